Source: an optimization exercise on an open RTL-to-GDS flow (aim: small area, a short achievable clock period and few clock cycles). Production flows keep margins and buffers that such runs may drop. RTL that was checked went through simulation tests only; none was proved equivalent to the original. Order is by start time. A run may have started before the one above it ended, and the first run may already hold edits. Some runs may be left out. An edit can pass the tests and still lose a function that they never use. Function not checked in runs 3 to 8, 11 and 12: the RTL went through the layout flow alone. Power is estimated from default activity; no workload was simulated.

--- flow/config.mk ---
export PLATFORM = sky130hd
export DESIGN_NAME = top
export DESIGN_NICKNAME = top
export VERILOG_FILES = /design/flow/design.v
export SDC_FILE = /design/flow/constraint.sdc
export NUM_CORES = 4
export LEC_CHECK = 0
export CAP_MARGIN = 20
export CORE_MARGIN = 2
export CORE_UTILIZATION = 40
export SLEW_MARGIN = 20
--- flow/constraint.sdc ---
create_clock -name core_clock -period 16.0 [get_ports {clk}]
set_input_delay 3.2000 -clock core_clock [delete_from_list [all_inputs] [get_ports {clk}]]
set_output_delay 3.2000 -clock core_clock [all_outputs]
set_load 0.01 [all_outputs]
--- flow/run.sh ---
#!/bin/bash
# synth_recipe.tcl (not shown) runs the flow's synth.tcl, then flattens the netlist and writes it again
# the make line also repeats each setting of config.mk as NAME=value (left out here)
make -C /OpenROAD-flow-scripts/flow DESIGN_CONFIG=/design/flow/config.mk WORK_HOME=/design/flow/orfs CLKGATE_MAP_FILE= SYNTH_SCRIPT=/design/flow/synth_recipe.tcl finish
--- flow/design.v ---
module maxpooling(
    input clk,
    input rst,
    input i_valid,
    output reg [15:0] address,
    output reg o_valid
);
reg [12:0] need_address_count_r;
reg [12:0] need_address_count_c;
reg [2:0] row_cnt;
reg [2:0] column_cnt;
reg [2:0] S_row_cnt;
reg [2:0] S_column_cnt;
reg [15:0] n_c;
reg [15:0] r_c;
reg [15:0] next_cnt;
always@(posedge clk)begin
    if(rst==1)begin
        address<=0;
        row_cnt<=0;
        column_cnt<=0;
        next_cnt<=0;
        need_address_count_r<=0;
        need_address_count_c<=0;
        S_row_cnt<=1;
        S_column_cnt<=2;
        n_c<=0;
        r_c<=0;
        o_valid<=0;
    end
    else if (i_valid) begin
            if(row_cnt<S_row_cnt) begin
               address<=column_cnt*5+n_c/4+row_cnt+r_c*5+next_cnt*100;
               row_cnt<=row_cnt+1; 
               o_valid<=1;
            end else if(column_cnt<S_column_cnt) begin
                column_cnt<=column_cnt+1;
                row_cnt<=0;
                o_valid<=0;
            end else if(need_address_count_r<1) begin
                column_cnt<=0;
                row_cnt<=0;
                need_address_count_r<=need_address_count_r+1;
                o_valid<=0;
            end else if(need_address_count_r<17) begin
                column_cnt<=0;
                row_cnt<=0;
                S_row_cnt<=2;
                need_address_count_r<=need_address_count_r+1;
                o_valid<=0;
                if(need_address_count_r==2) begin
                    n_c<=n_c;
                end else begin
                    n_c<=n_c+1;
                end
            end else if(need_address_count_r<19) begin
                S_row_cnt<=1;
                row_cnt<=0;
                column_cnt<=0;
                o_valid<=0;
                n_c<=n_c+1;
                need_address_count_r<=need_address_count_r+1;
            end else if(need_address_count_c<1) begin
                S_column_cnt<=3;
                o_valid<=0;
                row_cnt<=0;
                column_cnt<=0;
                need_address_count_r<=0;
                need_address_count_c<=need_address_count_c+1;
                n_c<=0;
            end else if(need_address_count_c<2) begin
                S_column_cnt<=4;
                o_valid<=0;
                row_cnt<=0;
                column_cnt<=0;
                need_address_count_r<=0;
                n_c<=0;
                need_address_count_c<=need_address_count_c+1;
            end else if(need_address_count_c<17) begin
                r_c<=r_c+1;
                S_column_cnt<=4;
                o_valid<=0;
                row_cnt<=0;
                column_cnt<=0;
                need_address_count_r<=0;
                n_c<=0;
                need_address_count_c<=need_address_count_c+1;
            end else if(need_address_count_c<18) begin
                r_c<=r_c+1;
                S_column_cnt<=3;
                o_valid<=0;
                row_cnt<=0;
                column_cnt<=0;
                need_address_count_r<=0;
                n_c<=0;
                need_address_count_c<=need_address_count_c+1;
            end else if(need_address_count_c<19) begin
                r_c<=r_c+1;
                S_column_cnt<=2;
                n_c<=0;
                row_cnt<=0;
                column_cnt<=0;
                o_valid<=0;
                need_address_count_r<=0;
                need_address_count_c<=need_address_count_c+1;
            end 
            else begin
            need_address_count_c<=0;
            need_address_count_r<=0;
            o_valid<=0;
            n_c<=0;
                row_cnt<=0;
                column_cnt<=0;
                o_valid<=0;
                next_cnt<=1+next_cnt;
            end
        end else begin
            o_valid<=0;
            row_cnt<=0;
        end
    end
endmodule
module maxpooling_i(
    input clk,
    input rst,
    input i_valid,
    input [63:0] i_data,
    output reg o_valid,
    output reg [15:0] o_data
);
reg [15:0] desire_data [0:39];
reg [15:0] max_temp;
reg [15:0] max_value;
reg [15:0] row_cnt;
reg [15:0] column_cnt;
reg [15:0] cnt;
reg [15:0] cnt_counter;
reg [15:0] next_matrix;
reg [15:0] matrix_cnt;
reg [15:0] row_size;
reg [2:0] step;
reg [15:0] timing_cnt;
reg [1:0]check;
reg [10:0] max_temp_cnt;
reg i_valid_u;
integer k;
reg [15:0] m1 [0:19];
reg [15:0] m2 [0:9];
reg [15:0] m3 [0:4];
reg [15:0] m4a, m4b, m5, dmax;
always @(*) begin
    for (k = 0; k < 20; k = k + 1)
        m1[k] = (desire_data[2*k+1] > desire_data[2*k]) ? desire_data[2*k+1] : desire_data[2*k];
    for (k = 0; k < 10; k = k + 1)
        m2[k] = (m1[2*k+1] > m1[2*k]) ? m1[2*k+1] : m1[2*k];
    for (k = 0; k < 5; k = k + 1)
        m3[k] = (m2[2*k+1] > m2[2*k]) ? m2[2*k+1] : m2[2*k];
    m4a = (m3[1] > m3[0]) ? m3[1] : m3[0];
    m4b = (m3[3] > m3[2]) ? m3[3] : m3[2];
    m5 = (m4b > m4a) ? m4b : m4a;
    dmax = (m3[4] > m5) ? m3[4] : m5;
end
reg [10:0] padding_cnt;
reg [10:0] padding_signal;
always@(posedge clk) begin
    if(i_valid||i_valid_u==1) begin
    if(cnt<cnt_counter+padding_signal*2) begin
    max_temp <= dmax;
         cnt<=cnt+1;
          o_valid<=0;
          check<=1;
    i_valid_u<=1;
    end 
   else begin
    max_temp_cnt<=0;
    o_valid<=1;
    cnt<=0;
    o_data <= max_temp;
    check<=2;
    i_valid_u<=0;
     matrix_cnt<=matrix_cnt+1;
     timing_cnt<=timing_cnt+1;
    end
end else begin
   o_data <= 0;
      o_valid<=0;
          desire_data[0]<=0;desire_data[1]<=0;desire_data[2]<=0;desire_data[3]<=0;desire_data[4]<=0;
    desire_data[5]<=0;desire_data[6]<=0;desire_data[7]<=0;desire_data[8]<=0;desire_data[9]<=0;
    desire_data[10]<=0;desire_data[11]<=0;desire_data[12]<=0;desire_data[13]<=0;desire_data[14]<=0;
    desire_data[15]<=0;desire_data[16]<=0;desire_data[17]<=0;desire_data[18]<=0;desire_data[19]<=0;
    desire_data[21]<=0;desire_data[22]<=0;desire_data[23]<=0;desire_data[24]<=0;desire_data[25]<=0;desire_data[20]<=0;
    desire_data[26]<=0;desire_data[27]<=0;desire_data[28]<=0;desire_data[29]<=0;desire_data[30]<=0;
    desire_data[31]<=0;desire_data[32]<=0;desire_data[33]<=0;desire_data[34]<=0;desire_data[35]<=0;
    desire_data[36]<=0;desire_data[37]<=0;desire_data[38]<=0;desire_data[39]<=0;
    max_temp <= 0;
    next_matrix<=0; 
    step<=0;
end
    if(rst==1)begin
    i_valid_u<=0;
    desire_data[0]<=0;desire_data[1]<=0;desire_data[2]<=0;desire_data[3]<=0;desire_data[4]<=0;
    desire_data[5]<=0;desire_data[6]<=0;desire_data[7]<=0;desire_data[8]<=0;desire_data[9]<=0;
    desire_data[10]<=0;desire_data[11]<=0;desire_data[12]<=0;desire_data[13]<=0;desire_data[14]<=0;
    desire_data[15]<=0;desire_data[16]<=0;desire_data[17]<=0;desire_data[18]<=0;desire_data[19]<=0;
    desire_data[21]<=0;desire_data[22]<=0;desire_data[23]<=0;desire_data[24]<=0;desire_data[25]<=0;desire_data[20]<=0;
    desire_data[26]<=0;desire_data[27]<=0;desire_data[28]<=0;desire_data[29]<=0;desire_data[30]<=0;
    desire_data[31]<=0;desire_data[32]<=0;desire_data[33]<=0;desire_data[34]<=0;desire_data[35]<=0;
    desire_data[36]<=0;desire_data[37]<=0;desire_data[38]<=0;desire_data[39]<=0;
        max_temp_cnt<=0;
        max_value <= 0;
        row_cnt<=0;
        next_matrix<=0;
        cnt_counter<=6;
        cnt<=0;
        column_cnt<=0;
        row_size<=3;
        matrix_cnt<=0;
        step<=0;
        timing_cnt<=0;
        o_valid<=0;
        o_data<=0;
        check<=0;
        padding_cnt<=0;
        padding_signal<=0;
    end
    else if (i_valid)begin 
    if(next_matrix<row_size+padding_cnt*2) begin
            if(step==1) begin
                step<=0;
            end else begin
                step<=step+1;
            end
            if(matrix_cnt>1&&matrix_cnt<18&&step==0)begin
                if(timing_cnt%4==2)begin
                    desire_data[next_matrix*4]  <= i_data[15:0];
                    desire_data[next_matrix*4+1]<= i_data[31:16];
                    desire_data[next_matrix*4+2]<= i_data[47:32];
                    desire_data[next_matrix*4+3]<= i_data[63:48];
                end
                else if(timing_cnt%4==3)begin
                    desire_data[next_matrix*4]  <= 0;
                    desire_data[next_matrix*4+1]<= i_data[31:16];
                    desire_data[next_matrix*4+2]<= i_data[47:32];
                    desire_data[next_matrix*4+3]<= i_data[63:48];
                end
                else if(timing_cnt%4==0)begin
                    desire_data[next_matrix*4]  <= 0;
                    desire_data[next_matrix*4+1]<= 0;
                    desire_data[next_matrix*4+2]<= i_data[47:32];
                    desire_data[next_matrix*4+3]<= i_data[63:48];
                end
                else if(timing_cnt%4==1)begin
                    desire_data[next_matrix*4]  <= 0;
                    desire_data[next_matrix*4+1]<= 0;
                    desire_data[next_matrix*4+2]<= 0;
                    desire_data[next_matrix*4+3]<= i_data[63:48];
                end
            end 
            else if(matrix_cnt>1&&matrix_cnt<18&&step==1)begin
                if(timing_cnt%4==2)begin
                    desire_data[next_matrix*4]  <= i_data[15:0];
                    desire_data[next_matrix*4+1]<= 0;
                    desire_data[next_matrix*4+2]<= 0;
                    desire_data[next_matrix*4+3]<= 0;
                end
                else if(timing_cnt%4==3)begin
                    desire_data[next_matrix*4]  <= i_data[15:0];
                    desire_data[next_matrix*4+1]<= i_data[31:16];
                    desire_data[next_matrix*4+2]<= 0;
                    desire_data[next_matrix*4+3]<= 0;
                end
                else if(timing_cnt%4==0)begin
                    desire_data[next_matrix*4]  <= i_data[15:0];
                    desire_data[next_matrix*4+1]<= i_data[31:16];
                    desire_data[next_matrix*4+2]<= i_data[47:32];
                    desire_data[next_matrix*4+3]<= 0;
                end
                else if(timing_cnt%4==1)begin
                    desire_data[next_matrix*4]  <= i_data[15:0];
                    desire_data[next_matrix*4+1]<= i_data[31:16];
                    desire_data[next_matrix*4+2]<= i_data[47:32];
                    desire_data[next_matrix*4+3]<= i_data[63:48];
                end           
                o_valid<=0;
                o_data<=0;
            end else begin
                    if (matrix_cnt==19) begin
                        desire_data[next_matrix*4]  <= 0;
                    end else begin
                        desire_data[next_matrix*4]  <= i_data[15:0];
                    end
                    desire_data[next_matrix*4+1]<= i_data[31:16];
                    desire_data[next_matrix*4+2]<= i_data[47:32];
                    if (row_size==3)begin
                        desire_data[next_matrix*4+3]<= 0;
                    end else begin
                        desire_data[next_matrix*4+3]<= i_data[63:48];
                    end
                end
            next_matrix<=next_matrix+1;
            o_valid<=0;
            o_data<=0;
    end 
end else if (matrix_cnt==0) begin
    check<=3;
end 
else if (matrix_cnt==1)begin
        row_size<=4;
    end else if (matrix_cnt>1&&matrix_cnt<18)begin;
        row_size<=6;
        cnt_counter<=9+padding_signal;
    end else if (matrix_cnt>16&&matrix_cnt<19)begin
        row_size<=4;
        cnt_counter<=6;
    end else if (matrix_cnt>19&&matrix_cnt<20)begin
        row_size<=3;
        cnt_counter<=6;
    end else if (matrix_cnt==20)begin
    if (padding_cnt==0||padding_cnt==17) begin
    padding_signal<=1;
    end else if (padding_cnt==18)begin
    padding_signal<=0;
    end else begin
    padding_signal<=2;
    end
    padding_cnt<=padding_cnt+1;
        matrix_cnt<=0;
        row_size<=3;
        cnt_counter<=6;
    end 
end
endmodule
module top(
    input wire clk,
    input wire rst,
    input wire [63:0]i_data,                     
    input wire start,
    output wire [15:0]address,                   
    output wire o_valid,                    
    output reg [63:0]out_data,
    output reg out_valid,
    output reg done,
    output reg [15:0] o_address,
    output reg [9:0] done_cnt
    );
    reg i_valid;
    reg [5:0] cnt;
    reg first;
    reg en;
    reg [2:0]check;
    reg [9:0] padding_cnt;
    reg [9:0] padding_count;
    reg [9:0] total_cnt;
    reg [9:0] max_cnt;
    reg [3:0] o_address_cnt;
    reg [15:0]  o_data_1, o_data_2, o_data_3, o_data_4;
    reg [5:0] cnt_output;
    wire [15:0] o_data;
    reg trigger;
    wire valid;
always@(posedge clk) begin
        done<=0;
        out_valid<=0;
    if (valid==1||trigger==1) begin
        if (max_cnt<=400||trigger==1) begin
        o_address_cnt<=o_address_cnt+1;
        if(max_cnt==403) begin
        done_cnt<=done_cnt+1;
            done<=1;
            max_cnt<=0;
            trigger<=0;
            o_address<=done_cnt*100;
        end
         if(o_address_cnt==0) begin
            if(cnt_output==0) begin
                o_data_1<=o_data;
            end else if (cnt_output==1||cnt_output==2) begin
                o_data_1<=o_data;
                out_data[15:0]<=o_data_1;
                out_data[31:16]<=o_data_2;
                out_data[47:32]<=o_data_3;
                out_data[63:48]<=o_data_4;
                out_valid<=1;
                if (cnt_output==1) begin
                cnt_output<=2;
                end else if (cnt_output==2) begin
                o_address<=o_address+1+done_cnt*100;
                end
            end
            end
         else if(o_address_cnt==1) begin
         o_data_2<=o_data;
         end 
         else if(o_address_cnt==2) begin
         o_data_3<=o_data;
         end
        else if(o_address_cnt==3) begin
        o_data_4<=o_data;
        o_address_cnt<=0;
        if (cnt_output==0) begin
                cnt_output<=1;
                end else if (cnt_output==2) begin
                cnt_output<=2;
                end
        end
        if(max_cnt==403) begin
        max_cnt<=0;
        end else begin
            max_cnt<=max_cnt+1;
            end
        end
    end
     else if(max_cnt==400) begin
        trigger<=1;
        end 
    if(rst==1) begin
    out_data<=0;
    trigger<=0;
    out_valid<=0;
    o_address<=0;
    max_cnt<=0;
    done<=0;
    cnt<=0;
    first<=0;
    i_valid<=0;
    en<=0;
    check<=0;
    padding_cnt<=0;
    padding_count<=0;
    total_cnt<=0;
    done_cnt<=0;
    o_address_cnt<=0;
    o_data_1<=0;
    o_data_2<=0;
    o_data_3<=0;
    o_data_4<=0;
    cnt_output<=0;
    end
    else if( start==1) begin
        if(padding_cnt>3)begin
            padding_cnt<=0;
            padding_count<=0;
            total_cnt<=total_cnt+1;
            first<=0;
        end
        if(total_cnt==0||total_cnt==19)begin
        if(padding_cnt<2||padding_count>209)begin
            if( first==0||valid==1)begin
                i_valid<=1;
                cnt<=cnt+1;
                first<=1;
                check<=1;
            end 
            else if (cnt==4||cnt==6||cnt==2) begin
                en<=1;
                check<=2;
                cnt<=cnt+1;
            end  
            else if(cnt==7)begin
                cnt<=cnt+1;       
                check<=3;
                i_valid<=0;
                en<=0;
            end
            else if(cnt==9)begin            
                cnt<=0;
                en<=0;
                padding_cnt<=padding_cnt+1;
            end
            else begin
                cnt<=cnt+1;
                en<=0;
            end
        end  else begin
        padding_count<=padding_count+1;
            if( first==0||valid==1)begin
                i_valid<=1;
                cnt<=cnt+1;
                first<=1;
                check<=1;
            end 
            else if (cnt==3||cnt==2||cnt==5||cnt==6||cnt==8||cnt==9) begin
                en<=1;
                check<=2;
                cnt<=cnt+1;
            end  
            else if(cnt==10)begin
                cnt<=cnt+1;       
                check<=3;
                i_valid<=0;
                en<=0;
            end
            else if(cnt==12)begin            
                cnt<=0;
                en<=0;
            end
            else begin
                cnt<=cnt+1;
                en<=0;
            end            
        end  
    end
        else if(total_cnt==1||total_cnt==18)begin
        if(padding_cnt<2||padding_count>257)begin
            if( first==0||valid==1)begin
                i_valid<=1;
                cnt<=cnt+1;
                first<=1;
                check<=1;
            end 
            else if (cnt==4||cnt==6||cnt==2||cnt==8) begin
                en<=1;
                check<=2;
                cnt<=cnt+1;
            end  
            else if(cnt==9)begin
                cnt<=cnt+1;       
                check<=3;
                i_valid<=0;
                en<=0;
            end
            else if(cnt==11)begin            
                cnt<=0;
                en<=0;
                padding_cnt<=padding_cnt+1;
            end
            else begin
                cnt<=cnt+1;
                en<=0;
            end
        end  else begin
        padding_count<=padding_count+1;
            if( first==0||valid==1)begin
                i_valid<=1;
                cnt<=cnt+1;
                first<=1;
                check<=1;
            end 
            else if (cnt==3||cnt==2||cnt==5||cnt==6||cnt==8||cnt==9||cnt==11||cnt==12) begin
                en<=1;
                check<=2;
                cnt<=cnt+1;
            end  
            else if(cnt==13)begin
                cnt<=cnt+1;       
                check<=3;
                i_valid<=0;
                en<=0;
            end
            else if(cnt==15)begin            
                cnt<=0;
                en<=0;
            end
            else begin
                cnt<=cnt+1;
                en<=0;
            end            
        end  
    end
        else if(total_cnt>1&&total_cnt<19)begin
        if(padding_cnt<2||padding_count>305)begin
            if( first==0||valid==1)begin
                i_valid<=1;
                cnt<=cnt+1;
                first<=1;
                check<=1;
            end 
            else if (cnt==4||cnt==6||cnt==2||cnt==8||cnt==10) begin
                en<=1;
                check<=2;
                cnt<=cnt+1;
            end  
            else if(cnt==11)begin
                cnt<=cnt+1;       
                check<=3;
                i_valid<=0;
                en<=0;
            end
            else if(cnt==13)begin            
                cnt<=0;
                en<=0;
                padding_cnt<=padding_cnt+1;
            end
            else begin
                cnt<=cnt+1;
                en<=0;
            end
        end  else begin
        padding_count<=padding_count+1;
            if( first==0||valid==1)begin
                i_valid<=1;
                cnt<=cnt+1;
                first<=1;
                check<=1;
            end 
            else if (cnt==3||cnt==2||cnt==5||cnt==6||cnt==8||cnt==9||cnt==11||cnt==12||cnt==14||cnt==15) begin
                en<=1;
                check<=2;
                cnt<=cnt+1;
            end  
            else if(cnt==16)begin
                cnt<=cnt+1;       
                check<=3;
                i_valid<=0;
                en<=0;
            end
            else if(cnt==18)begin            
                cnt<=0;
                en<=0;
            end
            else begin
                cnt<=cnt+1;
                en<=0;
            end            
        end  
    end
end
end
maxpooling dut (
        .clk(clk),
        .rst(rst),
        .i_valid(i_valid),
        .address(address),
        .o_valid(o_valid)
    );
maxpooling_i u_value (
        .clk     (clk),
        .rst     (rst),
        .i_valid (en),
        .i_data    (i_data),
        .o_valid (valid),
        .o_data  (o_data)
    );
endmodule
==> impl_metrics.toml, run 1 <==
[die]
rows = 150
core_area_um2 = 168000
dieWidth_um = 415
die_area_um2 = 173000
ios = 176
start_util = 0.404
die_h_um = 415

[global_routing]
first_global_vias = 51020
grt_pass1_wl_mm = 324
grt_use_total = 0.249
antenna_found_initial = 36
grt_max_degree = 174
grt.overflow.total = 0

[critical_path]
path_buf_inv = 4
cp.arrival_ns = 15.54
cp.required_ns = 16.67
slowest_delay_ns = 0.55
critPathKind = "reg2reg"
cpMaxStageDelayCell = "or3_1"
critical_path.most_common_cell = "a21oi_1"
crit_family = "compound AO/OA/AOI/OAI gates"
critPathLaunchType = "flop"
cp-end-kind = "flop"
crit_fanout = 25

[timing]
max_clock_freq_mhz = 67.2
clock_skew_ns = 0.0537
setup_viol = 0
finalSetupTns_ns = 0
worst_slack_ns = 1.13
worst_slew_pin_slew_ns = 1.23
min_period_ns = 14.87
period_share = 0.929
hold_violations = 0
rsz0062_at_grt = "false"
slew_headroom = 0.174
report.final.slew_viol_count = 0

[clock_network]
cts_buffer_depth = 3
clk_pin_slew_ns = 0.06
cts-htree-levels = 3
cts_root_buf = "clkbuf_16"
numCtsBuffers = 121
clock-sinks = 1059
cts_hold_buf = 0
cts_tree = "done"
clock_latency_ns = 0.80

[worst_hold_path]
hold_class = "reg2reg"

[logic_synthesis]
async_flop_share = 0
yosys_register_bits = 1059
netlist_top_cells_count = "ha_1 (795), nor2_1 (777), inv_1 (678)"
ys_warn_count = 6
synth_cells = 7149
synthTopCellsByArea = "edfxtp_1 (28%), ha_1 (15%), dfxtp_1 (12%), mux2i_1 (5.4%), nor2_1 (4.3%)"
synth.most_common_cell = "ha_1"
synth.avg_cell_area_um2 = 9.47
yosysTopAreaCellShare = 0.284
yosysTopAreaCell = "edfxtp_1"
synth.yosys.seq_area_share = 0.408
syn_area_um2 = 67700
yosysUniqueCellTypes = 96
synth-edff-count = 640
synth_ff_type = "edfxtp_1"

[cells_and_area]
final_area_um2 = 76500
top_regs = "u_value.desire_data x640, out_data x64"
regMostFlops = "u_value.desire_data"
fin_cells = 9679
final_nets = 8234
drive_gt1_frac = 0.0698
syn2layout_area_growth_pct = 13.1
largest_reg_flops = 640

[drt]
drt_iter0_drc = 4540
drt_first_pass_iters = 6
drcViolationCount = 0
routed_via_density = 5.52
wl_per_cell_um = 22.7
totalWireLength_mm = 219
vias = 53464
final_antenna_net_count = 0

[power_and_ir_drop]
p_per_area_nw_per_um2 = 154
leakage_nw = 33.7
ir_worst_vdd_mv = 0.398
power_mw = 11.8

[placed_design]
dp_hpwl_mm = 153
dp.cells = 9398
gp_congestion = 0.946
io_buffer_count = 175
pre_cts_ws_ns = 0.645
placed_cell_area_um2 = 72300

[outcome]
status = "complete, no violations"

[job]
cap_violations = 0
## where the power goes
part | internal (mW) | leakage (nW) | switching (mW)
sequential | 2.90 | 11.2 | 0.0232
clock | 1.60 | 1.96 | 1.21
combinational | 2.24 | 20.5 | 3.84
## layer usage
layer  vias up  part of all wire  GRT usage
met2      1805              0.46      0.410
met4         6             0.049      0.111
met5         -           0.00019          0
met1     25763              0.42      0.323
met3       394             0.067     0.0355
li1      25496                 -          -
## cells in the final DEF (no fill, tap or decap), drive strengths merged, types with 23 or more instances in the layout
master         count
a211oi            25
a21o             135
a21oi            524
a31oi             48
and2             343
and3              57
buf              144
clkbuf           177
clkdlybuf4s50    155
clkinv            31
dfxtp            419
diode             49
edfxtp           640
fa                49
ha               795
inv              690
mux2              83
mux2i            364
nand2            609
nand2b            69
nand3             99
nand4            140
nor2             778
nor2b             72
nor3              62
nor4              41
o211ai            35
o21a              62
o21ai            237
o21bai            32
or3               23
xnor2            103
xor2              91
## area by class of cell
type | count | area, µm²
fillers | 15973 | 91100
multi-input cells | 5159 | 36900
flip-flops and latches | 1059 | 27600
clock buffers | 177 | 3460
well taps | 2204 | 2760
repair buffers | 299 | 2620
inverters | 683 | 2560
clock inverters | 49 | 557
diodes | 49 | 123
## through the flow
stage,util,hold WS (ns)
final,0.457,0.450
after global routing,0.456,0.464
after CTS,0.455,0.453
after detailed placement,0.431,0.443
after global placement,0.431,0.436
after floorplan,-,0.430
## logic make-up (layout without fill, tap and decap cells)
logic type,count (synthesis),in the layout,share of synthesized area
XOR/XNOR,194,194,0.0251
buffers and inverters,931,1208,0.0519
AO/OA/AOI/OAI,1295,1295,0.118
AND/OR/NAND/NOR,2376,2376,0.167
flip-flops,1059,1059,0.408
multiplexers,447,447,0.0677
adder cells (fa/ha/maj),847,847,0.162
other,0,49,0
## worst register-to-register path: cells and delay by family (launching register included)
family / cells / cell delay (ns)
AO/OA/AOI/OAI: 43 / 8.81
adder cells (fa/ha/maj): 6 / 1.88
buffers and inverters: 4 / 0.35
flip-flops: 1 / 0.40
multiplexers: 2 / 0.70
AND/OR/NAND/NOR: 21 / 2.61
## final timing paths
path	end	depth (start not counted)	slack, ns	from
worst min-delay path	out_data[8]	2	0.45	o_data_1[8]
worst max-delay path	u_value.max_temp[8]	76	1.13	u_value.desire_data[17][5]
worst max register to register	u_value.max_temp[8]	76	1.13	u_value.desire_data[17][5]
worst min register to register	out_data[8]	2	0.45	o_data_1[8]
## repair_timing
item	in CTS	in global routing
buffers inserted	0	6
endpoints found under the setup margin	0	16
gates resized for setup	0	26
Testbench counts, summed over its fixed seeds: cycles 164,880.
==> run 2, diff against run 1 <==
==> flow/design.v (replaced) <==
module top(
    input  wire        clk,
    input  wire        rst,
    input  wire [63:0] i_data,
    input  wire        start,
    output wire [15:0] address,
    output reg         o_valid,
    output reg  [63:0] out_data,
    output reg         out_valid,
    output reg         done,
    output reg  [15:0] o_address,
    output wire [9:0]  done_cnt
);
    reg  [6:0] n;
    reg  [2:0] m;           
    reg        done_r;
    wire [6:0] n1 = n + 7'd1;
    assign address  = {9'd0, n};
    assign done_cnt = {9'd0, done_r};
    reg row0, flush;        
    reg left, right;        
    always @(posedge clk) begin
        if (rst || !start) begin
            n       <= 7'd0;
            m       <= 3'd0;
            o_valid <= 1'b1;
            row0    <= 1'b0;
            flush   <= 1'b0;
            left    <= 1'b0;
            right   <= 1'b0;
        end else if (n != 7'd114) begin
            n       <= n1;
            m       <= (m == 3'd4) ? 3'd0 : m + 3'd1;
            o_valid <= (n1 < 7'd100);
            row0    <= (n1 >= 7'd2) && (n1 < 7'd7);
            flush   <= (n1 >= 7'd102);
            left    <= (m == 3'd3);            
            right   <= (m == 3'd2);            
        end
    end
    always @(posedge clk) begin
        if (rst) begin
            out_valid <= 1'b0;
            done      <= 1'b0;
            done_r    <= 1'b0;
        end else begin
            out_valid <= start && (n >= 7'd14) && (n <= 7'd113);
            done      <= start && (n == 7'd113);
            if (start && n == 7'd113) done_r <= 1'b1;
        end
    end
    reg  [63:0]  X;
    reg  [255:0] ring [0:4];    
    wire [255:0] head = ring[4];
    wire [63:0]  hA = head[255:192], hB = head[191:128], hC = head[127:64], hD = head[63:0];
    reg  [63:0]  vA, vB, vC, vout;
    function [15:0] vmax(input [15:0] s, input [15:0] x, input r0, input fl);
        vmax = (!r0 && (fl || s > x)) ? s : x;
    endfunction
    integer j;
    always @(*) begin
        for (j = 0; j < 4; j = j + 1) begin
            vout[16*j +: 16] = vmax(hA[16*j +: 16], X[16*j +: 16], row0, flush);
            vA[16*j +: 16]   = vmax(hB[16*j +: 16], X[16*j +: 16], row0, flush);
            vB[16*j +: 16]   = vmax(hC[16*j +: 16], X[16*j +: 16], row0, flush);
            vC[16*j +: 16]   = vmax(hD[16*j +: 16], X[16*j +: 16], row0, flush);
        end
    end
    always @(posedge clk) begin
        X       <= i_data;
        ring[0] <= {vA, vB, vC, X};
        ring[1] <= ring[0];
        ring[2] <= ring[1];
        ring[3] <= ring[2];
        ring[4] <= ring[3];
    end
    reg [63:0] Vr, W1;
    reg [15:0] hprev, p1;
    function [15:0] max2(input [15:0] a, input [15:0] b);
        max2 = (a > b) ? a : b;
    endfunction
    wire [15:0] p2 = W1[15:0], p3 = W1[31:16], p4 = W1[47:32], p5 = W1[63:48];
    wire [15:0] p6 = Vr[15:0], p7 = Vr[31:16];
    wire [15:0] a = max2(p3, p4);
    wire [15:0] g = max2(p2, p3);
    wire [15:0] h = max2(p4, p5);
    wire [15:0] c = max2(p6, p7);
    wire [15:0] d = max2(p2, a);       
    wire [15:0] e = max2(a, p5);       
    wire [15:0] f = max2(g, h);        
    wire [15:0] o0 = (!left  && hprev > d) ? hprev : d;
    wire [15:0] o1 = (!left  && p1 > f)    ? p1    : f;
    wire [15:0] o2 = (!right && p6 > f)    ? p6    : f;
    wire [15:0] o3 = (!right && c > e)     ? c     : e;
    always @(posedge clk) begin
        Vr        <= vout;
        W1        <= Vr;
        hprev     <= h;
        p1        <= p5;
        out_data  <= {o3, o2, o1, o0};
        o_address <= {9'd0, n - 7'd14};
    end
endmodule
==> impl_metrics.toml, run 2 <==
[critical_path]
critical_path.most_common_cell = "a21oi_1"
r2r-end = "out_data[20]"
cp-end-kind = "flop"
worstRegToRegCells = 28
critPathKind = "reg2reg"
r2r_setup_slack_ns = 7.03
crit_fanout = 30
critPathLaunchType = "flop"
cp.required_ns = 16.64
cp.arrival_ns = 9.62
cpMaxStageDelayCell = "a221o_1"
slowest_delay_ns = 0.83
r2r_start = "W1[57]"

[clock_network]
numCtsBuffers = 156
cts_root_buf = "clkbuf_16"
clk_pin_slew_ns = 0.06
cts-htree-levels = 4
cts_buffer_depth = 3
clock-sinks = 1593
cts_tree = "done"
cts_resized = 0
cts_hold_buf = 0
post_cts_buffers = 0
clock_latency_ns = 0.77

[logic_synthesis]
synth.yosys.seq_area_share = 0.661
syn_area_um2 = 48300
async_flop_share = 0
synth.avg_cell_area_um2 = 13.3
netlist_top_cells_count = "dfxtp_1 (1,593), ha_1 (437), mux2_2 (272)"
yosysUniqueCellTypes = 66
synthTopCellsByArea = "dfxtp_1 (66%), ha_1 (11%), mux2_2 (6.3%), mux2i_1 (2.1%), inv_1 (2.0%)"
synth.most_common_cell = "dfxtp_1"
synth_cells = 3627
ys_warn_count = 2
synth_ff_type = "dfxtp_1"
yosysTopAreaCell = "dfxtp_1"
yosys_register_bits = 1593
synth-edff-count = 0
yosysTopAreaCellShare = 0.661

[timing]
min_period_ns = 8.97
worst_slack_ns = 7.03
finalSetupTns_ns = 0
clock_skew_ns = 0.0257
hold_violations = 0
max_clock_freq_mhz = 111
rsz0062_at_grt = "false"
setup_viol = 0
period_share = 0.561
report.final.slew_viol_count = 0
worst_slew_pin_slew_ns = 1.01
slew_headroom = 0.327

[global_routing]
grt_max_degree = 31
first_global_vias = 26032
antenna_found_initial = 6
grt_use_total = 0.168
grt_pass1_wl_mm = 156
grt.overflow.total = 0

[die]
ios = 176
dieWidth_um = 351
die_area_um2 = 123000
start_util = 0.403
rows = 127
die_h_um = 351
core_area_um2 = 120000

[placed_design]
gp_congestion = 0.888
dp_hpwl_mm = 75.4
pre_cts_ws_ns = 7.19
io_buffer_count = 148
dp.cells = 5351

[drt]
routed_via_density = 4.57
drt_first_pass_iters = 5
drt_iter0_drc = 949
wl_per_cell_um = 18.2
drcViolationCount = 0
totalWireLength_mm = 103
vias = 25746
final_antenna_net_count = 0

[worst_hold_path]
hold_class = "reg2reg"
hp-start = "ring[3][44]"
holdPathEnd = "ring[4][44]"
whs_path_depth = 0

[power_and_ir_drop]
ir_worst_vdd_mv = 0.165
power_mw = 12.9
p_per_area_nw_per_um2 = 226
leakage_nw = 25.3

[cells_and_area]
fin_cells = 5639
drive_gt1_frac = 0.151
finalCoreUtilization = 0.477
regMostFlops = "ring"
syn2layout_area_growth_pct = 18.4
final_nets = 4401
layout_commonest_cell = "dfxtp_1"
largest_reg_flops = 1280
layout_common_cells = "dfxtp_1 (1,593), ha_1 (437), mux2_2 (272)"

[outcome]
status = "complete, no violations"

[job]
cap_violations = 0
run 2: cell count changes in the layout (fill, tap and decap cells not counted), moves of 99 or more:
cell      change
and2_1      -340
buf_4        -99
o21ai_0     -142
a21oi_1     -386
inv_1       -417
dfxtp_1    +1174
ha_1        -358
edfxtp_1    -640
mux2i_1     -262
nand2_1     -524
xnor2_1     -100
nor2_1      -675
mux2_2      +190
run 2: worst max path at each step:
stage,startpoint,endpoint,cells after the start
floorplan,W1[34],out_data[10],39
global placement,W1[57],out_data[31],28
detailed placement,W1[27],out_data[20],29
CTS,W1[27],out_data[20],29
global route,W1[27],out_data[31],29
finish,W1[57],out_data[20],28
run 2: per-stage QoR:
stage               hold slack [ns]  area, µm²
floorplan                     0.310      48400
global placement              0.309      51600
detailed placement            0.312      51600
CTS                           0.301      57100
global route                  0.311      57100
finish                        0.301      57100
run 2: cell type report:
type / instances / area [µm²]
fillers: 10679 / 62700
well taps: 1612 / 2020
inverters: 261 / 980
clock inverters: 78 / 1080
flip-flops and latches: 1593 / 31900
clock buffers: 209 / 4390
repair buffers: 172 / 1670
diodes: 1 / 2.50
multi-input cells: 1713 / 15100
run 2: cell families (layout without fill, tap and decap cells):
group | Yosys count | in the layout | share of synthesized area
other cells | 1 | 28 | 0.0000777
mux | 389 | 389 | 0.0896
flops | 1593 | 1593 | 0.661
simple gates | 397 | 397 | 0.0430
fa+ha+maj | 437 | 437 | 0.113
compound gates | 452 | 452 | 0.0613
xor+xnor | 11 | 11 | 0.00200
buf+inv | 347 | 720 | 0.0299
run 2: worst max-delay path: cells and delay by family (launching register included):
| kind | cells | cell delay [ns] |
|---|---|---|
| and+or+nand+nor | 7 | 2.25 |
| buffers and inverters | 2 | 0.19 |
| AOI/OAI and AO/OA | 15 | 4.68 |
| adders and majority gates | 3 | 0.90 |
| muxes | 1 | 0.43 |
| DFF | 1 | 0.38 |
run 2: layer usage:
layer | part of all wire | global-route usage | wire length, µm
met1 | 0.48 | 0.225 | 49100
met2 | 0.45 | 0.265 | 45700
met3 | 0.042 | 0.0347 | 4270
met4 | 0.036 | 0.0701 | 3650
met5 | 0.00013 | 0 | 13
run 2: power breakdown:
part / switching, mW / total [mW] / internal, mW
clock network: 1.55 / 3.77 / 2.22
logic: 2.16 / 4.01 / 1.85
registers: 0.370 / 5.11 / 4.74
total: 4.08 / 12.9 / 8.81
Testbench counts for the RTL of run 2, summed over its fixed seeds: cycles 2,736.
==> run 3, diff against run 2 <==
==> flow/design.v (replaced) <==
module top(
    input  wire        clk,
    input  wire        rst,
    input  wire [63:0] i_data,
    input  wire        start,
    output wire [15:0] address,
    output reg         o_valid,
    output reg  [63:0] out_data,
    output reg         out_valid,
    output reg         done,
    output reg  [15:0] o_address,
    output wire [9:0]  done_cnt
);
    reg  [6:0] n;
    reg  [2:0] m;           
    reg        done_r;
    wire [6:0] n1 = n + 7'd1;
    assign address  = {9'd0, n};
    assign done_cnt = {9'd0, done_r};
    reg row0;               
    reg hopf;               
    reg flush;              
    reg left, right;        
    always @(posedge clk) begin
        if (rst || !start) begin
            n       <= 7'd0;
            m       <= 3'd0;
            o_valid <= 1'b1;
            row0    <= 1'b0;
            hopf    <= 1'b0;
            flush   <= 1'b0;
            left    <= 1'b0;
            right   <= 1'b0;
        end else if (n != 7'd113) begin
            n       <= n1;
            m       <= (m == 3'd4) ? 3'd0 : m + 3'd1;
            o_valid <= (n1 < 7'd100);
            row0    <= (n1 >= 7'd1)  && (n1 < 7'd6);
            hopf    <= (n1 >= 7'd2)  && (n1 < 7'd12);
            flush   <= (n1 >= 7'd101);
            left    <= (m == 3'd2);            
            right   <= (m == 3'd1);            
        end
    end
    always @(posedge clk) begin
        if (rst) begin
            out_valid <= 1'b0;
            done      <= 1'b0;
            done_r    <= 1'b0;
        end else begin
            out_valid <= start && (n >= 7'd13) && (n <= 7'd112);
            done      <= start && (n == 7'd112);
            if (start && n == 7'd112) done_r <= 1'b1;
        end
    end
    function gt16(input [15:0] a, input [15:0] b);
        reg [15:0] g, l;
        reg [7:0] g1, l1;
        reg [3:0] g2, l2;
        reg [1:0] g3, l3;
        integer i;
        begin
            g = a & ~b;
            l = ~a & b;
            for (i = 0; i < 8; i = i + 1) begin
                g1[i] = g[2*i+1] | (~l[2*i+1] & g[2*i]);
                l1[i] = l[2*i+1] | (~g[2*i+1] & l[2*i]);
            end
            for (i = 0; i < 4; i = i + 1) begin
                g2[i] = g1[2*i+1] | (~l1[2*i+1] & g1[2*i]);
                l2[i] = l1[2*i+1] | (~g1[2*i+1] & l1[2*i]);
            end
            for (i = 0; i < 2; i = i + 1) begin
                g3[i] = g2[2*i+1] | (~l2[2*i+1] & g2[2*i]);
                l3[i] = l2[2*i+1] | (~g2[2*i+1] & l2[2*i]);
            end
            gt16 = g3[1] | (~l3[1] & g3[0]);
        end
    endfunction
    function [15:0] max2(input [15:0] a, input [15:0] b);
        max2 = gt16(a, b) ? a : b;
    endfunction
    reg  [255:0] ring [0:4];    
    wire [255:0] head = ring[4];
    wire [63:0]  hQ = head[255:192], hR = head[191:128], hS = head[127:64], hY = head[63:0];
    wire [255:0] r0 = ring[0];
    wire [63:0]  r0R = r0[255:192], r0S = r0[191:128], r0P = r0[127:64], r0X = r0[63:0];
    wire [63:0]  x = i_data;
    reg  [63:0]  vout, pn, q1;
    integer j;
    always @(*) begin
        for (j = 0; j < 4; j = j + 1) begin
            vout[16*j +: 16] = (flush || gt16(hQ[16*j +: 16], x[16*j +: 16])) ? hQ[16*j +: 16] : x[16*j +: 16];
            pn[16*j +: 16]   = (!row0 && (flush || gt16(hY[16*j +: 16], x[16*j +: 16])))
                               ? hY[16*j +: 16] : x[16*j +: 16];
            q1[16*j +: 16]   = (!hopf && gt16(r0R[16*j +: 16], r0P[16*j +: 16])) ? r0R[16*j +: 16] : r0P[16*j +: 16];
        end
    end
    always @(posedge clk) begin
        ring[0] <= {hR, hS, pn, x};
        ring[1] <= {q1, r0S, r0P, r0X};
        ring[2] <= ring[1];
        ring[3] <= ring[2];
        ring[4] <= ring[3];
    end
    reg [63:0] Vr;
    reg [15:0] sd, se, sf, sh, sq3;     
    reg [15:0] ph, pq3;                 
    wire [15:0] q0 = Vr[15:0], q1v = Vr[31:16], q2 = Vr[47:32], q3 = Vr[63:48];
    wire [15:0] g  = max2(q0, q1v);
    wire [15:0] h  = max2(q2, q3);
    wire [15:0] a  = max2(q1v, q2);
    wire [15:0] d  = max2(q0, a);
    wire [15:0] e  = max2(a, q3);
    wire [15:0] f  = max2(g, h);
    wire [15:0] o0 = (!left  && gt16(ph, sd))  ? ph  : sd;
    wire [15:0] o1 = (!left  && gt16(pq3, sf)) ? pq3 : sf;
    wire [15:0] o2 = (!right && gt16(q0, sf))  ? q0  : sf;
    wire [15:0] o3 = (!right && gt16(g, se))   ? g   : se;
    always @(posedge clk) begin
        Vr        <= vout;
        sd        <= d;
        se        <= e;
        sf        <= f;
        sh        <= h;
        sq3       <= q3;
        ph        <= sh;
        pq3       <= sq3;
        out_data  <= {o3, o2, o1, o0};
        o_address <= {9'd0, n - 7'd13};
    end
endmodule
--- a/flow/config.mk
+++ b/flow/config.mk
@@ -7,2 +7,3 @@
 export LEC_CHECK = 0
+export ABC_CLOCK_PERIOD_IN_PS = 3000
 export CAP_MARGIN = 20
==> impl_metrics.toml, run 3 <==
[outcome]
status = "complete, no violations"

[clock_network]
clk_pin_slew_ns = 0.06
clock-sinks = 1546
numCtsBuffers = 143
clock_latency_ns = 0.75
cts_root_buf = "clkbuf_16"
cts_hold_buf = 0
cts_resized = 0
post_cts_buffers = 0
cts-htree-levels = 4
cts_buffer_depth = 3
cts_tree = "done"

[logic_synthesis]
synth-edff-count = 0
syn_area_um2 = 42400
synth.avg_cell_area_um2 = 13.1
synthTopCellsByArea = "dfxtp_1 (73%), mux2_2 (4.0%), maj3_1 (3.6%), inv_1 (2.2%), mux2i_1 (2.2%)"
synth.yosys.seq_area_share = 0.730
yosysTopAreaCellShare = 0.730
netlist_top_cells_count = "dfxtp_1 (1,546), inv_1 (250), maj3_1 (154)"
async_flop_share = 0
ys_warn_count = 2
yosysUniqueCellTypes = 83
yosysTopAreaCell = "dfxtp_1"
synth.most_common_cell = "dfxtp_1"
synth_cells = 3226
synth_ff_type = "dfxtp_1"
yosys_register_bits = 1546

[placed_design]
dp_hpwl_mm = 56.7
placed_cell_area_um2 = 45300
io_buffer_count = 148
gp_congestion = 0.870

[critical_path]
worstRegToRegCells = 15
crit_fanout = 18
worstPathCellList = "clkdlybuf4s50_1 > nand2b_1 > maj3_2 > maj3_2 > maj3_2 > maj3_2 > maj3_2 > maj3_2 > maj3_2 > maj3_2 > maj3_2 > o311ai_4 > mux2_2"
cp-end-kind = "flop"
critPathKind = "in2reg"
r2r_start = "Vr[34]"
slowest_delay_ns = 0.79
cp.required_ns = 16.62
r2r_setup_slack_ns = 10.16
cpMaxStageDelayCell = "o311ai_4"
critical_path.most_common_cell = "maj3_2"
cp.arrival_ns = 7.93
r2r-end = "se[6]"
critPathLaunchType = "input pin"

[cells_and_area]
top_regs = "ring x1280, Vr x64, out_data x64"
layout_commonest_cell = "dfxtp_1"
final_nets = 3538
largest_reg_flops = 1280
drive_gt1_frac = 0.134
final_area_um2 = 50300
regMostFlops = "ring"
syn2layout_area_growth_pct = 18.6
layout_common_cells = "dfxtp_1 (1,546), inv_1 (250), maj3_1 (154)"

[timing]
report.final.slew_viol_count = 0
max_clock_freq_mhz = 137
slew_headroom = 0.302
hold_violations = 0
clock_skew_ns = 0.0293
finalSetupTns_ns = 0
period_share = 0.457
setup_viol = 0
rsz0062_at_grt = "false"
worst_slew_pin_slew_ns = 1.05
min_period_ns = 7.31

[global_routing]
grt.overflow.total = 0
first_global_vias = 21807
grt_max_degree = 33
grt_pass1_wl_mm = 124
antenna_found_initial = 3
grt_use_total = 0.150

[worst_hold_path]
holdPathEnd = "ring[4][174]"
hold_class = "reg2reg"
whs_path_depth = 0
hp-start = "ring[3][174]"

[die]
core_area_um2 = 105000
dieWidth_um = 329
ios = 176
start_util = 0.403
die_h_um = 329
rows = 119
die_area_um2 = 109000

[power_and_ir_drop]
ir_worst_vdd_mv = 0.125
p_per_area_nw_per_um2 = 223
leakage_nw = 21.0

[drt]
wl_per_cell_um = 16.2
drt_iter0_drc = 1333
vias = 22279
final_antenna_net_count = 0
drcViolationCount = 0
totalWireLength_mm = 80.8
drt_first_pass_iters = 8
routed_via_density = 4.48

[job]
cap_violations = 0
## run 3: through the flow
stage / hold slack (ns) / instances / total power, mW / setup slack (ns) / util
global route: 0.311 / 4972 / 11.8 / 8.53 / 0.478
detailed placement: 0.312 / 4709 / 7.85 / 7.87 / 0.431
floorplan: 0.310 / 3252 / 6.86 / 8.83 / -
finish: 0.307 / 4973 / 11.2 / 8.69 / 0.478
CTS: 0.303 / 4970 / 11.3 / 8.68 / 0.478
global placement: 0.310 / 4708 / 7.80 / 7.89 / 0.431
## run 3: how the worst max path moves through the flow
stage | from | slack [ns] | to
after global routing | i_data[0] | 8.53 | Vr[1]
final | i_data[0] | 8.69 | Vr[2]
after floorplan | i_data[0] | 8.83 | Vr[12]
after CTS | i_data[0] | 8.68 | Vr[2]
after detailed placement | i_data[0] | 7.87 | Vr[2]
after global placement | i_data[0] | 7.89 | Vr[1]
## run 3: final cells by class
class	count	area, µm²
fillers	9312	54900
flip-flops and latches	1546	30900
multi-input cells	1361	10100
clock buffers	196	4090
well taps	1391	1740
repair buffers	160	1580
inverters	251	942
clock inverters	65	875
diodes	3	7.51
## run 3: power by group
| part | internal [mW] | switching [mW] | total, mW |
|---|---|---|---|
| Sequential | 4.63 | 0.462 | 5.09 |
| Clock | 2.03 | 1.44 | 3.47 |
| Combinational | 1.21 | 1.46 | 2.67 |
| Total | 7.87 | 3.36 | 11.2 |
## run 3: cell families after synthesis
| group | share of synthesized area |
|---|---|
| other | 0.0000885 |
| XOR/XNOR | 0.00248 |
| adder cells (fa/ha/maj) | 0.0478 |
| multiplexers | 0.0723 |
| flip-flops | 0.730 |
| AND/OR/NAND/NOR | 0.0502 |
| buffers and inverters | 0.0349 |
| AO/OA/AOI/OAI | 0.0619 |
## run 3: worst max-delay path, delay by kind of cell
kind | cells | cell delay (ns)
buffers and inverters | 1 | 0.48
AOI/OAI and AO/OA | 1 | 0.79
adders and majority gates | 9 | 2.83
and+or+nand+nor | 1 | 0.18
muxes | 1 | 0.42
## run 3: per-layer routing
| layer | routed length, µm | vias up | track usage | share of wire |
|---|---|---|---|---|
| li1 | - | 11170 | - | - |
| met1 | 38400 | 10528 | 0.198 | 0.47 |
| met2 | 37000 | 447 | 0.242 | 0.46 |
| met3 | 3280 | 134 | 0.0290 | 0.041 |
| met4 | 2130 | 0 | 0.0576 | 0.026 |
| met5 | 0 | - | 0 | 0 |
==> run 4, diff against run 3 <==
--- a/flow/config.mk
+++ b/flow/config.mk
@@ -7,3 +7,2 @@
 export LEC_CHECK = 0
-export ABC_CLOCK_PERIOD_IN_PS = 3000
 export CAP_MARGIN = 20
==> impl_metrics.toml, run 4 <==
[timing]
worst_slew_pin_slew_ns = 1.05
hold_violations = 0
report.final.slew_viol_count = 0
slew_headroom = 0.302
finalSetupTns_ns = 0
rsz0062_at_grt = "false"
min_period_ns = 7.31
setup_viol = 0
max_clock_freq_mhz = 137
clock_skew_ns = 0.0293
period_share = 0.457

[logic_synthesis]
synth_ff_type = "dfxtp_1"
synthTopCellsByArea = "dfxtp_1 (73%), mux2_2 (4.0%), maj3_1 (3.6%), inv_1 (2.2%), mux2i_1 (2.2%)"
synth.avg_cell_area_um2 = 13.1
syn_area_um2 = 42400
yosysUniqueCellTypes = 83
yosys_register_bits = 1546
ys_warn_count = 2
synth.yosys.seq_area_share = 0.730
netlist_top_cells_count = "dfxtp_1 (1,546), inv_1 (250), maj3_1 (154)"
synth_cells = 3226
synth.most_common_cell = "dfxtp_1"
yosysTopAreaCellShare = 0.730
yosysTopAreaCell = "dfxtp_1"
async_flop_share = 0
synth-edff-count = 0

[clock_network]
clk_pin_slew_ns = 0.06
cts_tree = "done"
cts_hold_buf = 0
clock-sinks = 1546
clock_latency_ns = 0.75
post_cts_buffers = 0
cts-htree-levels = 4
cts_resized = 0
numCtsBuffers = 143
cts_buffer_depth = 3
cts_root_buf = "clkbuf_16"

[cells_and_area]
top_regs = "ring x1280, Vr x64, out_data x64"
layout_commonest_cell = "dfxtp_1"
largest_reg_flops = 1280
regMostFlops = "ring"
final_area_um2 = 50300
layout_common_cells = "dfxtp_1 (1,546), inv_1 (250), maj3_1 (154)"
final_nets = 3538
drive_gt1_frac = 0.134
syn2layout_area_growth_pct = 18.6

[die]
dieWidth_um = 329
ios = 176
rows = 119
start_util = 0.403
die_area_um2 = 109000
die_h_um = 329
core_area_um2 = 105000

[drt]
totalWireLength_mm = 80.8
drcViolationCount = 0
final_antenna_net_count = 0
routed_via_density = 4.48
drt_iter0_drc = 1333
drt_first_pass_iters = 8
vias = 22279
wl_per_cell_um = 16.2

[critical_path]
cp.arrival_ns = 7.93
worstRegToRegCells = 15
cp-end-kind = "flop"
critical_path.most_common_cell = "maj3_2"
r2r_setup_slack_ns = 10.16
cpMaxStageDelayCell = "o311ai_4"
cp.required_ns = 16.62
crit_fanout = 18
critPathLaunchType = "input pin"
critPathKind = "in2reg"
worstPathCellList = "clkdlybuf4s50_1 > nand2b_1 > maj3_2 > maj3_2 > maj3_2 > maj3_2 > maj3_2 > maj3_2 > maj3_2 > maj3_2 > maj3_2 > o311ai_4 > mux2_2"
slowest_delay_ns = 0.79

[power_and_ir_drop]
ir_worst_vdd_mv = 0.125
p_per_area_nw_per_um2 = 223
power_mw = 11.2
leakage_nw = 21.0

[global_routing]
grt_use_total = 0.150
grt_max_degree = 33
grt_pass1_wl_mm = 124
antenna_found_initial = 3
grt.overflow.total = 0
first_global_vias = 21807

[outcome]
status = "complete, no violations"

[worst_hold_path]
hold_class = "reg2reg"
whs_path_depth = 0

[placed_design]
gp_congestion = 0.870
io_buffer_count = 148
dp_hpwl_mm = 56.7
placed_cell_area_um2 = 45300

[job]
cap_violations = 0
-- run 4: per-stage QoR --
stage | setup WS (ns) | instances | utilization | hold WS [ns]
5_1_grt | 8.53 | 4972 | 0.478 | 0.311
4_1_cts | 8.68 | 4970 | 0.478 | 0.303
3_3_place_gp | 7.89 | 4708 | 0.431 | 0.310
6_report | 8.69 | 4973 | 0.478 | 0.307
2_1_floorplan | 8.83 | 3252 | - | 0.310
3_5_place_dp | 7.87 | 4709 | 0.431 | 0.312
-- run 4: power by group --
group,leakage [nW],switching [mW],internal [mW]
registers,13.0,0.462,4.63
clock network,2.43,1.44,2.03
logic,5.49,1.46,1.21
-- run 4: metal layers --
metal	GRT usage	routed length, µm	vias up
li1	-	-	11170
met1	0.198	38400	10528
met2	0.242	37000	447
met3	0.0290	3280	134
met4	0.0576	2130	0
met5	0	0	-
-- run 4: kinds of logic after synthesis --
group | after synthesis | share of synthesized area
compound gates | 412 | 0.0619
other cells | 1 | 0.0000885
xor+xnor | 12 | 0.00248
simple gates | 441 | 0.0502
buf+inv | 345 | 0.0349
fa+ha+maj | 196 | 0.0478
flops | 1546 | 0.730
mux | 273 | 0.0723
-- run 4: area by class of cell --
class / instances / area (µm²)
clock inverters: 65 / 875
fillers: 9312 / 54900
clock buffers: 196 / 4090
flip-flops and latches: 1546 / 30900
repair buffers: 160 / 1580
diodes: 3 / 7.51
multi-input cells: 1361 / 10100
well taps: 1391 / 1740
inverters: 251 / 942
-- run 4: final timing paths --
check                             startpoint            to
worst max-delay path               i_data[0]         Vr[2]
worst min-delay path            ring[3][174]  ring[4][174]
worst max register to register        Vr[34]         se[6]
worst min register to register  ring[3][174]  ring[4][174]
-- run 4: critical path: cells and delay by family --
kind	cells	cell delay, ns
AND/OR/NAND/NOR	1	0.18
buffers and inverters	1	0.48
adder cells (fa/ha/maj)	9	2.83
multiplexers	1	0.42
AO/OA/AOI/OAI	1	0.79
==> run 5, diff against run 4 <==
==> flow/flow/run.sh (new file) <==
#!/bin/bash
# Standard layout, with timing repair aimed at a setup slack of 12 ns (a 4 ns path)
# instead of 0, so the resizer shortens the critical paths; the clock and SDC are unchanged.
set -euo pipefail
bash standard.sh SETUP_SLACK_MARGIN=12 finish > standard_flow.log 2>&1
==> flow/standard.sh (new file) <==
#!/bin/bash
# synth_recipe.tcl (not shown) runs the flow's synth.tcl, then flattens the netlist and writes it again
# the make line also repeats each setting of config.mk as NAME=value (left out here)
make -C /OpenROAD-flow-scripts/flow DESIGN_CONFIG=/design/flow/config.mk WORK_HOME=/design/flow/orfs CLKGATE_MAP_FILE= SYNTH_SCRIPT=/design/flow/synth_recipe.tcl "${@:-finish}"
removed: flow/run.sh
==> impl_metrics.toml, run 5 <==
[timing]
max_clock_freq_mhz = 157
min_period_ns = 6.35
worst_slack_ns = 9.65
hold_violations = 0
finalSetupTns_ns = 0
clock_skew_ns = 0.0312
worst_slew_pin_slew_ns = 1.12
report.final.slew_viol_count = 0
setup_viol = 0
fin_hold_ws_ns = 0.309
rsz0062_at_grt = "true"
period_share = 0.397
slew_headroom = 0.246

[placed_design]
pre_cts_ws_ns = 8.11
io_buffer_count = 148
dp_hpwl_mm = 58.1
dp.cells = 4711
gp_congestion = 0.879
placed_cell_area_um2 = 45700

[logic_synthesis]
yosysTopAreaCell = "dfxtp_1"
synth_cells = 3226
synth-edff-count = 0
netlist_top_cells_count = "dfxtp_1 (1,546), inv_1 (250), maj3_1 (154)"
synth.most_common_cell = "dfxtp_1"
synth_ff_type = "dfxtp_1"
ys_warn_count = 2
yosysTopAreaCellShare = 0.730
yosysUniqueCellTypes = 83
synthTopCellsByArea = "dfxtp_1 (73%), mux2_2 (4.0%), maj3_1 (3.6%), inv_1 (2.2%), mux2i_1 (2.2%)"
async_flop_share = 0
synth.avg_cell_area_um2 = 13.1
synth.yosys.seq_area_share = 0.730
syn_area_um2 = 42400
yosys_register_bits = 1546

[die]
dieWidth_um = 329
core_area_um2 = 105000
rows = 119
start_util = 0.403
die_h_um = 329
die_area_um2 = 109000
ios = 176

[cells_and_area]
diodes = 0
layout_commonest_cell = "dfxtp_1"
num-fill-cells = 8861
fin_cells = 5140
top_regs = "ring x1280, Vr x64, out_data x64"
finalCoreUtilization = 0.513
syn2layout_area_growth_pct = 27.1
layout_common_cells = "dfxtp_1 (1,434), inv_1 (236), clkbuf_16 (148)"
final_nets = 3710
final_area_um2 = 53900
regMostFlops = "ring"
drive_gt1_frac = 0.289
largest_reg_flops = 1280

[power_and_ir_drop]
p_per_area_nw_per_um2 = 233
power.share.switching = 0.304
p_comb_frac = 0.315
p_seq_frac = 0.415
ir_worst_vdd_mv = 0.140
p_int_mw = 8.72
leakage_nw = 22.7
clockPowerShare = 0.269
net-switching-power_mw = 3.81
power_mw = 12.5

[critical_path]
cp-end-kind = "flop"
crit_fanout = 7
critPathLaunchType = "input pin"
cp.required_ns = 16.61
cp.arrival_ns = 6.96
critPathKind = "in2reg"

[drt]
routed_via_density = 4.57
final_antenna_net_count = 0
drcViolationCount = 0
drt_first_pass_iters = 5
wl_per_cell_um = 17.3
totalWireLength_mm = 88.8
vias = 23471
drt_iter0_drc = 1453

[clock_network]
cts_root_buf = "clkbuf_16"
clk_pin_slew_ns = 0.06
cts_tree = "done"
numCtsBuffers = 145
cts_buffer_depth = 3
cts-htree-levels = 4
clock-sinks = 1546
clock_latency_ns = 0.73

[global_routing]
grt_max_degree = 26
antenna_found_initial = 3
grt_pass1_wl_mm = 133
first_global_vias = 22598
grt.overflow.total = 0
grt_use_total = 0.161

[job]
cap_violations = 0

[worst_hold_path]
hold_class = "reg2reg"

[outcome]
status = "complete, no violations"
[run 5: final timing paths]
path | cells past startpoint | to | start | slack, ns
hold / removal | 0 | ring[3][127] | ring[2][127] | 0.31
setup / recovery | 15 | Vr[3] | i_data[0] | 9.65
hold reg to reg | 0 | ring[3][127] | ring[2][127] | 0.31
setup reg to reg | 15 | ring[1][233] | ring[0][96] | 11.56
[run 5: layer usage]
layer  vias up  wire length (µm)  track usage  part of all wire
met5         -                 0            0                 0
met4         0              3140       0.0682             0.035
met3       194              4240       0.0314             0.048
met2       620             40300        0.255              0.45
met1     11114             41100        0.216              0.46
li1      11543                 -            -                 -
[run 5: cells by family after synthesis]
logic type | after synthesis | synth area share
buffers and inverters | 345 | 0.0349
DFF | 1546 | 0.730
adders and majority gates | 196 | 0.0478
and+or+nand+nor | 441 | 0.0502
muxes | 273 | 0.0723
xor gates and xnor gates | 12 | 0.00248
other | 1 | 0.0000885
AOI/OAI and AO/OA | 412 | 0.0619
[run 5: power groups by stage]
stage	combinational, mW	sequential, mW	clock [mW]
after floorplan	1.97	4.97	0
after global placement	2.62	5.21	0
after detailed placement	2.65	5.22	0
after CTS	3.56	5.20	3.46
after global routing	4.16	5.29	3.62
final	3.95	5.20	3.37
[run 5: what timing repair did]
item | 4_1_cts | 5_1_grt
resized for setup | 855 | 165
hold buffers | 0 | 0
pin swaps | 102 | 64
setup endpoints to repair | 315 | 332
setup buffers | 111 | 35
cloned | 20 | 2
[run 5: cell type report]
cell class / count / area (µm²) / area share
flip-flops and latches: 1546 / 31200 / 0.579
multi-input cells: 1369 / 11600 / 0.215
clock buffers: 193 / 4070 / 0.0755
repair buffers: 322 / 3610 / 0.0669
well taps: 1391 / 1740 / 0.0323
inverters: 251 / 968 / 0.0180
clock inverters: 68 / 726 / 0.0135
[run 5: critical path, stage by stage]
cell      delay, ns
buf_8          0.10
nand2b_4       0.13
maj3_2         0.29
maj3_2         0.30
maj3_2         0.30
maj3_2         0.30
maj3_2         0.29
maj3_2         0.29
maj3_2         0.29
maj3_2         0.31
maj3_2         0.32
o311ai_4       0.27
buf_6          0.15
buf_12         0.12
mux2_4         0.30
==> run 6, diff against run 5 <==
==> flow/flow/run.sh (replaced) <==
#!/bin/bash
# Standard layout, with timing repair aimed at a setup slack of 11 ns (a 5 ns path)
# instead of 0, so the resizer shortens the critical paths; the clock and SDC are unchanged.
set -euo pipefail
bash standard.sh SETUP_SLACK_MARGIN=11 finish > standard_flow.log 2>&1
==> impl_metrics.toml, run 6 <==
[outcome]
status = "complete, no violations"

[global_routing]
grt_pass1_wl_mm = 128
met2_usage = 0.245
busiest_layer = "met2"
met3_usage = 0.0288
first_global_vias = 22047
grt_max_degree = 35
antenna_found_initial = 1
grt_use_total = 0.155
grtUsageMet1 = 0.209
grt.overflow.total = 0

[cells_and_area]
top_regs = "ring x1280, Vr x64, out_data x64"
syn2layout_area_growth_pct = 22.6
num-fill-cells = 9059
largest_reg_flops = 1280
regMostFlops = "ring"
layout_commonest_cell = "dfxtp_1"
final_nets = 3623
finalCoreUtilization = 0.494
drive_gt1_frac = 0.194
layout_common_cells = "dfxtp_1 (1,528), inv_1 (245), clkbuf_16 (147)"

[job]
cap_violations = 0

[logic_synthesis]
ys_warn_count = 2
yosys_register_bits = 1546
synth.avg_cell_area_um2 = 13.1
synth-edff-count = 0
yosysTopAreaCellShare = 0.730
yosysUniqueCellTypes = 83
synth_ff_type = "dfxtp_1"
async_flop_share = 0
synthTopCellsByArea = "dfxtp_1 (73%), mux2_2 (4.0%), maj3_1 (3.6%), inv_1 (2.2%), mux2i_1 (2.2%)"
syn_area_um2 = 42400
synth.most_common_cell = "dfxtp_1"
synth_cells = 3226
synth.yosys.seq_area_share = 0.730
netlist_top_cells_count = "dfxtp_1 (1,546), inv_1 (250), maj3_1 (154)"
yosysTopAreaCell = "dfxtp_1"

[clock_network]
clock-sinks = 1546
cts_buffer_depth = 3
numCtsBuffers = 144
cts_root_buf = "clkbuf_16"
clk_pin_slew_ns = 0.06
cts-htree-levels = 4
cts_tree = "done"
clock_latency_ns = 0.74

[timing]
report.final.slew_viol_count = 0
min_period_ns = 6.27
setup_viol = 0
clock_skew_ns = 0.0222
worst_slew_pin_slew_ns = 0.950
hold_violations = 0
period_share = 0.392
rsz0062_at_grt = "true"
slew_headroom = 0.367
max_clock_freq_mhz = 159
finalSetupTns_ns = 0

[drt]
wl_per_cell_um = 16.9
routed_via_density = 4.55
drcViolationCount = 0
drt_first_pass_iters = 6
final_antenna_net_count = 0
vias = 22975
totalWireLength_mm = 85.2
drt_iter0_drc = 1357

[critical_path]
critical_path.most_common_cell = "maj3_2"
cp-end-kind = "flop"
crit_fanout = 4
worstPathCellList = "buf_8 > nand2b_4 > maj3_2 > maj3_2 > maj3_2 > maj3_2 > maj3_2 > maj3_2 > maj3_2 > maj3_2 > maj3_2 > o311ai_4 > buf_6 > mux2_4"
r2r_start = "Vr[35]"
cp.required_ns = 16.61
critPathKind = "in2reg"
cpMaxStageDelayCell = "maj3_2"
critPathLaunchType = "input pin"
startpoint = "i_data[0]"
slowest_delay_ns = 0.32
cp.arrival_ns = 6.89

[die]
die_area_um2 = 109000
dieWidth_um = 329
rows = 119
core_area_um2 = 105000
start_util = 0.403
die_h_um = 329
ios = 176

[power_and_ir_drop]
ir_worst_vdd_mv = 0.132
p_per_area_nw_per_um2 = 224
leakage_nw = 21.9

[placed_design]
io_buffer_count = 148
dp_hpwl_mm = 58.0
gp_congestion = 0.893

[worst_hold_path]
hold_class = "reg2reg"
hp-start = "ring[2][144]"
==> run 6: logic make-up after synthesis <==
logic type,Yosys count,synth area share
flip-flops,1546,0.730
AND/OR/NAND/NOR,441,0.0502
AO/OA/AOI/OAI,412,0.0619
buffers and inverters,345,0.0349
multiplexers,273,0.0723
adder cells (fa/ha/maj),196,0.0478
XOR/XNOR,12,0.00248
other,1,0.0000885
==> run 6: area by class of cell <==
| cell class | count | area [µm²] | share of cell area |
|---|---|---|---|
| clock buffer | 199 | 4090 | 0.0788 |
| timing repair buffer | 237 | 2460 | 0.0473 |
| sequential | 1546 | 31000 | 0.596 |
| clock inverter | 61 | 865 | 0.0166 |
| tap | 1391 | 1740 | 0.0335 |
| multi-input combinational | 1368 | 10900 | 0.209 |
| antenna | 1 | 2.50 | 0.0000482 |
| inverter | 251 | 955 | 0.0184 |
==> run 6: worst max-delay path: cells and delay by family <==
kind / cells / cell delay (ns)
adder cells (fa/ha/maj): 9 / 2.69
AO/OA/AOI/OAI: 1 / 0.30
multiplexers: 1 / 0.30
buffers and inverters: 2 / 0.28
AND/OR/NAND/NOR: 1 / 0.12
==> run 6: stage by stage <==
| stage | setup slack (ns) | instance area [µm²] | power [mW] | std cells | hold slack, ns |
|---|---|---|---|---|---|
| after global routing | 9.68 | 51900 | 12.2 | 5053 | 0.315 |
| after CTS | 9.73 | 51300 | 11.5 | 5013 | 0.310 |
| after floorplan | 8.96 | 42900 | 6.89 | 3252 | 0.310 |
| after global placement | 8.12 | 45600 | 7.80 | 4708 | 0.310 |
| after detailed placement | 8.09 | 45600 | 7.84 | 4708 | 0.312 |
| final | 9.73 | 51900 | 11.6 | 5054 | 0.313 |
==> run 6: final timing paths <==
check             cells past startpoint      endpoint  slack, ns
setup / recovery                     14         Vr[5]       9.73
hold / removal                        0  ring[3][144]       0.31
setup reg to reg                     15         sd[3]      11.14
hold reg to reg                       0  ring[3][144]       0.31
==> run 6: power by group <==
part | leakage (nW) | switching [mW] | total (mW) | internal (mW)
logic | 6.38 | 1.52 | 3.00 | 1.48
registers | 13.0 | 0.509 | 5.14 | 4.63
clock network | 2.44 | 1.44 | 3.48 | 2.04
==> run 6: layer usage <==
layer,share of wire,vias to the layer above
met5,0,-
met4,0.033,0
met3,0.041,175
met2,0.45,511
met1,0.48,10937
li1,-,11352
==> run 6: what timing repair did <==
| action | in CTS | in global routing |
|---|---|---|
| gates cloned | 11 | 2 |
| buffers inserted | 34 | 38 |
| endpoints found under the setup margin | 190 | 181 |
| pin swaps | 63 | 28 |
| gates resized for setup | 158 | 75 |
| hold buffers | 0 | 0 |
==> run 7, diff against run 6 <==
--- a/flow/design.v
+++ b/flow/design.v
@@ -33,3 +33,3 @@
             right   <= 1'b0;
-        end else if (n != 7'd113) begin
+        end else if (n != 7'd114) begin
             n       <= n1;
@@ -37,7 +37,7 @@
             o_valid <= (n1 < 7'd100);
-            row0    <= (n1 >= 7'd1)  && (n1 < 7'd6);
-            hopf    <= (n1 >= 7'd2)  && (n1 < 7'd12);
-            flush   <= (n1 >= 7'd101);
-            left    <= (m == 3'd2);            
-            right   <= (m == 3'd1);            
+            row0    <= (n1 >= 7'd2)  && (n1 < 7'd7);
+            hopf    <= (n1 >= 7'd3)  && (n1 < 7'd13);
+            flush   <= (n1 >= 7'd102);
+            left    <= (m == 3'd3);            
+            right   <= (m == 3'd2);            
         end
@@ -50,5 +50,5 @@
         end else begin
-            out_valid <= start && (n >= 7'd13) && (n <= 7'd112);
-            done      <= start && (n == 7'd112);
-            if (start && n == 7'd112) done_r <= 1'b1;
+            out_valid <= start && (n >= 7'd14) && (n <= 7'd113);
+            done      <= start && (n == 7'd113);
+            if (start && n == 7'd113) done_r <= 1'b1;
         end
@@ -87,3 +87,4 @@
     wire [63:0]  r0R = r0[255:192], r0S = r0[191:128], r0P = r0[127:64], r0X = r0[63:0];
-    wire [63:0]  x = i_data;
+    reg  [63:0]  X;
+    wire [63:0]  x = X;
     reg  [63:0]  vout, pn, q1;
@@ -99,2 +100,3 @@
     always @(posedge clk) begin
+        X       <= i_data;
         ring[0] <= {hR, hS, pn, x};
@@ -129,3 +131,3 @@
         out_data  <= {o3, o2, o1, o0};
-        o_address <= {9'd0, n - 7'd13};
+        o_address <= {9'd0, n - 7'd14};
     end
==> flow/flow/run.sh (replaced) <==
#!/bin/bash
# The standard layout (bash standard.sh), with two changes to how it is made; the clock,
# the SDC and the synthesis are unchanged:
#  - timing repair aims at a setup slack of 11.5 ns instead of 0, so the resizer keeps
#    shortening the critical paths well below the 16 ns clock period;
#  - the port buffers are buf_2 cells rather than the resizer's default choice.
set -euo pipefail
bash standard.sh SETUP_SLACK_MARGIN=11.5 "BUFFER_PORTS_ARGS=-buffer_cell sky130_fd_sc_hd__buf_2" finish > standard_flow.log 2>&1
==> impl_metrics.toml, run 7 <==
[logic_synthesis]
netlist_top_cells_count = "dfxtp_1 (1,610), inv_1 (238), maj3_1 (190)"
synth_ff_type = "dfxtp_1"
yosysTopAreaCell = "dfxtp_1"
synth.avg_cell_area_um2 = 13.0
synth.yosys.seq_area_share = 0.730
synth-edff-count = 0
synth_cells = 3386
yosysTopAreaCellShare = 0.730
synth.most_common_cell = "dfxtp_1"
yosysUniqueCellTypes = 86
yosys_register_bits = 1610
async_flop_share = 0
syn_area_um2 = 44200
ys_warn_count = 2
synthTopCellsByArea = "dfxtp_1 (73%), maj3_1 (4.3%), mux2_2 (3.2%), inv_1 (2.0%), mux2i_1 (1.8%)"

[drt]
drt_iter0_drc = 1229
wl_per_cell_um = 17.6
totalWireLength_mm = 93.0
drt_first_pass_iters = 5
vias = 24197
final_antenna_net_count = 0
drcViolationCount = 0
routed_via_density = 4.59

[cells_and_area]
final_nets = 3747
syn2layout_area_growth_pct = 20.6
layout_commonest_cell = "dfxtp_1"
layout_common_cells = "dfxtp_1 (1,533), inv_1 (237), maj3_1 (182)"
largest_reg_flops = 1280
finalCoreUtilization = 0.488
drive_gt1_frac = 0.214
regMostFlops = "ring"

[timing]
worst_slew_pin_slew_ns = 1.09
period_share = 0.286
report.final.slew_viol_count = 0
finalSetupTns_ns = 0
clock_skew_ns = 0.0337
max_clock_freq_mhz = 218
min_period_ns = 4.58
slew_headroom = 0.272
rsz0062_at_grt = "true"
hold_violations = 0
setup_viol = 0

[critical_path]
cp.required_ns = 16.64
critPathKind = "reg2reg"
worstRegToRegCells = 15
r2r_start = "ring[0][208]"
crit_fanout = 5
critPathLaunchType = "flop"
cp-end-kind = "flop"
cp.arrival_ns = 5.22
startpoint = "ring[0][208]"

[placed_design]
dp_hpwl_mm = 64.0
gp_congestion = 0.889
io_buffer_count = 148

[worst_hold_path]
whs_path_depth = 0
hp-start = "ring[3][147]"
hold_class = "reg2reg"

[power_and_ir_drop]
leakage_nw = 22.3
ir_worst_vdd_mv = 0.115
p_per_area_nw_per_um2 = 236

[die]
rows = 121
start_util = 0.404
die_h_um = 336
die_area_um2 = 113000
core_area_um2 = 109000
dieWidth_um = 336
ios = 176

[clock_network]
cts_tree = "done"
cts-htree-levels = 4
clk_pin_slew_ns = 0.06
cts_buffer_depth = 3
cts_root_buf = "clkbuf_16"
cts_hold_buf = 0
clock-sinks = 1610
numCtsBuffers = 155
clock_latency_ns = 0.76

[global_routing]
grt_max_degree = 36
grt_pass1_wl_mm = 140
antenna_found_initial = 3
first_global_vias = 23521
grt_use_total = 0.164
grt.overflow.total = 0

[outcome]
status = "complete, no violations"

[job]
cap_violations = 0
==> run 7: cell count changes in the layout (fill, tap and decap cells not counted), moves of 26 or more <==
cell,change
buf_2,+118
dfxtp_4,+26
clkdlybuf4s50_1,-132
mux2_4,-45
o21ai_0,+59
maj3_2,-37
maj3_1,+64
o21ai_1,-35
dfxtp_2,+33
==> run 7: per-layer routing <==
metal	up-vias	track usage	wire (µm)
li1	11885	-	-
met1	11525	0.215	43500
met2	575	0.256	41600
met3	212	0.0371	4580
met4	0	0.0748	3410
met5	-	0	0
==> run 7: kinds of logic after synthesis <==
group | Yosys count | share of synthesized area
buf+inv | 360 | 0.0343
flops | 1610 | 0.730
mux | 236 | 0.0588
simple gates | 468 | 0.0505
compound gates | 474 | 0.0716
xor+xnor | 12 | 0.00238
fa+ha+maj | 225 | 0.0523
other cells | 1 | 0.0000849
==> run 7: what timing repair did <==
| item | 4_1_cts | 5_1_grt |
|---|---|---|
| buffers inserted | 33 | 15 |
| pin swaps | 21 | 34 |
| setup endpoints to repair | 210 | 211 |
| cloned | 3 | 3 |
| gates resized for setup | 177 | 97 |
==> run 7: worst max-delay path: stages (launching register included) <==
cell	delay [ns]
dfxtp_2	0.32
nor2b_4	0.12
maj3_2	0.30
maj3_2	0.33
maj3_2	0.31
maj3_2	0.31
maj3_2	0.32
maj3_2	0.31
maj3_2	0.31
maj3_2	0.30
maj3_2	0.33
maj3_2	0.34
o31ai_4	0.29
buf_6	0.16
buf_16	0.12
mux2_4	0.29
==> run 7: final cells by class <==
type	instances	area [µm²]
Fill cell	9468	55900
Clock buffer	216	4500
Sequential cell	1610	32400
Timing Repair Buffer	223	1700
Inverter	238	893
Multi-Input combinational cell	1442	11000
Tap cell	1476	1850
Antenna cell	2	5.00
Clock inverter	68	876
==> run 7: final timing paths <==
path / to / slack, ns
setup reg to reg: ring[1][212] / 11.42
hold reg to reg: ring[4][147] / 0.31
setup / recovery: ring[1][212] / 11.42
hold / removal: ring[4][147] / 0.31
==> run 7: report_power, final <==
part / switching (mW) / internal [mW] / total (mW)
sequential: 0.563 / 4.87 / 5.43
combinational: 1.83 / 1.57 / 3.40
clock: 1.52 / 2.22 / 3.74
==> run 7: metrics by stage <==
step	area, µm²	hold slack, ns	total power [mW]	instances	setup WS (ns)
CTS	52700	0.312	12.4	5255	11.41
detailed placement	46400	0.312	8.26	4935	10.50
floorplan	44200	0.310	7.24	3412	11.53
global route	53200	0.318	13.2	5273	11.30
finish	53200	0.313	12.6	5275	11.42
global placement	46400	0.310	8.25	4935	10.53
==> run 8, diff against run 7 <==
==> flow/flow/run.sh (replaced) <==
#!/bin/bash
# The standard layout (bash standard.sh), with two changes to how it is made; the clock,
# the SDC and the synthesis are unchanged:
#  - timing repair aims at a setup slack of 11.5 ns instead of 0, so the resizer keeps
#    shortening the critical paths well below the 16 ns clock period;
#  - the port buffers are buf_4 cells rather than the resizer's default choice.
set -euo pipefail
bash standard.sh SETUP_SLACK_MARGIN=11.5 "BUFFER_PORTS_ARGS=-buffer_cell sky130_fd_sc_hd__buf_4" finish > standard_flow.log 2>&1
==> impl_metrics.toml, run 8 <==
[outcome]
status = "complete, no violations"

[power_and_ir_drop]
p_seq_frac = 0.439
power.share.switching = 0.310
p_int_mw = 8.55
p_comb_frac = 0.267
ir_worst_vdd_mv = 0.110
p_per_area_nw_per_um2 = 234
net-switching-power_mw = 3.85
clockPowerShare = 0.295
leakage_nw = 22.3

[logic_synthesis]
async_flop_share = 0
netlist_top_cells_count = "dfxtp_1 (1,610), inv_1 (238), maj3_1 (190)"
synth.avg_cell_area_um2 = 13.0
synth-edff-count = 0
synth.yosys.seq_area_share = 0.730
yosysTopAreaCellShare = 0.730
ys_warn_count = 2
yosys_register_bits = 1610
syn_area_um2 = 44200
synthTopCellsByArea = "dfxtp_1 (73%), maj3_1 (4.3%), mux2_2 (3.2%), inv_1 (2.0%), mux2i_1 (1.8%)"
synth.most_common_cell = "dfxtp_1"
yosysUniqueCellTypes = 86
synth_cells = 3386
synth_ff_type = "dfxtp_1"
yosysTopAreaCell = "dfxtp_1"

[die]
core_area_um2 = 109000
ios = 176
die_area_um2 = 113000
die_h_um = 336
start_util = 0.404
dieWidth_um = 336
rows = 121

[critical_path]
slowest_delay_ns = 0.33
critPathKind = "reg2reg"
worstRegToRegCells = 15
cp.arrival_ns = 5.19
crit_fanout = 7
r2r-end = "out_data[19]"
critPathLaunchType = "flop"
worstPathCellList = "nor2b_4 > maj3_2 > maj3_2 > maj3_2 > maj3_2 > maj3_2 > maj3_2 > maj3_2 > maj3_2 > maj3_2 > maj3_2 > o311ai_4 > buf_4 > buf_12 > mux2_4"
cp-end-kind = "flop"
path_buf_inv = 2
cp.required_ns = 16.64
r2r_setup_slack_ns = 11.45
crit_family = "adder cells"
r2r_start = "pq3[0]"
critical_path.most_common_cell = "maj3_2"
cpMaxStageDelayCell = "maj3_2"

[drt]
routed_via_density = 4.57
vias = 23994
drt_first_pass_iters = 6
final_antenna_net_count = 0
drt_iter0_drc = 1323
totalWireLength_mm = 92.3
wl_per_cell_um = 17.6
drcViolationCount = 0

[clock_network]
clock-sinks = 1610
cts_hold_buf = 0
numCtsBuffers = 154
clock_latency_ns = 0.77
clk_pin_slew_ns = 0.06
cts_buffer_depth = 3
cts_root_buf = "clkbuf_16"
cts-htree-levels = 4
cts_tree = "done"

[timing]
worst_slack_ns = 11.45
slew_headroom = 0.201
rsz0062_at_grt = "true"
setup_viol = 0
min_period_ns = 4.55
finalSetupTns_ns = 0
report.final.slew_viol_count = 0
period_share = 0.284
clock_skew_ns = 0.0382
max_clock_freq_mhz = 220
worst_slew_pin_slew_ns = 1.19
hold_violations = 0

[placed_design]
io_buffer_count = 148
dp_hpwl_mm = 64.1
pre_cts_ws_ns = 10.47
gp_congestion = 0.909

[worst_hold_path]
whs_path_depth = 0
holdPathEnd = "ring[0][254]"
hp-start = "ring[4][190]"
hold_class = "reg2reg"

[global_routing]
antenna_found_initial = 0
grt.overflow.total = 0
grt_pass1_wl_mm = 138
grt_use_total = 0.162
grt_max_degree = 36
first_global_vias = 23376

[cells_and_area]
final_nets = 3735
diodes = 0
syn2layout_area_growth_pct = 20.2
largest_reg_flops = 1280
regMostFlops = "ring"
num-fill-cells = 9454
layout_commonest_cell = "dfxtp_1"
multi_input_area_um2 = 10900
drive_gt1_frac = 0.206
seqCellArea_um2 = 32400
layout_common_cells = "dfxtp_1 (1,533), inv_1 (237), maj3_1 (183)"

[job]
cap_violations = 0
## run 8: metal layers
metal / track usage / vias up / share of wire
met5: 0 / - / 0
met4: 0.0698 / 0 / 0.033
met3: 0.0358 / 176 / 0.048
met2: 0.256 / 579 / 0.45
met1: 0.215 / 11379 / 0.47
li1: - / 11860 / -
## run 8: area by class of cell
type,instances,area share
flip-flops and latches,1610,0.610
multi-input cells,1443,0.205
clock buffers,220,0.0853
well taps,1476,0.0348
repair buffers,211,0.0343
inverters,238,0.0168
clock inverters,57,0.0135
## run 8: logic make-up after synthesis
family                     synth area share
AOI/OAI and AO/OA                    0.0716
xor gates and xnor gates            0.00238
adders and majority gates            0.0523
buffers and inverters                0.0343
DFF                                   0.730
muxes                                0.0588
other                             0.0000849
and+or+nand+nor                      0.0505
## run 8: through the flow
| stage | utilization | power [mW] | hold slack [ns] | instance area, µm² | std cells |
|---|---|---|---|---|---|
| after floorplan | - | 7.24 | 0.310 | 44200 | 3412 |
| after global placement | 0.429 | 8.33 | 0.310 | 46800 | 4939 |
| after detailed placement | 0.429 | 8.33 | 0.312 | 46800 | 4939 |
| after CTS | 0.482 | 12.3 | 0.305 | 52700 | 5242 |
| after global routing | 0.486 | 13.0 | 0.310 | 53100 | 5255 |
| final | 0.486 | 12.4 | 0.311 | 53100 | 5255 |
## run 8: worst register-to-register path, cell delays in order, from the launching register on
cell,delay [ns]
dfxtp_2,0.32
nor2b_4,0.12
maj3_2,0.31
maj3_2,0.31
maj3_2,0.31
maj3_2,0.31
maj3_2,0.31
maj3_2,0.30
maj3_2,0.30
maj3_2,0.30
maj3_2,0.30
maj3_2,0.33
o311ai_4,0.31
buf_4,0.17
buf_12,0.13
mux2_4,0.31
## run 8: timing repair
item,in CTS,in global routing
buffers inserted,24,11
gates cloned,2,2
resized for setup,148,89
setup endpoints to repair,205,199
pin swaps,16,15
## run 8: worst max-delay path by stage
stage | startpoint | cells past startpoint | slack [ns] | to
after CTS | pq3[0] | 15 | 11.40 | out_data[20]
after detailed placement | Vr[21] | 14 | 10.47 | out_data[55]
after global placement | Vr[21] | 14 | 10.49 | out_data[55]
after floorplan | pq3[0] | 14 | 11.53 | out_data[20]
final | pq3[0] | 15 | 11.45 | out_data[19]
after global routing | ring[0][208] | 14 | 11.35 | ring[1][222]
## run 8: power by group through the flow
stage | Combinational, mW | Sequential, mW | Clock (mW)
after global routing | 3.55 | 5.52 | 3.92
final | 3.31 | 5.44 | 3.65
after global placement | 2.86 | 5.47 | 0
after detailed placement | 2.86 | 5.48 | 0
after CTS | 3.13 | 5.43 | 3.75
after floorplan | 2.06 | 5.19 | 0
==> run 9, diff against run 8 <==
--- a/flow/design.v
+++ b/flow/design.v
@@ -108,23 +108,22 @@
     reg [63:0] Vr;
-    reg [15:0] sd, se, sf, sh, sq3;     
-    reg [15:0] ph, pq3;                 
+    reg [15:0] sp2, sp3, ss1, ss2, sq3;     
+    reg [15:0] ps2, pq3;                    
     wire [15:0] q0 = Vr[15:0], q1v = Vr[31:16], q2 = Vr[47:32], q3 = Vr[63:48];
-    wire [15:0] g  = max2(q0, q1v);
-    wire [15:0] h  = max2(q2, q3);
-    wire [15:0] a  = max2(q1v, q2);
-    wire [15:0] d  = max2(q0, a);
-    wire [15:0] e  = max2(a, q3);
-    wire [15:0] f  = max2(g, h);
-    wire [15:0] o0 = (!left  && gt16(ph, sd))  ? ph  : sd;
-    wire [15:0] o1 = (!left  && gt16(pq3, sf)) ? pq3 : sf;
-    wire [15:0] o2 = (!right && gt16(q0, sf))  ? q0  : sf;
-    wire [15:0] o3 = (!right && gt16(g, se))   ? g   : se;
+    wire [15:0] p1 = max2(q0, q1v);
+    wire [15:0] s2 = max2(q2, q3);
+    wire [15:0] p2 = max2(p1, q2);
+    wire [15:0] p3 = max2(p1, s2);
+    wire [15:0] s1 = max2(q1v, s2);
+    wire [15:0] o0 = (!left  && gt16(ps2, sp2)) ? ps2 : sp2;
+    wire [15:0] o1 = (!left  && gt16(pq3, sp3)) ? pq3 : sp3;
+    wire [15:0] o2 = (!right && gt16(q0, sp3))  ? q0  : sp3;
+    wire [15:0] o3 = (!right && gt16(p1, ss1))  ? p1  : ss1;
     always @(posedge clk) begin
         Vr        <= vout;
-        sd        <= d;
-        se        <= e;
-        sf        <= f;
-        sh        <= h;
+        sp2       <= p2;
+        sp3       <= p3;
+        ss1       <= s1;
+        ss2       <= s2;
         sq3       <= q3;
-        ph        <= sh;
+        ps2       <= ss2;
         pq3       <= sq3;
--- a/flow/flow/run.sh
+++ b/flow/flow/run.sh
@@ -7,2 +7,2 @@
 set -euo pipefail
-bash standard.sh SETUP_SLACK_MARGIN=11.5 "BUFFER_PORTS_ARGS=-buffer_cell sky130_fd_sc_hd__buf_4" finish > standard_flow.log 2>&1
+bash standard.sh SETUP_SLACK_MARGIN=11.5 "BUFFER_PORTS_ARGS=-buffer_cell sky130_fd_sc_hd__buf_4" "CTS_ARGS=-sink_clustering_enable -repair_clock_nets -buf_list sky130_fd_sc_hd__clkbuf_16 -sink_clustering_size 25 -sink_clustering_max_diameter 80 -dont_use_dummy_load" finish > standard_flow.log 2>&1
==> impl_metrics.toml, run 9 <==
[critical_path]
r2r_start = "Vr[40]"
cp.required_ns = 16.57
r2r_setup_slack_ns = 11.55
startpoint = "Vr[40]"
critPathKind = "reg2reg"
crit_fanout = 8
cp.arrival_ns = 5.02
critPathLaunchType = "flop"
cp-end-kind = "flop"

[timing]
report.final.slew_viol_count = 0
fin_hold_ws_ns = 0.264
slew_headroom = 0.303
setup_viol = 0
worst_slew_pin_slew_ns = 1.05
rsz0062_at_grt = "true"
period_share = 0.278
finalSetupTns_ns = 0
hold_violations = 0
min_period_ns = 4.45
clock_skew_ns = 0.0531
max_clock_freq_mhz = 225

[global_routing]
met2_usage = 0.232
first_global_vias = 21475
busiest_layer = "met2"
grt.overflow.total = 0
grt_pass1_wl_mm = 128
grtUsageMet1 = 0.217
grt_use_total = 0.152
grt_max_degree = 29
met3_usage = 0.0267
antenna_found_initial = 8

[clock_network]
cts_root_buf = "clkbuf_16"
clock-sinks = 1610
clk_pin_slew_ns = 0.09
cts_buffer_depth = 3
clock_latency_ns = 0.64
cts_tree = "done"
cts_hold_buf = 0
numCtsBuffers = 77
cts-htree-levels = 3

[die]
die_h_um = 333
start_util = 0.404
rows = 120
core_area_um2 = 107000
ios = 176
dieWidth_um = 333
die_area_um2 = 111000

[logic_synthesis]
synth.most_common_cell = "dfxtp_1"
synth.avg_cell_area_um2 = 13.2
yosysTopAreaCell = "dfxtp_1"
yosys_register_bits = 1610
yosysUniqueCellTypes = 78
synth_cells = 3286
synthTopCellsByArea = "dfxtp_1 (74%), maj3_1 (4.3%), mux2_2 (2.8%), inv_1 (1.9%), o21ai_0 (1.8%)"
synth_ff_type = "dfxtp_1"
syn_area_um2 = 43400
ys_warn_count = 2
yosysTopAreaCellShare = 0.742
netlist_top_cells_count = "dfxtp_1 (1,610), inv_1 (216), maj3_1 (188)"
async_flop_share = 0
synth.yosys.seq_area_share = 0.742
synth-edff-count = 0

[drt]
drcViolationCount = 0
vias = 22493
final_antenna_net_count = 0
totalWireLength_mm = 86.2
wl_per_cell_um = 17.5
drt_iter0_drc = 1250
routed_via_density = 4.56
drt_first_pass_iters = 5

[cells_and_area]
layout_commonest_cell = "dfxtp_1"
drive_gt1_frac = 0.164
regMostFlops = "ring"
layout_common_cells = "dfxtp_1 (1,579), inv_1 (213), buf_4 (210)"
syn2layout_area_growth_pct = 13.6
largest_reg_flops = 1280
final_nets = 3611

[power_and_ir_drop]
leakage_nw = 20.5
ir_worst_vdd_mv = 0.152
power_mw = 10.5
p_per_area_nw_per_um2 = 213

[worst_hold_path]
hold_class = "reg2reg"
hp-start = "ring[2][21]"

[outcome]
status = "complete, no violations"

[placed_design]
dp_hpwl_mm = 60.9
io_buffer_count = 148
gp_congestion = 0.903

[job]
cap_violations = 0
## run 9: report_power, final
part           internal [mW]  switching [mW]  total [mW]  leakage, nW
Clock                  0.862            1.14        2.00        0.949
Combinational           1.47            1.76        3.24         5.93
Sequential              4.83           0.437        5.26         13.6
## run 9: per-layer routing
layer,share of wire,vias up,wire length [µm]
met5,0.00035,-,30
met4,0.031,4,2670
met3,0.047,139,4060
met2,0.42,452,36600
met1,0.50,10589,42900
li1,-,11309,-
## run 9: cell type report
cell class,count,area [µm²]
timing repair buffer,234,1980
sequential,1610,32300
fill,9567,58000
clock buffer,77,1930
tap,1403,1760
antenna,1,2.50
multi-input combinational,1395,10600
inverter,216,811
## run 9: path summary, 6_finish.rpt
| kind | endpoint | cells past startpoint |
|---|---|---|
| setup / recovery | sp3[0] | 17 |
| hold / removal | ring[3][21] | 0 |
| setup reg to reg | sp3[0] | 17 |
| hold reg to reg | ring[3][21] | 0 |
## run 9: logic make-up (layout without fill, tap and decap cells)
family                   after synthesis  in the layout  share of synthesized area
flip-flops                          1610           1610                      0.742
AND/OR/NAND/NOR                      481            481                     0.0538
AO/OA/AOI/OAI                        439            440                     0.0643
buffers and inverters                308            527                     0.0306
adder cells (fa/ha/maj)              219            219                     0.0517
multiplexers                         216            216                     0.0547
XOR/XNOR                              12             12                    0.00242
other                                  1             28                  0.0000864
## run 9: worst max-delay path: stages, from the launching register on
cell and delay, ns:
dfxtp_1 0.57, nand2b_1 0.11, a211oi_1 0.36, nor4_1 0.09, nor4_1 0.49, a211oi_4 0.08, buf_6 0.16, buf_12 0.15
buf_12 0.13, mux2i_4 0.19, a22oi_1 0.12, a222oi_1 0.45, o211ai_1 0.22, maj3_2 0.34, maj3_2 0.33, o21ai_4 0.18
buf_6 0.18, mux2i_2 0.22
## run 9: through the flow
stage          instances  cell area [µm²]  utilization  setup WS (ns)
3_3_place_gp        4788            46000        0.429          10.42
4_1_cts             4894            48700        0.454          11.50
6_report            4936            49300        0.459          11.55
3_5_place_dp        4789            46000        0.429          10.40
2_1_floorplan       3312            43500            -          11.77
5_1_grt             4935            49300        0.459          11.42
## run 9: timing repair
item | in CTS | in global routing
gates cloned | 3 | 4
buffers inserted | 25 | 37
pin swaps | 18 | 25
gates resized for setup | 115 | 94
endpoints found under the setup margin | 172 | 134
Testbench counts for the RTL of run 9, summed over its fixed seeds: cycles 2,736.
==> run 10, diff against run 9 <==
--- a/flow/flow/run.sh
+++ b/flow/flow/run.sh
@@ -7,2 +7,2 @@
 set -euo pipefail
-bash standard.sh SETUP_SLACK_MARGIN=11.5 "BUFFER_PORTS_ARGS=-buffer_cell sky130_fd_sc_hd__buf_4" "CTS_ARGS=-sink_clustering_enable -repair_clock_nets -buf_list sky130_fd_sc_hd__clkbuf_16 -sink_clustering_size 25 -sink_clustering_max_diameter 80 -dont_use_dummy_load" finish > standard_flow.log 2>&1
+bash standard.sh SETUP_SLACK_MARGIN=11.5 "BUFFER_PORTS_ARGS=-buffer_cell sky130_fd_sc_hd__buf_4" "CTS_ARGS=-sink_clustering_enable -repair_clock_nets -buf_list sky130_fd_sc_hd__clkbuf_8 -sink_clustering_size 16 -sink_clustering_max_diameter 50 -dont_use_dummy_load" finish > standard_flow.log 2>&1
==> impl_metrics.toml, run 10 <==
[global_routing]
met2_usage = 0.238
met3_usage = 0.0298
busiest_layer = "met2"
grt_pass1_wl_mm = 131
grt_max_degree = 29
antenna_found_initial = 10
grt_use_total = 0.156
first_global_vias = 21964
grt.overflow.total = 0
grtUsageMet1 = 0.220

[timing]
fin_hold_ws_ns = 0.247
report.final.slew_viol_count = 0
rsz0062_at_grt = "true"
hold_violations = 0
clock_skew_ns = 0.111
min_period_ns = 4.49
max_clock_freq_mhz = 223
slew_headroom = 0.305
setup_viol = 0
period_share = 0.281
finalSetupTns_ns = 0
worst_slew_pin_slew_ns = 1.04

[critical_path]
critPathLaunchType = "flop"
r2r_start = "sp3[0]"
critPathKind = "reg2out"
worstRegToRegCells = 13
crit_family = "flip-flops"
cpMaxStageDelayCell = "dfxtp_4"
worstPathCellList = "buf_6"
r2r-end = "out_data[18]"
path_buf_inv = 1
slowest_delay_ns = 0.40
startpoint = "out_data[50]"
cp.required_ns = 12.80
r2r_setup_slack_ns = 11.60
crit_fanout = 1
cp.arrival_ns = 1.29
cp-end-kind = "primary output"

[drt]
vias = 22932
wl_per_cell_um = 17.5
final_antenna_net_count = 0
totalWireLength_mm = 87.5
drcViolationCount = 0
drt_first_pass_iters = 6
routed_via_density = 4.59
drt_iter0_drc = 1168

[power_and_ir_drop]
power.share.switching = 0.322
p_seq_frac = 0.506
net-switching-power_mw = 3.38
ir_worst_vdd_mv = 0.149
p_comb_frac = 0.309
power_mw = 10.5
clockPowerShare = 0.185
p_per_area_nw_per_um2 = 211
p_int_mw = 7.10
leakage_nw = 20.6

[placed_design]
io_buffer_count = 148
gp_congestion = 0.903
dp_hpwl_mm = 60.9
placed_cell_area_um2 = 46000

[outcome]
status = "complete, no violations"

[logic_synthesis]
synth-edff-count = 0
yosysTopAreaCell = "dfxtp_1"
synth.avg_cell_area_um2 = 13.2
async_flop_share = 0
syn_area_um2 = 43400
yosysTopAreaCellShare = 0.742
synthTopCellsByArea = "dfxtp_1 (74%), maj3_1 (4.3%), mux2_2 (2.8%), inv_1 (1.9%), o21ai_0 (1.8%)"
synth.most_common_cell = "dfxtp_1"
synth_ff_type = "dfxtp_1"
yosys_register_bits = 1610
synth_cells = 3286
synth.yosys.seq_area_share = 0.742
yosysUniqueCellTypes = 78
netlist_top_cells_count = "dfxtp_1 (1,610), inv_1 (216), maj3_1 (188)"
ys_warn_count = 2

[clock_network]
cts_hold_buf = 0
clock_latency_ns = 0.82
cts-htree-levels = 4
cts_tree = "done"
cts_root_buf = "clkbuf_8"
clock-sinks = 1610
clk_pin_slew_ns = 0.09
numCtsBuffers = 138
cts_buffer_depth = 3

[cells_and_area]
layout_common_cells = "dfxtp_1 (1,514), inv_1 (213), maj3_1 (178)"
largest_reg_flops = 1280
syn2layout_area_growth_pct = 14.3
regMostFlops = "ring"
final_area_um2 = 49600
finalCoreUtilization = 0.462
layout_commonest_cell = "dfxtp_1"
final_nets = 3667
drive_gt1_frac = 0.195

[job]
cap_violations = 0

[die]
ios = 176
start_util = 0.404
core_area_um2 = 107000
die_area_um2 = 111000
rows = 120
die_h_um = 333
dieWidth_um = 333

[worst_hold_path]
hp-start = "ring[2][21]"
hold_class = "reg2reg"
whs_path_depth = 0
holdPathEnd = "ring[3][21]"
[run 10: cell counts after synthesis]
No cell type changed its count.
[run 10: power by group through the flow]
stage / logic, mW / registers, mW / clock network [mW]
floorplan: 1.73 / 5.19 / 0
global placement: 2.65 / 5.32 / 0
detailed placement: 2.64 / 5.34 / 0
CTS: 2.96 / 5.30 / 2.03
global route: 3.43 / 5.40 / 2.18
finish: 3.24 / 5.30 / 1.94
[run 10: how the worst max path moves through the flow]
stage	endpoint	slack, ns	cells after the start
floorplan	Vr[46]	11.77	14
global placement	sp3[9]	10.42	15
detailed placement	sp3[10]	10.40	15
CTS	out_data[4]	11.41	1
global route	out_data[4]	11.43	1
finish	out_data[50]	11.51	1
[run 10: layer usage]
layer / up-vias / routed length (µm)
met4: 2 / 2470
met3: 153 / 4090
met2: 507 / 37600
li1: 11415 / -
met5: - / 16
met1: 10855 / 43300
[run 10: per-stage QoR]
step                cells  worst slack [ns]
floorplan            3312             11.77
global placement     4788             10.42
detailed placement   4789             10.40
CTS                  4959             11.41
global route         4992             11.43
finish               5000             11.51
[run 10: what timing repair did]
item                                    in CTS  in global routing
cloned                                       2                  4
hold endpoints to repair                     0                  0
endpoints found under the setup margin     245                185
pin swaps                                   17                 31
gates resized for setup                    269                 90
setup buffers                               30                 28
[run 10: logic make-up (layout without fill, tap and decap cells)]
family	Yosys count	in the layout	share of synthesized area
DFF	1610	1610	0.742
buffers and inverters	308	583	0.0306
and+or+nand+nor	481	481	0.0538
adders and majority gates	219	219	0.0517
AOI/OAI and AO/OA	439	440	0.0643
muxes	216	216	0.0547
xor gates and xnor gates	12	12	0.00242
other	1	36	0.0000864
[run 10: final cells by class]
class	instances	area (µm²)
diodes	9	22.5
flip-flops and latches	1610	32400
clock buffers	138	1900
multi-input cells	1395	10500
well taps	1403	1760
fillers	9572	57700
inverters	216	811
repair buffers	229	2210
==> run 11, diff against run 10 <==
==> flow/design.v (replaced) <==
module gt16(
    input  wire [15:0] a,
    input  wire [15:0] b,
    output wire        y
);
    wire [15:0] g = a & ~b;
    wire [15:0] l = ~a & b;
    wire [7:0] g1, l1;
    wire [3:0] g2, l2;
    wire [1:0] g3, l3;
    genvar i;
    generate
        for (i = 0; i < 8; i = i + 1) begin : s1
            assign g1[i] = g[2*i+1] | (~l[2*i+1] & g[2*i]);
            assign l1[i] = l[2*i+1] | (~g[2*i+1] & l[2*i]);
        end
        for (i = 0; i < 4; i = i + 1) begin : s2
            assign g2[i] = g1[2*i+1] | (~l1[2*i+1] & g1[2*i]);
            assign l2[i] = l1[2*i+1] | (~g1[2*i+1] & l1[2*i]);
        end
        for (i = 0; i < 2; i = i + 1) begin : s3
            assign g3[i] = g2[2*i+1] | (~l2[2*i+1] & g2[2*i]);
            assign l3[i] = l2[2*i+1] | (~g2[2*i+1] & l2[2*i]);
        end
    endgenerate
    assign y = g3[1] | (~l3[1] & g3[0]);
endmodule
module max16(
    input  wire [15:0] a,
    input  wire [15:0] b,
    output wire [15:0] y
);
    wire gt;
    gt16 u_gt (.a(a), .b(b), .y(gt));
    assign y = gt ? a : b;
endmodule
module fmax16(
    input  wire [15:0] a,
    input  wire [15:0] b,
    input  wire        ka,
    input  wire        kb,
    output wire [15:0] y
);
    wire gt;
    gt16 u_gt (.a(a), .b(b), .y(gt));
    assign y = (!kb && (ka || gt)) ? a : b;
endmodule
module top(
    input  wire        clk,
    input  wire        rst,
    input  wire [63:0] i_data,
    input  wire        start,
    output wire [15:0] address,
    output reg         o_valid,
    output reg  [63:0] out_data,
    output reg         out_valid,
    output reg         done,
    output reg  [15:0] o_address,
    output wire [9:0]  done_cnt
);
    reg  [6:0] n;
    reg  [2:0] m;           
    reg        done_r;
    wire [6:0] n1 = n + 7'd1;
    assign address  = {9'd0, n};
    assign done_cnt = {9'd0, done_r};
    reg row0;               
    reg hopf;               
    reg flush;              
    reg left, right;        
    always @(posedge clk) begin
        if (rst || !start) begin
            n       <= 7'd0;
            m       <= 3'd0;
            o_valid <= 1'b1;
            row0    <= 1'b0;
            hopf    <= 1'b0;
            flush   <= 1'b0;
            left    <= 1'b0;
            right   <= 1'b0;
        end else if (n != 7'd112) begin
            n       <= n1;
            m       <= (m == 3'd4) ? 3'd0 : m + 3'd1;
            o_valid <= (n1 < 7'd100);
            row0    <= (n1 >= 7'd1)  && (n1 < 7'd6);
            hopf    <= (n1 >= 7'd2)  && (n1 < 7'd12);
            flush   <= (n1 >= 7'd101);
            left    <= (m == 3'd1);            
            right   <= (m == 3'd0);            
        end
    end
    always @(posedge clk) begin
        if (rst) begin
            out_valid <= 1'b0;
            done      <= 1'b0;
            done_r    <= 1'b0;
        end else begin
            out_valid <= start && (n >= 7'd12) && (n <= 7'd111);
            done      <= start && (n == 7'd111);
            if (start && n == 7'd111) done_r <= 1'b1;
        end
    end
    reg  [255:0] ring [0:4];    
    wire [255:0] head = ring[4];
    wire [63:0]  hQ = head[255:192], hR = head[191:128], hS = head[127:64], hY = head[63:0];
    wire [255:0] r0 = ring[0];
    wire [63:0]  r0R = r0[255:192], r0S = r0[191:128], r0P = r0[127:64], r0X = r0[63:0];
    wire [63:0]  x = i_data;
    wire [63:0]  vout, pn, q1;
    genvar j;
    generate
        for (j = 0; j < 4; j = j + 1) begin : col
            fmax16 u_v (.a(hQ[16*j +: 16]), .b(x[16*j +: 16]), .ka(flush), .kb(1'b0), .y(vout[16*j +: 16]));
            fmax16 u_p (.a(hY[16*j +: 16]), .b(x[16*j +: 16]), .ka(flush), .kb(row0), .y(pn[16*j +: 16]));
            fmax16 u_q (.a(r0R[16*j +: 16]), .b(r0P[16*j +: 16]), .ka(1'b0), .kb(hopf), .y(q1[16*j +: 16]));
        end
    endgenerate
    always @(posedge clk) begin
        ring[0] <= {hR, hS, pn, x};
        ring[1] <= {q1, r0S, r0P, r0X};
        ring[2] <= ring[1];
        ring[3] <= ring[2];
        ring[4] <= ring[3];
    end
    wire [63:0] V = vout;
    reg  [15:0] sp2, sp3, ss1, ss2, sq3;     
    reg  [15:0] ps2, pq3;                    
    wire [15:0] q0 = V[15:0], q1v = V[31:16], q2 = V[47:32], q3 = V[63:48];
    wire [15:0] p1, s2, p2, p3, s1, o0, o1, o2, o3;
    max16  u_p1 (.a(q0),  .b(q1v), .y(p1));
    max16  u_s2 (.a(q2),  .b(q3),  .y(s2));
    max16  u_p2 (.a(p1),  .b(q2),  .y(p2));
    max16  u_p3 (.a(p1),  .b(s2),  .y(p3));
    max16  u_s1 (.a(q1v), .b(s2),  .y(s1));
    fmax16 u_o0 (.a(sp2), .b(ps2), .ka(left),  .kb(1'b0), .y(o0));
    fmax16 u_o1 (.a(sp3), .b(pq3), .ka(left),  .kb(1'b0), .y(o1));
    fmax16 u_o2 (.a(sp3), .b(q0),  .ka(right), .kb(1'b0), .y(o2));
    fmax16 u_o3 (.a(ss1), .b(p1),  .ka(right), .kb(1'b0), .y(o3));
    always @(posedge clk) begin
        sp2       <= p2;
        sp3       <= p3;
        ss1       <= s1;
        ss2       <= s2;
        sq3       <= q3;
        ps2       <= ss2;
        pq3       <= sq3;
        out_data  <= {o3, o2, o1, o0};
        o_address <= {9'd0, n - 7'd12};
    end
endmodule
--- a/flow/config.mk
+++ b/flow/config.mk
@@ -11 +11,2 @@
 export SLEW_MARGIN = 20
+export SYNTH_HIERARCHICAL = 1
==> impl_metrics.toml, run 11 <==
[outcome]
status = "complete, no violations"

[logic_synthesis]
synth.yosys.seq_area_share = 0.697
synth.avg_cell_area_um2 = 14.4
yosys_register_bits = 1482
yosysUniqueCellTypes = 55
synthSimpleGateAreaFrac = 0.0416
synth_top_family_by_area = "multiplexers"
synthMuxAreaShare = 0.108
synthAdderAreaFrac = 0.0638
syn_area_um2 = 42600
yosysTopAreaCell = "dfxtp_1"
synth_compound_area_frac = 0.0497
yosysTopAreaCellShare = 0.697
synth_cells = 2953
synth_xor_area_frac = 0.00165
synthTopCellsByArea = "dfxtp_1 (70%), mux2_4 (7.4%), maj3_1 (4.4%), mux2_2 (3.3%), inv_1 (1.9%)"
synth_ff_type = "dfxtp_1"
async_flop_share = 0
synth-edff-count = 0
ys_warn_count = 8
netlist_top_cells_count = "dfxtp_1 (1,482), inv_1 (218), mux2_4 (210)"
synth.most_common_cell = "dfxtp_1"

[cells_and_area]
layout_commonest_cell = "dfxtp_1"
final_nets = 3393
largest_reg_flops = 1280
top_regs = "ring x1280, out_data x64"
syn2layout_area_growth_pct = 15.9
layout_common_cells = "dfxtp_1 (1,424), mux2_4 (279), inv_1 (217)"
fin_cells = 4712
drive_gt1_frac = 0.306
regMostFlops = "ring"

[placed_design]
dp_hpwl_mm = 56.8
io_buffer_count = 148
gp_congestion = 0.829
dp.cells = 4471

[power_and_ir_drop]
leakage_nw = 21.1
ir_worst_vdd_mv = 0.0912
p_per_area_nw_per_um2 = 186

[timing]
slew_headroom = 0.443
report.final.slew_viol_count = 0
hold_violations = 0
worst_slew_pin_slew_ns = 0.833
period_share = 0.503
max_clock_freq_mhz = 124
min_period_ns = 8.05
rsz0062_at_grt = "true"
setup_viol = 0
clock_skew_ns = 0.0630
finalSetupTns_ns = 0

[die]
dieWidth_um = 330
die_area_um2 = 109000
ios = 176
core_area_um2 = 105000
die_h_um = 330
rows = 119
start_util = 0.404

[drt]
drcViolationCount = 0
drt_first_pass_iters = 24
totalWireLength_mm = 81.8
wl_per_cell_um = 17.4
routed_via_density = 4.46
final_antenna_net_count = 0
drt_iter0_drc = 995
vias = 21005

[clock_network]
cts_buffer_depth = 3
cts-htree-levels = 3
cts_tree = "done"
clock_latency_ns = 0.79
cts_hold_buf = 0
clk_pin_slew_ns = 0.09
cts_root_buf = "clkbuf_8"
numCtsBuffers = 119
clock-sinks = 1482

[worst_hold_path]
whs_path_depth = 0
hp-start = "ring[2][156]"
hold_class = "reg2reg"
holdPathEnd = "ring[3][156]"

[critical_path]
r2r_start = "ring[4][213]"
critPathLaunchType = "input pin"
slowest_delay_ns = 0.35
worstRegToRegCells = 22
critical_path.most_common_cell = "maj3_2"
critPathKind = "in2reg"
cp.arrival_ns = 8.65
worstPathCellList = "buf_12 > nand2b_4 > maj3_2 > maj3_2 > maj3_2 > a31oi_4 > o21bai_4 > buf_6 > mux2_4 > nor2b_4 > maj3_2 > maj3_2 > a221oi_4 > a31oi_4 > buf_12 > mux2_4 > nand2b_4 > maj3_2 > maj3_2 > maj3_2 > a31oi_4 > o21bai_4 > buf_12 > mux2_4"
cp-end-kind = "flop"
r2r_setup_slack_ns = 10.09
cp.required_ns = 16.61
r2r-end = "out_data[55]"
crit_family = "adder cells"
path_buf_inv = 4
cpMaxStageDelayCell = "maj3_2"
crit_fanout = 7

[job]
cap_violations = 0

[global_routing]
grt_max_degree = 17
antenna_found_initial = 2
first_global_vias = 20943
grt_use_total = 0.150
grt.overflow.total = 0
grt_pass1_wl_mm = 123
-- run 11: cell count changes after synthesis, sizes merged, moves of 27 or more --
cell / delta
mux2: +199
o21ai: -167
nand2: -145
dfxtp: -128
mux2i: -78
nor2: -72
nor2b: +66
maj3: +43
clkbuf: -38
a221oi: +34
nand2b: +27
-- run 11: worst reg2reg max path: stages, from the launching register on --
cell and delay (ns):
dfxtp_1 0.45, inv_2 0.07, maj3_2 0.31, maj3_2 0.29
maj3_2 0.32, a31oi_4 0.20, o21bai_4 0.12, buf_6 0.15
mux2_4 0.32, maj3_2 0.32, maj3_2 0.31, maj3_2 0.32
a31oi_4 0.27, buf_12 0.16, mux2_4 0.33, nand2b_4 0.14
maj3_2 0.29, maj3_2 0.29, maj3_2 0.33, a31oi_4 0.17
o21bai_4 0.11, buf_12 0.17, mux2_4 0.29
-- run 11: final cells by class --
class	count	area [µm²]
clock buffers	119	1640
inverters	240	903
multi-input cells	1205	12400
flip-flops and latches	1482	29800
repair buffers	269	2750
fillers	9299	56100
diodes	6	15.0
well taps	1391	1740
-- run 11: modules after synthesis (local to each module, per instance) --
module | cells | flops+latches | times used
max16 | 18 | 0 | 5
top | 1630 | 1482 | 1
fmax16 | 18 | 0 | 16
gt16 | 45 | 0 | 21
-- run 11: worst max-delay path by stage --
stage	startpoint	to	cells past startpoint
6_report	i_data[4]	out_data[55]	24
5_1_grt	i_data[4]	out_data[55]	24
3_3_place_gp	i_data[28]	out_data[63]	21
2_1_floorplan	i_data[20]	out_data[53]	23
4_1_cts	i_data[4]	out_data[55]	24
3_5_place_dp	i_data[28]	out_data[51]	21
-- run 11: routing by layer --
| layer | vias to the layer above | global-route usage | share of wire |
|---|---|---|---|
| li1 | 10445 | - | - |
| met1 | 10060 | 0.197 | 0.47 |
| met2 | 337 | 0.243 | 0.46 |
| met3 | 163 | 0.0255 | 0.038 |
| met4 | 0 | 0.0623 | 0.035 |
| met5 | - | 0 | 0 |
-- run 11: repair_timing --
item | 4_1_cts | 5_1_grt
hold endpoints to repair | 0 | 0
setup endpoints to repair | 236 | 197
cloned | 7 | 0
setup buffers | 86 | 23
resized for setup | 236 | 53
pin swaps | 49 | 45
-- run 11: kinds of logic after synthesis --
logic type      count (synthesis)
simple gates                  298
mux                           337
compound gates                262
fa+ha+maj                     261
flops                        1482
buf+inv                       304
other cells                     1
xor+xnor                        8
-- run 11: through the flow --
step	hold WS (ns)	total power, mW	cell area, µm²	utilization	setup WS [ns]
after floorplan	0.310	6.43	43300	-	7.47
after global placement	0.310	7.03	45500	0.432	6.00
after detailed placement	0.312	7.05	45500	0.432	5.92
after CTS	0.277	9.23	48900	0.464	7.98
after global routing	0.266	9.64	49300	0.468	7.85
final	0.269	9.19	49300	0.468	7.95
-- run 11: power breakdown --
part	internal, mW	leakage (nW)	switching [mW]
Sequential	4.38	12.5	0.345
Clock	0.659	0.856	1.06
Combinational	1.54	7.76	1.20
Total	6.59	21.1	2.60
==> run 12, diff against run 11 <==
--- a/flow/design.v
+++ b/flow/design.v
@@ -80,3 +80,3 @@
             right   <= 1'b0;
-        end else if (n != 7'd112) begin
+        end else if (n != 7'd113) begin
             n       <= n1;
@@ -87,4 +87,4 @@
             flush   <= (n1 >= 7'd101);
-            left    <= (m == 3'd1);            
-            right   <= (m == 3'd0);            
+            left    <= (m == 3'd2);            
+            right   <= (m == 3'd1);            
         end
@@ -97,5 +97,5 @@
         end else begin
-            out_valid <= start && (n >= 7'd12) && (n <= 7'd111);
-            done      <= start && (n == 7'd111);
-            if (start && n == 7'd111) done_r <= 1'b1;
+            out_valid <= start && (n >= 7'd13) && (n <= 7'd112);
+            done      <= start && (n == 7'd112);
+            if (start && n == 7'd112) done_r <= 1'b1;
         end
@@ -124,3 +124,4 @@
     end
-    wire [63:0] V = vout;
+    reg  [63:0] Vr;
+    wire [63:0] V = Vr;
     reg  [15:0] sp2, sp3, ss1, ss2, sq3;     
@@ -139,2 +140,3 @@
     always @(posedge clk) begin
+        Vr        <= vout;
         sp2       <= p2;
@@ -147,3 +149,3 @@
         out_data  <= {o3, o2, o1, o0};
-        o_address <= {9'd0, n - 7'd12};
+        o_address <= {9'd0, n - 7'd13};
     end
==> impl_metrics.toml, run 12 <==
[global_routing]
first_global_vias = 20540
grt_use_total = 0.145
grt_max_degree = 19
grt.overflow.total = 0
grt_pass1_wl_mm = 122
antenna_found_initial = 4

[logic_synthesis]
synth.most_common_cell = "dfxtp_1"
yosysTopAreaCellShare = 0.706
synth_top_family_by_area = "multiplexers"
synth_ff_type = "dfxtp_1"
synth.avg_cell_area_um2 = 14.5
synthAdderAreaFrac = 0.0616
synthMuxAreaShare = 0.104
yosysUniqueCellTypes = 48
synth-edff-count = 0
synth_compound_area_frac = 0.0478
synth_xor_area_frac = 0.00260
synthTopCellsByArea = "dfxtp_1 (71%), mux2_4 (7.2%), maj3_1 (4.3%), mux2_2 (3.2%), inv_1 (1.9%)"
synth.yosys.seq_area_share = 0.706
yosys_register_bits = 1546
async_flop_share = 0
yosysTopAreaCell = "dfxtp_1"
syn_area_um2 = 43900
synth_cells = 3019
netlist_top_cells_count = "dfxtp_1 (1,546), inv_1 (217), mux2_4 (210)"
ys_warn_count = 8
synthSimpleGateAreaFrac = 0.0404

[timing]
fin_hold_ws_ns = 0.255
hold_violations = 0
min_period_ns = 4.55
worst_slack_ns = 11.45
report.final.slew_viol_count = 0
clock_skew_ns = 0.107
period_share = 0.284
worst_slew_pin_slew_ns = 0.961
slew_headroom = 0.359
rsz0062_at_grt = "true"
max_clock_freq_mhz = 220
setup_viol = 0
finalSetupTns_ns = 0

[die]
ios = 176
dieWidth_um = 335
die_h_um = 335
die_area_um2 = 112000
core_area_um2 = 109000
rows = 121
start_util = 0.403

[cells_and_area]
drive_gt1_frac = 0.272
regMostFlops = "ring"
layout_commonest_cell = "dfxtp_1"
fin_cells = 4737
largest_reg_flops = 1280
top_regs = "ring x1280, Vr x64, out_data x64"
final_nets = 3398
final_area_um2 = 49500
finalCoreUtilization = 0.455
layout_common_cells = "dfxtp_1 (1,478), inv_1 (217), mux2_4 (213)"
syn2layout_area_growth_pct = 12.9

[drt]
routed_via_density = 4.46
final_antenna_net_count = 0
drcViolationCount = 0
vias = 21116
drt_first_pass_iters = 4
totalWireLength_mm = 82.1
drt_iter0_drc = 874
wl_per_cell_um = 17.3

[placed_design]
io_buffer_count = 148
dp_hpwl_mm = 58.1
pre_cts_ws_ns = 10.36
gp_congestion = 0.798
placed_cell_area_um2 = 46500
dp.cells = 4557

[clock_network]
cts_hold_buf = 0
clk_pin_slew_ns = 0.09
cts_buffer_depth = 3
clock-sinks = 1546
cts_tree = "done"
cts-htree-levels = 4
clock_latency_ns = 0.81
cts_root_buf = "clkbuf_8"
numCtsBuffers = 134

[outcome]
status = "complete, no violations"

[job]
cap_violations = 0

[power_and_ir_drop]
power_mw = 9.18
p_per_area_nw_per_um2 = 185
power.share.switching = 0.278
leakage_nw = 20.9
p_seq_frac = 0.546
clockPowerShare = 0.203
p_comb_frac = 0.250
ir_worst_vdd_mv = 0.108
p_int_mw = 6.63
net-switching-power_mw = 2.55

[critical_path]
critPathLaunchType = "input pin"
cp.arrival_ns = 5.13
cp-end-kind = "flop"
crit_fanout = 7
cp.required_ns = 16.58
critPathKind = "in2reg"

[worst_hold_path]
hold_class = "reg2reg"
==> run 12: cell count changes after synthesis, sizes merged, moves of 4 or more <==
cell	previous run	this run
nor2	5	12
clkbuf	7	3
buf	57	63
xor2	3	7
dfxtp	1482	1546
a21oi	57	51
==> run 12: final cells by class <==
class                      count  area (µm²)
clock buffer                 134        1840
sequential                  1546       31100
multi-input combinational   1207       11900
tap                         1414        1770
timing repair buffer         196        2030
fill                        9681       59300
antenna                        2        5.00
inverter                     238         893
==> run 12: logic make-up (layout without fill, tap and decap cells) <==
logic type / count (synthesis) / after routing
DFF: 1546 / 1546
muxes: 336 / 336
buffers and inverters: 304 / 568
and+or+nand+nor: 303 / 303
adders and majority gates: 260 / 260
AOI/OAI and AO/OA: 256 / 256
xor gates and xnor gates: 13 / 13
other: 1 / 41
==> run 12: per-layer routing <==
metal	share of wire	vias up	GRT usage	wire, µm
met1	0.48	10042	0.193	39300
met5	0	-	0	0
li1	-	10534	-	-
met2	0.44	378	0.226	36100
met3	0.045	162	0.0337	3730
met4	0.036	0	0.0629	2940
==> run 12: final timing paths <==
check                            startpoint      endpoint  slack [ns]  cells past startpoint
worst max-delay path             i_data[36]        Vr[40]       11.45                      9
worst min-delay path            ring[4][78]  ring[0][142]        0.25                      0
worst max register to register       Vr[12]  out_data[60]       11.62                     15
worst min register to register  ring[4][78]  ring[0][142]        0.25                      0
==> run 12: repair_timing <==
item / CTS / global route
setup endpoints to repair: 248 / 190
pin swaps: 17 / 23
buffers inserted: 29 / 11
cloned: 1 / 3
resized for setup: 177 / 41
==> run 12: power groups by stage <==
| stage | Combinational [mW] | Clock, mW | Sequential (mW) |
|---|---|---|---|
| finish | 2.30 | 1.87 | 5.01 |
| CTS | 2.26 | 1.95 | 5.03 |
| floorplan | 1.64 | 0 | 4.89 |
| global placement | 2.08 | 0 | 5.06 |
| detailed placement | 2.10 | 0 | 5.07 |
| global route | 2.45 | 2.09 | 5.09 |
==> run 12: modules after synthesis, one instance, submodules excluded <==
module	flip-flops and latches	cells
max16	0	18
top	1546	1696
gt16	0	45
fmax16	0	18
==> run 12: worst max-delay path: stages <==
cell and delay, ns:
buf_12 0.11, nand2b_4 0.13, maj3_2 0.29, maj3_2 0.30
maj3_2 0.35, a31oi_4 0.16, o21bai_4 0.11, buf_12 0.19
mux2_4 0.29
==> run 13, diff against run 12 <==
==> flow/design.v: back to that of run 9 <==
==> flow/flow/run.sh (replaced) <==
#!/bin/bash
# The standard layout (bash standard.sh), with two changes to how it is made; the clock,
# the SDC and the synthesis are unchanged:
#  - timing repair aims at a setup slack of 11.6 ns instead of 0, so the resizer keeps
#    shortening the critical paths well below the 16 ns clock period;
#  - the port buffers are buf_4 cells rather than the resizer's default choice.
set -euo pipefail
bash standard.sh SETUP_SLACK_MARGIN=11.6 "BUFFER_PORTS_ARGS=-buffer_cell sky130_fd_sc_hd__buf_4" "CTS_ARGS=-sink_clustering_enable -repair_clock_nets -root_buf sky130_fd_sc_hd__clkbuf_16 -tree_buf sky130_fd_sc_hd__clkbuf_16 -buf_list sky130_fd_sc_hd__clkbuf_8 -sink_clustering_size 16 -sink_clustering_max_diameter 50 -dont_use_dummy_load" finish > standard_flow.log 2>&1
--- a/flow/config.mk
+++ b/flow/config.mk
@@ -11,2 +11 @@
 export SLEW_MARGIN = 20
-export SYNTH_HIERARCHICAL = 1
==> impl_metrics.toml, run 13 <==
[drt]
totalWireLength_mm = 88.0
final_antenna_net_count = 0
wl_met1_mm = 42.9
routed_via_density = 4.60
wl_per_cell_um = 17.6
drt_first_pass_iters = 5
highest_layer = "met5"
vias = 23029
met2_length_mm = 38.0
drcViolationCount = 0
drt_iter0_drc = 1185
wl_met3_mm = 4.64

[critical_path]
cp.required_ns = 16.62
r2r_start = "Vr[56]"
crit_fanout = 8
critPathLaunchType = "flop"
worstRegToRegCells = 17
cp.arrival_ns = 5.04
cp-end-kind = "flop"
critPathKind = "reg2reg"
r2r_setup_slack_ns = 11.57
r2r-end = "sp3[0]"

[power_and_ir_drop]
p_per_area_nw_per_um2 = 214
ir_worst_vdd_mv = 0.151
leakage_nw = 20.8

[logic_synthesis]
synth.most_common_cell = "dfxtp_1"
yosysUniqueCellTypes = 78
synth.yosys.seq_area_share = 0.742
synthTopCellsByArea = "dfxtp_1 (74%), maj3_1 (4.3%), mux2_2 (2.8%), inv_1 (1.9%), o21ai_0 (1.8%)"
synth.avg_cell_area_um2 = 13.2
async_flop_share = 0
syn_area_um2 = 43400
synth_ff_type = "dfxtp_1"
synth-edff-count = 0
yosysTopAreaCell = "dfxtp_1"
yosys_register_bits = 1610
netlist_top_cells_count = "dfxtp_1 (1,610), inv_1 (216), maj3_1 (188)"
synth_cells = 3286
ys_warn_count = 2
yosysTopAreaCellShare = 0.742

[clock_network]
cts-htree-levels = 4
clock-sinks = 1610
clock_latency_ns = 0.71
cts_hold_buf = 0
clk_pin_slew_ns = 0.08
cts_buffer_depth = 3
cts_root_buf = "clkbuf_16"
numCtsBuffers = 138
cts_tree = "done"

[timing]
finalSetupTns_ns = 0
slew_headroom = 0.267
fin_hold_ws_ns = 0.259
max_clock_freq_mhz = 226
setup_viol = 0
clock_skew_ns = 0.0820
min_period_ns = 4.43
period_share = 0.277
worst_slew_pin_slew_ns = 1.10
worst_slack_ns = 11.57
report.final.slew_viol_count = 0
hold_violations = 0
rsz0062_at_grt = "true"

[placed_design]
gp_congestion = 0.903
dp.cells = 4789
io_buffer_count = 148
dp_hpwl_mm = 60.9
pre_cts_ws_ns = 10.40

[cells_and_area]
finalCoreUtilization = 0.467
largest_reg_flops = 1280
regMostFlops = "ring"
layout_common_cells = "dfxtp_1 (1,526), inv_1 (212), nand2_1 (177)"
num-fill-cells = 9494
layout_commonest_cell = "dfxtp_1"
fin_cells = 5011
drive_gt1_frac = 0.203
syn2layout_area_growth_pct = 15.5
final_nets = 3684

[global_routing]
first_global_vias = 22132
grt_use_total = 0.157
grt_pass1_wl_mm = 132
grt.overflow.total = 0
grt_max_degree = 29
antenna_found_initial = 9

[die]
rows = 120
die_h_um = 333
dieWidth_um = 333
core_area_um2 = 107000
start_util = 0.404
ios = 176
die_area_um2 = 111000

[outcome]
status = "complete, no violations"

[worst_hold_path]
hp-start = "ring[1][120]"
holdPathEnd = "ring[2][120]"
whs_path_depth = 0
hold_class = "reg2reg"

[job]
cap_violations = 0
[run 13: worst max path at each step]
stage,endpoint,slack (ns),startpoint
4_1_cts,Vr[58],11.50,X[48]
2_1_floorplan,Vr[46],11.77,X[32]
3_5_place_dp,sp3[10],10.40,Vr[60]
6_report,sp3[0],11.57,Vr[56]
3_3_place_gp,sp3[9],10.42,Vr[60]
5_1_grt,ss1[14],11.44,Vr[56]
[run 13: kinds of logic after synthesis]
group	after synthesis	synth area share
DFF	1610	0.742
and+or+nand+nor	481	0.0538
AOI/OAI and AO/OA	439	0.0643
buffers and inverters	308	0.0306
adders and majority gates	219	0.0517
muxes	216	0.0547
xor gates and xnor gates	12	0.00242
other	1	0.0000864
[run 13: cell type report]
cell class	count	area (µm²)	share of cell area
multi-input cells	1396	10700	0.214
well taps	1403	1760	0.0350
clock buffers	138	2090	0.0417
diodes	3	7.51	0.000150
inverters	216	811	0.0162
flip-flops and latches	1610	32400	0.646
repair buffers	245	2370	0.0472
[run 13: stage by stage]
step | instance area, µm² | power (mW)
floorplan | 43500 | 6.92
global placement | 46000 | 7.97
detailed placement | 46000 | 7.98
CTS | 49400 | 10.5
global route | 50200 | 11.3
finish | 50200 | 10.7
[run 13: report_power, final]
group          switching [mW]  leakage [nW]  total, mW  internal [mW]
Sequential              0.452          13.6       5.30           4.85
Combinational            1.80          6.17       3.37           1.57
Clock                    1.18          1.08       2.05          0.866
Total                    3.43          20.8       10.7           7.28
[run 13: timing repair]
item	CTS	global route
gates resized for setup	257	126
cloned	6	4
buffers inserted	41	30
pin swaps	26	57
setup endpoints to repair	232	202
[run 13: worst max-delay path: stages (launching register included)]
cell and delay (ns):
dfxtp_1 0.43, nand2b_1 0.21, a211oi_1 0.34, nor4_1 0.09
nor4_1 0.51, a211oi_4 0.08, buf_6 0.15, buf_12 0.13
buf_12 0.13, buf_4 0.14, a21oi_2 0.35, inv_1 0.24
maj3_1 0.43, a21oi_2 0.26, o211ai_1 0.23, o21ai_4 0.23
buf_6 0.18, mux2i_2 0.22
[run 13: per-layer routing]
layer	vias to the layer above	track usage
li1	11471	-
met1	10839	0.222
met2	551	0.240
met3	166	0.0309
met4	2	0.0545
met5	-	0
Testbench counts for the RTL of run 13, summed over its fixed seeds: cycles 2,736.
==> run 14, diff against run 13 <==
==> flow/flow/run.sh (replaced) <==
#!/bin/bash
# The standard layout (bash standard.sh), with two changes to how it is made; the clock,
# the SDC and the synthesis are unchanged:
#  - timing repair aims at a setup slack of 11.6 ns instead of 0, so the resizer keeps
#    shortening the critical paths well below the 16 ns clock period;
#  - the port buffers are buf_4 cells rather than the resizer's default choice.
set -euo pipefail
bash standard.sh SETUP_SLACK_MARGIN=11.6 "BUFFER_PORTS_ARGS=-buffer_cell sky130_fd_sc_hd__buf_4" "CTS_ARGS=-sink_clustering_enable -repair_clock_nets -root_buf sky130_fd_sc_hd__clkbuf_16 -buf_list {sky130_fd_sc_hd__clkbuf_8 sky130_fd_sc_hd__clkbuf_16} -sink_clustering_size 16 -sink_clustering_max_diameter 50 -dont_use_dummy_load" finish > standard_flow.log 2>&1
==> impl_metrics.toml, run 14 <==
[cells_and_area]
drive_gt1_frac = 0.204
seqCellArea_um2 = 32400
layout_common_cells = "dfxtp_1 (1,523), inv_1 (213), nand2_1 (177)"
largest_reg_flops = 1280
layout_commonest_cell = "dfxtp_1"
final_nets = 3685
multi_input_area_um2 = 10700
syn2layout_area_growth_pct = 18.6
regMostFlops = "ring"
num-fill-cells = 9352

[logic_synthesis]
synth_compound_area_frac = 0.0643
synth_top_family_by_area = "compound AO/OA/AOI/OAI gates"
netlist_top_cells_count = "dfxtp_1 (1,610), inv_1 (216), maj3_1 (188)"
syn_area_um2 = 43400
yosysTopAreaCell = "dfxtp_1"
synth_ff_type = "dfxtp_1"
synthMuxAreaShare = 0.0547
yosys_register_bits = 1610
yosysUniqueCellTypes = 78
synth.most_common_cell = "dfxtp_1"
synthTopCellsByArea = "dfxtp_1 (74%), maj3_1 (4.3%), mux2_2 (2.8%), inv_1 (1.9%), o21ai_0 (1.8%)"
synthAdderAreaFrac = 0.0517
async_flop_share = 0
synth_xor_area_frac = 0.00242
synthSimpleGateAreaFrac = 0.0538
ys_warn_count = 2
synth-edff-count = 0
synth.avg_cell_area_um2 = 13.2
synth.yosys.seq_area_share = 0.742
synth_cells = 3286
yosysTopAreaCellShare = 0.742

[power_and_ir_drop]
p_per_area_nw_per_um2 = 222
leakage_nw = 21.5
ir_worst_vdd_mv = 0.155

[critical_path]
critPathLaunchType = "flop"
cp-end-kind = "primary output"
cp.required_ns = 12.80
cpMaxStageDelayCell = "dfxtp_4"
worstSetupPathDepth = 1
critPathKind = "reg2out"
worstPathCellList = "buf_6"
crit_fanout = 1
cp.arrival_ns = 1.20
worstRegToRegCells = 15
slowest_delay_ns = 0.39
crit_family = "flip-flops"
path_buf_inv = 1

[worst_hold_path]
whs_path_depth = 0
hold_class = "reg2reg"

[clock_network]
numCtsBuffers = 138
cts_buffer_depth = 3
clock_latency_ns = 0.73
cts_tree = "done"
cts-htree-levels = 4
clk_pin_slew_ns = 0.06
clock-sinks = 1610
cts_hold_buf = 0
cts_root_buf = "clkbuf_16"

[die]
rows = 120
ios = 176
die_h_um = 333
start_util = 0.404
die_area_um2 = 111000
dieWidth_um = 333
core_area_um2 = 107000

[global_routing]
grt_max_degree = 29
first_global_vias = 22239
grt_use_total = 0.158
grt.overflow.total = 0
grt_pass1_wl_mm = 133
antenna_found_initial = 6

[placed_design]
io_buffer_count = 148
dp_hpwl_mm = 60.9
gp_congestion = 0.903
pre_cts_ws_ns = 10.40

[timing]
setup_viol = 0
worst_slack_ns = 11.60
worst_slew_pin_slew_ns = 1.15
max_clock_freq_mhz = 227
finalSetupTns_ns = 0
hold_violations = 0
slew_headroom = 0.234
report.final.slew_viol_count = 0
rsz0062_at_grt = "true"
clock_skew_ns = 0.0847
min_period_ns = 4.40
period_share = 0.275

[drt]
drt_first_pass_iters = 5
drcViolationCount = 0
final_antenna_net_count = 0
drt_iter0_drc = 1299
vias = 23172
totalWireLength_mm = 88.8
wl_per_cell_um = 17.7
routed_via_density = 4.62

[outcome]
status = "complete, no violations"

[job]
cap_violations = 0
## run 14: cell counts after synthesis
No cell type changed its count.
## run 14: metal layers
| metal | routed length (µm) | GRT usage | up-vias |
|---|---|---|---|
| met5 | 16 | 0 | - |
| met4 | 2120 | 0.0529 | 2 |
| met3 | 4480 | 0.0303 | 138 |
| met2 | 38800 | 0.243 | 535 |
| met1 | 43400 | 0.223 | 11016 |
| li1 | - | - | 11481 |
## run 14: repair_timing
action	4_1_cts	5_1_grt
resized for setup	260	126
pin swaps	26	44
buffers inserted	35	37
endpoints found under the setup margin	236	221
cloned	6	4
## run 14: metrics by stage
step	hold WS (ns)	cells	cell area (µm²)	utilization	power [mW]
2_1_floorplan	0.310	3312	43500	-	6.92
3_3_place_gp	0.310	4788	46000	0.429	7.97
3_5_place_dp	0.312	4789	46000	0.429	7.98
4_1_cts	0.253	4968	50700	0.473	11.2
5_1_grt	0.260	5009	51500	0.480	12.0
6_report	0.262	5013	51500	0.480	11.4
## run 14: logic make-up (layout without fill, tap and decap cells)
| kind of cell | Yosys count | after routing |
|---|---|---|
| simple gates | 481 | 481 |
| buf+inv | 308 | 600 |
| other cells | 1 | 31 |
| fa+ha+maj | 219 | 219 |
| xor+xnor | 12 | 12 |
| flops | 1610 | 1610 |
| compound gates | 439 | 441 |
| mux | 216 | 216 |
## run 14: area by class of cell
class	instances	area share
Clock buffer	138	0.0671
Sequential cell	1610	0.629
Inverter	216	0.0157
Antenna cell	4	0.000194
Multi-Input combinational cell	1396	0.208
Timing Repair Buffer	246	0.0456
Tap cell	1403	0.0341
## run 14: worst paths after layout
check	slack (ns)	start	to
hold / removal	0.26	ring[2][21]	ring[3][21]
setup / recovery	11.60	out_data[48]	out_data[48]
hold reg to reg	0.26	ring[2][21]	ring[3][21]
setup reg to reg	11.67	ring[4][32]	ring[0][104]
## run 14: power breakdown
part           leakage [nW]  internal [mW]  total, mW  switching (mW)
clock network          1.70           1.51       2.79            1.28
registers              13.6           4.85       5.31           0.453
logic                  6.18           1.55       3.35            1.80
total                  21.5           7.91       11.4            3.53
==> run 15, diff against run 14 <==
==> flow/flow/run.sh (replaced) <==
#!/bin/bash
# The standard layout (bash standard.sh), with two changes to how it is made; the clock,
# the SDC and the synthesis are unchanged:
#  - timing repair aims at a setup slack of 11.5 ns instead of 0, so the resizer keeps
#    shortening the critical paths well below the 16 ns clock period;
#  - the port buffers are buf_4 cells rather than the resizer's default choice.
set -euo pipefail
bash standard.sh SETUP_SLACK_MARGIN=11.5 "BUFFER_PORTS_ARGS=-buffer_cell sky130_fd_sc_hd__buf_4" "CTS_ARGS=-sink_clustering_enable -repair_clock_nets -buf_list sky130_fd_sc_hd__clkbuf_8 -sink_clustering_size 16 -sink_clustering_max_diameter 50 -dont_use_dummy_load" finish > standard_flow.log 2>&1
--- a/flow/config.mk
+++ b/flow/config.mk
@@ -9,3 +9,3 @@
 export CORE_MARGIN = 2
-export CORE_UTILIZATION = 40
+export CORE_UTILIZATION = 55
 export SLEW_MARGIN = 20
==> impl_metrics.toml, run 15 <==
[logic_synthesis]
netlist_top_cells_count = "dfxtp_1 (1,610), inv_1 (216), maj3_1 (188)"
synth.yosys.seq_area_share = 0.742
synthTopCellsByArea = "dfxtp_1 (74%), maj3_1 (4.3%), mux2_2 (2.8%), inv_1 (1.9%), o21ai_0 (1.8%)"
synth_ff_type = "dfxtp_1"
yosysUniqueCellTypes = 78
async_flop_share = 0
synth_cells = 3286
syn_area_um2 = 43400
ys_warn_count = 2
yosysTopAreaCell = "dfxtp_1"
yosys_register_bits = 1610
synth.avg_cell_area_um2 = 13.2
synth.most_common_cell = "dfxtp_1"
yosysTopAreaCellShare = 0.742
synth-edff-count = 0

[worst_hold_path]
hp-start = "ring[1][43]"
whs_path_depth = 0
holdPathEnd = "ring[2][43]"
hold_class = "reg2reg"

[timing]
rsz0062_at_grt = "true"
min_period_ns = 4.64
worst_slew_pin_slew_ns = 1.03
clock_skew_ns = 0.102
period_share = 0.290
report.final.slew_viol_count = 0
setup_viol = 0
max_clock_freq_mhz = 215
finalSetupTns_ns = 0
slew_headroom = 0.313
hold_violations = 0
fin_hold_ws_ns = 0.220

[critical_path]
worstRegToRegCells = 19
cp.arrival_ns = 5.23
cp.required_ns = 16.59
r2r-end = "ss1[14]"
cpMaxStageDelayCell = "dfxtp_1"
crit_fanout = 6
r2r_start = "Vr[33]"
cp-end-kind = "flop"
critical_path.most_common_cell = "buf_12"
critPathKind = "reg2reg"
crit_family = "compound AO/OA/AOI/OAI gates"
worstPathCellList = "nand2b_1 > a2111oi_2 > o2111ai_2 > o211ai_1 > a211oi_4 > buf_12 > buf_12 > buf_4 > buf_12 > mux2i_4 > o21ai_2 > a2111oi_4 > a31oi_4 > a221o_1 > o21ai_2 > maj3_2 > buf_12 > buf_8 > mux2_2"
r2r_setup_slack_ns = 11.36
critPathLaunchType = "flop"
slowest_delay_ns = 0.51
path_buf_inv = 6

[drt]
drt_iter0_drc = 1294
routed_via_density = 4.98
wl_per_cell_um = 19.2
vias = 23121
final_antenna_net_count = 0
drt_first_pass_iters = 7
totalWireLength_mm = 89.1
drcViolationCount = 0

[clock_network]
clk_pin_slew_ns = 0.09
cts_hold_buf = 0
numCtsBuffers = 136
clock_latency_ns = 0.80
clock-sinks = 1610
cts_root_buf = "clkbuf_8"
cts_tree = "done"
cts_buffer_depth = 3
cts-htree-levels = 4

[placed_design]
placed_cell_area_um2 = 45600
gp_congestion = 0.891
dp_hpwl_mm = 62.2
io_buffer_count = 148
dp.cells = 4433

[cells_and_area]
layout_common_cells = "dfxtp_1 (1,559), inv_1 (215), maj3_1 (179), buf_4 (179), nand2_1 (177)"
largest_reg_flops = 1280
drive_gt1_frac = 0.186
syn2layout_area_growth_pct = 13.2
fin_cells = 4646
final_nets = 3673
regMostFlops = "ring"
layout_commonest_cell = "dfxtp_1"
final_area_um2 = 49100
num-fill-cells = 6081

[power_and_ir_drop]
leakage_nw = 20.6
ir_worst_vdd_mv = 0.119
p_per_area_nw_per_um2 = 215

[global_routing]
first_global_vias = 23352
grt_pass1_wl_mm = 136
grt.overflow.total = 0
antenna_found_initial = 8
grt_max_degree = 29
grt_use_total = 0.219

[die]
ios = 176
die_h_um = 285
die_area_um2 = 81200
rows = 103
dieWidth_um = 285
core_area_um2 = 78600
start_util = 0.552

[outcome]
status = "complete, no violations"

[job]
cap_violations = 0
run 15: cell counts after synthesis:
Identical to the previous run, type by type.
run 15: final cells by class:
cell class                      instances  area [µm²]  share of cell area
Inverter                              216         811              0.0165
Sequential cell                      1610       32300               0.658
Antenna cell                            2        5.00            0.000102
Tap cell                             1050        1310              0.0267
Timing Repair Buffer                  236        2140              0.0436
Clock buffer                          136        1870              0.0381
Multi-Input combinational cell       1396       10700               0.217
run 15: worst max-delay path by stage:
stage	start	endpoint	slack, ns	depth (start not counted)
after floorplan	X[32]	Vr[46]	11.77	14
after global placement	Vr[2]	out_data[51]	10.04	13
after detailed placement	Vr[2]	out_data[51]	9.82	13
after CTS	Vr[34]	sp3[13]	11.39	17
after global routing	Vr[52]	ss1[14]	11.18	19
final	Vr[33]	ss1[14]	11.36	19
run 15: kinds of logic after synthesis:
kind of cell             synth area share
flip-flops                          0.742
AND/OR/NAND/NOR                    0.0538
AO/OA/AOI/OAI                      0.0643
buffers and inverters              0.0306
adder cells (fa/ha/maj)            0.0517
multiplexers                       0.0547
XOR/XNOR                          0.00242
other                           0.0000864
run 15: where the power goes:
part / switching (mW) / total, mW / internal (mW)
registers: 0.472 / 5.31 / 4.84
clock network: 1.15 / 1.91 / 0.759
logic: 1.80 / 3.35 / 1.55
run 15: timing repair:
action                                  4_1_cts  5_1_grt
gates resized for setup                     166      105
setup buffers                                46       25
pin swaps                                    23       32
endpoints found under the setup margin      171      140
cloned                                        2        2
run 15: layer usage:
| layer | up-vias | share of wire | track usage |
|---|---|---|---|
| met3 | 146 | 0.047 | 0.0411 |
| met4 | 0 | 0.021 | 0.0644 |
| met2 | 503 | 0.45 | 0.349 |
| met1 | 11064 | 0.48 | 0.305 |
| li1 | 11408 | - | - |
| met5 | - | 0 | 0 |
run 15: stage by stage:
stage	total power, mW	util	setup slack (ns)
finish	10.6	0.625	11.36
global route	11.1	0.625	11.18
floorplan	6.92	-	11.77
global placement	7.97	0.580	10.04
CTS	10.3	0.617	11.39
detailed placement	7.99	0.580	9.82
==> run 16, diff against run 15 <==
--- a/flow/design.v
+++ b/flow/design.v
@@ -33,3 +33,3 @@
             right   <= 1'b0;
-        end else if (n != 7'd114) begin
+        end else if (n != 7'd113) begin
             n       <= n1;
@@ -37,7 +37,7 @@
             o_valid <= (n1 < 7'd100);
-            row0    <= (n1 >= 7'd2)  && (n1 < 7'd7);
-            hopf    <= (n1 >= 7'd3)  && (n1 < 7'd13);
-            flush   <= (n1 >= 7'd102);
-            left    <= (m == 3'd3);            
-            right   <= (m == 3'd2);            
+            row0    <= (n1 >= 7'd3)  && (n1 < 7'd8);
+            hopf    <= (n1 >= 7'd4)  && (n1 < 7'd14);
+            flush   <= (n1 >= 7'd103);
+            left    <= (m == 3'd2);            
+            right   <= (m == 3'd1);            
         end
@@ -50,5 +50,5 @@
         end else begin
-            out_valid <= start && (n >= 7'd14) && (n <= 7'd113);
-            done      <= start && (n == 7'd113);
-            if (start && n == 7'd113) done_r <= 1'b1;
+            out_valid <= start && (n >= 7'd13) && (n <= 7'd112);
+            done      <= start && (n == 7'd112);
+            if (start && n == 7'd112) done_r <= 1'b1;
         end
@@ -82,32 +82,8 @@
     endfunction
-    reg  [255:0] ring [0:4];    
-    wire [255:0] head = ring[4];
-    wire [63:0]  hQ = head[255:192], hR = head[191:128], hS = head[127:64], hY = head[63:0];
-    wire [255:0] r0 = ring[0];
-    wire [63:0]  r0R = r0[255:192], r0S = r0[191:128], r0P = r0[127:64], r0X = r0[63:0];
-    reg  [63:0]  X;
-    wire [63:0]  x = X;
-    reg  [63:0]  vout, pn, q1;
-    integer j;
-    always @(*) begin
-        for (j = 0; j < 4; j = j + 1) begin
-            vout[16*j +: 16] = (flush || gt16(hQ[16*j +: 16], x[16*j +: 16])) ? hQ[16*j +: 16] : x[16*j +: 16];
-            pn[16*j +: 16]   = (!row0 && (flush || gt16(hY[16*j +: 16], x[16*j +: 16])))
-                               ? hY[16*j +: 16] : x[16*j +: 16];
-            q1[16*j +: 16]   = (!hopf && gt16(r0R[16*j +: 16], r0P[16*j +: 16])) ? r0R[16*j +: 16] : r0P[16*j +: 16];
-        end
-    end
-    always @(posedge clk) begin
-        X       <= i_data;
-        ring[0] <= {hR, hS, pn, x};
-        ring[1] <= {q1, r0S, r0P, r0X};
-        ring[2] <= ring[1];
-        ring[3] <= ring[2];
-        ring[4] <= ring[3];
-    end
-    reg [63:0] Vr;
-    reg [15:0] sp2, sp3, ss1, ss2, sq3;     
-    reg [15:0] ps2, pq3;                    
-    wire [15:0] q0 = Vr[15:0], q1v = Vr[31:16], q2 = Vr[47:32], q3 = Vr[63:48];
-    wire [15:0] p1 = max2(q0, q1v);
+    reg  [63:0] X;
+    reg  [15:0] sp2, sp3, ss1, ss2, sq3;     
+    reg  [15:0] ps2, pq3;                    
+    wire [15:0] q0 = X[15:0], q1v = X[31:16], q2 = X[47:32], q3 = X[63:48];
+    wire        g01 = gt16(q0, q1v);
+    wire [15:0] p1 = g01 ? q0 : q1v;
     wire [15:0] s2 = max2(q2, q3);
@@ -119,5 +95,8 @@
     wire [15:0] o2 = (!right && gt16(q0, sp3))  ? q0  : sp3;
-    wire [15:0] o3 = (!right && gt16(p1, ss1))  ? p1  : ss1;
+    wire        g0 = gt16(q0, ss1), g1 = gt16(q1v, ss1);
+    wire [15:0] o3 = (!right && g0 && g01)  ? q0  :
+                     (!right && g1 && !g01) ? q1v : ss1;
+    wire [63:0] hx = {o3, o2, o1, o0};
     always @(posedge clk) begin
-        Vr        <= vout;
+        X         <= i_data;
         sp2       <= p2;
@@ -129,4 +108,27 @@
         pq3       <= sq3;
-        out_data  <= {o3, o2, o1, o0};
-        o_address <= {9'd0, n - 7'd14};
+    end
+    reg  [255:0] ring [0:4];    
+    wire [255:0] head = ring[4];
+    wire [63:0]  hQ = head[255:192], hR = head[191:128], hS = head[127:64], hY = head[63:0];
+    wire [255:0] r0 = ring[0];
+    wire [63:0]  r0R = r0[255:192], r0S = r0[191:128], r0P = r0[127:64], r0X = r0[63:0];
+    wire [63:0]  x = hx;
+    reg  [63:0]  vout, pn, qn;
+    integer j;
+    always @(*) begin
+        for (j = 0; j < 4; j = j + 1) begin
+            vout[16*j +: 16] = (flush || gt16(hQ[16*j +: 16], x[16*j +: 16])) ? hQ[16*j +: 16] : x[16*j +: 16];
+            pn[16*j +: 16]   = (!row0 && (flush || gt16(hY[16*j +: 16], x[16*j +: 16])))
+                               ? hY[16*j +: 16] : x[16*j +: 16];
+            qn[16*j +: 16]   = (!hopf && gt16(r0R[16*j +: 16], r0P[16*j +: 16])) ? r0R[16*j +: 16] : r0P[16*j +: 16];
+        end
+    end
+    always @(posedge clk) begin
+        ring[0]   <= {hR, hS, pn, x};
+        ring[1]   <= {qn, r0S, r0P, r0X};
+        ring[2]   <= ring[1];
+        ring[3]   <= ring[2];
+        ring[4]   <= ring[3];
+        out_data  <= vout;
+        o_address <= {9'd0, n - 7'd13};
     end
--- a/flow/config.mk
+++ b/flow/config.mk
@@ -9,3 +9,3 @@
 export CORE_MARGIN = 2
-export CORE_UTILIZATION = 55
+export CORE_UTILIZATION = 40
 export SLEW_MARGIN = 20
==> impl_metrics.toml, run 16 <==
[power_and_ir_drop]
ir_worst_vdd_mv = 0.126
power_mw = 11.6
p_per_area_nw_per_um2 = 228
leakage_nw = 20.9

[timing]
worst_slew_pin_slew_ns = 0.793
fin_hold_ws_ns = 0.268
slew_headroom = 0.471
min_period_ns = 4.50
hold_violations = 0
max_clock_freq_mhz = 222
finalSetupTns_ns = 0
period_share = 0.281
clock_skew_ns = 0.0723
report.final.slew_viol_count = 0
setup_viol = 0
rsz0062_at_grt = "true"

[global_routing]
grt_pass1_wl_mm = 151
grt.overflow.total = 0
first_global_vias = 24812
antenna_found_initial = 7
grt_use_total = 0.179
grt_max_degree = 28

[logic_synthesis]
synth_ff_type = "dfxtp_1"
synth.yosys.seq_area_share = 0.711
syn_area_um2 = 43600
yosys_register_bits = 1546
yosysTopAreaCellShare = 0.711
synth.most_common_cell = "dfxtp_1"
async_flop_share = 0
ys_warn_count = 2
synth-edff-count = 0
netlist_top_cells_count = "dfxtp_1 (1,546), inv_1 (235), mux2_2 (153)"
synthTopCellsByArea = "dfxtp_1 (71%), mux2_2 (4.0%), maj3_1 (2.8%), inv_1 (2.0%), mux2i_1 (1.8%)"
synth_cells = 3432
yosysUniqueCellTypes = 92
synth.avg_cell_area_um2 = 12.7
yosysTopAreaCell = "dfxtp_1"

[drt]
totalWireLength_mm = 102
wl_per_cell_um = 19.7
drt_iter0_drc = 1982
vias = 25572
drt_first_pass_iters = 7
routed_via_density = 4.92
drcViolationCount = 0
final_antenna_net_count = 0

[clock_network]
cts_hold_buf = 0
clock-sinks = 1546
clk_pin_slew_ns = 0.09
clock_latency_ns = 0.83
cts-htree-levels = 4
cts_tree = "done"
numCtsBuffers = 138
cts_root_buf = "clkbuf_8"
cts_buffer_depth = 3

[critical_path]
cp-end-kind = "primary output"
cp.arrival_ns = 1.30
critPathLaunchType = "flop"
cpMaxStageDelayCell = "dfxtp_2"
worstPathCellList = "buf_6"
path_buf_inv = 1
cp.required_ns = 12.80
startpoint = "out_data[50]"
r2r_start = "ring[0][96]"
crit_fanout = 1
critPathKind = "reg2out"
r2r_setup_slack_ns = 11.53
slowest_delay_ns = 0.37
crit_family = "flip-flops"

[placed_design]
io_buffer_count = 148
placed_cell_area_um2 = 46100
gp_congestion = 0.925
dp.cells = 4930
dp_hpwl_mm = 70.5

[cells_and_area]
top_regs = "ring x1280, X x64, out_data x64"
syn2layout_area_growth_pct = 16.3
largest_reg_flops = 1280
seqCellArea_um2 = 31200
fin_cells = 5195
final_area_um2 = 50600
final_nets = 3856
layout_common_cells = "dfxtp_1 (1,411), inv_1 (227), buf_4 (185)"
multi_input_area_um2 = 12300
drive_gt1_frac = 0.244
layout_commonest_cell = "dfxtp_1"
num-fill-cells = 9844
regMostFlops = "ring"

[die]
rows = 121
ios = 176
core_area_um2 = 108000
die_h_um = 334
die_area_um2 = 112000
dieWidth_um = 334
start_util = 0.402

[outcome]
status = "complete, no violations"

[job]
cap_violations = 0

[worst_hold_path]
hold_class = "reg2reg"
hp-start = "sq3[6]"
==> run 16: cell count changes in the layout (fill, tap and decap cells not counted), moves of 23 or more <==
cell	before	now
a21o_1	10	33
a21oi_1	70	115
buf_6	39	84
dfxtp_1	1559	1411
dfxtp_2	41	107
maj3_1	179	101
mux2_2	100	148
nand2_1	177	118
nand2b_1	77	50
nor2_1	71	135
o21ai_0	149	94
==> run 16: kinds of logic (layout without fill, tap and decap cells) <==
group | after synthesis | in the layout | share of synthesized area
other cells | 1 | 30 | 0.0000861
xor+xnor | 12 | 12 | 0.00241
fa+ha+maj | 146 | 146 | 0.0346
simple gates | 494 | 497 | 0.0548
mux | 248 | 248 | 0.0623
compound gates | 636 | 643 | 0.101
buf+inv | 349 | 659 | 0.0346
flops | 1546 | 1546 | 0.711
==> run 16: power by group <==
part	internal, mW	switching, mW	leakage [nW]
clock network	0.769	1.14	0.992
registers	5.65	0.775	13.0
logic	1.62	1.59	6.90
==> run 16: final timing paths <==
check,to,cells after the start
max,out_data[50],1
min,pq3[6],0
max reg2reg,ring[1][236],13
min reg2reg,pq3[6],0
==> run 16: layout make-up <==
cell class / count / share of cell area
Timing Repair Buffer: 281 / 0.0508
Clock buffer: 138 / 0.0375
Antenna cell: 3 / 0.000148
Sequential cell: 1546 / 0.616
Inverter: 240 / 0.0180
Multi-Input combinational cell: 1573 / 0.243
Tap cell: 1414 / 0.0349
==> run 16: per-layer routing <==
| metal | vias up | wire length [µm] | share of wire | track usage |
|---|---|---|---|---|
| met3 | 253 | 5760 | 0.056 | 0.0346 |
| met5 | - | 29 | 0.00028 | 0 |
| met1 | 12193 | 46900 | 0.46 | 0.239 |
| li1 | 12307 | - | - | - |
| met4 | 4 | 4480 | 0.044 | 0.0815 |
| met2 | 815 | 45000 | 0.44 | 0.281 |
==> run 16: repair_timing <==
item / 4_1_cts / 5_1_grt
pin swaps: 44 / 47
cloned: 12 / 3
setup endpoints to repair: 299 / 275
resized for setup: 362 / 136
buffers inserted: 71 / 38
==> run 16: stage by stage <==
step,setup WS [ns],utilization
6_report,11.50,0.467
5_1_grt,11.40,0.467
4_1_cts,11.39,0.460
3_5_place_dp,10.07,0.425
3_3_place_gp,10.07,0.425
2_1_floorplan,11.53,-
Testbench counts for the RTL of run 16, summed over its fixed seeds: cycles 2,712.
==> run 17, diff against run 16 <==
==> flow/design.v: back to that of run 9 <==
==> flow/flow/run.sh (replaced) <==
#!/bin/bash
# The standard layout (bash standard.sh), with two changes to how it is made; the clock,
# the SDC and the synthesis are unchanged:
#  - timing repair aims at a setup slack of 11.5 ns instead of 0, so the resizer keeps
#    shortening the critical paths well below the 16 ns clock period;
#  - the port buffers are buf_2 cells rather than the resizer's default choice.
set -euo pipefail
bash standard.sh SETUP_SLACK_MARGIN=11.5 "BUFFER_PORTS_ARGS=-buffer_cell sky130_fd_sc_hd__buf_2" "CTS_ARGS=-sink_clustering_enable -repair_clock_nets -buf_list sky130_fd_sc_hd__clkbuf_8 -sink_clustering_size 16 -sink_clustering_max_diameter 50 -dont_use_dummy_load" finish > standard_flow.log 2>&1
==> impl_metrics.toml, run 17 <==
[outcome]
status = "complete, no violations"

[power_and_ir_drop]
p_per_area_nw_per_um2 = 212
ir_worst_vdd_mv = 0.141
leakage_nw = 20.4

[logic_synthesis]
synth_ff_type = "dfxtp_1"
yosysTopAreaCellShare = 0.742
synth.most_common_cell = "dfxtp_1"
yosysTopAreaCell = "dfxtp_1"
async_flop_share = 0
synth.avg_cell_area_um2 = 13.2
synth.yosys.seq_area_share = 0.742
syn_area_um2 = 43400
synthTopCellsByArea = "dfxtp_1 (74%), maj3_1 (4.3%), mux2_2 (2.8%), inv_1 (1.9%), o21ai_0 (1.8%)"
ys_warn_count = 2
netlist_top_cells_count = "dfxtp_1 (1,610), inv_1 (216), maj3_1 (188)"
yosys_register_bits = 1610
synth-edff-count = 0
synth_cells = 3286
yosysUniqueCellTypes = 78

[drt]
drcViolationCount = 0
totalWireLength_mm = 87.1
final_antenna_net_count = 0
drt_iter0_drc = 1245
drt_first_pass_iters = 5
wl_per_cell_um = 17.5
vias = 22835
routed_via_density = 4.58

[critical_path]
path_buf_inv = 1
cpMaxStageDelayCell = "dfxtp_4"
crit_fanout = 2
slowest_delay_ns = 0.37
critPathLaunchType = "flop"
cp-end-kind = "primary output"
worstPathCellList = "buf_6"
crit_family = "flip-flops"
cp.arrival_ns = 1.30
cp.required_ns = 12.80
critPathKind = "reg2out"

[clock_network]
cts_root_buf = "clkbuf_8"
numCtsBuffers = 138
cts_hold_buf = 0
clk_pin_slew_ns = 0.09
cts-htree-levels = 4
clock-sinks = 1610
clock_latency_ns = 0.83
cts_buffer_depth = 3
cts_tree = "done"

[cells_and_area]
layout_common_cells = "dfxtp_1 (1,541), inv_1 (214), maj3_1 (178)"
finalCoreUtilization = 0.458
regMostFlops = "ring"
syn2layout_area_growth_pct = 13.3
largest_reg_flops = 1280
final_nets = 3658
fin_cells = 4985
drive_gt1_frac = 0.186
layout_commonest_cell = "dfxtp_1"

[timing]
min_period_ns = 4.50
max_clock_freq_mhz = 222
slew_headroom = 0.277
period_share = 0.281
rsz0062_at_grt = "true"
hold_violations = 0
setup_viol = 0
report.final.slew_viol_count = 0
worst_slew_pin_slew_ns = 1.08
finalSetupTns_ns = 0
fin_hold_ws_ns = 0.218
clock_skew_ns = 0.116

[job]
cap_violations = 0

[global_routing]
grt_use_total = 0.156
grt_pass1_wl_mm = 131
antenna_found_initial = 4
grt.overflow.total = 0
first_global_vias = 21811
grt_max_degree = 29

[die]
rows = 120
ios = 176
die_h_um = 333
core_area_um2 = 107000
die_area_um2 = 111000
start_util = 0.404
dieWidth_um = 333

[placed_design]
dp.cells = 4787
dp_hpwl_mm = 60.9
io_buffer_count = 148
gp_congestion = 0.875

[worst_hold_path]
hold_class = "reg2reg"
## run 17: cell count changes after synthesis, sizes merged, moves of 26 or more
cell and change:
mux2 -31, nand2b +26, nand2 +55, nor2 -64
maj3 +72, dfxtp +64, o21ai +48, a21oi -59
## run 17: layout make-up
class	count	area, µm²
Fill cell	9616	58200
Clock buffer	138	1900
Tap cell	1403	1760
Timing Repair Buffer	220	1820
Inverter	216	811
Sequential cell	1610	32400
Antenna cell	3	7.51
Multi-Input combinational cell	1395	10500
## run 17: power breakdown
part	leakage, nW	internal (mW)	switching, mW
clock network	0.992	0.770	1.17
logic	5.84	1.47	1.75
registers	13.6	4.84	0.441
total	20.4	7.08	3.36
## run 17: what timing repair did
| action | 4_1_cts | 5_1_grt |
|---|---|---|
| cloned | 3 | 2 |
| pin swaps | 14 | 31 |
| gates resized for setup | 174 | 124 |
| buffers inserted | 37 | 15 |
| endpoints found under the setup margin | 241 | 211 |
## run 17: metrics by stage
step	worst slack, ns	power, mW	cell area [µm²]
after floorplan	11.77	6.92	43500
after global placement	10.52	7.93	45600
after detailed placement	10.52	7.93	45700
after CTS	11.39	10.3	48600
after global routing	11.41	11.0	49200
final	11.50	10.4	49200
## run 17: worst paths after layout
| path | startpoint | to | slack [ns] | cells past startpoint |
|---|---|---|---|---|
| worst min register to register | ring[0][21] | ring[1][21] | 0.22 | 0 |
| worst min-delay path | ring[0][21] | ring[1][21] | 0.22 | 0 |
| worst max register to register | Vr[0] | out_data[37] | 11.56 | 14 |
| worst max-delay path | n[3] | address[3] | 11.50 | 1 |
## run 17: per-layer routing
metal  global-route usage  vias to the layer above  wire length, µm  share of wire
met1                0.221                    10776            43500           0.50
met5                    0                        -                0              0
met3               0.0292                      152             3780          0.043
met2                0.235                      514            37500           0.43
li1                     -                    11393                -              -
met4               0.0582                        0             2360          0.027
## run 17: logic make-up (layout without fill, tap and decap cells)
group	Yosys count	after routing	share of synthesized area
xor gates and xnor gates	12	12	0.00242
buffers and inverters	308	574	0.0306
DFF	1610	1610	0.742
AOI/OAI and AO/OA	439	440	0.0643
muxes	216	216	0.0547
adders and majority gates	219	219	0.0517
and+or+nand+nor	481	481	0.0538
other	1	30	0.0000864
Testbench counts for the RTL of run 17, summed over its fixed seeds: cycles 2,736.
==> run 18, diff against run 17 <==
==> flow/flow/run.sh (replaced) <==
#!/bin/bash
# The standard layout (bash standard.sh), with two changes to how it is made; the clock,
# the SDC and the synthesis are unchanged:
#  - timing repair aims at a setup slack of 11.5 ns instead of 0, so the resizer keeps
#    shortening the critical paths well below the 16 ns clock period;
#  - the port buffers are buf_4 cells rather than the resizer's default choice.
set -euo pipefail
bash standard.sh SETUP_SLACK_MARGIN=11.5 "BUFFER_PORTS_ARGS=-buffer_cell sky130_fd_sc_hd__buf_4" "CTS_ARGS=-sink_clustering_enable -repair_clock_nets -buf_list sky130_fd_sc_hd__clkbuf_8 -sink_clustering_size 20 -sink_clustering_max_diameter 60 -dont_use_dummy_load" finish > standard_flow.log 2>&1
==> impl_metrics.toml, run 18 <==
[outcome]
status = "complete, no violations"

[die]
dieWidth_um = 333
die_h_um = 333
die_area_um2 = 111000
rows = 120
core_area_um2 = 107000
start_util = 0.404
ios = 176

[critical_path]
worstPathCellList = "buf_6"
cpMaxStageDelayCell = "dfxtp_4"
crit_family = "flip-flops"
crit_fanout = 1
slowest_delay_ns = 0.40
path_buf_inv = 1
critPathLaunchType = "flop"
cp-end-kind = "primary output"
cp.arrival_ns = 1.30
critPathKind = "reg2out"
cp.required_ns = 12.80

[global_routing]
grt_max_degree = 29
antenna_found_initial = 7
grt_pass1_wl_mm = 130
first_global_vias = 21737
grt_use_total = 0.154
grt.overflow.total = 0

[timing]
setup_viol = 0
hold_violations = 0
slew_headroom = 0.303
worst_slew_pin_slew_ns = 1.05
max_clock_freq_mhz = 222
rsz0062_at_grt = "true"
clock_skew_ns = 0.111
finalSetupTns_ns = 0
min_period_ns = 4.50
report.final.slew_viol_count = 0
period_share = 0.281

[clock_network]
cts_root_buf = "clkbuf_8"
numCtsBuffers = 103
clk_pin_slew_ns = 0.10
clock_latency_ns = 0.79
cts_tree = "done"
cts-htree-levels = 3
cts_buffer_depth = 3
clock-sinks = 1610

[cells_and_area]
layout_commonest_cell = "dfxtp_1"
fin_cells = 4974
seqCellArea_um2 = 32400
syn2layout_area_growth_pct = 13.3
largest_reg_flops = 1280
regMostFlops = "ring"
drive_gt1_frac = 0.186
num-fill-cells = 9624
multi_input_area_um2 = 10500
layout_common_cells = "dfxtp_1 (1,519), inv_1 (214), maj3_1 (179)"
final_nets = 3644

[drt]
vias = 22766
totalWireLength_mm = 87.0
final_antenna_net_count = 0
drcViolationCount = 0
drt_first_pass_iters = 6
routed_via_density = 4.58
drt_iter0_drc = 1235
wl_per_cell_um = 17.5

[logic_synthesis]
yosys_register_bits = 1610
async_flop_share = 0
netlist_top_cells_count = "dfxtp_1 (1,610), inv_1 (216), maj3_1 (188)"
yosysTopAreaCell = "dfxtp_1"
synth.most_common_cell = "dfxtp_1"
synth.yosys.seq_area_share = 0.742
synth_cells = 3286
synthMuxAreaShare = 0.0547
synthTopCellsByArea = "dfxtp_1 (74%), maj3_1 (4.3%), mux2_2 (2.8%), inv_1 (1.9%), o21ai_0 (1.8%)"
synthSimpleGateAreaFrac = 0.0538
ys_warn_count = 2
synth_ff_type = "dfxtp_1"
synth-edff-count = 0
syn_area_um2 = 43400
synthAdderAreaFrac = 0.0517
synth.avg_cell_area_um2 = 13.2
synth_xor_area_frac = 0.00242
synth_compound_area_frac = 0.0643
yosysTopAreaCellShare = 0.742
yosysUniqueCellTypes = 78
synth_top_family_by_area = "compound AO/OA/AOI/OAI gates"

[placed_design]
dp.cells = 4789
io_buffer_count = 148
dp_hpwl_mm = 60.9
gp_congestion = 0.903

[power_and_ir_drop]
p_per_area_nw_per_um2 = 208
leakage_nw = 20.4
ir_worst_vdd_mv = 0.146

[job]
cap_violations = 0

[worst_hold_path]
hold_class = "reg2reg"
## run 18: cell count changes in the layout (fill, tap and decap cells not counted), sizes merged
| cell | previous run | this run |
|---|---|---|
| diode | 3 | 6 |
| clkbuf | 139 | 105 |
| buf | 218 | 238 |
| o21a | 7 | 8 |
| bufbuf | 1 | 0 |
## run 18: path summary, 6_finish.rpt
| kind | startpoint | endpoint | slack (ns) | cells after the start |
|---|---|---|---|---|
| max | out_data[48] | out_data[48] | 11.50 | 1 |
| min | ring[1][120] | ring[2][120] | 0.25 | 0 |
| max reg2reg | ring[4][32] | ring[0][102] | 11.61 | 15 |
| min reg2reg | ring[1][120] | ring[2][120] | 0.25 | 0 |
## run 18: repair_timing
action                     CTS  global route
hold buffers                 0             0
pin swaps                   16            30
setup endpoints to repair  234           184
hold endpoints to repair     0             0
gates cloned                 1             5
buffers inserted            26            44
gates resized for setup    258            87
## run 18: final cells by class
cell class / count / area share
diodes: 6 / 0.000305
clock buffers: 103 / 0.0288
inverters: 216 / 0.0165
multi-input cells: 1396 / 0.214
flip-flops and latches: 1610 / 0.658
well taps: 1403 / 0.0357
repair buffers: 240 / 0.0460
## run 18: power breakdown
part           internal (mW)  switching [mW]  leakage [nW]
registers               4.84           0.450          13.6
logic                   1.50            1.75          6.04
clock network          0.577            1.13         0.741
## run 18: through the flow
stage          hold slack (ns)  power (mW)  instance area [µm²]  setup slack (ns)  utilization
3_5_place_dp             0.312        7.98                46000             10.40        0.429
3_3_place_gp             0.310        7.97                46000             10.42        0.429
4_1_cts                  0.246        10.0                48500             11.41        0.452
6_report                 0.246        10.3                49200             11.50        0.458
2_1_floorplan            0.310        6.92                43500             11.77            -
5_1_grt                  0.241        10.8                49200             11.43        0.458
## run 18: logic make-up after synthesis
group                    after synthesis
other                                  1
multiplexers                         216
flip-flops                          1610
XOR/XNOR                              12
AO/OA/AOI/OAI                        439
adder cells (fa/ha/maj)              219
buffers and inverters                308
AND/OR/NAND/NOR                      481
## run 18: layer usage
metal / vias up / GRT usage / share of wire
li1: 11370 / - / -
met5: - / 0 / 0.00018
met2: 485 / 0.237 / 0.43
met4: 2 / 0.0449 / 0.024
met3: 136 / 0.0285 / 0.045
met1: 10773 / 0.220 / 0.50
==> run 19, diff against run 18 <==
--- a/flow/design.v
+++ b/flow/design.v
@@ -23,2 +23,3 @@
     reg left, right;        
+    reg leftv;              
     always @(posedge clk) begin
@@ -33,2 +34,3 @@
             right   <= 1'b0;
+            leftv   <= 1'b0;
         end else if (n != 7'd114) begin
@@ -42,2 +44,3 @@
             right   <= (m == 3'd2);            
+            leftv   <= (m == 3'd2);            
         end
@@ -108,4 +111,4 @@
     reg [63:0] Vr;
-    reg [15:0] sp2, sp3, ss1, ss2, sq3;     
-    reg [15:0] ps2, pq3;                    
+    reg [15:0] so0, sp3, ss1, ss2, sq3;     
+    reg [15:0] pq3;                         
     wire [15:0] q0 = Vr[15:0], q1v = Vr[31:16], q2 = Vr[47:32], q3 = Vr[63:48];
@@ -113,6 +116,6 @@
     wire [15:0] s2 = max2(q2, q3);
-    wire [15:0] p2 = max2(p1, q2);
+    wire [15:0] lq = (!leftv && gt16(ss2, q2)) ? ss2 : q2;
+    wire [15:0] o0n = max2(lq, p1);
     wire [15:0] p3 = max2(p1, s2);
     wire [15:0] s1 = max2(q1v, s2);
-    wire [15:0] o0 = (!left  && gt16(ps2, sp2)) ? ps2 : sp2;
     wire [15:0] o1 = (!left  && gt16(pq3, sp3)) ? pq3 : sp3;
@@ -122,3 +125,3 @@
         Vr        <= vout;
-        sp2       <= p2;
+        so0       <= o0n;
         sp3       <= p3;
@@ -127,5 +130,4 @@
         sq3       <= q3;
-        ps2       <= ss2;
         pq3       <= sq3;
-        out_data  <= {o3, o2, o1, o0};
+        out_data  <= {o3, o2, o1, so0};
         o_address <= {9'd0, n - 7'd14};
--- a/flow/flow/run.sh
+++ b/flow/flow/run.sh
@@ -7,2 +7,2 @@
 set -euo pipefail
-bash standard.sh SETUP_SLACK_MARGIN=11.5 "BUFFER_PORTS_ARGS=-buffer_cell sky130_fd_sc_hd__buf_4" "CTS_ARGS=-sink_clustering_enable -repair_clock_nets -buf_list sky130_fd_sc_hd__clkbuf_8 -sink_clustering_size 20 -sink_clustering_max_diameter 60 -dont_use_dummy_load" finish > standard_flow.log 2>&1
+bash standard.sh SETUP_SLACK_MARGIN=11.5 "BUFFER_PORTS_ARGS=-buffer_cell sky130_fd_sc_hd__buf_4" "CTS_ARGS=-sink_clustering_enable -repair_clock_nets -buf_list sky130_fd_sc_hd__clkbuf_8 -sink_clustering_size 16 -sink_clustering_max_diameter 50 -dont_use_dummy_load" finish > standard_flow.log 2>&1
==> impl_metrics.toml, run 19 <==
[outcome]
status = "complete, no violations"

[cells_and_area]
regMostFlops = "ring"
fin_cells = 4957
num-fill-cells = 9638
final_nets = 3630
syn2layout_area_growth_pct = 14.7
multi_input_area_um2 = 10500
seqCellArea_um2 = 32100
drive_gt1_frac = 0.204
largest_reg_flops = 1280
layout_commonest_cell = "dfxtp_1"
layout_common_cells = "dfxtp_1 (1,496), inv_1 (211), maj3_1 (180)"

[die]
rows = 120
core_area_um2 = 107000
ios = 176
die_area_um2 = 111000
dieWidth_um = 333
die_h_um = 333
start_util = 0.403

[critical_path]
cp-end-kind = "primary output"
cp.required_ns = 12.80
critPathLaunchType = "flop"
cpMaxStageDelayCell = "dfxtp_4"
slowest_delay_ns = 0.40
path_buf_inv = 1
cp.arrival_ns = 1.32
crit_family = "flip-flops"
critPathKind = "reg2out"
worstPathCellList = "buf_6"
crit_fanout = 1

[logic_synthesis]
synth_ff_type = "dfxtp_1"
synth_compound_area_frac = 0.0573
synth.avg_cell_area_um2 = 13.3
yosysTopAreaCellShare = 0.739
ys_warn_count = 2
yosysUniqueCellTypes = 77
synth.most_common_cell = "dfxtp_1"
async_flop_share = 0
synth-edff-count = 0
synth_cells = 3238
synthTopCellsByArea = "dfxtp_1 (74%), maj3_1 (4.4%), mux2_2 (3.4%), mux2i_1 (2.0%), inv_1 (1.8%)"
synth_xor_area_frac = 0.00243
syn_area_um2 = 43200
synth_top_family_by_area = "multiplexers"
synthSimpleGateAreaFrac = 0.0546
synthAdderAreaFrac = 0.0525
yosysTopAreaCell = "dfxtp_1"
synth.yosys.seq_area_share = 0.739
yosys_register_bits = 1594
netlist_top_cells_count = "dfxtp_1 (1,594), inv_1 (212), maj3_1 (188)"
synthMuxAreaShare = 0.0631

[drt]
drcViolationCount = 0
wl_per_cell_um = 17.6
drt_iter0_drc = 1167
vias = 22583
drt_first_pass_iters = 5
totalWireLength_mm = 87.1
final_antenna_net_count = 0
routed_via_density = 4.56

[clock_network]
cts_tree = "done"
clock-sinks = 1594
clock_latency_ns = 0.84
cts_root_buf = "clkbuf_8"
cts_buffer_depth = 3
cts-htree-levels = 4
clk_pin_slew_ns = 0.09
numCtsBuffers = 146
cts_hold_buf = 0

[placed_design]
io_buffer_count = 148
gp_congestion = 0.873
dp.cells = 4735
dp_hpwl_mm = 58.8
pre_cts_ws_ns = 10.69

[timing]
worst_slack_ns = 11.48
report.final.slew_viol_count = 0
min_period_ns = 4.52
clock_skew_ns = 0.0832
hold_violations = 0
period_share = 0.283
rsz0062_at_grt = "true"
slew_headroom = 0.260
finalSetupTns_ns = 0
fin_hold_ws_ns = 0.263
setup_viol = 0
worst_slew_pin_slew_ns = 1.11
max_clock_freq_mhz = 221

[job]
cap_violations = 0

[global_routing]
grt.overflow.total = 0
first_global_vias = 22015
grt_max_degree = 46
grt_pass1_wl_mm = 130
grt_use_total = 0.155
antenna_found_initial = 4

[worst_hold_path]
hold_class = "reg2reg"
-- run 19: cell types whose count changed after synthesis, moves of 16 or more --
cell     previous run  this run
a21oi_1            80        64
mux2_2            107       129
nand2_1           179       153
a22oi_1            22         5
o21ai_0           160       133
nor3_1             16        43
dfxtp_1          1610      1594
-- run 19: kinds of logic (layout without fill, tap and decap cells) --
| family | after synthesis | count (layout) |
|---|---|---|
| flip-flops | 1594 | 1594 |
| AND/OR/NAND/NOR | 474 | 474 |
| AO/OA/AOI/OAI | 382 | 383 |
| buffers and inverters | 309 | 593 |
| multiplexers | 245 | 245 |
| adder cells (fa/ha/maj) | 221 | 223 |
| XOR/XNOR | 12 | 12 |
| other | 1 | 30 |
-- run 19: metrics by stage --
stage,cell area (µm²),utilization
finish,49500,0.463
global route,49500,0.463
CTS,48800,0.456
detailed placement,45800,0.427
global placement,45800,0.427
floorplan,43300,-
-- run 19: repair_timing --
action	CTS	global route
pin swaps	13	24
resized for setup	243	86
setup endpoints to repair	234	202
gates cloned	5	7
buffers inserted	22	38
-- run 19: worst paths after layout --
kind,slack [ns],endpoint,startpoint,cells past startpoint
max,11.48,out_data[17],out_data[17],1
min reg2reg,0.26,ring[4][67],ring[3][67],0
max reg2reg,11.57,ss1[1],Vr[60],17
min,0.26,ring[4][67],ring[3][67],0
-- run 19: area by class of cell --
cell class,count,area share
Sequential cell,1594,0.649
Multi-Input combinational cell,1364,0.213
Timing Repair Buffer,234,0.0462
Clock buffer,146,0.0406
Tap cell,1403,0.0354
Inverter,213,0.0161
Antenna cell,3,0.000152
-- run 19: per-layer routing --
| layer | wire length (µm) | track usage | vias up | part of all wire |
|---|---|---|---|---|
| met5 | 0 | 0 | - | 0 |
| met4 | 2640 | 0.0618 | 0 | 0.030 |
| met3 | 4240 | 0.0349 | 170 | 0.049 |
| met2 | 37000 | 0.231 | 515 | 0.43 |
| met1 | 43200 | 0.216 | 10648 | 0.50 |
| li1 | - | - | 11250 | - |
Testbench counts for the RTL of run 19, summed over its fixed seeds: cycles 2,736.
Power of run 19 is not shown: the default activity estimate is doubtful for this run.
==> run 20, diff against run 19 <==
--- a/flow/flow/run.sh
+++ b/flow/flow/run.sh
@@ -7,2 +7,2 @@
 set -euo pipefail
-bash standard.sh SETUP_SLACK_MARGIN=11.5 "BUFFER_PORTS_ARGS=-buffer_cell sky130_fd_sc_hd__buf_4" "CTS_ARGS=-sink_clustering_enable -repair_clock_nets -buf_list sky130_fd_sc_hd__clkbuf_8 -sink_clustering_size 16 -sink_clustering_max_diameter 50 -dont_use_dummy_load" finish > standard_flow.log 2>&1
+bash standard.sh SETUP_SLACK_MARGIN=11.5 "BUFFER_PORTS_ARGS=-buffer_cell sky130_fd_sc_hd__buf_4" "CTS_ARGS=-sink_clustering_enable -repair_clock_nets -buf_list sky130_fd_sc_hd__clkbuf_8 -sink_clustering_size 18 -sink_clustering_max_diameter 55 -dont_use_dummy_load" finish > standard_flow.log 2>&1
==> impl_metrics.toml, run 20 <==
[logic_synthesis]
synth.most_common_cell = "dfxtp_1"
syn_area_um2 = 43200
synthAdderAreaFrac = 0.0525
synthTopCellsByArea = "dfxtp_1 (74%), maj3_1 (4.4%), mux2_2 (3.4%), mux2i_1 (2.0%), inv_1 (1.8%)"
synth_top_family_by_area = "multiplexers"
synth-edff-count = 0
synth_compound_area_frac = 0.0573
synth.avg_cell_area_um2 = 13.3
synthMuxAreaShare = 0.0631
synth_ff_type = "dfxtp_1"
ys_warn_count = 2
yosys_register_bits = 1594
yosysTopAreaCell = "dfxtp_1"
async_flop_share = 0
synth.yosys.seq_area_share = 0.739
netlist_top_cells_count = "dfxtp_1 (1,594), inv_1 (212), maj3_1 (188)"
yosysUniqueCellTypes = 77
yosysTopAreaCellShare = 0.739
synthSimpleGateAreaFrac = 0.0546
synth_xor_area_frac = 0.00243
synth_cells = 3238

[cells_and_area]
drive_gt1_frac = 0.196
regMostFlops = "ring"
largest_reg_flops = 1280
syn2layout_area_growth_pct = 13.6
layout_commonest_cell = "dfxtp_1"
final_nets = 3602
fin_cells = 4934
layout_common_cells = "dfxtp_1 (1,506), inv_1 (210), maj3_1 (179)"

[die]
rows = 120
dieWidth_um = 333
core_area_um2 = 107000
die_h_um = 333
die_area_um2 = 111000
start_util = 0.403
ios = 176

[clock_network]
numCtsBuffers = 121
cts-htree-levels = 3
clk_pin_slew_ns = 0.11
clock-sinks = 1594
cts_hold_buf = 0
cts_tree = "done"
cts_buffer_depth = 3
clock_latency_ns = 0.79
cts_root_buf = "clkbuf_8"

[global_routing]
grt_pass1_wl_mm = 129
grt_use_total = 0.153
grt_max_degree = 46
first_global_vias = 21732
antenna_found_initial = 3
grt.overflow.total = 0

[drt]
routed_via_density = 4.56
final_antenna_net_count = 0
drcViolationCount = 0
totalWireLength_mm = 86.8
drt_iter0_drc = 1215
drt_first_pass_iters = 5
wl_per_cell_um = 17.6
vias = 22514

[critical_path]
critPathKind = "reg2out"
worstRegToRegCells = 14
path_buf_inv = 1
worstPathCellList = "buf_6"
cp.arrival_ns = 1.31
cp-end-kind = "primary output"
crit_fanout = 1
critPathLaunchType = "flop"
r2r_setup_slack_ns = 11.56
r2r-end = "ring[1][241]"
cp.required_ns = 12.80
r2r_start = "ring[0][240]"
slowest_delay_ns = 0.41
cpMaxStageDelayCell = "dfxtp_4"
crit_family = "flip-flops"

[timing]
hold_violations = 0
clock_skew_ns = 0.0828
max_clock_freq_mhz = 222
slew_headroom = 0.186
period_share = 0.282
report.final.slew_viol_count = 0
rsz0062_at_grt = "true"
min_period_ns = 4.51
worst_slew_pin_slew_ns = 1.22
finalSetupTns_ns = 0
setup_viol = 0

[worst_hold_path]
hold_class = "reg2reg"
holdPathEnd = "ring[2][16]"
hp-start = "ring[1][16]"
whs_path_depth = 0

[placed_design]
dp_hpwl_mm = 58.8
gp_congestion = 0.873
dp.cells = 4735
io_buffer_count = 148

[job]
cap_violations = 0

[outcome]
status = "complete, no violations"
## run 20: area by class of cell
class                      instances  area (µm²)
timing repair buffer             231        2140
antenna                            8        20.0
multi-input combinational       1364       10500
inverter                         213         800
sequential                      1594       32100
tap                             1403        1760
clock buffer                     121        1670
fill                            9629       58000
## run 20: layer usage
layer / share of wire / routed length (µm) / global-route usage / vias up
met5: 0 / 0 / 0 / -
met4: 0.025 / 2160 / 0.0504 / 0
met3: 0.053 / 4640 / 0.0283 / 147
met2: 0.43 / 37300 / 0.233 / 499
met1: 0.49 / 42700 / 0.218 / 10666
li1: - / - / - / 11202
## run 20: worst max path at each step
stage	start	end	slack, ns	depth (start not counted)
2_1_floorplan	ring[0][112]	ring[1][244]	11.73	14
3_3_place_gp	Vr[24]	so0[6]	10.81	14
3_5_place_dp	Vr[24]	out_data[49]	10.69	14
4_1_cts	out_data[18]	out_data[18]	11.40	1
5_1_grt	out_data[18]	out_data[18]	11.42	1
6_report	out_data[21]	out_data[21]	11.49	1
## run 20: kinds of logic after synthesis
logic type | after synthesis
adders and majority gates | 221
buffers and inverters | 309
other | 1
xor gates and xnor gates | 12
and+or+nand+nor | 474
AOI/OAI and AO/OA | 382
DFF | 1594
muxes | 245
## run 20: metrics by stage
step	util	setup WS, ns	instance area (µm²)	hold slack (ns)
after floorplan	-	11.73	43300	0.310
after global placement	0.427	10.81	45800	0.310
after detailed placement	0.427	10.69	45800	0.312
after CTS	0.451	11.40	48300	0.240
after global routing	0.458	11.42	49000	0.257
final	0.458	11.49	49000	0.258
## run 20: timing repair
item                                   4_1_cts  5_1_grt
gates resized for setup                    200       86
endpoints found under the hold margin        0        0
gates cloned                                 3       12
pin swaps                                   11       31
setup endpoints to repair                  213      177
setup buffers                               29       26
Power of run 20 is not shown: the default activity estimate is doubtful for this run.
==> run 21, diff against run 20 <==
--- a/flow/config.mk
+++ b/flow/config.mk
@@ -10,2 +10,3 @@
 export CORE_UTILIZATION = 40
+export PLACE_DENSITY = 0.75
 export SLEW_MARGIN = 20
==> impl_metrics.toml, run 21 <==
[outcome]
status = "complete, no violations"

[worst_hold_path]
hp-start = "ring[1][69]"
holdPathEnd = "ring[2][69]"
whs_path_depth = 0
hold_class = "reg2reg"

[clock_network]
cts_tree = "done"
cts_buffer_depth = 3
clock-sinks = 1594
clk_pin_slew_ns = 0.10
cts_root_buf = "clkbuf_8"
numCtsBuffers = 118
cts_hold_buf = 0
cts-htree-levels = 3
clock_latency_ns = 0.80

[drt]
routed_via_density = 4.65
totalWireLength_mm = 87.3
drcViolationCount = 0
wl_per_cell_um = 17.8
final_antenna_net_count = 0
vias = 22827
drt_iter0_drc = 1736
drt_first_pass_iters = 6

[logic_synthesis]
async_flop_share = 0
synth_cells = 3238
syn_area_um2 = 43200
synthTopCellsByArea = "dfxtp_1 (74%), maj3_1 (4.4%), mux2_2 (3.4%), mux2i_1 (2.0%), inv_1 (1.8%)"
yosysTopAreaCell = "dfxtp_1"
synth.avg_cell_area_um2 = 13.3
yosysUniqueCellTypes = 77
yosysTopAreaCellShare = 0.739
netlist_top_cells_count = "dfxtp_1 (1,594), inv_1 (212), maj3_1 (188)"
synth_ff_type = "dfxtp_1"
synth.most_common_cell = "dfxtp_1"
yosys_register_bits = 1594
synth-edff-count = 0
ys_warn_count = 2
synth.yosys.seq_area_share = 0.739

[cells_and_area]
syn2layout_area_growth_pct = 13.2
largest_reg_flops = 1280
drive_gt1_frac = 0.187
layout_commonest_cell = "dfxtp_1"
fin_cells = 4909
layout_common_cells = "dfxtp_1 (1,529), inv_1 (212), maj3_1 (185)"
regMostFlops = "ring"
final_nets = 3583

[critical_path]
critPathKind = "reg2out"
r2r_setup_slack_ns = 11.53
path_buf_inv = 1
crit_family = "flip-flops"
cp-end-kind = "primary output"
crit_fanout = 1
cp.arrival_ns = 1.31
cp.required_ns = 12.80
cpMaxStageDelayCell = "dfxtp_4"
worstPathCellList = "buf_6"
r2r-end = "ring[1][248]"
critPathLaunchType = "flop"
r2r_start = "ring[0][240]"
slowest_delay_ns = 0.41
worstRegToRegCells = 14

[timing]
report.final.slew_viol_count = 0
period_share = 0.282
hold_violations = 0
worst_slew_pin_slew_ns = 1.09
clock_skew_ns = 0.0826
worst_slack_ns = 11.49
min_period_ns = 4.51
setup_viol = 0
finalSetupTns_ns = 0
max_clock_freq_mhz = 222
rsz0062_at_grt = "true"
slew_headroom = 0.276

[global_routing]
antenna_found_initial = 1
grt_pass1_wl_mm = 128
first_global_vias = 21813
grt_use_total = 0.152
grt.overflow.total = 0
grt_max_degree = 37

[die]
rows = 120
dieWidth_um = 333
die_area_um2 = 111000
ios = 176
core_area_um2 = 107000
start_util = 0.403
die_h_um = 333

[job]
cap_violations = 0

[placed_design]
io_buffer_count = 148
pre_cts_ws_ns = 10.76
dp.cells = 4734
dp_hpwl_mm = 60.5
gp_congestion = 0.942
==> run 21: cell families after synthesis <==
logic type,count (synthesis),synth area share
compound gates,382,0.0573
xor+xnor,12,0.00243
fa+ha+maj,221,0.0525
buf+inv,309,0.0309
flops,1594,0.739
mux,245,0.0631
other cells,1,0.0000869
simple gates,474,0.0546
==> run 21: through the flow <==
stage / instance area, µm² / util / hold slack [ns]
finish: 48900 / 0.457 / 0.268
global route: 48900 / 0.457 / 0.269
CTS: 48200 / 0.450 / 0.273
detailed placement: 45700 / 0.427 / 0.312
global placement: 45700 / 0.427 / 0.310
floorplan: 43300 / - / 0.310
==> run 21: what timing repair did <==
item                                    CTS  global route
setup buffers                            22            23
pin swaps                                11            28
cloned                                    2             8
endpoints found under the setup margin  220           142
resized for setup                       176            79
==> run 21: how the worst max path moves through the flow <==
stage                         to    startpoint  slack, ns  depth (start not counted)
finish              out_data[22]  out_data[22]      11.49                          1
global route        out_data[22]  out_data[22]      11.45                          1
CTS                 out_data[17]  out_data[17]      11.43                          1
detailed placement  out_data[55]        Vr[24]      10.76                         14
global placement    out_data[55]        Vr[24]      10.82                         14
floorplan           ring[1][244]  ring[0][112]      11.73                         14
==> run 21: final cells by class <==
class                           count  area, µm²
Multi-Input combinational cell   1365      10600
Tap cell                         1403       1760
Inverter                          213        800
Timing Repair Buffer              214       1980
Fill cell                        9427      58200
Clock buffer                      118       1620
Sequential cell                  1594      32100
Antenna cell                        2       5.00
==> run 21: layer usage <==
layer  wire length (µm)  global-route usage  vias to the layer above  share of wire
met3               5570              0.0344                      164          0.064
met4               2820              0.0583                        0          0.032
met1              41400               0.210                    10882           0.47
li1                   -                   -                    11154              -
met2              37600               0.230                      627           0.43
met5                  0                   0                        -              0
Power of run 21 is not shown: the default activity estimate is doubtful for this run.
==> run 22, diff against run 21 <==
==> flow/flow/run.sh (replaced) <==
#!/bin/bash
# The standard layout (bash standard.sh), with two changes to how it is made; the clock,
# the SDC and the synthesis are unchanged:
#  - timing repair aims at a setup slack of 11.6 ns instead of 0, so the resizer keeps
#    shortening the critical paths well below the 16 ns clock period;
#  - the port buffers are buf_4 cells rather than the resizer's default choice.
set -euo pipefail
bash standard.sh SETUP_SLACK_MARGIN=11.6 "BUFFER_PORTS_ARGS=-buffer_cell sky130_fd_sc_hd__buf_4" "CTS_ARGS=-sink_clustering_enable -repair_clock_nets -buf_list sky130_fd_sc_hd__clkbuf_8 -sink_clustering_size 18 -sink_clustering_max_diameter 55 -dont_use_dummy_load" finish > standard_flow.log 2>&1
--- a/flow/config.mk
+++ b/flow/config.mk
@@ -10,3 +10,2 @@
 export CORE_UTILIZATION = 40
-export PLACE_DENSITY = 0.75
 export SLEW_MARGIN = 20
==> impl_metrics.toml, run 22 <==
[clock_network]
clock-sinks = 1594
clock_latency_ns = 0.79
clk_pin_slew_ns = 0.10
cts_tree = "done"
cts_root_buf = "clkbuf_8"
cts_buffer_depth = 3
cts-htree-levels = 3
numCtsBuffers = 121
cts_hold_buf = 0

[global_routing]
grt.overflow.total = 0
grt_max_degree = 37
first_global_vias = 22078
grt_use_total = 0.155
grt_pass1_wl_mm = 131
antenna_found_initial = 3

[logic_synthesis]
synth_cells = 3238
yosys_register_bits = 1594
synth-edff-count = 0
async_flop_share = 0
syn_area_um2 = 43200
synthTopCellsByArea = "dfxtp_1 (74%), maj3_1 (4.4%), mux2_2 (3.4%), mux2i_1 (2.0%), inv_1 (1.8%)"
synth.most_common_cell = "dfxtp_1"
synth_ff_type = "dfxtp_1"
yosysUniqueCellTypes = 77
ys_warn_count = 2
synth.avg_cell_area_um2 = 13.3
yosysTopAreaCellShare = 0.739
netlist_top_cells_count = "dfxtp_1 (1,594), inv_1 (212), maj3_1 (188)"
synth.yosys.seq_area_share = 0.739
yosysTopAreaCell = "dfxtp_1"

[timing]
max_clock_freq_mhz = 222
slew_headroom = 0.272
clock_skew_ns = 0.0796
report.final.slew_viol_count = 0
rsz0062_at_grt = "true"
period_share = 0.282
worst_slew_pin_slew_ns = 1.09
finalSetupTns_ns = 0
setup_viol = 0
hold_violations = 0
min_period_ns = 4.51

[placed_design]
io_buffer_count = 148
gp_congestion = 0.873
dp_hpwl_mm = 58.8

[critical_path]
critPathKind = "reg2out"
r2r_start = "ring[4][48]"
worstRegToRegCells = 13
path_buf_inv = 1
cp.required_ns = 12.80
cp.arrival_ns = 1.31
startpoint = "out_data[21]"
slowest_delay_ns = 0.41
r2r-end = "ring[0][112]"
cp-end-kind = "primary output"
crit_fanout = 1
worstPathCellList = "buf_6"
critPathLaunchType = "flop"
r2r_setup_slack_ns = 11.69
crit_family = "flip-flops"
cpMaxStageDelayCell = "dfxtp_4"

[cells_and_area]
drive_gt1_frac = 0.213
num-fill-cells = 9623
seqCellArea_um2 = 32200
largest_reg_flops = 1280
layout_common_cells = "dfxtp_1 (1,473), inv_1 (209), maj3_1 (171)"
final_nets = 3605
syn2layout_area_growth_pct = 14.4
layout_commonest_cell = "dfxtp_1"
regMostFlops = "ring"
multi_input_area_um2 = 10700

[drt]
drcViolationCount = 0
final_antenna_net_count = 0
routed_via_density = 4.58
drt_first_pass_iters = 7
drt_iter0_drc = 1301
wl_per_cell_um = 17.7
vias = 22587
totalWireLength_mm = 87.3

[job]
cap_violations = 0

[die]
die_area_um2 = 111000
rows = 120
ios = 176
dieWidth_um = 333
core_area_um2 = 107000
die_h_um = 333
start_util = 0.403

[outcome]
status = "complete, no violations"

[worst_hold_path]
hp-start = "ring[1][68]"
hold_class = "reg2reg"
holdPathEnd = "ring[2][68]"
whs_path_depth = 0
==> run 22: metal layers <==
layer,GRT usage,up-vias,part of all wire
met4,0.0527,0,0.027
met5,0,-,0
met1,0.220,10668,0.49
met2,0.238,555,0.43
met3,0.0292,161,0.051
li1,-,11203,-
==> run 22: cells by family (layout without fill, tap and decap cells) <==
logic type | count (synthesis) | after routing | share of synthesized area
DFF | 1594 | 1594 | 0.739
and+or+nand+nor | 474 | 475 | 0.0546
AOI/OAI and AO/OA | 382 | 384 | 0.0573
buffers and inverters | 309 | 567 | 0.0309
muxes | 245 | 245 | 0.0631
adders and majority gates | 221 | 222 | 0.0525
xor gates and xnor gates | 12 | 12 | 0.00243
other | 1 | 31 | 0.0000869
==> run 22: repair_timing <==
item / CTS / global route
setup endpoints to repair: 258 / 254
setup buffers: 46 / 11
gates resized for setup: 284 / 116
pin swaps: 30 / 49
cloned: 13 / 3
==> run 22: worst max path at each step <==
stage / end / slack, ns / depth (start not counted)
detailed placement: out_data[49] / 10.69 / 14
CTS: out_data[18] / 11.40 / 1
global placement: so0[6] / 10.81 / 14
global route: out_data[18] / 11.43 / 1
floorplan: ring[1][244] / 11.73 / 14
finish: out_data[21] / 11.49 / 1
==> run 22: area by class of cell <==
cell class	instances	share of cell area
multi-input cells	1365	0.217
well taps	1403	0.0356
diodes	4	0.000203
repair buffers	233	0.0462
flip-flops and latches	1594	0.651
inverters	213	0.0162
clock buffers	121	0.0337
==> run 22: through the flow <==
stage               std cells  hold slack (ns)  setup WS [ns]  cell area (µm²)   util
floorplan                3264            0.310          11.73            43300      -
global placement         4735            0.310          10.81            45800  0.427
detailed placement       4735            0.312          10.69            45800  0.427
CTS                      4915            0.240          11.40            48900  0.456
global route             4931            0.257          11.43            49400  0.461
finish                   4933            0.262          11.49            49400  0.461
Power of run 22 is not shown: the default activity estimate is doubtful for this run.
==> run 23, diff against run 22 <==
==> flow/flow/run.sh (replaced) <==
#!/bin/bash
# The standard layout (bash standard.sh), with two changes to how it is made; the clock,
# the SDC and the synthesis are unchanged:
#  - timing repair aims at a setup slack of 11.5 ns instead of 0, so the resizer keeps
#    shortening the critical paths well below the 16 ns clock period;
#  - the port buffers are buf_4 cells rather than the resizer's default choice.
set -euo pipefail
bash standard.sh SETUP_SLACK_MARGIN=11.5 "BUFFER_PORTS_ARGS=-buffer_cell sky130_fd_sc_hd__buf_4" "CTS_ARGS=-sink_clustering_enable -repair_clock_nets -buf_list sky130_fd_sc_hd__clkbuf_8 -sink_clustering_size 18 -sink_clustering_max_diameter 55 -dont_use_dummy_load" finish > standard_flow.log 2>&1
--- a/flow/config.mk
+++ b/flow/config.mk
@@ -10,2 +10,3 @@
 export CORE_UTILIZATION = 40
+export GPL_TIMING_DRIVEN = 0
 export SLEW_MARGIN = 20
==> impl_metrics.toml, run 23 <==
[critical_path]
path_buf_inv = 1
critPathKind = "reg2out"
crit_fanout = 1
crit_family = "flip-flops"
cp.arrival_ns = 1.31
cp-end-kind = "primary output"
critPathLaunchType = "flop"
cpMaxStageDelayCell = "dfxtp_4"
slowest_delay_ns = 0.41
worstPathCellList = "buf_6"
cp.required_ns = 12.80

[logic_synthesis]
yosys_register_bits = 1594
yosysTopAreaCell = "dfxtp_1"
yosysTopAreaCellShare = 0.739
syn_area_um2 = 43200
yosysUniqueCellTypes = 77
synth_ff_type = "dfxtp_1"
ys_warn_count = 2
async_flop_share = 0
synth.yosys.seq_area_share = 0.739
synth-edff-count = 0
synth.most_common_cell = "dfxtp_1"
netlist_top_cells_count = "dfxtp_1 (1,594), inv_1 (212), maj3_1 (188)"
synth_cells = 3238
synth.avg_cell_area_um2 = 13.3
synthTopCellsByArea = "dfxtp_1 (74%), maj3_1 (4.4%), mux2_2 (3.4%), mux2i_1 (2.0%), inv_1 (1.8%)"

[timing]
clock_skew_ns = 0.0748
max_clock_freq_mhz = 222
rsz0062_at_grt = "true"
finalSetupTns_ns = 0
period_share = 0.282
hold_violations = 0
slew_headroom = 0.202
min_period_ns = 4.51
report.final.slew_viol_count = 0
setup_viol = 0
worst_slew_pin_slew_ns = 1.20

[cells_and_area]
layout_common_cells = "dfxtp_1 (1,518), inv_1 (210), maj3_1 (179)"
num-fill-cells = 9609
seqCellArea_um2 = 32100
multi_input_area_um2 = 10800
layout_commonest_cell = "dfxtp_1"
final_area_um2 = 49600
regMostFlops = "ring"
final_nets = 3670
syn2layout_area_growth_pct = 14.9
drive_gt1_frac = 0.211
largest_reg_flops = 1280

[clock_network]
cts_hold_buf = 0
cts-htree-levels = 3
numCtsBuffers = 117
cts_buffer_depth = 3
clk_pin_slew_ns = 0.11
clock_latency_ns = 0.78
cts_tree = "done"
clock-sinks = 1594
cts_root_buf = "clkbuf_8"

[worst_hold_path]
hold_class = "reg2reg"

[die]
die_area_um2 = 111000
die_h_um = 333
core_area_um2 = 107000
dieWidth_um = 333
ios = 176
start_util = 0.403
rows = 120

[drt]
final_antenna_net_count = 0
vias = 22924
routed_via_density = 4.59
wl_per_cell_um = 17.3
drt_iter0_drc = 1392
totalWireLength_mm = 86.5
drt_first_pass_iters = 5
drcViolationCount = 0

[placed_design]
gp_congestion = 0.908
placed_cell_area_um2 = 46200
dp_hpwl_mm = 60.6
io_buffer_count = 148

[global_routing]
first_global_vias = 21568
grt_pass1_wl_mm = 129
antenna_found_initial = 4
grt_max_degree = 19
grt_use_total = 0.153
grt.overflow.total = 0

[job]
cap_violations = 0

[outcome]
status = "complete, no violations"
run 23: cell types whose count changed in the layout (fill, tap and decap cells not counted), moves of 9 or more:
cell and change:
mux2i_4 +16, mux2_2 +10, dfxtp_1 +45, mux2i_1 -25, dfxtp_2 -30, dfxtp_4 -15
mux2i_2 +9, buf_6 -22, buf_4 +52, clkbuf_1 +29, mux2_4 -9
run 23: final cells by class:
class	count	area share
multi-input cells	1361	0.218
diodes	2	0.000101
plain buffers	96	0.0134
repair buffers	210	0.0376
clock buffers	117	0.0325
inverters	213	0.0162
well taps	1403	0.0354
flip-flops and latches	1594	0.647
run 23: path summary, 6_finish.rpt:
check	from	endpoint	slack (ns)	depth (start not counted)
setup / recovery	out_data[17]	out_data[17]	11.49	1
hold / removal	ring[3][98]	ring[4][98]	0.24	0
setup reg to reg	ring[0][240]	ring[1][254]	11.57	14
hold reg to reg	ring[3][98]	ring[4][98]	0.24	0
run 23: what timing repair did:
item,CTS,global route
buffers inserted,31,28
endpoints found under the setup margin,234,188
cloned,0,2
gates resized for setup,240,150
pin swaps,12,22
run 23: logic make-up (layout without fill, tap and decap cells):
kind of cell,Yosys count,count (layout),synth area share
flip-flops,1594,1594,0.739
AND/OR/NAND/NOR,474,474,0.0546
AO/OA/AOI/OAI,382,382,0.0573
buffers and inverters,309,636,0.0309
multiplexers,245,245,0.0631
adder cells (fa/ha/maj),221,221,0.0525
XOR/XNOR,12,12,0.00243
other,1,29,0.0000869
run 23: per-stage QoR:
step | utilization | setup WS [ns] | instances | hold slack (ns)
2_1_floorplan | - | 11.73 | 3264 | 0.310
3_3_place_gp | 0.431 | 10.44 | 4815 | 0.310
3_5_place_dp | 0.431 | 10.53 | 4816 | 0.312
4_1_cts | 0.456 | 11.38 | 4964 | 0.241
5_1_grt | 0.463 | 11.41 | 4995 | 0.249
6_report | 0.463 | 11.49 | 4996 | 0.241
run 23: per-layer routing:
metal | GRT usage | vias to the layer above | share of wire
met4 | 0.0538 | 0 | 0.028
li1 | - | 11329 | -
met2 | 0.230 | 587 | 0.43
met3 | 0.0306 | 148 | 0.057
met1 | 0.218 | 10860 | 0.49
met5 | 0 | - | 0
Power of run 23 is not shown: the default activity estimate is doubtful for this run.
==> run 24, diff against run 23 <==
--- a/flow/flow/run.sh
+++ b/flow/flow/run.sh
@@ -5,3 +5,4 @@
 #    shortening the critical paths well below the 16 ns clock period;
-#  - the port buffers are buf_4 cells rather than the resizer's default choice.
+#  - the port buffers are buf_4 cells rather than the resizer's default choice;
+#  - the clock tree uses the CTS options below (clkbuf_8 buffers, no dummy loads).
 set -euo pipefail
--- a/flow/config.mk
+++ b/flow/config.mk
@@ -7,2 +7,3 @@
 export LEC_CHECK = 0
+export ABC_AREA = 1
 export CAP_MARGIN = 20
@@ -10,3 +11,2 @@
 export CORE_UTILIZATION = 40
-export GPL_TIMING_DRIVEN = 0
 export SLEW_MARGIN = 20
==> impl_metrics.toml, run 24 <==
[global_routing]
grt_use_total = 0.153
grt_pass1_wl_mm = 132
grt_max_degree = 33
grt.overflow.total = 0
first_global_vias = 23978
antenna_found_initial = 4

[cells_and_area]
syn2layout_area_growth_pct = 10.3
multi_input_area_um2 = 9330
largest_reg_flops = 1280
drive_gt1_frac = 0.0955
seqCellArea_um2 = 32000
regMostFlops = "ring"
layout_commonest_cell = "dfxtp_1"
layout_common_cells = "dfxtp_1 (1,535), nand2_1 (915), inv_1 (391)"
final_nets = 4392
num-fill-cells = 10048

[worst_hold_path]
hold_class = "reg2reg"
whs_path_depth = 0
holdPathEnd = "ring[4][114]"
hp-start = "ring[3][114]"

[logic_synthesis]
synthTopCellsByArea = "dfxtp_1 (74%), nand2_1 (7.9%), inv_1 (3.4%), o21ai_0 (3.4%), nand3_1 (2.3%)"
synth_ff_type = "dfxtp_1"
netlist_top_cells_count = "dfxtp_1 (1,594), nand2_1 (915), inv_1 (391)"
synth.most_common_cell = "dfxtp_1"
synth.yosys.seq_area_share = 0.738
yosysTopAreaCellShare = 0.738
synth.avg_cell_area_um2 = 10.5
synth-edff-count = 0
async_flop_share = 0
synth_cells = 4104
syn_area_um2 = 43200
yosysUniqueCellTypes = 55
yosysTopAreaCell = "dfxtp_1"
ys_warn_count = 2
yosys_register_bits = 1594

[drt]
drt_first_pass_iters = 6
vias = 25877
drt_iter0_drc = 1696
routed_via_density = 4.53
drcViolationCount = 0
final_antenna_net_count = 0
wl_per_cell_um = 15.1
totalWireLength_mm = 86.1

[critical_path]
worstRegToRegCells = 19
r2r_setup_slack_ns = 12.12
cp.arrival_ns = 1.30
crit_fanout = 1
worstPathCellList = "buf_6"
cpMaxStageDelayCell = "dfxtp_4"
cp-end-kind = "primary output"
r2r_start = "Vr[43]"
crit_family = "flip-flops"
slowest_delay_ns = 0.37
critPathLaunchType = "flop"
path_buf_inv = 1
cp.required_ns = 12.80
critPathKind = "reg2out"
r2r-end = "so0[0]"

[timing]
min_period_ns = 4.50
clock_skew_ns = 0.144
max_clock_freq_mhz = 222
fin_hold_ws_ns = 0.239
rsz0062_at_grt = "true"
finalSetupTns_ns = 0
setup_viol = 0
worst_slew_pin_slew_ns = 1.04
period_share = 0.281
hold_violations = 0
report.final.slew_viol_count = 0
slew_headroom = 0.304

[placed_design]
gp_congestion = 0.934
io_buffer_count = 148
dp_hpwl_mm = 62.4

[die]
core_area_um2 = 107000
dieWidth_um = 333
rows = 120
die_area_um2 = 111000
die_h_um = 333
start_util = 0.403
ios = 176

[clock_network]
numCtsBuffers = 119
clock-sinks = 1594
clock_latency_ns = 0.80
cts-htree-levels = 3
cts_hold_buf = 0
clk_pin_slew_ns = 0.11
cts_root_buf = "clkbuf_8"
cts_tree = "done"
cts_buffer_depth = 3

[job]
cap_violations = 0

[outcome]
status = "complete, no violations"
run 24: cell types whose count changed after synthesis, moves of 23 or more:
cell	before	now
a31oi_1	12	39
inv_1	212	391
maj3_1	188	0
maj3_2	23	0
mux2_2	129	0
mux2i_1	85	0
nand2_1	153	915
nand2b_1	67	0
nand3_1	12	198
nor2_1	88	231
nor2b_1	60	0
o21ai_0	133	293
run 24: layer usage:
metal  share of wire  global-route usage
met1            0.47               0.207
met2            0.45               0.251
met3           0.052              0.0262
met4           0.023              0.0487
met5               0                   0
run 24: repair_timing:
action                                  in CTS  in global routing
buffers inserted                             3                  4
pin swaps                                    0                  0
endpoints found under the setup margin      62                 41
cloned                                       0                  0
gates resized for setup                    121                  3
run 24: cell type report:
cell class              instances  area share
multi-input cells            2025       0.196
inverters                     414      0.0326
repair buffers                161      0.0297
diodes                          1   0.0000525
well taps                    1403      0.0368
clock buffers                 119      0.0343
flip-flops and latches       1594       0.671
run 24: worst max path at each step:
stage,from,to,slack [ns],cells after the start
floorplan,start,flush,11.82,8
global placement,rst,flush,11.36,8
finish,out_data[50],out_data[50],11.50,1
global route,out_data[50],out_data[50],11.44,1
detailed placement,rst,flush,11.38,8
CTS,out_data[54],out_data[54],11.41,1
run 24: through the flow:
step,util,worst slack [ns],instance area (µm²),std cells
2_1_floorplan,-,11.82,43300,4130
6_report,0.445,11.50,47700,5717
4_1_cts,0.445,11.41,47700,5712
3_5_place_dp,0.426,11.38,45700,5590
3_3_place_gp,0.426,11.36,45700,5590
5_1_grt,0.445,11.44,47700,5717
run 24: logic make-up (layout without fill, tap and decap cells):
family	Yosys count	count (layout)	synth area share
buffers and inverters	511	694	0.0487
flip-flops	1594	1594	0.738
adder cells (fa/ha/maj)	10	10	0.00289
AO/OA/AOI/OAI	559	559	0.0745
XOR/XNOR	7	7	0.00142
AND/OR/NAND/NOR	1422	1422	0.135
other	1	28	0.0000867
Power of run 24 is not shown: default switching activity piles up to over one toggle a cycle in this logic, so the estimate is an artifact.
==> run 25, diff against run 24 <==
--- a/flow/flow/run.sh
+++ b/flow/flow/run.sh
@@ -8,2 +8,2 @@
 set -euo pipefail
-bash standard.sh SETUP_SLACK_MARGIN=11.5 "BUFFER_PORTS_ARGS=-buffer_cell sky130_fd_sc_hd__buf_4" "CTS_ARGS=-sink_clustering_enable -repair_clock_nets -buf_list sky130_fd_sc_hd__clkbuf_8 -sink_clustering_size 18 -sink_clustering_max_diameter 55 -dont_use_dummy_load" finish > standard_flow.log 2>&1
+bash standard.sh SETUP_SLACK_MARGIN=11.5 "BUFFER_PORTS_ARGS=-buffer_cell sky130_fd_sc_hd__buf_4" "CTS_ARGS=-sink_clustering_enable -repair_clock_nets -buf_list sky130_fd_sc_hd__clkbuf_8 -sink_clustering_size 16 -sink_clustering_max_diameter 50 -dont_use_dummy_load" finish > standard_flow.log 2>&1
==> impl_metrics.toml, run 25 <==
[outcome]
status = "complete, no violations"

[drt]
totalWireLength_mm = 86.8
drt_iter0_drc = 1807
final_antenna_net_count = 0
drt_first_pass_iters = 6
drcViolationCount = 0
wl_per_cell_um = 15.1
routed_via_density = 4.53
vias = 25997

[die]
die_area_um2 = 111000
core_area_um2 = 107000
die_h_um = 333
start_util = 0.403
dieWidth_um = 333
rows = 120
ios = 176

[timing]
finalSetupTns_ns = 0
clock_skew_ns = 0.0965
fin_hold_ws_ns = 0.242
worst_slew_pin_slew_ns = 1.03
report.final.slew_viol_count = 0
setup_viol = 0
slew_headroom = 0.309
min_period_ns = 4.50
hold_violations = 0
period_share = 0.281
rsz0062_at_grt = "true"
max_clock_freq_mhz = 222

[logic_synthesis]
synthMuxAreaShare = 0
yosysTopAreaCellShare = 0.738
synth_compound_area_frac = 0.0745
synth.most_common_cell = "dfxtp_1"
yosysTopAreaCell = "dfxtp_1"
synth_top_family_by_area = "simple AND/OR/NAND/NOR gates"
ys_warn_count = 2
synth.yosys.seq_area_share = 0.738
yosys_register_bits = 1594
syn_area_um2 = 43200
synth.avg_cell_area_um2 = 10.5
async_flop_share = 0
synthSimpleGateAreaFrac = 0.135
synth_cells = 4104
synthAdderAreaFrac = 0.00289
synthTopCellsByArea = "dfxtp_1 (74%), nand2_1 (7.9%), inv_1 (3.4%), o21ai_0 (3.4%), nand3_1 (2.3%)"
yosysUniqueCellTypes = 55
netlist_top_cells_count = "dfxtp_1 (1,594), nand2_1 (915), inv_1 (391)"
synth_ff_type = "dfxtp_1"
synth-edff-count = 0
synth_xor_area_frac = 0.00142

[cells_and_area]
regMostFlops = "ring"
drive_gt1_frac = 0.104
layout_common_cells = "dfxtp_1 (1,515), nand2_1 (915), inv_1 (391)"
num-fill-cells = 10008
fin_cells = 5738
layout_commonest_cell = "dfxtp_1"
final_area_um2 = 48100
largest_reg_flops = 1280
syn2layout_area_growth_pct = 11.2
final_nets = 4411

[clock_network]
clk_pin_slew_ns = 0.10
clock-sinks = 1594
clock_latency_ns = 0.83
cts_tree = "done"
cts_hold_buf = 0
cts-htree-levels = 4
cts_root_buf = "clkbuf_8"
numCtsBuffers = 138
cts_buffer_depth = 3

[critical_path]
r2r_setup_slack_ns = 12.09
critPathLaunchType = "flop"
startpoint = "out_data[50]"
cp-end-kind = "primary output"
cp.arrival_ns = 1.30
worstPathCellList = "buf_6"
slowest_delay_ns = 0.37
critPathKind = "reg2out"
cp.required_ns = 12.80
path_buf_inv = 1
crit_family = "flip-flops"
cpMaxStageDelayCell = "dfxtp_4"
crit_fanout = 1
r2r_start = "Vr[30]"

[placed_design]
gp_congestion = 0.934
placed_cell_area_um2 = 45700
dp_hpwl_mm = 62.4
io_buffer_count = 148
dp.cells = 5590

[global_routing]
first_global_vias = 24204
antenna_found_initial = 5
grt_pass1_wl_mm = 133
grt_use_total = 0.155
grt_max_degree = 33
grt.overflow.total = 0

[job]
cap_violations = 0

[worst_hold_path]
hp-start = "ring[1][136]"
hold_class = "reg2reg"
-- run 25: logic make-up (layout without fill, tap and decap cells) --
group,count (synthesis),count (layout)
flip-flops,1594,1594
AND/OR/NAND/NOR,1422,1422
AO/OA/AOI/OAI,559,559
buffers and inverters,511,713
adder cells (fa/ha/maj),10,10
XOR/XNOR,7,7
other,1,30
-- run 25: stage by stage --
stage          worst slack, ns   util
6_report                 11.50  0.449
4_1_cts                  11.38  0.448
3_3_place_gp             11.36  0.426
3_5_place_dp             11.38  0.426
2_1_floorplan            11.82      -
5_1_grt                  11.41  0.449
-- run 25: what timing repair did --
action	CTS	global route
setup endpoints to repair	80	77
gates resized for setup	157	13
buffers inserted	7	0
-- run 25: layout make-up --
type	count	area [µm²]	area share
Sequential cell	1594	32000	0.666
Clock buffer	138	1900	0.0395
Multi-Input combinational cell	2025	9330	0.194
Antenna cell	3	7.51	0.000156
Tap cell	1403	1760	0.0365
Inverter	414	1550	0.0323
Timing Repair Buffer	161	1510	0.0314
-- run 25: worst paths after layout --
| check | end | cells after the start |
|---|---|---|
| min reg2reg | ring[2][136] | 0 |
| max reg2reg | sp3[13] | 18 |
| min | ring[2][136] | 0 |
| max | out_data[50] | 1 |
-- run 25: layer usage --
metal	track usage	vias to the layer above	share of wire
li1	-	13264	-
met1	0.208	11950	0.48
met2	0.250	615	0.45
met3	0.0286	168	0.047
met4	0.0591	0	0.029
met5	0	-	0
Power of run 25 is not shown: the default activity estimate is doubtful for this run.
==> run 26, diff against run 25 <==
==> flow/design.v: back to that of run 16 <==
--- a/flow/flow/run.sh
+++ b/flow/flow/run.sh
@@ -8,2 +8,2 @@
 set -euo pipefail
-bash standard.sh SETUP_SLACK_MARGIN=11.5 "BUFFER_PORTS_ARGS=-buffer_cell sky130_fd_sc_hd__buf_4" "CTS_ARGS=-sink_clustering_enable -repair_clock_nets -buf_list sky130_fd_sc_hd__clkbuf_8 -sink_clustering_size 16 -sink_clustering_max_diameter 50 -dont_use_dummy_load" finish > standard_flow.log 2>&1
+bash standard.sh SETUP_SLACK_MARGIN=11.5 "BUFFER_PORTS_ARGS=-buffer_cell sky130_fd_sc_hd__buf_4" "CTS_ARGS=-sink_clustering_enable -repair_clock_nets -buf_list sky130_fd_sc_hd__clkbuf_8 -sink_clustering_size 18 -sink_clustering_max_diameter 55 -dont_use_dummy_load" finish > standard_flow.log 2>&1
==> impl_metrics.toml, run 26 <==
[cells_and_area]
drive_gt1_frac = 0.0940
num-fill-cells = 10294
finalCoreUtilization = 0.443
regMostFlops = "ring"
final_nets = 4663
multi_input_area_um2 = 10700
top_regs = "ring x1280, X x64, out_data x64"
layout_commonest_cell = "dfxtp_1"
seqCellArea_um2 = 31100
syn2layout_area_growth_pct = 10.1
largest_reg_flops = 1280
fin_cells = 6002
layout_common_cells = "dfxtp_1 (1,484), nand2_1 (1,230), inv_1 (368)"

[logic_synthesis]
synth-edff-count = 0
yosysTopAreaCellShare = 0.709
syn_area_um2 = 43600
netlist_top_cells_count = "dfxtp_1 (1,546), nand2_1 (1,231), inv_1 (369)"
synthTopCellsByArea = "dfxtp_1 (71%), nand2_1 (11%), nand3_1 (3.8%), inv_1 (3.2%), o21ai_0 (2.2%)"
synth.yosys.seq_area_share = 0.709
synth_cells = 4389
yosysTopAreaCell = "dfxtp_1"
synth_ff_type = "dfxtp_1"
ys_warn_count = 2
async_flop_share = 0
synth.most_common_cell = "dfxtp_1"
yosysUniqueCellTypes = 53
synth.avg_cell_area_um2 = 9.94
yosys_register_bits = 1546

[die]
dieWidth_um = 334
die_area_um2 = 112000
rows = 121
start_util = 0.402
core_area_um2 = 109000
die_h_um = 334
ios = 176

[outcome]
status = "complete, no violations"

[drt]
wl_per_cell_um = 15.8
drcViolationCount = 0
totalWireLength_mm = 94.7
routed_via_density = 4.60
final_antenna_net_count = 0
vias = 27623
drt_iter0_drc = 1949
drt_first_pass_iters = 6

[critical_path]
cp-end-kind = "primary output"
crit_family = "flip-flops"
worstSetupPathDepth = 1
critPathLaunchType = "flop"
worstRegToRegCells = 19
cpMaxStageDelayCell = "dfxtp_4"
crit_fanout = 1
worstPathCellList = "buf_6"
path_buf_inv = 1
slowest_delay_ns = 0.38
critPathKind = "reg2out"
cp.required_ns = 12.80
cp.arrival_ns = 1.27

[placed_design]
pre_cts_ws_ns = 11.46
io_buffer_count = 148
dp.cells = 5878
dp_hpwl_mm = 68.9
gp_congestion = 0.907

[global_routing]
grt_max_degree = 36
antenna_found_initial = 5
grt.overflow.total = 0
grt_use_total = 0.168
grt_pass1_wl_mm = 145
grtUsageMet1 = 0.234
first_global_vias = 25457
busiest_layer = "met2"
met2_usage = 0.259
met3_usage = 0.0305

[timing]
clock_skew_ns = 0.0786
finalSetupTns_ns = 0
setup_viol = 0
slew_headroom = 0.298
period_share = 0.280
min_period_ns = 4.47
hold_violations = 0
max_clock_freq_mhz = 224
report.final.slew_viol_count = 0
worst_slew_pin_slew_ns = 1.05
worst_slack_ns = 11.53
rsz0062_at_grt = "true"

[clock_network]
cts_tree = "done"
clk_pin_slew_ns = 0.10
cts_buffer_depth = 3
clock-sinks = 1546
numCtsBuffers = 115
clock_latency_ns = 0.80
cts-htree-levels = 3
cts_root_buf = "clkbuf_8"

[worst_hold_path]
hold_class = "reg2reg"
whs_path_depth = 0

[job]
cap_violations = 0
[run 26: cell count changes in the layout (fill, tap and decap cells not counted), moves of 23 or more]
cell | before | now
clkbuf_8 | 138 | 115
dfxtp_1 | 1515 | 1484
dfxtp_2 | 68 | 44
inv_1 | 391 | 368
nand2_1 | 915 | 1230
nand3_1 | 198 | 330
o21ai_0 | 292 | 189
o22ai_1 | 47 | 21
[run 26: cells by family after synthesis]
kind of cell,after synthesis,synth area share
compound gates,453,0.0590
other cells,1,0.0000859
fa+ha+maj,9,0.00258
flops,1546,0.709
xor+xnor,10,0.00201
simple gates,1879,0.179
buf+inv,491,0.0482
[run 26: metal layers]
layer	vias to the layer above	wire (µm)
met2	725	40900
met3	209	5160
met5	-	0
li1	14054	-
met4	0	3470
met1	12635	45100
[run 26: area by class of cell]
cell class | instances | area share
diodes | 3 | 0.000156
multi-input cells | 2378 | 0.223
repair buffers | 159 | 0.0298
well taps | 1414 | 0.0368
flip-flops and latches | 1546 | 0.647
inverters | 387 | 0.0303
clock buffers | 115 | 0.0329
[run 26: stage by stage]
| stage | hold WS [ns] | cell area, µm² |
|---|---|---|
| after floorplan | 0.310 | 43700 |
| after global placement | 0.310 | 46000 |
| after detailed placement | 0.312 | 46000 |
| after CTS | 0.274 | 48000 |
| after global routing | 0.269 | 48000 |
| final | 0.278 | 48000 |
[run 26: final timing paths]
path	start	to	slack [ns]
worst max-delay path	out_data[63]	out_data[63]	11.53
worst min-delay path	ring[1][20]	ring[2][20]	0.28
worst min register to register	ring[1][20]	ring[2][20]	0.28
worst max register to register	X[2]	out_data[45]	11.85
[run 26: what timing repair did]
item,4_1_cts,5_1_grt
hold buffers,0,0
setup buffers,6,0
endpoints found under the setup margin,79,79
gates resized for setup,135,14
hold endpoints to repair,0,0
[run 26: worst reg2reg max path, stage by stage, from the launching register on]
cell     delay (ns)
dfxtp_1        0.58
inv_1          0.24
o21ai_0        0.18
o21ai_0        0.10
nand2_1        0.08
nand2_1        0.05
nand2_1        0.06
nand2_1        0.05
nand2_1        0.44
nand2_8        0.27
o21ai_2        0.49
nor2_1         0.08
nand2_1        0.07
nand2_1        0.07
o21ai_1        0.23
nor2_1         0.10
nor2_4         0.37
nand2_2        0.34
nand2_1        0.14
nand2_1        0.09
Testbench counts for the RTL of run 26, summed over its fixed seeds: cycles 2,712.
Power of run 26 is not shown: the default activity estimate is doubtful for this run.
==> run 27, diff against run 26 <==
--- a/flow/design.v
+++ b/flow/design.v
@@ -23,2 +23,3 @@
     reg left, right;        
+    reg leftx;              
     always @(posedge clk) begin
@@ -33,2 +34,3 @@
             right   <= 1'b0;
+            leftx   <= 1'b0;
         end else if (n != 7'd113) begin
@@ -42,2 +44,3 @@
             right   <= (m == 3'd1);            
+            leftx   <= (m == 3'd1);            
         end
@@ -83,4 +86,4 @@
     reg  [63:0] X;
-    reg  [15:0] sp2, sp3, ss1, ss2, sq3;     
-    reg  [15:0] ps2, pq3;                    
+    reg  [15:0] so0, sp3, ss1, ss2, sq3;     
+    reg  [15:0] pq3;                         
     wire [15:0] q0 = X[15:0], q1v = X[31:16], q2 = X[47:32], q3 = X[63:48];
@@ -89,6 +92,6 @@
     wire [15:0] s2 = max2(q2, q3);
-    wire [15:0] p2 = max2(p1, q2);
+    wire [15:0] lq = (!leftx && gt16(ss2, q2)) ? ss2 : q2;
+    wire [15:0] o0n = max2(lq, p1);
     wire [15:0] p3 = max2(p1, s2);
     wire [15:0] s1 = max2(q1v, s2);
-    wire [15:0] o0 = (!left  && gt16(ps2, sp2)) ? ps2 : sp2;
     wire [15:0] o1 = (!left  && gt16(pq3, sp3)) ? pq3 : sp3;
@@ -98,6 +101,6 @@
                      (!right && g1 && !g01) ? q1v : ss1;
-    wire [63:0] hx = {o3, o2, o1, o0};
+    wire [63:0] hx = {o3, o2, o1, so0};
     always @(posedge clk) begin
         X         <= i_data;
-        sp2       <= p2;
+        so0       <= o0n;
         sp3       <= p3;
@@ -106,3 +109,2 @@
         sq3       <= q3;
-        ps2       <= ss2;
         pq3       <= sq3;
==> impl_metrics.toml, run 27 <==
[outcome]
status = "complete, no violations"

[logic_synthesis]
ys_warn_count = 2
yosysTopAreaCell = "dfxtp_1"
synth-edff-count = 0
synth.most_common_cell = "dfxtp_1"
synth_cells = 4296
synth.avg_cell_area_um2 = 10.0
async_flop_share = 0
yosysTopAreaCellShare = 0.712
synth_compound_area_frac = 0.0638
yosys_register_bits = 1530
yosysUniqueCellTypes = 54
synthSimpleGateAreaFrac = 0.170
synthTopCellsByArea = "dfxtp_1 (71%), nand2_1 (9.9%), nand3_1 (3.6%), inv_1 (3.3%), o21ai_0 (2.7%)"
synth_top_family_by_area = "simple AND/OR/NAND/NOR gates"
synthAdderAreaFrac = 0.00262
synth.yosys.seq_area_share = 0.712
syn_area_um2 = 43000
netlist_top_cells_count = "dfxtp_1 (1,530), nand2_1 (1,130), inv_1 (381)"
synth_ff_type = "dfxtp_1"
synth_xor_area_frac = 0.00204
synthMuxAreaShare = 0

[critical_path]
path_buf_inv = 1
startpoint = "out_data[50]"
worstRegToRegCells = 19
cp.arrival_ns = 1.29
critPathLaunchType = "flop"
worstPathCellList = "buf_6"
cp-end-kind = "primary output"
cpMaxStageDelayCell = "dfxtp_4"
cp.required_ns = 12.80
crit_family = "flip-flops"
slowest_delay_ns = 0.38
r2r_setup_slack_ns = 11.99
critPathKind = "reg2out"
crit_fanout = 1
r2r_start = "sp3[14]"
r2r-end = "out_data[24]"

[cells_and_area]
regMostFlops = "ring"
largest_reg_flops = 1280
top_regs = "ring x1280, X x64, out_data x64"
layout_common_cells = "dfxtp_1 (1,477), nand2_1 (1,128), inv_1 (381)"
final_nets = 4572
syn2layout_area_growth_pct = 10.0
final_area_um2 = 47300
fin_cells = 5900
num-fill-cells = 10176
layout_commonest_cell = "dfxtp_1"
drive_gt1_frac = 0.0917

[timing]
finalSetupTns_ns = 0
report.final.slew_viol_count = 0
setup_viol = 0
min_period_ns = 4.49
rsz0062_at_grt = "true"
period_share = 0.281
fin_hold_ws_ns = 0.245
hold_violations = 0
worst_slew_pin_slew_ns = 0.978
slew_headroom = 0.346
clock_skew_ns = 0.110
max_clock_freq_mhz = 223

[drt]
wl_per_cell_um = 15.1
drcViolationCount = 0
drt_iter0_drc = 1754
routed_via_density = 4.55
vias = 26817
final_antenna_net_count = 0
drt_first_pass_iters = 5
totalWireLength_mm = 89.3

[die]
rows = 120
ios = 176
die_h_um = 332
dieWidth_um = 332
start_util = 0.402
die_area_um2 = 110000
core_area_um2 = 107000

[global_routing]
grt_max_degree = 54
first_global_vias = 24630
antenna_found_initial = 5
grt.overflow.total = 0
grt_pass1_wl_mm = 137
grt_use_total = 0.159

[placed_design]
gp_congestion = 0.882
dp_hpwl_mm = 64.7
placed_cell_area_um2 = 45400
dp.cells = 5778
io_buffer_count = 148

[clock_network]
cts_hold_buf = 0
clk_pin_slew_ns = 0.11
cts_buffer_depth = 3
cts-htree-levels = 3
cts_tree = "done"
clock_latency_ns = 0.79
clock-sinks = 1530
cts_root_buf = "clkbuf_8"
numCtsBuffers = 111

[job]
cap_violations = 0

[worst_hold_path]
hp-start = "ring[1][67]"
hold_class = "reg2reg"
holdPathEnd = "ring[2][67]"
whs_path_depth = 0
## run 27: changes by cell type in the layout (fill, tap and decap cells not counted), moves of 7 or more
cell	change
o22ai_1	+7
buf_6	-10
inv_1	+13
nand2_1	-102
o21ai_1	-15
dfxtp_1	-7
o21ai_0	+45
or2_2	-7
buf_4	+11
nor2_1	+16
nand3_1	-24
a21oi_1	-9
## run 27: kinds of logic (layout without fill, tap and decap cells)
logic type                 count (synthesis)  in the layout
adders and majority gates                  9              9
xor gates and xnor gates                  10             10
other                                      1             30
buffers and inverters                    502            674
AOI/OAI and AO/OA                        481            481
DFF                                     1530           1530
and+or+nand+nor                         1763           1763
## run 27: cell type report
class	count	area, µm²	area share
repair buffers	160	1400	0.0296
inverters	403	1520	0.0320
diodes	3	7.51	0.000159
flip-flops and latches	1530	30700	0.650
multi-input cells	2290	10400	0.219
clock buffers	111	1530	0.0323
well taps	1403	1760	0.0371
## run 27: per-stage QoR
| step | util | worst slack, ns |
|---|---|---|
| after floorplan | - | 12.09 |
| after global placement | 0.425 | 11.75 |
| after detailed placement | 0.425 | 11.76 |
| after CTS | 0.442 | 11.42 |
| after global routing | 0.442 | 11.44 |
| final | 0.442 | 11.51 |
## run 27: worst max path at each step
stage	end	slack [ns]	cells past startpoint
3_5_place_dp	hopf	11.76	6
5_1_grt	out_data[50]	11.44	1
6_report	out_data[50]	11.51	1
4_1_cts	out_data[55]	11.42	1
3_3_place_gp	hopf	11.75	6
2_1_floorplan	hopf	12.09	6
## run 27: worst reg2reg max path, cell delays in order (launching register included)
cell and delay [ns]:
dfxtp_1 0.44, inv_1 0.14, o21ai_0 0.17, nand2_1 0.08, a21oi_1 0.20, inv_1 0.06
nor2_1 0.13, nand2_2 0.22, nand2_2 0.37, nand2_1 0.22, nand2_1 0.24, nor2_1 0.09
a31oi_1 0.19, nand3_1 0.11, nand3_1 0.10, nand3_1 0.08, nand2_1 0.48, nand2_2 0.37
nand2_1 0.14, nand2_1 0.06
## run 27: repair_timing
item / 4_1_cts / 5_1_grt
resized for setup: 112 / 11
setup endpoints to repair: 54 / 91
setup buffers: 6 / 2
## run 27: layer usage
layer  up-vias  wire (µm)  GRT usage
met4         0       3050     0.0570
met5         -          0          0
met2       597      37300      0.241
met1     12244      44700      0.230
li1      13792          -          -
met3       184       4270     0.0262
Testbench counts for the RTL of run 27, summed over its fixed seeds: cycles 2,712.
Power of run 27 is not shown: the default activity estimate is doubtful for this run.
==> run 28, diff against run 27 <==
==> flow/flow/run.sh (replaced) <==
#!/bin/bash
# The standard layout (bash standard.sh), with two changes to how it is made; the clock,
# the SDC and the synthesis are unchanged:
#  - timing repair aims at a setup slack of 11.7 ns instead of 0, so the resizer keeps
#    shortening the critical paths well below the 16 ns clock period;
#  - the port buffers are buf_4 cells rather than the resizer's default choice;
#  - the clock tree uses the CTS options below (clkbuf_8 buffers, no dummy loads).
set -euo pipefail
bash standard.sh SETUP_SLACK_MARGIN=11.7 "BUFFER_PORTS_ARGS=-buffer_cell sky130_fd_sc_hd__buf_4" "CTS_ARGS=-sink_clustering_enable -repair_clock_nets -root_buf sky130_fd_sc_hd__clkbuf_16 -tree_buf sky130_fd_sc_hd__clkbuf_16 -buf_list sky130_fd_sc_hd__clkbuf_8 -sink_clustering_size 18 -sink_clustering_max_diameter 55 -dont_use_dummy_load" finish > standard_flow.log 2>&1
==> impl_metrics.toml, run 28 <==
[outcome]
status = "complete, no violations"

[logic_synthesis]
synth.most_common_cell = "dfxtp_1"
yosysUniqueCellTypes = 54
synthTopCellsByArea = "dfxtp_1 (71%), nand2_1 (9.9%), nand3_1 (3.6%), inv_1 (3.3%), o21ai_0 (2.7%)"
yosysTopAreaCellShare = 0.712
async_flop_share = 0
yosys_register_bits = 1530
synth.avg_cell_area_um2 = 10.0
ys_warn_count = 2
synth_ff_type = "dfxtp_1"
synth-edff-count = 0
synth.yosys.seq_area_share = 0.712
synth_cells = 4296
yosysTopAreaCell = "dfxtp_1"
netlist_top_cells_count = "dfxtp_1 (1,530), nand2_1 (1,130), inv_1 (381)"
syn_area_um2 = 43000

[cells_and_area]
regMostFlops = "ring"
top_regs = "ring x1280, X x64, out_data x64"
layout_common_cells = "dfxtp_1 (1,449), nand2_1 (1,127), inv_1 (381)"
final_nets = 4573
num-fill-cells = 10148
largest_reg_flops = 1280
layout_commonest_cell = "dfxtp_1"
fin_cells = 5901
drive_gt1_frac = 0.0983
syn2layout_area_growth_pct = 10.6

[global_routing]
grt.overflow.total = 0
first_global_vias = 24691
grt_max_degree = 54
grt_pass1_wl_mm = 137
antenna_found_initial = 2
grt_use_total = 0.160

[clock_network]
cts_buffer_depth = 3
cts_hold_buf = 0
cts_root_buf = "clkbuf_16"
cts-htree-levels = 3
numCtsBuffers = 111
clock_latency_ns = 0.67
clk_pin_slew_ns = 0.11
clock-sinks = 1530
cts_tree = "done"

[critical_path]
crit_fanout = 1
worstPathCellList = "buf_6"
slowest_delay_ns = 0.38
critPathLaunchType = "flop"
crit_family = "flip-flops"
cpMaxStageDelayCell = "dfxtp_4"
critPathKind = "reg2out"
cp.arrival_ns = 1.16
cp.required_ns = 12.80
cp-end-kind = "primary output"
path_buf_inv = 1

[die]
rows = 120
die_h_um = 332
ios = 176
dieWidth_um = 332
start_util = 0.402
core_area_um2 = 107000
die_area_um2 = 110000

[timing]
rsz0062_at_grt = "true"
min_period_ns = 4.36
worst_slew_pin_slew_ns = 0.971
hold_violations = 0
setup_viol = 0
worst_slack_ns = 11.64
period_share = 0.273
slew_headroom = 0.351
max_clock_freq_mhz = 229
finalSetupTns_ns = 0
fin_hold_ws_ns = 0.251
clock_skew_ns = 0.0896
report.final.slew_viol_count = 0

[drt]
routed_via_density = 4.55
final_antenna_net_count = 0
wl_per_cell_um = 15.2
drcViolationCount = 0
vias = 26864
totalWireLength_mm = 89.5
drt_iter0_drc = 1931
drt_first_pass_iters = 6

[placed_design]
dp_hpwl_mm = 64.7
gp_congestion = 0.882
io_buffer_count = 148
dp.cells = 5778
pre_cts_ws_ns = 11.76

[job]
cap_violations = 0

[worst_hold_path]
hold_class = "reg2reg"
==> run 28: cell counts after synthesis <==
No cell type changed its count.
==> run 28: kinds of logic (layout without fill, tap and decap cells) <==
kind of cell	Yosys count	in the layout	share of synthesized area
compound gates	481	481	0.0638
xor+xnor	10	10	0.00204
fa+ha+maj	9	9	0.00262
buf+inv	502	675	0.0493
flops	1530	1530	0.712
other cells	1	30	0.0000872
simple gates	1763	1763	0.170
==> run 28: path summary, 6_finish.rpt <==
kind / cells past startpoint / end / start / slack, ns
worst min register to register: 0 / ring[2][67] / ring[1][67] / 0.25
worst max-delay path: 1 / out_data[50] / out_data[50] / 11.64
worst min-delay path: 0 / ring[2][67] / ring[1][67] / 0.25
worst max register to register: 19 / sp3[11] / X[63] / 12.04
==> run 28: area by class of cell <==
type | instances | area (µm²) | share of cell area
clock buffer | 111 | 1630 | 0.0343
multi-input combinational | 2290 | 10400 | 0.218
sequential | 1530 | 30800 | 0.647
inverter | 403 | 1520 | 0.0319
antenna | 3 | 7.51 | 0.000158
tap | 1403 | 1760 | 0.0369
timing repair buffer | 161 | 1500 | 0.0316
==> run 28: worst register-to-register path, delay by kind of cell, from the launching register on <==
kind	cells	cell delay, ns
buf+inv	2	0.27
simple gates	11	1.75
flops	1	0.51
compound gates	6	1.34
==> run 28: repair_timing <==
action | 4_1_cts | 5_1_grt
resized for setup | 151 | 29
pin swaps | 0 | 0
endpoints found under the setup margin | 78 | 152
buffers inserted | 6 | 3
==> run 28: per-layer routing <==
layer,global-route usage,vias to the layer above,routed length (µm)
met5,0,-,0
met3,0.0263,180,4350
met1,0.230,12257,44600
met2,0.241,630,37400
met4,0.0578,0,3060
li1,-,13797,-
==> run 28: through the flow <==
step                instance area [µm²]  utilization
floorplan                         43100            -
global placement                  45400        0.425
detailed placement                45400        0.425
CTS                               47500        0.444
global route                      47600        0.445
finish                            47600        0.445
Power of run 28 is not shown: the default activity estimate is doubtful for this run.
==> run 29, diff against run 28 <==
==> flow/flow/run.sh (replaced) <==
#!/bin/bash
# The standard layout (bash standard.sh), with two changes to how it is made; the clock,
# the SDC and the synthesis are unchanged:
#  - timing repair aims at a setup slack of 11.6 ns instead of 0, so the resizer keeps
#    shortening the critical paths well below the 16 ns clock period;
#  - the port buffers are buf_4 cells rather than the resizer's default choice;
#  - the clock tree uses the CTS options below (clkbuf_8 buffers, no dummy loads).
set -euo pipefail
bash standard.sh SETUP_SLACK_MARGIN=11.6 "BUFFER_PORTS_ARGS=-buffer_cell sky130_fd_sc_hd__buf_4" "CTS_ARGS=-sink_clustering_enable -repair_clock_nets -root_buf sky130_fd_sc_hd__clkbuf_16 -tree_buf sky130_fd_sc_hd__clkbuf_16 -buf_list sky130_fd_sc_hd__clkbuf_8 -sink_clustering_size 18 -sink_clustering_max_diameter 55 -dont_use_dummy_load" finish > standard_flow.log 2>&1
==> impl_metrics.toml, run 29 <==
[outcome]
status = "complete, no violations"

[drt]
totalWireLength_mm = 89.4
highest_layer = "met4"
wl_met3_mm = 4.51
routed_via_density = 4.55
wl_per_cell_um = 15.1
drt_first_pass_iters = 5
met2_length_mm = 37.4
drt_iter0_drc = 1772
final_antenna_net_count = 0
wl_met1_mm = 44.5
vias = 26861
drcViolationCount = 0

[die]
start_util = 0.402
die_h_um = 332
core_area_um2 = 107000
die_area_um2 = 110000
dieWidth_um = 332
ios = 176
rows = 120

[clock_network]
clk_pin_slew_ns = 0.11
numCtsBuffers = 111
cts-htree-levels = 3
cts_root_buf = "clkbuf_16"
clock-sinks = 1530
clock_latency_ns = 0.67
cts_buffer_depth = 3
cts_hold_buf = 0
cts_tree = "done"

[logic_synthesis]
synth.most_common_cell = "dfxtp_1"
syn_area_um2 = 43000
yosys_register_bits = 1530
synth.yosys.seq_area_share = 0.712
yosysUniqueCellTypes = 54
async_flop_share = 0
netlist_top_cells_count = "dfxtp_1 (1,530), nand2_1 (1,130), inv_1 (381)"
synth-edff-count = 0
yosysTopAreaCell = "dfxtp_1"
synth_cells = 4296
ys_warn_count = 2
yosysTopAreaCellShare = 0.712
synth.avg_cell_area_um2 = 10.0
synth_ff_type = "dfxtp_1"
synthTopCellsByArea = "dfxtp_1 (71%), nand2_1 (9.9%), nand3_1 (3.6%), inv_1 (3.3%), o21ai_0 (2.7%)"

[critical_path]
cpMaxStageDelayCell = "dfxtp_4"
slowest_delay_ns = 0.38
path_buf_inv = 1
crit_family = "flip-flops"
crit_fanout = 1
cp-end-kind = "primary output"
critPathLaunchType = "flop"
cp.required_ns = 12.80
cp.arrival_ns = 1.16
worstPathCellList = "buf_6"
critPathKind = "reg2out"

[global_routing]
antenna_found_initial = 2
grt_pass1_wl_mm = 137
first_global_vias = 24592
grt_max_degree = 54
grt.overflow.total = 0
grt_use_total = 0.159

[worst_hold_path]
hold_class = "reg2reg"

[timing]
finalSetupTns_ns = 0
rsz0062_at_grt = "true"
min_period_ns = 4.36
hold_violations = 0
slew_headroom = 0.345
period_share = 0.273
clock_skew_ns = 0.0900
report.final.slew_viol_count = 0
worst_slack_ns = 11.64
max_clock_freq_mhz = 229
worst_slew_pin_slew_ns = 0.980
setup_viol = 0

[cells_and_area]
top_regs = "ring x1280, X x64, out_data x64"
layout_common_cells = "dfxtp_1 (1,495), nand2_1 (1,127), inv_1 (381)"
final_nets = 4575
layout_commonest_cell = "dfxtp_1"
drive_gt1_frac = 0.0885
regMostFlops = "ring"
syn2layout_area_growth_pct = 9.98
largest_reg_flops = 1280

[placed_design]
gp_congestion = 0.882
io_buffer_count = 148
dp_hpwl_mm = 64.7
pre_cts_ws_ns = 11.76

[job]
cap_violations = 0
## run 29: cell counts after synthesis
Identical to the previous run, type by type.
## run 29: layer usage
metal  vias to the layer above  track usage
li1                      13799            -
met1                     12238        0.230
met2                       644        0.241
met3                       180       0.0265
met4                         0       0.0578
met5                         -            0
## run 29: through the flow
step	hold slack [ns]	utilization	std cells	area [µm²]
after global placement	0.310	0.425	5778	45400
after detailed placement	0.312	0.425	5778	45400
after global routing	0.251	0.442	5900	47300
after CTS	0.258	0.441	5892	47200
final	0.251	0.442	5901	47300
after floorplan	0.310	-	4322	43100
## run 29: cell families (layout without fill, tap and decap cells)
family | Yosys count | count (layout) | synth area share
AO/OA/AOI/OAI | 481 | 481 | 0.0638
XOR/XNOR | 10 | 10 | 0.00204
adder cells (fa/ha/maj) | 9 | 9 | 0.00262
buffers and inverters | 502 | 677 | 0.0493
flip-flops | 1530 | 1530 | 0.712
other | 1 | 28 | 0.0000872
AND/OR/NAND/NOR | 1763 | 1763 | 0.170
## run 29: final cells by class
class,count,area [µm²]
diodes,1,2.50
clock buffers,111,1630
fillers,10165,59600
inverters,403,1520
multi-input cells,2290,10400
flip-flops and latches,1530,30700
well taps,1403,1760
repair buffers,163,1300
## run 29: final timing paths
kind	slack (ns)	startpoint	depth (start not counted)	to
setup / recovery	11.64	out_data[50]	1	out_data[50]
hold / removal	0.25	ring[1][67]	0	ring[2][67]
setup reg to reg	12.01	X[2]	22	ring[0][117]
hold reg to reg	0.25	ring[1][67]	0	ring[2][67]
## run 29: what timing repair did
action,in CTS,in global routing
setup buffers,3,8
setup endpoints to repair,32,73
gates resized for setup,62,12
Power of run 29 is not shown: the default activity estimate is doubtful for this run.
==> run 30, diff against run 29 <==
--- a/flow/flow/run.sh
+++ b/flow/flow/run.sh
@@ -8,2 +8,2 @@
 set -euo pipefail
-bash standard.sh SETUP_SLACK_MARGIN=11.6 "BUFFER_PORTS_ARGS=-buffer_cell sky130_fd_sc_hd__buf_4" "CTS_ARGS=-sink_clustering_enable -repair_clock_nets -root_buf sky130_fd_sc_hd__clkbuf_16 -tree_buf sky130_fd_sc_hd__clkbuf_16 -buf_list sky130_fd_sc_hd__clkbuf_8 -sink_clustering_size 18 -sink_clustering_max_diameter 55 -dont_use_dummy_load" finish > standard_flow.log 2>&1
+bash standard.sh SETUP_SLACK_MARGIN=11.6 "BUFFER_PORTS_ARGS=-buffer_cell sky130_fd_sc_hd__buf_4" "CTS_ARGS=-sink_clustering_enable -repair_clock_nets -root_buf sky130_fd_sc_hd__clkbuf_16 -tree_buf sky130_fd_sc_hd__clkbuf_16 -buf_list sky130_fd_sc_hd__clkbuf_16 -sink_clustering_size 24 -sink_clustering_max_diameter 60 -dont_use_dummy_load" finish > standard_flow.log 2>&1
==> impl_metrics.toml, run 30 <==
[drt]
wl_per_cell_um = 15.2
totalWireLength_mm = 89.3
final_antenna_net_count = 0
drt_first_pass_iters = 6
routed_via_density = 4.56
vias = 26808
drcViolationCount = 0
drt_iter0_drc = 1856

[logic_synthesis]
synth.most_common_cell = "dfxtp_1"
ys_warn_count = 2
yosysUniqueCellTypes = 54
synth.avg_cell_area_um2 = 10.0
synth_ff_type = "dfxtp_1"
synthTopCellsByArea = "dfxtp_1 (71%), nand2_1 (9.9%), nand3_1 (3.6%), inv_1 (3.3%), o21ai_0 (2.7%)"
yosysTopAreaCell = "dfxtp_1"
synth-edff-count = 0
yosys_register_bits = 1530
synth.yosys.seq_area_share = 0.712
synth_cells = 4296
syn_area_um2 = 43000
yosysTopAreaCellShare = 0.712
netlist_top_cells_count = "dfxtp_1 (1,530), nand2_1 (1,130), inv_1 (381)"
async_flop_share = 0

[timing]
worst_slack_ns = 11.64
hold_violations = 0
period_share = 0.273
rsz0062_at_grt = "true"
setup_viol = 0
min_period_ns = 4.36
report.final.slew_viol_count = 0
finalSetupTns_ns = 0
slew_headroom = 0.345
clock_skew_ns = 0.103
worst_slew_pin_slew_ns = 0.980
max_clock_freq_mhz = 229

[cells_and_area]
largest_reg_flops = 1280
layout_common_cells = "dfxtp_1 (1,491), nand2_1 (1,127), inv_1 (381)"
drive_gt1_frac = 0.0861
final_nets = 4559
num-fill-cells = 10076
layout_commonest_cell = "dfxtp_1"
top_regs = "ring x1280, X x64, out_data x64"
regMostFlops = "ring"
syn2layout_area_growth_pct = 11.7

[critical_path]
cp.arrival_ns = 1.16
cp.required_ns = 12.80
cp-end-kind = "primary output"
crit_fanout = 1
path_buf_inv = 1
worstRegToRegCells = 19
critPathLaunchType = "flop"
crit_family = "flip-flops"
worstSetupPathDepth = 1
critPathKind = "reg2out"
cpMaxStageDelayCell = "dfxtp_2"
worstPathCellList = "buf_6"
slowest_delay_ns = 0.34

[global_routing]
grt_max_degree = 54
grt_use_total = 0.159
first_global_vias = 24516
antenna_found_initial = 4
grt_pass1_wl_mm = 137
grt.overflow.total = 0

[clock_network]
numCtsBuffers = 95
cts-htree-levels = 3
clock-sinks = 1530
cts_buffer_depth = 3
cts_tree = "done"
clock_latency_ns = 0.71
cts_root_buf = "clkbuf_16"
cts_hold_buf = 0
clk_pin_slew_ns = 0.09

[job]
cap_violations = 0

[worst_hold_path]
hold_class = "reg2reg"
whs_path_depth = 0

[placed_design]
dp_hpwl_mm = 64.7
pre_cts_ws_ns = 11.76
io_buffer_count = 148
gp_congestion = 0.882

[die]
start_util = 0.402
ios = 176
dieWidth_um = 332
rows = 120
core_area_um2 = 107000
die_area_um2 = 110000
die_h_um = 332

[outcome]
status = "complete, no violations"
run 30: cell counts after synthesis:
No cell type changed its count.
run 30: cell type report:
type                            instances  area (µm²)  area share
Multi-Input combinational cell       2290       10400       0.216
Clock buffer                           95        2380      0.0495
Sequential cell                      1530       30700       0.640
Tap cell                             1403        1760      0.0366
Antenna cell                            1        2.50   0.0000521
Inverter                              403        1520      0.0316
Timing Repair Buffer                  163        1290      0.0269
run 30: worst register-to-register path, stage by stage, from the launching register on:
cell	delay, ns
dfxtp_1	0.50
inv_1	0.13
nor2_1	0.14
a21oi_1	0.08
a211o_1	0.23
nand2_1	0.11
a21oi_2	0.07
nor2_4	0.19
nand2_4	0.23
o21ai_0	0.64
inv_2	0.14
o21ai_0	0.16
o21ai_0	0.15
nand2_1	0.10
nand2_1	0.06
nor2_1	0.11
nand2_2	0.23
nand2_2	0.34
nand2_1	0.08
nand2_1	0.17
run 30: worst paths after layout:
| path | from | to | slack, ns |
|---|---|---|---|
| setup / recovery | out_data[17] | out_data[17] | 11.64 |
| hold / removal | ring[1][67] | ring[2][67] | 0.25 |
| setup reg to reg | X[63] | sp3[7] | 12.02 |
| hold reg to reg | ring[1][67] | ring[2][67] | 0.25 |
run 30: per-stage QoR:
step | util | hold WS (ns) | area [µm²] | instances
after global routing | 0.449 | 0.247 | 48000 | 5884
after CTS | 0.448 | 0.244 | 47900 | 5878
after detailed placement | 0.425 | 0.312 | 45400 | 5778
final | 0.449 | 0.246 | 48000 | 5885
after floorplan | - | 0.310 | 43100 | 4322
after global placement | 0.425 | 0.310 | 45400 | 5778
run 30: what timing repair did:
| item | 4_1_cts | 5_1_grt |
|---|---|---|
| endpoints found under the setup margin | 35 | 73 |
| gates resized for setup | 59 | 12 |
| buffers inserted | 5 | 5 |
run 30: logic make-up (layout without fill, tap and decap cells):
logic type / Yosys count / count (layout) / synth area share
compound gates: 481 / 481 / 0.0638
xor+xnor: 10 / 10 / 0.00204
fa+ha+maj: 9 / 9 / 0.00262
buf+inv: 502 / 661 / 0.0493
flops: 1530 / 1530 / 0.712
other cells: 1 / 28 / 0.0000872
simple gates: 1763 / 1763 / 0.170
run 30: metal layers:
| layer | wire length (µm) | vias up | part of all wire | GRT usage |
|---|---|---|---|---|
| met5 | 0 | - | 0 | 0 |
| met4 | 2780 | 0 | 0.031 | 0.0542 |
| met3 | 4160 | 149 | 0.047 | 0.0250 |
| met2 | 37900 | 602 | 0.42 | 0.242 |
| met1 | 44500 | 12262 | 0.50 | 0.230 |
| li1 | - | 13795 | - | - |
Power of run 30 is not shown: the default activity estimate is doubtful for this run.
==> run 31, diff against run 30 <==
--- a/flow/flow/run.sh
+++ b/flow/flow/run.sh
@@ -8,2 +8,2 @@
 set -euo pipefail
-bash standard.sh SETUP_SLACK_MARGIN=11.6 "BUFFER_PORTS_ARGS=-buffer_cell sky130_fd_sc_hd__buf_4" "CTS_ARGS=-sink_clustering_enable -repair_clock_nets -root_buf sky130_fd_sc_hd__clkbuf_16 -tree_buf sky130_fd_sc_hd__clkbuf_16 -buf_list sky130_fd_sc_hd__clkbuf_16 -sink_clustering_size 24 -sink_clustering_max_diameter 60 -dont_use_dummy_load" finish > standard_flow.log 2>&1
+bash standard.sh SETUP_SLACK_MARGIN=11.6 "BUFFER_PORTS_ARGS=-buffer_cell sky130_fd_sc_hd__buf_4" "CTS_ARGS=-sink_clustering_enable -repair_clock_nets -root_buf sky130_fd_sc_hd__clkbuf_16 -tree_buf sky130_fd_sc_hd__clkbuf_16 -buf_list sky130_fd_sc_hd__clkbuf_8 -sink_clustering_size 14 -sink_clustering_max_diameter 45 -dont_use_dummy_load" finish > standard_flow.log 2>&1
==> impl_metrics.toml, run 31 <==
[outcome]
status = "complete, no violations"

[clock_network]
clock-sinks = 1530
cts_buffer_depth = 3
numCtsBuffers = 151
cts_hold_buf = 0
cts_tree = "done"
clk_pin_slew_ns = 0.09
cts-htree-levels = 4
cts_root_buf = "clkbuf_16"
clock_latency_ns = 0.72

[die]
start_util = 0.402
die_h_um = 332
core_area_um2 = 107000
ios = 176
rows = 120
die_area_um2 = 110000
dieWidth_um = 332

[logic_synthesis]
synth-edff-count = 0
yosysUniqueCellTypes = 54
synth.avg_cell_area_um2 = 10.0
yosys_register_bits = 1530
synth_cells = 4296
async_flop_share = 0
yosysTopAreaCellShare = 0.712
ys_warn_count = 2
synth.yosys.seq_area_share = 0.712
synthTopCellsByArea = "dfxtp_1 (71%), nand2_1 (9.9%), nand3_1 (3.6%), inv_1 (3.3%), o21ai_0 (2.7%)"
netlist_top_cells_count = "dfxtp_1 (1,530), nand2_1 (1,130), inv_1 (381)"
syn_area_um2 = 43000
yosysTopAreaCell = "dfxtp_1"
synth.most_common_cell = "dfxtp_1"
synth_ff_type = "dfxtp_1"

[timing]
period_share = 0.275
max_clock_freq_mhz = 227
min_period_ns = 4.40
hold_violations = 0
clock_skew_ns = 0.0788
setup_viol = 0
finalSetupTns_ns = 0
worst_slew_pin_slew_ns = 0.968
report.final.slew_viol_count = 0
rsz0062_at_grt = "true"
slew_headroom = 0.353

[critical_path]
worstRegToRegCells = 18
path_buf_inv = 1
worstSetupPathDepth = 1
worstPathCellList = "buf_6"
critPathLaunchType = "flop"
crit_family = "flip-flops"
cp-end-kind = "primary output"
slowest_delay_ns = 0.37
cp.required_ns = 12.80
cp.arrival_ns = 1.20
crit_fanout = 1
critPathKind = "reg2out"
cpMaxStageDelayCell = "dfxtp_2"

[drt]
drcViolationCount = 0
vias = 27016
wl_per_cell_um = 15.1
routed_via_density = 4.55
drt_first_pass_iters = 5
drt_iter0_drc = 1820
totalWireLength_mm = 89.8
final_antenna_net_count = 0

[global_routing]
grtUsageMet1 = 0.230
grt_max_degree = 54
met3_usage = 0.0289
met2_usage = 0.244
grt_use_total = 0.162
antenna_found_initial = 4
grt.overflow.total = 0
busiest_layer = "met2"
grt_pass1_wl_mm = 139
first_global_vias = 25071

[cells_and_area]
num-fill-cells = 10117
largest_reg_flops = 1280
seqCellArea_um2 = 30700
layout_commonest_cell = "dfxtp_1"
drive_gt1_frac = 0.101
multi_input_area_um2 = 10400
finalCoreUtilization = 0.450
regMostFlops = "ring"
syn2layout_area_growth_pct = 11.8
final_nets = 4612
layout_common_cells = "dfxtp_1 (1,473), nand2_1 (1,128), inv_1 (381)"
top_regs = "ring x1280, X x64, out_data x64"

[job]
cap_violations = 0

[worst_hold_path]
hold_class = "reg2reg"
whs_path_depth = 0

[placed_design]
dp_hpwl_mm = 64.7
io_buffer_count = 148
gp_congestion = 0.882
[run 31: cell counts after synthesis]
Identical to the previous run, type by type.
[run 31: timing repair]
item / in CTS / in global routing
endpoints found under the setup margin: 52 / 110
buffers inserted: 6 / 2
resized for setup: 113 / 16
[run 31: stage by stage]
stage                     std cells  setup slack (ns)  hold WS [ns]  cell area (µm²)
after floorplan                4322             12.09         0.310            43100
after global placement         5778             11.75         0.310            45400
after detailed placement       5778             11.76         0.312            45400
after CTS                      5935             11.53         0.262            48000
after global routing           5937             11.55         0.268            48100
final                          5940             11.60         0.270            48100
[run 31: logic make-up (layout without fill, tap and decap cells)]
kind of cell / after synthesis / count (layout) / synth area share
adders and majority gates: 9 / 9 / 0.00262
and+or+nand+nor: 1763 / 1763 / 0.170
DFF: 1530 / 1530 / 0.712
AOI/OAI and AO/OA: 481 / 481 / 0.0638
xor gates and xnor gates: 10 / 10 / 0.00204
buffers and inverters: 502 / 714 / 0.0493
other: 1 / 30 / 0.0000872
[run 31: final timing paths]
path                                    from            to  slack (ns)
worst max-delay path            out_data[52]  out_data[52]       11.60
worst min-delay path                  sq3[8]        pq3[8]        0.27
worst max register to register          X[7]  out_data[42]       12.00
worst min register to register        sq3[8]        pq3[8]        0.27
[run 31: final cells by class]
type | count | area share
timing repair buffer | 160 | 0.0292
inverter | 403 | 0.0315
antenna | 3 | 0.000156
tap | 1403 | 0.0365
multi-input combinational | 2290 | 0.216
sequential | 1530 | 0.640
clock buffer | 151 | 0.0472
[run 31: layer usage]
metal,wire length [µm],vias up
li1,-,13881
met1,44600,12285
met5,0,-
met3,4420,188
met2,37900,662
met4,2890,0
Power of run 31 is not shown: the default activity estimate is doubtful for this run.
==> run 32, diff against run 31 <==
--- a/flow/flow/run.sh
+++ b/flow/flow/run.sh
@@ -8,2 +8,2 @@
 set -euo pipefail
-bash standard.sh SETUP_SLACK_MARGIN=11.6 "BUFFER_PORTS_ARGS=-buffer_cell sky130_fd_sc_hd__buf_4" "CTS_ARGS=-sink_clustering_enable -repair_clock_nets -root_buf sky130_fd_sc_hd__clkbuf_16 -tree_buf sky130_fd_sc_hd__clkbuf_16 -buf_list sky130_fd_sc_hd__clkbuf_8 -sink_clustering_size 14 -sink_clustering_max_diameter 45 -dont_use_dummy_load" finish > standard_flow.log 2>&1
+bash standard.sh SETUP_SLACK_MARGIN=11.6 "BUFFER_PORTS_ARGS=-buffer_cell sky130_fd_sc_hd__buf_4" "CTS_ARGS=-sink_clustering_enable -repair_clock_nets -root_buf sky130_fd_sc_hd__clkbuf_16 -tree_buf sky130_fd_sc_hd__clkbuf_16 -buf_list sky130_fd_sc_hd__clkbuf_8 -sink_clustering_size 18 -sink_clustering_max_diameter 55 -dont_use_dummy_load" finish > standard_flow.log 2>&1
--- a/flow/config.mk
+++ b/flow/config.mk
@@ -10,3 +10,3 @@
 export CORE_MARGIN = 2
-export CORE_UTILIZATION = 40
+export CORE_UTILIZATION = 45
 export SLEW_MARGIN = 20
==> impl_metrics.toml, run 32 <==
[job]
cap_violations = 0

[logic_synthesis]
synth.most_common_cell = "dfxtp_1"
yosysTopAreaCell = "dfxtp_1"
synthTopCellsByArea = "dfxtp_1 (71%), nand2_1 (9.9%), nand3_1 (3.6%), inv_1 (3.3%), o21ai_0 (2.7%)"
async_flop_share = 0
synth_cells = 4296
yosysTopAreaCellShare = 0.712
yosys_register_bits = 1530
synth.avg_cell_area_um2 = 10.0
syn_area_um2 = 43000
synth_ff_type = "dfxtp_1"
synth.yosys.seq_area_share = 0.712
yosysUniqueCellTypes = 54
netlist_top_cells_count = "dfxtp_1 (1,530), nand2_1 (1,130), inv_1 (381)"
ys_warn_count = 2
synth-edff-count = 0

[critical_path]
crit_path_end = "out_data[29]"
critPathLaunchType = "flop"
worstSetupPathDepth = 1
startpoint = "out_data[29]"
r2r_setup_slack_ns = 12.04
crit_family = "flip-flops"
crit_fanout = 1
worstPathCellList = "buf_4"
cp.required_ns = 12.80
slowest_delay_ns = 0.35
cpMaxStageDelayCell = "dfxtp_2"
cp.arrival_ns = 1.15
path_buf_inv = 1
r2r-end = "out_data[57]"
critPathKind = "reg2out"
worstRegToRegCells = 24
cp-end-kind = "primary output"
r2r_start = "X[3]"

[cells_and_area]
syn2layout_area_growth_pct = 9.50
final_area_um2 = 47100
fin_cells = 5758
diodes = 0
regMostFlops = "ring"
top_regs = "ring x1280, X x64, out_data x64"
largest_reg_flops = 1280
layout_commonest_cell = "dfxtp_1"
final_nets = 4571
drive_gt1_frac = 0.0886
num-fill-cells = 8750
layout_common_cells = "dfxtp_1 (1,491), nand2_1 (1,127), inv_1 (381)"

[die]
die_area_um2 = 98000
rows = 113
start_util = 0.453
dieWidth_um = 313
ios = 176
core_area_um2 = 94900
die_h_um = 313

[worst_hold_path]
hold_class = "reg2reg"
hp-start = "ring[2][110]"

[timing]
clock_skew_ns = 0.0652
fin_hold_ws_ns = 0.269
hold_violations = 0
setup_viol = 0
rsz0062_at_grt = "true"
report.final.slew_viol_count = 0
min_period_ns = 4.35
max_clock_freq_mhz = 230
finalSetupTns_ns = 0
worst_slew_pin_slew_ns = 1.03
period_share = 0.272
slew_headroom = 0.313

[placed_design]
dp_hpwl_mm = 62.9
placed_cell_area_um2 = 45200
dp.cells = 5638
gp_congestion = 0.890
io_buffer_count = 148

[global_routing]
grt_pass1_wl_mm = 135
grt_max_degree = 43
grt_use_total = 0.177
first_global_vias = 24681
grt.overflow.total = 0
antenna_found_initial = 3

[drt]
drt_first_pass_iters = 5
drt_iter0_drc = 2044
drcViolationCount = 0
routed_via_density = 4.64
wl_per_cell_um = 15.2
totalWireLength_mm = 87.3
vias = 26745
final_antenna_net_count = 0

[clock_network]
clk_pin_slew_ns = 0.10
cts_buffer_depth = 3
cts_hold_buf = 0
cts-htree-levels = 3
clock_latency_ns = 0.66
numCtsBuffers = 112
clock-sinks = 1530
cts_tree = "done"
cts_root_buf = "clkbuf_16"

[outcome]
status = "complete, no violations"
==> run 32: stage by stage <==
step	setup WS (ns)	utilization
3_5_place_dp	11.73	0.476
6_report	11.65	0.496
4_1_cts	11.59	0.495
3_3_place_gp	11.78	0.476
5_1_grt	11.59	0.496
2_1_floorplan	12.09	-
==> run 32: kinds of logic after synthesis <==
kind of cell,count (synthesis),share of synthesized area
xor+xnor,10,0.00204
fa+ha+maj,9,0.00262
simple gates,1763,0.170
buf+inv,502,0.0493
compound gates,481,0.0638
other cells,1,0.0000872
flops,1530,0.712
==> run 32: worst min path at each step <==
stage | end | slack, ns | cells after the start
6_report | ring[3][110] | 0.27 | 0
5_1_grt | ring[3][110] | 0.27 | 0
4_1_cts | ring[3][110] | 0.27 | 0
3_5_place_dp | ring[2][114] | 0.31 | 0
2_1_floorplan | pq3[0] | 0.31 | 0
3_3_place_gp | ring[2][246] | 0.31 | 0
==> run 32: what timing repair did <==
| action | in CTS | in global routing |
|---|---|---|
| hold endpoints to repair | 0 | 0 |
| setup endpoints to repair | 36 | 85 |
| buffers inserted | 6 | 2 |
| gates resized for setup | 55 | 22 |
| cloned | 0 | 0 |
==> run 32: cell type report <==
type,instances,area [µm²],share of cell area
Clock buffer,112,1640,0.0349
Timing Repair Buffer,158,1260,0.0269
Multi-Input combinational cell,2290,10400,0.220
Sequential cell,1530,30700,0.652
Inverter,403,1520,0.0322
Tap cell,1265,1580,0.0336
==> run 32: per-layer routing <==
layer	GRT usage	wire length, µm	share of wire	up-vias
li1	-	-	-	13791
met1	0.255	43300	0.50	12226
met2	0.270	37100	0.42	571
met3	0.0292	4050	0.046	157
met4	0.0612	2880	0.033	0
met5	0	0	0	-
Power of run 32 is not shown: the default activity estimate is doubtful for this run.
==> run 33, diff against run 32 <==
--- a/flow/config.mk
+++ b/flow/config.mk
@@ -10,3 +10,4 @@
 export CORE_MARGIN = 2
-export CORE_UTILIZATION = 45
+export CORE_UTILIZATION = 40
+export PLACE_DENSITY = 0.7
 export SLEW_MARGIN = 20
==> impl_metrics.toml, run 33 <==
[die]
die_area_um2 = 110000
dieWidth_um = 332
rows = 120
die_h_um = 332
core_area_um2 = 107000
ios = 176
start_util = 0.402

[timing]
finalSetupTns_ns = 0
clock_skew_ns = 0.0715
worst_slew_pin_slew_ns = 0.975
setup_viol = 0
max_clock_freq_mhz = 229
worst_slack_ns = 11.64
hold_violations = 0
rsz0062_at_grt = "true"
period_share = 0.272
report.final.slew_viol_count = 0
slew_headroom = 0.348
min_period_ns = 4.36
fin_hold_ws_ns = 0.268

[global_routing]
antenna_found_initial = 7
grt.overflow.total = 0
grt_use_total = 0.160
grt_pass1_wl_mm = 138
grt_max_degree = 53
first_global_vias = 25457

[logic_synthesis]
yosysTopAreaCellShare = 0.712
synth.most_common_cell = "dfxtp_1"
yosysUniqueCellTypes = 54
synth.yosys.seq_area_share = 0.712
synthTopCellsByArea = "dfxtp_1 (71%), nand2_1 (9.9%), nand3_1 (3.6%), inv_1 (3.3%), o21ai_0 (2.7%)"
synth_ff_type = "dfxtp_1"
yosysTopAreaCell = "dfxtp_1"
synth_cells = 4296
yosys_register_bits = 1530
ys_warn_count = 2
synth.avg_cell_area_um2 = 10.0
syn_area_um2 = 43000
synth-edff-count = 0
netlist_top_cells_count = "dfxtp_1 (1,530), nand2_1 (1,130), inv_1 (381)"
async_flop_share = 0

[drt]
vias = 27267
wl_met3_mm = 5.85
wl_per_cell_um = 15.2
wl_met1_mm = 43.1
highest_layer = "met5"
drt_first_pass_iters = 5
final_antenna_net_count = 0
met2_length_mm = 37.9
totalWireLength_mm = 89.9
routed_via_density = 4.62
drcViolationCount = 0
drt_iter0_drc = 2171

[critical_path]
slowest_delay_ns = 0.38
critPathKind = "reg2out"
worstSetupPathDepth = 1
crit_fanout = 1
r2r_start = "X[7]"
worstPathCellList = "buf_6"
cpMaxStageDelayCell = "dfxtp_2"
path_buf_inv = 1
cp.arrival_ns = 1.16
cp-end-kind = "primary output"
crit_family = "flip-flops"
critPathLaunchType = "flop"
cp.required_ns = 12.80
worstRegToRegCells = 18
startpoint = "out_data[48]"

[placed_design]
io_buffer_count = 148
pre_cts_ws_ns = 11.73
dp_hpwl_mm = 65.3
gp_congestion = 0.915

[cells_and_area]
regMostFlops = "ring"
top_regs = "ring x1280, X x64, out_data x64"
drive_gt1_frac = 0.0876
finalCoreUtilization = 0.442
largest_reg_flops = 1280
syn2layout_area_growth_pct = 9.90
layout_common_cells = "dfxtp_1 (1,499), nand2_1 (1,128), inv_1 (381)"
layout_commonest_cell = "dfxtp_1"
final_nets = 4576

[clock_network]
cts_tree = "done"
cts-htree-levels = 3
clk_pin_slew_ns = 0.10
clock-sinks = 1530
cts_root_buf = "clkbuf_16"
clock_latency_ns = 0.67
cts_buffer_depth = 3
numCtsBuffers = 111

[worst_hold_path]
whs_path_depth = 0
hp-start = "ring[4][103]"
hold_class = "reg2reg"

[outcome]
status = "complete, no violations"

[job]
cap_violations = 0
## run 33: layer usage
layer,vias up,track usage
li1,13809,-
met1,12540,0.224
met2,740,0.242
met3,176,0.0349
met4,2,0.0605
met5,-,0
## run 33: through the flow
step,instances,cell area [µm²]
final,5903,47300
after CTS,5893,47200
after global placement,5777,45400
after global routing,5901,47200
after floorplan,4322,43100
after detailed placement,5777,45400
## run 33: area by class of cell
| type | count | area, µm² |
|---|---|---|
| tap | 1403 | 1760 |
| multi-input combinational | 2290 | 10400 |
| antenna | 2 | 5.00 |
| fill | 10059 | 59600 |
| sequential | 1530 | 30700 |
| inverter | 403 | 1520 |
| timing repair buffer | 164 | 1290 |
| clock buffer | 111 | 1630 |
## run 33: final timing paths
check / slack [ns] / endpoint
max: 11.64 / out_data[48]
min: 0.27 / ring[0][167]
max reg2reg: 11.96 / out_data[46]
min reg2reg: 0.27 / ring[0][167]
## run 33: what timing repair did
item | in CTS | in global routing
buffers inserted | 5 | 8
hold buffers | 0 | 0
gates resized for setup | 48 | 11
setup endpoints to repair | 29 | 63
pin swaps | 0 | 0
## run 33: kinds of logic after synthesis
kind of cell               synth area share
other                             0.0000872
adders and majority gates           0.00262
and+or+nand+nor                       0.170
buffers and inverters                0.0493
DFF                                   0.712
xor gates and xnor gates            0.00204
AOI/OAI and AO/OA                    0.0638
## run 33: worst register-to-register path, stage by stage (launching register included)
cell and delay [ns]:
dfxtp_1 0.72, nor2_1 0.14, a31oi_1 0.21, a21boi_1 0.20, nand2_1 0.06, nand2_1 0.07, nand2_1 0.08, nand2_4 0.12
nand2_4 0.21, o21ai_2 0.41, inv_1 0.11, o21ai_0 0.20, nand2_1 0.09, o21bai_1 0.18, a21oi_1 0.09, nor2_4 0.35
nand2_2 0.32, nand2_1 0.14, nand2_1 0.14
Power of run 33 is not shown: the default activity estimate is doubtful for this run.
==> run 34, diff against run 33 <==
--- a/flow/config.mk
+++ b/flow/config.mk
@@ -10,4 +10,3 @@
 export CORE_MARGIN = 2
-export CORE_UTILIZATION = 40
-export PLACE_DENSITY = 0.7
+export CORE_UTILIZATION = 55
 export SLEW_MARGIN = 20
==> impl_metrics.toml, run 34 <==
[logic_synthesis]
synth-edff-count = 0
yosysUniqueCellTypes = 54
yosysTopAreaCellShare = 0.712
synthTopCellsByArea = "dfxtp_1 (71%), nand2_1 (9.9%), nand3_1 (3.6%), inv_1 (3.3%), o21ai_0 (2.7%)"
netlist_top_cells_count = "dfxtp_1 (1,530), nand2_1 (1,130), inv_1 (381)"
synth.avg_cell_area_um2 = 10.0
synth_cells = 4296
ys_warn_count = 2
syn_area_um2 = 43000
yosysTopAreaCell = "dfxtp_1"
async_flop_share = 0
synth.most_common_cell = "dfxtp_1"
synth.yosys.seq_area_share = 0.712
synth_ff_type = "dfxtp_1"
yosys_register_bits = 1530

[clock_network]
clock-sinks = 1530
clk_pin_slew_ns = 0.10
cts-htree-levels = 3
cts_buffer_depth = 3
clock_latency_ns = 0.64
cts_tree = "done"
cts_hold_buf = 0
numCtsBuffers = 108
cts_root_buf = "clkbuf_16"

[global_routing]
grt_use_total = 0.209
antenna_found_initial = 2
grt.overflow.total = 0
first_global_vias = 24480
grt_pass1_wl_mm = 133
grt_max_degree = 51

[timing]
worst_slew_pin_slew_ns = 1.04
hold_violations = 0
slew_headroom = 0.304
report.final.slew_viol_count = 0
fin_hold_ws_ns = 0.280
clock_skew_ns = 0.0796
min_period_ns = 4.37
setup_viol = 0
max_clock_freq_mhz = 229
period_share = 0.273
rsz0062_at_grt = "true"
finalSetupTns_ns = 0

[critical_path]
crit_fanout = 1
crit_family = "flip-flops"
cp-end-kind = "primary output"
worstPathCellList = "buf_4"
path_buf_inv = 1
critPathKind = "reg2out"
cp.arrival_ns = 1.17
cp.required_ns = 12.80
critPathLaunchType = "flop"
cpMaxStageDelayCell = "dfxtp_1"
slowest_delay_ns = 0.39

[cells_and_area]
diodes = 0
drive_gt1_frac = 0.0828
largest_reg_flops = 1280
final_nets = 4571
layout_commonest_cell = "dfxtp_1"
num-fill-cells = 6653
syn2layout_area_growth_pct = 8.57
top_regs = "ring x1280, X x64, out_data x64"
regMostFlops = "ring"
layout_common_cells = "dfxtp_1 (1,517), nand2_1 (1,127), inv_1 (381)"

[placed_design]
dp_hpwl_mm = 61.5
gp_congestion = 0.897
io_buffer_count = 148

[drt]
wl_per_cell_um = 15.4
vias = 26715
drcViolationCount = 0
routed_via_density = 4.83
drt_first_pass_iters = 5
final_antenna_net_count = 0
totalWireLength_mm = 85.1
drt_iter0_drc = 1864

[die]
start_util = 0.555
dieWidth_um = 284
core_area_um2 = 77500
die_area_um2 = 80400
rows = 102
ios = 176
die_h_um = 284

[worst_hold_path]
hold_class = "reg2reg"

[job]
cap_violations = 0

[outcome]
status = "complete, no violations"
[run 34: cell families after synthesis]
family          synth area share
fa+ha+maj                0.00262
compound gates            0.0638
simple gates               0.170
buf+inv                   0.0493
flops                      0.712
xor+xnor                 0.00204
other cells            0.0000872
[run 34: timing repair]
action	CTS	global route
resized for setup	15	13
pin swaps	0	1
setup buffers	1	11
cloned	0	0
setup endpoints to repair	27	47
[run 34: metrics by stage]
step | instance area [µm²] | cells | util | setup WS (ns)
final | 46700 | 5533 | 0.603 | 11.63
after global routing | 46700 | 5533 | 0.603 | 11.59
after CTS | 46500 | 5522 | 0.601 | 11.53
after floorplan | 43100 | 4322 | - | 12.09
after global placement | 44900 | 5413 | 0.580 | 11.47
after detailed placement | 44900 | 5413 | 0.580 | 11.53
[run 34: worst paths after layout]
kind | from | endpoint | slack [ns] | cells past startpoint
setup / recovery | out_data[50] | out_data[50] | 11.63 | 1
hold / removal | ring[3][14] | ring[4][14] | 0.28 | 0
setup reg to reg | X[14] | out_data[48] | 12.03 | 22
hold reg to reg | ring[3][14] | ring[4][14] | 0.28 | 0
[run 34: area by class of cell]
| class | instances | area [µm²] | area share |
|---|---|---|---|
| Clock buffer | 108 | 1590 | 0.0340 |
| Inverter | 403 | 1520 | 0.0325 |
| Multi-Input combinational cell | 2290 | 10400 | 0.222 |
| Sequential cell | 1530 | 30700 | 0.657 |
| Tap cell | 1040 | 1300 | 0.0279 |
| Timing Repair Buffer | 162 | 1240 | 0.0266 |
[run 34: metal layers]
metal	up-vias	global-route usage	share of wire
met5	-	0	0
met4	0	0.0710	0.033
met3	146	0.0318	0.046
met2	601	0.321	0.43
met1	12177	0.301	0.49
li1	13791	-	-
Power of run 34 is not shown: the default activity estimate is doubtful for this run.
==> run 35, diff against run 34 <==
--- a/flow/config.mk
+++ b/flow/config.mk
@@ -10,3 +10,3 @@
 export CORE_MARGIN = 2
-export CORE_UTILIZATION = 55
+export CORE_UTILIZATION = 65
 export SLEW_MARGIN = 20
==> impl_metrics.toml, run 35 <==
[logic_synthesis]
synth-edff-count = 0
yosys_register_bits = 1530
netlist_top_cells_count = "dfxtp_1 (1,530), nand2_1 (1,130), inv_1 (381)"
async_flop_share = 0
synth_cells = 4296
yosysTopAreaCellShare = 0.712
syn_area_um2 = 43000
synth.avg_cell_area_um2 = 10.0
yosysUniqueCellTypes = 54
ys_warn_count = 2
yosysTopAreaCell = "dfxtp_1"
synth_ff_type = "dfxtp_1"
synth.yosys.seq_area_share = 0.712
synthTopCellsByArea = "dfxtp_1 (71%), nand2_1 (9.9%), nand3_1 (3.6%), inv_1 (3.3%), o21ai_0 (2.7%)"
synth.most_common_cell = "dfxtp_1"

[die]
start_util = 0.655
die_h_um = 261
core_area_um2 = 65600
ios = 176
die_area_um2 = 68200
rows = 94
dieWidth_um = 261

[cells_and_area]
largest_reg_flops = 1280
drive_gt1_frac = 0.0806
layout_common_cells = "dfxtp_1 (1,516), nand2_1 (1,127), inv_1 (381)"
top_regs = "ring x1280, X x64, out_data x64"
diodes = 0
syn2layout_area_growth_pct = 7.75
final_nets = 4559
layout_commonest_cell = "dfxtp_1"
regMostFlops = "ring"

[placed_design]
io_buffer_count = 148
gp_congestion = 0.921
dp_hpwl_mm = 60.6

[clock_network]
cts_buffer_depth = 3
numCtsBuffers = 102
cts_root_buf = "clkbuf_16"
clk_pin_slew_ns = 0.11
clock_latency_ns = 0.64
cts_tree = "done"
cts-htree-levels = 3
clock-sinks = 1530
cts_hold_buf = 0

[timing]
max_clock_freq_mhz = 230
finalSetupTns_ns = 0
report.final.slew_viol_count = 0
worst_slew_pin_slew_ns = 0.992
setup_viol = 0
min_period_ns = 4.34
clock_skew_ns = 0.0702
period_share = 0.272
hold_violations = 0
rsz0062_at_grt = "false"
slew_headroom = 0.337

[drt]
drt_first_pass_iters = 5
vias = 27040
routed_via_density = 5.06
drt_iter0_drc = 1699
wl_per_cell_um = 15.8
final_antenna_net_count = 0
drcViolationCount = 0
totalWireLength_mm = 84.6

[worst_hold_path]
hold_class = "reg2reg"

[global_routing]
grt.overflow.total = 0
grt_use_total = 0.245
antenna_found_initial = 4
grt_max_degree = 41
grt_pass1_wl_mm = 130
first_global_vias = 24633

[critical_path]
worstPathCellList = "buf_4"
critPathKind = "reg2out"
cp-end-kind = "primary output"
path_buf_inv = 1
crit_family = "flip-flops"
cp.required_ns = 12.80
r2r_setup_slack_ns = 11.89
critPathLaunchType = "flop"
crit_fanout = 6
cpMaxStageDelayCell = "dfxtp_4"
cp.arrival_ns = 1.14
slowest_delay_ns = 0.38

[job]
cap_violations = 0

[outcome]
status = "complete, no violations"
-- run 35: changes by cell type in the layout (fill, tap and decap cells not counted), sizes merged --
cell    delta
buf        -6
clkbuf     -6
-- run 35: worst paths after layout --
check / to / from / cells past startpoint
max: address[1] / n[1] / 1
min: ring[2][123] / ring[1][123] / 0
max reg2reg: sp3[13] / X[59] / 20
min reg2reg: ring[2][123] / ring[1][123] / 0
-- run 35: per-stage QoR --
step                utilization  area (µm²)  instances  setup slack (ns)  hold slack [ns]
CTS                       0.704       46200       5339             11.54            0.281
global route              0.706       46300       5345             11.60            0.283
floorplan                     -       43100       4322             12.09            0.310
global placement          0.681       44700       5237             11.70            0.309
finish                    0.706       46300       5345             11.66            0.274
detailed placement        0.681       44700       5237             11.70            0.312
-- run 35: area by class of cell --
class | instances | area (µm²)
Inverter | 403 | 1520
Multi-Input combinational cell | 2290 | 10400
Sequential cell | 1530 | 30700
Fill cell | 4984 | 19300
Clock buffer | 102 | 1510
Tap cell | 864 | 1080
Timing Repair Buffer | 156 | 1190
-- run 35: repair_timing --
| action | in CTS | in global routing |
|---|---|---|
| setup buffers | 0 | 6 |
| pin swaps | 0 | 1 |
| endpoints found under the setup margin | 8 | 59 |
| resized for setup | 9 | 18 |
| gates cloned | 0 | 0 |
-- run 35: kinds of logic (layout without fill, tap and decap cells) --
group / Yosys count / in the layout / synth area share
compound gates: 481 / 481 / 0.0638
simple gates: 1763 / 1763 / 0.170
other cells: 1 / 27 / 0.0000872
fa+ha+maj: 9 / 9 / 0.00262
xor+xnor: 10 / 10 / 0.00204
flops: 1530 / 1530 / 0.712
buf+inv: 502 / 661 / 0.0493
-- run 35: metal layers --
| metal | routed length [µm] | global-route usage | part of all wire | vias up |
|---|---|---|---|---|
| met4 | 3240 | 0.0961 | 0.038 | 2 |
| met5 | 13 | 0 | 0.00015 | - |
| met2 | 37100 | 0.386 | 0.44 | 776 |
| li1 | - | - | - | 13769 |
| met3 | 4740 | 0.0394 | 0.056 | 182 |
| met1 | 39400 | 0.342 | 0.47 | 12311 |
Power of run 35 is not shown: the default activity estimate is doubtful for this run.
==> run 36, diff against run 35 <==
--- a/flow/flow/run.sh
+++ b/flow/flow/run.sh
@@ -8,2 +8,2 @@
 set -euo pipefail
-bash standard.sh SETUP_SLACK_MARGIN=11.6 "BUFFER_PORTS_ARGS=-buffer_cell sky130_fd_sc_hd__buf_4" "CTS_ARGS=-sink_clustering_enable -repair_clock_nets -root_buf sky130_fd_sc_hd__clkbuf_16 -tree_buf sky130_fd_sc_hd__clkbuf_16 -buf_list sky130_fd_sc_hd__clkbuf_8 -sink_clustering_size 18 -sink_clustering_max_diameter 55 -dont_use_dummy_load" finish > standard_flow.log 2>&1
+bash standard.sh SETUP_SLACK_MARGIN=11.6 "BUFFER_PORTS_ARGS=-buffer_cell sky130_fd_sc_hd__buf_4" "CTS_ARGS=-sink_clustering_enable -repair_clock_nets -root_buf sky130_fd_sc_hd__clkbuf_16 -tree_buf sky130_fd_sc_hd__clkbuf_16 -buf_list sky130_fd_sc_hd__clkbuf_8 -sink_clustering_size 16 -sink_clustering_max_diameter 50 -dont_use_dummy_load" finish > standard_flow.log 2>&1
==> impl_metrics.toml, run 36 <==
[outcome]
status = "complete, no violations"

[cells_and_area]
layout_commonest_cell = "dfxtp_1"
top_regs = "ring x1280, X x64, out_data x64"
final_area_um2 = 46500
regMostFlops = "ring"
multi_input_area_um2 = 10400
drive_gt1_frac = 0.0832
syn2layout_area_growth_pct = 8.23
largest_reg_flops = 1280
final_nets = 4574
seqCellArea_um2 = 30700
layout_common_cells = "dfxtp_1 (1,517), nand2_1 (1,128), inv_1 (381)"
num-fill-cells = 4957

[drt]
drt_first_pass_iters = 6
totalWireLength_mm = 84.8
vias = 27186
drt_iter0_drc = 1833
drcViolationCount = 0
met2_length_mm = 36.9
routed_via_density = 5.07
wl_met3_mm = 4.76
final_antenna_net_count = 0
wl_per_cell_um = 15.8
highest_layer = "met5"
wl_met1_mm = 39.4

[critical_path]
worstRegToRegCells = 19
r2r_setup_slack_ns = 11.82
cp-end-kind = "primary output"
cp.arrival_ns = 1.14
r2r-end = "sp3[11]"
crit_fanout = 1
r2r_start = "X[63]"
startpoint = "out_data[28]"
path_buf_inv = 1
critPathLaunchType = "flop"
worstSetupPathDepth = 1
slowest_delay_ns = 0.38
worstPathCellList = "buf_4"
cp.required_ns = 12.80
critPathKind = "reg2out"
cpMaxStageDelayCell = "dfxtp_1"
crit_family = "flip-flops"
crit_path_end = "out_data[28]"

[job]
cap_violations = 0

[clock_network]
cts-htree-levels = 3
clock-sinks = 1530
cts_root_buf = "clkbuf_16"
numCtsBuffers = 118
cts_hold_buf = 0
cts_buffer_depth = 3
clock_latency_ns = 0.64
cts_tree = "done"
clk_pin_slew_ns = 0.09

[logic_synthesis]
synth.most_common_cell = "dfxtp_1"
synth.yosys.seq_area_share = 0.712
ys_warn_count = 2
yosysTopAreaCell = "dfxtp_1"
yosysTopAreaCellShare = 0.712
netlist_top_cells_count = "dfxtp_1 (1,530), nand2_1 (1,130), inv_1 (381)"
yosys_register_bits = 1530
async_flop_share = 0
synth_cells = 4296
syn_area_um2 = 43000
synthTopCellsByArea = "dfxtp_1 (71%), nand2_1 (9.9%), nand3_1 (3.6%), inv_1 (3.3%), o21ai_0 (2.7%)"
yosysUniqueCellTypes = 54
synth_ff_type = "dfxtp_1"
synth.avg_cell_area_um2 = 10.0
synth-edff-count = 0

[timing]
slew_headroom = 0.351
max_clock_freq_mhz = 230
clock_skew_ns = 0.0826
worst_slew_pin_slew_ns = 0.972
period_share = 0.271
report.final.slew_viol_count = 0
rsz0062_at_grt = "true"
hold_violations = 0
fin_hold_ws_ns = 0.270
min_period_ns = 4.34
finalSetupTns_ns = 0
setup_viol = 0

[die]
rows = 94
ios = 176
die_h_um = 261
start_util = 0.655
die_area_um2 = 68200
core_area_um2 = 65600
dieWidth_um = 261

[global_routing]
first_global_vias = 24765
grt.overflow.total = 0
grt_max_degree = 41
grt_pass1_wl_mm = 130
antenna_found_initial = 4
grt_use_total = 0.246

[placed_design]
placed_cell_area_um2 = 44700
dp_hpwl_mm = 60.6
io_buffer_count = 148
gp_congestion = 0.921

[worst_hold_path]
hold_class = "reg2reg"
[run 36: cell counts after synthesis]
No cell type changed its count.
[run 36: cells by family after synthesis]
family                   Yosys count  share of synthesized area
XOR/XNOR                          10                    0.00204
AO/OA/AOI/OAI                    481                     0.0638
flip-flops                      1530                      0.712
adder cells (fa/ha/maj)            9                    0.00262
other                              1                  0.0000872
buffers and inverters            502                     0.0493
AND/OR/NAND/NOR                 1763                      0.170
[run 36: per-layer routing]
layer,vias up,GRT usage
li1,13801,-
met1,12368,0.343
met3,204,0.0394
met5,-,0
met4,2,0.103
met2,811,0.383
[run 36: worst min-delay path by stage]
stage / slack, ns / from / end / depth (start not counted)
floorplan: 0.31 / sq3[0] / pq3[0] / 0
global route: 0.27 / ring[3][120] / ring[4][120] / 0
finish: 0.27 / ring[3][120] / ring[4][120] / 0
detailed placement: 0.31 / ring[0][178] / ring[1][178] / 0
global placement: 0.31 / ring[0][150] / ring[1][150] / 0
CTS: 0.27 / ring[3][120] / ring[4][120] / 0
[run 36: what timing repair did]
item / CTS / global route
buffers inserted: 0 / 5
pin swaps: 0 / 1
resized for setup: 9 / 14
setup endpoints to repair: 8 / 59
[run 36: final cells by class]
type                       instances  share of cell area
antenna                            1           0.0000538
inverter                         403              0.0326
clock buffer                     118              0.0371
tap                              864              0.0232
sequential                      1530               0.659
multi-input combinational       2290               0.223
timing repair buffer             155              0.0253
[run 36: per-stage QoR]
stage                     std cells   util  worst slack [ns]
after detailed placement       5237  0.681             11.70
after CTS                      5355  0.708             11.56
after floorplan                4322      -             12.09
after global routing           5360  0.709             11.60
after global placement         5237  0.681             11.70
final                          5361  0.709             11.66
Power of run 36 is not shown: the default activity estimate is doubtful for this run.
==> run 37, diff against run 36 <==
--- a/flow/flow/run.sh
+++ b/flow/flow/run.sh
@@ -8,2 +8,2 @@
 set -euo pipefail
-bash standard.sh SETUP_SLACK_MARGIN=11.6 "BUFFER_PORTS_ARGS=-buffer_cell sky130_fd_sc_hd__buf_4" "CTS_ARGS=-sink_clustering_enable -repair_clock_nets -root_buf sky130_fd_sc_hd__clkbuf_16 -tree_buf sky130_fd_sc_hd__clkbuf_16 -buf_list sky130_fd_sc_hd__clkbuf_8 -sink_clustering_size 16 -sink_clustering_max_diameter 50 -dont_use_dummy_load" finish > standard_flow.log 2>&1
+bash standard.sh SETUP_SLACK_MARGIN=11.6 "BUFFER_PORTS_ARGS=-buffer_cell sky130_fd_sc_hd__buf_4" "CTS_ARGS=-sink_clustering_enable -repair_clock_nets -root_buf sky130_fd_sc_hd__clkbuf_16 -tree_buf sky130_fd_sc_hd__clkbuf_16 -buf_list sky130_fd_sc_hd__clkbuf_16 -sink_clustering_size 20 -sink_clustering_max_diameter 50 -dont_use_dummy_load" finish > standard_flow.log 2>&1
==> impl_metrics.toml, run 37 <==
[global_routing]
grt.overflow.total = 0
first_global_vias = 25336
antenna_found_initial = 7
grt_use_total = 0.255
grt_pass1_wl_mm = 135
grt_max_degree = 41

[cells_and_area]
num-fill-cells = 4762
regMostFlops = "ring"
largest_reg_flops = 1280
drive_gt1_frac = 0.0816
syn2layout_area_growth_pct = 10.4
final_nets = 4565
seqCellArea_um2 = 30700
layout_common_cells = "dfxtp_1 (1,518), nand2_1 (1,127), inv_1 (381)"
diodes = 0
top_regs = "ring x1280, X x64, out_data x64"
multi_input_area_um2 = 10400
layout_commonest_cell = "dfxtp_1"

[clock_network]
cts_root_buf = "clkbuf_16"
clock_latency_ns = 0.69
cts_buffer_depth = 3
cts-htree-levels = 3
numCtsBuffers = 105
cts_tree = "done"
clock-sinks = 1530
clk_pin_slew_ns = 0.08

[critical_path]
r2r_setup_slack_ns = 11.93
cp.required_ns = 12.80
crit_path_end = "out_data[54]"
cpMaxStageDelayCell = "dfxtp_1"
startpoint = "out_data[54]"
critPathLaunchType = "flop"
cp-end-kind = "primary output"
r2r_start = "X[63]"
cp.arrival_ns = 1.16
worstPathCellList = "buf_4"
crit_fanout = 1
critPathKind = "reg2out"
slowest_delay_ns = 0.40
worstRegToRegCells = 19
worstSetupPathDepth = 1
crit_family = "flip-flops"
path_buf_inv = 1
r2r-end = "sp3[8]"

[timing]
worst_slack_ns = 11.64
setup_viol = 0
slew_headroom = 0.321
min_period_ns = 4.36
finalSetupTns_ns = 0
max_clock_freq_mhz = 229
clock_skew_ns = 0.103
worst_slew_pin_slew_ns = 1.02
report.final.slew_viol_count = 0
rsz0062_at_grt = "false"
period_share = 0.273
hold_violations = 0

[logic_synthesis]
synthTopCellsByArea = "dfxtp_1 (71%), nand2_1 (9.9%), nand3_1 (3.6%), inv_1 (3.3%), o21ai_0 (2.7%)"
async_flop_share = 0
synth.most_common_cell = "dfxtp_1"
yosys_register_bits = 1530
synth.avg_cell_area_um2 = 10.0
synth_ff_type = "dfxtp_1"
yosysUniqueCellTypes = 54
ys_warn_count = 2
netlist_top_cells_count = "dfxtp_1 (1,530), nand2_1 (1,130), inv_1 (381)"
synth_cells = 4296
synth-edff-count = 0
synth.yosys.seq_area_share = 0.712
yosysTopAreaCell = "dfxtp_1"
yosysTopAreaCellShare = 0.712
syn_area_um2 = 43000

[die]
rows = 94
dieWidth_um = 261
core_area_um2 = 65600
start_util = 0.655
die_h_um = 261
ios = 176
die_area_um2 = 68200

[outcome]
status = "complete, no violations"

[drt]
totalWireLength_mm = 87.9
routed_via_density = 5.12
final_antenna_net_count = 0
wl_met3_mm = 4.82
wl_met1_mm = 39.9
drcViolationCount = 0
highest_layer = "met5"
wl_per_cell_um = 16.4
drt_iter0_drc = 1954
met2_length_mm = 40.0
drt_first_pass_iters = 6
vias = 27409

[worst_hold_path]
whs_path_depth = 0
hold_class = "reg2reg"

[placed_design]
gp_congestion = 0.921
pre_cts_ws_ns = 11.70
dp_hpwl_mm = 60.6
io_buffer_count = 148

[job]
cap_violations = 0
## run 37: cell count changes in the layout (fill, tap and decap cells not counted)
cell,delta
buf_4,+3
nor2_2,+1
nand2_2,+1
clkbuf_8,-109
diode_2,-1
clkbuf_16,+96
dfxtp_2,-1
nor2_1,-1
buf_6,+1
nand2_1,-1
dfxtp_1,+1
## run 37: worst min-delay path by stage
stage                     slack, ns         start           end
after floorplan                0.31        sq3[0]        pq3[0]
after global placement         0.31  ring[0][150]  ring[1][150]
after detailed placement       0.31  ring[0][178]  ring[1][178]
after CTS                      0.27   ring[0][32]   ring[1][32]
after global routing           0.27   ring[2][51]   ring[3][51]
final                          0.27   ring[1][20]   ring[2][20]
## run 37: cell families after synthesis
logic type                 synth area share
and+or+nand+nor                       0.170
DFF                                   0.712
buffers and inverters                0.0493
AOI/OAI and AO/OA                    0.0638
xor gates and xnor gates            0.00204
adders and majority gates           0.00262
other                             0.0000872
## run 37: final cells by class
type                            instances  share of cell area
Timing Repair Buffer                  159              0.0255
Multi-Input combinational cell       2290               0.219
Clock buffer                          105              0.0553
Tap cell                              864              0.0228
Sequential cell                      1530               0.646
Inverter                              403              0.0319
## run 37: metal layers
| layer | vias up | global-route usage |
|---|---|---|
| li1 | 13798 | - |
| met1 | 12635 | 0.350 |
| met2 | 788 | 0.412 |
| met3 | 184 | 0.0380 |
| met4 | 4 | 0.0955 |
| met5 | - | 0 |
## run 37: repair_timing
| item | 4_1_cts | 5_1_grt |
|---|---|---|
| gates resized for setup | 13 | 12 |
| setup endpoints to repair | 9 | 60 |
| cloned | 0 | 0 |
| setup buffers | 1 | 8 |
| pin swaps | 0 | 1 |
| hold buffers | 0 | 0 |
## run 37: metrics by stage
stage | std cells | hold WS (ns) | instance area, µm² | util
2_1_floorplan | 4322 | 0.310 | 43100 | -
3_5_place_dp | 5237 | 0.312 | 44700 | 0.681
4_1_cts | 5343 | 0.268 | 47400 | 0.722
6_report | 5351 | 0.273 | 47500 | 0.723
5_1_grt | 5351 | 0.267 | 47500 | 0.723
3_3_place_gp | 5237 | 0.309 | 44700 | 0.681
Power of run 37 is not shown: the default activity estimate is doubtful for this run.
==> run 38, diff against run 37 <==
--- a/flow/flow/run.sh
+++ b/flow/flow/run.sh
@@ -8,2 +8,2 @@
 set -euo pipefail
-bash standard.sh SETUP_SLACK_MARGIN=11.6 "BUFFER_PORTS_ARGS=-buffer_cell sky130_fd_sc_hd__buf_4" "CTS_ARGS=-sink_clustering_enable -repair_clock_nets -root_buf sky130_fd_sc_hd__clkbuf_16 -tree_buf sky130_fd_sc_hd__clkbuf_16 -buf_list sky130_fd_sc_hd__clkbuf_16 -sink_clustering_size 20 -sink_clustering_max_diameter 50 -dont_use_dummy_load" finish > standard_flow.log 2>&1
+bash standard.sh SETUP_SLACK_MARGIN=11.6 "BUFFER_PORTS_ARGS=-buffer_cell sky130_fd_sc_hd__buf_4" "CTS_ARGS=-sink_clustering_enable -repair_clock_nets -root_buf sky130_fd_sc_hd__clkbuf_16 -tree_buf sky130_fd_sc_hd__clkbuf_16 -buf_list sky130_fd_sc_hd__clkbuf_8 -sink_clustering_size 18 -sink_clustering_max_diameter 55 -dont_use_dummy_load" finish > standard_flow.log 2>&1
--- a/flow/config.mk
+++ b/flow/config.mk
@@ -10,3 +10,3 @@
 export CORE_MARGIN = 2
-export CORE_UTILIZATION = 65
+export CORE_UTILIZATION = 70
 export SLEW_MARGIN = 20
==> impl_metrics.toml, run 38 <==
[critical_path]
cp.arrival_ns = 1.16
crit_family = "flip-flops"
worstPathCellList = "buf_4"
critPathLaunchType = "flop"
path_buf_inv = 1
crit_fanout = 6
cp-end-kind = "primary output"
cpMaxStageDelayCell = "dfxtp_4"
slowest_delay_ns = 0.38
critPathKind = "reg2out"
cp.required_ns = 12.80

[job]
cap_violations = 0

[clock_network]
clock_latency_ns = 0.64
cts_buffer_depth = 3
numCtsBuffers = 99
cts_tree = "done"
clock-sinks = 1530
cts_root_buf = "clkbuf_16"
cts-htree-levels = 3
cts_hold_buf = 0
clk_pin_slew_ns = 0.11

[cells_and_area]
layout_common_cells = "dfxtp_1 (1,519), nand2_1 (1,127), inv_1 (381)"
final_nets = 4559
drive_gt1_frac = 0.0799
fin_cells = 5266
seqCellArea_um2 = 30700
top_regs = "ring x1280, X x64, out_data x64"
largest_reg_flops = 1280
layout_commonest_cell = "dfxtp_1"
regMostFlops = "ring"
multi_input_area_um2 = 10400
num-fill-cells = 4066
syn2layout_area_growth_pct = 7.47

[timing]
clock_skew_ns = 0.0784
worst_slack_ns = 11.64
finalSetupTns_ns = 0
period_share = 0.272
report.final.slew_viol_count = 0
min_period_ns = 4.36
max_clock_freq_mhz = 230
hold_violations = 0
fin_hold_ws_ns = 0.279
setup_viol = 0
slew_headroom = 0.324
worst_slew_pin_slew_ns = 1.01
rsz0062_at_grt = "false"

[logic_synthesis]
synthTopCellsByArea = "dfxtp_1 (71%), nand2_1 (9.9%), nand3_1 (3.6%), inv_1 (3.3%), o21ai_0 (2.7%)"
synth-edff-count = 0
synth.avg_cell_area_um2 = 10.0
synth.yosys.seq_area_share = 0.712
syn_area_um2 = 43000
yosysTopAreaCellShare = 0.712
yosys_register_bits = 1530
synth.most_common_cell = "dfxtp_1"
async_flop_share = 0
netlist_top_cells_count = "dfxtp_1 (1,530), nand2_1 (1,130), inv_1 (381)"
synth_ff_type = "dfxtp_1"
ys_warn_count = 2
yosysUniqueCellTypes = 54
yosysTopAreaCell = "dfxtp_1"
synth_cells = 4296

[placed_design]
pre_cts_ws_ns = 11.66
dp.cells = 5155
io_buffer_count = 148
dp_hpwl_mm = 61.3
gp_congestion = 0.929

[drt]
drt_iter0_drc = 1915
highest_layer = "met4"
final_antenna_net_count = 0
drt_first_pass_iters = 6
vias = 27342
drcViolationCount = 0
met2_length_mm = 37.9
routed_via_density = 5.19
wl_per_cell_um = 16.2
totalWireLength_mm = 85.6
wl_met3_mm = 5.49
wl_met1_mm = 38.4

[worst_hold_path]
hold_class = "reg2reg"

[die]
dieWidth_um = 252
die_area_um2 = 63400
ios = 176
core_area_um2 = 60600
start_util = 0.710
rows = 90
die_h_um = 252

[outcome]
status = "complete, no violations"

[global_routing]
antenna_found_initial = 5
grt_pass1_wl_mm = 133
grt_use_total = 0.270
grt.overflow.total = 0
first_global_vias = 25711
grt_max_degree = 52
run 38: metrics by stage:
step	utilization	cell area, µm²
floorplan	-	43100
global placement	0.736	44600
detailed placement	0.736	44600
CTS	0.761	46100
global route	0.763	46200
finish	0.763	46200
run 38: area by class of cell:
class,instances,share of cell area
antenna,3,0.000162
clock buffer,99,0.0317
inverter,403,0.0328
multi-input combinational,2290,0.225
sequential,1530,0.663
tap,782,0.0212
timing repair buffer,159,0.0261
run 38: what timing repair did:
item	4_1_cts	5_1_grt
setup buffers	1	8
endpoints found under the setup margin	6	61
gates resized for setup	8	17
run 38: final timing paths:
check	depth (start not counted)	endpoint	slack [ns]	from
worst min-delay path	0	ring[1][11]	0.28	ring[0][11]
worst max register to register	22	ring[0][118]	11.92	X[14]
worst min register to register	0	ring[1][11]	0.28	ring[0][11]
worst max-delay path	1	address[3]	11.64	n[3]
run 38: metal layers:
| layer | global-route usage | vias up |
|---|---|---|
| met5 | 0 | - |
| met1 | 0.370 | 12479 |
| met3 | 0.0486 | 204 |
| met2 | 0.422 | 883 |
| met4 | 0.121 | 0 |
| li1 | - | 13776 |
run 38: cell families (layout without fill, tap and decap cells):
family | Yosys count | in the layout | synth area share
fa+ha+maj | 9 | 9 | 0.00262
xor+xnor | 10 | 10 | 0.00204
flops | 1530 | 1530 | 0.712
compound gates | 481 | 481 | 0.0638
other cells | 1 | 30 | 0.0000872
buf+inv | 502 | 661 | 0.0493
simple gates | 1763 | 1763 | 0.170
Power of run 38 is not shown: the default activity estimate is doubtful for this run.
==> run 39, diff against run 38 <==
--- a/flow/flow/run.sh
+++ b/flow/flow/run.sh
@@ -8,2 +8,2 @@
 set -euo pipefail
-bash standard.sh SETUP_SLACK_MARGIN=11.6 "BUFFER_PORTS_ARGS=-buffer_cell sky130_fd_sc_hd__buf_4" "CTS_ARGS=-sink_clustering_enable -repair_clock_nets -root_buf sky130_fd_sc_hd__clkbuf_16 -tree_buf sky130_fd_sc_hd__clkbuf_16 -buf_list sky130_fd_sc_hd__clkbuf_8 -sink_clustering_size 18 -sink_clustering_max_diameter 55 -dont_use_dummy_load" finish > standard_flow.log 2>&1
+bash standard.sh SETUP_SLACK_MARGIN=11.6 "BUFFER_PORTS_ARGS=-buffer_cell sky130_fd_sc_hd__buf_4" "CTS_ARGS=-sink_clustering_enable -repair_clock_nets -root_buf sky130_fd_sc_hd__clkbuf_16 -tree_buf sky130_fd_sc_hd__clkbuf_16 -buf_list sky130_fd_sc_hd__clkbuf_8 -sink_clustering_size 16 -sink_clustering_max_diameter 50 -dont_use_dummy_load" finish > standard_flow.log 2>&1
==> impl_metrics.toml, run 39 <==
[timing]
slew_headroom = 0.344
hold_violations = 0
rsz0062_at_grt = "false"
worst_slew_pin_slew_ns = 0.981
fin_hold_ws_ns = 0.268
report.final.slew_viol_count = 0
finalSetupTns_ns = 0
clock_skew_ns = 0.0829
setup_viol = 0
min_period_ns = 4.36
period_share = 0.272
max_clock_freq_mhz = 230

[clock_network]
cts_buffer_depth = 3
cts-htree-levels = 3
cts_tree = "done"
clock-sinks = 1530
clk_pin_slew_ns = 0.09
numCtsBuffers = 117
cts_root_buf = "clkbuf_16"
clock_latency_ns = 0.65

[critical_path]
cp.arrival_ns = 1.16
cpMaxStageDelayCell = "dfxtp_1"
cp-end-kind = "primary output"
r2r_setup_slack_ns = 12.04
crit_family = "flip-flops"
path_buf_inv = 1
cp.required_ns = 12.80
critPathKind = "reg2out"
critPathLaunchType = "flop"
slowest_delay_ns = 0.38
crit_fanout = 1
worstPathCellList = "buf_4"

[logic_synthesis]
synthTopCellsByArea = "dfxtp_1 (71%), nand2_1 (9.9%), nand3_1 (3.6%), inv_1 (3.3%), o21ai_0 (2.7%)"
syn_area_um2 = 43000
synth_ff_type = "dfxtp_1"
synth.avg_cell_area_um2 = 10.0
synth-edff-count = 0
yosysTopAreaCellShare = 0.712
netlist_top_cells_count = "dfxtp_1 (1,530), nand2_1 (1,130), inv_1 (381)"
synth.most_common_cell = "dfxtp_1"
yosysUniqueCellTypes = 54
ys_warn_count = 2
yosys_register_bits = 1530
synth_cells = 4296
synth.yosys.seq_area_share = 0.712
yosysTopAreaCell = "dfxtp_1"
async_flop_share = 0

[die]
dieWidth_um = 252
core_area_um2 = 60600
ios = 176
die_h_um = 252
rows = 90
start_util = 0.710
die_area_um2 = 63400

[global_routing]
grt_max_degree = 52
grt_pass1_wl_mm = 134
grt_use_total = 0.270
grt.overflow.total = 0
antenna_found_initial = 3
first_global_vias = 25920

[worst_hold_path]
hold_class = "reg2reg"

[placed_design]
io_buffer_count = 148
dp_hpwl_mm = 61.3
gp_congestion = 0.929

[cells_and_area]
diodes = 0
largest_reg_flops = 1280
syn2layout_area_growth_pct = 8.06
layout_common_cells = "dfxtp_1 (1,518), nand2_1 (1,127), inv_1 (381)"
top_regs = "ring x1280, X x64, out_data x64"
final_nets = 4579
drive_gt1_frac = 0.0842
layout_commonest_cell = "dfxtp_1"
regMostFlops = "ring"

[drt]
routed_via_density = 5.22
drt_iter0_drc = 1996
final_antenna_net_count = 0
drcViolationCount = 0
vias = 27588
wl_per_cell_um = 16.2
totalWireLength_mm = 85.4
drt_first_pass_iters = 7

[job]
cap_violations = 0

[outcome]
status = "complete, no violations"
-- run 39: cell families (layout without fill, tap and decap cells) --
group / count (synthesis) / after routing / share of synthesized area
other cells: 1 / 27 / 0.0000872
fa+ha+maj: 9 / 9 / 0.00262
flops: 1530 / 1530 / 0.712
compound gates: 481 / 481 / 0.0638
simple gates: 1763 / 1763 / 0.170
buf+inv: 502 / 681 / 0.0493
xor+xnor: 10 / 10 / 0.00204
-- run 39: area by class of cell --
cell class / instances / area [µm²]
well taps: 782 / 978
clock buffers: 117 / 1710
multi-input cells: 2290 / 10400
inverters: 403 / 1520
flip-flops and latches: 1530 / 30700
fillers: 4036 / 14100
repair buffers: 161 / 1220
-- run 39: path summary, 6_finish.rpt --
kind                     start  depth (start not counted)            to
setup / recovery  out_data[54]                          1  out_data[54]
hold / removal     ring[0][63]                          0   ring[1][63]
setup reg to reg          X[1]                         24  ring[0][123]
hold reg to reg    ring[0][63]                          0   ring[1][63]
-- run 39: metal layers --
metal	global-route usage	vias up	share of wire
li1	-	13816	-
met1	0.368	12673	0.45
met2	0.423	869	0.44
met3	0.0479	230	0.063
met4	0.129	0	0.047
met5	0	-	0
-- run 39: what timing repair did --
| item | CTS | global route |
|---|---|---|
| buffers inserted | 0 | 11 |
| endpoints found under the setup margin | 7 | 62 |
| hold buffers | 0 | 0 |
| gates resized for setup | 9 | 17 |
| hold endpoints to repair | 0 | 0 |
-- run 39: per-stage QoR --
step / utilization / worst slack, ns / cells / cell area [µm²]
2_1_floorplan: - / 12.09 / 4322 / 43100
3_3_place_gp: 0.736 / 11.72 / 5155 / 44600
3_5_place_dp: 0.736 / 11.66 / 5155 / 44600
4_1_cts: 0.765 / 11.55 / 5272 / 46300
5_1_grt: 0.767 / 11.61 / 5283 / 46500
6_report: 0.767 / 11.64 / 5283 / 46500
Power of run 39 is not shown: the default activity estimate is doubtful for this run.

[port drivers added, routing unchanged]
Ports are ideal in the flow. The routed layouts listed here were re-timed in OpenROAD. Step 1, drivers: a clkbuf_16 drives clk and a buf_2 each remaining input, both assumed. Step 2 times the ports against the registers' clock, not the clock port: input delays grow and output delays shrink by t, the midpoint of the rising clock arrivals with the driver on. a / b / c = ideal ports / drivers / drivers and shift; a / b = the first two.
run	shift t [ns]	slack for setup (ns)	hold slack, ns	cell pins on the clock port's net
run 1	0.859	1.130 / 1.130 / 1.130	0.450 / 0.450 / 0.450	1
run 2	0.821	7.028 / 7.028 / 7.028	0.301 / 0.301 / 0.301	1
run 3	0.802	8.688 / 8.738 / 7.935	0.307 / 0.307 / 0.307	1
run 4	0.802	8.688 / 8.738 / 7.935	0.307 / 0.307 / 0.307	1
run 5	0.790	9.648 / 9.677 / 8.887	0.309 / 0.309 / 0.309	1
run 6	0.793	9.729 / 9.752 / 8.959	0.313 / 0.313 / 0.313	1
run 7	0.811	11.419 / 11.419 / 11.366	0.313 / 0.313 / 0.313	1
run 8	0.817	11.448 / 11.446 / 11.448	0.311 / 0.311 / 0.311	1
run 9	0.689	11.552 / 11.517 / 11.552	0.264 / 0.264 / 0.264	1
run 10	0.835	11.510 / 11.447 / 11.573	0.247 / 0.247 / 0.247	1
run 11	0.818	7.953 / 7.948 / 7.131	0.269 / 0.269 / 0.269	1
run 12	0.828	11.451 / 11.424 / 10.638	0.255 / 0.255 / 0.255	1
run 13	0.735	11.575 / 11.541 / 11.574	0.259 / 0.259 / 0.259	1
run 14	0.760	11.597 / 11.530 / 11.570	0.262 / 0.262 / 0.262	1
run 15	0.816	11.355 / 11.355 / 11.355	0.220 / 0.220 / 0.220	1
run 16	0.851	11.498 / 11.430 / 11.527	0.268 / 0.268 / 0.268	1
run 17	0.832	11.497 / 11.435 / 11.557	0.218 / 0.218 / 0.218	1
run 18	0.806	11.499 / 11.437 / 11.610	0.246 / 0.246 / 0.246	1
run 19	0.861	11.478 / 11.413 / 11.503	0.263 / 0.263 / 0.263	1
run 20	0.816	11.488 / 11.423 / 11.500	0.258 / 0.258 / 0.258	1
run 21	0.810	11.492 / 11.428 / 11.525	0.268 / 0.268 / 0.268	1
run 22	0.811	11.489 / 11.424 / 11.504	0.262 / 0.262 / 0.262	1
run 23	0.809	11.493 / 11.427 / 11.433	0.241 / 0.241 / 0.241	1
run 24	0.793	11.501 / 11.441 / 11.321	0.239 / 0.239 / 0.239	1
run 25	0.845	11.499 / 11.436 / 11.362	0.242 / 0.242 / 0.242	1
run 26	0.826	11.527 / 11.459 / 11.765	0.278 / 0.278 / 0.278	1
run 27	0.808	11.510 / 11.442 / 11.769	0.245 / 0.245 / 0.245	1
run 28	0.699	11.636 / 11.561 / 11.758	0.251 / 0.251 / 0.251	1
run 29	0.699	11.638 / 11.562 / 11.767	0.251 / 0.251 / 0.251	1
run 30	0.725	11.636 / 11.567 / 11.718	0.246 / 0.246 / 0.246	1
run 31	0.752	11.599 / 11.530 / 11.738	0.270 / 0.270 / 0.270	1
run 32	0.698	11.649 / 11.582 / 11.665	0.269 / 0.269 / 0.269	1
run 33	0.695	11.640 / 11.571 / 11.725	0.268 / 0.268 / 0.268	1
run 34	0.675	11.629 / 11.561 / 11.778	0.280 / 0.280 / 0.280	1
run 35	0.676	11.655 / 11.590 / 11.824	0.274 / 0.274 / 0.274	1
run 36	0.664	11.656 / 11.593 / 11.817	0.270 / 0.270 / 0.270	1
run 37	0.702	11.635 / 11.571 / 11.816	0.273 / 0.273 / 0.273	1
run 38	0.664	11.645 / 11.580 / 11.804	0.279 / 0.279 / 0.279	1
run 39	0.671	11.644 / 11.579 / 11.789	0.268 / 0.268 / 0.268	1
After both steps setup and hold are still met in every run listed. For run 11, which loses most, drivers alone change the setup slack by -0.005 ns; drivers and shift together by -0.822 ns.
